Background: an optimization exercise with open tools, aiming at small area and a short achievable clock period. Do not read the settings as production practice.
Where RTL was checked, it was by simulation tests only, not by an equivalence proof against the original.
The runs stand in the order in which they began. Some may have run side by side, so a run need not build on the results above it, and the first need not be the original design.
Some runs may be left out. An edit can pass the tests and still lose a function that they never use.
No functional check of the RTL was part of runs 7, 13, 14, 23 to 25 and 34.

`flow/config.mk`:
```
export PLATFORM = sky130hd
export DESIGN_NAME = final_log
export DESIGN_NICKNAME = final_log
export VERILOG_FILES = /design/flow/design.v
export SDC_FILE = /design/flow/constraint.sdc
export NUM_CORES = 4
export LEC_CHECK = 0
export CAP_MARGIN = 20
export CORE_MARGIN = 2
export CORE_UTILIZATION = 40
export SLEW_MARGIN = 20
```
`flow/design.v`:
```
`timescale 1ns / 1ps
module final_log(clk, reset, base, in_data, out_data );
    input clk, reset;
    input [1:0] base;
    input [31:0] in_data;
    output reg [31:0] out_data;
    reg [23:0] temp_x, temp_y, err;
    reg [7:0] exp;
    reg [7:0] temp_exp;
    reg [4:0] count;
    reg flag;
    reg [31:0] next_data;
    integer i;
    always@(*)
    begin
         exp = in_data[30:23] - 8'd127;
         temp_x = {1'b1,in_data[22:0]};
         temp_y = 24'd0;
         err = 24'd0;
         temp_exp = 8'd0;
         count = 5'd0;
         flag = 1'b0;
         next_data = 32'hffffffff;
                if(in_data[31]==1'b1)
                    next_data = 32'hffffffff;   
                    else if(exp > 8'd9)
                    next_data = 32'hffffffff;   
                    else
                       begin 
                       if(base ==2'b00)
				        begin  
                            case (exp)
                                8'd0 :begin
                                        temp_x = temp_x >> 1 ;                           
                                        temp_y = 24'b000001001101000100000101 ;         
                                      end
                                8'd1 :begin
                                        temp_x = temp_x >> 1 ;                           
                                        temp_y = 24'b000010011010001000001010 ;         
                                      end
                                8'd2 :begin
                                        temp_x = temp_x >> 1 ;                           
                                        temp_y = 24'b000011100111001100001110 ;         
                                      end
                                8'd3 :begin
                                        temp_x = temp_x >> 1 ;                           
                                        temp_y = 24'b000100110100010000010011 ;         
                                      end
                                8'd4 :begin
                                        temp_x = temp_x >> 1 ;                           
                                        temp_y = 24'b000110000001010100011000 ;         
                                      end
                                8'd5 :begin
                                        temp_x = temp_x >> 1 ;                           
                                        temp_y = 24'b000111001110011000011101 ;         
                                      end
                                8'd6 :begin
                                        temp_x = temp_x >> 1 ;                           
                                        temp_y = 24'b001000011011011100100010 ;         
                                      end
                                8'd7 :begin
                                        temp_x = temp_x >> 1 ;                           
                                        temp_y = 24'b001001101000100000100111 ;         
                                      end
                                8'd8 :begin
                                        temp_x = temp_x >> 1 ;                           
                                        temp_y = 24'b001010110101100100101011 ;         
                                      end
                                8'd9 :begin
                                        temp_x = temp_x >> 1 ;                           
                                        temp_y = 24'b001100000010101000110000 ;         
                                      end       
                            endcase
                            if( ((temp_x + (temp_x>>1)) & 24'h800000)==24'd0)
                                begin
                                temp_x = temp_x + (temp_x>>1) ;                          
                                temp_y = temp_y - 24'b000000101101000101000101 ;         
                                end
                            if( ((temp_x + (temp_x>>2)) & 24'h800000)==24'd0) 
                                begin
                                temp_x = temp_x + (temp_x>>2) ;                           
                                temp_y = temp_y - 24'b000000011000110011110010 ;         
                                end
                            if( ((temp_x + (temp_x>>3)) & 24'h800000)==24'd0) 
                                begin
                                temp_x = temp_x + (temp_x>>3) ;                           
                                temp_y = temp_y - 24'b000000001101000110000101 ;         
                                end
                            if( ((temp_x + (temp_x>>4)) & 24'h800000)==24'd0) 
                                begin
                                temp_x = temp_x + (temp_x>>4) ;                           
                                temp_y = temp_y - 24'b000000000110101111011000 ;         
                                end
                            if( ((temp_x + (temp_x>>5)) & 24'h800000)==24'd0) 
                                begin
                                temp_x = temp_x + (temp_x>>5) ;                           
                                temp_y = temp_y - 24'b000000000011011010111101 ;         
                                end
                            if( ((temp_x + (temp_x>>6)) & 24'h800000)==24'd0) 
                                begin
                                temp_x = temp_x + (temp_x>>6) ;                           
                                temp_y = temp_y - 24'b000000000001101110010100 ;         
                                end
                             if( ((temp_x + (temp_x>>7)) & 24'h800000)==24'd0) 
                                begin
                                temp_x = temp_x + (temp_x>>7) ;                           
                                temp_y = temp_y - 24'b000000000000110111011000 ;         
                                end   
                             err = 24'h800000 - temp_x;
                             err = err >> 3 ;
                             temp_y = temp_y - err;
                             flag=0;
                             count=0;
                             for( i=0; i<24; i=i+1)
                                if(temp_y[23-i]==0 && flag == 0)
                                 count=count+1;
                                 else flag=1;
                             if (count <= 32'd3)
                                begin
                                temp_y = temp_y >> (3 - count);
                                temp_exp = 3-count +8'd127;
                                end
                               else
                                begin
                                temp_y = temp_y << (count - 3);
                                temp_exp = 8'd127 - (count - 3);
                                end
                              next_data = {1'd0,temp_exp[7:0],temp_y[19:0],3'b0}; 
                         end 
                       else if(base == 2'b01)
                        begin
                            case (exp)
                                8'd0 :begin
                                        temp_x = temp_x >> 1 ;                           
                                        temp_y = 24'b000010110001011100100001 ;         
                                      end
                                8'd1 :begin
                                        temp_x = temp_x >> 1 ;                           
                                        temp_y = 24'b000101100010111001000011 ;         
                                      end
                                8'd2 :begin
                                        temp_x = temp_x >> 1 ;                           
                                        temp_y = 24'b001000010100010101100100 ;         
                                      end
                                8'd3 :begin
                                        temp_x = temp_x >> 1 ;                           
                                        temp_y = 24'b001011000101110010000110 ;         
                                      end
                                8'd4 :begin
                                        temp_x = temp_x >> 1 ;                           
                                        temp_y = 24'b001101110111001110100111 ;         
                                      end
                                8'd5 :begin
                                        temp_x = temp_x >> 1 ;                           
                                        temp_y = 24'b010000101000101011001001 ;         
                                      end
                                8'd6 :begin
                                        temp_x = temp_x >> 1 ;                           
                                        temp_y = 24'b010011011010000111101010 ;         
                                      end
                                8'd7 :begin
                                        temp_x = temp_x >> 1 ;                           
                                        temp_y = 24'b010110001011100100001100 ;         
                                      end
                                8'd8 :begin
                                        temp_x = temp_x >> 1 ;                           
                                        temp_y = 24'b011000111101000000101101 ;         
                                      end
                                8'd9 :begin
                                        temp_x = temp_x >> 1 ;                           
                                        temp_y = 24'b011011101110011101001111 ;         
                                      end       
                            endcase
                            if( ((temp_x + (temp_x>>1)) & 24'h800000)==24'd0)
                                begin
                                temp_x = temp_x + (temp_x>>1) ;                          
                                temp_y = temp_y - 24'b000001100111110011001001 ;         
                                end
                            if( ((temp_x + (temp_x>>2)) & 24'h800000)==24'd0) 
                                begin
                                temp_x = temp_x + (temp_x>>2) ;                           
                                temp_y = temp_y - 24'b000000111001000111111111 ;         
                                end
                            if( ((temp_x + (temp_x>>3)) & 24'h800000)==24'd0) 
                                begin
                                temp_x = temp_x + (temp_x>>3) ;                           
                                temp_y = temp_y - 24'b000000011110001001110000 ;         
                                end
                            if( ((temp_x + (temp_x>>4)) & 24'h800000)==24'd0) 
                                begin
                                temp_x = temp_x + (temp_x>>4) ;                           
                                temp_y = temp_y - 24'b000000001111100001010010 ;         
                                end
                            if( ((temp_x + (temp_x>>5)) & 24'h800000)==24'd0) 
                                begin
                                temp_x = temp_x + (temp_x>>5) ;                           
                                temp_y = temp_y - 24'b000000000111111000001010 ;         
                                end
                            if( ((temp_x + (temp_x>>6)) & 24'h800000)==24'd0) 
                                begin
                                temp_x = temp_x + (temp_x>>6) ;                           
                                temp_y = temp_y - 24'b000000000011111110000001 ;         
                                end
                             if( ((temp_x + (temp_x>>7)) & 24'h800000)==24'd0) 
                                begin
                                temp_x = temp_x + (temp_x>>7) ;                           
                                temp_y = temp_y - 24'b000000000001111111100000 ;         
                                end   
                             err = 24'h800000 - temp_x;
                             err = err >> 3 ;
                             temp_y = temp_y - err;
                             flag=0;
                             count=0;
                             for( i=0; i<24; i=i+1)
                                if(temp_y[23-i]==0 && flag == 0)
                                 count=count+1;
                                 else flag=1;
                             if (count <= 32'd3)
                                begin
                                temp_y = temp_y >> (3 - count);
                                temp_exp = 3-count +8'd127;
                                end
                               else
                                begin
                                temp_y = temp_y << (count - 3);
                                temp_exp = 8'd127 - (count - 3);
                                end
                              next_data = {1'd0,temp_exp[7:0],temp_y[19:0],3'b0}; 
                          end   
                     else 
                        begin
                            case (exp)
                                8'd0 :begin
                                        temp_x = temp_x >> 1 ;                           
                                        temp_y = 24'b000100000000000000000000 ;         
                                      end
                                8'd1 :begin
                                        temp_x = temp_x >> 1 ;                           
                                        temp_y = 24'b001000000000000000000000 ;         
                                      end
                                8'd2 :begin
                                        temp_x = temp_x >> 1 ;                           
                                        temp_y = 24'b001100000000000000000000 ;         
                                      end
                                8'd3 :begin
                                        temp_x = temp_x >> 1 ;                           
                                        temp_y = 24'b010000000000000000000000 ;         
                                      end
                                8'd4 :begin
                                        temp_x = temp_x >> 1 ;                           
                                        temp_y = 24'b010100000000000000000000 ;         
                                      end
                                8'd5 :begin
                                        temp_x = temp_x >> 1 ;                           
                                        temp_y = 24'b011000000000000000000000 ;         
                                      end
                                8'd6 :begin
                                        temp_x = temp_x >> 1 ;                           
                                        temp_y = 24'b011100000000000000000000 ;         
                                      end
                                8'd7 :begin
                                        temp_x = temp_x >> 1 ;                           
                                        temp_y = 24'b100000000000000000000000 ;         
                                      end
                                8'd8 :begin
                                        temp_x = temp_x >> 1 ;                           
                                        temp_y = 24'b100100000000000000000000 ;         
                                      end
                                8'd9 :begin
                                        temp_x = temp_x >> 1 ;                           
                                        temp_y = 24'b101000000000000000000000 ;         
                                      end       
                            endcase
                            if( ((temp_x + (temp_x>>1)) & 24'h800000)==24'd0)
                                begin
                                temp_x = temp_x + (temp_x>>1) ;                          
                                temp_y = temp_y - 24'b000010010101110000000010 ;         
                                end
                            if( ((temp_x + (temp_x>>2)) & 24'h800000)==24'd0) 
                                begin
                                temp_x = temp_x + (temp_x>>2) ;                           
                                temp_y = temp_y - 24'b000001010010011010011110 ;         
                                end
                            if( ((temp_x + (temp_x>>3)) & 24'h800000)==24'd0) 
                                begin
                                temp_x = temp_x + (temp_x>>3) ;                           
                                temp_y = temp_y - 24'b000000101011100000000011 ;         
                                end
                            if( ((temp_x + (temp_x>>4)) & 24'h800000)==24'd0) 
                                begin
                                temp_x = temp_x + (temp_x>>4) ;                           
                                temp_y = temp_y - 24'b000000010110011000111111 ;         
                                end
                            if( ((temp_x + (temp_x>>5)) & 24'h800000)==24'd0) 
                                begin
                                temp_x = temp_x + (temp_x>>5) ;                           
                                temp_y = temp_y - 24'b000000001011010111010111 ;         
                                end
                            if( ((temp_x + (temp_x>>6)) & 24'h800000)==24'd0) 
                                begin
                                temp_x = temp_x + (temp_x>>6) ;                           
                                temp_y = temp_y - 24'b000000000101101110011110 ;         
                                end
                             if( ((temp_x + (temp_x>>7)) & 24'h800000)==24'd0) 
                                begin
                                temp_x = temp_x + (temp_x>>7) ;                           
                                temp_y = temp_y - 24'b000000000010110111111101 ;         
                                end   
                             err = 24'h800000 - temp_x;
                             err = err >> 3 ;
                             temp_y = temp_y - err;
                             flag=0;
                             count=0;
                             for( i=0; i<24; i=i+1)
                                if(temp_y[23-i]==0 && flag == 0)
                                 count=count+1;
                                 else flag=1;
                             if (count <= 32'd3)
                                begin
                                temp_y = temp_y >> (3 - count);
                                temp_exp = 3-count +8'd127;
                                end
                               else
                                begin
                                temp_y = temp_y << (count - 3);
                                temp_exp = 8'd127 - (count - 3);
                                end
                              next_data = {1'd0,temp_exp[7:0],temp_y[19:0],3'b0}; 
                          end     
                       end
    end
    always@(posedge clk or posedge reset)
    begin
        if(reset)
        out_data <= 0;
        else
        out_data <= next_data;
    end
endmodule
```
`flow/constraint.sdc`:
```
create_clock -name core_clock -period 60.0 [get_ports {clk}]
set_input_delay 12.0000 -clock core_clock [delete_from_list [all_inputs] [get_ports {clk}]]
set_output_delay 12.0000 -clock core_clock [all_outputs]
set_load 0.01 [all_outputs]
```
`flow/run.sh`:
```
#!/bin/bash
# synth_recipe.tcl (not shown) runs the flow's synth.tcl, then flattens the netlist and writes it again
# the make line also repeats each setting of config.mk as NAME=value (left out here)
make -C /OpenROAD-flow-scripts/flow DESIGN_CONFIG=/design/flow/config.mk WORK_HOME=/design/flow/orfs CLKGATE_MAP_FILE= SYNTH_SCRIPT=/design/flow/synth_recipe.tcl finish
```
==> impl_results.md, run 1 <==
* Area grow syn2layout at 10.4%
* CTS clk-pin slew, worst paths at 50 ps
* Final period util at 0.953
* FF+latch area at 726 µm²
* Vias at 43.7k
* Data arrival, critical path at 57280 ps
* PortBufs at 67
* Crit start category: primary input
* Crit path largest cell delay at 610 ps
* Final Hold Vio Count at 0
* Met3 wire len at 6330 µm
* Synth warnings at 1
* DR top layer: met4
* Final Non-Filler Cells at 7128
* Core Region at 0.0963 mm²
* CP Max Fanout at 34
* Initial Util at 0.402
* Num rows at 114
* Die area at 0.0993 mm²
* Max Cap Viol at 0
* IO Pins at 68
* DP HPWL at 117000 µm
* Max Fclk at 17.5 MHz
* Setup violations, final at 0
* Share of layout cells above drive strength 1 at 0.104
* GRT Total Usage at 0.274
* Critical Path Sink Type: flip-flop
* # fillers at 10.3k
* CTS buffer count at 5
* Die boundary height at 315 µm
* Worst-margin pin slew at 1090 ps
* Root buf cell: clkbuf_16
* Max-slew violations at 0
* Largest net degree at the start of global routing at 58
* WL met2 at 68600 µm
* Avg Inst Size Synth at 6.62 µm²
* Post-layout util at 0.444
* Diodes inserted at 0
* Slowest-stage cell, CP: or4b_4
* Vias in the first global route at 40.4k
* Cell mode on critical path: ha_1
* Min setup slack post-route at 2830 ps
* Max reg flops at 29
* Fin crit period at 57170 ps
* Initial drt markers at 3891
* DRT met1 WL at 63100 µm
* Synth unique cells at 140
* Number of nets with antenna violations after detailed routing at 0
* Synth Register Bits at 29
* Global route overflow at 0
* Avg WL per Cell at 20.2 µm
* Crit Path Class: primary input to flip-flop
* Run status: timing/DRC/antenna clean
* Top_reg_cell synth: dfrtp_1
* CTS tree: built
* Routed WL at 144000 µm
* Post-synthesis net count at 6200
* Clock buffer depth at 2
* Seq/Total Area, Yosys at 0.0188
* CP delay by family, top: compound AO/OA/AOI/OAI gates
* Placed insts at 7061
* Post-synth EDFFs at 0
* Sink Count at 29
* First-pass GRT wire length at 225000 µm
* CP Data Required Time at 60110 ps
* Nets at 6202
* Number of vias per cell at 6.14
* CTS Hold Buffers Added at 0
* Async S/R FF share, synth at 1.00
* Worst path bufs/invs at 25
* Syn Inst Count at 5849
* Slew margin rel. at 0.269
* Multi-input combinational cell area at 0.0369 mm²
* Synthesized area at 0.0387 mm²
* Residual DRC at 0
* GP Congestion at 1.00
* Top flop regs: out_data (29)
* CTS H-tree depth at 2
* Post-Place Setup Slack at -2380 ps
* RSZ-0062 raised after global routing: true
* Antenna violations before repair at 0
* Worst min-delay path class: primary input to asynchronous set/reset pin
* Die extent in x at 315 µm
* Initial DRT Pass Iterations at 8
* Reg with most FFs: out_data
## per-stage QoR
step                cell area [µm²]  hold WS, ps  setup TNS, ps
floorplan                     38800        12080              0
global placement              40900        12610         -34560
detailed placement            40900        12610         -53250
CTS                           41300        12330              0
global route                  42700        12180          -6080
finish                        42700        12110              0
## routing by layer
metal | GRT usage | up-vias
met4 | 0.0932 | 0
met1 | 0.358 | 20700
met2 | 0.480 | 1387
met3 | 0.0124 | 290
li1 | - | 21400
met5 | 0 | -
## timing repair
item / 4_1_cts / 5_1_grt
buffers inserted: 5 / 51
endpoints found under the hold margin: 0 / 0
setup endpoints to repair: 27 / 27
pin swaps: 2 / 38
cloned: 0 / 3
gates resized for setup: 37 / 207
## cell usage in the layout (no fill, tap or decap), types with 59 or more instances in the layout
cell / Yosys / routed
nand3_1: 192 / 189
ha_1: 303 / 279
nor2_1: 534 / 522
nand2b_1: 83 / 83
a21o_1: 119 / 119
nor2b_1: 69 / 66
buf_4: 14 / 189
nor3_1: 133 / 125
and3_1: 75 / 75
a211oi_1: 77 / 74
or3_1: 67 / 65
o21ai_0: 374 / 356
a31oi_1: 79 / 71
nand2_1: 721 / 716
xor2_1: 206 / 200
and2_1: 80 / 80
clkdlybuf4s50_1: 0 / 67
a21oi_1: 500 / 475
mux2i_1: 163 / 155
inv_1: 260 / 256
xnor2_1: 398 / 383
mux2_2: 59 / 59
## final cells by class
type / count / share of cell area
Sequential cell: 29 / 0.0170
Timing Repair Buffer: 269 / 0.0534
Clock buffer: 5 / 0.00293
Tap cell: 1276 / 0.0374
Clock inverter: 3 / 0.00152
Inverter: 280 / 0.0247
Multi-Input combinational cell: 5266 / 0.863
## worst max path at each step
stage / from / endpoint / slack [ps] / depth (start not counted)
after global routing: in_data[28] / out_data[21] / -410 / 237
final: in_data[28] / out_data[14] / 2830 / 230
after CTS: in_data[28] / out_data[18] / 30 / 235
after floorplan: in_data[28] / out_data[18] / 3 / 267
after global placement: in_data[29] / out_data[21] / -1770 / 233
after detailed placement: in_data[29] / out_data[21] / -2380 / 233
## cell usage after synthesis, types with 77 or more instances
cell      number  area, µm²
nand3_1      192        961
clkbuf_1     188        706
a21oi_1      500       2500
xnor2_1      398       3490
xor2_1       206       1800
inv_1        260        976
o21ai_0      374       1870
and2_1        80        500
mux2i_1      163       1630
nand2b_1      83        519
nor2_1       534       2000
a211oi_1      77        578
nor3_1       133        666
a31oi_1       79        494
ha_1         303       3790
nand2_1      721       2710
a21o_1       119        893
## cell families after synthesis
logic type / synth area share
multiplexers: 0.0624
buffers and inverters: 0.0602
flip-flops: 0.0188
AND/OR/NAND/NOR: 0.282
XOR/XNOR: 0.156
adder cells (fa/ha/maj): 0.110
AO/OA/AOI/OAI: 0.311
Power of run 1 is not shown: default switching activity piles up to over one toggle a cycle in this logic, so the estimate is an artifact.
==> run 2, diff against run 1 <==
==> flow/design.v (replaced) <==
`timescale 1ns / 1ps
module final_log(clk, reset, base, in_data, out_data);
    input clk, reset;
    input [1:0] base;
    input [31:0] in_data;
    output reg [31:0] out_data;
    function [20:0] tn0;
        input [1:0] b;
        input [2:0] d;    
        begin
            case ({b[1], b[1] ? 1'b0 : b[0], d})
                5'b00000: tn0 = 21'h1fffff;
                5'b00001: tn0 = 21'h1d2eba;
                5'b00010: tn0 = 21'h1e730d;
                5'b00011: tn0 = 21'h1ba1c8;
                5'b00100: tn0 = 21'h1f2e7a;
                5'b00101: tn0 = 21'h1c5d35;
                5'b00110: tn0 = 21'h1da188;
                5'b00111: tn0 = 21'h1ad043;
                5'b01000: tn0 = 21'h1fffff;
                5'b01001: tn0 = 21'h198336;
                5'b01010: tn0 = 21'h1c6e00;
                5'b01011: tn0 = 21'h15f137;
                5'b01100: tn0 = 21'h1e1d8f;
                5'b01101: tn0 = 21'h17a0c6;
                5'b01110: tn0 = 21'h1a8b90;
                5'b01111: tn0 = 21'h140ec7;
                5'b10000: tn0 = 21'h1fffff;
                5'b10001: tn0 = 21'h16a3fd;
                5'b10010: tn0 = 21'h1ad961;
                5'b10011: tn0 = 21'h117d5f;
                5'b10100: tn0 = 21'h1d47fc;
                5'b10101: tn0 = 21'h13ebfa;
                5'b10110: tn0 = 21'h18215e;
                5'b10111: tn0 = 21'hec55c;
                default: tn0 = 21'h1fffff;
            endcase
        end
    endfunction
    function [17:0] tn1;
        input [1:0] b;
        input [1:0] d;    
        begin
            case ({b[1], b[1] ? 1'b0 : b[0], d})
                4'b0000: tn1 = 18'h3ffff;
                4'b0001: tn1 = 18'h39427;
                4'b0010: tn1 = 18'h3c942;
                4'b0011: tn1 = 18'h35d6a;
                4'b0100: tn1 = 18'h3ffff;
                4'b0101: tn1 = 18'h307ad;
                4'b0110: tn1 = 18'h381f5;
                4'b0111: tn1 = 18'h289a3;
                4'b1000: tn1 = 18'h3ffff;
                4'b1001: tn1 = 18'h299c0;
                4'b1010: tn1 = 18'h34a28;
                4'b1011: tn1 = 18'h1e3e9;
                default: tn1 = 18'h3ffff;
            endcase
        end
    endfunction
    function [15:0] tn2;
        input [1:0] b;
        input [1:0] d;    
        begin
            case ({b[1], b[1] ? 1'b0 : b[0], d})
                4'b0000: tn2 = 16'hffff;
                4'b0001: tn2 = 16'he46b;
                4'b0010: tn2 = 16'hf227;
                4'b0011: tn2 = 16'hd693;
                4'b0100: tn2 = 16'hffff;
                4'b0101: tn2 = 16'hc07e;
                4'b0110: tn2 = 16'he01f;
                4'b0111: tn2 = 16'ha09e;
                4'b1000: tn2 = 16'hffff;
                4'b1001: tn2 = 16'ha461;
                4'b1010: tn2 = 16'hd202;
                4'b1011: tn2 = 16'h7664;
                default: tn2 = 16'hffff;
            endcase
        end
    endfunction
    function [23:0] cst;
        input [1:0] b;
        input [3:0] e;
        begin
            case ({b[1], b[1] ? 1'b0 : b[0], e})
                6'b000000: cst = 24'he4820d;
                6'b000001: cst = 24'he95311;
                6'b000010: cst = 24'hee2416;
                6'b000011: cst = 24'hf2f51b;
                6'b000100: cst = 24'hf7c620;
                6'b000101: cst = 24'hfc9725;
                6'b000110: cst = 24'h01682a;
                6'b000111: cst = 24'h06392e;
                6'b001000: cst = 24'h0b0a33;
                6'b001001: cst = 24'hdae003;
                6'b001010: cst = 24'hdae003;
                6'b001011: cst = 24'hdae003;
                6'b001100: cst = 24'hdae003;
                6'b001101: cst = 24'hdae003;
                6'b001110: cst = 24'hdae003;
                6'b001111: cst = 24'hdfb108;
                6'b010000: cst = 24'hf10e46;
                6'b010001: cst = 24'hfc2567;
                6'b010010: cst = 24'h073c89;
                6'b010011: cst = 24'h1253aa;
                6'b010100: cst = 24'h1d6acc;
                6'b010101: cst = 24'h2881ed;
                6'b010110: cst = 24'h33990f;
                6'b010111: cst = 24'h3eb030;
                6'b011000: cst = 24'h49c752;
                6'b011001: cst = 24'hdae003;
                6'b011010: cst = 24'hdae003;
                6'b011011: cst = 24'hdae003;
                6'b011100: cst = 24'hdae003;
                6'b011101: cst = 24'hdae003;
                6'b011110: cst = 24'hdae003;
                6'b011111: cst = 24'he5f724;
                6'b100000: cst = 24'hfae003;
                6'b100001: cst = 24'h0ae003;
                6'b100010: cst = 24'h1ae003;
                6'b100011: cst = 24'h2ae003;
                6'b100100: cst = 24'h3ae003;
                6'b100101: cst = 24'h4ae003;
                6'b100110: cst = 24'h5ae003;
                6'b100111: cst = 24'h6ae003;
                6'b101000: cst = 24'h7ae003;
                6'b101001: cst = 24'hdae003;
                6'b101010: cst = 24'hdae003;
                6'b101011: cst = 24'hdae003;
                6'b101100: cst = 24'hdae003;
                6'b101101: cst = 24'hdae003;
                6'b101110: cst = 24'hdae003;
                6'b101111: cst = 24'heae003;
                default: cst = 24'hdae003;
            endcase
        end
    endfunction
    wire [7:0] e8 = in_data[30:23];
    wire valid = ~in_data[31] & ((e8 == 8'd127) | ((e8[7:4] == 4'h8) & (e8[3:0] <= 4'd8)));
    wire w0_0 = ~in_data[1];
    wire w0_1 = ~in_data[2];
    wire w0_2 = ~in_data[3];
    wire w0_3 = ~in_data[4];
    wire w0_4 = ~in_data[5];
    wire w0_5 = ~in_data[6];
    wire w0_6 = ~in_data[7];
    wire w0_7 = ~in_data[8];
    wire w0_8 = ~in_data[9];
    wire w0_9 = ~in_data[10];
    wire w0_10 = ~in_data[11];
    wire w0_11 = ~in_data[12];
    wire w0_12 = ~in_data[13];
    wire w0_13 = ~in_data[14];
    wire w0_14 = ~in_data[15];
    wire w0_15 = ~in_data[16];
    wire w0_16 = ~in_data[17];
    wire w0_17 = ~in_data[18];
    wire w0_18 = ~in_data[19];
    wire w0_19 = ~in_data[20];
    wire w0_20 = ~in_data[21];
    wire w0_21 = ~in_data[22];
    wire x1_0 = w0_0 ^ w0_1;
    wire x1_1 = w0_1 ^ w0_2;
    wire x1_2 = w0_2 ^ w0_3;
    wire x1_3 = w0_3 ^ w0_4;
    wire x1_4 = w0_4 ^ w0_5;
    wire x1_5 = w0_5 ^ w0_6;
    wire x1_6 = w0_6 ^ w0_7;
    wire x1_7 = w0_7 ^ w0_8;
    wire x1_8 = w0_8 ^ w0_9;
    wire x1_9 = w0_9 ^ w0_10;
    wire x1_10 = w0_10 ^ w0_11;
    wire x1_11 = w0_11 ^ w0_12;
    wire x1_12 = w0_12 ^ w0_13;
    wire x1_13 = w0_13 ^ w0_14;
    wire x1_14 = w0_14 ^ w0_15;
    wire x1_15 = w0_15 ^ w0_16;
    wire x1_16 = w0_16 ^ w0_17;
    wire x1_17 = w0_17 ^ w0_18;
    wire x1_18 = w0_18 ^ w0_19;
    wire x1_19 = w0_19 ^ w0_20;
    wire x1_20 = w0_20 ^ w0_21;
    wire x1_21 = w0_0 & w0_1;
    wire x1_22 = w0_1 & w0_2;
    wire x1_23 = w0_2 & w0_3;
    wire x1_24 = w0_3 & w0_4;
    wire x1_25 = w0_4 & w0_5;
    wire x1_26 = w0_5 & w0_6;
    wire x1_27 = w0_6 & w0_7;
    wire x1_28 = w0_7 & w0_8;
    wire x1_29 = w0_8 & w0_9;
    wire x1_30 = w0_9 & w0_10;
    wire x1_31 = w0_10 & w0_11;
    wire x1_32 = w0_11 & w0_12;
    wire x1_33 = w0_12 & w0_13;
    wire x1_34 = w0_13 & w0_14;
    wire x1_35 = w0_14 & w0_15;
    wire x1_36 = w0_15 & w0_16;
    wire x1_37 = w0_16 & w0_17;
    wire x1_38 = w0_17 & w0_18;
    wire x1_39 = w0_18 & w0_19;
    wire x1_40 = w0_19 & w0_20;
    wire x1_41 = w0_20 & w0_21;
    wire x1_42 = x1_21 | x1_0;
    wire x1_43 = x1_1 & x1_42;
    wire x1_44 = x1_22 | x1_43;
    wire x1_45 = x1_3 & x1_23;
    wire x1_46 = x1_24 | x1_45;
    wire x1_47 = x1_3 & x1_2;
    wire x1_48 = x1_5 & x1_25;
    wire x1_49 = x1_26 | x1_48;
    wire x1_50 = x1_5 & x1_4;
    wire x1_51 = x1_7 & x1_27;
    wire x1_52 = x1_28 | x1_51;
    wire x1_53 = x1_7 & x1_6;
    wire x1_54 = x1_9 & x1_29;
    wire x1_55 = x1_30 | x1_54;
    wire x1_56 = x1_9 & x1_8;
    wire x1_57 = x1_11 & x1_31;
    wire x1_58 = x1_32 | x1_57;
    wire x1_59 = x1_11 & x1_10;
    wire x1_60 = x1_13 & x1_33;
    wire x1_61 = x1_34 | x1_60;
    wire x1_62 = x1_13 & x1_12;
    wire x1_63 = x1_15 & x1_35;
    wire x1_64 = x1_36 | x1_63;
    wire x1_65 = x1_15 & x1_14;
    wire x1_66 = x1_17 & x1_37;
    wire x1_67 = x1_38 | x1_66;
    wire x1_68 = x1_17 & x1_16;
    wire x1_69 = x1_19 & x1_39;
    wire x1_70 = x1_40 | x1_69;
    wire x1_71 = x1_19 & x1_18;
    wire x1_72 = w0_21 & x1_41;
    wire x1_73 = w0_21 & x1_20;
    wire x1_74 = x1_47 & x1_44;
    wire x1_75 = x1_46 | x1_74;
    wire x1_76 = x1_53 & x1_49;
    wire x1_77 = x1_52 | x1_76;
    wire x1_78 = x1_53 & x1_50;
    wire x1_79 = x1_59 & x1_55;
    wire x1_80 = x1_58 | x1_79;
    wire x1_81 = x1_59 & x1_56;
    wire x1_82 = x1_65 & x1_61;
    wire x1_83 = x1_64 | x1_82;
    wire x1_84 = x1_65 & x1_62;
    wire x1_85 = x1_71 & x1_67;
    wire x1_86 = x1_70 | x1_85;
    wire x1_87 = x1_71 & x1_68;
    wire x1_88 = x1_78 & x1_75;
    wire x1_89 = x1_77 | x1_88;
    wire x1_90 = x1_84 & x1_80;
    wire x1_91 = x1_83 | x1_90;
    wire x1_92 = x1_84 & x1_81;
    wire x1_93 = x1_92 & x1_89;
    wire x1_94 = x1_91 | x1_93;
    wire x1_95 = x1_81 & x1_89;
    wire x1_96 = x1_80 | x1_95;
    wire x1_97 = x1_87 & x1_94;
    wire x1_98 = x1_86 | x1_97;
    wire x1_99 = x1_50 & x1_75;
    wire x1_100 = x1_49 | x1_99;
    wire x1_101 = x1_56 & x1_89;
    wire x1_102 = x1_55 | x1_101;
    wire x1_103 = x1_62 & x1_96;
    wire x1_104 = x1_61 | x1_103;
    wire x1_105 = x1_68 & x1_94;
    wire x1_106 = x1_67 | x1_105;
    wire x1_107 = x1_73 & x1_98;
    wire x1_108 = x1_72 | x1_107;
    wire x1_109 = x1_2 & x1_44;
    wire x1_110 = x1_23 | x1_109;
    wire x1_111 = x1_4 & x1_75;
    wire x1_112 = x1_25 | x1_111;
    wire x1_113 = x1_6 & x1_100;
    wire x1_114 = x1_27 | x1_113;
    wire x1_115 = x1_8 & x1_89;
    wire x1_116 = x1_29 | x1_115;
    wire x1_117 = x1_10 & x1_102;
    wire x1_118 = x1_31 | x1_117;
    wire x1_119 = x1_12 & x1_96;
    wire x1_120 = x1_33 | x1_119;
    wire x1_121 = x1_14 & x1_104;
    wire x1_122 = x1_35 | x1_121;
    wire x1_123 = x1_16 & x1_94;
    wire x1_124 = x1_37 | x1_123;
    wire x1_125 = x1_18 & x1_106;
    wire x1_126 = x1_39 | x1_125;
    wire x1_127 = x1_20 & x1_98;
    wire x1_128 = x1_41 | x1_127;
    wire x1_129 = ~x1_0;
    wire x1_130 = x1_1 ^ x1_42;
    wire x1_131 = x1_2 ^ x1_44;
    wire x1_132 = x1_3 ^ x1_110;
    wire x1_133 = x1_4 ^ x1_75;
    wire x1_134 = x1_5 ^ x1_112;
    wire x1_135 = x1_6 ^ x1_100;
    wire x1_136 = x1_7 ^ x1_114;
    wire x1_137 = x1_8 ^ x1_89;
    wire x1_138 = x1_9 ^ x1_116;
    wire x1_139 = x1_10 ^ x1_102;
    wire x1_140 = x1_11 ^ x1_118;
    wire x1_141 = x1_12 ^ x1_96;
    wire x1_142 = x1_13 ^ x1_120;
    wire x1_143 = x1_14 ^ x1_104;
    wire x1_144 = x1_15 ^ x1_122;
    wire x1_145 = x1_16 ^ x1_94;
    wire x1_146 = x1_17 ^ x1_124;
    wire x1_147 = x1_18 ^ x1_106;
    wire x1_148 = x1_19 ^ x1_126;
    wire x1_149 = x1_20 ^ x1_98;
    wire x1_150 = w0_21 ^ x1_128;
    wire d1 = x1_108;
    wire w1_0 = d1 ? x1_129 : w0_0;
    wire w1_1 = d1 ? x1_130 : w0_1;
    wire w1_2 = d1 ? x1_131 : w0_2;
    wire w1_3 = d1 ? x1_132 : w0_3;
    wire w1_4 = d1 ? x1_133 : w0_4;
    wire w1_5 = d1 ? x1_134 : w0_5;
    wire w1_6 = d1 ? x1_135 : w0_6;
    wire w1_7 = d1 ? x1_136 : w0_7;
    wire w1_8 = d1 ? x1_137 : w0_8;
    wire w1_9 = d1 ? x1_138 : w0_9;
    wire w1_10 = d1 ? x1_139 : w0_10;
    wire w1_11 = d1 ? x1_140 : w0_11;
    wire w1_12 = d1 ? x1_141 : w0_12;
    wire w1_13 = d1 ? x1_142 : w0_13;
    wire w1_14 = d1 ? x1_143 : w0_14;
    wire w1_15 = d1 ? x1_144 : w0_15;
    wire w1_16 = d1 ? x1_145 : w0_16;
    wire w1_17 = d1 ? x1_146 : w0_17;
    wire w1_18 = d1 ? x1_147 : w0_18;
    wire w1_19 = d1 ? x1_148 : w0_19;
    wire w1_20 = d1 ? x1_149 : w0_20;
    wire w1_21 = d1 ? x1_150 : w0_21;
    wire x2_0 = w1_0 ^ w1_2;
    wire x2_1 = w1_1 ^ w1_3;
    wire x2_2 = w1_2 ^ w1_4;
    wire x2_3 = w1_3 ^ w1_5;
    wire x2_4 = w1_4 ^ w1_6;
    wire x2_5 = w1_5 ^ w1_7;
    wire x2_6 = w1_6 ^ w1_8;
    wire x2_7 = w1_7 ^ w1_9;
    wire x2_8 = w1_8 ^ w1_10;
    wire x2_9 = w1_9 ^ w1_11;
    wire x2_10 = w1_10 ^ w1_12;
    wire x2_11 = w1_11 ^ w1_13;
    wire x2_12 = w1_12 ^ w1_14;
    wire x2_13 = w1_13 ^ w1_15;
    wire x2_14 = w1_14 ^ w1_16;
    wire x2_15 = w1_15 ^ w1_17;
    wire x2_16 = w1_16 ^ w1_18;
    wire x2_17 = w1_17 ^ w1_19;
    wire x2_18 = w1_18 ^ w1_20;
    wire x2_19 = w1_19 ^ w1_21;
    wire x2_20 = w1_0 & w1_2;
    wire x2_21 = w1_1 & w1_3;
    wire x2_22 = w1_2 & w1_4;
    wire x2_23 = w1_3 & w1_5;
    wire x2_24 = w1_4 & w1_6;
    wire x2_25 = w1_5 & w1_7;
    wire x2_26 = w1_6 & w1_8;
    wire x2_27 = w1_7 & w1_9;
    wire x2_28 = w1_8 & w1_10;
    wire x2_29 = w1_9 & w1_11;
    wire x2_30 = w1_10 & w1_12;
    wire x2_31 = w1_11 & w1_13;
    wire x2_32 = w1_12 & w1_14;
    wire x2_33 = w1_13 & w1_15;
    wire x2_34 = w1_14 & w1_16;
    wire x2_35 = w1_15 & w1_17;
    wire x2_36 = w1_16 & w1_18;
    wire x2_37 = w1_17 & w1_19;
    wire x2_38 = w1_18 & w1_20;
    wire x2_39 = w1_19 & w1_21;
    wire x2_40 = x2_20 | x2_0;
    wire x2_41 = x2_1 & x2_40;
    wire x2_42 = x2_21 | x2_41;
    wire x2_43 = x2_3 & x2_22;
    wire x2_44 = x2_23 | x2_43;
    wire x2_45 = x2_3 & x2_2;
    wire x2_46 = x2_5 & x2_24;
    wire x2_47 = x2_25 | x2_46;
    wire x2_48 = x2_5 & x2_4;
    wire x2_49 = x2_7 & x2_26;
    wire x2_50 = x2_27 | x2_49;
    wire x2_51 = x2_7 & x2_6;
    wire x2_52 = x2_9 & x2_28;
    wire x2_53 = x2_29 | x2_52;
    wire x2_54 = x2_9 & x2_8;
    wire x2_55 = x2_11 & x2_30;
    wire x2_56 = x2_31 | x2_55;
    wire x2_57 = x2_11 & x2_10;
    wire x2_58 = x2_13 & x2_32;
    wire x2_59 = x2_33 | x2_58;
    wire x2_60 = x2_13 & x2_12;
    wire x2_61 = x2_15 & x2_34;
    wire x2_62 = x2_35 | x2_61;
    wire x2_63 = x2_15 & x2_14;
    wire x2_64 = x2_17 & x2_36;
    wire x2_65 = x2_37 | x2_64;
    wire x2_66 = x2_17 & x2_16;
    wire x2_67 = x2_19 & x2_38;
    wire x2_68 = x2_39 | x2_67;
    wire x2_69 = x2_19 & x2_18;
    wire x2_70 = w1_21 & w1_20;
    wire x2_71 = x2_45 & x2_42;
    wire x2_72 = x2_44 | x2_71;
    wire x2_73 = x2_51 & x2_47;
    wire x2_74 = x2_50 | x2_73;
    wire x2_75 = x2_51 & x2_48;
    wire x2_76 = x2_57 & x2_53;
    wire x2_77 = x2_56 | x2_76;
    wire x2_78 = x2_57 & x2_54;
    wire x2_79 = x2_63 & x2_59;
    wire x2_80 = x2_62 | x2_79;
    wire x2_81 = x2_63 & x2_60;
    wire x2_82 = x2_69 & x2_65;
    wire x2_83 = x2_68 | x2_82;
    wire x2_84 = x2_69 & x2_66;
    wire x2_85 = x2_75 & x2_72;
    wire x2_86 = x2_74 | x2_85;
    wire x2_87 = x2_81 & x2_77;
    wire x2_88 = x2_80 | x2_87;
    wire x2_89 = x2_81 & x2_78;
    wire x2_90 = x2_89 & x2_86;
    wire x2_91 = x2_88 | x2_90;
    wire x2_92 = x2_78 & x2_86;
    wire x2_93 = x2_77 | x2_92;
    wire x2_94 = x2_84 & x2_91;
    wire x2_95 = x2_83 | x2_94;
    wire x2_96 = x2_48 & x2_72;
    wire x2_97 = x2_47 | x2_96;
    wire x2_98 = x2_54 & x2_86;
    wire x2_99 = x2_53 | x2_98;
    wire x2_100 = x2_60 & x2_93;
    wire x2_101 = x2_59 | x2_100;
    wire x2_102 = x2_66 & x2_91;
    wire x2_103 = x2_65 | x2_102;
    wire x2_104 = x2_70 & x2_95;
    wire x2_105 = x2_2 & x2_42;
    wire x2_106 = x2_22 | x2_105;
    wire x2_107 = x2_4 & x2_72;
    wire x2_108 = x2_24 | x2_107;
    wire x2_109 = x2_6 & x2_97;
    wire x2_110 = x2_26 | x2_109;
    wire x2_111 = x2_8 & x2_86;
    wire x2_112 = x2_28 | x2_111;
    wire x2_113 = x2_10 & x2_99;
    wire x2_114 = x2_30 | x2_113;
    wire x2_115 = x2_12 & x2_93;
    wire x2_116 = x2_32 | x2_115;
    wire x2_117 = x2_14 & x2_101;
    wire x2_118 = x2_34 | x2_117;
    wire x2_119 = x2_16 & x2_91;
    wire x2_120 = x2_36 | x2_119;
    wire x2_121 = x2_18 & x2_103;
    wire x2_122 = x2_38 | x2_121;
    wire x2_123 = w1_20 & x2_95;
    wire x2_124 = ~x2_0;
    wire x2_125 = x2_1 ^ x2_40;
    wire x2_126 = x2_2 ^ x2_42;
    wire x2_127 = x2_3 ^ x2_106;
    wire x2_128 = x2_4 ^ x2_72;
    wire x2_129 = x2_5 ^ x2_108;
    wire x2_130 = x2_6 ^ x2_97;
    wire x2_131 = x2_7 ^ x2_110;
    wire x2_132 = x2_8 ^ x2_86;
    wire x2_133 = x2_9 ^ x2_112;
    wire x2_134 = x2_10 ^ x2_99;
    wire x2_135 = x2_11 ^ x2_114;
    wire x2_136 = x2_12 ^ x2_93;
    wire x2_137 = x2_13 ^ x2_116;
    wire x2_138 = x2_14 ^ x2_101;
    wire x2_139 = x2_15 ^ x2_118;
    wire x2_140 = x2_16 ^ x2_91;
    wire x2_141 = x2_17 ^ x2_120;
    wire x2_142 = x2_18 ^ x2_103;
    wire x2_143 = x2_19 ^ x2_122;
    wire x2_144 = w1_20 ^ x2_95;
    wire x2_145 = w1_21 ^ x2_123;
    wire d2 = x2_145;
    wire w2_0 = d2 ? x2_124 : w1_0;
    wire w2_1 = d2 ? x2_125 : w1_1;
    wire w2_2 = d2 ? x2_126 : w1_2;
    wire w2_3 = d2 ? x2_127 : w1_3;
    wire w2_4 = d2 ? x2_128 : w1_4;
    wire w2_5 = d2 ? x2_129 : w1_5;
    wire w2_6 = d2 ? x2_130 : w1_6;
    wire w2_7 = d2 ? x2_131 : w1_7;
    wire w2_8 = d2 ? x2_132 : w1_8;
    wire w2_9 = d2 ? x2_133 : w1_9;
    wire w2_10 = d2 ? x2_134 : w1_10;
    wire w2_11 = d2 ? x2_135 : w1_11;
    wire w2_12 = d2 ? x2_136 : w1_12;
    wire w2_13 = d2 ? x2_137 : w1_13;
    wire w2_14 = d2 ? x2_138 : w1_14;
    wire w2_15 = d2 ? x2_139 : w1_15;
    wire w2_16 = d2 ? x2_140 : w1_16;
    wire w2_17 = d2 ? x2_141 : w1_17;
    wire w2_18 = d2 ? x2_142 : w1_18;
    wire w2_19 = d2 ? x2_143 : w1_19;
    wire w2_20 = d2 ? x2_144 : w1_20;
    wire x3_0 = w2_0 ^ w2_3;
    wire x3_1 = w2_1 ^ w2_4;
    wire x3_2 = w2_2 ^ w2_5;
    wire x3_3 = w2_3 ^ w2_6;
    wire x3_4 = w2_4 ^ w2_7;
    wire x3_5 = w2_5 ^ w2_8;
    wire x3_6 = w2_6 ^ w2_9;
    wire x3_7 = w2_7 ^ w2_10;
    wire x3_8 = w2_8 ^ w2_11;
    wire x3_9 = w2_9 ^ w2_12;
    wire x3_10 = w2_10 ^ w2_13;
    wire x3_11 = w2_11 ^ w2_14;
    wire x3_12 = w2_12 ^ w2_15;
    wire x3_13 = w2_13 ^ w2_16;
    wire x3_14 = w2_14 ^ w2_17;
    wire x3_15 = w2_15 ^ w2_18;
    wire x3_16 = w2_16 ^ w2_19;
    wire x3_17 = w2_17 ^ w2_20;
    wire x3_18 = w2_0 & w2_3;
    wire x3_19 = w2_1 & w2_4;
    wire x3_20 = w2_2 & w2_5;
    wire x3_21 = w2_3 & w2_6;
    wire x3_22 = w2_4 & w2_7;
    wire x3_23 = w2_5 & w2_8;
    wire x3_24 = w2_6 & w2_9;
    wire x3_25 = w2_7 & w2_10;
    wire x3_26 = w2_8 & w2_11;
    wire x3_27 = w2_9 & w2_12;
    wire x3_28 = w2_10 & w2_13;
    wire x3_29 = w2_11 & w2_14;
    wire x3_30 = w2_12 & w2_15;
    wire x3_31 = w2_13 & w2_16;
    wire x3_32 = w2_14 & w2_17;
    wire x3_33 = w2_15 & w2_18;
    wire x3_34 = w2_16 & w2_19;
    wire x3_35 = w2_17 & w2_20;
    wire x3_36 = x3_18 | x3_0;
    wire x3_37 = x3_1 & x3_36;
    wire x3_38 = x3_19 | x3_37;
    wire x3_39 = x3_3 & x3_20;
    wire x3_40 = x3_21 | x3_39;
    wire x3_41 = x3_3 & x3_2;
    wire x3_42 = x3_5 & x3_22;
    wire x3_43 = x3_23 | x3_42;
    wire x3_44 = x3_5 & x3_4;
    wire x3_45 = x3_7 & x3_24;
    wire x3_46 = x3_25 | x3_45;
    wire x3_47 = x3_7 & x3_6;
    wire x3_48 = x3_9 & x3_26;
    wire x3_49 = x3_27 | x3_48;
    wire x3_50 = x3_9 & x3_8;
    wire x3_51 = x3_11 & x3_28;
    wire x3_52 = x3_29 | x3_51;
    wire x3_53 = x3_11 & x3_10;
    wire x3_54 = x3_13 & x3_30;
    wire x3_55 = x3_31 | x3_54;
    wire x3_56 = x3_13 & x3_12;
    wire x3_57 = x3_15 & x3_32;
    wire x3_58 = x3_33 | x3_57;
    wire x3_59 = x3_15 & x3_14;
    wire x3_60 = x3_17 & x3_34;
    wire x3_61 = x3_35 | x3_60;
    wire x3_62 = x3_17 & x3_16;
    wire x3_63 = w2_19 & w2_18;
    wire x3_64 = x3_41 & x3_38;
    wire x3_65 = x3_40 | x3_64;
    wire x3_66 = x3_47 & x3_43;
    wire x3_67 = x3_46 | x3_66;
    wire x3_68 = x3_47 & x3_44;
    wire x3_69 = x3_53 & x3_49;
    wire x3_70 = x3_52 | x3_69;
    wire x3_71 = x3_53 & x3_50;
    wire x3_72 = x3_59 & x3_55;
    wire x3_73 = x3_58 | x3_72;
    wire x3_74 = x3_59 & x3_56;
    wire x3_75 = x3_63 & x3_61;
    wire x3_76 = x3_63 & x3_62;
    wire x3_77 = x3_68 & x3_65;
    wire x3_78 = x3_67 | x3_77;
    wire x3_79 = x3_74 & x3_70;
    wire x3_80 = x3_73 | x3_79;
    wire x3_81 = x3_74 & x3_71;
    wire x3_82 = x3_81 & x3_78;
    wire x3_83 = x3_80 | x3_82;
    wire x3_84 = x3_71 & x3_78;
    wire x3_85 = x3_70 | x3_84;
    wire x3_86 = x3_76 & x3_83;
    wire x3_87 = x3_75 | x3_86;
    wire x3_88 = x3_44 & x3_65;
    wire x3_89 = x3_43 | x3_88;
    wire x3_90 = x3_50 & x3_78;
    wire x3_91 = x3_49 | x3_90;
    wire x3_92 = x3_56 & x3_85;
    wire x3_93 = x3_55 | x3_92;
    wire x3_94 = x3_62 & x3_83;
    wire x3_95 = x3_61 | x3_94;
    wire x3_96 = x3_2 & x3_38;
    wire x3_97 = x3_20 | x3_96;
    wire x3_98 = x3_4 & x3_65;
    wire x3_99 = x3_22 | x3_98;
    wire x3_100 = x3_6 & x3_89;
    wire x3_101 = x3_24 | x3_100;
    wire x3_102 = x3_8 & x3_78;
    wire x3_103 = x3_26 | x3_102;
    wire x3_104 = x3_10 & x3_91;
    wire x3_105 = x3_28 | x3_104;
    wire x3_106 = x3_12 & x3_85;
    wire x3_107 = x3_30 | x3_106;
    wire x3_108 = x3_14 & x3_93;
    wire x3_109 = x3_32 | x3_108;
    wire x3_110 = x3_16 & x3_83;
    wire x3_111 = x3_34 | x3_110;
    wire x3_112 = w2_18 & x3_95;
    wire x3_113 = w2_20 & x3_87;
    wire x3_114 = ~x3_0;
    wire x3_115 = x3_1 ^ x3_36;
    wire x3_116 = x3_2 ^ x3_38;
    wire x3_117 = x3_3 ^ x3_97;
    wire x3_118 = x3_4 ^ x3_65;
    wire x3_119 = x3_5 ^ x3_99;
    wire x3_120 = x3_6 ^ x3_89;
    wire x3_121 = x3_7 ^ x3_101;
    wire x3_122 = x3_8 ^ x3_78;
    wire x3_123 = x3_9 ^ x3_103;
    wire x3_124 = x3_10 ^ x3_91;
    wire x3_125 = x3_11 ^ x3_105;
    wire x3_126 = x3_12 ^ x3_85;
    wire x3_127 = x3_13 ^ x3_107;
    wire x3_128 = x3_14 ^ x3_93;
    wire x3_129 = x3_15 ^ x3_109;
    wire x3_130 = x3_16 ^ x3_83;
    wire x3_131 = x3_17 ^ x3_111;
    wire x3_132 = w2_18 ^ x3_95;
    wire x3_133 = w2_19 ^ x3_112;
    wire x3_134 = w2_20 ^ x3_87;
    wire d3 = x3_134;
    wire w3_0 = d3 ? x3_114 : w2_0;
    wire w3_1 = d3 ? x3_115 : w2_1;
    wire w3_2 = d3 ? x3_116 : w2_2;
    wire w3_3 = d3 ? x3_117 : w2_3;
    wire w3_4 = d3 ? x3_118 : w2_4;
    wire w3_5 = d3 ? x3_119 : w2_5;
    wire w3_6 = d3 ? x3_120 : w2_6;
    wire w3_7 = d3 ? x3_121 : w2_7;
    wire w3_8 = d3 ? x3_122 : w2_8;
    wire w3_9 = d3 ? x3_123 : w2_9;
    wire w3_10 = d3 ? x3_124 : w2_10;
    wire w3_11 = d3 ? x3_125 : w2_11;
    wire w3_12 = d3 ? x3_126 : w2_12;
    wire w3_13 = d3 ? x3_127 : w2_13;
    wire w3_14 = d3 ? x3_128 : w2_14;
    wire w3_15 = d3 ? x3_129 : w2_15;
    wire w3_16 = d3 ? x3_130 : w2_16;
    wire w3_17 = d3 ? x3_131 : w2_17;
    wire w3_18 = d3 ? x3_132 : w2_18;
    wire w3_19 = d3 ? x3_133 : w2_19;
    wire x4_0 = w3_0 ^ w3_4;
    wire x4_1 = w3_1 ^ w3_5;
    wire x4_2 = w3_2 ^ w3_6;
    wire x4_3 = w3_3 ^ w3_7;
    wire x4_4 = w3_4 ^ w3_8;
    wire x4_5 = w3_5 ^ w3_9;
    wire x4_6 = w3_6 ^ w3_10;
    wire x4_7 = w3_7 ^ w3_11;
    wire x4_8 = w3_8 ^ w3_12;
    wire x4_9 = w3_9 ^ w3_13;
    wire x4_10 = w3_10 ^ w3_14;
    wire x4_11 = w3_11 ^ w3_15;
    wire x4_12 = w3_12 ^ w3_16;
    wire x4_13 = w3_13 ^ w3_17;
    wire x4_14 = w3_14 ^ w3_18;
    wire x4_15 = w3_15 ^ w3_19;
    wire x4_16 = w3_0 & w3_4;
    wire x4_17 = w3_1 & w3_5;
    wire x4_18 = w3_2 & w3_6;
    wire x4_19 = w3_3 & w3_7;
    wire x4_20 = w3_4 & w3_8;
    wire x4_21 = w3_5 & w3_9;
    wire x4_22 = w3_6 & w3_10;
    wire x4_23 = w3_7 & w3_11;
    wire x4_24 = w3_8 & w3_12;
    wire x4_25 = w3_9 & w3_13;
    wire x4_26 = w3_10 & w3_14;
    wire x4_27 = w3_11 & w3_15;
    wire x4_28 = w3_12 & w3_16;
    wire x4_29 = w3_13 & w3_17;
    wire x4_30 = w3_14 & w3_18;
    wire x4_31 = w3_15 & w3_19;
    wire x4_32 = x4_16 | x4_0;
    wire x4_33 = x4_1 & x4_32;
    wire x4_34 = x4_17 | x4_33;
    wire x4_35 = x4_3 & x4_18;
    wire x4_36 = x4_19 | x4_35;
    wire x4_37 = x4_3 & x4_2;
    wire x4_38 = x4_5 & x4_20;
    wire x4_39 = x4_21 | x4_38;
    wire x4_40 = x4_5 & x4_4;
    wire x4_41 = x4_7 & x4_22;
    wire x4_42 = x4_23 | x4_41;
    wire x4_43 = x4_7 & x4_6;
    wire x4_44 = x4_9 & x4_24;
    wire x4_45 = x4_25 | x4_44;
    wire x4_46 = x4_9 & x4_8;
    wire x4_47 = x4_11 & x4_26;
    wire x4_48 = x4_27 | x4_47;
    wire x4_49 = x4_11 & x4_10;
    wire x4_50 = x4_13 & x4_28;
    wire x4_51 = x4_29 | x4_50;
    wire x4_52 = x4_13 & x4_12;
    wire x4_53 = x4_15 & x4_30;
    wire x4_54 = x4_31 | x4_53;
    wire x4_55 = x4_15 & x4_14;
    wire x4_56 = w3_17 & w3_16;
    wire x4_57 = w3_19 & w3_18;
    wire x4_58 = x4_37 & x4_34;
    wire x4_59 = x4_36 | x4_58;
    wire x4_60 = x4_43 & x4_39;
    wire x4_61 = x4_42 | x4_60;
    wire x4_62 = x4_43 & x4_40;
    wire x4_63 = x4_49 & x4_45;
    wire x4_64 = x4_48 | x4_63;
    wire x4_65 = x4_49 & x4_46;
    wire x4_66 = x4_55 & x4_51;
    wire x4_67 = x4_54 | x4_66;
    wire x4_68 = x4_55 & x4_52;
    wire x4_69 = x4_57 & x4_56;
    wire x4_70 = x4_62 & x4_59;
    wire x4_71 = x4_61 | x4_70;
    wire x4_72 = x4_68 & x4_64;
    wire x4_73 = x4_67 | x4_72;
    wire x4_74 = x4_68 & x4_65;
    wire x4_75 = x4_74 & x4_71;
    wire x4_76 = x4_73 | x4_75;
    wire x4_77 = x4_65 & x4_71;
    wire x4_78 = x4_64 | x4_77;
    wire x4_79 = x4_69 & x4_76;
    wire x4_80 = x4_40 & x4_59;
    wire x4_81 = x4_39 | x4_80;
    wire x4_82 = x4_46 & x4_71;
    wire x4_83 = x4_45 | x4_82;
    wire x4_84 = x4_52 & x4_78;
    wire x4_85 = x4_51 | x4_84;
    wire x4_86 = x4_56 & x4_76;
    wire x4_87 = x4_2 & x4_34;
    wire x4_88 = x4_18 | x4_87;
    wire x4_89 = x4_4 & x4_59;
    wire x4_90 = x4_20 | x4_89;
    wire x4_91 = x4_6 & x4_81;
    wire x4_92 = x4_22 | x4_91;
    wire x4_93 = x4_8 & x4_71;
    wire x4_94 = x4_24 | x4_93;
    wire x4_95 = x4_10 & x4_83;
    wire x4_96 = x4_26 | x4_95;
    wire x4_97 = x4_12 & x4_78;
    wire x4_98 = x4_28 | x4_97;
    wire x4_99 = x4_14 & x4_85;
    wire x4_100 = x4_30 | x4_99;
    wire x4_101 = w3_16 & x4_76;
    wire x4_102 = w3_18 & x4_86;
    wire x4_103 = ~x4_0;
    wire x4_104 = x4_1 ^ x4_32;
    wire x4_105 = x4_2 ^ x4_34;
    wire x4_106 = x4_3 ^ x4_88;
    wire x4_107 = x4_4 ^ x4_59;
    wire x4_108 = x4_5 ^ x4_90;
    wire x4_109 = x4_6 ^ x4_81;
    wire x4_110 = x4_7 ^ x4_92;
    wire x4_111 = x4_8 ^ x4_71;
    wire x4_112 = x4_9 ^ x4_94;
    wire x4_113 = x4_10 ^ x4_83;
    wire x4_114 = x4_11 ^ x4_96;
    wire x4_115 = x4_12 ^ x4_78;
    wire x4_116 = x4_13 ^ x4_98;
    wire x4_117 = x4_14 ^ x4_85;
    wire x4_118 = x4_15 ^ x4_100;
    wire x4_119 = w3_16 ^ x4_76;
    wire x4_120 = w3_17 ^ x4_101;
    wire x4_121 = w3_18 ^ x4_86;
    wire x4_122 = w3_19 ^ x4_102;
    wire d4 = x4_122;
    wire w4_0 = d4 ? x4_103 : w3_0;
    wire w4_1 = d4 ? x4_104 : w3_1;
    wire w4_2 = d4 ? x4_105 : w3_2;
    wire w4_3 = d4 ? x4_106 : w3_3;
    wire w4_4 = d4 ? x4_107 : w3_4;
    wire w4_5 = d4 ? x4_108 : w3_5;
    wire w4_6 = d4 ? x4_109 : w3_6;
    wire w4_7 = d4 ? x4_110 : w3_7;
    wire w4_8 = d4 ? x4_111 : w3_8;
    wire w4_9 = d4 ? x4_112 : w3_9;
    wire w4_10 = d4 ? x4_113 : w3_10;
    wire w4_11 = d4 ? x4_114 : w3_11;
    wire w4_12 = d4 ? x4_115 : w3_12;
    wire w4_13 = d4 ? x4_116 : w3_13;
    wire w4_14 = d4 ? x4_117 : w3_14;
    wire w4_15 = d4 ? x4_118 : w3_15;
    wire w4_16 = d4 ? x4_119 : w3_16;
    wire w4_17 = d4 ? x4_120 : w3_17;
    wire w4_18 = d4 ? x4_121 : w3_18;
    reg [18:0] wq;         
    reg [3:0] dq;          
    reg [1:0] bq;
    reg [3:0] eq;          
    reg invq;              
    reg nzq;               
    always @(posedge clk or posedge reset)
        if (reset) begin
            wq <= 19'd0; dq <= 4'd0;
            bq <= 2'd0; eq <= 4'd9; invq <= 1'b0; nzq <= 1'b0;
        end else begin
            wq <= {w4_18, w4_17, w4_16, w4_15, w4_14, w4_13, w4_12, w4_11, w4_10, w4_9, w4_8, w4_7, w4_6, w4_5, w4_4, w4_3, w4_2, w4_1, w4_0};
            dq <= {d4, d3, d2, d1};
            bq <= base; eq <= e8[3:0]; invq <= ~valid; nzq <= 1'b1;
        end
    wire x5_0 = wq[0] ^ wq[5];
    wire x5_1 = wq[1] ^ wq[6];
    wire x5_2 = wq[2] ^ wq[7];
    wire x5_3 = wq[3] ^ wq[8];
    wire x5_4 = wq[4] ^ wq[9];
    wire x5_5 = wq[5] ^ wq[10];
    wire x5_6 = wq[6] ^ wq[11];
    wire x5_7 = wq[7] ^ wq[12];
    wire x5_8 = wq[8] ^ wq[13];
    wire x5_9 = wq[9] ^ wq[14];
    wire x5_10 = wq[10] ^ wq[15];
    wire x5_11 = wq[11] ^ wq[16];
    wire x5_12 = wq[12] ^ wq[17];
    wire x5_13 = wq[13] ^ wq[18];
    wire x5_14 = wq[0] & wq[5];
    wire x5_15 = wq[1] & wq[6];
    wire x5_16 = wq[2] & wq[7];
    wire x5_17 = wq[3] & wq[8];
    wire x5_18 = wq[4] & wq[9];
    wire x5_19 = wq[5] & wq[10];
    wire x5_20 = wq[6] & wq[11];
    wire x5_21 = wq[7] & wq[12];
    wire x5_22 = wq[8] & wq[13];
    wire x5_23 = wq[9] & wq[14];
    wire x5_24 = wq[10] & wq[15];
    wire x5_25 = wq[11] & wq[16];
    wire x5_26 = wq[12] & wq[17];
    wire x5_27 = wq[13] & wq[18];
    wire x5_28 = x5_14 | x5_0;
    wire x5_29 = x5_1 & x5_28;
    wire x5_30 = x5_15 | x5_29;
    wire x5_31 = x5_3 & x5_16;
    wire x5_32 = x5_17 | x5_31;
    wire x5_33 = x5_3 & x5_2;
    wire x5_34 = x5_5 & x5_18;
    wire x5_35 = x5_19 | x5_34;
    wire x5_36 = x5_5 & x5_4;
    wire x5_37 = x5_7 & x5_20;
    wire x5_38 = x5_21 | x5_37;
    wire x5_39 = x5_7 & x5_6;
    wire x5_40 = x5_9 & x5_22;
    wire x5_41 = x5_23 | x5_40;
    wire x5_42 = x5_9 & x5_8;
    wire x5_43 = x5_11 & x5_24;
    wire x5_44 = x5_25 | x5_43;
    wire x5_45 = x5_11 & x5_10;
    wire x5_46 = x5_13 & x5_26;
    wire x5_47 = x5_27 | x5_46;
    wire x5_48 = x5_13 & x5_12;
    wire x5_49 = wq[15] & wq[14];
    wire x5_50 = wq[17] & wq[16];
    wire x5_51 = x5_33 & x5_30;
    wire x5_52 = x5_32 | x5_51;
    wire x5_53 = x5_39 & x5_35;
    wire x5_54 = x5_38 | x5_53;
    wire x5_55 = x5_39 & x5_36;
    wire x5_56 = x5_45 & x5_41;
    wire x5_57 = x5_44 | x5_56;
    wire x5_58 = x5_45 & x5_42;
    wire x5_59 = x5_49 & x5_47;
    wire x5_60 = x5_49 & x5_48;
    wire x5_61 = x5_55 & x5_52;
    wire x5_62 = x5_54 | x5_61;
    wire x5_63 = x5_60 & x5_57;
    wire x5_64 = x5_59 | x5_63;
    wire x5_65 = x5_60 & x5_58;
    wire x5_66 = x5_65 & x5_62;
    wire x5_67 = x5_64 | x5_66;
    wire x5_68 = x5_58 & x5_62;
    wire x5_69 = x5_57 | x5_68;
    wire x5_70 = x5_36 & x5_52;
    wire x5_71 = x5_35 | x5_70;
    wire x5_72 = x5_42 & x5_62;
    wire x5_73 = x5_41 | x5_72;
    wire x5_74 = x5_48 & x5_69;
    wire x5_75 = x5_47 | x5_74;
    wire x5_76 = x5_50 & x5_67;
    wire x5_77 = x5_2 & x5_30;
    wire x5_78 = x5_16 | x5_77;
    wire x5_79 = x5_4 & x5_52;
    wire x5_80 = x5_18 | x5_79;
    wire x5_81 = x5_6 & x5_71;
    wire x5_82 = x5_20 | x5_81;
    wire x5_83 = x5_8 & x5_62;
    wire x5_84 = x5_22 | x5_83;
    wire x5_85 = x5_10 & x5_73;
    wire x5_86 = x5_24 | x5_85;
    wire x5_87 = x5_12 & x5_69;
    wire x5_88 = x5_26 | x5_87;
    wire x5_89 = wq[14] & x5_75;
    wire x5_90 = wq[16] & x5_67;
    wire x5_91 = wq[18] & x5_76;
    wire x5_92 = ~x5_0;
    wire x5_93 = x5_1 ^ x5_28;
    wire x5_94 = x5_2 ^ x5_30;
    wire x5_95 = x5_3 ^ x5_78;
    wire x5_96 = x5_4 ^ x5_52;
    wire x5_97 = x5_5 ^ x5_80;
    wire x5_98 = x5_6 ^ x5_71;
    wire x5_99 = x5_7 ^ x5_82;
    wire x5_100 = x5_8 ^ x5_62;
    wire x5_101 = x5_9 ^ x5_84;
    wire x5_102 = x5_10 ^ x5_73;
    wire x5_103 = x5_11 ^ x5_86;
    wire x5_104 = x5_12 ^ x5_69;
    wire x5_105 = x5_13 ^ x5_88;
    wire x5_106 = wq[14] ^ x5_75;
    wire x5_107 = wq[15] ^ x5_89;
    wire x5_108 = wq[16] ^ x5_67;
    wire x5_109 = wq[17] ^ x5_90;
    wire x5_110 = wq[18] ^ x5_76;
    wire d5 = x5_110;
    wire w5_0 = d5 ? x5_92 : wq[0];
    wire w5_1 = d5 ? x5_93 : wq[1];
    wire w5_2 = d5 ? x5_94 : wq[2];
    wire w5_3 = d5 ? x5_95 : wq[3];
    wire w5_4 = d5 ? x5_96 : wq[4];
    wire w5_5 = d5 ? x5_97 : wq[5];
    wire w5_6 = d5 ? x5_98 : wq[6];
    wire w5_7 = d5 ? x5_99 : wq[7];
    wire w5_8 = d5 ? x5_100 : wq[8];
    wire w5_9 = d5 ? x5_101 : wq[9];
    wire w5_10 = d5 ? x5_102 : wq[10];
    wire w5_11 = d5 ? x5_103 : wq[11];
    wire w5_12 = d5 ? x5_104 : wq[12];
    wire w5_13 = d5 ? x5_105 : wq[13];
    wire w5_14 = d5 ? x5_106 : wq[14];
    wire w5_15 = d5 ? x5_107 : wq[15];
    wire w5_16 = d5 ? x5_108 : wq[16];
    wire w5_17 = d5 ? x5_109 : wq[17];
    wire x6_0 = w5_0 ^ w5_6;
    wire x6_1 = w5_1 ^ w5_7;
    wire x6_2 = w5_2 ^ w5_8;
    wire x6_3 = w5_3 ^ w5_9;
    wire x6_4 = w5_4 ^ w5_10;
    wire x6_5 = w5_5 ^ w5_11;
    wire x6_6 = w5_6 ^ w5_12;
    wire x6_7 = w5_7 ^ w5_13;
    wire x6_8 = w5_8 ^ w5_14;
    wire x6_9 = w5_9 ^ w5_15;
    wire x6_10 = w5_10 ^ w5_16;
    wire x6_11 = w5_11 ^ w5_17;
    wire x6_12 = w5_0 & w5_6;
    wire x6_13 = w5_1 & w5_7;
    wire x6_14 = w5_2 & w5_8;
    wire x6_15 = w5_3 & w5_9;
    wire x6_16 = w5_4 & w5_10;
    wire x6_17 = w5_5 & w5_11;
    wire x6_18 = w5_6 & w5_12;
    wire x6_19 = w5_7 & w5_13;
    wire x6_20 = w5_8 & w5_14;
    wire x6_21 = w5_9 & w5_15;
    wire x6_22 = w5_10 & w5_16;
    wire x6_23 = w5_11 & w5_17;
    wire x6_24 = x6_12 | x6_0;
    wire x6_25 = x6_1 & x6_24;
    wire x6_26 = x6_13 | x6_25;
    wire x6_27 = x6_3 & x6_14;
    wire x6_28 = x6_15 | x6_27;
    wire x6_29 = x6_3 & x6_2;
    wire x6_30 = x6_5 & x6_16;
    wire x6_31 = x6_17 | x6_30;
    wire x6_32 = x6_5 & x6_4;
    wire x6_33 = x6_7 & x6_18;
    wire x6_34 = x6_19 | x6_33;
    wire x6_35 = x6_7 & x6_6;
    wire x6_36 = x6_9 & x6_20;
    wire x6_37 = x6_21 | x6_36;
    wire x6_38 = x6_9 & x6_8;
    wire x6_39 = x6_11 & x6_22;
    wire x6_40 = x6_23 | x6_39;
    wire x6_41 = x6_11 & x6_10;
    wire x6_42 = w5_13 & w5_12;
    wire x6_43 = w5_15 & w5_14;
    wire x6_44 = w5_17 & w5_16;
    wire x6_45 = x6_29 & x6_26;
    wire x6_46 = x6_28 | x6_45;
    wire x6_47 = x6_35 & x6_31;
    wire x6_48 = x6_34 | x6_47;
    wire x6_49 = x6_35 & x6_32;
    wire x6_50 = x6_41 & x6_37;
    wire x6_51 = x6_40 | x6_50;
    wire x6_52 = x6_41 & x6_38;
    wire x6_53 = x6_43 & x6_42;
    wire x6_54 = x6_49 & x6_46;
    wire x6_55 = x6_48 | x6_54;
    wire x6_56 = x6_53 & x6_51;
    wire x6_57 = x6_53 & x6_52;
    wire x6_58 = x6_57 & x6_55;
    wire x6_59 = x6_56 | x6_58;
    wire x6_60 = x6_52 & x6_55;
    wire x6_61 = x6_51 | x6_60;
    wire x6_62 = x6_32 & x6_46;
    wire x6_63 = x6_31 | x6_62;
    wire x6_64 = x6_38 & x6_55;
    wire x6_65 = x6_37 | x6_64;
    wire x6_66 = x6_42 & x6_61;
    wire x6_67 = x6_44 & x6_59;
    wire x6_68 = x6_2 & x6_26;
    wire x6_69 = x6_14 | x6_68;
    wire x6_70 = x6_4 & x6_46;
    wire x6_71 = x6_16 | x6_70;
    wire x6_72 = x6_6 & x6_63;
    wire x6_73 = x6_18 | x6_72;
    wire x6_74 = x6_8 & x6_55;
    wire x6_75 = x6_20 | x6_74;
    wire x6_76 = x6_10 & x6_65;
    wire x6_77 = x6_22 | x6_76;
    wire x6_78 = w5_12 & x6_61;
    wire x6_79 = w5_14 & x6_66;
    wire x6_80 = w5_16 & x6_59;
    wire x6_81 = ~x6_0;
    wire x6_82 = x6_1 ^ x6_24;
    wire x6_83 = x6_2 ^ x6_26;
    wire x6_84 = x6_3 ^ x6_69;
    wire x6_85 = x6_4 ^ x6_46;
    wire x6_86 = x6_5 ^ x6_71;
    wire x6_87 = x6_6 ^ x6_63;
    wire x6_88 = x6_7 ^ x6_73;
    wire x6_89 = x6_8 ^ x6_55;
    wire x6_90 = x6_9 ^ x6_75;
    wire x6_91 = x6_10 ^ x6_65;
    wire x6_92 = x6_11 ^ x6_77;
    wire x6_93 = w5_12 ^ x6_61;
    wire x6_94 = w5_13 ^ x6_78;
    wire x6_95 = w5_14 ^ x6_66;
    wire x6_96 = w5_15 ^ x6_79;
    wire x6_97 = w5_16 ^ x6_59;
    wire x6_98 = w5_17 ^ x6_80;
    wire d6 = x6_98;
    wire w6_0 = d6 ? x6_81 : w5_0;
    wire w6_1 = d6 ? x6_82 : w5_1;
    wire w6_2 = d6 ? x6_83 : w5_2;
    wire w6_3 = d6 ? x6_84 : w5_3;
    wire w6_4 = d6 ? x6_85 : w5_4;
    wire w6_5 = d6 ? x6_86 : w5_5;
    wire w6_6 = d6 ? x6_87 : w5_6;
    wire w6_7 = d6 ? x6_88 : w5_7;
    wire w6_8 = d6 ? x6_89 : w5_8;
    wire w6_9 = d6 ? x6_90 : w5_9;
    wire w6_10 = d6 ? x6_91 : w5_10;
    wire w6_11 = d6 ? x6_92 : w5_11;
    wire w6_12 = d6 ? x6_93 : w5_12;
    wire w6_13 = d6 ? x6_94 : w5_13;
    wire w6_14 = d6 ? x6_95 : w5_14;
    wire w6_15 = d6 ? x6_96 : w5_15;
    wire w6_16 = d6 ? x6_97 : w5_16;
    wire x7_0 = w6_0 ^ w6_7;
    wire x7_1 = w6_1 ^ w6_8;
    wire x7_2 = w6_2 ^ w6_9;
    wire x7_3 = w6_3 ^ w6_10;
    wire x7_4 = w6_4 ^ w6_11;
    wire x7_5 = w6_5 ^ w6_12;
    wire x7_6 = w6_6 ^ w6_13;
    wire x7_7 = w6_7 ^ w6_14;
    wire x7_8 = w6_8 ^ w6_15;
    wire x7_9 = w6_9 ^ w6_16;
    wire x7_10 = w6_0 & w6_7;
    wire x7_11 = w6_1 & w6_8;
    wire x7_12 = w6_2 & w6_9;
    wire x7_13 = w6_3 & w6_10;
    wire x7_14 = w6_4 & w6_11;
    wire x7_15 = w6_5 & w6_12;
    wire x7_16 = w6_6 & w6_13;
    wire x7_17 = w6_7 & w6_14;
    wire x7_18 = w6_8 & w6_15;
    wire x7_19 = w6_9 & w6_16;
    wire x7_20 = x7_10 | x7_0;
    wire x7_21 = x7_1 & x7_20;
    wire x7_22 = x7_11 | x7_21;
    wire x7_23 = x7_3 & x7_12;
    wire x7_24 = x7_13 | x7_23;
    wire x7_25 = x7_3 & x7_2;
    wire x7_26 = x7_5 & x7_14;
    wire x7_27 = x7_15 | x7_26;
    wire x7_28 = x7_5 & x7_4;
    wire x7_29 = x7_7 & x7_16;
    wire x7_30 = x7_17 | x7_29;
    wire x7_31 = x7_7 & x7_6;
    wire x7_32 = x7_9 & x7_18;
    wire x7_33 = x7_19 | x7_32;
    wire x7_34 = x7_9 & x7_8;
    wire x7_35 = w6_11 & w6_10;
    wire x7_36 = w6_13 & w6_12;
    wire x7_37 = w6_15 & w6_14;
    wire x7_38 = x7_25 & x7_22;
    wire x7_39 = x7_24 | x7_38;
    wire x7_40 = x7_31 & x7_27;
    wire x7_41 = x7_30 | x7_40;
    wire x7_42 = x7_31 & x7_28;
    wire x7_43 = x7_35 & x7_33;
    wire x7_44 = x7_35 & x7_34;
    wire x7_45 = x7_37 & x7_36;
    wire x7_46 = x7_42 & x7_39;
    wire x7_47 = x7_41 | x7_46;
    wire x7_48 = x7_45 & x7_43;
    wire x7_49 = x7_45 & x7_44;
    wire x7_50 = x7_49 & x7_47;
    wire x7_51 = x7_48 | x7_50;
    wire x7_52 = x7_44 & x7_47;
    wire x7_53 = x7_43 | x7_52;
    wire x7_54 = x7_28 & x7_39;
    wire x7_55 = x7_27 | x7_54;
    wire x7_56 = x7_34 & x7_47;
    wire x7_57 = x7_33 | x7_56;
    wire x7_58 = x7_36 & x7_53;
    wire x7_59 = x7_2 & x7_22;
    wire x7_60 = x7_12 | x7_59;
    wire x7_61 = x7_4 & x7_39;
    wire x7_62 = x7_14 | x7_61;
    wire x7_63 = x7_6 & x7_55;
    wire x7_64 = x7_16 | x7_63;
    wire x7_65 = x7_8 & x7_47;
    wire x7_66 = x7_18 | x7_65;
    wire x7_67 = w6_10 & x7_57;
    wire x7_68 = w6_12 & x7_53;
    wire x7_69 = w6_14 & x7_58;
    wire x7_70 = w6_16 & x7_51;
    wire x7_71 = ~x7_0;
    wire x7_72 = x7_1 ^ x7_20;
    wire x7_73 = x7_2 ^ x7_22;
    wire x7_74 = x7_3 ^ x7_60;
    wire x7_75 = x7_4 ^ x7_39;
    wire x7_76 = x7_5 ^ x7_62;
    wire x7_77 = x7_6 ^ x7_55;
    wire x7_78 = x7_7 ^ x7_64;
    wire x7_79 = x7_8 ^ x7_47;
    wire x7_80 = x7_9 ^ x7_66;
    wire x7_81 = w6_10 ^ x7_57;
    wire x7_82 = w6_11 ^ x7_67;
    wire x7_83 = w6_12 ^ x7_53;
    wire x7_84 = w6_13 ^ x7_68;
    wire x7_85 = w6_14 ^ x7_58;
    wire x7_86 = w6_15 ^ x7_69;
    wire x7_87 = w6_16 ^ x7_51;
    wire d7 = x7_87;
    wire w7_0 = d7 ? x7_71 : w6_0;
    wire w7_1 = d7 ? x7_72 : w6_1;
    wire w7_2 = d7 ? x7_73 : w6_2;
    wire w7_3 = d7 ? x7_74 : w6_3;
    wire w7_4 = d7 ? x7_75 : w6_4;
    wire w7_5 = d7 ? x7_76 : w6_5;
    wire w7_6 = d7 ? x7_77 : w6_6;
    wire w7_7 = d7 ? x7_78 : w6_7;
    wire w7_8 = d7 ? x7_79 : w6_8;
    wire w7_9 = d7 ? x7_80 : w6_9;
    wire w7_10 = d7 ? x7_81 : w6_10;
    wire w7_11 = d7 ? x7_82 : w6_11;
    wire w7_12 = d7 ? x7_83 : w6_12;
    wire w7_13 = d7 ? x7_84 : w6_13;
    wire w7_14 = d7 ? x7_85 : w6_14;
    wire w7_15 = d7 ? x7_86 : w6_15;
    wire c7 = w7_0 & w7_1 & w7_2;    
    wire [23:0] yc = cst(bq, eq);
    wire [20:0] yt0 = tn0(bq, {dq[2], dq[1], dq[0]});
    wire [17:0] yt1 = tn1(bq, {d5, dq[3]});
    wire [15:0] yt2 = tn2(bq, {d7, d6});
    wire y_0 = yc[0] ^ yt0[0];
    wire y_1 = y_0 ^ yt1[0];
    wire y_2 = (yc[0] & yt0[0]) | (yc[0] & yt1[0]) | (yt0[0] & yt1[0]);
    wire y_3 = yc[1] ^ yt0[1];
    wire y_4 = y_3 ^ yt1[1];
    wire y_5 = (yc[1] & yt0[1]) | (yc[1] & yt1[1]) | (yt0[1] & yt1[1]);
    wire y_6 = yc[2] ^ yt0[2];
    wire y_7 = y_6 ^ yt1[2];
    wire y_8 = (yc[2] & yt0[2]) | (yc[2] & yt1[2]) | (yt0[2] & yt1[2]);
    wire y_9 = yc[3] ^ yt0[3];
    wire y_10 = y_9 ^ yt1[3];
    wire y_11 = (yc[3] & yt0[3]) | (yc[3] & yt1[3]) | (yt0[3] & yt1[3]);
    wire y_12 = yc[4] ^ yt0[4];
    wire y_13 = y_12 ^ yt1[4];
    wire y_14 = (yc[4] & yt0[4]) | (yc[4] & yt1[4]) | (yt0[4] & yt1[4]);
    wire y_15 = yc[5] ^ yt0[5];
    wire y_16 = y_15 ^ yt1[5];
    wire y_17 = (yc[5] & yt0[5]) | (yc[5] & yt1[5]) | (yt0[5] & yt1[5]);
    wire y_18 = yc[6] ^ yt0[6];
    wire y_19 = y_18 ^ yt1[6];
    wire y_20 = (yc[6] & yt0[6]) | (yc[6] & yt1[6]) | (yt0[6] & yt1[6]);
    wire y_21 = yc[7] ^ yt0[7];
    wire y_22 = y_21 ^ yt1[7];
    wire y_23 = (yc[7] & yt0[7]) | (yc[7] & yt1[7]) | (yt0[7] & yt1[7]);
    wire y_24 = yc[8] ^ yt0[8];
    wire y_25 = y_24 ^ yt1[8];
    wire y_26 = (yc[8] & yt0[8]) | (yc[8] & yt1[8]) | (yt0[8] & yt1[8]);
    wire y_27 = yc[9] ^ yt0[9];
    wire y_28 = y_27 ^ yt1[9];
    wire y_29 = (yc[9] & yt0[9]) | (yc[9] & yt1[9]) | (yt0[9] & yt1[9]);
    wire y_30 = yc[10] ^ yt0[10];
    wire y_31 = y_30 ^ yt1[10];
    wire y_32 = (yc[10] & yt0[10]) | (yc[10] & yt1[10]) | (yt0[10] & yt1[10]);
    wire y_33 = yc[11] ^ yt0[11];
    wire y_34 = y_33 ^ yt1[11];
    wire y_35 = (yc[11] & yt0[11]) | (yc[11] & yt1[11]) | (yt0[11] & yt1[11]);
    wire y_36 = yc[12] ^ yt0[12];
    wire y_37 = y_36 ^ yt1[12];
    wire y_38 = (yc[12] & yt0[12]) | (yc[12] & yt1[12]) | (yt0[12] & yt1[12]);
    wire y_39 = yc[13] ^ yt0[13];
    wire y_40 = y_39 ^ yt1[13];
    wire y_41 = (yc[13] & yt0[13]) | (yc[13] & yt1[13]) | (yt0[13] & yt1[13]);
    wire y_42 = yc[14] ^ yt0[14];
    wire y_43 = y_42 ^ yt1[14];
    wire y_44 = (yc[14] & yt0[14]) | (yc[14] & yt1[14]) | (yt0[14] & yt1[14]);
    wire y_45 = yc[15] ^ yt0[15];
    wire y_46 = y_45 ^ yt1[15];
    wire y_47 = (yc[15] & yt0[15]) | (yc[15] & yt1[15]) | (yt0[15] & yt1[15]);
    wire y_48 = yc[16] ^ yt0[16];
    wire y_49 = y_48 ^ yt1[16];
    wire y_50 = (yc[16] & yt0[16]) | (yc[16] & yt1[16]) | (yt0[16] & yt1[16]);
    wire y_51 = yc[17] ^ yt0[17];
    wire y_52 = y_51 ^ yt1[17];
    wire y_53 = (yc[17] & yt0[17]) | (yc[17] & yt1[17]) | (yt0[17] & yt1[17]);
    wire y_54 = yc[18] ^ yt0[18];
    wire y_55 = yc[18] & yt0[18];
    wire y_56 = yc[18] ^ yt0[18];
    wire y_57 = yc[19] ^ yt0[19];
    wire y_58 = yc[19] & yt0[19];
    wire y_59 = yc[19] ^ yt0[19];
    wire y_60 = yc[20] ^ yt0[20];
    wire y_61 = yc[20] & yt0[20];
    wire y_62 = yc[20] ^ yt0[20];
    wire y_63 = y_1 ^ yt2[0];
    wire y_64 = y_1 & yt2[0];
    wire y_65 = y_4 ^ y_2;
    wire y_66 = y_65 ^ yt2[1];
    wire y_67 = (y_4 & y_2) | (y_4 & yt2[1]) | (y_2 & yt2[1]);
    wire y_68 = y_7 ^ y_5;
    wire y_69 = y_68 ^ yt2[2];
    wire y_70 = (y_7 & y_5) | (y_7 & yt2[2]) | (y_5 & yt2[2]);
    wire y_71 = y_10 ^ y_8;
    wire y_72 = y_71 ^ yt2[3];
    wire y_73 = (y_10 & y_8) | (y_10 & yt2[3]) | (y_8 & yt2[3]);
    wire y_74 = y_13 ^ y_11;
    wire y_75 = y_74 ^ yt2[4];
    wire y_76 = (y_13 & y_11) | (y_13 & yt2[4]) | (y_11 & yt2[4]);
    wire y_77 = y_16 ^ y_14;
    wire y_78 = y_77 ^ yt2[5];
    wire y_79 = (y_16 & y_14) | (y_16 & yt2[5]) | (y_14 & yt2[5]);
    wire y_80 = y_19 ^ y_17;
    wire y_81 = y_80 ^ yt2[6];
    wire y_82 = (y_19 & y_17) | (y_19 & yt2[6]) | (y_17 & yt2[6]);
    wire y_83 = y_22 ^ y_20;
    wire y_84 = y_83 ^ yt2[7];
    wire y_85 = (y_22 & y_20) | (y_22 & yt2[7]) | (y_20 & yt2[7]);
    wire y_86 = y_25 ^ y_23;
    wire y_87 = y_86 ^ yt2[8];
    wire y_88 = (y_25 & y_23) | (y_25 & yt2[8]) | (y_23 & yt2[8]);
    wire y_89 = y_28 ^ y_26;
    wire y_90 = y_89 ^ yt2[9];
    wire y_91 = (y_28 & y_26) | (y_28 & yt2[9]) | (y_26 & yt2[9]);
    wire y_92 = y_31 ^ y_29;
    wire y_93 = y_92 ^ yt2[10];
    wire y_94 = (y_31 & y_29) | (y_31 & yt2[10]) | (y_29 & yt2[10]);
    wire y_95 = y_34 ^ y_32;
    wire y_96 = y_95 ^ yt2[11];
    wire y_97 = (y_34 & y_32) | (y_34 & yt2[11]) | (y_32 & yt2[11]);
    wire y_98 = y_37 ^ y_35;
    wire y_99 = y_98 ^ yt2[12];
    wire y_100 = (y_37 & y_35) | (y_37 & yt2[12]) | (y_35 & yt2[12]);
    wire y_101 = y_40 ^ y_38;
    wire y_102 = y_101 ^ yt2[13];
    wire y_103 = (y_40 & y_38) | (y_40 & yt2[13]) | (y_38 & yt2[13]);
    wire y_104 = y_43 ^ y_41;
    wire y_105 = y_104 ^ yt2[14];
    wire y_106 = (y_43 & y_41) | (y_43 & yt2[14]) | (y_41 & yt2[14]);
    wire y_107 = y_46 ^ y_44;
    wire y_108 = y_107 ^ yt2[15];
    wire y_109 = (y_46 & y_44) | (y_46 & yt2[15]) | (y_44 & yt2[15]);
    wire y_110 = y_49 ^ y_47;
    wire y_111 = y_49 & y_47;
    wire y_112 = y_49 ^ y_47;
    wire y_113 = y_52 ^ y_50;
    wire y_114 = y_52 & y_50;
    wire y_115 = y_52 ^ y_50;
    wire y_116 = y_54 ^ y_53;
    wire y_117 = y_54 & y_53;
    wire y_118 = y_54 ^ y_53;
    wire y_119 = y_57 ^ y_55;
    wire y_120 = y_57 & y_55;
    wire y_121 = y_57 ^ y_55;
    wire y_122 = y_60 ^ y_58;
    wire y_123 = y_60 & y_58;
    wire y_124 = y_60 ^ y_58;
    wire y_125 = yc[21] ^ y_61;
    wire y_126 = yc[21] & y_61;
    wire y_127 = yc[21] ^ y_61;
    wire y_128 = y_63 ^ ~w7_3;
    wire y_129 = y_63 & ~w7_3;
    wire y_130 = y_66 ^ y_64;
    wire y_131 = y_130 ^ ~w7_4;
    wire y_132 = (y_66 & y_64) | (y_66 & ~w7_4) | (y_64 & ~w7_4);
    wire y_133 = y_69 ^ y_67;
    wire y_134 = y_133 ^ ~w7_5;
    wire y_135 = (y_69 & y_67) | (y_69 & ~w7_5) | (y_67 & ~w7_5);
    wire y_136 = y_72 ^ y_70;
    wire y_137 = y_136 ^ ~w7_6;
    wire y_138 = (y_72 & y_70) | (y_72 & ~w7_6) | (y_70 & ~w7_6);
    wire y_139 = y_75 ^ y_73;
    wire y_140 = y_139 ^ ~w7_7;
    wire y_141 = (y_75 & y_73) | (y_75 & ~w7_7) | (y_73 & ~w7_7);
    wire y_142 = y_78 ^ y_76;
    wire y_143 = y_142 ^ ~w7_8;
    wire y_144 = (y_78 & y_76) | (y_78 & ~w7_8) | (y_76 & ~w7_8);
    wire y_145 = y_81 ^ y_79;
    wire y_146 = y_145 ^ ~w7_9;
    wire y_147 = (y_81 & y_79) | (y_81 & ~w7_9) | (y_79 & ~w7_9);
    wire y_148 = y_84 ^ y_82;
    wire y_149 = y_148 ^ ~w7_10;
    wire y_150 = (y_84 & y_82) | (y_84 & ~w7_10) | (y_82 & ~w7_10);
    wire y_151 = y_87 ^ y_85;
    wire y_152 = y_151 ^ ~w7_11;
    wire y_153 = (y_87 & y_85) | (y_87 & ~w7_11) | (y_85 & ~w7_11);
    wire y_154 = y_90 ^ y_88;
    wire y_155 = y_154 ^ ~w7_12;
    wire y_156 = (y_90 & y_88) | (y_90 & ~w7_12) | (y_88 & ~w7_12);
    wire y_157 = y_93 ^ y_91;
    wire y_158 = y_157 ^ ~w7_13;
    wire y_159 = (y_93 & y_91) | (y_93 & ~w7_13) | (y_91 & ~w7_13);
    wire y_160 = y_96 ^ y_94;
    wire y_161 = y_160 ^ ~w7_14;
    wire y_162 = (y_96 & y_94) | (y_96 & ~w7_14) | (y_94 & ~w7_14);
    wire y_163 = y_99 ^ y_97;
    wire y_164 = y_163 ^ ~w7_15;
    wire y_165 = (y_99 & y_97) | (y_99 & ~w7_15) | (y_97 & ~w7_15);
    wire y_166 = y_102 ^ y_100;
    wire y_167 = y_102 & y_100;
    wire y_168 = y_102 ^ y_100;
    wire y_169 = y_105 ^ y_103;
    wire y_170 = y_105 & y_103;
    wire y_171 = y_105 ^ y_103;
    wire y_172 = y_108 ^ y_106;
    wire y_173 = y_108 & y_106;
    wire y_174 = y_108 ^ y_106;
    wire y_175 = y_110 ^ y_109;
    wire y_176 = y_110 & y_109;
    wire y_177 = y_110 ^ y_109;
    wire y_178 = y_113 ^ y_111;
    wire y_179 = y_113 & y_111;
    wire y_180 = y_113 ^ y_111;
    wire y_181 = y_116 ^ y_114;
    wire y_182 = y_116 & y_114;
    wire y_183 = y_116 ^ y_114;
    wire y_184 = y_119 ^ y_117;
    wire y_185 = y_119 & y_117;
    wire y_186 = y_119 ^ y_117;
    wire y_187 = y_122 ^ y_120;
    wire y_188 = y_122 & y_120;
    wire y_189 = y_122 ^ y_120;
    wire y_190 = y_125 ^ y_123;
    wire y_191 = y_125 & y_123;
    wire y_192 = y_125 ^ y_123;
    wire y_193 = yc[22] ^ y_126;
    wire y_194 = yc[22] & y_126;
    wire y_195 = yc[22] ^ y_126;
    wire y_196 = y_131 ^ y_129;
    wire y_197 = y_134 ^ y_132;
    wire y_198 = y_137 ^ y_135;
    wire y_199 = y_140 ^ y_138;
    wire y_200 = y_143 ^ y_141;
    wire y_201 = y_146 ^ y_144;
    wire y_202 = y_149 ^ y_147;
    wire y_203 = y_152 ^ y_150;
    wire y_204 = y_155 ^ y_153;
    wire y_205 = y_158 ^ y_156;
    wire y_206 = y_161 ^ y_159;
    wire y_207 = y_164 ^ y_162;
    wire y_208 = y_166 ^ y_165;
    wire y_209 = y_169 ^ y_167;
    wire y_210 = y_172 ^ y_170;
    wire y_211 = y_175 ^ y_173;
    wire y_212 = y_178 ^ y_176;
    wire y_213 = y_181 ^ y_179;
    wire y_214 = y_184 ^ y_182;
    wire y_215 = y_187 ^ y_185;
    wire y_216 = y_190 ^ y_188;
    wire y_217 = y_193 ^ y_191;
    wire y_218 = yc[23] ^ y_194;
    wire y_219 = y_131 & y_129;
    wire y_220 = y_134 & y_132;
    wire y_221 = y_137 & y_135;
    wire y_222 = y_140 & y_138;
    wire y_223 = y_143 & y_141;
    wire y_224 = y_146 & y_144;
    wire y_225 = y_149 & y_147;
    wire y_226 = y_152 & y_150;
    wire y_227 = y_155 & y_153;
    wire y_228 = y_158 & y_156;
    wire y_229 = y_161 & y_159;
    wire y_230 = y_164 & y_162;
    wire y_231 = y_166 & y_165;
    wire y_232 = y_169 & y_167;
    wire y_233 = y_172 & y_170;
    wire y_234 = y_175 & y_173;
    wire y_235 = y_178 & y_176;
    wire y_236 = y_181 & y_179;
    wire y_237 = y_184 & y_182;
    wire y_238 = y_187 & y_185;
    wire y_239 = y_190 & y_188;
    wire y_240 = y_193 & y_191;
    wire y_241 = yc[23] & y_194;
    wire y_242 = y_128 & ~c7;
    wire y_243 = y_196 & y_242;
    wire y_244 = y_219 | y_243;
    wire y_245 = y_198 & y_220;
    wire y_246 = y_221 | y_245;
    wire y_247 = y_198 & y_197;
    wire y_248 = y_200 & y_222;
    wire y_249 = y_223 | y_248;
    wire y_250 = y_200 & y_199;
    wire y_251 = y_202 & y_224;
    wire y_252 = y_225 | y_251;
    wire y_253 = y_202 & y_201;
    wire y_254 = y_204 & y_226;
    wire y_255 = y_227 | y_254;
    wire y_256 = y_204 & y_203;
    wire y_257 = y_206 & y_228;
    wire y_258 = y_229 | y_257;
    wire y_259 = y_206 & y_205;
    wire y_260 = y_208 & y_230;
    wire y_261 = y_231 | y_260;
    wire y_262 = y_208 & y_207;
    wire y_263 = y_210 & y_232;
    wire y_264 = y_233 | y_263;
    wire y_265 = y_210 & y_209;
    wire y_266 = y_212 & y_234;
    wire y_267 = y_235 | y_266;
    wire y_268 = y_212 & y_211;
    wire y_269 = y_214 & y_236;
    wire y_270 = y_237 | y_269;
    wire y_271 = y_214 & y_213;
    wire y_272 = y_216 & y_238;
    wire y_273 = y_239 | y_272;
    wire y_274 = y_216 & y_215;
    wire y_275 = y_218 & y_240;
    wire y_276 = y_241 | y_275;
    wire y_277 = y_218 & y_217;
    wire y_278 = y_247 & y_244;
    wire y_279 = y_246 | y_278;
    wire y_280 = y_253 & y_249;
    wire y_281 = y_252 | y_280;
    wire y_282 = y_253 & y_250;
    wire y_283 = y_259 & y_255;
    wire y_284 = y_258 | y_283;
    wire y_285 = y_259 & y_256;
    wire y_286 = y_265 & y_261;
    wire y_287 = y_264 | y_286;
    wire y_288 = y_265 & y_262;
    wire y_289 = y_271 & y_267;
    wire y_290 = y_270 | y_289;
    wire y_291 = y_271 & y_268;
    wire y_292 = y_277 & y_273;
    wire y_293 = y_276 | y_292;
    wire y_294 = y_277 & y_274;
    wire y_295 = y_282 & y_279;
    wire y_296 = y_281 | y_295;
    wire y_297 = y_288 & y_284;
    wire y_298 = y_287 | y_297;
    wire y_299 = y_288 & y_285;
    wire y_300 = y_294 & y_290;
    wire y_301 = y_293 | y_300;
    wire y_302 = y_294 & y_291;
    wire y_303 = y_299 & y_296;
    wire y_304 = y_298 | y_303;
    wire y_305 = y_302 & y_304;
    wire y_306 = y_301 | y_305;
    wire y_307 = y_285 & y_296;
    wire y_308 = y_284 | y_307;
    wire y_309 = y_291 & y_304;
    wire y_310 = y_290 | y_309;
    wire y_311 = y_250 & y_279;
    wire y_312 = y_249 | y_311;
    wire y_313 = y_256 & y_296;
    wire y_314 = y_255 | y_313;
    wire y_315 = y_262 & y_308;
    wire y_316 = y_261 | y_315;
    wire y_317 = y_268 & y_304;
    wire y_318 = y_267 | y_317;
    wire y_319 = y_274 & y_310;
    wire y_320 = y_273 | y_319;
    wire y_321 = y_197 & y_244;
    wire y_322 = y_220 | y_321;
    wire y_323 = y_199 & y_279;
    wire y_324 = y_222 | y_323;
    wire y_325 = y_201 & y_312;
    wire y_326 = y_224 | y_325;
    wire y_327 = y_203 & y_296;
    wire y_328 = y_226 | y_327;
    wire y_329 = y_205 & y_314;
    wire y_330 = y_228 | y_329;
    wire y_331 = y_207 & y_308;
    wire y_332 = y_230 | y_331;
    wire y_333 = y_209 & y_316;
    wire y_334 = y_232 | y_333;
    wire y_335 = y_211 & y_304;
    wire y_336 = y_234 | y_335;
    wire y_337 = y_213 & y_318;
    wire y_338 = y_236 | y_337;
    wire y_339 = y_215 & y_310;
    wire y_340 = y_238 | y_339;
    wire y_341 = y_217 & y_320;
    wire y_342 = y_240 | y_341;
    wire y_343 = y_128 ^ ~c7;
    wire y_344 = y_196 ^ y_242;
    wire y_345 = y_197 ^ y_244;
    wire y_346 = y_198 ^ y_322;
    wire y_347 = y_199 ^ y_279;
    wire y_348 = y_200 ^ y_324;
    wire y_349 = y_201 ^ y_312;
    wire y_350 = y_202 ^ y_326;
    wire y_351 = y_203 ^ y_296;
    wire y_352 = y_204 ^ y_328;
    wire y_353 = y_205 ^ y_314;
    wire y_354 = y_206 ^ y_330;
    wire y_355 = y_207 ^ y_308;
    wire y_356 = y_208 ^ y_332;
    wire y_357 = y_209 ^ y_316;
    wire y_358 = y_210 ^ y_334;
    wire y_359 = y_211 ^ y_304;
    wire y_360 = y_212 ^ y_336;
    wire y_361 = y_213 ^ y_318;
    wire y_362 = y_214 ^ y_338;
    wire y_363 = y_215 ^ y_310;
    wire y_364 = y_216 ^ y_340;
    wire y_365 = y_217 ^ y_320;
    wire y_366 = y_218 ^ y_342;
    wire [23:0] y = {y_366, y_365, y_364, y_363, y_362, y_361, y_360, y_359, y_358, y_357, y_356, y_355, y_354, y_353, y_352, y_351, y_350, y_349, y_348, y_347, y_346, y_345, y_344, y_343};
    reg [4:0] cnt;
    integer i;
    always @(*) begin
        cnt = 5'd24;
        for (i = 0; i < 24; i = i + 1)
            if (y[i]) cnt = 5'd23 - i;
    end
    wire [23:0] ys = y << cnt;
    wire [7:0] expo = (8'd130 - {3'd0, cnt}) & {8{nzq}};
    always @(*) out_data = invq ? 32'hffffffff : {1'b0, expo, ys[22:3], 3'b0};
endmodule
--- a/flow/config.mk
+++ b/flow/config.mk
@@ -5,6 +5,7 @@
 export SDC_FILE = /design/flow/constraint.sdc
 export NUM_CORES = 4
 export LEC_CHECK = 0
+export ABC_AREA = 1
 export CAP_MARGIN = 20
 export CORE_MARGIN = 2
 export CORE_UTILIZATION = 40
==> impl_results.md, run 2 <==
* Run status: timing/DRC/antenna clean
* PortBufs at 66
* IO Pins at 68
* Largest cells by area after synthesis: ha_1 (18%), fa_1 (17%), nand2_1 (13%), inv_1 (10%), o21ai_0 (6.3%)
* Cell mode on critical path: nand2_1
* Number of nets with antenna violations after detailed routing at 0
* Max Fclk at 36.5 MHz
* Final Hold Vio Count at 0
* Syn Inst Count at 1901
* Die area at 0.0335 mm²
* Die extent in x at 183 µm
* Num rows at 65
* Critical Path Sink Type: output pin
* GP Congestion at 0.924
* DP HPWL at 26900 µm
* Reg with most FFs: wq
* Post-synthesis net count at 2227
* Initial drt markers at 712
* Residual DRC at 0
* Crit path largest cell delay at 720 ps
* Synth unique cells at 61
* Data arrival, critical path at 15420 ps
* Most frequent cell after synthesis: nand2_1
* Synth Register Bits at 31
* CTS tree: built
* Global route overflow at 0
* Critical Path Source: wq[5]
* Vias at 11.7k
* Clock buffer depth at 2
* First-pass GRT wire length at 54300 µm
* Root buf cell: clkbuf_16
* Fin Setup TNS at 0 ps
* CP Max Fanout at 39
* CTS H-tree depth at 2
* CP Data Required Time at 48000 ps
* Area grow syn2layout at 8.32%
* Synth area leader: ha_1
* Final period util at 0.457
* Diodes inserted at 0
* Leading cell type in the layout, fill and taps excluded: nand2_1
* # Post-CTS Setup Buffers at 0
* Core Region at 0.0316 mm²
* Die boundary height at 183 µm
* Routed WL at 31300 µm
* Worst-margin pin slew at 980 ps
* CTS clk-pin slew, worst paths at 70 ps
* Slew margin rel. at 0.345
* PostCTS Resize Cnt at 0
* Share of the synthesized area in the top cell type at 0.177
* Worst min-delay path class: primary input to asynchronous set/reset pin
* Initial DRT Pass Iterations at 5
* Avg Inst Size Synth at 6.74 µm²
* Top_reg_cell synth: dfrtp_1
* Async S/R FF share, synth at 1.00
* Avg WL per Cell at 13.5 µm
* Synthesized area at 0.0128 mm²
* Min setup slack post-route at 32580 ps
* Share of layout cells above drive strength 1 at 0.0469
* Crit start category: flip-flop
* Top flop regs: wq (19), dq (4), eq (4)
* Vias in the first global route at 11.6k
* Slowest-stage cell, CP: nand2_1
* Most frequent cells in the layout: nand2_1 (436), inv_1 (350), ha_1 (181)
* GRT Total Usage at 0.193
* Initial Util at 0.406
* Synth top cells by count: nand2_1 (436), inv_1 (350), ha_1 (181)
* CTS Hold Buffers Added at 0
* CTS buffer count at 5
* Number of vias per cell at 5.05
* RSZ-0062 raised after global routing: false
* Crit Path Class: flip-flop to output pin
* Max Cap Viol at 0
* Largest net degree at the start of global routing at 42
* Setup violations, final at 0
* Sink Count at 31
* Antenna violations before repair at 0
* Post-synth EDFFs at 0
* Seq/Total Area, Yosys at 0.0607
* Post-Place Setup Slack at 32880 ps
* Max reg flops at 19
* Synth warnings at 1
* Nets at 2243
* Fin crit period at 27420 ps
* Max-slew violations at 0
## run 2: cell types whose count changed in the layout (fill, tap and decap cells not counted), sizes merged, moves of 196 or more
cell | before | now
nor2 | 536 | 114
nand2 | 724 | 467
xnor2 | 402 | 26
o21ai | 406 | 190
a21oi | 507 | 66
buf | 200 | 4
## run 2: layer usage
layer  track usage  routed length, µm  up-vias
met4        0.0531                668        0
li1              -                  -     6118
met1         0.252              14800     5308
met3        0.0133               1210       42
met2         0.345              14700      259
met5             0                  0        -
## run 2: worst max-delay path: cells and delay by family, from the launching register on
| kind | cells | cell delay, ps |
|---|---|---|
| xor+xnor | 2 | 240 |
| compound gates | 16 | 3660 |
| buf+inv | 12 | 1950 |
| simple gates | 36 | 4570 |
| fa+ha+maj | 12 | 4310 |
| flops | 1 | 390 |
## run 2: kinds of logic (layout without fill, tap and decap cells)
kind of cell / after synthesis / count (layout) / share of synthesized area
DFF: 31 / 31 / 0.0607
adders and majority gates: 290 / 290 / 0.347
other: 1 / 1 / 0.000293
muxes: 3 / 3 / 0.00244
xor gates and xnor gates: 68 / 68 / 0.0485
and+or+nand+nor: 720 / 720 / 0.244
AOI/OAI and AO/OA: 368 / 368 / 0.168
buffers and inverters: 420 / 437 / 0.129
## run 2: final timing paths
path                                 to  slack (ps)
worst min-delay path              dq[3]       12120
max in group asynchronous         eq[0]       47520
worst max-delay path       out_data[14]       32580
min in group core_clock           bq[0]       12140
## run 2: metrics by stage
step	area, µm²	instances	hold slack (ps)	utilization
2_1_floorplan	12800	1901	12000	-
3_3_place_gp	13700	2312	12450	0.434
3_5_place_dp	13700	2312	12450	0.434
4_1_cts	13900	2320	12130	0.440
5_1_grt	13900	2320	12150	0.440
6_report	13900	2320	12120	0.440
## run 2: layout make-up
| class | instances | area, µm² |
|---|---|---|
| Tap cell | 402 | 503 |
| Clock inverter | 3 | 43.8 |
| Timing Repair Buffer | 70 | 691 |
| Fill cell | 3350 | 17700 |
| Sequential cell | 31 | 778 |
| Multi-Input combinational cell | 1450 | 10400 |
| Inverter | 359 | 1350 |
| Clock buffer | 5 | 125 |
Power of run 2 is left out for the same reason.
==> run 3, diff against run 2 <==
--- a/flow/design.v
+++ b/flow/design.v
@@ -806,15 +806,14 @@
     reg [1:0] bq;
     reg [3:0] eq;          
     reg invq;              
-    reg nzq;               
     always @(posedge clk or posedge reset)
         if (reset) begin
             wq <= 19'd0; dq <= 4'd0;
-            bq <= 2'd0; eq <= 4'd9; invq <= 1'b0; nzq <= 1'b0;
+            bq <= 2'd0; eq <= 4'd9; invq <= 1'b0;
         end else begin
             wq <= {w4_18, w4_17, w4_16, w4_15, w4_14, w4_13, w4_12, w4_11, w4_10, w4_9, w4_8, w4_7, w4_6, w4_5, w4_4, w4_3, w4_2, w4_1, w4_0};
             dq <= {d4, d3, d2, d1};
-            bq <= base; eq <= e8[3:0]; invq <= ~valid; nzq <= 1'b1;
+            bq <= base; eq <= e8[3:0]; invq <= ~valid;
         end
     wire x5_0 = wq[0] ^ wq[5];
     wire x5_1 = wq[1] ^ wq[6];
@@ -1549,6 +1548,6 @@
             if (y[i]) cnt = 5'd23 - i;
     end
     wire [23:0] ys = y << cnt;
-    wire [7:0] expo = (8'd130 - {3'd0, cnt}) & {8{nzq}};
+    wire [7:0] expo = (8'd130 - {3'd0, cnt}) & {8{eq != 4'd9}};    
     always @(*) out_data = invq ? 32'hffffffff : {1'b0, expo, ys[22:3], 3'b0};
 endmodule
--- a/flow/config.mk
+++ b/flow/config.mk
@@ -6,7 +6,7 @@
 export NUM_CORES = 4
 export LEC_CHECK = 0
 export ABC_AREA = 1
-export CAP_MARGIN = 20
+export CAP_MARGIN = 70
 export CORE_MARGIN = 2
 export CORE_UTILIZATION = 40
-export SLEW_MARGIN = 20
+export SLEW_MARGIN = 70
==> impl_results.md, run 3 <==
* PostCTS Resize Cnt at 0
* Antenna violations before repair at 0
* Share of the synthesized area in the top cell type at 0.175
* Multi-input combinational cell area at 0.0106 mm²
* Nets at 2262
* CTS clk-pin slew, worst paths at 50 ps
* Fin Setup TNS at 0 ps
* Max Fclk at 38.2 MHz
* CTS H-tree depth at 2
* Syn Inst Count at 1911
* Run status: timing/DRC/antenna clean
* Worst min-delay path class: primary input to asynchronous set/reset pin
* FF+latch area at 757 µm²
* Fin crit period at 26160 ps
* Cell mode on critical path: nand2_1
* First-pass GRT wire length at 54100 µm
* Synth area leader: ha_1
* Most frequent cell after synthesis: nand2_1
* Data arrival, critical path at 14160 ps
* GRT Total Usage at 0.192
* Clock buffer depth at 2
* Synth warnings at 1
* CTS Hold Buffers Added at 0
* Crit path largest cell delay at 530 ps
* DRT met1 WL at 15000 µm
* CP Max Fanout at 34
* IO Pins at 68
* Initial Util at 0.408
* # Post-CTS Setup Buffers at 0
* CTS buffer count at 5
* Synth top cells by count: nand2_1 (430), inv_1 (360), ha_1 (181)
* Initial drt markers at 592
* Crit start category: flip-flop
* Die boundary height at 184 µm
* Slew margin rel. at 0.684
* Met3 wire len at 1190 µm
* DR top layer: met4
* Final period util at 0.436
* RSZ-0062 raised after global routing: false
* Diodes inserted at 0
* Share of layout cells above drive strength 1 at 0.0712
* Post-layout util at 0.448
* Fin Hold WS at 12050 ps
* Die extent in x at 184 µm
* Top flop regs: wq (19), dq (4), eq (4)
* Largest cells by area after synthesis: ha_1 (18%), fa_1 (17%), nand2_1 (12%), inv_1 (10%), o21ai_0 (6.4%)
* Async S/R FF share, synth at 1.00
* Leading cell type in the layout, fill and taps excluded: nand2_1
* Initial DRT Pass Iterations at 5
* Die area at 0.0338 mm²
* Synth Register Bits at 30
* Post-synth EDFFs at 0
* # fillers at 3253
* Routed WL at 31300 µm
* Max reg flops at 19
* Reg with most FFs: wq
* PortBufs at 66
* Final Hold Vio Count at 0
* Max-slew violations at 0
* Worst-margin pin slew at 470 ps
* Critical Path Sink Type: output pin
* Global route overflow at 0
* Residual DRC at 0
* GP Congestion at 0.935
* Slowest-stage cell, CP: fa_1
* Num rows at 65
* Number of vias per cell at 5.01
* Area grow syn2layout at 9.78%
* Crit Path Class: flip-flop to output pin
* Placed cell area at 0.0140 mm²
* Seq/Total Area, Yosys at 0.0582
* DP HPWL at 27000 µm
* Sink Count at 30
* Post-synthesis net count at 2237
* Max Cap Viol at 0
* Root buf cell: clkbuf_16
* Top_reg_cell synth: dfrtp_1
* Number of nets with antenna violations after detailed routing at 0
* CTS tree: built
* Vias in the first global route at 11.5k
* WL met2 at 14700 µm
* Synth unique cells at 64
* Vias at 11.7k
* Most frequent cells in the layout: nand2_1 (428), inv_1 (356), ha_1 (181)
* CP Data Required Time at 48000 ps
* Core Region at 0.0317 mm²
* Final Cell Area at 0.0142 mm²
* Avg Inst Size Synth at 6.77 µm²
* Largest net degree at the start of global routing at 42
* Avg WL per Cell at 13.4 µm
* Setup violations, final at 0
* Synthesized area at 0.0129 mm²
## run 3: cell count changes after synthesis, moves of 4 or more
cell      before  now
nor2_1       109  105
nand2_2       22   26
o21ai_1       22   17
nand2_1      436  430
nand3_1       93   98
buf_1          5    1
inv_1        350  360
o211ai_1       8   13
## run 3: area by class of cell
class | instances | share of cell area
multi-input combinational | 1452 | 0.747
inverter | 371 | 0.0982
sequential | 30 | 0.0533
timing repair buffer | 76 | 0.0519
tap | 402 | 0.0354
clock buffer | 6 | 0.00978
clock inverter | 2 | 0.00423
## run 3: logic make-up after synthesis
family / after synthesis / synth area share
AOI/OAI and AO/OA: 366 / 0.167
xor gates and xnor gates: 69 / 0.0499
adders and majority gates: 290 / 0.344
buffers and inverters: 429 / 0.132
DFF: 30 / 0.0582
muxes: 7 / 0.00561
and+or+nand+nor: 720 / 0.243
## run 3: per-stage QoR
| stage | worst slack [ps] | cells |
|---|---|---|
| 2_1_floorplan | 36000 | 1911 |
| 3_3_place_gp | 33530 | 2328 |
| 3_5_place_dp | 33760 | 2331 |
| 4_1_cts | 33410 | 2339 |
| 5_1_grt | 32380 | 2339 |
| 6_report | 33840 | 2339 |
## run 3: layer usage
layer | vias to the layer above | global-route usage
met5 | - | 0
met1 | 5297 | 0.262
li1 | 6173 | -
met4 | 0 | 0.0400
met3 | 31 | 0.00812
met2 | 225 | 0.337
## run 3: worst paths after layout
check,endpoint,start,depth (start not counted),slack (ps)
max,out_data[22],wq[5],81,33840
min,wq[18],reset,3,12050
max in group asynchronous,eq[0],reset,3,47660
min in group core_clock,bq[1],base[1],1,12170
## run 3: worst max-delay path: cells and delay by family, from the launching register on
kind | cells | cell delay, ps
AOI/OAI and AO/OA | 15 | 2640
adders and majority gates | 12 | 4250
xor gates and xnor gates | 2 | 240
muxes | 1 | 150
buffers and inverters | 14 | 2040
and+or+nand+nor | 37 | 4170
DFF | 1 | 390
Power of run 3 is left out for the same reason.
==> run 4, diff against run 3 <==
==> flow/flow/run.sh (new file) <==
#!/bin/bash
# The standard layout, with ORFS's timing repair asked to leave 38 ns of setup
# slack (a 22 ns period) instead of none, so that it sizes and buffers the
# critical paths; every tool's output is kept in the ORFS logs and in run.log.
set -euo pipefail
bash standard.sh SETUP_SLACK_MARGIN=38 finish > run.log 2>&1
==> flow/standard.sh (new file) <==
#!/bin/bash
# synth_recipe.tcl (not shown) runs the flow's synth.tcl, then flattens the netlist and writes it again
# the make line also repeats each setting of config.mk as NAME=value (left out here)
make -C /OpenROAD-flow-scripts/flow DESIGN_CONFIG=/design/flow/config.mk WORK_HOME=/design/flow/orfs CLKGATE_MAP_FILE= SYNTH_SCRIPT=/design/flow/synth_recipe.tcl "${@:-finish}"
--- a/flow/config.mk
+++ b/flow/config.mk
@@ -6,7 +6,7 @@
 export NUM_CORES = 4
 export LEC_CHECK = 0
 export ABC_AREA = 1
-export CAP_MARGIN = 70
+export CAP_MARGIN = 20
 export CORE_MARGIN = 2
 export CORE_UTILIZATION = 40
-export SLEW_MARGIN = 70
+export SLEW_MARGIN = 20
removed: flow/run.sh
==> impl_results.md, run 4 <==
* Max reg flops at 19
* Synth unique cells at 64
* Synth area leader: ha_1
* Cell mode on critical path: nand2_2
* IO Pins at 68
* Initial DRT Pass Iterations at 5
* Synth top cells by count: nand2_1 (430), inv_1 (360), ha_1 (181)
* CP Data Required Time at 48000 ps
* Avg Inst Size Synth at 6.77 µm²
* Sink Count at 30
* Fin Setup TNS at 0 ps
* Max Cap Viol at 0
* Crit path largest cell delay at 540 ps
* CTS H-tree depth at 2
* Worst-margin pin slew at 941 ps
* CTS clk-pin slew, worst paths at 60 ps
* Multi-input combinational cell area at 0.0124 mm²
* Num rows at 65
* Post-synth EDFFs at 0
* Residual DRC at 0
* Crit start category: flip-flop
* GRT Total Usage at 0.220
* FF+latch area at 756 µm²
* # fillers at 2952
* RSZ-0062 raised after global routing: true
* Synth Register Bits at 30
* Core Region at 0.0317 mm²
* Top flop regs: wq (19), dq (4), eq (4)
* Fin crit period at 23220 ps
* Placed cell area at 0.0142 mm²
* Run status: timing/DRC/antenna clean
* Share of the synthesized area in the top cell type at 0.175
* Number of vias per cell at 5.15
* CTS buffer count at 5
* Largest net degree at the start of global routing at 31
* Initial Util at 0.408
* Clock buffer depth at 2
* Die area at 0.0338 mm²
* Slowest-stage cell, CP: fa_1
* Synthesized area at 0.0129 mm²
* GP Congestion at 0.946
* Final Hold Vio Count at 0
* Synth warnings at 1
* Area grow syn2layout at 33.6%
* Reg with most FFs: wq
* PortBufs at 66
* Share of layout cells above drive strength 1 at 0.287
* Final Cell Area at 0.0173 mm²
* Leading cell type in the layout, fill and taps excluded: nand2_1
* Final period util at 0.387
* Data arrival, critical path at 11220 ps
* Root buf cell: clkbuf_16
* Number of nets with antenna violations after detailed routing at 0
* Vias at 13.0k
* Syn Inst Count at 1911
* Setup violations, final at 0
* Most frequent cells in the layout: nand2_1 (376), inv_1 (320), buf_4 (154)
* Slew margin rel. at 0.372
* Max-slew violations at 0
* First-pass GRT wire length at 61600 µm
* Diodes inserted at 0
* Largest cells by area after synthesis: ha_1 (18%), fa_1 (17%), nand2_1 (12%), inv_1 (10%), o21ai_0 (6.4%)
* Die boundary height at 184 µm
* Global route overflow at 0
* Top_reg_cell synth: dfrtp_1
* Worst min-delay path class: primary input to asynchronous set/reset pin
* CTS tree: built
* Antenna violations before repair at 0
* DP HPWL at 27100 µm
* Avg WL per Cell at 15.0 µm
* Critical Path Sink Type: output pin
* Most frequent cell after synthesis: nand2_1
* Nets at 2443
* Max Fclk at 43.1 MHz
* Die extent in x at 184 µm
* CP Max Fanout at 28
* Seq/Total Area, Yosys at 0.0582
* Async S/R FF share, synth at 1.00
* Routed WL at 37700 µm
* Vias in the first global route at 12.7k
* Crit Path Class: flip-flop to output pin
* Initial drt markers at 695
* CTS Hold Buffers Added at 0
* Post-synthesis net count at 2237
-- run 4: cell counts after synthesis --
No cell type changed its count.
-- run 4: worst max-delay path, delay by kind of cell, from the launching register on --
| kind | cells | cell delay (ps) |
|---|---|---|
| and+or+nand+nor | 30 | 3050 |
| adders and majority gates | 10 | 3430 |
| xor gates and xnor gates | 2 | 430 |
| AOI/OAI and AO/OA | 16 | 2260 |
| buffers and inverters | 13 | 1360 |
| DFF | 1 | 380 |
-- run 4: metrics by stage --
stage	instances	hold WS, ps	setup WS (ps)	utilization
2_1_floorplan	1911	12000	37110	-
3_3_place_gp	2327	12400	34580	0.449
3_5_place_dp	2327	12410	34390	0.449
4_1_cts	2466	12110	36760	0.513
5_1_grt	2520	12150	36110	0.545
6_report	2520	12090	36780	0.545
-- run 4: per-layer routing --
layer / global-route usage / share of wire / vias up
met5: 0 / 0 / -
li1: - / - / 6566
met1: 0.290 / 0.44 / 6069
met4: 0.0573 / 0.019 / 0
met3: 0.00990 / 0.035 / 47
met2: 0.393 / 0.50 / 294
-- run 4: layout make-up --
cell class	instances	share of cell area
Timing Repair inverter	1	0.000507
Tap cell	402	0.0291
Sequential cell	30	0.0437
Clock inverter	2	0.000724
Clock buffer	6	0.00804
Inverter	371	0.0829
Multi-Input combinational cell	1469	0.718
Timing Repair Buffer	239	0.117
-- run 4: final timing paths --
kind	start	endpoint
max in group asynchronous	reset	eq[0]
worst max-delay path	wq[5]	out_data[22]
worst min-delay path	reset	wq[0]
min in group core_clock	base[0]	bq[0]
-- run 4: logic make-up (layout without fill, tap and decap cells) --
group | after synthesis | after routing | synth area share
AND/OR/NAND/NOR | 720 | 737 | 0.243
flip-flops | 30 | 30 | 0.0582
adder cells (fa/ha/maj) | 290 | 290 | 0.344
buffers and inverters | 429 | 619 | 0.132
multiplexers | 7 | 7 | 0.00561
XOR/XNOR | 69 | 69 | 0.0499
AO/OA/AOI/OAI | 366 | 366 | 0.167
-- run 4: what timing repair did --
action	4_1_cts	5_1_grt
resized for setup	330	174
buffers inserted	115	51
pin swaps	106	90
setup endpoints to repair	48	48
gates cloned	16	3
Power of run 4 is left out for the same reason.
==> run 5, diff against run 4 <==
==> flow/flow/run.sh (replaced) <==
#!/bin/bash
# The standard layout, with ORFS's timing repair asked to leave 41 ns of setup
# slack (a 19 ns period) instead of none, so that it sizes and buffers the
# critical paths; every tool's output is kept in the ORFS logs and in run.log.
set -euo pipefail
bash standard.sh SETUP_SLACK_MARGIN=41 finish > run.log 2>&1
==> impl_results.md, run 5 <==
* DP HPWL at 27400 µm
* Final Hold Vio Count at 0
* Reg with most FFs: wq
* Initial drt markers at 688
* Met3 usage at 0.0153
* Setup violations, final at 0
* RSZ-0062 raised after global routing: true
* Antenna violations before repair at 0
* Most frequent cells in the layout: nand2_1 (360), inv_1 (310), buf_4 (187)
* Vias in the first global route at 13.2k
* CP Max Fanout at 6
* Max Cap Viol at 0
* Max-slew violations at 0
* Share of the synthesized area in the top cell type at 0.175
* IO Pins at 68
* Run status: timing/DRC/antenna clean
* Met2 GRT Util at 0.425
* Area grow syn2layout at 42.4%
* Most frequent cell after synthesis: nand2_1
* First-pass GRT wire length at 63100 µm
* Sink Count at 30
* Global route overflow at 0
* Share of layout cells above drive strength 1 at 0.345
* CP Data Required Time at 48000 ps
* Synthesized area at 0.0129 mm²
* Busiest grt layer: met2
* Clock buffer depth at 2
* Worst min-delay path class: primary input to asynchronous set/reset pin
* Synth area leader: ha_1
* Critical Path Sink Type: output pin
* Routed WL at 39900 µm
* Synth Register Bits at 30
* Worst path bufs/invs at 13
* CP delay by family, top: adder cells
* CTS buffer count at 5
* Diodes inserted at 0
* Synth unique cells at 64
* Number of vias per cell at 5.24
* GP Congestion at 0.930
* Largest net degree at the start of global routing at 31
* Max reg flops at 19
* Crit path largest cell delay at 590 ps
* Synth warnings at 1
* Avg Inst Size Synth at 6.77 µm²
* Die extent in x at 184 µm
* CTS tree: built
* PortBufs at 66
* GRT Total Usage at 0.227
* Slowest-stage cell, CP: fa_2
* Synth top cells by count: nand2_1 (430), inv_1 (360), ha_1 (181)
* CTS clk-pin slew, worst paths at 60 ps
* Post-synthesis net count at 2237
* Avg WL per Cell at 15.6 µm
* Nets at 2491
* Post-synth EDFFs at 0
* M1 GR Usage at 0.278
* Top_reg_cell synth: dfrtp_1
* Leading cell type in the layout, fill and taps excluded: nand2_1
* Vias at 13.5k
* Data arrival, critical path at 11130 ps
* Crit Path Class: flip-flop to output pin
* Async S/R FF share, synth at 1.00
* Initial DRT Pass Iterations at 7
* Number of nets with antenna violations after detailed routing at 0
* Syn Inst Count at 1911
* Worst-margin pin slew at 1020 ps
* Fin Setup TNS at 0 ps
* Cell mode on critical path: nand2_4
* Num rows at 65
* Die area at 0.0338 mm²
* Seq/Total Area, Yosys at 0.0582
* Die boundary height at 184 µm
* Critical Path Source: wq[0]
* Residual DRC at 0
* Crit start category: flip-flop
* Initial Util at 0.408
* Top flop regs: wq (19), dq (4), eq (4)
* Root buf cell: clkbuf_16
* CTS H-tree depth at 2
* Largest cells by area after synthesis: ha_1 (18%), fa_1 (17%), nand2_1 (12%), inv_1 (10%), o21ai_0 (6.4%)
* Final period util at 0.385
* Core Region at 0.0317 mm²
* Max Fclk at 43.2 MHz
* Slew margin rel. at 0.315
* Fin crit period at 23130 ps
## run 5: cell counts after synthesis
Identical to the previous run, type by type.
## run 5: final cells by class
cell class,count,area [µm²]
repair buffers,285,2450
well taps,402,503
fillers,2805,13300
clock inverters,2,12.5
multi-input cells,1470,13100
inverters,371,1450
flip-flops and latches,30,756
clock buffers,6,139
repair inverters,2,15.0
## run 5: per-stage QoR
stage                      util  instance area (µm²)  instances  hold WS, ps  worst slack [ps]
after floorplan               -                13700       1911        12000             37110
after global placement    0.455                14400       2326        12410             34600
after detailed placement  0.455                14400       2326        12420             34410
after CTS                 0.545                17300       2521        12120             36870
after global routing      0.581                18400       2568        12140             36230
final                     0.581                18400       2568        12100             36870
## run 5: kinds of logic (layout without fill, tap and decap cells)
group                      count (synthesis)  after routing  share of synthesized area
AOI/OAI and AO/OA                        366            366                      0.167
xor gates and xnor gates                  69             69                     0.0499
adders and majority gates                290            290                      0.344
buffers and inverters                    429            666                      0.132
DFF                                       30             30                     0.0582
muxes                                      7              7                    0.00561
and+or+nand+nor                          720            738                      0.243
## run 5: worst max path at each step
stage | end | slack (ps) | cells after the start
floorplan | out_data[21] | 37110 | 88
global placement | out_data[22] | 34600 | 82
detailed placement | out_data[22] | 34410 | 82
CTS | out_data[22] | 36870 | 78
global route | out_data[18] | 36230 | 76
finish | out_data[22] | 36870 | 77
## run 5: timing repair
item / CTS / global route
pin swaps: 164 / 115
hold buffers: 0 / 0
gates resized for setup: 445 / 178
setup endpoints to repair: 49 / 48
setup buffers: 168 / 45
endpoints found under the hold margin: 0 / 0
cloned: 19 / 2
## run 5: metal layers
| layer | routed length (µm) | share of wire |
|---|---|---|
| met1 | 16800 | 0.42 |
| met4 | 1020 | 0.026 |
| met2 | 20500 | 0.51 |
| met3 | 1650 | 0.041 |
| met5 | 0 | 0 |
Power of run 5 is left out for the same reason.
==> run 6, diff against run 5 <==
==> flow/flow/run.sh (replaced) <==
#!/bin/bash
# The standard layout (standard.sh: ORFS from synthesis to the final
# layout, unchanged), with ORFS's timing repair asked to leave 33 ns of setup
# slack instead of none, so that it sizes and buffers the critical paths.
# The ORFS logs keep each tool's output; run.log keeps make's.
set -euo pipefail
bash standard.sh SETUP_SLACK_MARGIN=33 finish > run.log 2>&1
==> impl_results.md, run 6 <==
* Worst path bufs/invs at 12
* Nets at 2266
* Initial Util at 0.408
* Synth area leader: ha_1
* RSZ-0062 raised after global routing: false
* Seq/Total Area, Yosys at 0.0582
* Reg with most FFs: wq
* PortBufs at 66
* Synth unique cells at 64
* Top_reg_cell synth: dfrtp_1
* Most frequent cells in the layout: nand2_1 (428), inv_1 (357), ha_1 (181)
* # fillers at 3315
* Global route overflow at 0
* Post-synthesis net count at 2237
* Die boundary height at 184 µm
* Worst-margin pin slew at 925 ps
* Vias at 11.8k
* Crit path largest cell delay at 670 ps
* Residual DRC at 0
* Avg Inst Size Synth at 6.77 µm²
* GRT Total Usage at 0.190
* Synth warnings at 1
* Die extent in x at 184 µm
* Async S/R FF share, synth at 1.00
* Met2 GRT Util at 0.336
* Max reg flops at 19
* Fin Setup TNS at 0 ps
* Sink Count at 30
* Initial drt markers at 768
* Max Cap Viol at 0
* Setup violations, final at 0
* Final Hold Vio Count at 0
* CTS clk-pin slew, worst paths at 50 ps
* Root buf cell: clkbuf_16
* CTS Hold Buffers Added at 0
* Slew margin rel. at 0.377
* Initial DRT Pass Iterations at 7
* Synth top cells by count: nand2_1 (430), inv_1 (360), ha_1 (181)
* Final period util at 0.429
* Largest net degree at the start of global routing at 42
* Most frequent cell after synthesis: nand2_1
* Synthesized area at 0.0129 mm²
* DP HPWL at 26900 µm
* Top flop regs: wq (19), dq (4), eq (4)
* Num rows at 65
* Number of nets with antenna violations after detailed routing at 0
* M1 GR Usage at 0.259
* Share of layout cells above drive strength 1 at 0.0623
* Crit start category: flip-flop
* Synth Register Bits at 30
* Syn Inst Count at 1911
* Post-synth EDFFs at 0
* Max Fclk at 38.9 MHz
* CP delay by family, top: simple AND/OR/NAND/NOR gates
* CP Max Fanout at 35
* IO Pins at 68
* Crit Path Class: flip-flop to output pin
* Critical Path Sink Type: output pin
* Antenna violations before repair at 0
* Busiest grt layer: met2
* Core Region at 0.0317 mm²
* Clock buffer depth at 2
* Number of vias per cell at 5.04
* CTS H-tree depth at 2
* Run status: timing/DRC/antenna clean
* Leading cell type in the layout, fill and taps excluded: nand2_1
* CTS tree: built
* Avg WL per Cell at 13.5 µm
* Diodes inserted at 0
* Cell mode on critical path: nand2_1
* CTS buffer count at 5
* GP Congestion at 0.935
* CP Data Required Time at 48000 ps
* Worst min-delay path class: primary input to asynchronous set/reset pin
* Slowest-stage cell, CP: o21ai_0
* Data arrival, critical path at 13730 ps
* Routed WL at 31600 µm
* Area grow syn2layout at 9.38%
* First-pass GRT wire length at 53800 µm
* Share of the synthesized area in the top cell type at 0.175
* Vias in the first global route at 11.5k
* Largest cells by area after synthesis: ha_1 (18%), fa_1 (17%), nand2_1 (12%), inv_1 (10%), o21ai_0 (6.4%)
* Fin crit period at 25730 ps
* Met3 usage at 0.0103
* Die area at 0.0338 mm²
* Max-slew violations at 0
-- run 6: changes by cell type in the layout (fill, tap and decap cells not counted), moves of 32 or more --
cell	delta
buf_4	-177
o21ai_0	+104
nand2_1	+68
o21ai_2	-55
inv_1	+47
clkdlybuf4s50_1	+46
ha_1	+43
ha_4	-41
inv_2	-41
nand2_4	-37
nand3_1	+32
-- run 6: logic make-up after synthesis --
logic type	Yosys count	share of synthesized area
and+or+nand+nor	720	0.243
buffers and inverters	429	0.132
xor gates and xnor gates	69	0.0499
AOI/OAI and AO/OA	366	0.167
DFF	30	0.0582
muxes	7	0.00561
adders and majority gates	290	0.344
-- run 6: worst paths after layout --
| check | start | endpoint | slack, ps | depth (start not counted) |
|---|---|---|---|---|
| worst max-delay path | wq[5] | out_data[22] | 34270 | 77 |
| worst min-delay path | reset | wq[14] | 12090 | 3 |
| max in group asynchronous | reset | eq[0] | 47580 | 3 |
| min in group core_clock | base[1] | bq[1] | 12160 | 1 |
-- run 6: cell type report --
cell class / count / area [µm²] / area share
well taps: 402 / 503 / 0.0356
repair buffers: 77 / 747 / 0.0528
flip-flops and latches: 30 / 753 / 0.0532
clock buffers: 6 / 139 / 0.00982
inverters: 371 / 1400 / 0.0992
clock inverters: 2 / 60.1 / 0.00425
repair inverters: 2 / 12.5 / 0.000884
multi-input cells: 1453 / 10500 / 0.744
-- run 6: through the flow --
stage	cells	hold WS, ps	cell area, µm²	worst slack, ps	utilization
after global routing	2343	12160	14100	33030	0.446
after detailed placement	2328	12410	13800	33370	0.436
after CTS	2336	12110	14000	33020	0.443
after floorplan	1911	12000	12900	36000	-
final	2343	12090	14100	34270	0.446
after global placement	2328	12400	13800	33530	0.436
-- run 6: repair_timing --
action,4_1_cts,5_1_grt
resized for setup,0,18
buffers inserted,0,4
setup endpoints to repair,0,27
-- run 6: layer usage --
metal	wire length [µm]	share of wire
met1	15200	0.48
met2	14900	0.47
met3	1160	0.037
met4	280	0.0089
met5	0	0
Power of run 6 is left out for the same reason.
==> run 7, diff against run 6 <==
--- a/flow/design.v
+++ b/flow/design.v
@@ -801,48 +801,34 @@
     wire w4_16 = d4 ? x4_119 : w3_16;
     wire w4_17 = d4 ? x4_120 : w3_17;
     wire w4_18 = d4 ? x4_121 : w3_18;
-    reg [18:0] wq;         
-    reg [3:0] dq;          
-    reg [1:0] bq;
-    reg [3:0] eq;          
-    reg invq;              
-    always @(posedge clk or posedge reset)
-        if (reset) begin
-            wq <= 19'd0; dq <= 4'd0;
-            bq <= 2'd0; eq <= 4'd9; invq <= 1'b0;
-        end else begin
-            wq <= {w4_18, w4_17, w4_16, w4_15, w4_14, w4_13, w4_12, w4_11, w4_10, w4_9, w4_8, w4_7, w4_6, w4_5, w4_4, w4_3, w4_2, w4_1, w4_0};
-            dq <= {d4, d3, d2, d1};
-            bq <= base; eq <= e8[3:0]; invq <= ~valid;
-        end
-    wire x5_0 = wq[0] ^ wq[5];
-    wire x5_1 = wq[1] ^ wq[6];
-    wire x5_2 = wq[2] ^ wq[7];
-    wire x5_3 = wq[3] ^ wq[8];
-    wire x5_4 = wq[4] ^ wq[9];
-    wire x5_5 = wq[5] ^ wq[10];
-    wire x5_6 = wq[6] ^ wq[11];
-    wire x5_7 = wq[7] ^ wq[12];
-    wire x5_8 = wq[8] ^ wq[13];
-    wire x5_9 = wq[9] ^ wq[14];
-    wire x5_10 = wq[10] ^ wq[15];
-    wire x5_11 = wq[11] ^ wq[16];
-    wire x5_12 = wq[12] ^ wq[17];
-    wire x5_13 = wq[13] ^ wq[18];
-    wire x5_14 = wq[0] & wq[5];
-    wire x5_15 = wq[1] & wq[6];
-    wire x5_16 = wq[2] & wq[7];
-    wire x5_17 = wq[3] & wq[8];
-    wire x5_18 = wq[4] & wq[9];
-    wire x5_19 = wq[5] & wq[10];
-    wire x5_20 = wq[6] & wq[11];
-    wire x5_21 = wq[7] & wq[12];
-    wire x5_22 = wq[8] & wq[13];
-    wire x5_23 = wq[9] & wq[14];
-    wire x5_24 = wq[10] & wq[15];
-    wire x5_25 = wq[11] & wq[16];
-    wire x5_26 = wq[12] & wq[17];
-    wire x5_27 = wq[13] & wq[18];
+    wire x5_0 = w4_0 ^ w4_5;
+    wire x5_1 = w4_1 ^ w4_6;
+    wire x5_2 = w4_2 ^ w4_7;
+    wire x5_3 = w4_3 ^ w4_8;
+    wire x5_4 = w4_4 ^ w4_9;
+    wire x5_5 = w4_5 ^ w4_10;
+    wire x5_6 = w4_6 ^ w4_11;
+    wire x5_7 = w4_7 ^ w4_12;
+    wire x5_8 = w4_8 ^ w4_13;
+    wire x5_9 = w4_9 ^ w4_14;
+    wire x5_10 = w4_10 ^ w4_15;
+    wire x5_11 = w4_11 ^ w4_16;
+    wire x5_12 = w4_12 ^ w4_17;
+    wire x5_13 = w4_13 ^ w4_18;
+    wire x5_14 = w4_0 & w4_5;
+    wire x5_15 = w4_1 & w4_6;
+    wire x5_16 = w4_2 & w4_7;
+    wire x5_17 = w4_3 & w4_8;
+    wire x5_18 = w4_4 & w4_9;
+    wire x5_19 = w4_5 & w4_10;
+    wire x5_20 = w4_6 & w4_11;
+    wire x5_21 = w4_7 & w4_12;
+    wire x5_22 = w4_8 & w4_13;
+    wire x5_23 = w4_9 & w4_14;
+    wire x5_24 = w4_10 & w4_15;
+    wire x5_25 = w4_11 & w4_16;
+    wire x5_26 = w4_12 & w4_17;
+    wire x5_27 = w4_13 & w4_18;
     wire x5_28 = x5_14 | x5_0;
     wire x5_29 = x5_1 & x5_28;
     wire x5_30 = x5_15 | x5_29;
@@ -864,8 +850,8 @@
     wire x5_46 = x5_13 & x5_26;
     wire x5_47 = x5_27 | x5_46;
     wire x5_48 = x5_13 & x5_12;
-    wire x5_49 = wq[15] & wq[14];
-    wire x5_50 = wq[17] & wq[16];
+    wire x5_49 = w4_15 & w4_14;
+    wire x5_50 = w4_17 & w4_16;
     wire x5_51 = x5_33 & x5_30;
     wire x5_52 = x5_32 | x5_51;
     wire x5_53 = x5_39 & x5_35;
@@ -904,9 +890,9 @@
     wire x5_86 = x5_24 | x5_85;
     wire x5_87 = x5_12 & x5_69;
     wire x5_88 = x5_26 | x5_87;
-    wire x5_89 = wq[14] & x5_75;
-    wire x5_90 = wq[16] & x5_67;
-    wire x5_91 = wq[18] & x5_76;
+    wire x5_89 = w4_14 & x5_75;
+    wire x5_90 = w4_16 & x5_67;
+    wire x5_91 = w4_18 & x5_76;
     wire x5_92 = ~x5_0;
     wire x5_93 = x5_1 ^ x5_28;
     wire x5_94 = x5_2 ^ x5_30;
@@ -921,54 +907,68 @@
     wire x5_103 = x5_11 ^ x5_86;
     wire x5_104 = x5_12 ^ x5_69;
     wire x5_105 = x5_13 ^ x5_88;
-    wire x5_106 = wq[14] ^ x5_75;
-    wire x5_107 = wq[15] ^ x5_89;
-    wire x5_108 = wq[16] ^ x5_67;
-    wire x5_109 = wq[17] ^ x5_90;
-    wire x5_110 = wq[18] ^ x5_76;
+    wire x5_106 = w4_14 ^ x5_75;
+    wire x5_107 = w4_15 ^ x5_89;
+    wire x5_108 = w4_16 ^ x5_67;
+    wire x5_109 = w4_17 ^ x5_90;
+    wire x5_110 = w4_18 ^ x5_76;
     wire d5 = x5_110;
-    wire w5_0 = d5 ? x5_92 : wq[0];
-    wire w5_1 = d5 ? x5_93 : wq[1];
-    wire w5_2 = d5 ? x5_94 : wq[2];
-    wire w5_3 = d5 ? x5_95 : wq[3];
-    wire w5_4 = d5 ? x5_96 : wq[4];
-    wire w5_5 = d5 ? x5_97 : wq[5];
-    wire w5_6 = d5 ? x5_98 : wq[6];
-    wire w5_7 = d5 ? x5_99 : wq[7];
-    wire w5_8 = d5 ? x5_100 : wq[8];
-    wire w5_9 = d5 ? x5_101 : wq[9];
-    wire w5_10 = d5 ? x5_102 : wq[10];
-    wire w5_11 = d5 ? x5_103 : wq[11];
-    wire w5_12 = d5 ? x5_104 : wq[12];
-    wire w5_13 = d5 ? x5_105 : wq[13];
-    wire w5_14 = d5 ? x5_106 : wq[14];
-    wire w5_15 = d5 ? x5_107 : wq[15];
-    wire w5_16 = d5 ? x5_108 : wq[16];
-    wire w5_17 = d5 ? x5_109 : wq[17];
-    wire x6_0 = w5_0 ^ w5_6;
-    wire x6_1 = w5_1 ^ w5_7;
-    wire x6_2 = w5_2 ^ w5_8;
-    wire x6_3 = w5_3 ^ w5_9;
-    wire x6_4 = w5_4 ^ w5_10;
-    wire x6_5 = w5_5 ^ w5_11;
-    wire x6_6 = w5_6 ^ w5_12;
-    wire x6_7 = w5_7 ^ w5_13;
-    wire x6_8 = w5_8 ^ w5_14;
-    wire x6_9 = w5_9 ^ w5_15;
-    wire x6_10 = w5_10 ^ w5_16;
-    wire x6_11 = w5_11 ^ w5_17;
-    wire x6_12 = w5_0 & w5_6;
-    wire x6_13 = w5_1 & w5_7;
-    wire x6_14 = w5_2 & w5_8;
-    wire x6_15 = w5_3 & w5_9;
-    wire x6_16 = w5_4 & w5_10;
-    wire x6_17 = w5_5 & w5_11;
-    wire x6_18 = w5_6 & w5_12;
-    wire x6_19 = w5_7 & w5_13;
-    wire x6_20 = w5_8 & w5_14;
-    wire x6_21 = w5_9 & w5_15;
-    wire x6_22 = w5_10 & w5_16;
-    wire x6_23 = w5_11 & w5_17;
+    wire w5_0 = d5 ? x5_92 : w4_0;
+    wire w5_1 = d5 ? x5_93 : w4_1;
+    wire w5_2 = d5 ? x5_94 : w4_2;
+    wire w5_3 = d5 ? x5_95 : w4_3;
+    wire w5_4 = d5 ? x5_96 : w4_4;
+    wire w5_5 = d5 ? x5_97 : w4_5;
+    wire w5_6 = d5 ? x5_98 : w4_6;
+    wire w5_7 = d5 ? x5_99 : w4_7;
+    wire w5_8 = d5 ? x5_100 : w4_8;
+    wire w5_9 = d5 ? x5_101 : w4_9;
+    wire w5_10 = d5 ? x5_102 : w4_10;
+    wire w5_11 = d5 ? x5_103 : w4_11;
+    wire w5_12 = d5 ? x5_104 : w4_12;
+    wire w5_13 = d5 ? x5_105 : w4_13;
+    wire w5_14 = d5 ? x5_106 : w4_14;
+    wire w5_15 = d5 ? x5_107 : w4_15;
+    wire w5_16 = d5 ? x5_108 : w4_16;
+    wire w5_17 = d5 ? x5_109 : w4_17;
+    reg [17:0] wq;         
+    reg [4:0] dq;          
+    reg [1:0] bq;
+    reg [3:0] eq;          
+    reg invq;              
+    always @(posedge clk or posedge reset)
+        if (reset) begin
+            wq <= 18'd0; dq <= 5'd0;
+            bq <= 2'd0; eq <= 4'd9; invq <= 1'b0;
+        end else begin
+            wq <= {w5_17, w5_16, w5_15, w5_14, w5_13, w5_12, w5_11, w5_10, w5_9, w5_8, w5_7, w5_6, w5_5, w5_4, w5_3, w5_2, w5_1, w5_0};
+            dq <= {d5, d4, d3, d2, d1};
+            bq <= base; eq <= e8[3:0]; invq <= ~valid;
+        end
+    wire x6_0 = wq[0] ^ wq[6];
+    wire x6_1 = wq[1] ^ wq[7];
+    wire x6_2 = wq[2] ^ wq[8];
+    wire x6_3 = wq[3] ^ wq[9];
+    wire x6_4 = wq[4] ^ wq[10];
+    wire x6_5 = wq[5] ^ wq[11];
+    wire x6_6 = wq[6] ^ wq[12];
+    wire x6_7 = wq[7] ^ wq[13];
+    wire x6_8 = wq[8] ^ wq[14];
+    wire x6_9 = wq[9] ^ wq[15];
+    wire x6_10 = wq[10] ^ wq[16];
+    wire x6_11 = wq[11] ^ wq[17];
+    wire x6_12 = wq[0] & wq[6];
+    wire x6_13 = wq[1] & wq[7];
+    wire x6_14 = wq[2] & wq[8];
+    wire x6_15 = wq[3] & wq[9];
+    wire x6_16 = wq[4] & wq[10];
+    wire x6_17 = wq[5] & wq[11];
+    wire x6_18 = wq[6] & wq[12];
+    wire x6_19 = wq[7] & wq[13];
+    wire x6_20 = wq[8] & wq[14];
+    wire x6_21 = wq[9] & wq[15];
+    wire x6_22 = wq[10] & wq[16];
+    wire x6_23 = wq[11] & wq[17];
     wire x6_24 = x6_12 | x6_0;
     wire x6_25 = x6_1 & x6_24;
     wire x6_26 = x6_13 | x6_25;
@@ -987,9 +987,9 @@
     wire x6_39 = x6_11 & x6_22;
     wire x6_40 = x6_23 | x6_39;
     wire x6_41 = x6_11 & x6_10;
-    wire x6_42 = w5_13 & w5_12;
-    wire x6_43 = w5_15 & w5_14;
-    wire x6_44 = w5_17 & w5_16;
+    wire x6_42 = wq[13] & wq[12];
+    wire x6_43 = wq[15] & wq[14];
+    wire x6_44 = wq[17] & wq[16];
     wire x6_45 = x6_29 & x6_26;
     wire x6_46 = x6_28 | x6_45;
     wire x6_47 = x6_35 & x6_31;
@@ -1023,9 +1023,9 @@
     wire x6_75 = x6_20 | x6_74;
     wire x6_76 = x6_10 & x6_65;
     wire x6_77 = x6_22 | x6_76;
-    wire x6_78 = w5_12 & x6_61;
-    wire x6_79 = w5_14 & x6_66;
-    wire x6_80 = w5_16 & x6_59;
+    wire x6_78 = wq[12] & x6_61;
+    wire x6_79 = wq[14] & x6_66;
+    wire x6_80 = wq[16] & x6_59;
     wire x6_81 = ~x6_0;
     wire x6_82 = x6_1 ^ x6_24;
     wire x6_83 = x6_2 ^ x6_26;
@@ -1038,30 +1038,30 @@
     wire x6_90 = x6_9 ^ x6_75;
     wire x6_91 = x6_10 ^ x6_65;
     wire x6_92 = x6_11 ^ x6_77;
-    wire x6_93 = w5_12 ^ x6_61;
-    wire x6_94 = w5_13 ^ x6_78;
-    wire x6_95 = w5_14 ^ x6_66;
-    wire x6_96 = w5_15 ^ x6_79;
-    wire x6_97 = w5_16 ^ x6_59;
-    wire x6_98 = w5_17 ^ x6_80;
+    wire x6_93 = wq[12] ^ x6_61;
+    wire x6_94 = wq[13] ^ x6_78;
+    wire x6_95 = wq[14] ^ x6_66;
+    wire x6_96 = wq[15] ^ x6_79;
+    wire x6_97 = wq[16] ^ x6_59;
+    wire x6_98 = wq[17] ^ x6_80;
     wire d6 = x6_98;
-    wire w6_0 = d6 ? x6_81 : w5_0;
-    wire w6_1 = d6 ? x6_82 : w5_1;
-    wire w6_2 = d6 ? x6_83 : w5_2;
-    wire w6_3 = d6 ? x6_84 : w5_3;
-    wire w6_4 = d6 ? x6_85 : w5_4;
-    wire w6_5 = d6 ? x6_86 : w5_5;
-    wire w6_6 = d6 ? x6_87 : w5_6;
-    wire w6_7 = d6 ? x6_88 : w5_7;
-    wire w6_8 = d6 ? x6_89 : w5_8;
-    wire w6_9 = d6 ? x6_90 : w5_9;
-    wire w6_10 = d6 ? x6_91 : w5_10;
-    wire w6_11 = d6 ? x6_92 : w5_11;
-    wire w6_12 = d6 ? x6_93 : w5_12;
-    wire w6_13 = d6 ? x6_94 : w5_13;
-    wire w6_14 = d6 ? x6_95 : w5_14;
-    wire w6_15 = d6 ? x6_96 : w5_15;
-    wire w6_16 = d6 ? x6_97 : w5_16;
+    wire w6_0 = d6 ? x6_81 : wq[0];
+    wire w6_1 = d6 ? x6_82 : wq[1];
+    wire w6_2 = d6 ? x6_83 : wq[2];
+    wire w6_3 = d6 ? x6_84 : wq[3];
+    wire w6_4 = d6 ? x6_85 : wq[4];
+    wire w6_5 = d6 ? x6_86 : wq[5];
+    wire w6_6 = d6 ? x6_87 : wq[6];
+    wire w6_7 = d6 ? x6_88 : wq[7];
+    wire w6_8 = d6 ? x6_89 : wq[8];
+    wire w6_9 = d6 ? x6_90 : wq[9];
+    wire w6_10 = d6 ? x6_91 : wq[10];
+    wire w6_11 = d6 ? x6_92 : wq[11];
+    wire w6_12 = d6 ? x6_93 : wq[12];
+    wire w6_13 = d6 ? x6_94 : wq[13];
+    wire w6_14 = d6 ? x6_95 : wq[14];
+    wire w6_15 = d6 ? x6_96 : wq[15];
+    wire w6_16 = d6 ? x6_97 : wq[16];
     wire x7_0 = w6_0 ^ w6_7;
     wire x7_1 = w6_1 ^ w6_8;
     wire x7_2 = w6_2 ^ w6_9;
@@ -1170,7 +1170,7 @@
     wire c7 = w7_0 & w7_1 & w7_2;    
     wire [23:0] yc = cst(bq, eq);
     wire [20:0] yt0 = tn0(bq, {dq[2], dq[1], dq[0]});
-    wire [17:0] yt1 = tn1(bq, {d5, dq[3]});
+    wire [17:0] yt1 = tn1(bq, {dq[4], dq[3]});
     wire [15:0] yt2 = tn2(bq, {d7, d6});
     wire y_0 = yc[0] ^ yt0[0];
     wire y_1 = y_0 ^ yt1[0];
==> flow/flow/run.sh (replaced) <==
#!/bin/bash
# The standard layout (standard.sh: ORFS from synthesis to the final
# layout, unchanged), with ORFS's timing repair asked to leave 35 ns of setup
# slack instead of none, so that it sizes and buffers the critical paths.
# The ORFS logs keep each tool's output; run.log keeps make's.
set -euo pipefail
bash standard.sh SETUP_SLACK_MARGIN=35 finish > run.log 2>&1
==> impl_results.md, run 7 <==
* Final Hold Vio Count at 0
* Fin Setup TNS at 0 ps
* Largest cells by area after synthesis: ha_1 (18%), fa_1 (16%), nand2_1 (12%), inv_1 (10%), o21ai_0 (6.6%)
* Die boundary height at 185 µm
* CTS tree: built
* Crit path largest cell delay at 490 ps
* Top flop regs: wq (18), dq (5), eq (4)
* Clock buffer depth at 2
* Initial Util at 0.404
* Worst-margin pin slew at 788 ps
* Slowest-stage cell, CP: fa_1
* Worst path bufs/invs at 17
* Antenna violations before repair at 0
* Share of layout cells above drive strength 1 at 0.0961
* M1 GR Usage at 0.261
* Number of vias per cell at 5.07
* Avg Inst Size Synth at 6.76 µm²
* Top_reg_cell synth: dfrtp_1
* CP delay by family, top: simple AND/OR/NAND/NOR gates
* Synthesized area at 0.0131 mm²
* Largest net degree at the start of global routing at 43
* Reg with most FFs: wq
* PortBufs at 66
* Met2 GRT Util at 0.364
* Residual DRC at 0
* Post-synthesis net count at 2260
* Cell mode on critical path: nand2_1
* Final period util at 0.404
* GP Congestion at 0.911
* Fin crit period at 24250 ps
* Root buf cell: clkbuf_16
* Number of nets with antenna violations after detailed routing at 0
* Max Cap Viol at 0
* Leading cell type in the layout, fill and taps excluded: nand2_1
* WP depth at 81
* Seq/Total Area, Yosys at 0.0576
* Run status: timing/DRC/antenna clean
* First-pass GRT wire length at 56900 µm
* Area grow syn2layout at 12.9%
* Most frequent cell after synthesis: nand2_1
* Synth area leader: ha_1
* Busiest grt layer: met2
* CP Max Fanout at 19
* Share of the synthesized area in the top cell type at 0.175
* Max reg flops at 18
* Sink Count at 30
* Setup violations, final at 0
* Initial drt markers at 612
* Synth warnings at 1
* CTS H-tree depth at 2
* Max Fclk at 41.2 MHz
* Die area at 0.0342 mm²
* Vias at 12.3k
* Critical Path Source: wq[6]
* Crit Path Class: flip-flop to output pin
* Data arrival, critical path at 12250 ps
* Initial DRT Pass Iterations at 6
* Global route overflow at 0
* CTS buffer count at 5
* Num rows at 66
* Crit start category: flip-flop
* Vias in the first global route at 11.9k
* Synth top cells by count: nand2_1 (423), inv_1 (354), ha_1 (183)
* DP HPWL at 28400 µm
* Diodes inserted at 0
* CTS clk-pin slew, worst paths at 50 ps
* IO Pins at 68
* Nets at 2312
* GRT Total Usage at 0.201
* Syn Inst Count at 1934
* Synth Register Bits at 30
* Post-synth EDFFs at 0
* Met3 usage at 0.0106
* CP Data Required Time at 48000 ps
* Worst min-delay path class: primary input to asynchronous set/reset pin
* Critical Path Sink Type: output pin
* Die extent in x at 185 µm
* Synth unique cells at 61
* Async S/R FF share, synth at 1.00
* RSZ-0062 raised after global routing: true
* Max-slew violations at 0
* Slew margin rel. at 0.469
* CTS Hold Buffers Added at 0
* Most frequent cells in the layout: nand2_1 (418), inv_1 (348), ha_1 (181)
* Routed WL at 34600 µm
* Avg WL per Cell at 14.2 µm
* Core Region at 0.0324 mm²
[run 7: cell count changes after synthesis, moves of 7 or more]
cell,delta
a21oi_1,-8
nand2_1,-7
nand2_4,+9
nand3_2,+8
nand4_1,+9
nor2_1,+18
nor3_1,+7
o21ai_0,+7
o21ai_1,-13
xor2_1,+10
[run 7: path summary, 6_finish.rpt]
kind / to / slack (ps)
worst max-delay path: out_data[22] / 35750
worst min-delay path: invq / 12080
max in group asynchronous: eq[0] / 47610
min in group core_clock: eq[0] / 12190
[run 7: through the flow]
| step | hold WS, ps | instances | utilization | setup WS [ps] | instance area (µm²) |
|---|---|---|---|---|---|
| finish | 12080 | 2429 | 0.456 | 35750 | 14800 |
| global route | 12190 | 2429 | 0.456 | 34850 | 14800 |
| CTS | 12110 | 2411 | 0.445 | 35020 | 14400 |
| detailed placement | 12400 | 2390 | 0.434 | 33430 | 14100 |
| global placement | 12390 | 2390 | 0.434 | 33580 | 14000 |
| floorplan | 12000 | 1934 | - | 36260 | 13100 |
[run 7: what timing repair did]
item	4_1_cts	5_1_grt
gates resized for setup	32	74
setup buffers	8	14
pin swaps	0	14
cloned	5	4
endpoints found under the setup margin	28	28
[run 7: metal layers]
layer	up-vias	share of wire
met5	-	0
met4	0	0.023
met3	49	0.035
met2	253	0.49
met1	5689	0.45
li1	6333	-
[run 7: cell families (layout without fill, tap and decap cells)]
logic type	Yosys count	after routing	share of synthesized area
and+or+nand+nor	762	764	0.264
muxes	7	7	0.00536
DFF	30	30	0.0576
buffers and inverters	424	475	0.128
xor gates and xnor gates	69	69	0.0462
adders and majority gates	290	290	0.339
AOI/OAI and AO/OA	352	352	0.159
[run 7: area by class of cell]
type | instances | area [µm²]
tap | 442 | 553
clock inverter | 2 | 12.5
timing repair buffer | 98 | 978
timing repair inverter | 6 | 42.5
sequential | 30 | 753
inverter | 363 | 1380
fill | 3402 | 17600
multi-input combinational | 1482 | 10900
clock buffer | 6 | 139
Power of run 7 is left out for the same reason.
==> run 8, diff against run 7 <==
==> flow/design.v: back to that of run 3 <==
--- a/flow/config.mk
+++ b/flow/config.mk
@@ -8,5 +8,5 @@
 export ABC_AREA = 1
 export CAP_MARGIN = 20
 export CORE_MARGIN = 2
-export CORE_UTILIZATION = 40
+export CORE_UTILIZATION = 60
 export SLEW_MARGIN = 20
==> impl_results.md, run 8 <==
* Slew margin rel. at 0.422
* Max Cap Viol at 0
* Clock buffer depth at 2
* Residual DRC at 0
* Crit start category: flip-flop
* Data arrival, critical path at 12420 ps
* Vias at 12.3k
* # fillers at 1879
* DP HPWL at 26800 µm
* Cell mode on critical path: nand2_1
* Nets at 2292
* Final period util at 0.407
* Max reg flops at 19
* First-pass GRT wire length at 53500 µm
* Fin Setup TNS at 0 ps
* Most frequent cells in the layout: nand2_1 (419), inv_1 (351), ha_1 (178)
* Synth top cells by count: nand2_1 (430), inv_1 (360), ha_1 (181)
* CTS clk-pin slew, worst paths at 50 ps
* Synth area leader: ha_1
* Run status: timing/DRC/antenna clean
* Sink Count at 30
* Top_reg_cell synth: dfrtp_1
* CTS tree: built
* Post-synthesis net count at 2237
* Core Region at 0.0211 mm²
* Die area at 0.0227 mm²
* Reg with most FFs: wq
* Avg WL per Cell at 14.6 µm
* Largest cells by area after synthesis: ha_1 (18%), fa_1 (17%), nand2_1 (12%), inv_1 (10%), o21ai_0 (6.4%)
* Avg Inst Size Synth at 6.77 µm²
* Final Hold Vio Count at 0
* Die extent in x at 151 µm
* CTS H-tree depth at 2
* Global route overflow at 0
* Initial Util at 0.613
* Synth warnings at 1
* Worst-margin pin slew at 858 ps
* Post-Synth Adder-Cell Area at 0.344
* Crit Path Class: flip-flop to output pin
* Share of the synthesized area in the top cell type at 0.175
* Setup violations, final at 0
* RSZ-0062 raised after global routing: false
* Fin crit period at 24420 ps
* Root buf cell: clkbuf_16
* Seq/Total Area, Yosys at 0.0582
* Async S/R FF share, synth at 1.00
* Synthesized area at 0.0129 mm²
* Worst path bufs/invs at 15
* Synth unique cells at 64
* Area grow syn2layout at 12.3%
* Simple-Gate Fraction of Synth Area at 0.243
* Routed WL at 32700 µm
* Share of layout cells above drive strength 1 at 0.102
* CTS Hold Buffers Added at 0
* Synth Area in XOR/XNOR at 0.0499
* Synth Register Bits at 30
* Number of nets with antenna violations after detailed routing at 0
* Leading cell type in the layout, fill and taps excluded: nand2_1
* Vias in the first global route at 11.6k
* Top flop regs: wq (19), dq (4), eq (4)
* GRT Total Usage at 0.288
* Initial DRT Pass Iterations at 5
* IO Pins at 68
* GP Congestion at 0.975
* Post-synth EDFFs at 0
* Worst min-delay path class: primary input to asynchronous set/reset pin
* CP Max Fanout at 11
* Num rows at 53
* CP Data Required Time at 48000 ps
* PortBufs at 66
* Synth Area in Compound Gates at 0.167
* Diodes inserted at 0
* Mux cell area share after synthesis at 0.00561
* Initial drt markers at 698
* Syn Inst Count at 1911
* Number of vias per cell at 5.49
* Crit path largest cell delay at 540 ps
* CP delay by family, top: adder cells
* Antenna violations before repair at 0
* Most frequent cell after synthesis: nand2_1
* Max Fclk at 40.9 MHz
* Largest net degree at the start of global routing at 42
* Max-slew violations at 0
* Critical Path Sink Type: output pin
* Largest family of logic cells by synthesized area: adder cells
* Die boundary height at 151 µm
* CTS buffer count at 5
* Slowest-stage cell, CP: fa_1
[run 8: cell count changes after synthesis, moves of 7 or more]
cell / delta
a21oi_1: +8
nand2_1: +7
nand2_4: -9
nand3_2: -8
nand4_1: -9
nor2_1: -18
nor3_1: -7
o21ai_0: -7
o21ai_1: +13
xor2_1: -10
[run 8: cell type report]
type	instances	area, µm²	share of cell area
Inverter	371	1410	0.0972
Clock inverter	2	12.5	0.000861
Tap cell	275	344	0.0237
Multi-Input combinational cell	1457	10900	0.749
Timing Repair Buffer	99	975	0.0671
Clock buffer	6	139	0.00956
Timing Repair inverter	2	15.0	0.00103
Sequential cell	30	753	0.0519
[run 8: kinds of logic (layout without fill, tap and decap cells)]
group	Yosys count	count (layout)
AO/OA/AOI/OAI	366	366
flip-flops	30	30
adder cells (fa/ha/maj)	290	290
multiplexers	7	7
XOR/XNOR	69	69
AND/OR/NAND/NOR	720	725
buffers and inverters	429	480
[run 8: timing repair]
action	in CTS	in global routing
setup buffers	9	21
pin swaps	7	14
gates cloned	6	1
endpoints found under the setup margin	28	48
gates resized for setup	48	100
endpoints found under the hold margin	0	0
[run 8: how the worst max path moves through the flow]
stage	from	endpoint	slack (ps)	cells past startpoint
floorplan	wq[5]	out_data[21]	36000	85
global route	wq[0]	out_data[22]	34910	83
global placement	wq[5]	out_data[20]	33180	81
detailed placement	wq[5]	out_data[22]	32880	80
CTS	wq[5]	out_data[22]	34940	82
finish	wq[5]	out_data[22]	35580	83
[run 8: metrics by stage]
step / cell area [µm²] / util / hold slack [ps] / cells / worst slack (ps)
after floorplan: 12900 / - / 12000 / 1911 / 36000
after global placement: 13700 / 0.647 / 12450 / 2197 / 33180
after detailed placement: 13700 / 0.647 / 12450 / 2197 / 32880
after CTS: 14100 / 0.667 / 12150 / 2220 / 34940
after global routing: 14500 / 0.689 / 12160 / 2242 / 34910
final: 14500 / 0.689 / 12150 / 2242 / 35580
[run 8: per-layer routing]
metal	track usage	up-vias	wire, µm
li1	-	6242	-
met1	0.368	5653	14100
met2	0.516	354	16000
met3	0.0238	66	1620
met4	0.0953	0	978
met5	0	-	0
Power of run 8 is left out for the same reason.
==> run 9, diff against run 8 <==
--- a/flow/config.mk
+++ b/flow/config.mk
@@ -5,8 +5,7 @@
 export SDC_FILE = /design/flow/constraint.sdc
 export NUM_CORES = 4
 export LEC_CHECK = 0
-export ABC_AREA = 1
 export CAP_MARGIN = 20
 export CORE_MARGIN = 2
-export CORE_UTILIZATION = 60
+export CORE_UTILIZATION = 40
 export SLEW_MARGIN = 20
==> impl_results.md, run 9 <==
* Run status: timing/DRC/antenna clean
* Avg WL per Cell at 16.4 µm
* Crit path largest cell delay at 460 ps
* RSZ-0062 raised after global routing: true
* Largest net degree at the start of global routing at 68
* Number of vias per cell at 5.45
* Setup violations, final at 0
* Max Cap Viol at 0
* Seq/Total Area, Yosys at 0.0576
* Largest cells by area after synthesis: ha_1 (17%), fa_1 (17%), inv_1 (5.6%), dfrtp_1 (5.4%), mux2i_1 (5.4%)
* Crit Path Class: flip-flop to output pin
* Slowest-stage cell, CP: fa_1
* Vias at 12.5k
* Reg with most FFs: wq
* CP Max Fanout at 7
* Final period util at 0.422
* Area grow syn2layout at 27.9%
* Synth unique cells at 84
* CTS clk-pin slew, worst paths at 50 ps
* Synth Register Bits at 30
* Data arrival, critical path at 13310 ps
* Synthesized area at 0.0131 mm²
* Avg Inst Size Synth at 7.76 µm²
* Critical Path Source: wq[5]
* IO Pins at 68
* Antenna violations before repair at 0
* Residual DRC at 0
* Die area at 0.0342 mm²
* DP HPWL at 26800 µm
* Num rows at 66
* Post-synth EDFFs at 0
* Fin crit period at 25310 ps
* Share of layout cells above drive strength 1 at 0.239
* CTS Hold Buffers Added at 0
* Leading cell type in the layout, fill and taps excluded: inv_1
* Synth warnings at 1
* Vias in the first global route at 11.9k
* PortBufs at 66
* Fin Setup TNS at 0 ps
* Max Fclk at 39.5 MHz
* CP Data Required Time at 48000 ps
* Share of the synthesized area in the top cell type at 0.173
* Sink Count at 30
* Top flop regs: wq (19), dq (4), eq (4)
* CTS H-tree depth at 2
* Worst min-delay path class: primary input to asynchronous set/reset pin
* Critical Path Sink Type: output pin
* Number of nets with antenna violations after detailed routing at 0
* Most frequent cells in the layout: inv_1 (183), nand2_1 (169), ha_1 (166)
* Max-slew violations at 0
* Post-synthesis net count at 2013
* Most frequent cell after synthesis: inv_1
* Crit path capture: out_data[10]
* GRT Total Usage at 0.209
* Final Hold Vio Count at 0
* Clock buffer depth at 2
* Crit start category: flip-flop
* Syn Inst Count at 1687
* Initial DRT Pass Iterations at 5
* Root buf cell: clkbuf_16
* Die extent in x at 185 µm
* Global route overflow at 0
* First-pass GRT wire length at 59200 µm
* Slew margin rel. at 0.431
* Diodes inserted at 0
* Worst-margin pin slew at 854 ps
* Async S/R FF share, synth at 1.00
* Max reg flops at 19
* Cell mode on critical path: a21o_1
* Synth top cells by count: inv_1 (194), ha_1 (181), nand2_1 (177)
* Initial Util at 0.404
* CTS tree: built
* GP Congestion at 0.880
* Initial drt markers at 833
* Core Region at 0.0324 mm²
* Nets at 2173
* Die boundary height at 185 µm
* Top_reg_cell synth: dfrtp_1
* Synth area leader: ha_1
* Routed WL at 37500 µm
* CTS buffer count at 5
-- run 9: changes by cell type after synthesis, sizes merged, moves of 31 or more --
cell   change
mux2      +31
nand3     -59
o21ai     -56
mux2i     +65
a21oi     +72
a21o      +31
inv      -168
nand2    -287
-- run 9: layout make-up --
type | instances | area (µm²)
fillers | 3042 | 15600
multi-input cells | 1385 | 12500
repair buffers | 225 | 1990
inverters | 199 | 776
flip-flops and latches | 30 | 762
well taps | 442 | 553
clock buffers | 6 | 139
clock inverters | 2 | 12.5
repair inverters | 1 | 8.76
-- run 9: worst min-delay path by stage --
| stage | startpoint | endpoint | depth (start not counted) |
|---|---|---|---|
| 3_3_place_gp | reset | dq[0] | 3 |
| 4_1_cts | reset | eq[2] | 3 |
| 6_report | reset | dq[0] | 3 |
| 2_1_floorplan | in_data[23] | eq[0] | 0 |
| 5_1_grt | reset | eq[2] | 3 |
| 3_5_place_dp | reset | dq[0] | 3 |
-- run 9: logic make-up (layout without fill, tap and decap cells) --
logic type	after synthesis	after routing	share of synthesized area
buffers and inverters	278	433	0.0849
multiplexers	103	103	0.0819
XOR/XNOR	85	86	0.0589
AND/OR/NAND/NOR	441	446	0.154
adder cells (fa/ha/maj)	291	291	0.341
AO/OA/AOI/OAI	459	459	0.222
flip-flops	30	30	0.0576
-- run 9: per-layer routing --
metal | up-vias | global-route usage | part of all wire
met5 | - | 0 | 0
met4 | 0 | 0.0451 | 0.019
met3 | 61 | 0.0132 | 0.038
met2 | 327 | 0.359 | 0.49
met1 | 5946 | 0.289 | 0.46
li1 | 6155 | - | -
-- run 9: through the flow --
step           std cells  utilization  instance area, µm²  hold WS (ps)  setup WS [ps]
6_report            2290        0.517               16700         12110          34690
5_1_grt             2290        0.517               16700         12160          34050
4_1_cts             2220        0.484               15700         12120          34750
3_5_place_dp        2126        0.437               14200         12420          31890
3_3_place_gp        2126        0.437               14200         12430          31980
2_1_floorplan       1687            -               13300         12000          35000
-- run 9: critical path: cells and delay by family, from the launching register on --
kind                     cells  cell delay (ps)
AND/OR/NAND/NOR              8             1160
XOR/XNOR                     3              720
multiplexers                 5              890
flip-flops                   1              370
buffers and inverters       14             1520
AO/OA/AOI/OAI               29             5140
adder cells (fa/ha/maj)     10             3180
-- run 9: what timing repair did --
action	CTS	global route
gates resized for setup	226	165
setup endpoints to repair	48	48
pin swaps	72	90
gates cloned	11	2
buffers inserted	75	68
Power of run 9 is left out for the same reason.
==> run 10, diff against run 9 <==
==> flow/flow/run.sh (replaced) <==
#!/bin/bash
# The standard layout, with ORFS's timing repair asked to leave 35 ns of setup
# slack (a 25 ns period) instead of none, so that it sizes and buffers the
# critical paths; every tool's output is kept in the ORFS logs and in run.log.
set -euo pipefail
bash standard.sh SETUP_SLACK_MARGIN=35 finish > run.log 2>&1
--- a/flow/config.mk
+++ b/flow/config.mk
@@ -5,6 +5,7 @@
 export SDC_FILE = /design/flow/constraint.sdc
 export NUM_CORES = 4
 export LEC_CHECK = 0
+export ABC_AREA = 1
 export CAP_MARGIN = 20
 export CORE_MARGIN = 2
 export CORE_UTILIZATION = 40
==> impl_results.md, run 10 <==
* Run status: timing/DRC/antenna clean
* CTS H-tree depth at 2
* Crit Path Class: flip-flop to output pin
* Antenna violations before repair at 0
* Vias in the first global route at 11.7k
* Synthesized area at 0.0129 mm²
* Max reg flops at 19
* Seq/Total Area, Yosys at 0.0582
* Synth warnings at 1
* Share of the synthesized area in the top cell type at 0.175
* Diodes inserted at 0
* Syn Inst Count at 1911
* Slowest-stage cell, CP: o21ai_0
* Met3 usage at 0.0105
* Slew margin rel. at 0.377
* Final period util at 0.405
* RSZ-0062 raised after global routing: true
* Busiest grt layer: met2
* Worst-margin pin slew at 925 ps
* Most frequent cells in the layout: nand2_1 (419), inv_1 (355), ha_1 (176)
* CTS buffer count at 5
* Synth unique cells at 64
* Data arrival, critical path at 12270 ps
* CP Max Fanout at 28
* Residual DRC at 0
* Max Fclk at 41.2 MHz
* Number of vias per cell at 5.04
* PortBufs at 66
* Reg with most FFs: wq
* Fin Setup TNS at 0 ps
* Die boundary height at 184 µm
* Crit start category: flip-flop
* Async S/R FF share, synth at 1.00
* Clock buffer depth at 2
* # fillers at 3249
* Number of nets with antenna violations after detailed routing at 0
* IO Pins at 68
* Post-Place Setup Slack at 33370 ps
* Initial DRT Pass Iterations at 7
* GP Congestion at 0.935
* Area grow syn2layout at 13.7%
* Crit path largest cell delay at 620 ps
* Initial drt markers at 673
* GRT Total Usage at 0.193
* Top_reg_cell synth: dfrtp_1
* Met2 GRT Util at 0.342
* Share of layout cells above drive strength 1 at 0.0955
* Global route overflow at 0
* Nets at 2293
* Most frequent cell after synthesis: nand2_1
* M1 GR Usage at 0.262
* Sink Count at 30
* Post-synth EDFFs at 0
* Avg Inst Size Synth at 6.77 µm²
* Vias at 11.9k
* Max Cap Viol at 0
* Setup violations, final at 0
* Synth Register Bits at 30
* Largest cells by area after synthesis: ha_1 (18%), fa_1 (17%), nand2_1 (12%), inv_1 (10%), o21ai_0 (6.4%)
* Final Hold Vio Count at 0
* Min setup slack post-route at 35730 ps
* CTS tree: built
* Critical Path Sink Type: output pin
* Fin crit period at 24270 ps
* Top flop regs: wq (19), dq (4), eq (4)
* Synth area leader: ha_1
* Die area at 0.0338 mm²
* CTS clk-pin slew, worst paths at 60 ps
* Max-slew violations at 0
* CP Data Required Time at 48000 ps
* Post-synthesis net count at 2237
* Leading cell type in the layout, fill and taps excluded: nand2_1
* CTS Hold Buffers Added at 0
* Initial Util at 0.408
* Synth top cells by count: nand2_1 (430), inv_1 (360), ha_1 (181)
* Multi-input combinational cell area at 0.0108 mm²
* Root buf cell: clkbuf_16
* Die extent in x at 184 µm
* FF+latch area at 753 µm²
* Routed WL at 32300 µm
* Core Region at 0.0317 mm²
* DP HPWL at 26900 µm
* Num rows at 65
* First-pass GRT wire length at 54600 µm
* Avg WL per Cell at 13.6 µm
* Worst min-delay path class: primary input to asynchronous set/reset pin
* Largest net degree at the start of global routing at 42
==> run 10: cell count changes in the layout (fill, tap and decap cells not counted), moves of 27 or more <==
cell	delta
a21o_1	-30
mux2i_1	-35
nand3_1	+55
a21oi_1	-48
inv_1	+172
buf_4	-96
o21ai_0	+43
nand2_2	+27
nand2_1	+250
==> run 10: repair_timing <==
| action | CTS | global route |
|---|---|---|
| pin swaps | 5 | 15 |
| cloned | 3 | 2 |
| setup buffers | 14 | 15 |
| hold endpoints to repair | 0 | 0 |
| setup endpoints to repair | 28 | 48 |
| gates resized for setup | 42 | 80 |
==> run 10: logic make-up after synthesis <==
kind of cell	after synthesis	share of synthesized area
fa+ha+maj	290	0.344
flops	30	0.0582
compound gates	366	0.167
buf+inv	429	0.132
xor+xnor	69	0.0499
simple gates	720	0.243
mux	7	0.00561
==> run 10: metrics by stage <==
step	hold slack [ps]	utilization	cells	instance area (µm²)
2_1_floorplan	12000	-	1911	12900
3_3_place_gp	12400	0.436	2328	13800
3_5_place_dp	12410	0.436	2328	13800
4_1_cts	12110	0.451	2353	14300
5_1_grt	12160	0.463	2370	14700
6_report	12090	0.463	2370	14700
==> run 10: final timing paths <==
path,from,end,depth (start not counted)
setup / recovery,wq[0],out_data[25],78
hold / removal,reset,wq[14],3
max in group asynchronous,reset,eq[0],3
min in group core_clock,base[1],bq[1],1
==> run 10: cell type report <==
cell class,count,share of cell area
Multi-Input combinational cell,1454,0.735
Tap cell,402,0.0342
Sequential cell,30,0.0512
Inverter,371,0.0961
Clock buffer,6,0.00945
Timing Repair Buffer,104,0.0692
Clock inverter,2,0.00409
Timing Repair inverter,1,0.000511
==> run 10: layer usage <==
| metal | routed length (µm) | vias up |
|---|---|---|
| met5 | 0 | - |
| met4 | 359 | 0 |
| met3 | 1250 | 29 |
| met2 | 15400 | 262 |
| met1 | 15300 | 5411 |
| li1 | - | 6240 |
==> run 10: worst max-delay path, delay by kind of cell, from the launching register on <==
kind	cells	cell delay (ps)
XOR/XNOR	2	410
adder cells (fa/ha/maj)	10	3210
AND/OR/NAND/NOR	38	4100
buffers and inverters	15	1890
flip-flops	1	350
AO/OA/AOI/OAI	13	1950
Power of run 10 is left out for the same reason.
==> run 11, diff against run 10 <==
==> flow/flow/run.sh (replaced) <==
#!/bin/bash
# The standard layout (standard.sh: ORFS from synthesis to the final
# layout, unchanged), with ORFS's timing repair asked to leave 35 ns of setup
# slack instead of none, so that it sizes and buffers the critical paths.
# The ORFS logs keep each tool's output; run.log keeps make's.
set -euo pipefail
bash standard.sh SETUP_SLACK_MARGIN=35 finish > run.log 2>&1
--- a/flow/config.mk
+++ b/flow/config.mk
@@ -10,3 +10,4 @@
 export CORE_MARGIN = 2
 export CORE_UTILIZATION = 40
 export SLEW_MARGIN = 20
+export TNS_END_PERCENT = 10
==> impl_results.md, run 11 <==
* First-pass GRT wire length at 54500 µm
* Data arrival, critical path at 12360 ps
* Largest cells by area after synthesis: ha_1 (18%), fa_1 (17%), nand2_1 (12%), inv_1 (10%), o21ai_0 (6.4%)
* Nets at 2295
* Area grow syn2layout at 13.4%
* Worst-margin pin slew at 923 ps
* Synth warnings at 1
* CP Data Required Time at 48000 ps
* Synthesized area at 0.0129 mm²
* GRT Total Usage at 0.193
* Leading cell type in the layout, fill and taps excluded: nand2_1
* Max-slew violations at 0
* Vias in the first global route at 11.6k
* Most frequent cells in the layout: nand2_1 (420), inv_1 (355), ha_1 (176)
* FF+latch area at 753 µm²
* Crit path largest cell delay at 570 ps
* Synth unique cells at 64
* Max Cap Viol at 0
* Max Fclk at 41.1 MHz
* IO Pins at 68
* Initial drt markers at 696
* Setup violations, final at 0
* Initial DRT Pass Iterations at 5
* CP Max Fanout at 17
* CTS tree: built
* CTS H-tree depth at 2
* Die area at 0.0338 mm²
* CTS clk-pin slew, worst paths at 60 ps
* Antenna violations before repair at 0
* Placed cell area at 0.0138 mm²
* Root buf cell: clkbuf_16
* GP Congestion at 0.935
* Synth top cells by count: nand2_1 (430), inv_1 (360), ha_1 (181)
* Post-synthesis net count at 2237
* Diodes inserted at 0
* Number of nets with antenna violations after detailed routing at 0
* Fin Setup TNS at 0 ps
* Seq/Total Area, Yosys at 0.0582
* Number of vias per cell at 5.05
* Share of layout cells above drive strength 1 at 0.0949
* Crit start category: flip-flop
* Synth Register Bits at 30
* PortBufs at 66
* Slowest-stage cell, CP: clkdlybuf4s50_1
* Placed insts at 2328
* Top_reg_cell synth: dfrtp_1
* Worst min-delay path class: primary input to asynchronous set/reset pin
* Multi-input combinational cell area at 0.0108 mm²
* Residual DRC at 0
* Avg Inst Size Synth at 6.77 µm²
* Vias at 12.0k
* Avg WL per Cell at 13.6 µm
* Max reg flops at 19
* Synth area leader: ha_1
* DP HPWL at 26900 µm
* Fin crit period at 24360 ps
* Global route overflow at 0
* Run status: timing/DRC/antenna clean
* Die extent in x at 184 µm
* Async S/R FF share, synth at 1.00
* CTS buffer count at 5
* Top flop regs: wq (19), dq (4), eq (4)
* Slew margin rel. at 0.378
* Final period util at 0.406
* Num rows at 65
* Critical Path Sink Type: output pin
* Core Region at 0.0317 mm²
* Reg with most FFs: wq
* Die boundary height at 184 µm
* # fillers at 3259
* Sink Count at 30
* Cell mode on critical path: inv_1
* Initial Util at 0.408
* Post-synth EDFFs at 0
* Final Hold Vio Count at 0
* Crit Path Class: flip-flop to output pin
* Final Non-Filler Cells at 2372
* Share of the synthesized area in the top cell type at 0.175
* RSZ-0062 raised after global routing: true
* Routed WL at 32300 µm
* Largest net degree at the start of global routing at 42
* Syn Inst Count at 1911
* Final Cell Area at 0.0147 mm²
* Most frequent cell after synthesis: nand2_1
* Clock buffer depth at 2
-- run 11: cell type report --
cell class,instances,share of cell area
Inverter,371,0.0963
Timing Repair inverter,1,0.000512
Sequential cell,30,0.0513
Clock inverter,2,0.00409
Timing Repair Buffer,106,0.0687
Clock buffer,6,0.00947
Tap cell,402,0.0343
Multi-Input combinational cell,1454,0.735
-- run 11: logic make-up after synthesis --
group / count (synthesis) / share of synthesized area
AND/OR/NAND/NOR: 720 / 0.243
buffers and inverters: 429 / 0.132
AO/OA/AOI/OAI: 366 / 0.167
adder cells (fa/ha/maj): 290 / 0.344
XOR/XNOR: 69 / 0.0499
flip-flops: 30 / 0.0582
multiplexers: 7 / 0.00561
-- run 11: repair_timing --
item | 4_1_cts | 5_1_grt
pin swaps | 5 | 17
hold endpoints to repair | 0 | 0
endpoints found under the setup margin | 28 | 48
hold buffers | 0 | 0
resized for setup | 35 | 74
setup buffers | 10 | 22
gates cloned | 3 | 1
-- run 11: worst max-delay path by stage --
stage                from           end  slack [ps]
floorplan           wq[5]  out_data[21]       36000
global placement    wq[5]  out_data[22]       33530
detailed placement  wq[5]  out_data[22]       33370
CTS                 wq[5]  out_data[12]       34880
global route        wq[5]  out_data[22]       34840
finish              wq[0]  out_data[25]       35640
-- run 11: routing by layer --
metal,GRT usage,share of wire,vias up
met5,0,0,-
met4,0.0362,0.0096,0
met3,0.0105,0.040,22
met2,0.341,0.48,266
met1,0.261,0.47,5446
li1,-,-,6239
-- run 11: stage by stage --
stage | hold WS, ps | util | setup WS (ps)
2_1_floorplan | 12000 | - | 36000
3_3_place_gp | 12400 | 0.436 | 33530
3_5_place_dp | 12410 | 0.436 | 33370
4_1_cts | 12110 | 0.449 | 34880
5_1_grt | 12160 | 0.463 | 34840
6_report | 12090 | 0.463 | 35640
-- run 11: critical path: cells and delay by family, from the launching register on --
family	cells	cell delay, ps
fa+ha+maj	14	4860
simple gates	28	2970
compound gates	13	1690
xor+xnor	2	320
buf+inv	16	1860
flops	1	350
Power of run 11 is left out for the same reason.
==> run 12, diff against run 11 <==
==> flow/flow/run.sh (replaced) <==
#!/bin/bash
# The standard layout (standard.sh: ORFS from synthesis to the final
# layout, unchanged), with ORFS's timing repair asked to leave 35 ns of setup
# slack instead of none, so that it sizes and buffers the critical paths, then lets it downsize the gates off them (RECOVER_POWER).
# The ORFS logs keep each tool's output; run.log keeps make's.
set -euo pipefail
bash standard.sh SETUP_SLACK_MARGIN=35 RECOVER_POWER=100 finish > run.log 2>&1
--- a/flow/config.mk
+++ b/flow/config.mk
@@ -10,4 +10,3 @@
 export CORE_MARGIN = 2
 export CORE_UTILIZATION = 40
 export SLEW_MARGIN = 20
-export TNS_END_PERCENT = 10
==> impl_results.md, run 12 <==
* Antenna violations before repair at 0
* Core Region at 0.0317 mm²
* Most frequent cell after synthesis: nand2_1
* Sink Count at 30
* DP HPWL at 26900 µm
* Area grow syn2layout at 12.3%
* Synth warnings at 1
* CP delay by family, top: simple AND/OR/NAND/NOR gates
* Seq/Total Area, Yosys at 0.0582
* Diodes inserted at 0
* Root buf cell: clkbuf_16
* Number of vias per cell at 5.04
* Hold path endpoint: invq
* Synth area leader: ha_1
* Multi-input combinational cell area at 0.0107 mm²
* PortBufs at 66
* Global route overflow at 0
* Die extent in x at 184 µm
* GRT Total Usage at 0.193
* Max Fclk at 36.7 MHz
* Initial Util at 0.408
* First-pass GRT wire length at 54600 µm
* Syn Inst Count at 1911
* Routed WL at 32300 µm
* DRT met1 WL at 15300 µm
* Cell mode on critical path: nand2_1
* Max reg flops at 19
* CP Max Fanout at 41
* Post-layout util at 0.458
* CTS tree: built
* FF+latch area at 753 µm²
* Final Hold Vio Count at 0
* WP depth at 72
* Most frequent cells in the layout: nand2_1 (428), inv_1 (355), ha_1 (177)
* Violated checks: max-capacitance violations, max-slew violations
* Run status: failed layout checks
* Synth top cells by count: nand2_1 (430), inv_1 (360), ha_1 (181)
* Share of layout cells above drive strength 1 at 0.0843
* Data arrival, critical path at 27400 ps
* WL met2 at 15400 µm
* Leading cell type in the layout, fill and taps excluded: nand2_1
* Async S/R FF share, synth at 1.00
* Top flop regs: wq (19), dq (4), eq (4)
* CTS H-tree depth at 2
* Synthesized area at 0.0129 mm²
* Critical Path Sink Type: flip-flop
* CTS buffer count at 5
* Num rows at 65
* Die boundary height at 184 µm
* Largest cells by area after synthesis: ha_1 (18%), fa_1 (17%), nand2_1 (12%), inv_1 (10%), o21ai_0 (6.4%)
* Fin Setup TNS at 0 ps
* Reg with most FFs: wq
* Worst-margin pin slew at 1620 ps
* Max Cap Viol at 1
* # fillers at 3272
* Residual DRC at 0
* Crit start category: primary input
* Number of nets with antenna violations after detailed routing at 0
* Vias at 12.0k
* Worst min-delay path class: primary input to flip-flop
* Synth Register Bits at 30
* Largest net degree at the start of global routing at 42
* Share of the synthesized area in the top cell type at 0.175
* Post-synthesis net count at 2237
* GP Congestion at 0.935
* CTS Hold Buffers Added at 0
* CTS clk-pin slew, worst paths at 50 ps
* Nets at 2293
* Crit Path Class: primary input to flip-flop
* Fin crit period at 27240 ps
* Worst path bufs/invs at 14
* Initial DRT Pass Iterations at 6
* Die area at 0.0338 mm²
* RSZ-0062 raised after global routing: true
* Avg WL per Cell at 13.6 µm
* Final period util at 0.454
* CP Data Required Time at 60170 ps
* DR top layer: met4
* Post-synth EDFFs at 0
* Top_reg_cell synth: dfrtp_1
* Initial drt markers at 764
* Setup violations, final at 0
* Max-slew violations at 31
* Worst Hold Path Cells at 3
* Slew margin rel. at -0.0815
* Crit path largest cell delay at 780 ps
* Avg Inst Size Synth at 6.77 µm²
* Slowest-stage cell, CP: nand2_1
* Clock buffer depth at 2
* Vias in the first global route at 11.7k
* Worst hold start: in_data[31]
* Synth unique cells at 64
* Met3 wire len at 1220 µm
* IO Pins at 68
[run 12: metal layers]
| layer | vias up | GRT usage |
|---|---|---|
| met5 | - | 0 |
| met4 | 0 | 0.0362 |
| met3 | 25 | 0.0105 |
| met2 | 280 | 0.342 |
| met1 | 5417 | 0.262 |
| li1 | 6231 | - |
[run 12: how the worst max path moves through the flow]
| stage | startpoint | end | slack, ps |
|---|---|---|---|
| final | in_data[1] | wq[9] | 32770 |
| after global routing | in_data[1] | wq[13] | 30780 |
| after CTS | wq[5] | out_data[11] | 35040 |
| after detailed placement | wq[5] | out_data[22] | 33370 |
| after global placement | wq[5] | out_data[22] | 33530 |
| after floorplan | wq[5] | out_data[21] | 36000 |
[run 12: kinds of logic after synthesis]
kind of cell             Yosys count  synth area share
multiplexers                       7           0.00561
adder cells (fa/ha/maj)          290             0.344
AO/OA/AOI/OAI                    366             0.167
AND/OR/NAND/NOR                  720             0.243
buffers and inverters            429             0.132
flip-flops                        30            0.0582
XOR/XNOR                          69            0.0499
[run 12: timing repair]
action	4_1_cts	5_1_grt
endpoints found under the setup margin	28	48
pin swaps	5	15
endpoints found under the hold margin	0	0
setup buffers	14	15
cloned	3	2
resized for setup	42	80
[run 12: worst min-delay path: cells and delay by family]
kind	cells	cell delay [ps]
AND/OR/NAND/NOR	1	60
buffers and inverters	2	440
[run 12: per-stage QoR]
stage | worst slack [ps] | cell area, µm² | hold slack (ps) | cells
global placement | 33530 | 13800 | 12400 | 2328
CTS | 35040 | 14300 | 12110 | 2353
finish | 32770 | 14500 | 12270 | 2370
global route | 30780 | 14500 | 12270 | 2370
detailed placement | 33370 | 13800 | 12410 | 2328
floorplan | 36000 | 12900 | 12000 | 1911
[run 12: final cells by class]
cell class	instances	area share
Clock buffer	6	0.00956
Clock inverter	2	0.00413
Inverter	371	0.0971
Multi-Input combinational cell	1454	0.735
Sequential cell	30	0.0518
Tap cell	402	0.0346
Timing Repair Buffer	104	0.0669
Timing Repair inverter	1	0.000517
Power of run 12 is left out for the same reason.
==> run 13: too many edits to list; what changed since run 12 <==
flow/design.v: 1553 -> 1701 lines; modules unchanged: 0
  final_log: edited, 1552 -> 1700 lines, shown in part
==> module final_log as of run 13, first 48 of 1700 lines <==
module final_log(clk, reset, base, in_data, out_data);
    input clk, reset;
    input [1:0] base;
    input [31:0] in_data;
    output reg [31:0] out_data;
    function [20:0] tn0;
        input [1:0] b;
        input [2:0] d;    
        begin
            case ({b[1], b[1] ? 1'b0 : b[0], d})
                5'b00000: tn0 = 21'h1fffff;
                5'b00001: tn0 = 21'h1d2eba;
                5'b00010: tn0 = 21'h1e730d;
                5'b00011: tn0 = 21'h1ba1c8;
                5'b00100: tn0 = 21'h1f2e7a;
                5'b00101: tn0 = 21'h1c5d35;
                5'b00110: tn0 = 21'h1da188;
                5'b00111: tn0 = 21'h1ad043;
                5'b01000: tn0 = 21'h1fffff;
                5'b01001: tn0 = 21'h198336;
                5'b01010: tn0 = 21'h1c6e00;
                5'b01011: tn0 = 21'h15f137;
                5'b01100: tn0 = 21'h1e1d8f;
                5'b01101: tn0 = 21'h17a0c6;
                5'b01110: tn0 = 21'h1a8b90;
                5'b01111: tn0 = 21'h140ec7;
                5'b10000: tn0 = 21'h1fffff;
                5'b10001: tn0 = 21'h16a3fd;
                5'b10010: tn0 = 21'h1ad961;
                5'b10011: tn0 = 21'h117d5f;
                5'b10100: tn0 = 21'h1d47fc;
                5'b10101: tn0 = 21'h13ebfa;
                5'b10110: tn0 = 21'h18215e;
                5'b10111: tn0 = 21'hec55c;
                default: tn0 = 21'h1fffff;
            endcase
        end
    endfunction
    function [17:0] tn1;
        input [1:0] b;
        input [1:0] d;    
        begin
            case ({b[1], b[1] ? 1'b0 : b[0], d})
                4'b0000: tn1 = 18'h3ffff;
                4'b0001: tn1 = 18'h39427;
                4'b0010: tn1 = 18'h3c942;
                4'b0011: tn1 = 18'h35d6a;
                4'b0100: tn1 = 18'h3ffff;
==> flow/flow/run.sh (replaced) <==
#!/bin/bash
# The standard layout (standard.sh: ORFS from synthesis to the final
# layout, unchanged), with ORFS's timing repair asked to leave 35 ns of setup
# slack instead of none, so that it sizes and buffers the critical paths.
# The ORFS logs keep each tool's output; run.log keeps make's.
set -euo pipefail
bash standard.sh SETUP_SLACK_MARGIN=35 finish > run.log 2>&1
==> impl_results.md, run 13 <==
* Synth Register Bits at 30
* Avg Inst Size Synth at 6.60 µm²
* Max Fclk at 41.3 MHz
* Worst min-delay path class: primary input to asynchronous set/reset pin
* CP Max Fanout at 20
* Largest cells by area after synthesis: ha_1 (17%), fa_1 (13%), nand2_1 (13%), inv_1 (9.4%), o21ai_0 (6.7%)
* Root buf cell: clkbuf_16
* Placed cell area at 0.0135 mm²
* Crit path largest cell delay at 560 ps
* Die area at 0.0330 mm²
* Slowest-stage cell, CP: fa_2
* Final Non-Filler Cells at 2385
* CTS tree: built
* Top_reg_cell synth: dfrtp_1
* Placed insts at 2323
* Residual DRC at 0
* Num rows at 65
* Leading cell type in the layout, fill and taps excluded: nand2_1
* CP Data Required Time at 48000 ps
* Share of layout cells above drive strength 1 at 0.123
* Most frequent cell after synthesis: nand2_1
* Core Region at 0.0313 mm²
* Final Hold Vio Count at 0
* Sink Count at 30
* Post-layout util at 0.470
* GRT Total Usage at 0.199
* Top flop regs: wq (19), dq (4), eq (4)
* Async S/R FF share, synth at 1.00
* Run status: timing/DRC/antenna clean
* Number of vias per cell at 5.22
* Largest net degree at the start of global routing at 44
* Max Cap Viol at 0
* Die boundary height at 182 µm
* Synthesized area at 0.0126 mm²
* Fin crit period at 24210 ps
* Data arrival, critical path at 12210 ps
* Max reg flops at 19
* Synth top cells by count: nand2_1 (423), inv_1 (315), ha_1 (175)
* Nets at 2278
* Die extent in x at 182 µm
* Global route overflow at 0
* Synth unique cells at 63
* Initial drt markers at 727
* Routed WL at 34200 µm
* Worst-margin pin slew at 893 ps
* Max-slew violations at 0
* IO Pins at 68
* Final period util at 0.403
* Initial Util at 0.403
* Post-synth EDFFs at 0
* DP HPWL at 26800 µm
* PortBufs at 66
* Vias at 12.4k
* Vias in the first global route at 11.8k
* Reg with most FFs: wq
* Initial DRT Pass Iterations at 6
* Slew margin rel. at 0.398
* Clock buffer depth at 2
* CTS H-tree depth at 2
* GP Congestion at 0.945
* Share of the synthesized area in the top cell type at 0.174
* Crit start category: flip-flop
* Syn Inst Count at 1911
* Most frequent cells in the layout: nand2_1 (417), inv_1 (309), ha_1 (169)
* CTS buffer count at 5
* Critical Path Sink Type: output pin
* Fin Setup TNS at 0 ps
* Diodes inserted at 0
* Avg WL per Cell at 14.3 µm
* Synth warnings at 1
* First-pass GRT wire length at 55400 µm
* CTS clk-pin slew, worst paths at 60 ps
* Post-synthesis net count at 2207
* Final Cell Area at 0.0147 mm²
* Setup violations, final at 0
* Area grow syn2layout at 16.6%
* Crit Path Class: flip-flop to output pin
* Seq/Total Area, Yosys at 0.0597
* Antenna violations before repair at 0
* Synth area leader: ha_1
* Number of nets with antenna violations after detailed routing at 0
* RSZ-0062 raised after global routing: true
run 13: worst max-delay path, delay by kind of cell (launching register included):
family	cells	cell delay (ps)
XOR/XNOR	1	140
AND/OR/NAND/NOR	41	4170
AO/OA/AOI/OAI	14	2000
multiplexers	1	270
adder cells (fa/ha/maj)	11	3670
buffers and inverters	12	1310
flip-flops	1	350
run 13: cells by family (layout without fill, tap and decap cells):
group | count (synthesis) | in the layout | share of synthesized area
flip-flops | 30 | 30 | 0.0597
adder cells (fa/ha/maj) | 260 | 260 | 0.308
AO/OA/AOI/OAI | 385 | 385 | 0.177
AND/OR/NAND/NOR | 758 | 768 | 0.270
buffers and inverters | 389 | 451 | 0.122
XOR/XNOR | 82 | 82 | 0.0575
multiplexers | 7 | 7 | 0.00555
run 13: per-stage QoR:
stage	hold slack [ps]	worst slack (ps)
after floorplan	12000	35540
after global placement	12430	33300
after detailed placement	12420	33190
after CTS	12110	34950
after global routing	12150	34870
final	12100	35790
run 13: layout make-up:
cell class              instances  area (µm²)
fillers                      3153       16600
repair inverters                5        37.5
repair buffers                111        1110
well taps                     402         503
flip-flops and latches         30         753
multi-input cells            1502       10900
clock buffers                   6         139
clock inverters                 2        60.1
inverters                     327        1250
run 13: what timing repair did:
| action | in CTS | in global routing |
|---|---|---|
| resized for setup | 53 | 117 |
| setup endpoints to repair | 48 | 48 |
| setup buffers | 6 | 31 |
| hold buffers | 0 | 0 |
| gates cloned | 6 | 11 |
| pin swaps | 5 | 27 |
run 13: metal layers:
metal,vias up,global-route usage,wire length [µm]
met5,-,0,0
met1,5764,0.270,15900
met4,0,0.0465,385
met2,281,0.350,16700
met3,31,0.00842,1260
li1,6367,-,-
run 13: path summary, 6_finish.rpt:
check | start | slack [ps] | endpoint | depth (start not counted)
min | reset | 12100 | dq[1] | 3
max | wq[0] | 35790 | out_data[22] | 80
max in group asynchronous | reset | 47580 | eq[3] | 3
min in group core_clock | base[1] | 12170 | bq[1] | 1
Power of run 13 is left out for the same reason.
## Run 14: large edit since run 13, in outline
flow/design.v: 1701 -> 1557 lines; modules unchanged: 0
  final_log: edited, 1700 -> 1556 lines, shown in part
==> module final_log as of run 14, first 48 of 1556 lines <==
module final_log(clk, reset, base, in_data, out_data);
    input clk, reset;
    input [1:0] base;
    input [31:0] in_data;
    output reg [31:0] out_data;
    function [20:0] tn0;
        input [1:0] b;
        input [2:0] d;    
        begin
            case ({b[1], b[1] ? 1'b0 : b[0], d})
                5'b00000: tn0 = 21'h1fffff;
                5'b00001: tn0 = 21'h1d2eba;
                5'b00010: tn0 = 21'h1e730d;
                5'b00011: tn0 = 21'h1ba1c8;
                5'b00100: tn0 = 21'h1f2e7a;
                5'b00101: tn0 = 21'h1c5d35;
                5'b00110: tn0 = 21'h1da188;
                5'b00111: tn0 = 21'h1ad043;
                5'b01000: tn0 = 21'h1fffff;
                5'b01001: tn0 = 21'h198336;
                5'b01010: tn0 = 21'h1c6e00;
                5'b01011: tn0 = 21'h15f137;
                5'b01100: tn0 = 21'h1e1d8f;
                5'b01101: tn0 = 21'h17a0c6;
                5'b01110: tn0 = 21'h1a8b90;
                5'b01111: tn0 = 21'h140ec7;
                5'b10000: tn0 = 21'h1fffff;
                5'b10001: tn0 = 21'h16a3fd;
                5'b10010: tn0 = 21'h1ad961;
                5'b10011: tn0 = 21'h117d5f;
                5'b10100: tn0 = 21'h1d47fc;
                5'b10101: tn0 = 21'h13ebfa;
                5'b10110: tn0 = 21'h18215e;
                5'b10111: tn0 = 21'hec55c;
                default: tn0 = 21'h1fffff;
            endcase
        end
    endfunction
    function [17:0] tn1;
        input [1:0] b;
        input [1:0] d;    
        begin
            case ({b[1], b[1] ? 1'b0 : b[0], d})
                4'b0000: tn1 = 18'h3ffff;
                4'b0001: tn1 = 18'h39427;
                4'b0010: tn1 = 18'h3c942;
                4'b0011: tn1 = 18'h35d6a;
                4'b0100: tn1 = 18'h3ffff;
==> impl_results.md, run 14 <==
* Number of vias per cell at 5.14
* Avg Inst Size Synth at 6.74 µm²
* Largest cells by area after synthesis: ha_1 (18%), fa_1 (17%), nand2_1 (12%), inv_1 (10%), o21ai_0 (5.7%)
* # fillers at 3233
* CTS clk-pin slew, worst paths at 60 ps
* Synth unique cells at 67
* Max Cap Viol at 0
* Synth warnings at 1
* Seq/Total Area, Yosys at 0.0589
* Run status: timing/DRC/antenna clean
* Share of the synthesized area in the top cell type at 0.177
* Async S/R FF share, synth at 1.00
* Initial Util at 0.405
* Initial drt markers at 699
* Most frequent cells in the layout: nand2_1 (408), inv_1 (343), ha_1 (176)
* Synth Register Bits at 30
* Global route overflow at 0
* Die extent in x at 183 µm
* Residual DRC at 0
* Largest net degree at the start of global routing at 42
* Initial DRT Pass Iterations at 5
* Avg WL per Cell at 14.2 µm
* Fin Setup TNS at 0 ps
* Crit Path Class: flip-flop to output pin
* Synth top cells by count: nand2_1 (422), inv_1 (351), ha_1 (181)
* CP delay by family, top: adder cells
* Clock buffer depth at 2
* Critical Path Sink Type: output pin
* GP Congestion at 0.947
* Nets at 2295
* Crit path largest cell delay at 500 ps
* Top_reg_cell synth: dfrtp_1
* FF+latch area at 753 µm²
* Vias at 12.2k
* Max-slew violations at 0
* Number of nets with antenna violations after detailed routing at 0
* Leading cell type in the layout, fill and taps excluded: nand2_1
* RSZ-0062 raised after global routing: true
* Max Fclk at 41.4 MHz
* IO Pins at 68
* Diodes inserted at 0
* Routed WL at 33800 µm
* Core Region at 0.0316 mm²
* Num rows at 65
* Synthesized area at 0.0128 mm²
* CTS tree: built
* Die boundary height at 183 µm
* CP Data Required Time at 48000 ps
* Slowest-stage cell, CP: fa_1
* Max reg flops at 19
* Data arrival, critical path at 12150 ps
* Worst-margin pin slew at 928 ps
* Worst min-delay path class: primary input to asynchronous set/reset pin
* Slew margin rel. at 0.379
* Final Hold Vio Count at 0
* CTS H-tree depth at 2
* Worst path bufs/invs at 9
* Die area at 0.0334 mm²
* Top flop regs: wq (19), dq (4), eq (4)
* First-pass GRT wire length at 55700 µm
* Root buf cell: clkbuf_16
* Fin crit period at 24150 ps
* Antenna violations before repair at 0
* GRT Total Usage at 0.199
* Final period util at 0.403
* Vias in the first global route at 11.5k
* CP Max Fanout at 5
* Multi-input combinational cell area at 0.0110 mm²
* CTS buffer count at 5
* Area grow syn2layout at 15.7%
* PortBufs at 66
* Post-synthesis net count at 2223
* Synth area leader: ha_1
* Share of layout cells above drive strength 1 at 0.116
* Post-synth EDFFs at 0
* Crit start category: flip-flop
* Syn Inst Count at 1897
* CTS Hold Buffers Added at 0
* Reg with most FFs: wq
* Setup violations, final at 0
* Sink Count at 30
* Most frequent cell after synthesis: nand2_1
* DP HPWL at 27300 µm
==> run 14: final timing paths <==
kind / startpoint / end / slack (ps) / cells past startpoint
hold / removal: reset / dq[2] / 12090 / 3
setup / recovery: wq[0] / out_data[17] / 35850 / 76
max in group asynchronous: reset / eq[3] / 47580 / 3
min in group core_clock: base[0] / bq[0] / 12160 / 1
==> run 14: cell type report <==
type / count / area share
multi-input combinational: 1452 / 0.741
sequential: 30 / 0.0509
clock buffer: 6 / 0.00938
timing repair inverter: 2 / 0.000845
tap: 402 / 0.0340
inverter: 359 / 0.0934
clock inverter: 2 / 0.000845
timing repair buffer: 119 / 0.0701
==> run 14: worst min-delay path: stages <==
cell             delay, ps
clkdlybuf4s50_1        390
inv_1                   50
buf_4                  350
==> run 14: logic make-up after synthesis <==
group | synth area share
muxes | 0.00401
adders and majority gates | 0.348
AOI/OAI and AO/OA | 0.163
xor gates and xnor gates | 0.0493
DFF | 0.0589
buffers and inverters | 0.128
and+or+nand+nor | 0.249
==> run 14: through the flow <==
| step | instance area, µm² | util | std cells | setup slack, ps | hold WS, ps |
|---|---|---|---|---|---|
| CTS | 14100 | 0.448 | 2335 | 35000 | 12100 |
| detailed placement | 13700 | 0.434 | 2309 | 33440 | 12420 |
| finish | 14800 | 0.469 | 2372 | 35850 | 12090 |
| global route | 14800 | 0.469 | 2372 | 34880 | 12160 |
| floorplan | 12800 | - | 1897 | 35730 | 12000 |
| global placement | 13700 | 0.434 | 2309 | 33610 | 12440 |
==> run 14: metal layers <==
metal / GRT usage / wire, µm / vias to the layer above
li1: - / - / 6254
met1: 0.262 / 15300 / 5619
met2: 0.356 / 16600 / 281
met3: 0.0141 / 1360 / 38
met4: 0.0493 / 592 / 0
met5: 0 / 0 / -
==> run 14: timing repair <==
action | in CTS | in global routing
endpoints found under the setup margin | 28 | 48
resized for setup | 84 | 125
endpoints found under the hold margin | 0 | 0
pin swaps | 8 | 25
setup buffers | 14 | 35
cloned | 4 | 2
Power of run 14 is left out for the same reason.
==> run 15, diff against run 14 <==
--- a/flow/design.v
+++ b/flow/design.v
@@ -1547,11 +1547,7 @@
         for (i = 0; i < 24; i = i + 1)
             if (y[i]) cnt = 5'd23 - i;
     end
-    wire [23:0] ys16 = cnt[4] ? {y[7:0], 16'd0} : y;
-    wire [23:0] ys8 = cnt[3] ? {ys16[15:0], 8'd0} : ys16;
-    wire [23:0] ys4 = cnt[2] ? {ys8[19:0], 4'd0} : ys8;
-    wire [23:0] ys2 = cnt[1] ? {ys4[21:0], 2'd0} : ys4;
-    wire [23:0] ys = cnt[0] ? {ys2[22:0], 1'd0} : ys2;
+    wire [23:0] ys = y << cnt;
     wire [7:0] expo = (8'd130 - {3'd0, cnt}) & {8{eq != 4'd9}};    
     always @(*) out_data = invq ? 32'hffffffff : {1'b0, expo, ys[22:3], 3'b0};
 endmodule
==> flow/flow/run.sh (replaced) <==
#!/bin/bash
# The standard layout (standard.sh: ORFS from synthesis to the final
# layout, unchanged), with ORFS's timing repair asked to leave 35 ns of setup
# slack instead of none, so that it sizes and buffers the critical paths.
# Ports get buf_1 buffers rather than the delay cells buffer_ports picks on
# its own; the timing repair resizes them where that matters.
# The ORFS logs keep each tool's output; run.log keeps make's.
set -euo pipefail
bash standard.sh SETUP_SLACK_MARGIN=35 "BUFFER_PORTS_ARGS=-buffer_cell sky130_fd_sc_hd__buf_1" finish > run.log 2>&1
==> impl_results.md, run 15 <==
* Clock buffer depth at 2
* First-pass GRT wire length at 55200 µm
* Fin crit period at 24120 ps
* GRT Total Usage at 0.196
* Global route overflow at 0
* Crit Path Class: flip-flop to output pin
* Data arrival, critical path at 12120 ps
* Crit start category: flip-flop
* Core Region at 0.0317 mm²
* CTS buffer count at 5
* Post-synth EDFFs at 0
* Diodes inserted at 0
* CP delay by family, top: adder cells
* IO Pins at 68
* CTS Hold Buffers Added at 0
* Run status: timing/DRC/antenna clean
* Vias at 12.0k
* Synth Register Bits at 30
* Initial DRT Pass Iterations at 5
* Synthesized area at 0.0129 mm²
* Vias in the first global route at 11.6k
* Most frequent cells in the layout: nand2_1 (422), inv_1 (356), ha_1 (177)
* Routed WL at 32300 µm
* # fillers at 3347
* Initial drt markers at 625
* Sink Count at 30
* PortBufs at 66
* CTS H-tree depth at 2
* DP HPWL at 27100 µm
* Avg WL per Cell at 13.7 µm
* Residual DRC at 0
* Top flop regs: wq (19), dq (4), eq (4)
* Fin Setup TNS at 0 ps
* Async S/R FF share, synth at 1.00
* Max Cap Viol at 0
* Critical Path Source: wq[0]
* Share of the synthesized area in the top cell type at 0.175
* GP Congestion at 0.922
* RSZ-0062 raised after global routing: true
* Worst path bufs/invs at 15
* CP Max Fanout at 11
* Final Hold Vio Count at 0
* Cell mode on critical path: nand2_1
* Die area at 0.0338 mm²
* Share of layout cells above drive strength 1 at 0.0879
* Max reg flops at 19
* Synth top cells by count: nand2_1 (430), inv_1 (360), ha_1 (181)
* Largest cells by area after synthesis: ha_1 (18%), fa_1 (17%), nand2_1 (12%), inv_1 (10%), o21ai_0 (6.4%)
* Final period util at 0.402
* Fin Hold WS at 11750 ps
* CP Data Required Time at 48000 ps
* Root buf cell: clkbuf_16
* Top_reg_cell synth: dfrtp_1
* Largest net degree at the start of global routing at 42
* Antenna violations before repair at 0
* Reg with most FFs: wq
* Critical Path Sink Type: output pin
* CTS clk-pin slew, worst paths at 60 ps
* Syn Inst Count at 1911
* Die extent in x at 184 µm
* Num rows at 65
* Initial Util at 0.408
* Worst-margin pin slew at 897 ps
* Number of vias per cell at 5.07
* Setup violations, final at 0
* Seq/Total Area, Yosys at 0.0582
* Slew margin rel. at 0.395
* Area grow syn2layout at 8.80%
* Nets at 2281
* Leading cell type in the layout, fill and taps excluded: nand2_1
* Synth area leader: ha_1
* Crit path largest cell delay at 610 ps
* Most frequent cell after synthesis: nand2_1
* Post-synthesis net count at 2237
* Synth unique cells at 64
* Die boundary height at 184 µm
* Max-slew violations at 0
* Number of nets with antenna violations after detailed routing at 0
* Max Fclk at 41.5 MHz
* CTS tree: built
* Worst min-delay path class: primary input to asynchronous set/reset pin
* Slowest-stage cell, CP: fa_1
* Synth warnings at 1
* Avg Inst Size Synth at 6.77 µm²
## run 15: per-layer routing
| metal | global-route usage | part of all wire | vias up |
|---|---|---|---|
| met5 | 0 | 0 | - |
| met4 | 0.0371 | 0.012 | 0 |
| met3 | 0.0131 | 0.040 | 21 |
| met2 | 0.341 | 0.47 | 228 |
| met1 | 0.268 | 0.48 | 5506 |
| li1 | - | - | 6201 |
## run 15: stage by stage
| stage | utilization | cell area [µm²] | setup WS (ps) | instances |
|---|---|---|---|---|
| global placement | 0.423 | 13400 | 33780 | 2327 |
| floorplan | - | 12900 | 36000 | 1911 |
| CTS | 0.434 | 13800 | 35030 | 2345 |
| finish | 0.444 | 14100 | 35880 | 2358 |
| global route | 0.444 | 14100 | 34950 | 2358 |
| detailed placement | 0.423 | 13400 | 33630 | 2327 |
## run 15: area by class of cell
cell class              count  area [µm²]  share of cell area
repair buffers             91         508              0.0361
repair inverters            2        15.0             0.00107
flip-flops and latches     30         753              0.0535
multi-input cells        1454       10700               0.763
inverters                 371        1410              0.0999
clock inverters             2        12.5            0.000889
clock buffers               6         139             0.00987
well taps                 402         503              0.0357
## run 15: worst paths after layout
kind,cells past startpoint,to
worst min-delay path,3,wq[18]
max in group asynchronous,3,eq[0]
worst max-delay path,82,out_data[22]
min in group core_clock,1,eq[3]
## run 15: worst min-delay path: cells and delay by family
family	cells	cell delay [ps]
buffers and inverters	3	450
## run 15: kinds of logic (layout without fill, tap and decap cells)
family	Yosys count	count (layout)	share of synthesized area
buf+inv	429	472	0.132
mux	7	7	0.00561
simple gates	720	722	0.243
flops	30	30	0.0582
xor+xnor	69	69	0.0499
fa+ha+maj	290	290	0.344
compound gates	366	366	0.167
## run 15: what timing repair did
action,in CTS,in global routing
endpoints found under the setup margin,28,47
setup buffers,6,10
cloned,4,3
gates resized for setup,29,59
pin swaps,5,9
Power of run 15 is left out for the same reason.
==> run 16, diff against run 15 <==
--- a/flow/config.mk
+++ b/flow/config.mk
@@ -9,4 +9,7 @@
 export CAP_MARGIN = 20
 export CORE_MARGIN = 2
 export CORE_UTILIZATION = 40
+export CTS_BUF_LIST = sky130_fd_sc_hd__clkbuf_8
+export CTS_CLUSTER_DIAMETER = 200
+export CTS_CLUSTER_SIZE = 30
 export SLEW_MARGIN = 20
==> impl_results.md, run 16 <==
* Synth top cells by count: nand2_1 (430), inv_1 (360), ha_1 (181)
* Crit Path Class: flip-flop to output pin
* CP Max Fanout at 11
* CTS clk-pin slew, worst paths at 80 ps
* Critical Path Sink Type: output pin
* Initial DRT Pass Iterations at 7
* CTS tree: built
* Synth warnings at 1
* Avg Inst Size Synth at 6.77 µm²
* CTS H-tree depth at 2
* Crit start category: flip-flop
* CP Data Required Time at 48000 ps
* Residual DRC at 0
* Async S/R FF share, synth at 1.00
* Root buf cell: clkbuf_8
* DP HPWL at 27100 µm
* Final period util at 0.402
* Initial Util at 0.408
* Die boundary height at 184 µm
* Run status: timing/DRC/antenna clean
* Number of nets with antenna violations after detailed routing at 0
* Share of the synthesized area in the top cell type at 0.175
* Fin Setup TNS at 0 ps
* Top_reg_cell synth: dfrtp_1
* Seq/Total Area, Yosys at 0.0582
* Die area at 0.0338 mm²
* Max reg flops at 19
* Reg with most FFs: wq
* Data arrival, critical path at 12140 ps
* IO Pins at 68
* Sink Count at 30
* First-pass GRT wire length at 55100 µm
* Max Cap Viol at 0
* Leading cell type in the layout, fill and taps excluded: nand2_1
* Nets at 2281
* Post-synth EDFFs at 0
* Share of layout cells above drive strength 1 at 0.0879
* Antenna violations before repair at 0
* Slowest-stage cell, CP: fa_1
* Crit path largest cell delay at 550 ps
* GP Congestion at 0.922
* Die extent in x at 184 µm
* Max Fclk at 41.4 MHz
* Final Hold Vio Count at 0
* Diodes inserted at 0
* Worst min-delay path class: primary input to asynchronous set/reset pin
* WL met2 at 15200 µm
* Max-slew violations at 0
* Vias in the first global route at 11.6k
* Routed WL at 32400 µm
* Initial drt markers at 637
* Post-Place Setup Slack at 33630 ps
* CTS buffer count at 5
* Worst-margin pin slew at 896 ps
* Synth Register Bits at 30
* Most frequent cells in the layout: nand2_1 (422), inv_1 (356), ha_1 (177)
* RSZ-0062 raised after global routing: true
* Largest cells by area after synthesis: ha_1 (18%), fa_1 (17%), nand2_1 (12%), inv_1 (10%), o21ai_0 (6.4%)
* Synth area leader: ha_1
* Top flop regs: wq (19), dq (4), eq (4)
* DRT met1 WL at 15400 µm
* Number of vias per cell at 5.08
* CTS Hold Buffers Added at 0
* Met3 wire len at 1300 µm
* Avg WL per Cell at 13.7 µm
* DR top layer: met4
* Setup violations, final at 0
* Post-synthesis net count at 2237
* Num rows at 65
* Syn Inst Count at 1911
* Area grow syn2layout at 8.37%
* Cell mode on critical path: nand2_1
* Fin crit period at 24140 ps
* Synthesized area at 0.0129 mm²
* Largest net degree at the start of global routing at 42
* Core Region at 0.0317 mm²
* Clock buffer depth at 2
* Global route overflow at 0
* Vias at 12.0k
* PortBufs at 66
* Min setup slack post-route at 35860 ps
* Synth unique cells at 64
* Most frequent cell after synthesis: nand2_1
* GRT Total Usage at 0.196
* Slew margin rel. at 0.396
[run 16: logic make-up (layout without fill, tap and decap cells)]
family | after synthesis | in the layout | synth area share
fa+ha+maj | 290 | 290 | 0.344
mux | 7 | 7 | 0.00561
compound gates | 366 | 366 | 0.167
simple gates | 720 | 722 | 0.243
xor+xnor | 69 | 69 | 0.0499
flops | 30 | 30 | 0.0582
buf+inv | 429 | 472 | 0.132
[run 16: repair_timing]
action,CTS,global route
cloned,4,3
buffers inserted,6,10
resized for setup,29,59
endpoints found under the hold margin,0,0
pin swaps,5,9
setup endpoints to repair,28,47
[run 16: per-stage QoR]
| step | hold slack (ps) | utilization | area [µm²] | cells |
|---|---|---|---|---|
| 6_report | 11730 | 0.442 | 14000 | 2358 |
| 5_1_grt | 11790 | 0.442 | 14000 | 2358 |
| 4_1_cts | 11740 | 0.432 | 13700 | 2345 |
| 3_5_place_dp | 12070 | 0.423 | 13400 | 2327 |
| 3_3_place_gp | 12070 | 0.423 | 13400 | 2327 |
| 2_1_floorplan | 12000 | - | 12900 | 1911 |
[run 16: worst max-delay path, delay by kind of cell, from the launching register on]
kind            cells  cell delay, ps
fa+ha+maj          12            3870
simple gates       37            3830
mux                 1             110
flops               1             350
compound gates     15            2050
xor+xnor            2             230
buf+inv            15            1370
[run 16: cell type report]
class | instances | area [µm²]
Clock inverter | 2 | 12.5
Sequential cell | 30 | 753
Tap cell | 402 | 503
Multi-Input combinational cell | 1454 | 10700
Inverter | 371 | 1410
Timing Repair inverter | 2 | 15.0
Clock buffer | 6 | 82.6
Timing Repair Buffer | 91 | 508
Fill cell | 3349 | 17700
[run 16: how the worst max path moves through the flow]
stage	startpoint	end	slack (ps)
after floorplan	wq[5]	out_data[21]	36000
after global placement	wq[5]	out_data[17]	33780
after detailed placement	wq[5]	out_data[17]	33630
after CTS	wq[5]	out_data[22]	35010
after global routing	wq[0]	out_data[22]	34920
final	wq[0]	out_data[22]	35860
[run 16: per-layer routing]
layer	GRT usage	up-vias
li1	-	6202
met5	0	-
met4	0.0403	0
met2	0.340	246
met3	0.0123	23
met1	0.268	5513
Power of run 16 is left out for the same reason.
==> run 17, diff against run 16 <==
==> flow/flow/run.sh (replaced) <==
#!/bin/bash
set -euo pipefail
bash standard.sh SETUP_SLACK_MARGIN=35 "BUFFER_PORTS_ARGS=-buffer_cell sky130_fd_sc_hd__buf_1" SKIP_GATE_CLONING=1 finish > run.log 2>&1
--- a/flow/config.mk
+++ b/flow/config.mk
@@ -9,7 +9,4 @@
 export CAP_MARGIN = 20
 export CORE_MARGIN = 2
 export CORE_UTILIZATION = 40
-export CTS_BUF_LIST = sky130_fd_sc_hd__clkbuf_8
-export CTS_CLUSTER_DIAMETER = 200
-export CTS_CLUSTER_SIZE = 30
 export SLEW_MARGIN = 20
==> impl_results.md, run 17 <==
* Die area at 0.0338 mm²
* Max Cap Viol at 0
* Leading cell type in the layout, fill and taps excluded: nand2_1
* Seq/Total Area, Yosys at 0.0582
* Diodes inserted at 0
* Synthesized area at 0.0129 mm²
* Residual DRC at 0
* PortBufs at 66
* Reg with most FFs: wq
* Crit start category: flip-flop
* Async S/R FF share, synth at 1.00
* Initial DRT Pass Iterations at 6
* Max Fclk at 41.6 MHz
* Post-layout util at 0.442
* Final period util at 0.401
* Synth area leader: ha_1
* Data arrival, critical path at 12060 ps
* Synth warnings at 1
* GRT Total Usage at 0.196
* Number of vias per cell at 5.05
* Avg WL per Cell at 13.7 µm
* IO Pins at 68
* Global route overflow at 0
* Synth Register Bits at 30
* Crit Path Class: flip-flop to output pin
* Sink Count at 30
* Worst min-delay path class: primary input to asynchronous set/reset pin
* Share of the synthesized area in the top cell type at 0.175
* Post-synthesis net count at 2237
* Nets at 2280
* CTS Hold Buffers Added at 0
* Vias in the first global route at 11.6k
* Routed WL at 32200 µm
* Most frequent cell after synthesis: nand2_1
* CP Data Required Time at 48000 ps
* Die extent in x at 184 µm
* Die boundary height at 184 µm
* Run status: timing/DRC/antenna clean
* Initial Util at 0.408
* Placed cell area at 0.0134 mm²
* Cell mode on critical path: nand2_1
* Vias at 11.9k
* Largest cells by area after synthesis: ha_1 (18%), fa_1 (17%), nand2_1 (12%), inv_1 (10%), o21ai_0 (6.4%)
* Slowest-stage cell, CP: fa_1
* Fin Setup TNS at 0 ps
* Clock buffer depth at 2
* Root buf cell: clkbuf_16
* Final Hold Vio Count at 0
* Most frequent cells in the layout: nand2_1 (423), inv_1 (356), ha_1 (176)
* Synth top cells by count: nand2_1 (430), inv_1 (360), ha_1 (181)
* Critical Path Sink Type: output pin
* Max-slew violations at 0
* Largest net degree at the start of global routing at 42
* Max reg flops at 19
* GP Congestion at 0.922
* Worst-margin pin slew at 892 ps
* CTS H-tree depth at 2
* Crit path largest cell delay at 540 ps
* CTS tree: built
* Area grow syn2layout at 8.28%
* Setup violations, final at 0
* Number of nets with antenna violations after detailed routing at 0
* First-pass GRT wire length at 55200 µm
* Share of layout cells above drive strength 1 at 0.0870
* Synth unique cells at 64
* DP HPWL at 27100 µm
* Post-synth EDFFs at 0
* Top flop regs: wq (19), dq (4), eq (4)
* CTS buffer count at 5
* Final Cell Area at 0.0140 mm²
* Syn Inst Count at 1911
* Antenna violations before repair at 0
* RSZ-0062 raised after global routing: false
* CTS clk-pin slew, worst paths at 60 ps
* Fin crit period at 24060 ps
* Avg Inst Size Synth at 6.77 µm²
* Top_reg_cell synth: dfrtp_1
* Slew margin rel. at 0.399
* Core Region at 0.0317 mm²
* CP Max Fanout at 18
* Num rows at 65
* Initial drt markers at 636
## run 17: cell counts after synthesis
No cell type changed its count.
## run 17: logic make-up after synthesis
| logic type | count (synthesis) | synth area share |
|---|---|---|
| compound gates | 366 | 0.167 |
| xor+xnor | 69 | 0.0499 |
| fa+ha+maj | 290 | 0.344 |
| buf+inv | 429 | 0.132 |
| flops | 30 | 0.0582 |
| mux | 7 | 0.00561 |
| simple gates | 720 | 0.243 |
## run 17: what timing repair did
action	CTS	global route
gates resized for setup	26	58
buffers inserted	11	11
pin swaps	4	9
setup endpoints to repair	28	47
## run 17: path summary, 6_finish.rpt
path / from / end / slack [ps] / depth (start not counted)
setup / recovery: wq[0] / out_data[12] / 35940 / 80
hold / removal: reset / wq[18] / 11750 / 3
max in group asynchronous: reset / eq[0] / 47920 / 3
min in group core_clock: in_data[26] / eq[3] / 11830 / 1
## run 17: cell type report
cell class,instances,area [µm²]
clock buffers,6,139
clock inverters,2,12.5
fillers,3366,17700
inverters,371,1410
multi-input cells,1452,10700
flip-flops and latches,30,753
well taps,402,503
repair buffers,94,483
## run 17: per-layer routing
| layer | GRT usage | routed length (µm) | vias up |
|---|---|---|---|
| met1 | 0.267 | 15400 | 5459 |
| met3 | 0.0143 | 1220 | 23 |
| met2 | 0.341 | 15100 | 213 |
| met4 | 0.0371 | 411 | 0 |
| li1 | - | - | 6198 |
| met5 | 0 | 0 | - |
## run 17: critical path: cells and delay by family, from the launching register on
kind            cells  cell delay [ps]
fa+ha+maj          12             3980
mux                 2              430
xor+xnor            2              310
compound gates     12             1460
flops               1              340
buf+inv            14             1350
simple gates       38             3860
## run 17: per-stage QoR
step | setup WS, ps | instances | hold slack, ps
floorplan | 36000 | 1911 | 12000
global route | 34990 | 2357 | 11820
detailed placement | 33630 | 2327 | 12070
CTS | 35020 | 2346 | 11770
finish | 35940 | 2357 | 11750
global placement | 33780 | 2327 | 12070
Power of run 17 is left out for the same reason.
==> run 18, diff against run 17 <==
--- a/flow/config.mk
+++ b/flow/config.mk
@@ -9,4 +9,7 @@
 export CAP_MARGIN = 20
 export CORE_MARGIN = 2
 export CORE_UTILIZATION = 40
+export CTS_BUF_LIST = sky130_fd_sc_hd__clkbuf_8
+export CTS_CLUSTER_DIAMETER = 200
+export CTS_CLUSTER_SIZE = 30
 export SLEW_MARGIN = 20
==> impl_results.md, run 18 <==
* Run status: timing/DRC/antenna clean
* Slew margin rel. at 0.396
* CTS Hold Buffers Added at 0
* Synth area leader: ha_1
* Global route overflow at 0
* Mux cell area share after synthesis at 0.00561
* Area grow syn2layout at 7.93%
* Crit Path Class: flip-flop to output pin
* Die boundary height at 184 µm
* Share of layout cells above drive strength 1 at 0.0875
* Final Non-Filler Cells at 2357
* Initial DRT Pass Iterations at 5
* Syn Inst Count at 1911
* Fin crit period at 24090 ps
* Routed WL at 32100 µm
* Diodes inserted at 0
* Vias at 11.9k
* Min setup slack post-route at 35910 ps
* Die extent in x at 184 µm
* Nets at 2280
* Post-synthesis net count at 2237
* Top_reg_cell synth: dfrtp_1
* DP HPWL at 27100 µm
* CTS buffer count at 5
* Largest family of logic cells by synthesized area: adder cells
* Synth top cells by count: nand2_1 (430), inv_1 (360), ha_1 (181)
* Post-Place Setup Slack at 33630 ps
* Slowest-stage cell, CP: fa_1
* Async S/R FF share, synth at 1.00
* Max-slew violations at 0
* Fin Setup TNS at 0 ps
* Avg Inst Size Synth at 6.77 µm²
* Largest cells by area after synthesis: ha_1 (18%), fa_1 (17%), nand2_1 (12%), inv_1 (10%), o21ai_0 (6.4%)
* Critical Path Sink Type: output pin
* Max Cap Viol at 0
* Most frequent cells in the layout: nand2_1 (423), inv_1 (356), ha_1 (176)
* PortBufs at 66
* Largest net degree at the start of global routing at 42
* Placed insts at 2327
* CP Data Required Time at 48000 ps
* Final period util at 0.401
* Leading cell type in the layout, fill and taps excluded: nand2_1
* Setup violations, final at 0
* CTS clk-pin slew, worst paths at 70 ps
* Max Fclk at 41.5 MHz
* Avg WL per Cell at 13.6 µm
* Final Cell Area at 0.0140 mm²
* Synth unique cells at 64
* GRT Total Usage at 0.196
* Post-Synth Adder-Cell Area at 0.344
* Clock buffer depth at 2
* CP Max Fanout at 18
* Cell mode on critical path: nand2_1
* Final Hold Vio Count at 0
* Seq/Total Area, Yosys at 0.0582
* Reg with most FFs: wq
* GP Congestion at 0.922
* Crit path largest cell delay at 540 ps
* Placed cell area at 0.0134 mm²
* Root buf cell: clkbuf_8
* Core Region at 0.0317 mm²
* Post-synth EDFFs at 0
* Share of the synthesized area in the top cell type at 0.175
* Crit start category: flip-flop
* Worst path bufs/invs at 15
* Worst min-delay path class: primary input to asynchronous set/reset pin
* Synth warnings at 1
* Number of vias per cell at 5.06
* Num rows at 65
* Synth Area in XOR/XNOR at 0.0499
* CTS tree: built
* Top flop regs: wq (19), dq (4), eq (4)
* Simple-Gate Fraction of Synth Area at 0.243
* Number of nets with antenna violations after detailed routing at 0
* Sink Count at 30
* Antenna violations before repair at 0
* CTS H-tree depth at 2
* Worst-margin pin slew at 896 ps
* Synth Register Bits at 30
* Initial drt markers at 576
* RSZ-0062 raised after global routing: false
* IO Pins at 68
* Residual DRC at 0
* Initial Util at 0.408
* Synth Area in Compound Gates at 0.167
* First-pass GRT wire length at 55200 µm
* Synthesized area at 0.0129 mm²
* CP delay by family, top: adder cells
* Max reg flops at 19
* Most frequent cell after synthesis: nand2_1
* Die area at 0.0338 mm²
* Data arrival, critical path at 12090 ps
* Vias in the first global route at 11.7k
## run 18: through the flow
step | util | hold slack, ps
after global placement | 0.423 | 12070
after CTS | 0.432 | 11740
final | 0.440 | 11730
after global routing | 0.440 | 11790
after detailed placement | 0.423 | 12070
after floorplan | - | 12000
## run 18: metal layers
| metal | global-route usage | vias to the layer above | share of wire |
|---|---|---|---|
| met4 | 0.0403 | 0 | 0.013 |
| met2 | 0.340 | 206 | 0.47 |
| met5 | 0 | - | 0 |
| met1 | 0.267 | 5491 | 0.48 |
| li1 | - | 6197 | - |
| met3 | 0.0135 | 23 | 0.036 |
## run 18: logic make-up (layout without fill, tap and decap cells)
logic type,after synthesis,count (layout)
AOI/OAI and AO/OA,366,366
muxes,7,7
DFF,30,30
adders and majority gates,290,290
buffers and inverters,429,473
and+or+nand+nor,720,720
xor gates and xnor gates,69,69
## run 18: area by class of cell
| type | instances | area, µm² |
|---|---|---|
| clock inverters | 2 | 12.5 |
| inverters | 371 | 1410 |
| flip-flops and latches | 30 | 753 |
| clock buffers | 6 | 82.6 |
| fillers | 3362 | 17800 |
| multi-input cells | 1452 | 10700 |
| well taps | 402 | 503 |
| repair buffers | 94 | 483 |
## run 18: repair_timing
action                     4_1_cts  5_1_grt
setup endpoints to repair       28       47
gates resized for setup         27       61
pin swaps                        4        9
setup buffers                   11       11
cloned                           0        0
## run 18: path summary, 6_finish.rpt
path                        startpoint  cells after the start           end  slack (ps)
max                              wq[0]                     81  out_data[12]       35910
max in group asynchronous        reset                      3         eq[0]       47940
min in group core_clock    in_data[26]                      1         eq[3]       11810
min                              reset                      3         wq[0]       11730
Power of run 18 is left out for the same reason.
==> run 19, diff against run 18 <==
==> flow/flow/run.sh (replaced) <==
#!/bin/bash
set -euo pipefail
bash standard.sh SETUP_SLACK_MARGIN=37 "BUFFER_PORTS_ARGS=-buffer_cell sky130_fd_sc_hd__buf_1" SKIP_GATE_CLONING=1 finish > run.log 2>&1
==> impl_results.md, run 19 <==
* Run status: timing/DRC/antenna clean
* GP Congestion at 0.941
* Max Cap Viol at 0
* Crit Path Class: flip-flop to output pin
* CP Data Required Time at 48000 ps
* Residual DRC at 0
* Synth Register Bits at 30
* Worst min-delay path class: primary input to asynchronous set/reset pin
* Simple-Gate Fraction of Synth Area at 0.243
* WP depth at 80
* CTS buffer count at 5
* Syn Inst Count at 1911
* Most frequent cells in the layout: nand2_1 (386), inv_1 (326), ha_1 (160)
* Initial drt markers at 727
* CTS tree: built
* Max reg flops at 19
* Synth top cells by count: nand2_1 (430), inv_1 (360), ha_1 (181)
* Die boundary height at 184 µm
* Sink Count at 30
* Setup violations, final at 0
* Antenna violations before repair at 0
* CP Max Fanout at 7
* CTS H-tree depth at 2
* Max Fclk at 42.8 MHz
* Root buf cell: clkbuf_8
* Max-slew violations at 0
* Synth warnings at 1
* Crit start category: flip-flop
* Critical Path Sink Type: output pin
* Core Region at 0.0317 mm²
* GRT Total Usage at 0.199
* Leading cell type in the layout, fill and taps excluded: nand2_1
* Fin crit period at 23350 ps
* Seq/Total Area, Yosys at 0.0582
* Most frequent cell after synthesis: nand2_1
* Synth unique cells at 64
* Final period util at 0.389
* Initial Util at 0.408
* Crit path capture: out_data[22]
* Largest family of logic cells by synthesized area: adder cells
* Vias in the first global route at 12.1k
* Synth area leader: ha_1
* Worst-margin pin slew at 824 ps
* Num rows at 65
* Final Hold Vio Count at 0
* Reg with most FFs: wq
* Cell mode on critical path: nand2_4
* Area grow syn2layout at 25.7%
* Top flop regs: wq (19), dq (4), eq (4)
* Clock buffer depth at 2
* CTS clk-pin slew, worst paths at 70 ps
* Data arrival, critical path at 11350 ps
* Largest cells by area after synthesis: ha_1 (18%), fa_1 (17%), nand2_1 (12%), inv_1 (10%), o21ai_0 (6.4%)
* Number of vias per cell at 5.15
* Crit path largest cell delay at 600 ps
* Routed WL at 35100 µm
* Diodes inserted at 0
* RSZ-0062 raised after global routing: true
* Share of the synthesized area in the top cell type at 0.175
* CP delay by family, top: simple AND/OR/NAND/NOR gates
* Initial DRT Pass Iterations at 5
* Nets at 2394
* Avg Inst Size Synth at 6.77 µm²
* Synth Area in Compound Gates at 0.167
* DP HPWL at 26500 µm
* Die extent in x at 184 µm
* Slew margin rel. at 0.445
* First-pass GRT wire length at 56400 µm
* Synthesized area at 0.0129 mm²
* Fin Setup TNS at 0 ps
* Mux cell area share after synthesis at 0.00561
* Number of nets with antenna violations after detailed routing at 0
* IO Pins at 68
* Avg WL per Cell at 14.2 µm
* Share of layout cells above drive strength 1 at 0.246
* Post-synth EDFFs at 0
* Slowest-stage cell, CP: fa_2
* Global route overflow at 0
* Worst path bufs/invs at 13
* Critical Path Source: wq[0]
* CTS Hold Buffers Added at 0
* Largest net degree at the start of global routing at 42
* Post-synthesis net count at 2237
* PortBufs at 66
* Post-Synth Adder-Cell Area at 0.344
* Async S/R FF share, synth at 1.00
* Vias at 12.7k
* Die area at 0.0338 mm²
* Top_reg_cell synth: dfrtp_1
* Synth Area in XOR/XNOR at 0.0499
## run 19: cells by family after synthesis
logic type | count (synthesis)
flops | 30
buf+inv | 429
simple gates | 720
compound gates | 366
fa+ha+maj | 290
xor+xnor | 69
mux | 7
## run 19: metrics by stage
step	hold slack [ps]	instances	setup WS (ps)	cell area (µm²)	utilization
2_1_floorplan	12000	1911	37020	13200	-
3_3_place_gp	12070	2326	34800	13600	0.429
3_5_place_dp	12070	2326	34670	13600	0.429
4_1_cts	11750	2407	36830	14800	0.467
5_1_grt	11800	2471	36070	16300	0.513
6_report	11740	2471	36650	16300	0.513
## run 19: layout make-up
cell class / count / area, µm²
multi-input combinational: 1452 / 12000
sequential: 30 / 757
fill: 3066 / 15500
clock buffer: 6 / 82.6
tap: 402 / 503
timing repair buffer: 208 / 1500
inverter: 371 / 1430
clock inverter: 2 / 12.5
## run 19: worst min-delay path by stage
stage | start | end | cells after the start
floorplan | in_data[23] | eq[0] | 0
global placement | reset | wq[18] | 3
detailed placement | reset | wq[16] | 3
CTS | reset | wq[16] | 3
global route | reset | wq[16] | 3
finish | reset | wq[16] | 3
## run 19: metal layers
layer,track usage,share of wire
met2,0.361,0.50
met4,0.0400,0.014
met1,0.261,0.45
met3,0.0133,0.039
met5,0,0
## run 19: repair_timing
| action | CTS | global route |
|---|---|---|
| setup buffers | 73 | 64 |
| pin swaps | 74 | 78 |
| resized for setup | 177 | 256 |
| setup endpoints to repair | 48 | 48 |
Power of run 19 is left out for the same reason.
## Run 20: large edit since run 19, in outline
flow/design.v: 1553 -> 2113 lines; modules unchanged: 0
  final_log: edited, 1552 -> 2112 lines, shown in part
==> module final_log as of run 20, first 48 of 2112 lines <==
module final_log(clk, reset, base, in_data, out_data);
    input clk, reset;
    input [1:0] base;
    input [31:0] in_data;
    output reg [31:0] out_data;
    function [20:0] tn0;
        input [1:0] b;
        input [2:0] d;    
        begin
            case ({b[1], b[1] ? 1'b0 : b[0], d})
                5'b00000: tn0 = 21'h1fffff;
                5'b00001: tn0 = 21'h1d2eba;
                5'b00010: tn0 = 21'h1e730d;
                5'b00011: tn0 = 21'h1ba1c8;
                5'b00100: tn0 = 21'h1f2e7a;
                5'b00101: tn0 = 21'h1c5d35;
                5'b00110: tn0 = 21'h1da188;
                5'b00111: tn0 = 21'h1ad043;
                5'b01000: tn0 = 21'h1fffff;
                5'b01001: tn0 = 21'h198336;
                5'b01010: tn0 = 21'h1c6e00;
                5'b01011: tn0 = 21'h15f137;
                5'b01100: tn0 = 21'h1e1d8f;
                5'b01101: tn0 = 21'h17a0c6;
                5'b01110: tn0 = 21'h1a8b90;
                5'b01111: tn0 = 21'h140ec7;
                5'b10000: tn0 = 21'h1fffff;
                5'b10001: tn0 = 21'h16a3fd;
                5'b10010: tn0 = 21'h1ad961;
                5'b10011: tn0 = 21'h117d5f;
                5'b10100: tn0 = 21'h1d47fc;
                5'b10101: tn0 = 21'h13ebfa;
                5'b10110: tn0 = 21'h18215e;
                5'b10111: tn0 = 21'hec55c;
                default: tn0 = 21'h1fffff;
            endcase
        end
    endfunction
    function [17:0] tn1;
        input [1:0] b;
        input [1:0] d;    
        begin
            case ({b[1], b[1] ? 1'b0 : b[0], d})
                4'b0000: tn1 = 18'h3ffff;
                4'b0001: tn1 = 18'h39427;
                4'b0010: tn1 = 18'h3c942;
                4'b0011: tn1 = 18'h35d6a;
                4'b0100: tn1 = 18'h3ffff;
==> flow/flow/run.sh (replaced) <==
#!/bin/bash
set -euo pipefail
bash standard.sh SETUP_SLACK_MARGIN=38 "BUFFER_PORTS_ARGS=-buffer_cell sky130_fd_sc_hd__buf_1" SKIP_GATE_CLONING=1 finish > run.log 2>&1
==> impl_results.md, run 20 <==
* Vias at 12.7k
* CTS tree: built
* Reg with most FFs: wq
* Initial DRT Pass Iterations at 6
* Final Hold Vio Count at 0
* Crit start category: primary input
* DP HPWL at 29500 µm
* Syn Inst Count at 1902
* Top_reg_cell synth: dfrtp_1
* Final period util at 0.365
* Leading cell type in the layout, fill and taps excluded: nand2_1
* Worst-margin pin slew at 783 ps
* Synth warnings at 1
* CTS H-tree depth at 2
* Post-synthesis net count at 2277
* Post-synth EDFFs at 0
* Max-slew violations at 0
* Die area at 0.0347 mm²
* RSZ-0062 raised after global routing: true
* CTS Hold Buffers Added at 0
* GP Congestion at 0.915
* First-pass GRT wire length at 61200 µm
* Max Fclk at 45.7 MHz
* Number of vias per cell at 5.14
* Run status: timing/DRC/antenna clean
* Synth top cells by count: nand2_1 (422), inv_1 (404), fa_1 (181)
* Most frequent cell after synthesis: nand2_1
* Fin crit period at 21900 ps
* Worst path bufs/invs at 11
* Initial Util at 0.408
* GRT Total Usage at 0.210
* Synth unique cells at 57
* Diodes inserted at 0
* CTS clk-pin slew, worst paths at 70 ps
* Critical Path Sink Type: flip-flop
* CP delay by family, top: adder cells
* Core Region at 0.0326 mm²
* Largest net degree at the start of global routing at 34
* Number of nets with antenna violations after detailed routing at 0
* CP Data Required Time at 60210 ps
* Slowest-stage cell, CP: fa_1
* Crit Path Class: primary input to flip-flop
* Largest cells by area after synthesis: fa_1 (27%), ha_1 (15%), nand2_1 (12%), inv_1 (11%), nand3_1 (5.3%)
* Root buf cell: clkbuf_8
* Global route overflow at 0
* Fin Setup TNS at 0 ps
* Share of layout cells above drive strength 1 at 0.159
* Synth Register Bits at 30
* Nets at 2396
* Initial drt markers at 754
* Num rows at 66
* Residual DRC at 0
* Sink Count at 30
* Avg Inst Size Synth at 7.00 µm²
* Seq/Total Area, Yosys at 0.0566
* IO Pins at 68
* Clock buffer depth at 2
* Antenna violations before repair at 0
* Die extent in x at 186 µm
* CTS buffer count at 5
* Crit path largest cell delay at 580 ps
* Post-Place Setup Slack at 34400 ps
* Synth area leader: fa_1
* Max reg flops at 18
* Async S/R FF share, synth at 1.00
* Avg WL per Cell at 15.3 µm
* Area grow syn2layout at 19.5%
* Data arrival, critical path at 22110 ps
* CP Max Fanout at 8
* PortBufs at 66
* Min setup slack post-route at 38100 ps
* Max Cap Viol at 0
* Die boundary height at 186 µm
* WP depth at 54
* Routed WL at 37700 µm
* Synthesized area at 0.0133 mm²
* Worst min-delay path class: primary input to asynchronous set/reset pin
* Vias in the first global route at 13.0k
* Slew margin rel. at 0.473
* Setup violations, final at 0
* Top flop regs: wq (18), dq (5), eq (4)
* Share of the synthesized area in the top cell type at 0.272
* Most frequent cells in the layout: nand2_1 (391), inv_1 (378), fa_1 (163)
run 20: kinds of logic after synthesis:
group,after synthesis,synth area share
AND/OR/NAND/NOR,766,0.240
buffers and inverters,466,0.134
adder cells (fa/ha/maj),339,0.421
AO/OA/AOI/OAI,252,0.116
XOR/XNOR,49,0.0323
flip-flops,30,0.0566
run 20: how the worst max path moves through the flow:
stage                      from  endpoint  slack, ps
floorplan           in_data[15]     wq[7]      38050
global placement    in_data[17]     wq[0]      34610
detailed placement  in_data[15]     wq[5]      34400
CTS                  in_data[2]     wq[5]      37970
global route         in_data[2]    wq[14]      37620
finish               in_data[2]    wq[14]      38100
run 20: cell type report:
cell class / instances / area (µm²)
clock buffers: 6 / 82.6
clock inverters: 1 / 30.0
fillers: 3302 / 16700
inverters: 414 / 1600
multi-input cells: 1406 / 11800
flip-flops and latches: 30 / 754
well taps: 442 / 553
repair buffers: 164 / 1100
run 20: worst min-delay path, cell delays in order:
cell	delay, ps
buf_1	70
inv_1	40
buf_4	350
run 20: what timing repair did:
action | CTS | global route
setup buffers | 48 | 44
gates resized for setup | 134 | 145
endpoints found under the setup margin | 47 | 47
pin swaps | 37 | 68
run 20: through the flow:
stage / instance area (µm²) / utilization / hold slack (ps) / cells
final: 15900 / 0.487 / 11730 / 2463
after global routing: 15900 / 0.487 / 11780 / 2463
after floorplan: 13300 / - / 12000 / 1902
after CTS: 14900 / 0.457 / 11750 / 2419
after detailed placement: 13900 / 0.427 / 12090 / 2364
after global placement: 13900 / 0.427 / 12090 / 2364
run 20: metal layers:
layer	vias to the layer above	wire length [µm]	global-route usage
met5	-	0	0
met4	0	1140	0.0714
met3	65	1230	0.00922
met2	315	19500	0.397
met1	6066	15800	0.255
li1	6219	-	-
Power of run 20 is left out for the same reason.
==> run 21, diff against run 20 <==
==> flow/flow/run.sh (replaced) <==
#!/bin/bash
set -euo pipefail
bash standard.sh SETUP_SLACK_MARGIN=36 "BUFFER_PORTS_ARGS=-buffer_cell sky130_fd_sc_hd__buf_1" SKIP_GATE_CLONING=1 finish > run.log 2>&1
==> impl_results.md, run 21 <==
* Seq/Total Area, Yosys at 0.0566
* Die boundary height at 186 µm
* Diodes inserted at 0
* Routed WL at 34900 µm
* Leading cell type in the layout, fill and taps excluded: nand2_1
* Multi-input combinational cell area at 0.0109 mm²
* PortBufs at 66
* Worst-margin pin slew at 784 ps
* Crit Path Class: primary input to flip-flop
* Max Cap Viol at 0
* Slowest-stage cell, CP: fa_1
* Final period util at 0.385
* Placed cell area at 0.0139 mm²
* Clock buffer depth at 2
* Critical Path Sink Type: flip-flop
* Most frequent cells in the layout: nand2_1 (413), inv_1 (401), fa_1 (181)
* Post-synth EDFFs at 0
* Vias in the first global route at 12.1k
* Data arrival, critical path at 23310 ps
* Synth unique cells at 57
* Fin crit period at 23120 ps
* Initial Util at 0.408
* Crit path largest cell delay at 500 ps
* Cell mode on critical path: fa_1
* Num rows at 66
* Root buf cell: clkbuf_8
* Initial drt markers at 729
* Antenna violations before repair at 0
* Synthesized area at 0.0133 mm²
* First-pass GRT wire length at 58100 µm
* Avg Inst Size Synth at 7.00 µm²
* Vias at 12.2k
* Die extent in x at 186 µm
* CP Max Fanout at 20
* Sink Count at 30
* CTS H-tree depth at 2
* Initial DRT Pass Iterations at 5
* Worst min-delay path class: primary input to asynchronous set/reset pin
* Post-synthesis net count at 2277
* Residual DRC at 0
* Fin Setup TNS at 0 ps
* Avg WL per Cell at 14.7 µm
* Post-layout util at 0.435
* FF+latch area at 753 µm²
* IO Pins at 68
* Synth area leader: fa_1
* Die area at 0.0347 mm²
* Top flop regs: wq (18), dq (5), eq (4)
* Max-slew violations at 0
* Top_reg_cell synth: dfrtp_1
* Core Region at 0.0326 mm²
* Final Hold Vio Count at 0
* Run status: timing/DRC/antenna clean
* Largest cells by area after synthesis: fa_1 (27%), ha_1 (15%), nand2_1 (12%), inv_1 (11%), nand3_1 (5.3%)
* Synth Register Bits at 30
* CTS tree: built
* Synth top cells by count: nand2_1 (422), inv_1 (404), fa_1 (181)
* Fin Hold WS at 11740 ps
* Area grow syn2layout at 6.60%
* Async S/R FF share, synth at 1.00
* Crit start category: primary input
* Share of the synthesized area in the top cell type at 0.272
* Most frequent cell after synthesis: nand2_1
* CTS buffer count at 5
* Synth warnings at 1
* Setup violations, final at 0
* Largest net degree at the start of global routing at 34
* # fillers at 3444
* Slew margin rel. at 0.473
* Max reg flops at 18
* Reg with most FFs: wq
* Share of layout cells above drive strength 1 at 0.0351
* Final Cell Area at 0.0142 mm²
* Number of vias per cell at 5.13
* Global route overflow at 0
* CP Data Required Time at 60190 ps
* CTS clk-pin slew, worst paths at 70 ps
* RSZ-0062 raised after global routing: false
* GRT Total Usage at 0.199
* Number of nets with antenna violations after detailed routing at 0
* Nets at 2310
* GP Congestion at 0.908
* Max Fclk at 43.3 MHz
* Syn Inst Count at 1902
* DP HPWL at 29500 µm
[run 21: cell counts after synthesis]
Identical to the previous run, type by type.
[run 21: what timing repair did]
item / 4_1_cts / 5_1_grt
buffers inserted: 2 / 5
resized for setup: 18 / 22
hold buffers: 0 / 0
pin swaps: 0 / 1
endpoints found under the setup margin: 36 / 47
[run 21: per-stage QoR]
step,setup slack [ps],std cells
CTS,36010,2373
global placement,34310,2363
detailed placement,34110,2363
floorplan,37750,1902
finish,36880,2378
global route,35960,2378
[run 21: how the worst max path moves through the flow]
| stage | startpoint | end | slack (ps) |
|---|---|---|---|
| 2_1_floorplan | in_data[15] | wq[7] | 37750 |
| 3_3_place_gp | in_data[15] | wq[0] | 34310 |
| 3_5_place_dp | in_data[15] | wq[5] | 34110 |
| 4_1_cts | in_data[15] | wq[1] | 36010 |
| 5_1_grt | wq[8] | out_data[27] | 35960 |
| 6_report | in_data[15] | wq[5] | 36880 |
[run 21: cell families (layout without fill, tap and decap cells)]
group / after synthesis / after routing / share of synthesized area
adder cells (fa/ha/maj): 339 / 339 / 0.421
XOR/XNOR: 49 / 49 / 0.0323
buffers and inverters: 466 / 500 / 0.134
AND/OR/NAND/NOR: 766 / 766 / 0.240
flip-flops: 30 / 30 / 0.0566
AO/OA/AOI/OAI: 252 / 252 / 0.116
[run 21: area by class of cell]
type / instances / share of cell area
Multi-Input combinational cell: 1406 / 0.766
Sequential cell: 30 / 0.0531
Timing Repair Buffer: 78 / 0.0238
Inverter: 414 / 0.111
Tap cell: 442 / 0.0390
Clock buffer: 6 / 0.00582
Clock inverter: 2 / 0.000882
[run 21: critical path, delay by kind of cell]
family | cells | cell delay, ps
AO/OA/AOI/OAI | 12 | 2550
XOR/XNOR | 1 | 150
adder cells (fa/ha/maj) | 10 | 4080
buffers and inverters | 7 | 850
AND/OR/NAND/NOR | 25 | 3670
[run 21: routing by layer]
layer	vias up	track usage	part of all wire
li1	6046	-	-
met1	5769	0.251	0.44
met2	313	0.365	0.51
met3	60	0.0102	0.034
met4	0	0.0612	0.024
met5	-	0	0
Power of run 21 is left out for the same reason.
==> run 22, diff against run 21 <==
==> flow/flow/run.sh (replaced) <==
#!/bin/bash
set -euo pipefail
bash standard.sh SETUP_SLACK_MARGIN=37 "BUFFER_PORTS_ARGS=-buffer_cell sky130_fd_sc_hd__buf_1" SKIP_GATE_CLONING=1 finish > run.log 2>&1
==> impl_results.md, run 22 <==
* CP Max Fanout at 11
* CTS H-tree depth at 2
* Diodes inserted at 0
* Worst path bufs/invs at 7
* Most frequent cells in the layout: nand2_1 (408), inv_1 (395), fa_1 (174)
* Global route overflow at 0
* Crit Path Class: primary input to flip-flop
* RSZ-0062 raised after global routing: false
* Cell mode on critical path: fa_1
* Initial DRT Pass Iterations at 5
* Routed WL at 35800 µm
* Worst-margin pin slew at 866 ps
* Area grow syn2layout at 10.4%
* Post-synth EDFFs at 0
* FF+latch area at 753 µm²
* GRT Total Usage at 0.202
* Synth area leader: fa_1
* Synthesized area at 0.0133 mm²
* Largest cells by area after synthesis: fa_1 (27%), ha_1 (15%), nand2_1 (12%), inv_1 (11%), nand3_1 (5.3%)
* Top flop regs: wq (18), dq (5), eq (4)
* Residual DRC at 0
* Crit start category: primary input
* Data arrival, critical path at 22580 ps
* Avg WL per Cell at 14.9 µm
* Crit path largest cell delay at 470 ps
* Post-synthesis net count at 2277
* Initial Util at 0.408
* IO Pins at 68
* Die area at 0.0347 mm²
* Most frequent cell after synthesis: nand2_1
* Critical Path Sink Type: flip-flop
* Run status: timing/DRC/antenna clean
* Synth unique cells at 57
* Multi-input combinational cell area at 0.0111 mm²
* Initial drt markers at 706
* Leading cell type in the layout, fill and taps excluded: nand2_1
* CP delay by family, top: adder cells
* # fillers at 3395
* Sink Count at 30
* Final period util at 0.373
* Die extent in x at 186 µm
* Fin Setup TNS at 0 ps
* Fin crit period at 22370 ps
* Number of nets with antenna violations after detailed routing at 0
* CP Data Required Time at 60210 ps
* Reg with most FFs: wq
* Max Fclk at 44.7 MHz
* Avg Inst Size Synth at 7.00 µm²
* Num rows at 66
* Async S/R FF share, synth at 1.00
* GP Congestion at 0.908
* Max-slew violations at 0
* Vias at 12.3k
* Die boundary height at 186 µm
* Slew margin rel. at 0.418
* Root buf cell: clkbuf_8
* Max reg flops at 18
* Nets at 2338
* PortBufs at 66
* Core Region at 0.0326 mm²
* CTS buffer count at 5
* First-pass GRT wire length at 58900 µm
* Syn Inst Count at 1902
* Number of vias per cell at 5.13
* Final Hold Vio Count at 0
* Share of the synthesized area in the top cell type at 0.272
* Antenna violations before repair at 0
* CTS tree: built
* DP HPWL at 29500 µm
* Top_reg_cell synth: dfrtp_1
* Synth Register Bits at 30
* Clock buffer depth at 2
* Setup violations, final at 0
* Slowest-stage cell, CP: fa_1
* Synth top cells by count: nand2_1 (422), inv_1 (404), fa_1 (181)
* CTS clk-pin slew, worst paths at 80 ps
* Worst min-delay path class: primary input to asynchronous set/reset pin
* Max Cap Viol at 0
* Largest net degree at the start of global routing at 34
* Synth warnings at 1
* Share of layout cells above drive strength 1 at 0.0754
* Vias in the first global route at 12.2k
* Seq/Total Area, Yosys at 0.0566
==> run 22: cell counts after synthesis <==
No cell type changed its count.
==> run 22: what timing repair did <==
action                                  in CTS  in global routing
hold buffers                                 0                  0
pin swaps                                    1                 21
gates resized for setup                     49                 65
buffers inserted                            14                 21
endpoints found under the setup margin      47                 47
==> run 22: cell type report <==
class,count,share of cell area
sequential,30,0.0513
clock inverter,2,0.000852
tap,442,0.0377
clock buffer,6,0.00562
timing repair buffer,106,0.0394
multi-input combinational,1406,0.757
inverter,414,0.108
==> run 22: layer usage <==
layer  track usage  wire (µm)  vias to the layer above
met1         0.254      15400                     5855
met5             0          0                        -
met4        0.0563        826                        0
li1              -          -                     6102
met3       0.00828       1250                       55
met2         0.375      18300                      325
==> run 22: stage by stage <==
stage | setup slack (ps) | util | area (µm²) | instances | hold WS, ps
after global routing | 36950 | 0.450 | 14700 | 2406 | 11790
after global placement | 34310 | 0.427 | 13900 | 2363 | 12080
after detailed placement | 34110 | 0.427 | 13900 | 2363 | 12090
after CTS | 37020 | 0.438 | 14300 | 2385 | 11760
final | 37630 | 0.450 | 14700 | 2406 | 11740
after floorplan | 37750 | - | 13300 | 1902 | 12000
==> run 22: tightest hold or removal path, cell delays in order <==
cell	delay, ps
buf_1	70
inv_1	40
buf_4	340
==> run 22: kinds of logic after synthesis <==
group,after synthesis,synth area share
AOI/OAI and AO/OA,252,0.116
xor gates and xnor gates,49,0.0323
and+or+nand+nor,766,0.240
DFF,30,0.0566
buffers and inverters,466,0.134
adders and majority gates,339,0.421
==> run 22: worst max path at each step <==
stage	startpoint	depth (start not counted)	end	slack (ps)
finish	in_data[2]	57	wq[5]	37630
floorplan	in_data[15]	60	wq[7]	37750
global placement	in_data[15]	55	wq[0]	34310
detailed placement	in_data[15]	55	wq[5]	34110
global route	wq[8]	54	out_data[12]	36950
CTS	wq[8]	52	out_data[27]	37020
Power of run 22 is left out for the same reason.
==> run 23, diff against run 22 <==
--- a/flow/design.v
+++ b/flow/design.v
@@ -2107,7 +2107,11 @@
         for (i = 0; i < 24; i = i + 1)
             if (y[i]) cnt = 5'd23 - i;
     end
-    wire [23:0] ys = y << cnt;
+    wire [23:0] ys16 = cnt[4] ? {y[7:0], 16'd0} : y;
+    wire [23:0] ys8 = cnt[3] ? {ys16[15:0], 8'd0} : ys16;
+    wire [23:0] ys4 = cnt[2] ? {ys8[19:0], 4'd0} : ys8;
+    wire [23:0] ys2 = cnt[1] ? {ys4[21:0], 2'd0} : ys4;
+    wire [23:0] ys = cnt[0] ? {ys2[22:0], 1'd0} : ys2;
     wire [7:0] expo = (8'd130 - {3'd0, cnt}) & {8{eq != 4'd9}};    
     always @(*) out_data = invq ? 32'hffffffff : {1'b0, expo, ys[22:3], 3'b0};
 endmodule
==> flow/flow/run.sh (replaced) <==
#!/bin/bash
set -euo pipefail
bash standard.sh SETUP_SLACK_MARGIN=36 "BUFFER_PORTS_ARGS=-buffer_cell sky130_fd_sc_hd__buf_1" SKIP_GATE_CLONING=1 finish > run.log 2>&1
==> impl_results.md, run 23 <==
* Run status: timing/DRC/antenna clean
* Synth top cells by count: nand2_1 (431), inv_1 (402), fa_1 (181)
* PortBufs at 66
* Seq/Total Area, Yosys at 0.0568
* Global route overflow at 0
* Setup violations, final at 0
* Worst min-delay path class: primary input to asynchronous set/reset pin
* Share of the synthesized area in the top cell type at 0.273
* Synth unique cells at 62
* Crit Path Class: primary input to flip-flop
* Clock buffer depth at 2
* Max Cap Viol at 0
* Die boundary height at 186 µm
* GP Congestion at 0.946
* Root buf cell: clkbuf_8
* RSZ-0062 raised after global routing: false
* Multi-input combinational cell area at 0.0108 mm²
* Vias at 12.0k
* Placed insts at 2337
* Num rows at 66
* Avg Inst Size Synth at 7.08 µm²
* CTS clk-pin slew, worst paths at 80 ps
* Reg with most FFs: wq
* Synth warnings at 1
* CTS H-tree depth at 2
* Sink Count at 30
* Most frequent cells in the layout: nand2_1 (428), inv_1 (399), fa_1 (180)
* CTS tree: built
* First-pass GRT wire length at 57000 µm
* Area grow syn2layout at 6.42%
* Fin Hold WS at 11750 ps
* Top_reg_cell synth: dfrtp_1
* Antenna violations before repair at 0
* Die extent in x at 186 µm
* FF+latch area at 753 µm²
* Final Non-Filler Cells at 2355
* Final Hold Vio Count at 0
* Cell mode on critical path: nand2_1
* Share of layout cells above drive strength 1 at 0.0470
* Post-synthesis net count at 2247
* Crit path largest cell delay at 590 ps
* CTS buffer count at 5
* Max-slew violations at 0
* Die area at 0.0346 mm²
* Leading cell type in the layout, fill and taps excluded: nand2_1
* Synthesized area at 0.0133 mm²
* Fin crit period at 22890 ps
* CP Max Fanout at 19
* Core Region at 0.0326 mm²
* Final period util at 0.381
* GRT Total Usage at 0.201
* Initial drt markers at 526
* Initial DRT Pass Iterations at 5
* Syn Inst Count at 1872
* Synth Register Bits at 30
* Largest net degree at the start of global routing at 34
* Worst-margin pin slew at 842 ps
* Routed WL at 33800 µm
* Initial Util at 0.406
* Synth area leader: fa_1
* Nets at 2287
* # fillers at 3476
* Max Fclk at 43.7 MHz
* Largest cells by area after synthesis: fa_1 (27%), ha_1 (15%), nand2_1 (12%), inv_1 (11%), dfrtp_1 (5.3%)
* IO Pins at 68
* Max reg flops at 18
* Number of nets with antenna violations after detailed routing at 0
* Data arrival, critical path at 23060 ps
* CP delay by family, top: adder cells
* Most frequent cell after synthesis: nand2_1
* Post-synth EDFFs at 0
* Avg WL per Cell at 14.3 µm
* Async S/R FF share, synth at 1.00
* Fin Setup TNS at 0 ps
* DP HPWL at 28800 µm
* Worst path bufs/invs at 11
* Slowest-stage cell, CP: fa_1
* Slew margin rel. at 0.432
* Vias in the first global route at 12.0k
* Residual DRC at 0
* Diodes inserted at 0
* Crit start category: primary input
* Number of vias per cell at 5.10
* Critical Path Sink Type: flip-flop
* CP Data Required Time at 60170 ps
* WP depth at 58
* Top flop regs: wq (18), dq (5), eq (4)
-- run 23: changes by cell type after synthesis, moves of 5 or more --
cell | before | now
nand3_1 | 141 | 105
xor2_1 | 25 | 31
o21ai_0 | 74 | 59
o31ai_1 | 8 | 2
xnor2_1 | 24 | 15
nand2_1 | 422 | 431
buf_2 | 13 | 8
clkbuf_1 | 30 | 24
a31oi_1 | 17 | 22
a211oi_1 | 7 | 2
-- run 23: worst paths after layout --
path,startpoint,endpoint,slack [ps]
min,reset,dq[4],11750
min in group core_clock,base[0],bq[0],11790
max,in_data[3],wq[0],37110
max in group asynchronous,reset,eq[3],47930
-- run 23: per-layer routing --
metal / track usage / share of wire
met1: 0.252 / 0.43
met2: 0.371 / 0.51
met3: 0.0108 / 0.033
met4: 0.0605 / 0.026
met5: 0 / 0
-- run 23: repair_timing --
action                                  in CTS  in global routing
hold buffers                                 0                  0
resized for setup                            8                 16
setup buffers                                1                  9
endpoints found under the setup margin      19                 47
pin swaps                                    1                  3
-- run 23: cell type report --
class	count	share of cell area
multi-input combinational	1379	0.763
inverter	415	0.112
sequential	30	0.0534
tap	442	0.0392
timing repair buffer	81	0.0255
clock buffer	6	0.00585
clock inverter	2	0.000887
-- run 23: cells by family after synthesis --
logic type                 synth area share
AOI/OAI and AO/OA                     0.119
DFF                                  0.0568
xor gates and xnor gates             0.0328
buffers and inverters                 0.136
adders and majority gates             0.422
and+or+nand+nor                       0.233
-- run 23: tightest hold or removal path: stages --
cell	delay (ps)
buf_1	70
inv_1	40
buf_4	350
-- run 23: per-stage QoR --
stage	cell area [µm²]	setup slack (ps)	util
after floorplan	13300	37760	-
after global placement	13900	34630	0.425
after detailed placement	13900	34550	0.425
after CTS	14000	36020	0.429
after global routing	14100	36020	0.433
final	14100	37110	0.433
Power of run 23 is left out for the same reason.
==> run 24, diff against run 23 <==
--- a/flow/design.v
+++ b/flow/design.v
@@ -1727,11 +1727,11 @@
     wire w7_13 = x6_387;
     wire w7_14 = x6_388;
     wire w7_15 = x6_389;
-    wire c7 = w7_0 & w7_1 & w7_2;    
     wire [23:0] yc = cst(bq, eq);
     wire [20:0] yt0 = tn0(bq, {dq[2], dq[1], dq[0]});
     wire [17:0] yt1 = tn1(bq, {dq[4], dq[3]});
     wire [15:0] yt2 = tn2(bq, {d7, d6});
+    wire c7 = w7_0 & w7_1 & w7_2;    
     wire y_0 = yc[0] ^ yt0[0];
     wire y_1 = y_0 ^ yt1[0];
     wire y_2 = (yc[0] & yt0[0]) | (yc[0] & yt1[0]) | (yt0[0] & yt1[0]);
==> flow/flow/run.sh (replaced) <==
#!/bin/bash
set -euo pipefail
bash standard.sh SETUP_SLACK_MARGIN=35 "BUFFER_PORTS_ARGS=-buffer_cell sky130_fd_sc_hd__buf_1" SKIP_GATE_CLONING=1 finish > run.log 2>&1
==> impl_results.md, run 24 <==
* Clock buffer depth at 2
* Async S/R FF share, synth at 1.00
* Die area at 0.0346 mm²
* Max Fclk at 41.9 MHz
* Antenna violations before repair at 0
* Number of vias per cell at 5.11
* CTS H-tree depth at 2
* GRT Total Usage at 0.201
* First-pass GRT wire length at 57000 µm
* GP Congestion at 0.946
* PortBufs at 66
* Avg Inst Size Synth at 7.08 µm²
* Vias in the first global route at 12.0k
* Largest net degree at the start of global routing at 34
* CTS tree: built
* Synth Register Bits at 30
* Synth area leader: fa_1
* Die boundary height at 186 µm
* Share of the synthesized area in the top cell type at 0.273
* CTS clk-pin slew, worst paths at 80 ps
* Area grow syn2layout at 5.56%
* CTS buffer count at 5
* Fin crit period at 23840 ps
* Cell mode on critical path: nand2_1
* CP Data Required Time at 60170 ps
* Worst-margin pin slew at 850 ps
* Syn Inst Count at 1872
* CP Max Fanout at 19
* Max Cap Viol at 0
* Data arrival, critical path at 24020 ps
* Most frequent cells in the layout: nand2_1 (429), inv_1 (400), fa_1 (181)
* Slew margin rel. at 0.426
* Seq/Total Area, Yosys at 0.0568
* Die extent in x at 186 µm
* Critical Path Source: in_data[6]
* Most frequent cell after synthesis: nand2_1
* Number of nets with antenna violations after detailed routing at 0
* Residual DRC at 0
* Vias at 12.0k
* Share of layout cells above drive strength 1 at 0.0383
* Avg WL per Cell at 14.3 µm
* Synth warnings at 1
* Post-synthesis net count at 2247
* Final period util at 0.397
* Core Region at 0.0326 mm²
* Post-synth EDFFs at 0
* Routed WL at 33600 µm
* Crit start category: primary input
* IO Pins at 68
* Leading cell type in the layout, fill and taps excluded: nand2_1
* Num rows at 66
* Max reg flops at 18
* Critical Path Sink Type: flip-flop
* DP HPWL at 28800 µm
* Final Hold Vio Count at 0
* Synthesized area at 0.0133 mm²
* Top flop regs: wq (18), dq (5), eq (4)
* Nets at 2279
* Diodes inserted at 0
* Crit Path Class: primary input to flip-flop
* Top_reg_cell synth: dfrtp_1
* Synth top cells by count: nand2_1 (431), inv_1 (402), fa_1 (181)
* Initial drt markers at 530
* Initial Util at 0.406
* Setup violations, final at 0
* Slowest-stage cell, CP: fa_1
* Largest cells by area after synthesis: fa_1 (27%), ha_1 (15%), nand2_1 (12%), inv_1 (11%), dfrtp_1 (5.3%)
* RSZ-0062 raised after global routing: false
* Run status: timing/DRC/antenna clean
* Worst min-delay path class: primary input to asynchronous set/reset pin
* Sink Count at 30
* Crit path largest cell delay at 590 ps
* CTS Hold Buffers Added at 0
* Initial DRT Pass Iterations at 7
* Global route overflow at 0
* Max-slew violations at 0
* Fin Setup TNS at 0 ps
* Synth unique cells at 62
* Reg with most FFs: wq
* Root buf cell: clkbuf_8
## run 24: worst max-delay path, delay by kind of cell
family	cells	cell delay (ps)
compound gates	12	2780
xor+xnor	1	110
fa+ha+maj	9	3740
buf+inv	11	1950
simple gates	27	3390
## run 24: kinds of logic (layout without fill, tap and decap cells)
kind of cell	Yosys count	in the layout	share of synthesized area
buf+inv	463	496	0.136
xor+xnor	48	48	0.0328
fa+ha+maj	339	339	0.422
simple gates	742	742	0.233
flops	30	30	0.0568
compound gates	250	250	0.119
## run 24: final cells by class
| type | instances | area, µm² |
|---|---|---|
| clock buffer | 6 | 82.6 |
| clock inverter | 2 | 12.5 |
| fill | 3481 | 18600 |
| inverter | 415 | 1580 |
| multi-input combinational | 1379 | 10700 |
| sequential | 30 | 753 |
| tap | 442 | 553 |
| timing repair buffer | 73 | 300 |
## run 24: stage by stage
stage          hold WS [ps]  setup WS (ps)  utilization  area [µm²]  std cells
2_1_floorplan         12000          37760            -       13300       1872
3_3_place_gp          12100          34630        0.425       13900       2337
3_5_place_dp          12090          34550        0.425       13900       2337
4_1_cts               11770          35070        0.428       14000       2345
5_1_grt               11800          35050        0.429       14000       2347
6_report              11750          36160        0.429       14000       2347
## run 24: routing by layer
layer	wire, µm	share of wire	GRT usage
met5	0	0	0
met4	858	0.026	0.0611
met2	17100	0.51	0.371
met3	1230	0.037	0.0108
met1	14400	0.43	0.252
## run 24: how the worst max path moves through the flow
stage                         endpoint  slack (ps)  cells after the start
after detailed placement         wq[0]       34550                     61
final                            wq[0]       36160                     60
after global routing      out_data[27]       35050                     52
after global placement           wq[3]       34630                     64
after floorplan                 wq[15]       37760                     62
after CTS                        wq[0]       35070                     58
## run 24: timing repair
item | CTS | global route
setup buffers | 0 | 2
resized for setup | 1 | 8
endpoints found under the hold margin | 0 | 0
pin swaps | 0 | 1
endpoints found under the setup margin | 19 | 21
Power of run 24 is left out for the same reason.
==> run 25, diff against run 24 <==
==> flow/flow/run.sh (replaced) <==
#!/bin/bash
set -euo pipefail
bash standard.sh SETUP_SLACK_MARGIN=37 "BUFFER_PORTS_ARGS=-buffer_cell sky130_fd_sc_hd__buf_1" SKIP_GATE_CLONING=1 finish > run.log 2>&1
==> impl_results.md, run 25 <==
* Max reg flops at 18
* Share of the synthesized area in the top cell type at 0.273
* Crit start category: primary input
* CTS H-tree depth at 2
* Final Hold Vio Count at 0
* Leading cell type in the layout, fill and taps excluded: nand2_1
* DP HPWL at 28800 µm
* Vias at 12.1k
* Global route overflow at 0
* Cell mode on critical path: nand2_1
* Sink Count at 30
* Residual DRC at 0
* Post-synth EDFFs at 0
* Synth unique cells at 62
* Largest cells by area after synthesis: fa_1 (27%), ha_1 (15%), nand2_1 (12%), inv_1 (11%), dfrtp_1 (5.3%)
* Data arrival, critical path at 22640 ps
* Antenna violations before repair at 0
* Clock buffer depth at 2
* Most frequent cell after synthesis: nand2_1
* GRT Total Usage at 0.202
* Synthesized area at 0.0133 mm²
* Synth area leader: fa_1
* Core Region at 0.0326 mm²
* CP Max Fanout at 15
* Reg with most FFs: wq
* Post-layout util at 0.446
* Initial drt markers at 518
* Syn Inst Count at 1872
* Avg Inst Size Synth at 7.08 µm²
* Setup violations, final at 0
* Area grow syn2layout at 9.82%
* Most frequent cells in the layout: nand2_1 (424), inv_1 (393), fa_1 (174)
* Seq/Total Area, Yosys at 0.0568
* Share of layout cells above drive strength 1 at 0.0825
* Post-synthesis net count at 2247
* Slowest-stage cell, CP: fa_2
* CTS clk-pin slew, worst paths at 80 ps
* Diodes inserted at 0
* Top flop regs: wq (18), dq (5), eq (4)
* Max-slew violations at 0
* Final Non-Filler Cells at 2370
* Slew margin rel. at 0.409
* Post-Place Setup Slack at 34550 ps
* Max Fclk at 44.5 MHz
* Synth top cells by count: nand2_1 (431), inv_1 (402), fa_1 (181)
* CTS buffer count at 5
* Die area at 0.0346 mm²
* Crit path largest cell delay at 630 ps
* Max Cap Viol at 0
* Top_reg_cell synth: dfrtp_1
* Worst min-delay path class: primary input to asynchronous set/reset pin
* Largest net degree at the start of global routing at 34
* Synth Register Bits at 30
* Min setup slack post-route at 37540 ps
* Crit Path Class: primary input to flip-flop
* CTS tree: built
* Vias in the first global route at 12.1k
* Avg WL per Cell at 14.4 µm
* Die boundary height at 186 µm
* Fin Setup TNS at 0 ps
* Fin crit period at 22460 ps
* Synth warnings at 1
* Die extent in x at 186 µm
* CTS Hold Buffers Added at 0
* Number of vias per cell at 5.10
* Placed insts at 2337
* Async S/R FF share, synth at 1.00
* GP Congestion at 0.946
* IO Pins at 68
* Critical Path Sink Type: flip-flop
* Root buf cell: clkbuf_8
* PortBufs at 66
* Routed WL at 34100 µm
* RSZ-0062 raised after global routing: false
* Initial DRT Pass Iterations at 6
* Nets at 2302
* Initial Util at 0.406
* Final period util at 0.374
* Run status: timing/DRC/antenna clean
* First-pass GRT wire length at 57300 µm
* Number of nets with antenna violations after detailed routing at 0
* Worst-margin pin slew at 876 ps
* CP Data Required Time at 60180 ps
* Num rows at 66
run 25: changes by cell type in the layout (fill, tap and decap cells not counted), sizes merged:
cell and change:
clkinv +1, clkinvlp -2, inv +1, clkbuf +8, buf +15
run 25: area by class of cell:
type,instances,area (µm²)
clock buffers,6,82.6
repair buffers,96,508
clock inverters,2,12.5
flip-flops and latches,30,754
well taps,442,553
fillers,3440,18100
multi-input cells,1379,11100
inverters,415,1590
run 25: worst max-delay path: cells and delay by family:
kind            cells  cell delay (ps)
xor+xnor            1              150
simple gates       24             2120
fa+ha+maj          11             4220
buf+inv            11             1280
compound gates     14             2800
run 25: metrics by stage:
| stage | instance area [µm²] | hold slack (ps) |
|---|---|---|
| floorplan | 13300 | 12000 |
| global placement | 13900 | 12100 |
| detailed placement | 13900 | 12090 |
| CTS | 14100 | 11770 |
| global route | 14600 | 11800 |
| finish | 14600 | 11750 |
run 25: per-layer routing:
layer	global-route usage	vias to the layer above	wire length, µm	share of wire
met5	0	-	0	0
met4	0.0611	0	858	0.025
met3	0.0110	51	1300	0.038
met2	0.373	279	17500	0.51
met1	0.254	5787	14500	0.42
li1	-	5970	-	-
run 25: worst max path at each step:
stage / startpoint / to / cells past startpoint
floorplan: in_data[2] / wq[15] / 62
global placement: in_data[8] / wq[3] / 64
detailed placement: in_data[6] / wq[0] / 61
CTS: wq[7] / out_data[20] / 55
global route: in_data[5] / wq[15] / 61
finish: in_data[3] / wq[8] / 61
run 25: kinds of logic after synthesis:
kind of cell    after synthesis  synth area share
buf+inv                     463             0.136
simple gates                742             0.233
compound gates              250             0.119
fa+ha+maj                   339             0.422
flops                        30            0.0568
xor+xnor                     48            0.0328
run 25: repair_timing:
action                     4_1_cts  5_1_grt
gates resized for setup         23       78
setup endpoints to repair       47       47
setup buffers                    7       18
pin swaps                        2       14
Power of run 25 is left out for the same reason.
==> run 26, diff against run 25 <==
--- a/flow/design.v
+++ b/flow/design.v
@@ -39,100 +39,115 @@
     endfunction
     function [17:0] tn1;
         input [1:0] b;
-        input [1:0] d;    
+        input [3:0] d;    
         begin
             case ({b[1], b[1] ? 1'b0 : b[0], d})
-                4'b0000: tn1 = 18'h3ffff;
-                4'b0001: tn1 = 18'h39427;
-                4'b0010: tn1 = 18'h3c942;
-                4'b0011: tn1 = 18'h35d6a;
-                4'b0100: tn1 = 18'h3ffff;
-                4'b0101: tn1 = 18'h307ad;
-                4'b0110: tn1 = 18'h381f5;
-                4'b0111: tn1 = 18'h289a3;
-                4'b1000: tn1 = 18'h3ffff;
-                4'b1001: tn1 = 18'h299c0;
-                4'b1010: tn1 = 18'h34a28;
-                4'b1011: tn1 = 18'h1e3e9;
+                6'b000000: tn1 = 18'h3ffff;
+                6'b000001: tn1 = 18'h39427;
+                6'b000010: tn1 = 18'h3c942;
+                6'b000011: tn1 = 18'h35d6a;
+                6'b000100: tn1 = 18'h3e46b;
+                6'b000101: tn1 = 18'h37893;
+                6'b000110: tn1 = 18'h3adae;
+                6'b000111: tn1 = 18'h341d6;
+                6'b001000: tn1 = 18'h3f227;
+                6'b001001: tn1 = 18'h3864f;
+                6'b001010: tn1 = 18'h3bb6a;
+                6'b001011: tn1 = 18'h34f92;
+                6'b001100: tn1 = 18'h3d693;
+                6'b001101: tn1 = 18'h36abb;
+                6'b001110: tn1 = 18'h39fd6;
+                6'b001111: tn1 = 18'h333fe;
+                6'b010000: tn1 = 18'h3ffff;
+                6'b010001: tn1 = 18'h307ad;
+                6'b010010: tn1 = 18'h381f5;
+                6'b010011: tn1 = 18'h289a3;
+                6'b010100: tn1 = 18'h3c07e;
+                6'b010101: tn1 = 18'h2c82c;
+                6'b010110: tn1 = 18'h34274;
+                6'b010111: tn1 = 18'h24a22;
+                6'b011000: tn1 = 18'h3e01f;
+                6'b011001: tn1 = 18'h2e7cd;
+                6'b011010: tn1 = 18'h36215;
+                6'b011011: tn1 = 18'h269c3;
+                6'b011100: tn1 = 18'h3a09e;
+                6'b011101: tn1 = 18'h2a84c;
+                6'b011110: tn1 = 18'h32294;
+                6'b011111: tn1 = 18'h22a42;
+                6'b100000: tn1 = 18'h3ffff;
+                6'b100001: tn1 = 18'h299c0;
+                6'b100010: tn1 = 18'h34a28;
+                6'b100011: tn1 = 18'h1e3e9;
+                6'b100100: tn1 = 18'h3a461;
+                6'b100101: tn1 = 18'h23e22;
+                6'b100110: tn1 = 18'h2ee8a;
+                6'b100111: tn1 = 18'h1884b;
+                6'b101000: tn1 = 18'h3d202;
+                6'b101001: tn1 = 18'h26bc3;
+                6'b101010: tn1 = 18'h31c2b;
+                6'b101011: tn1 = 18'h1b5ec;
+                6'b101100: tn1 = 18'h37664;
+                6'b101101: tn1 = 18'h21025;
+                6'b101110: tn1 = 18'h2c08d;
+                6'b101111: tn1 = 18'h15a4e;
                 default: tn1 = 18'h3ffff;
             endcase
         end
     endfunction
-    function [15:0] tn2;
-        input [1:0] b;
-        input [1:0] d;    
-        begin
-            case ({b[1], b[1] ? 1'b0 : b[0], d})
-                4'b0000: tn2 = 16'hffff;
-                4'b0001: tn2 = 16'he46b;
-                4'b0010: tn2 = 16'hf227;
-                4'b0011: tn2 = 16'hd693;
-                4'b0100: tn2 = 16'hffff;
-                4'b0101: tn2 = 16'hc07e;
-                4'b0110: tn2 = 16'he01f;
-                4'b0111: tn2 = 16'ha09e;
-                4'b1000: tn2 = 16'hffff;
-                4'b1001: tn2 = 16'ha461;
-                4'b1010: tn2 = 16'hd202;
-                4'b1011: tn2 = 16'h7664;
-                default: tn2 = 16'hffff;
-            endcase
-        end
-    endfunction
     function [23:0] cst;
         input [1:0] b;
         input [3:0] e;
         begin
             case ({b[1], b[1] ? 1'b0 : b[0], e})
-                6'b000000: cst = 24'he4820d;
-                6'b000001: cst = 24'he95311;
-                6'b000010: cst = 24'hee2416;
-                6'b000011: cst = 24'hf2f51b;
-                6'b000100: cst = 24'hf7c620;
-                6'b000101: cst = 24'hfc9725;
-                6'b000110: cst = 24'h01682a;
-                6'b000111: cst = 24'h06392e;
-                6'b001000: cst = 24'h0b0a33;
-                6'b001001: cst = 24'hdae003;
-                6'b001010: cst = 24'hdae003;
-                6'b001011: cst = 24'hdae003;
-                6'b001100: cst = 24'hdae003;
-                6'b001101: cst = 24'hdae003;
-                6'b001110: cst = 24'hdae003;
-                6'b001111: cst = 24'hdfb108;
-                6'b010000: cst = 24'hf10e46;
-                6'b010001: cst = 24'hfc2567;
-                6'b010010: cst = 24'h073c89;
-                6'b010011: cst = 24'h1253aa;
-                6'b010100: cst = 24'h1d6acc;
-                6'b010101: cst = 24'h2881ed;
-                6'b010110: cst = 24'h33990f;
-                6'b010111: cst = 24'h3eb030;
-                6'b011000: cst = 24'h49c752;
-                6'b011001: cst = 24'hdae003;
-                6'b011010: cst = 24'hdae003;
-                6'b011011: cst = 24'hdae003;
-                6'b011100: cst = 24'hdae003;
-                6'b011101: cst = 24'hdae003;
-                6'b011110: cst = 24'hdae003;
-                6'b011111: cst = 24'he5f724;
-                6'b100000: cst = 24'hfae003;
-                6'b100001: cst = 24'h0ae003;
-                6'b100010: cst = 24'h1ae003;
-                6'b100011: cst = 24'h2ae003;
-                6'b100100: cst = 24'h3ae003;
-                6'b100101: cst = 24'h4ae003;
-                6'b100110: cst = 24'h5ae003;
-                6'b100111: cst = 24'h6ae003;
-                6'b101000: cst = 24'h7ae003;
-                6'b101001: cst = 24'hdae003;
-                6'b101010: cst = 24'hdae003;
-                6'b101011: cst = 24'hdae003;
-                6'b101100: cst = 24'hdae003;
-                6'b101101: cst = 24'hdae003;
-                6'b101110: cst = 24'hdae003;
-                6'b101111: cst = 24'heae003;
-                default: cst = 24'hdae003;
+                6'b000000: cst = 24'he5820c;
+                6'b000001: cst = 24'hea5310;
+                6'b000010: cst = 24'hef2415;
+                6'b000011: cst = 24'hf3f51a;
+                6'b000100: cst = 24'hf8c61f;
+                6'b000101: cst = 24'hfd9724;
+                6'b000110: cst = 24'h026829;
+                6'b000111: cst = 24'h07392d;
+                6'b001000: cst = 24'h0c0a32;
+                6'b001001: cst = 24'hdbe002;
+                6'b001010: cst = 24'hdbe002;
+                6'b001011: cst = 24'hdbe002;
+                6'b001100: cst = 24'hdbe002;
+                6'b001101: cst = 24'hdbe002;
+                6'b001110: cst = 24'hdbe002;
+                6'b001111: cst = 24'he0b107;
+                6'b010000: cst = 24'hf20e45;
+                6'b010001: cst = 24'hfd2566;
+                6'b010010: cst = 24'h083c88;
+                6'b010011: cst = 24'h1353a9;
+                6'b010100: cst = 24'h1e6acb;
+                6'b010101: cst = 24'h2981ec;
+                6'b010110: cst = 24'h34990e;
+                6'b010111: cst = 24'h3fb02f;
+                6'b011000: cst = 24'h4ac751;
+                6'b011001: cst = 24'hdbe002;
+                6'b011010: cst = 24'hdbe002;
+                6'b011011: cst = 24'hdbe002;
+                6'b011100: cst = 24'hdbe002;
+                6'b011101: cst = 24'hdbe002;
+                6'b011110: cst = 24'hdbe002;
+                6'b011111: cst = 24'he6f723;
+                6'b100000: cst = 24'hfbe002;
+                6'b100001: cst = 24'h0be002;
+                6'b100010: cst = 24'h1be002;
+                6'b100011: cst = 24'h2be002;
+                6'b100100: cst = 24'h3be002;
+                6'b100101: cst = 24'h4be002;
+                6'b100110: cst = 24'h5be002;
+                6'b100111: cst = 24'h6be002;
+                6'b101000: cst = 24'h7be002;
+                6'b101001: cst = 24'hdbe002;
+                6'b101010: cst = 24'hdbe002;
+                6'b101011: cst = 24'hdbe002;
+                6'b101100: cst = 24'hdbe002;
+                6'b101101: cst = 24'hdbe002;
+                6'b101110: cst = 24'hdbe002;
+                6'b101111: cst = 24'hebe002;
+                default: cst = 24'hdbe002;
             endcase
         end
     endfunction
@@ -1729,8 +1744,7 @@
     wire w7_15 = x6_389;
     wire [23:0] yc = cst(bq, eq);
     wire [20:0] yt0 = tn0(bq, {dq[2], dq[1], dq[0]});
-    wire [17:0] yt1 = tn1(bq, {dq[4], dq[3]});
-    wire [15:0] yt2 = tn2(bq, {d7, d6});
+    wire [17:0] yt1 = tn1(bq, {d7, d6, dq[4], dq[3]});
     wire c7 = w7_0 & w7_1 & w7_2;    
     wire y_0 = yc[0] ^ yt0[0];
     wire y_1 = y_0 ^ yt1[0];
@@ -1795,53 +1809,53 @@
     wire y_60 = yc[20] ^ yt0[20];
     wire y_61 = yc[20] & yt0[20];
     wire y_62 = yc[20] ^ yt0[20];
-    wire y_63 = y_1 ^ yt2[0];
-    wire y_64 = y_1 & yt2[0];
+    wire y_63 = y_1 ^ ~w7_3;
+    wire y_64 = y_1 & ~w7_3;
     wire y_65 = y_4 ^ y_2;
-    wire y_66 = y_65 ^ yt2[1];
-    wire y_67 = (y_4 & y_2) | (y_4 & yt2[1]) | (y_2 & yt2[1]);
+    wire y_66 = y_65 ^ ~w7_4;
+    wire y_67 = (y_4 & y_2) | (y_4 & ~w7_4) | (y_2 & ~w7_4);
     wire y_68 = y_7 ^ y_5;
-    wire y_69 = y_68 ^ yt2[2];
-    wire y_70 = (y_7 & y_5) | (y_7 & yt2[2]) | (y_5 & yt2[2]);
+    wire y_69 = y_68 ^ ~w7_5;
+    wire y_70 = (y_7 & y_5) | (y_7 & ~w7_5) | (y_5 & ~w7_5);
     wire y_71 = y_10 ^ y_8;
-    wire y_72 = y_71 ^ yt2[3];
-    wire y_73 = (y_10 & y_8) | (y_10 & yt2[3]) | (y_8 & yt2[3]);
+    wire y_72 = y_71 ^ ~w7_6;
+    wire y_73 = (y_10 & y_8) | (y_10 & ~w7_6) | (y_8 & ~w7_6);
     wire y_74 = y_13 ^ y_11;
-    wire y_75 = y_74 ^ yt2[4];
-    wire y_76 = (y_13 & y_11) | (y_13 & yt2[4]) | (y_11 & yt2[4]);
+    wire y_75 = y_74 ^ ~w7_7;
+    wire y_76 = (y_13 & y_11) | (y_13 & ~w7_7) | (y_11 & ~w7_7);
     wire y_77 = y_16 ^ y_14;
-    wire y_78 = y_77 ^ yt2[5];
-    wire y_79 = (y_16 & y_14) | (y_16 & yt2[5]) | (y_14 & yt2[5]);
+    wire y_78 = y_77 ^ ~w7_8;
+    wire y_79 = (y_16 & y_14) | (y_16 & ~w7_8) | (y_14 & ~w7_8);
     wire y_80 = y_19 ^ y_17;
-    wire y_81 = y_80 ^ yt2[6];
-    wire y_82 = (y_19 & y_17) | (y_19 & yt2[6]) | (y_17 & yt2[6]);
+    wire y_81 = y_80 ^ ~w7_9;
+    wire y_82 = (y_19 & y_17) | (y_19 & ~w7_9) | (y_17 & ~w7_9);
     wire y_83 = y_22 ^ y_20;
-    wire y_84 = y_83 ^ yt2[7];
-    wire y_85 = (y_22 & y_20) | (y_22 & yt2[7]) | (y_20 & yt2[7]);
+    wire y_84 = y_83 ^ ~w7_10;
+    wire y_85 = (y_22 & y_20) | (y_22 & ~w7_10) | (y_20 & ~w7_10);
     wire y_86 = y_25 ^ y_23;
-    wire y_87 = y_86 ^ yt2[8];
-    wire y_88 = (y_25 & y_23) | (y_25 & yt2[8]) | (y_23 & yt2[8]);
+    wire y_87 = y_86 ^ ~w7_11;
+    wire y_88 = (y_25 & y_23) | (y_25 & ~w7_11) | (y_23 & ~w7_11);
     wire y_89 = y_28 ^ y_26;
-    wire y_90 = y_89 ^ yt2[9];
-    wire y_91 = (y_28 & y_26) | (y_28 & yt2[9]) | (y_26 & yt2[9]);
+    wire y_90 = y_89 ^ ~w7_12;
+    wire y_91 = (y_28 & y_26) | (y_28 & ~w7_12) | (y_26 & ~w7_12);
     wire y_92 = y_31 ^ y_29;
-    wire y_93 = y_92 ^ yt2[10];
-    wire y_94 = (y_31 & y_29) | (y_31 & yt2[10]) | (y_29 & yt2[10]);
+    wire y_93 = y_92 ^ ~w7_13;
+    wire y_94 = (y_31 & y_29) | (y_31 & ~w7_13) | (y_29 & ~w7_13);
     wire y_95 = y_34 ^ y_32;
-    wire y_96 = y_95 ^ yt2[11];
-    wire y_97 = (y_34 & y_32) | (y_34 & yt2[11]) | (y_32 & yt2[11]);
+    wire y_96 = y_95 ^ ~w7_14;
+    wire y_97 = (y_34 & y_32) | (y_34 & ~w7_14) | (y_32 & ~w7_14);
     wire y_98 = y_37 ^ y_35;
-    wire y_99 = y_98 ^ yt2[12];
-    wire y_100 = (y_37 & y_35) | (y_37 & yt2[12]) | (y_35 & yt2[12]);
+    wire y_99 = y_98 ^ ~w7_15;
+    wire y_100 = (y_37 & y_35) | (y_37 & ~w7_15) | (y_35 & ~w7_15);
     wire y_101 = y_40 ^ y_38;
-    wire y_102 = y_101 ^ yt2[13];
-    wire y_103 = (y_40 & y_38) | (y_40 & yt2[13]) | (y_38 & yt2[13]);
+    wire y_102 = y_40 & y_38;
+    wire y_103 = y_40 ^ y_38;
     wire y_104 = y_43 ^ y_41;
-    wire y_105 = y_104 ^ yt2[14];
-    wire y_106 = (y_43 & y_41) | (y_43 & yt2[14]) | (y_41 & yt2[14]);
+    wire y_105 = y_43 & y_41;
+    wire y_106 = y_43 ^ y_41;
     wire y_107 = y_46 ^ y_44;
-    wire y_108 = y_107 ^ yt2[15];
-    wire y_109 = (y_46 & y_44) | (y_46 & yt2[15]) | (y_44 & yt2[15]);
+    wire y_108 = y_46 & y_44;
+    wire y_109 = y_46 ^ y_44;
     wire y_110 = y_49 ^ y_47;
     wire y_111 = y_49 & y_47;
     wire y_112 = y_49 ^ y_47;
@@ -1860,246 +1874,175 @@
     wire y_125 = yc[21] ^ y_61;
     wire y_126 = yc[21] & y_61;
     wire y_127 = yc[21] ^ y_61;
-    wire y_128 = y_63 ^ ~w7_3;
-    wire y_129 = y_63 & ~w7_3;
-    wire y_130 = y_66 ^ y_64;
-    wire y_131 = y_130 ^ ~w7_4;
-    wire y_132 = (y_66 & y_64) | (y_66 & ~w7_4) | (y_64 & ~w7_4);
-    wire y_133 = y_69 ^ y_67;
-    wire y_134 = y_133 ^ ~w7_5;
-    wire y_135 = (y_69 & y_67) | (y_69 & ~w7_5) | (y_67 & ~w7_5);
-    wire y_136 = y_72 ^ y_70;
-    wire y_137 = y_136 ^ ~w7_6;
-    wire y_138 = (y_72 & y_70) | (y_72 & ~w7_6) | (y_70 & ~w7_6);
-    wire y_139 = y_75 ^ y_73;
-    wire y_140 = y_139 ^ ~w7_7;
-    wire y_141 = (y_75 & y_73) | (y_75 & ~w7_7) | (y_73 & ~w7_7);
-    wire y_142 = y_78 ^ y_76;
-    wire y_143 = y_142 ^ ~w7_8;
-    wire y_144 = (y_78 & y_76) | (y_78 & ~w7_8) | (y_76 & ~w7_8);
-    wire y_145 = y_81 ^ y_79;
-    wire y_146 = y_145 ^ ~w7_9;
-    wire y_147 = (y_81 & y_79) | (y_81 & ~w7_9) | (y_79 & ~w7_9);
-    wire y_148 = y_84 ^ y_82;
-    wire y_149 = y_148 ^ ~w7_10;
-    wire y_150 = (y_84 & y_82) | (y_84 & ~w7_10) | (y_82 & ~w7_10);
-    wire y_151 = y_87 ^ y_85;
-    wire y_152 = y_151 ^ ~w7_11;
-    wire y_153 = (y_87 & y_85) | (y_87 & ~w7_11) | (y_85 & ~w7_11);
-    wire y_154 = y_90 ^ y_88;
-    wire y_155 = y_154 ^ ~w7_12;
-    wire y_156 = (y_90 & y_88) | (y_90 & ~w7_12) | (y_88 & ~w7_12);
-    wire y_157 = y_93 ^ y_91;
-    wire y_158 = y_157 ^ ~w7_13;
-    wire y_159 = (y_93 & y_91) | (y_93 & ~w7_13) | (y_91 & ~w7_13);
-    wire y_160 = y_96 ^ y_94;
-    wire y_161 = y_160 ^ ~w7_14;
-    wire y_162 = (y_96 & y_94) | (y_96 & ~w7_14) | (y_94 & ~w7_14);
-    wire y_163 = y_99 ^ y_97;
-    wire y_164 = y_163 ^ ~w7_15;
-    wire y_165 = (y_99 & y_97) | (y_99 & ~w7_15) | (y_97 & ~w7_15);
-    wire y_166 = y_102 ^ y_100;
-    wire y_167 = y_102 & y_100;
-    wire y_168 = y_102 ^ y_100;
-    wire y_169 = y_105 ^ y_103;
-    wire y_170 = y_105 & y_103;
-    wire y_171 = y_105 ^ y_103;
-    wire y_172 = y_108 ^ y_106;
-    wire y_173 = y_108 & y_106;
-    wire y_174 = y_108 ^ y_106;
-    wire y_175 = y_110 ^ y_109;
-    wire y_176 = y_110 & y_109;
-    wire y_177 = y_110 ^ y_109;
-    wire y_178 = y_113 ^ y_111;
-    wire y_179 = y_113 & y_111;
-    wire y_180 = y_113 ^ y_111;
-    wire y_181 = y_116 ^ y_114;
-    wire y_182 = y_116 & y_114;
-    wire y_183 = y_116 ^ y_114;
-    wire y_184 = y_119 ^ y_117;
-    wire y_185 = y_119 & y_117;
-    wire y_186 = y_119 ^ y_117;
-    wire y_187 = y_122 ^ y_120;
-    wire y_188 = y_122 & y_120;
-    wire y_189 = y_122 ^ y_120;
-    wire y_190 = y_125 ^ y_123;
-    wire y_191 = y_125 & y_123;
-    wire y_192 = y_125 ^ y_123;
-    wire y_193 = yc[22] ^ y_126;
-    wire y_194 = yc[22] & y_126;
-    wire y_195 = yc[22] ^ y_126;
-    wire y_196 = y_131 ^ y_129;
-    wire y_197 = y_134 ^ y_132;
-    wire y_198 = y_137 ^ y_135;
-    wire y_199 = y_140 ^ y_138;
-    wire y_200 = y_143 ^ y_141;
-    wire y_201 = y_146 ^ y_144;
-    wire y_202 = y_149 ^ y_147;
-    wire y_203 = y_152 ^ y_150;
-    wire y_204 = y_155 ^ y_153;
-    wire y_205 = y_158 ^ y_156;
-    wire y_206 = y_161 ^ y_159;
-    wire y_207 = y_164 ^ y_162;
-    wire y_208 = y_166 ^ y_165;
-    wire y_209 = y_169 ^ y_167;
-    wire y_210 = y_172 ^ y_170;
-    wire y_211 = y_175 ^ y_173;
-    wire y_212 = y_178 ^ y_176;
-    wire y_213 = y_181 ^ y_179;
-    wire y_214 = y_184 ^ y_182;
-    wire y_215 = y_187 ^ y_185;
-    wire y_216 = y_190 ^ y_188;
-    wire y_217 = y_193 ^ y_191;
-    wire y_218 = yc[23] ^ y_194;
-    wire y_219 = y_131 & y_129;
-    wire y_220 = y_134 & y_132;
-    wire y_221 = y_137 & y_135;
-    wire y_222 = y_140 & y_138;
-    wire y_223 = y_143 & y_141;
-    wire y_224 = y_146 & y_144;
-    wire y_225 = y_149 & y_147;
-    wire y_226 = y_152 & y_150;
-    wire y_227 = y_155 & y_153;
-    wire y_228 = y_158 & y_156;
-    wire y_229 = y_161 & y_159;
-    wire y_230 = y_164 & y_162;
-    wire y_231 = y_166 & y_165;
-    wire y_232 = y_169 & y_167;
-    wire y_233 = y_172 & y_170;
-    wire y_234 = y_175 & y_173;
-    wire y_235 = y_178 & y_176;
-    wire y_236 = y_181 & y_179;
-    wire y_237 = y_184 & y_182;
-    wire y_238 = y_187 & y_185;
-    wire y_239 = y_190 & y_188;
-    wire y_240 = y_193 & y_191;
-    wire y_241 = yc[23] & y_194;
-    wire y_242 = y_128 & ~c7;
-    wire y_243 = y_196 & y_242;
-    wire y_244 = y_219 | y_243;
-    wire y_245 = y_198 & y_220;
-    wire y_246 = y_221 | y_245;
-    wire y_247 = y_198 & y_197;
-    wire y_248 = y_200 & y_222;
-    wire y_249 = y_223 | y_248;
-    wire y_250 = y_200 & y_199;
-    wire y_251 = y_202 & y_224;
-    wire y_252 = y_225 | y_251;
-    wire y_253 = y_202 & y_201;
-    wire y_254 = y_204 & y_226;
-    wire y_255 = y_227 | y_254;
-    wire y_256 = y_204 & y_203;
-    wire y_257 = y_206 & y_228;
-    wire y_258 = y_229 | y_257;
-    wire y_259 = y_206 & y_205;
-    wire y_260 = y_208 & y_230;
-    wire y_261 = y_231 | y_260;
-    wire y_262 = y_208 & y_207;
-    wire y_263 = y_210 & y_232;
-    wire y_264 = y_233 | y_263;
-    wire y_265 = y_210 & y_209;
-    wire y_266 = y_212 & y_234;
-    wire y_267 = y_235 | y_266;
-    wire y_268 = y_212 & y_211;
-    wire y_269 = y_214 & y_236;
-    wire y_270 = y_237 | y_269;
-    wire y_271 = y_214 & y_213;
-    wire y_272 = y_216 & y_238;
-    wire y_273 = y_239 | y_272;
-    wire y_274 = y_216 & y_215;
-    wire y_275 = y_218 & y_240;
-    wire y_276 = y_241 | y_275;
-    wire y_277 = y_218 & y_217;
-    wire y_278 = y_247 & y_244;
-    wire y_279 = y_246 | y_278;
-    wire y_280 = y_253 & y_249;
-    wire y_281 = y_252 | y_280;
-    wire y_282 = y_253 & y_250;
-    wire y_283 = y_259 & y_255;
-    wire y_284 = y_258 | y_283;
-    wire y_285 = y_259 & y_256;
-    wire y_286 = y_265 & y_261;
-    wire y_287 = y_264 | y_286;
-    wire y_288 = y_265 & y_262;
-    wire y_289 = y_271 & y_267;
-    wire y_290 = y_270 | y_289;
-    wire y_291 = y_271 & y_268;
-    wire y_292 = y_277 & y_273;
-    wire y_293 = y_276 | y_292;
-    wire y_294 = y_277 & y_274;
-    wire y_295 = y_282 & y_279;
-    wire y_296 = y_281 | y_295;
-    wire y_297 = y_288 & y_284;
-    wire y_298 = y_287 | y_297;
-    wire y_299 = y_288 & y_285;
-    wire y_300 = y_294 & y_290;
-    wire y_301 = y_293 | y_300;
-    wire y_302 = y_294 & y_291;
-    wire y_303 = y_299 & y_296;
-    wire y_304 = y_298 | y_303;
-    wire y_305 = y_302 & y_304;
-    wire y_306 = y_301 | y_305;
-    wire y_307 = y_285 & y_296;
-    wire y_308 = y_284 | y_307;
-    wire y_309 = y_291 & y_304;
-    wire y_310 = y_290 | y_309;
-    wire y_311 = y_250 & y_279;
-    wire y_312 = y_249 | y_311;
-    wire y_313 = y_256 & y_296;
-    wire y_314 = y_255 | y_313;
-    wire y_315 = y_262 & y_308;
-    wire y_316 = y_261 | y_315;
-    wire y_317 = y_268 & y_304;
-    wire y_318 = y_267 | y_317;
-    wire y_319 = y_274 & y_310;
-    wire y_320 = y_273 | y_319;
-    wire y_321 = y_197 & y_244;
-    wire y_322 = y_220 | y_321;
-    wire y_323 = y_199 & y_279;
-    wire y_324 = y_222 | y_323;
-    wire y_325 = y_201 & y_312;
-    wire y_326 = y_224 | y_325;
-    wire y_327 = y_203 & y_296;
-    wire y_328 = y_226 | y_327;
-    wire y_329 = y_205 & y_314;
-    wire y_330 = y_228 | y_329;
-    wire y_331 = y_207 & y_308;
-    wire y_332 = y_230 | y_331;
-    wire y_333 = y_209 & y_316;
-    wire y_334 = y_232 | y_333;
-    wire y_335 = y_211 & y_304;
-    wire y_336 = y_234 | y_335;
-    wire y_337 = y_213 & y_318;
-    wire y_338 = y_236 | y_337;
-    wire y_339 = y_215 & y_310;
-    wire y_340 = y_238 | y_339;
-    wire y_341 = y_217 & y_320;
-    wire y_342 = y_240 | y_341;
-    wire y_343 = y_128 ^ ~c7;
-    wire y_344 = y_196 ^ y_242;
-    wire y_345 = y_197 ^ y_244;
-    wire y_346 = y_198 ^ y_322;
-    wire y_347 = y_199 ^ y_279;
-    wire y_348 = y_200 ^ y_324;
-    wire y_349 = y_201 ^ y_312;
-    wire y_350 = y_202 ^ y_326;
-    wire y_351 = y_203 ^ y_296;
-    wire y_352 = y_204 ^ y_328;
-    wire y_353 = y_205 ^ y_314;
-    wire y_354 = y_206 ^ y_330;
-    wire y_355 = y_207 ^ y_308;
-    wire y_356 = y_208 ^ y_332;
-    wire y_357 = y_209 ^ y_316;
-    wire y_358 = y_210 ^ y_334;
-    wire y_359 = y_211 ^ y_304;
-    wire y_360 = y_212 ^ y_336;
-    wire y_361 = y_213 ^ y_318;
-    wire y_362 = y_214 ^ y_338;
-    wire y_363 = y_215 ^ y_310;
-    wire y_364 = y_216 ^ y_340;
-    wire y_365 = y_217 ^ y_320;
-    wire y_366 = y_218 ^ y_342;
-    wire [23:0] y = {y_366, y_365, y_364, y_363, y_362, y_361, y_360, y_359, y_358, y_357, y_356, y_355, y_354, y_353, y_352, y_351, y_350, y_349, y_348, y_347, y_346, y_345, y_344, y_343};
+    wire y_128 = y_66 ^ y_64;
+    wire y_129 = y_69 ^ y_67;
+    wire y_130 = y_72 ^ y_70;
+    wire y_131 = y_75 ^ y_73;
+    wire y_132 = y_78 ^ y_76;
+    wire y_133 = y_81 ^ y_79;
+    wire y_134 = y_84 ^ y_82;
+    wire y_135 = y_87 ^ y_85;
+    wire y_136 = y_90 ^ y_88;
+    wire y_137 = y_93 ^ y_91;
+    wire y_138 = y_96 ^ y_94;
+    wire y_139 = y_99 ^ y_97;
+    wire y_140 = y_101 ^ y_100;
+    wire y_141 = y_104 ^ y_102;
+    wire y_142 = y_107 ^ y_105;
+    wire y_143 = y_110 ^ y_108;
+    wire y_144 = y_113 ^ y_111;
+    wire y_145 = y_116 ^ y_114;
+    wire y_146 = y_119 ^ y_117;
+    wire y_147 = y_122 ^ y_120;
+    wire y_148 = y_125 ^ y_123;
+    wire y_149 = yc[22] ^ y_126;
+    wire y_150 = y_66 & y_64;
+    wire y_151 = y_69 & y_67;
+    wire y_152 = y_72 & y_70;
+    wire y_153 = y_75 & y_73;
+    wire y_154 = y_78 & y_76;
+    wire y_155 = y_81 & y_79;
+    wire y_156 = y_84 & y_82;
+    wire y_157 = y_87 & y_85;
+    wire y_158 = y_90 & y_88;
+    wire y_159 = y_93 & y_91;
+    wire y_160 = y_96 & y_94;
+    wire y_161 = y_99 & y_97;
+    wire y_162 = y_101 & y_100;
+    wire y_163 = y_104 & y_102;
+    wire y_164 = y_107 & y_105;
+    wire y_165 = y_110 & y_108;
+    wire y_166 = y_113 & y_111;
+    wire y_167 = y_116 & y_114;
+    wire y_168 = y_119 & y_117;
+    wire y_169 = y_122 & y_120;
+    wire y_170 = y_125 & y_123;
+    wire y_171 = yc[22] & y_126;
+    wire y_172 = y_63 & ~c7;
+    wire y_173 = y_128 & y_172;
+    wire y_174 = y_150 | y_173;
+    wire y_175 = y_130 & y_151;
+    wire y_176 = y_152 | y_175;
+    wire y_177 = y_130 & y_129;
+    wire y_178 = y_132 & y_153;
+    wire y_179 = y_154 | y_178;
+    wire y_180 = y_132 & y_131;
+    wire y_181 = y_134 & y_155;
+    wire y_182 = y_156 | y_181;
+    wire y_183 = y_134 & y_133;
+    wire y_184 = y_136 & y_157;
+    wire y_185 = y_158 | y_184;
+    wire y_186 = y_136 & y_135;
+    wire y_187 = y_138 & y_159;
+    wire y_188 = y_160 | y_187;
+    wire y_189 = y_138 & y_137;
+    wire y_190 = y_140 & y_161;
+    wire y_191 = y_162 | y_190;
+    wire y_192 = y_140 & y_139;
+    wire y_193 = y_142 & y_163;
+    wire y_194 = y_164 | y_193;
+    wire y_195 = y_142 & y_141;
+    wire y_196 = y_144 & y_165;
+    wire y_197 = y_166 | y_196;
+    wire y_198 = y_144 & y_143;
+    wire y_199 = y_146 & y_167;
+    wire y_200 = y_168 | y_199;
+    wire y_201 = y_146 & y_145;
+    wire y_202 = y_148 & y_169;
+    wire y_203 = y_170 | y_202;
+    wire y_204 = y_148 & y_147;
+    wire y_205 = yc[23] & y_171;
+    wire y_206 = yc[23] & y_149;
+    wire y_207 = y_177 & y_174;
+    wire y_208 = y_176 | y_207;
+    wire y_209 = y_183 & y_179;
+    wire y_210 = y_182 | y_209;
+    wire y_211 = y_183 & y_180;
+    wire y_212 = y_189 & y_185;
+    wire y_213 = y_188 | y_212;
+    wire y_214 = y_189 & y_186;
+    wire y_215 = y_195 & y_191;
+    wire y_216 = y_194 | y_215;
+    wire y_217 = y_195 & y_192;
+    wire y_218 = y_201 & y_197;
+    wire y_219 = y_200 | y_218;
+    wire y_220 = y_201 & y_198;
+    wire y_221 = y_206 & y_203;
+    wire y_222 = y_205 | y_221;
+    wire y_223 = y_206 & y_204;
+    wire y_224 = y_211 & y_208;
+    wire y_225 = y_210 | y_224;
+    wire y_226 = y_217 & y_213;
+    wire y_227 = y_216 | y_226;
+    wire y_228 = y_217 & y_214;
+    wire y_229 = y_223 & y_219;
+    wire y_230 = y_222 | y_229;
+    wire y_231 = y_223 & y_220;
+    wire y_232 = y_228 & y_225;
+    wire y_233 = y_227 | y_232;
+    wire y_234 = y_231 & y_233;
+    wire y_235 = y_230 | y_234;
+    wire y_236 = y_214 & y_225;
+    wire y_237 = y_213 | y_236;
+    wire y_238 = y_220 & y_233;
+    wire y_239 = y_219 | y_238;
+    wire y_240 = y_180 & y_208;
+    wire y_241 = y_179 | y_240;
+    wire y_242 = y_186 & y_225;
+    wire y_243 = y_185 | y_242;
+    wire y_244 = y_192 & y_237;
+    wire y_245 = y_191 | y_244;
+    wire y_246 = y_198 & y_233;
+    wire y_247 = y_197 | y_246;
+    wire y_248 = y_204 & y_239;
+    wire y_249 = y_203 | y_248;
+    wire y_250 = y_129 & y_174;
+    wire y_251 = y_151 | y_250;
+    wire y_252 = y_131 & y_208;
+    wire y_253 = y_153 | y_252;
+    wire y_254 = y_133 & y_241;
+    wire y_255 = y_155 | y_254;
+    wire y_256 = y_135 & y_225;
+    wire y_257 = y_157 | y_256;
+    wire y_258 = y_137 & y_243;
+    wire y_259 = y_159 | y_258;
+    wire y_260 = y_139 & y_237;
+    wire y_261 = y_161 | y_260;
+    wire y_262 = y_141 & y_245;
+    wire y_263 = y_163 | y_262;
+    wire y_264 = y_143 & y_233;
+    wire y_265 = y_165 | y_264;
+    wire y_266 = y_145 & y_247;
+    wire y_267 = y_167 | y_266;
+    wire y_268 = y_147 & y_239;
+    wire y_269 = y_169 | y_268;
+    wire y_270 = y_149 & y_249;
+    wire y_271 = y_171 | y_270;
+    wire y_272 = y_63 ^ ~c7;
+    wire y_273 = y_128 ^ y_172;
+    wire y_274 = y_129 ^ y_174;
+    wire y_275 = y_130 ^ y_251;
+    wire y_276 = y_131 ^ y_208;
+    wire y_277 = y_132 ^ y_253;
+    wire y_278 = y_133 ^ y_241;
+    wire y_279 = y_134 ^ y_255;
+    wire y_280 = y_135 ^ y_225;
+    wire y_281 = y_136 ^ y_257;
+    wire y_282 = y_137 ^ y_243;
+    wire y_283 = y_138 ^ y_259;
+    wire y_284 = y_139 ^ y_237;
+    wire y_285 = y_140 ^ y_261;
+    wire y_286 = y_141 ^ y_245;
+    wire y_287 = y_142 ^ y_263;
+    wire y_288 = y_143 ^ y_233;
+    wire y_289 = y_144 ^ y_265;
+    wire y_290 = y_145 ^ y_247;
+    wire y_291 = y_146 ^ y_267;
+    wire y_292 = y_147 ^ y_239;
+    wire y_293 = y_148 ^ y_269;
+    wire y_294 = y_149 ^ y_249;
+    wire y_295 = yc[23] ^ y_271;
+    wire [23:0] y = {y_295, y_294, y_293, y_292, y_291, y_290, y_289, y_288, y_287, y_286, y_285, y_284, y_283, y_282, y_281, y_280, y_279, y_278, y_277, y_276, y_275, y_274, y_273, y_272};
     reg [4:0] cnt;
     integer i;
     always @(*) begin
==> impl_results.md, run 26 <==
* Run status: timing/DRC/antenna clean
* Reg with most FFs: wq
* Largest net degree at the start of global routing at 38
* Data arrival, critical path at 22680 ps
* Crit path largest cell delay at 570 ps
* Cell mode on critical path: nand2_1
* Avg Inst Size Synth at 6.95 µm²
* Met3 usage at 0.00889
* Synth unique cells at 65
* M1 GR Usage at 0.265
* CP Data Required Time at 60170 ps
* Crit start category: primary input
* Residual DRC at 0
* CP Max Fanout at 6
* Share of layout cells above drive strength 1 at 0.101
* PortBufs at 66
* Number of vias per cell at 5.25
* Synth top cells by count: nand2_1 (417), inv_1 (373), fa_1 (165)
* Root buf cell: clkbuf_8
* Async S/R FF share, synth at 1.00
* Crit Path Class: primary input to flip-flop
* Leading cell type in the layout, fill and taps excluded: nand2_1
* Num rows at 65
* Setup violations, final at 0
* Top flop regs: wq (18), dq (5), eq (4)
* Area grow syn2layout at 12.1%
* Die boundary height at 184 µm
* CTS clk-pin slew, worst paths at 80 ps
* Worst-margin pin slew at 881 ps
* Most frequent cells in the layout: nand2_1 (412), inv_1 (354), fa_1 (158)
* Busiest grt layer: met2
* Sink Count at 30
* Synth warnings at 1
* Diodes inserted at 0
* Slowest-stage cell, CP: fa_2
* Fin crit period at 22520 ps
* Fin Hold WS at 11740 ps
* Placed cell area at 0.0135 mm²
* Critical Path Sink Type: flip-flop
* Initial drt markers at 870
* Post-synth EDFFs at 0
* Final Cell Area at 0.0145 mm²
* CTS tree: built
* Largest cells by area after synthesis: fa_1 (25%), ha_1 (15%), nand2_1 (12%), inv_1 (11%), dfrtp_1 (5.4%)
* GRT Total Usage at 0.206
* Nets at 2292
* Clock buffer depth at 2
* Synthesized area at 0.0130 mm²
* Syn Inst Count at 1866
* Seq/Total Area, Yosys at 0.0581
* First-pass GRT wire length at 56800 µm
* Antenna violations before repair at 0
* Avg WL per Cell at 15.1 µm
* Fin Setup TNS at 0 ps
* Top_reg_cell synth: dfrtp_1
* Most frequent cell after synthesis: nand2_1
* Post-synthesis net count at 2218
* Max Fclk at 44.4 MHz
* Routed WL at 35400 µm
* Initial DRT Pass Iterations at 5
* DP HPWL at 29100 µm
* Max-slew violations at 0
* Vias at 12.3k
* Final period util at 0.375
* RSZ-0062 raised after global routing: false
* CTS H-tree depth at 2
* Share of the synthesized area in the top cell type at 0.255
* IO Pins at 68
* Max Cap Viol at 0
* Core Region at 0.0317 mm²
* Final Hold Vio Count at 0
* Slew margin rel. at 0.405
* CTS Hold Buffers Added at 0
* CTS buffer count at 5
* Global route overflow at 0
* GP Congestion at 0.896
* Synth area leader: fa_1
* Vias in the first global route at 11.6k
* Initial Util at 0.409
* Max reg flops at 18
* Die area at 0.0339 mm²
* Worst min-delay path class: primary input to asynchronous set/reset pin
* Synth Register Bits at 30
* Met2 GRT Util at 0.370
* Number of nets with antenna violations after detailed routing at 0
* Die extent in x at 184 µm
[run 26: cell type report]
class,instances,area [µm²]
Tap cell,402,503
Sequential cell,30,753
Clock buffer,6,82.6
Multi-Input combinational cell,1395,11000
Fill cell,3334,17200
Clock inverter,1,30.0
Inverter,384,1480
Timing Repair Buffer,124,722
[run 26: cells by family (layout without fill, tap and decap cells)]
family                     after synthesis  in the layout  synth area share
buffers and inverters                  441            515             0.132
adders and majority gates              316            316             0.400
and+or+nand+nor                        728            728             0.233
DFF                                     30             30            0.0581
AOI/OAI and AO/OA                      299            299             0.140
xor gates and xnor gates                51             51            0.0350
muxes                                    1              1          0.000772
[run 26: layer usage]
layer	part of all wire	vias to the layer above	wire length [µm]
li1	-	6065	-
met4	0.029	0	1030
met3	0.036	61	1280
met2	0.50	361	17800
met5	0	-	0
met1	0.43	5817	15400
[run 26: stage by stage]
step	setup WS [ps]	utilization	std cells
after global routing	36840	0.458	2342
final	37480	0.458	2342
after detailed placement	35110	0.426	2285
after CTS	37040	0.436	2309
after floorplan	37790	-	1866
after global placement	35200	0.426	2285
[run 26: repair_timing]
| item | in CTS | in global routing |
|---|---|---|
| setup buffers | 17 | 33 |
| gates resized for setup | 20 | 114 |
| pin swaps | 6 | 42 |
| setup endpoints to repair | 40 | 46 |
[run 26: worst max-delay path: cells and delay by family]
kind	cells	cell delay, ps
simple gates	25	2550
compound gates	12	2550
xor+xnor	1	150
fa+ha+maj	10	4070
buf+inv	14	1340
[run 26: path summary, 6_finish.rpt]
kind,to,start,cells past startpoint,slack (ps)
worst max-delay path,wq[16],in_data[1],62,37480
max in group asynchronous,eq[0],reset,3,47940
min in group core_clock,bq[1],base[1],1,11800
worst min-delay path,dq[4],reset,3,11740
Power of run 26 is left out for the same reason.
==> run 27, diff against run 26 <==
==> flow/flow/run.sh (replaced) <==
#!/bin/bash
set -euo pipefail
bash standard.sh SETUP_SLACK_MARGIN=36 "BUFFER_PORTS_ARGS=-buffer_cell sky130_fd_sc_hd__buf_1" SKIP_GATE_CLONING=1 finish > run.log 2>&1
==> impl_results.md, run 27 <==
* CP Data Required Time at 60170 ps
* Synth Area in Compound Gates at 0.140
* Share of the synthesized area in the top cell type at 0.255
* Die area at 0.0339 mm²
* Critical Path Sink Type: flip-flop
* First-pass GRT wire length at 56200 µm
* Nets at 2257
* GRT Total Usage at 0.204
* Worst-margin pin slew at 884 ps
* Routed WL at 34400 µm
* Crit path largest cell delay at 580 ps
* Max Fclk at 43.1 MHz
* Number of nets with antenna violations after detailed routing at 0
* Avg Inst Size Synth at 6.95 µm²
* Max Cap Viol at 0
* Largest net degree at the start of global routing at 38
* Synth Area in XOR/XNOR at 0.0350
* Initial DRT Pass Iterations at 6
* Crit start category: primary input
* PortBufs at 66
* Fin crit period at 23190 ps
* Setup violations, final at 0
* Slowest-stage cell, CP: fa_1
* Diodes inserted at 0
* Largest family of logic cells by synthesized area: adder cells
* Async S/R FF share, synth at 1.00
* Vias in the first global route at 11.5k
* Final Hold Vio Count at 0
* Die boundary height at 184 µm
* Num rows at 65
* Synth warnings at 1
* Initial Util at 0.409
* Synth area leader: fa_1
* Global route overflow at 0
* Vias at 12.0k
* # fillers at 3363
* CTS tree: built
* Top flop regs: wq (18), dq (5), eq (4)
* Number of vias per cell at 5.22
* FF+latch area at 753 µm²
* Worst min-delay path class: primary input to asynchronous set/reset pin
* Post-synth EDFFs at 0
* Core Region at 0.0317 mm²
* Crit Path Class: primary input to flip-flop
* Area grow syn2layout at 6.59%
* Avg WL per Cell at 14.9 µm
* Seq/Total Area, Yosys at 0.0581
* Max reg flops at 18
* Syn Inst Count at 1866
* Largest cells by area after synthesis: fa_1 (25%), ha_1 (15%), nand2_1 (12%), inv_1 (11%), dfrtp_1 (5.4%)
* Run status: timing/DRC/antenna clean
* Slew margin rel. at 0.403
* Antenna violations before repair at 0
* CP Max Fanout at 25
* Simple-Gate Fraction of Synth Area at 0.233
* Final period util at 0.387
* Share of layout cells above drive strength 1 at 0.0457
* Initial drt markers at 873
* Most frequent cells in the layout: nand2_1 (417), inv_1 (370), fa_1 (164)
* CTS H-tree depth at 2
* IO Pins at 68
* Reg with most FFs: wq
* Max-slew violations at 0
* Multi-input combinational cell area at 0.0106 mm²
* Post-Synth Adder-Cell Area at 0.400
* CTS clk-pin slew, worst paths at 80 ps
* Root buf cell: clkbuf_8
* GP Congestion at 0.896
* Synth unique cells at 65
* Top_reg_cell synth: dfrtp_1
* Synth Register Bits at 30
* Clock buffer depth at 2
* RSZ-0062 raised after global routing: false
* Post-synthesis net count at 2218
* Most frequent cell after synthesis: nand2_1
* Mux cell area share after synthesis at 0.000772
* Synthesized area at 0.0130 mm²
* CTS buffer count at 5
* Residual DRC at 0
* DP HPWL at 29100 µm
* Data arrival, critical path at 23360 ps
* Die extent in x at 184 µm
* Fin Setup TNS at 0 ps
* Synth top cells by count: nand2_1 (417), inv_1 (373), fa_1 (165)
* Leading cell type in the layout, fill and taps excluded: nand2_1
* Critical Path Source: in_data[3]
* Sink Count at 30
==> run 27: path summary, 6_finish.rpt <==
path / cells past startpoint / end / slack (ps)
max: 64 / wq[16] / 36810
min: 3 / dq[4] / 11740
max in group asynchronous: 3 / eq[0] / 47940
min in group core_clock: 1 / bq[1] / 11800
==> run 27: logic make-up (layout without fill, tap and decap cells) <==
logic type                 count (synthesis)  count (layout)
muxes                                      1               1
and+or+nand+nor                          728             728
xor gates and xnor gates                  51              51
AOI/OAI and AO/OA                        299             299
buffers and inverters                    441             480
adders and majority gates                316             316
DFF                                       30              30
==> run 27: critical path: cells and delay by family <==
kind | cells | cell delay (ps)
compound gates | 13 | 2720
xor+xnor | 1 | 150
fa+ha+maj | 10 | 4130
buf+inv | 14 | 1540
simple gates | 26 | 2790
==> run 27: through the flow <==
stage,setup slack (ps),utilization,std cells,area [µm²],hold slack [ps]
final,36810,0.436,2307,13800,11740
after CTS,36090,0.431,2295,13700,11740
after global routing,35920,0.436,2307,13800,11770
after global placement,35200,0.426,2285,13500,12080
after floorplan,37790,-,1866,13000,12000
after detailed placement,35110,0.426,2285,13500,12080
==> run 27: layer usage <==
metal	GRT usage	vias up	wire (µm)
met2	0.365	319	17100
met1	0.263	5672	15200
met5	0	-	0
met3	0.00869	53	1170
met4	0.0662	0	922
li1	-	6001	-
==> run 27: layout make-up <==
| type | count | share of cell area |
|---|---|---|
| multi-input cells | 1395 | 0.765 |
| inverters | 384 | 0.106 |
| flip-flops and latches | 30 | 0.0545 |
| well taps | 402 | 0.0364 |
| repair buffers | 89 | 0.0305 |
| clock buffers | 6 | 0.00597 |
| clock inverters | 1 | 0.00217 |
==> run 27: what timing repair did <==
item,CTS,global route
hold endpoints to repair,0,0
buffers inserted,3,12
resized for setup,5,20
hold buffers,0,0
setup endpoints to repair,19,40
cloned,0,0
pin swaps,0,3
Power of run 27 is left out for the same reason.
==> run 28, diff against run 27 <==
--- a/flow/config.mk
+++ b/flow/config.mk
@@ -12,4 +12,5 @@
 export CTS_BUF_LIST = sky130_fd_sc_hd__clkbuf_8
 export CTS_CLUSTER_DIAMETER = 200
 export CTS_CLUSTER_SIZE = 30
+export PLACE_DENSITY = 0.85
 export SLEW_MARGIN = 20
==> impl_results.md, run 28 <==
* Seq/Total Area, Yosys at 0.0581
* CTS buffer count at 5
* Critical Path Sink Type: flip-flop
* Final Hold Vio Count at 0
* Synth warnings at 1
* Synth unique cells at 65
* Initial drt markers at 1091
* Syn Inst Count at 1866
* Avg WL per Cell at 15.1 µm
* Vias at 12.5k
* First-pass GRT wire length at 57800 µm
* Largest cells by area after synthesis: fa_1 (25%), ha_1 (15%), nand2_1 (12%), inv_1 (11%), dfrtp_1 (5.4%)
* Slew margin rel. at 0.454
* Routed WL at 34800 µm
* Post-synth EDFFs at 0
* Area grow syn2layout at 7.27%
* Synth top cells by count: nand2_1 (417), inv_1 (373), fa_1 (165)
* Async S/R FF share, synth at 1.00
* Crit Path Class: primary input to flip-flop
* PortBufs at 66
* Antenna violations before repair at 1
* Largest net degree at the start of global routing at 38
* Avg Inst Size Synth at 6.95 µm²
* Initial DRT Pass Iterations at 8
* Max-slew violations at 0
* Crit path largest cell delay at 500 ps
* Die area at 0.0339 mm²
* Setup violations, final at 0
* CTS tree: built
* CTS clk-pin slew, worst paths at 80 ps
* Residual DRC at 0
* Synth Register Bits at 30
* Vias in the first global route at 12.3k
* FF+latch area at 753 µm²
* Multi-input combinational cell area at 0.0106 mm²
* Root buf cell: clkbuf_8
* Number of vias per cell at 5.39
* Max Cap Viol at 0
* Run status: timing/DRC/antenna clean
* IO Pins at 68
* Max Fclk at 42.9 MHz
* Nets at 2261
* RSZ-0062 raised after global routing: false
* Post-synthesis net count at 2218
* Top_reg_cell synth: dfrtp_1
* Most frequent cells in the layout: nand2_1 (415), inv_1 (368), fa_1 (164)
* Sink Count at 30
* Initial Util at 0.409
* Die boundary height at 184 µm
* Share of layout cells above drive strength 1 at 0.0513
* Clock buffer depth at 2
* Fin crit period at 23310 ps
* Most frequent cell after synthesis: nand2_1
* GP Congestion at 1.00
* CP delay by family, top: adder cells
* Die extent in x at 184 µm
* Slowest-stage cell, CP: fa_1
* CTS H-tree depth at 2
* Core Region at 0.0317 mm²
* Crit start category: primary input
* CP Data Required Time at 60180 ps
* Reg with most FFs: wq
* Share of the synthesized area in the top cell type at 0.255
* # fillers at 3175
* Final period util at 0.389
* Worst path bufs/invs at 13
* Fin Setup TNS at 0 ps
* Data arrival, critical path at 23490 ps
* Max reg flops at 18
* Synth area leader: fa_1
* CP Max Fanout at 14
* GRT Total Usage at 0.205
* Leading cell type in the layout, fill and taps excluded: nand2_1
* Critical Path Source: in_data[3]
* Worst min-delay path class: primary input to asynchronous set/reset pin
* Worst-margin pin slew at 808 ps
* CTS Hold Buffers Added at 0
* Cell mode on critical path: nand2_1
* Number of nets with antenna violations after detailed routing at 0
* Global route overflow at 0
* Top flop regs: wq (18), dq (5), eq (4)
* Num rows at 65
* Synthesized area at 0.0130 mm²
* DP HPWL at 28800 µm
run 28: cells by family after synthesis:
family	share of synthesized area
xor+xnor	0.0350
fa+ha+maj	0.400
compound gates	0.140
simple gates	0.233
buf+inv	0.132
mux	0.000772
flops	0.0581
run 28: repair_timing:
action	4_1_cts	5_1_grt
endpoints found under the setup margin	18	46
pin swaps	0	7
resized for setup	4	28
buffers inserted	3	18
run 28: area by class of cell:
| cell class | instances | area share |
|---|---|---|
| timing repair buffer | 93 | 0.0323 |
| clock buffer | 6 | 0.00593 |
| tap | 402 | 0.0361 |
| multi-input combinational | 1395 | 0.762 |
| inverter | 384 | 0.105 |
| antenna | 1 | 0.000180 |
| clock inverter | 2 | 0.00432 |
| sequential | 30 | 0.0541 |
run 28: final timing paths:
| kind | endpoint | slack (ps) | cells past startpoint |
|---|---|---|---|
| max in group asynchronous | eq[3] | 47950 | 3 |
| max | wq[8] | 36690 | 65 |
| min | eq[1] | 11740 | 3 |
| min in group core_clock | bq[1] | 11800 | 1 |
run 28: layer usage:
layer  vias up  GRT usage  part of all wire
met5         -          0                 0
met2       463      0.376              0.50
met4         0     0.0672             0.029
met3        75     0.0158             0.055
met1      5940      0.253              0.41
li1       6000          -                 -
run 28: per-stage QoR:
step | setup WS [ps] | util | cells | hold slack [ps] | cell area [µm²]
2_1_floorplan | 37790 | - | 1866 | 12000 | 13000
6_report | 36690 | 0.439 | 2313 | 11740 | 13900
5_1_grt | 35960 | 0.439 | 2313 | 11780 | 13900
4_1_cts | 36020 | 0.431 | 2294 | 11750 | 13700
3_3_place_gp | 35670 | 0.426 | 2283 | 12060 | 13500
3_5_place_dp | 35340 | 0.426 | 2283 | 12080 | 13500
Power of run 28 is left out for the same reason.
==> run 29, diff against run 28 <==
--- a/flow/design.v
+++ b/flow/design.v
@@ -607,101 +607,125 @@
     wire x1_427 = x1_376 & x1_396;
     wire x1_428 = x1_397 | x1_427;
     wire x1_429 = x1_376 & x1_375;
-    wire x1_430 = x1_405 & x1_402;
-    wire x1_431 = x1_404 | x1_430;
-    wire x1_432 = x1_411 & x1_407;
-    wire x1_433 = x1_410 | x1_432;
-    wire x1_434 = x1_411 & x1_408;
-    wire x1_435 = x1_417 & x1_413;
-    wire x1_436 = x1_416 | x1_435;
-    wire x1_437 = x1_417 & x1_414;
-    wire x1_438 = x1_423 & x1_419;
-    wire x1_439 = x1_422 | x1_438;
-    wire x1_440 = x1_423 & x1_420;
-    wire x1_441 = x1_429 & x1_425;
-    wire x1_442 = x1_428 | x1_441;
-    wire x1_443 = x1_429 & x1_426;
-    wire x1_444 = x1_434 & x1_431;
-    wire x1_445 = x1_433 | x1_444;
-    wire x1_446 = x1_440 & x1_436;
-    wire x1_447 = x1_439 | x1_446;
-    wire x1_448 = x1_440 & x1_437;
-    wire x1_449 = x1_448 & x1_445;
-    wire x1_450 = x1_447 | x1_449;
-    wire x1_451 = x1_437 & x1_445;
-    wire x1_452 = x1_436 | x1_451;
-    wire x1_453 = x1_443 & x1_450;
-    wire x1_454 = x1_442 | x1_453;
-    wire x1_455 = x1_408 & x1_431;
-    wire x1_456 = x1_407 | x1_455;
-    wire x1_457 = x1_414 & x1_445;
-    wire x1_458 = x1_413 | x1_457;
-    wire x1_459 = x1_420 & x1_452;
-    wire x1_460 = x1_419 | x1_459;
-    wire x1_461 = x1_426 & x1_450;
-    wire x1_462 = x1_425 | x1_461;
-    wire x1_463 = x1_359 & x1_402;
-    wire x1_464 = x1_380 | x1_463;
-    wire x1_465 = x1_361 & x1_431;
-    wire x1_466 = x1_382 | x1_465;
-    wire x1_467 = x1_363 & x1_456;
-    wire x1_468 = x1_384 | x1_467;
-    wire x1_469 = x1_365 & x1_445;
-    wire x1_470 = x1_386 | x1_469;
-    wire x1_471 = x1_367 & x1_458;
-    wire x1_472 = x1_388 | x1_471;
-    wire x1_473 = x1_369 & x1_452;
-    wire x1_474 = x1_390 | x1_473;
-    wire x1_475 = x1_371 & x1_460;
-    wire x1_476 = x1_392 | x1_475;
-    wire x1_477 = x1_373 & x1_450;
-    wire x1_478 = x1_394 | x1_477;
-    wire x1_479 = x1_375 & x1_462;
-    wire x1_480 = x1_396 | x1_479;
-    wire x1_481 = x1_377 & x1_454;
-    wire x1_482 = x1_398 | x1_481;
-    wire x1_483 = x1_357 ^ x1_230;
-    wire x1_484 = x1_358 ^ x1_400;
-    wire x1_485 = x1_359 ^ x1_402;
-    wire x1_486 = x1_360 ^ x1_464;
-    wire x1_487 = x1_361 ^ x1_431;
-    wire x1_488 = x1_362 ^ x1_466;
-    wire x1_489 = x1_363 ^ x1_456;
-    wire x1_490 = x1_364 ^ x1_468;
-    wire x1_491 = x1_365 ^ x1_445;
-    wire x1_492 = x1_366 ^ x1_470;
-    wire x1_493 = x1_367 ^ x1_458;
-    wire x1_494 = x1_368 ^ x1_472;
-    wire x1_495 = x1_369 ^ x1_452;
-    wire x1_496 = x1_370 ^ x1_474;
-    wire x1_497 = x1_371 ^ x1_460;
-    wire x1_498 = x1_372 ^ x1_476;
-    wire x1_499 = x1_373 ^ x1_450;
-    wire x1_500 = x1_374 ^ x1_478;
-    wire x1_501 = x1_375 ^ x1_462;
-    wire x1_502 = x1_376 ^ x1_480;
-    wire x1_503 = x1_377 ^ x1_454;
-    wire w2_0 = x1_483;
-    wire w2_1 = x1_484;
-    wire w2_2 = x1_485;
-    wire w2_3 = x1_486;
-    wire w2_4 = x1_487;
-    wire w2_5 = x1_488;
-    wire w2_6 = x1_489;
-    wire w2_7 = x1_490;
-    wire w2_8 = x1_491;
-    wire w2_9 = x1_492;
-    wire w2_10 = x1_493;
-    wire w2_11 = x1_494;
-    wire w2_12 = x1_495;
-    wire w2_13 = x1_496;
-    wire w2_14 = x1_497;
-    wire w2_15 = x1_498;
-    wire w2_16 = x1_499;
-    wire w2_17 = x1_500;
-    wire w2_18 = x1_501;
-    wire w2_19 = x1_502;
-    wire w2_20 = x1_503;
+    wire x1_430 = x1_359 & x1_402;
+    wire x1_431 = x1_380 | x1_430;
+    wire x1_432 = x1_405 & x1_402;
+    wire x1_433 = x1_404 | x1_432;
+    wire x1_434 = x1_363 & x1_407;
+    wire x1_435 = x1_384 | x1_434;
+    wire x1_436 = x1_363 & x1_408;
+    wire x1_437 = x1_411 & x1_407;
+    wire x1_438 = x1_410 | x1_437;
+    wire x1_439 = x1_411 & x1_408;
+    wire x1_440 = x1_367 & x1_413;
+    wire x1_441 = x1_388 | x1_440;
+    wire x1_442 = x1_367 & x1_414;
+    wire x1_443 = x1_417 & x1_413;
+    wire x1_444 = x1_416 | x1_443;
+    wire x1_445 = x1_417 & x1_414;
+    wire x1_446 = x1_371 & x1_419;
+    wire x1_447 = x1_392 | x1_446;
+    wire x1_448 = x1_371 & x1_420;
+    wire x1_449 = x1_423 & x1_419;
+    wire x1_450 = x1_422 | x1_449;
+    wire x1_451 = x1_423 & x1_420;
+    wire x1_452 = x1_375 & x1_425;
+    wire x1_453 = x1_396 | x1_452;
+    wire x1_454 = x1_375 & x1_426;
+    wire x1_455 = x1_429 & x1_425;
+    wire x1_456 = x1_428 | x1_455;
+    wire x1_457 = x1_429 & x1_426;
+    wire x1_458 = x1_361 & x1_433;
+    wire x1_459 = x1_382 | x1_458;
+    wire x1_460 = x1_408 & x1_433;
+    wire x1_461 = x1_407 | x1_460;
+    wire x1_462 = x1_436 & x1_433;
+    wire x1_463 = x1_435 | x1_462;
+    wire x1_464 = x1_439 & x1_433;
+    wire x1_465 = x1_438 | x1_464;
+    wire x1_466 = x1_369 & x1_444;
+    wire x1_467 = x1_390 | x1_466;
+    wire x1_468 = x1_369 & x1_445;
+    wire x1_469 = x1_420 & x1_444;
+    wire x1_470 = x1_419 | x1_469;
+    wire x1_471 = x1_420 & x1_445;
+    wire x1_472 = x1_448 & x1_444;
+    wire x1_473 = x1_447 | x1_472;
+    wire x1_474 = x1_448 & x1_445;
+    wire x1_475 = x1_451 & x1_444;
+    wire x1_476 = x1_450 | x1_475;
+    wire x1_477 = x1_451 & x1_445;
+    wire x1_478 = x1_377 & x1_456;
+    wire x1_479 = x1_398 | x1_478;
+    wire x1_480 = x1_377 & x1_457;
+    wire x1_481 = x1_365 & x1_465;
+    wire x1_482 = x1_386 | x1_481;
+    wire x1_483 = x1_414 & x1_465;
+    wire x1_484 = x1_413 | x1_483;
+    wire x1_485 = x1_442 & x1_465;
+    wire x1_486 = x1_441 | x1_485;
+    wire x1_487 = x1_445 & x1_465;
+    wire x1_488 = x1_444 | x1_487;
+    wire x1_489 = x1_468 & x1_465;
+    wire x1_490 = x1_467 | x1_489;
+    wire x1_491 = x1_471 & x1_465;
+    wire x1_492 = x1_470 | x1_491;
+    wire x1_493 = x1_474 & x1_465;
+    wire x1_494 = x1_473 | x1_493;
+    wire x1_495 = x1_477 & x1_465;
+    wire x1_496 = x1_476 | x1_495;
+    wire x1_497 = x1_373 & x1_496;
+    wire x1_498 = x1_394 | x1_497;
+    wire x1_499 = x1_426 & x1_496;
+    wire x1_500 = x1_425 | x1_499;
+    wire x1_501 = x1_454 & x1_496;
+    wire x1_502 = x1_453 | x1_501;
+    wire x1_503 = x1_457 & x1_496;
+    wire x1_504 = x1_456 | x1_503;
+    wire x1_505 = x1_480 & x1_496;
+    wire x1_506 = x1_479 | x1_505;
+    wire x1_507 = x1_357 ^ x1_230;
+    wire x1_508 = x1_358 ^ x1_400;
+    wire x1_509 = x1_359 ^ x1_402;
+    wire x1_510 = x1_360 ^ x1_431;
+    wire x1_511 = x1_361 ^ x1_433;
+    wire x1_512 = x1_362 ^ x1_459;
+    wire x1_513 = x1_363 ^ x1_461;
+    wire x1_514 = x1_364 ^ x1_463;
+    wire x1_515 = x1_365 ^ x1_465;
+    wire x1_516 = x1_366 ^ x1_482;
+    wire x1_517 = x1_367 ^ x1_484;
+    wire x1_518 = x1_368 ^ x1_486;
+    wire x1_519 = x1_369 ^ x1_488;
+    wire x1_520 = x1_370 ^ x1_490;
+    wire x1_521 = x1_371 ^ x1_492;
+    wire x1_522 = x1_372 ^ x1_494;
+    wire x1_523 = x1_373 ^ x1_496;
+    wire x1_524 = x1_374 ^ x1_498;
+    wire x1_525 = x1_375 ^ x1_500;
+    wire x1_526 = x1_376 ^ x1_502;
+    wire x1_527 = x1_377 ^ x1_504;
+    wire w2_0 = x1_507;
+    wire w2_1 = x1_508;
+    wire w2_2 = x1_509;
+    wire w2_3 = x1_510;
+    wire w2_4 = x1_511;
+    wire w2_5 = x1_512;
+    wire w2_6 = x1_513;
+    wire w2_7 = x1_514;
+    wire w2_8 = x1_515;
+    wire w2_9 = x1_516;
+    wire w2_10 = x1_517;
+    wire w2_11 = x1_518;
+    wire w2_12 = x1_519;
+    wire w2_13 = x1_520;
+    wire w2_14 = x1_521;
+    wire w2_15 = x1_522;
+    wire w2_16 = x1_523;
+    wire w2_17 = x1_524;
+    wire w2_18 = x1_525;
+    wire w2_19 = x1_526;
+    wire w2_20 = x1_527;
     wire x3_0 = ~w2_20;
     wire x3_1 = x3_0 & w2_19;
     wire x3_2 = ~w2_16;
@@ -1106,90 +1130,111 @@
     wire x3_399 = x3_353 & x3_371;
     wire x3_400 = x3_372 | x3_399;
     wire x3_401 = x3_353 & x3_352;
-    wire x3_402 = x3_380 & x3_377;
-    wire x3_403 = x3_379 | x3_402;
-    wire x3_404 = x3_386 & x3_382;
-    wire x3_405 = x3_385 | x3_404;
-    wire x3_406 = x3_386 & x3_383;
-    wire x3_407 = x3_392 & x3_388;
-    wire x3_408 = x3_391 | x3_407;
-    wire x3_409 = x3_392 & x3_389;
-    wire x3_410 = x3_398 & x3_394;
-    wire x3_411 = x3_397 | x3_410;
-    wire x3_412 = x3_398 & x3_395;
-    wire x3_413 = x3_406 & x3_403;
-    wire x3_414 = x3_405 | x3_413;
-    wire x3_415 = x3_412 & x3_408;
-    wire x3_416 = x3_411 | x3_415;
-    wire x3_417 = x3_412 & x3_409;
-    wire x3_418 = x3_417 & x3_414;
-    wire x3_419 = x3_416 | x3_418;
-    wire x3_420 = x3_409 & x3_414;
-    wire x3_421 = x3_408 | x3_420;
-    wire x3_422 = x3_383 & x3_403;
-    wire x3_423 = x3_382 | x3_422;
-    wire x3_424 = x3_389 & x3_414;
-    wire x3_425 = x3_388 | x3_424;
-    wire x3_426 = x3_395 & x3_421;
-    wire x3_427 = x3_394 | x3_426;
-    wire x3_428 = x3_401 & x3_419;
-    wire x3_429 = x3_400 | x3_428;
-    wire x3_430 = x3_338 & x3_377;
-    wire x3_431 = x3_357 | x3_430;
-    wire x3_432 = x3_340 & x3_403;
-    wire x3_433 = x3_359 | x3_432;
-    wire x3_434 = x3_342 & x3_423;
-    wire x3_435 = x3_361 | x3_434;
-    wire x3_436 = x3_344 & x3_414;
-    wire x3_437 = x3_363 | x3_436;
-    wire x3_438 = x3_346 & x3_425;
-    wire x3_439 = x3_365 | x3_438;
-    wire x3_440 = x3_348 & x3_421;
-    wire x3_441 = x3_367 | x3_440;
-    wire x3_442 = x3_350 & x3_427;
-    wire x3_443 = x3_369 | x3_442;
-    wire x3_444 = x3_352 & x3_419;
-    wire x3_445 = x3_371 | x3_444;
-    wire x3_446 = x3_354 & x3_429;
-    wire x3_447 = x3_373 | x3_446;
-    wire x3_448 = x3_336 ^ x3_224;
-    wire x3_449 = x3_337 ^ x3_375;
-    wire x3_450 = x3_338 ^ x3_377;
-    wire x3_451 = x3_339 ^ x3_431;
-    wire x3_452 = x3_340 ^ x3_403;
-    wire x3_453 = x3_341 ^ x3_433;
-    wire x3_454 = x3_342 ^ x3_423;
-    wire x3_455 = x3_343 ^ x3_435;
-    wire x3_456 = x3_344 ^ x3_414;
-    wire x3_457 = x3_345 ^ x3_437;
-    wire x3_458 = x3_346 ^ x3_425;
-    wire x3_459 = x3_347 ^ x3_439;
-    wire x3_460 = x3_348 ^ x3_421;
-    wire x3_461 = x3_349 ^ x3_441;
-    wire x3_462 = x3_350 ^ x3_427;
-    wire x3_463 = x3_351 ^ x3_443;
-    wire x3_464 = x3_352 ^ x3_419;
-    wire x3_465 = x3_353 ^ x3_445;
-    wire x3_466 = x3_354 ^ x3_429;
-    wire w4_0 = x3_448;
-    wire w4_1 = x3_449;
-    wire w4_2 = x3_450;
-    wire w4_3 = x3_451;
-    wire w4_4 = x3_452;
-    wire w4_5 = x3_453;
-    wire w4_6 = x3_454;
-    wire w4_7 = x3_455;
-    wire w4_8 = x3_456;
-    wire w4_9 = x3_457;
-    wire w4_10 = x3_458;
-    wire w4_11 = x3_459;
-    wire w4_12 = x3_460;
-    wire w4_13 = x3_461;
-    wire w4_14 = x3_462;
-    wire w4_15 = x3_463;
-    wire w4_16 = x3_464;
-    wire w4_17 = x3_465;
-    wire w4_18 = x3_466;
+    wire x3_402 = x3_338 & x3_377;
+    wire x3_403 = x3_357 | x3_402;
+    wire x3_404 = x3_380 & x3_377;
+    wire x3_405 = x3_379 | x3_404;
+    wire x3_406 = x3_342 & x3_382;
+    wire x3_407 = x3_361 | x3_406;
+    wire x3_408 = x3_342 & x3_383;
+    wire x3_409 = x3_386 & x3_382;
+    wire x3_410 = x3_385 | x3_409;
+    wire x3_411 = x3_386 & x3_383;
+    wire x3_412 = x3_346 & x3_388;
+    wire x3_413 = x3_365 | x3_412;
+    wire x3_414 = x3_346 & x3_389;
+    wire x3_415 = x3_392 & x3_388;
+    wire x3_416 = x3_391 | x3_415;
+    wire x3_417 = x3_392 & x3_389;
+    wire x3_418 = x3_350 & x3_394;
+    wire x3_419 = x3_369 | x3_418;
+    wire x3_420 = x3_350 & x3_395;
+    wire x3_421 = x3_398 & x3_394;
+    wire x3_422 = x3_397 | x3_421;
+    wire x3_423 = x3_398 & x3_395;
+    wire x3_424 = x3_354 & x3_400;
+    wire x3_425 = x3_373 | x3_424;
+    wire x3_426 = x3_354 & x3_401;
+    wire x3_427 = x3_340 & x3_405;
+    wire x3_428 = x3_359 | x3_427;
+    wire x3_429 = x3_383 & x3_405;
+    wire x3_430 = x3_382 | x3_429;
+    wire x3_431 = x3_408 & x3_405;
+    wire x3_432 = x3_407 | x3_431;
+    wire x3_433 = x3_411 & x3_405;
+    wire x3_434 = x3_410 | x3_433;
+    wire x3_435 = x3_348 & x3_416;
+    wire x3_436 = x3_367 | x3_435;
+    wire x3_437 = x3_348 & x3_417;
+    wire x3_438 = x3_395 & x3_416;
+    wire x3_439 = x3_394 | x3_438;
+    wire x3_440 = x3_395 & x3_417;
+    wire x3_441 = x3_420 & x3_416;
+    wire x3_442 = x3_419 | x3_441;
+    wire x3_443 = x3_420 & x3_417;
+    wire x3_444 = x3_423 & x3_416;
+    wire x3_445 = x3_422 | x3_444;
+    wire x3_446 = x3_423 & x3_417;
+    wire x3_447 = x3_344 & x3_434;
+    wire x3_448 = x3_363 | x3_447;
+    wire x3_449 = x3_389 & x3_434;
+    wire x3_450 = x3_388 | x3_449;
+    wire x3_451 = x3_414 & x3_434;
+    wire x3_452 = x3_413 | x3_451;
+    wire x3_453 = x3_417 & x3_434;
+    wire x3_454 = x3_416 | x3_453;
+    wire x3_455 = x3_437 & x3_434;
+    wire x3_456 = x3_436 | x3_455;
+    wire x3_457 = x3_440 & x3_434;
+    wire x3_458 = x3_439 | x3_457;
+    wire x3_459 = x3_443 & x3_434;
+    wire x3_460 = x3_442 | x3_459;
+    wire x3_461 = x3_446 & x3_434;
+    wire x3_462 = x3_445 | x3_461;
+    wire x3_463 = x3_352 & x3_462;
+    wire x3_464 = x3_371 | x3_463;
+    wire x3_465 = x3_401 & x3_462;
+    wire x3_466 = x3_400 | x3_465;
+    wire x3_467 = x3_426 & x3_462;
+    wire x3_468 = x3_425 | x3_467;
+    wire x3_469 = x3_336 ^ x3_224;
+    wire x3_470 = x3_337 ^ x3_375;
+    wire x3_471 = x3_338 ^ x3_377;
+    wire x3_472 = x3_339 ^ x3_403;
+    wire x3_473 = x3_340 ^ x3_405;
+    wire x3_474 = x3_341 ^ x3_428;
+    wire x3_475 = x3_342 ^ x3_430;
+    wire x3_476 = x3_343 ^ x3_432;
+    wire x3_477 = x3_344 ^ x3_434;
+    wire x3_478 = x3_345 ^ x3_448;
+    wire x3_479 = x3_346 ^ x3_450;
+    wire x3_480 = x3_347 ^ x3_452;
+    wire x3_481 = x3_348 ^ x3_454;
+    wire x3_482 = x3_349 ^ x3_456;
+    wire x3_483 = x3_350 ^ x3_458;
+    wire x3_484 = x3_351 ^ x3_460;
+    wire x3_485 = x3_352 ^ x3_462;
+    wire x3_486 = x3_353 ^ x3_464;
+    wire x3_487 = x3_354 ^ x3_466;
+    wire w4_0 = x3_469;
+    wire w4_1 = x3_470;
+    wire w4_2 = x3_471;
+    wire w4_3 = x3_472;
+    wire w4_4 = x3_473;
+    wire w4_5 = x3_474;
+    wire w4_6 = x3_475;
+    wire w4_7 = x3_476;
+    wire w4_8 = x3_477;
+    wire w4_9 = x3_478;
+    wire w4_10 = x3_479;
+    wire w4_11 = x3_480;
+    wire w4_12 = x3_481;
+    wire w4_13 = x3_482;
+    wire w4_14 = x3_483;
+    wire w4_15 = x3_484;
+    wire w4_16 = x3_485;
+    wire w4_17 = x3_486;
+    wire w4_18 = x3_487;
     wire x5_0 = w4_0 ^ w4_5;
     wire x5_1 = w4_1 ^ w4_6;
     wire x5_2 = w4_2 ^ w4_7;
--- a/flow/config.mk
+++ b/flow/config.mk
@@ -12,5 +12,4 @@
 export CTS_BUF_LIST = sky130_fd_sc_hd__clkbuf_8
 export CTS_CLUSTER_DIAMETER = 200
 export CTS_CLUSTER_SIZE = 30
-export PLACE_DENSITY = 0.85
 export SLEW_MARGIN = 20
==> impl_results.md, run 29 <==
* Fin Hold WS at 11750 ps
* Antenna violations before repair at 0
* First-pass GRT wire length at 60000 µm
* Synth Register Bits at 30
* Sink Count at 30
* Post-synth EDFFs at 0
* Share of layout cells above drive strength 1 at 0.0446
* Routed WL at 35900 µm
* IO Pins at 68
* Slowest-stage cell, CP: fa_1
* Global route overflow at 0
* Nets at 2358
* Max-slew violations at 0
* Diodes inserted at 0
* Cell mode on critical path: nand2_1
* Number of vias per cell at 5.18
* Multi-input combinational cell area at 0.0109 mm²
* Final Hold Vio Count at 0
* Die extent in x at 186 µm
* Most frequent cell after synthesis: nand2_1
* Leading cell type in the layout, fill and taps excluded: nand2_1
* CP Max Fanout at 30
* Syn Inst Count at 1985
* Avg Inst Size Synth at 6.70 µm²
* Final period util at 0.383
* Final Non-Filler Cells at 2460
* Post-synthesis net count at 2326
* CTS H-tree depth at 2
* Synth top cells by count: nand2_1 (492), inv_1 (370), nor2_1 (170)
* Initial DRT Pass Iterations at 6
* CTS buffer count at 5
* Residual DRC at 0
* CTS tree: built
* Post-Place Setup Slack at 35930 ps
* Max reg flops at 18
* DP HPWL at 30200 µm
* Crit Path Class: flip-flop to output pin
* Seq/Total Area, Yosys at 0.0566
* Vias in the first global route at 12.4k
* CP delay by family, top: adder cells
* Avg WL per Cell at 14.6 µm
* Die boundary height at 186 µm
* Setup violations, final at 0
* Synth area leader: fa_1
* Worst path bufs/invs at 9
* Crit start category: flip-flop
* Number of nets with antenna violations after detailed routing at 0
* Max Cap Viol at 0
* Async S/R FF share, synth at 1.00
* Synthesized area at 0.0133 mm²
* Synth warnings at 1
* Worst-margin pin slew at 966 ps
* Placed insts at 2445
* Fin Setup TNS at 0 ps
* Core Region at 0.0326 mm²
* Initial drt markers at 933
* Most frequent cells in the layout: nand2_1 (490), inv_1 (368), nor2_1 (170)
* RSZ-0062 raised after global routing: false
* Crit path largest cell delay at 520 ps
* Largest cells by area after synthesis: fa_1 (23%), ha_1 (14%), nand2_1 (14%), inv_1 (10%), nand3_1 (5.9%)
* Die area at 0.0347 mm²
* GP Congestion at 0.934
* Run status: timing/DRC/antenna clean
* Synth unique cells at 67
* Max Fclk at 43.5 MHz
* Clock buffer depth at 2
* Fin crit period at 22980 ps
* CP Data Required Time at 48000 ps
* Share of the synthesized area in the top cell type at 0.233
* Top_reg_cell synth: dfrtp_1
* FF+latch area at 753 µm²
* # fillers at 3435
* GRT Total Usage at 0.207
* Vias at 12.7k
* PortBufs at 66
* Worst min-delay path class: primary input to asynchronous set/reset pin
* Data arrival, critical path at 10980 ps
* Critical Path Sink Type: output pin
* Num rows at 66
* Largest net degree at the start of global routing at 35
* Top flop regs: wq (18), dq (5), eq (4)
* Root buf cell: clkbuf_8
* Min setup slack post-route at 37020 ps
* Slew margin rel. at 0.348
* Initial Util at 0.408
* Area grow syn2layout at 5.89%
* Reg with most FFs: wq
* CTS clk-pin slew, worst paths at 100 ps
==> run 29: layout make-up <==
type | count | share of cell area
inverters | 384 | 0.103
repair buffers | 81 | 0.0258
clock inverters | 2 | 0.000888
well taps | 442 | 0.0392
clock buffers | 6 | 0.00586
multi-input cells | 1515 | 0.771
flip-flops and latches | 30 | 0.0535
==> run 29: through the flow <==
stage	util	instance area [µm²]
after floorplan	-	13300
after global placement	0.426	13900
after detailed placement	0.426	13900
after CTS	0.429	14000
after global routing	0.432	14100
final	0.432	14100
==> run 29: timing repair <==
item | in CTS | in global routing
gates resized for setup | 0 | 10
hold buffers | 0 | 0
setup endpoints to repair | 0 | 47
setup buffers | 0 | 7
==> run 29: metal layers <==
layer	up-vias	track usage	wire length, µm
met5	-	0	0
met2	388	0.366	17400
li1	6328	-	-
met4	0	0.0646	1010
met1	5945	0.270	16000
met3	70	0.0117	1590
==> run 29: cell families after synthesis <==
kind of cell	after synthesis	synth area share
AO/OA/AOI/OAI	252	0.114
XOR/XNOR	52	0.0370
AND/OR/NAND/NOR	904	0.288
multiplexers	2	0.00150
buffers and inverters	440	0.129
adder cells (fa/ha/maj)	305	0.374
flip-flops	30	0.0566
==> run 29: worst paths after layout <==
check                             from           end  slack, ps  depth (start not counted)
min                              reset         dq[0]      11750                          3
min in group core_clock    in_data[23]         eq[0]      11780                          1
max                              wq[7]  out_data[18]      37020                         49
max in group asynchronous        reset         eq[3]      47900                          3
Power of run 29 is left out for the same reason.
==> run 30, diff against run 29 <==
==> flow/design.v: back to that of run 26 <==
==> flow/run.sh (new file) <==
#!/bin/bash
# synth_recipe.tcl (not shown) runs the flow's synth.tcl, then flattens the netlist and writes it again
# the make line also repeats each setting of config.mk as NAME=value (left out here)
make -C /OpenROAD-flow-scripts/flow DESIGN_CONFIG=/design/flow/config.mk WORK_HOME=/design/flow/orfs CLKGATE_MAP_FILE= SYNTH_SCRIPT=/design/flow/synth_recipe.tcl finish
--- a/flow/config.mk
+++ b/flow/config.mk
@@ -12,4 +12,5 @@
 export CTS_BUF_LIST = sky130_fd_sc_hd__clkbuf_8
 export CTS_CLUSTER_DIAMETER = 200
 export CTS_CLUSTER_SIZE = 30
+export SETUP_SLACK_MARGIN = 5
 export SLEW_MARGIN = 20
removed: flow/flow/run.sh
removed: flow/standard.sh
==> impl_results.md, run 30 <==
* Run status: timing/DRC/antenna clean
* Clock buffer depth at 2
* Fin Setup TNS at 0 ps
* DP HPWL at 29300 µm
* Synth top cells by count: nand2_1 (417), inv_1 (373), fa_1 (165)
* Largest cells by area after synthesis: fa_1 (25%), ha_1 (15%), nand2_1 (12%), inv_1 (11%), dfrtp_1 (5.4%)
* DR top layer: met4
* Top flop regs: wq (18), dq (5), eq (4)
* Synth warnings at 1
* Setup violations, final at 0
* Max Fclk at 39.9 MHz
* Leading cell type in the layout, fill and taps excluded: nand2_1
* # Post-CTS Setup Buffers at 0
* GRT Total Usage at 0.211
* Root buf cell: clkbuf_8
* Slowest-stage cell, CP: fa_1
* Diodes inserted at 0
* CTS H-tree depth at 2
* Initial Util at 0.409
* Worst min-delay path class: primary input to asynchronous set/reset pin
* PostCTS Resize Cnt at 0
* Die area at 0.0339 mm²
* Die boundary height at 184 µm
* Share of the synthesized area in the top cell type at 0.255
* Most frequent cell after synthesis: nand2_1
* Crit path largest cell delay at 620 ps
* GP Congestion at 0.923
* Initial DRT Pass Iterations at 5
* Vias in the first global route at 11.9k
* Core Region at 0.0317 mm²
* Routed WL at 34300 µm
* Residual DRC at 0
* Top_reg_cell synth: dfrtp_1
* Initial drt markers at 856
* CP Data Required Time at 60200 ps
* Max reg flops at 18
* Synth unique cells at 65
* Final Cell Area at 0.0140 mm²
* Cell mode on critical path: inv_1
* Antenna violations before repair at 0
* Final period util at 0.418
* Seq/Total Area, Yosys at 0.0581
* Final Non-Filler Cells at 2292
* Fin crit period at 25060 ps
* IO Pins at 68
* RSZ-0062 raised after global routing: false
* CTS tree: built
* CP Max Fanout at 25
* Share of layout cells above drive strength 1 at 0.0291
* Area grow syn2layout at 8.26%
* Min setup slack post-route at 34940 ps
* Largest net degree at the start of global routing at 38
* Reg with most FFs: wq
* Placed cell area at 0.0139 mm²
* CTS Hold Buffers Added at 0
* Syn Inst Count at 1866
* PortBufs at 66
* WL met2 at 17300 µm
* Synth Register Bits at 30
* First-pass GRT wire length at 58200 µm
* Crit Path Class: primary input to flip-flop
* CTS clk-pin slew, worst paths at 80 ps
* Avg WL per Cell at 15.0 µm
* Max Cap Viol at 0
* Placed insts at 2285
* Number of nets with antenna violations after detailed routing at 0
* Nets at 2242
* Number of vias per cell at 5.25
* Post-synth EDFFs at 0
* DRT met1 WL at 14700 µm
* Vias at 12.0k
* Post-Place Setup Slack at 34730 ps
* Max-slew violations at 0
* Sink Count at 30
* Async S/R FF share, synth at 1.00
* Crit start category: primary input
* Worst-margin pin slew at 954 ps
* Most frequent cells in the layout: nand2_1 (417), inv_1 (373), fa_1 (165)
* Num rows at 65
* Slew margin rel. at 0.356
* Synthesized area at 0.0130 mm²
* Data arrival, critical path at 25260 ps
* Met3 wire len at 1260 µm
* Post-synthesis net count at 2218
* CTS buffer count at 5
* Global route overflow at 0
* # fillers at 3311
* Die extent in x at 184 µm
* Final Hold Vio Count at 0
* Avg Inst Size Synth at 6.95 µm²
* Synth area leader: fa_1
* Critical Path Sink Type: flip-flop
-- run 30: layout make-up --
class / count / area, µm² / area share
inverters: 384 / 1450 / 0.103
multi-input cells: 1395 / 10500 / 0.748
repair buffers: 74 / 721 / 0.0513
clock buffers: 6 / 82.6 / 0.00588
flip-flops and latches: 30 / 753 / 0.0536
well taps: 402 / 503 / 0.0358
clock inverters: 1 / 30.0 / 0.00214
-- run 30: final timing paths --
| kind | slack, ps | end | start |
|---|---|---|---|
| min in group core_clock | 12140 | bq[0] | base[0] |
| min | 12070 | dq[4] | reset |
| max in group asynchronous | 47610 | eq[0] | reset |
| max | 34940 | wq[11] | in_data[19] |
-- run 30: logic make-up after synthesis --
| logic type | count (synthesis) | share of synthesized area |
|---|---|---|
| muxes | 1 | 0.000772 |
| xor gates and xnor gates | 51 | 0.0350 |
| and+or+nand+nor | 728 | 0.233 |
| adders and majority gates | 316 | 0.400 |
| AOI/OAI and AO/OA | 299 | 0.140 |
| buffers and inverters | 441 | 0.132 |
| DFF | 30 | 0.0581 |
-- run 30: critical path: cells and delay by family --
kind / cells / cell delay, ps
buf+inv: 13 / 3360
simple gates: 29 / 3890
fa+ha+maj: 9 / 3650
xor+xnor: 1 / 190
compound gates: 12 / 2160
-- run 30: through the flow --
stage          utilization  hold WS (ps)
6_report             0.443         12070
5_1_grt              0.443         12120
4_1_cts              0.443         12070
3_5_place_dp         0.439         12410
3_3_place_gp         0.439         12400
2_1_floorplan            -         12000
-- run 30: per-layer routing --
layer,up-vias,track usage
li1,5970,-
met1,5662,0.271
met2,353,0.378
met3,58,0.00988
met4,0,0.0800
met5,-,0
Power of run 30 is left out for the same reason.
==> run 31, diff against run 30 <==
==> flow/design.v: back to that of run 29 <==
==> flow/flow/run.sh (new file) <==
#!/bin/bash
set -euo pipefail
bash standard.sh SETUP_SLACK_MARGIN=38 "BUFFER_PORTS_ARGS=-buffer_cell sky130_fd_sc_hd__buf_1" SKIP_GATE_CLONING=1 finish > run.log 2>&1
==> flow/standard.sh (new file) <==
#!/bin/bash
# synth_recipe.tcl (not shown) runs the flow's synth.tcl, then flattens the netlist and writes it again
# the make line also repeats each setting of config.mk as NAME=value (left out here)
make -C /OpenROAD-flow-scripts/flow DESIGN_CONFIG=/design/flow/config.mk WORK_HOME=/design/flow/orfs CLKGATE_MAP_FILE= SYNTH_SCRIPT=/design/flow/synth_recipe.tcl "${@:-finish}"
--- a/flow/config.mk
+++ b/flow/config.mk
@@ -12,5 +12,4 @@
 export CTS_BUF_LIST = sky130_fd_sc_hd__clkbuf_8
 export CTS_CLUSTER_DIAMETER = 200
 export CTS_CLUSTER_SIZE = 30
-export SETUP_SLACK_MARGIN = 5
 export SLEW_MARGIN = 20
removed: flow/run.sh
==> impl_results.md, run 31 <==
* CTS buffer count at 5
* CTS clk-pin slew, worst paths at 100 ps
* Antenna violations before repair at 0
* Core Region at 0.0326 mm²
* RSZ-0062 raised after global routing: true
* Leading cell type in the layout, fill and taps excluded: nand2_1
* Synth unique cells at 67
* Final Hold Vio Count at 0
* Slowest-stage cell, CP: fa_1
* Clock buffer depth at 2
* Fin Setup TNS at 0 ps
* Nets at 2416
* Root buf cell: clkbuf_8
* Number of nets with antenna violations after detailed routing at 0
* Setup violations, final at 0
* Post-synthesis net count at 2326
* Reg with most FFs: wq
* IO Pins at 68
* Post-Place Setup Slack at 35930 ps
* Residual DRC at 0
* Worst min-delay path class: primary input to asynchronous set/reset pin
* Slew margin rel. at 0.338
* Sink Count at 30
* Initial DRT Pass Iterations at 5
* Most frequent cell after synthesis: nand2_1
* Final period util at 0.361
* Area grow syn2layout at 16.5%
* PortBufs at 66
* CTS tree: built
* Synth top cells by count: nand2_1 (492), inv_1 (370), nor2_1 (170)
* Most frequent cells in the layout: nand2_1 (471), inv_1 (351), nor2_1 (157)
* Crit Path Class: primary input to flip-flop
* Vias in the first global route at 12.6k
* Data arrival, critical path at 21830 ps
* Worst-margin pin slew at 981 ps
* Global route overflow at 0
* Initial drt markers at 1135
* Max Cap Viol at 0
* Worst path bufs/invs at 10
* Cell mode on critical path: nand2_2
* Synthesized area at 0.0133 mm²
* Max Fclk at 46.2 MHz
* Avg Inst Size Synth at 6.70 µm²
* GP Congestion at 0.934
* Max-slew violations at 0
* Routed WL at 38100 µm
* Fin Hold WS at 11760 ps
* Die extent in x at 186 µm
* Top flop regs: wq (18), dq (5), eq (4)
* Largest cells by area after synthesis: fa_1 (23%), ha_1 (14%), nand2_1 (14%), inv_1 (10%), nand3_1 (5.9%)
* Seq/Total Area, Yosys at 0.0566
* Synth area leader: fa_1
* First-pass GRT wire length at 61100 µm
* Fin crit period at 21640 ps
* Share of the synthesized area in the top cell type at 0.233
* Syn Inst Count at 1985
* Synth warnings at 1
* CP Data Required Time at 60190 ps
* Die boundary height at 186 µm
* Number of vias per cell at 5.20
* Run status: timing/DRC/antenna clean
* Crit start category: primary input
* Top_reg_cell synth: dfrtp_1
* Vias at 13.1k
* DP HPWL at 30200 µm
* Num rows at 66
* Async S/R FF share, synth at 1.00
* Largest net degree at the start of global routing at 34
* Min setup slack post-route at 38360 ps
* Max reg flops at 18
* Die area at 0.0347 mm²
* Share of layout cells above drive strength 1 at 0.149
* Avg WL per Cell at 15.1 µm
* Critical Path Sink Type: flip-flop
* Post-synth EDFFs at 0
* GRT Total Usage at 0.211
* CP Max Fanout at 10
* Synth Register Bits at 30
* CP delay by family, top: adder cells
* Initial Util at 0.408
* Crit path largest cell delay at 580 ps
* CTS H-tree depth at 2
[run 31: cell count changes after synthesis, moves of 6 or more]
cell and delta:
a31oi_1 -13, nor3_1 +6, o21ai_1 -13, nand4_1 -6, nand3_1 +63, nand2_2 +9
a21oi_1 +9, o21ai_0 -15, clkbuf_1 -11, xnor2_1 -6, nor2_1 +24, fa_1 -10
nand2_1 +75, buf_1 +7
[run 31: area by class of cell]
| type | count | area [µm²] |
|---|---|---|
| sequential | 30 | 757 |
| antenna | 1 | 2.50 |
| fill | 3306 | 17100 |
| multi-input combinational | 1515 | 11600 |
| tap | 442 | 553 |
| clock buffer | 6 | 82.6 |
| timing repair buffer | 139 | 976 |
| inverter | 384 | 1480 |
| clock inverter | 2 | 12.5 |
[run 31: through the flow]
step                instance area (µm²)   util  instances
global placement                  13900  0.426       2445
detailed placement                13900  0.426       2445
global route                      15500  0.475       2518
floorplan                         13300      -       1985
finish                            15500  0.475       2519
CTS                               14400  0.442       2467
[run 31: worst paths after layout]
check / cells past startpoint / endpoint / startpoint / slack [ps]
worst min-delay path: 3 / dq[0] / reset / 11760
max in group asynchronous: 3 / wq[11] / reset / 47880
min in group core_clock: 1 / eq[0] / in_data[23] / 11780
worst max-delay path: 63 / wq[13] / in_data[3] / 38360
[run 31: kinds of logic after synthesis]
logic type | Yosys count | share of synthesized area
compound gates | 252 | 0.114
xor+xnor | 52 | 0.0370
fa+ha+maj | 305 | 0.374
buf+inv | 440 | 0.129
flops | 30 | 0.0566
mux | 2 | 0.00150
simple gates | 904 | 0.288
[run 31: tightest hold or removal path, cell delays in order]
cell and delay, ps:
buf_1 90, inv_1 60, buf_4 360
[run 31: what timing repair did]
item,in CTS,in global routing
pin swaps,9,92
hold buffers,0,0
buffers inserted,14,51
resized for setup,77,184
endpoints found under the setup margin,47,47
[run 31: layer usage]
layer	vias up	wire [µm]	track usage
met5	-	0	0
met1	6179	16500	0.275
met4	0	933	0.0658
met3	69	1760	0.0117
met2	413	18900	0.375
li1	6448	-	-
Power of run 31 is left out for the same reason.
==> run 32, diff against run 31 <==
==> flow/flow/run.sh (replaced) <==
#!/bin/bash
set -euo pipefail
bash standard.sh SETUP_SLACK_MARGIN=37 "BUFFER_PORTS_ARGS=-buffer_cell sky130_fd_sc_hd__buf_1" SKIP_GATE_CLONING=1 finish > run.log 2>&1
==> impl_results.md, run 32 <==
* CTS tree: built
* Async S/R FF share, synth at 1.00
* Avg WL per Cell at 14.8 µm
* Largest cells by area after synthesis: fa_1 (23%), ha_1 (14%), nand2_1 (14%), inv_1 (10%), nand3_1 (5.9%)
* Final period util at 0.370
* Crit start category: flip-flop
* Initial DRT Pass Iterations at 5
* First-pass GRT wire length at 60200 µm
* Syn Inst Count at 1985
* Avg Inst Size Synth at 6.70 µm²
* Die area at 0.0347 mm²
* Data arrival, critical path at 10170 ps
* Synth top cells by count: nand2_1 (492), inv_1 (370), nor2_1 (170)
* Cell mode on critical path: nand2_1
* Global route overflow at 0
* IO Pins at 68
* Post-synthesis net count at 2326
* DP HPWL at 30200 µm
* Sink Count at 30
* Synth area leader: fa_1
* Slowest-stage cell, CP: fa_1
* Number of vias per cell at 5.16
* Synthesized area at 0.0133 mm²
* Fin crit period at 22170 ps
* GP Congestion at 0.934
* Number of nets with antenna violations after detailed routing at 0
* CP Data Required Time at 48000 ps
* Run status: timing/DRC/antenna clean
* Most frequent cells in the layout: nand2_1 (490), inv_1 (368), nor2_1 (166)
* Nets at 2373
* Initial Util at 0.408
* CP Max Fanout at 30
* Setup violations, final at 0
* Root buf cell: clkbuf_8
* Crit Path Class: flip-flop to output pin
* Final Cell Area at 0.0144 mm²
* Synth Register Bits at 30
* Leading cell type in the layout, fill and taps excluded: nand2_1
* Largest net degree at the start of global routing at 34
* Die boundary height at 186 µm
* Placed cell area at 0.0139 mm²
* Antenna violations before repair at 0
* Synth unique cells at 67
* Fin Setup TNS at 0 ps
* Num rows at 66
* CTS H-tree depth at 2
* Max-slew violations at 0
* GRT Total Usage at 0.207
* Vias in the first global route at 12.5k
* Share of layout cells above drive strength 1 at 0.0649
* Most frequent cell after synthesis: nand2_1
* Reg with most FFs: wq
* Area grow syn2layout at 7.90%
* Max Cap Viol at 0
* RSZ-0062 raised after global routing: false
* Core Region at 0.0326 mm²
* Share of the synthesized area in the top cell type at 0.233
* Max reg flops at 18
* CTS Hold Buffers Added at 0
* Clock buffer depth at 2
* Worst min-delay path class: primary input to asynchronous set/reset pin
* Slew margin rel. at 0.341
* CTS clk-pin slew, worst paths at 100 ps
* Max Fclk at 45.1 MHz
* Seq/Total Area, Yosys at 0.0566
* Synth warnings at 1
* PortBufs at 66
* Residual DRC at 0
* Initial drt markers at 1022
* # fillers at 3408
* Critical Path Sink Type: output pin
* Routed WL at 36600 µm
* Crit path largest cell delay at 560 ps
* Vias at 12.8k
* Worst-margin pin slew at 976 ps
* CTS buffer count at 5
* Die extent in x at 186 µm
* Top flop regs: wq (18), dq (5), eq (4)
* Post-synth EDFFs at 0
* Top_reg_cell synth: dfrtp_1
* Final Hold Vio Count at 0
## run 32: how the worst max path moves through the flow
stage	startpoint	endpoint	slack [ps]	cells past startpoint
finish	wq[11]	out_data[20]	37830	46
global route	in_data[15]	wq[17]	36970	73
CTS	in_data[7]	wq[4]	37020	66
detailed placement	in_data[7]	wq[4]	35930	70
global placement	in_data[7]	wq[4]	36100	67
floorplan	in_data[19]	wq[9]	38460	59
## run 32: kinds of logic (layout without fill, tap and decap cells)
kind of cell,Yosys count,after routing,synth area share
AO/OA/AOI/OAI,252,252,0.114
XOR/XNOR,52,52,0.0370
adder cells (fa/ha/maj),305,305,0.374
buffers and inverters,440,488,0.129
flip-flops,30,30,0.0566
multiplexers,2,2,0.00150
other,0,1,0
AND/OR/NAND/NOR,904,904,0.288
## run 32: layer usage
layer	track usage	vias to the layer above	part of all wire	routed length, µm
li1	-	6356	-	-
met1	0.271	5994	0.45	16400
met2	0.367	380	0.48	17700
met3	0.0117	55	0.042	1520
met4	0.0674	0	0.025	903
met5	0	-	0	0
## run 32: repair_timing
item	CTS	global route
endpoints found under the hold margin	0	0
pin swaps	1	4
setup endpoints to repair	47	46
gates resized for setup	9	42
buffers inserted	7	15
## run 32: area by class of cell
cell class	instances	area (µm²)	area share
clock inverters	2	12.5	0.000871
diodes	1	2.50	0.000174
flip-flops and latches	30	753	0.0525
inverters	384	1460	0.102
well taps	442	553	0.0385
multi-input cells	1515	11000	0.764
clock buffers	6	82.6	0.00575
repair buffers	96	519	0.0362
## run 32: per-stage QoR
stage	instances	hold slack, ps	setup WS, ps	util
2_1_floorplan	1985	12000	38460	-
3_3_place_gp	2445	12110	36100	0.426
3_5_place_dp	2445	12110	35930	0.426
4_1_cts	2460	11760	37020	0.432
5_1_grt	2475	11780	36970	0.440
6_report	2476	11740	37830	0.440
## run 32: critical path: cells and delay by family, from the launching register on
kind / cells / cell delay (ps)
simple gates: 16 / 1980
compound gates: 13 / 2610
buf+inv: 8 / 1370
flops: 1 / 450
fa+ha+maj: 8 / 3280
xor+xnor: 1 / 160
Power of run 32 is left out for the same reason.
==> run 33, diff against run 32 <==
--- a/flow/config.mk
+++ b/flow/config.mk
@@ -12,4 +12,5 @@
 export CTS_BUF_LIST = sky130_fd_sc_hd__clkbuf_8
 export CTS_CLUSTER_DIAMETER = 200
 export CTS_CLUSTER_SIZE = 30
+export GPL_TIMING_DRIVEN = 0
 export SLEW_MARGIN = 20
==> impl_results.md, run 33 <==
* Run status: timing/DRC/antenna clean
* Initial Util at 0.408
* Post-synth EDFFs at 0
* Largest cells by area after synthesis: fa_1 (23%), ha_1 (14%), nand2_1 (14%), inv_1 (10%), nand3_1 (5.9%)
* Initial DRT Pass Iterations at 5
* Crit Path Class: primary input to flip-flop
* Synth unique cells at 67
* Share of the synthesized area in the top cell type at 0.233
* PortBufs at 66
* Async S/R FF share, synth at 1.00
* CTS buffer count at 5
* Worst min-delay path class: primary input to asynchronous set/reset pin
* Final period util at 0.370
* Routed WL at 38200 µm
* Seq/Total Area, Yosys at 0.0566
* Initial drt markers at 1071
* Crit path largest cell delay at 470 ps
* Core Region at 0.0326 mm²
* CTS tree: built
* Post-synthesis net count at 2326
* Die extent in x at 186 µm
* RSZ-0062 raised after global routing: false
* Worst path bufs/invs at 13
* Antenna violations before repair at 0
* IO Pins at 68
* Number of nets with antenna violations after detailed routing at 0
* Vias at 12.9k
* Reg with most FFs: wq
* Num rows at 66
* Residual DRC at 0
* Cell mode on critical path: nand2_1
* Synth warnings at 1
* Final Non-Filler Cells at 2504
* Avg WL per Cell at 15.2 µm
* GP Congestion at 0.939
* Diodes inserted at 0
* Sink Count at 30
* Synthesized area at 0.0133 mm²
* Data arrival, critical path at 22410 ps
* Max Fclk at 45.1 MHz
* Final Hold Vio Count at 0
* CP Max Fanout at 11
* Clock buffer depth at 2
* CTS clk-pin slew, worst paths at 80 ps
* Synth Register Bits at 30
* Number of vias per cell at 5.17
* Largest net degree at the start of global routing at 31
* Share of layout cells above drive strength 1 at 0.0698
* Leading cell type in the layout, fill and taps excluded: nand2_1
* Die boundary height at 186 µm
* Max-slew violations at 0
* CTS H-tree depth at 2
* CP delay by family, top: adder cells
* Top flop regs: wq (18), dq (5), eq (4)
* Vias in the first global route at 12.8k
* GRT Total Usage at 0.219
* Global route overflow at 0
* Worst-margin pin slew at 976 ps
* Slowest-stage cell, CP: fa_1
* Nets at 2402
* Placed insts at 2493
* First-pass GRT wire length at 63000 µm
* Avg Inst Size Synth at 6.70 µm²
* Fin Setup TNS at 0 ps
* Synth top cells by count: nand2_1 (492), inv_1 (370), nor2_1 (170)
* Die area at 0.0347 mm²
* Crit start category: primary input
* Root buf cell: clkbuf_8
* Syn Inst Count at 1985
* # fillers at 3461
* Setup violations, final at 0
* CP Data Required Time at 60220 ps
* Top_reg_cell synth: dfrtp_1
* CTS Hold Buffers Added at 0
* Synth area leader: fa_1
* DP HPWL at 32600 µm
* Slew margin rel. at 0.333
* Max reg flops at 18
* Area grow syn2layout at 8.64%
* Max Cap Viol at 0
* Most frequent cells in the layout: nand2_1 (492), inv_1 (367), nor2_1 (166)
* Fin crit period at 22190 ps
* Critical Path Sink Type: flip-flop
* Most frequent cell after synthesis: nand2_1
-- run 33: changes by cell type in the layout (fill, tap and decap cells not counted), sizes merged --
cell	change
clkbuf	+29
clkinvlp	-1
inv	+1
diode	-1
-- run 33: cell type report --
type | count | area, µm² | share of cell area
flip-flops and latches | 30 | 756 | 0.0523
clock inverters | 2 | 12.5 | 0.000865
inverters | 384 | 1450 | 0.100
repair buffers | 69 | 284 | 0.0196
plain buffers | 56 | 292 | 0.0202
multi-input cells | 1515 | 11000 | 0.763
clock buffers | 6 | 82.6 | 0.00571
well taps | 442 | 553 | 0.0383
-- run 33: final timing paths --
kind,cells past startpoint,end,start,slack [ps]
min,2,dq[2],reset,11780
max in group asynchronous,2,wq[11],reset,47710
max,61,wq[5],in_data[6],37810
min in group core_clock,1,eq[0],in_data[23],11800
-- run 33: metrics by stage --
stage | cell area, µm² | setup slack, ps | hold WS [ps] | utilization
6_report | 14500 | 37810 | 11780 | 0.443
5_1_grt | 14500 | 36990 | 11800 | 0.443
3_5_place_dp | 14100 | 35670 | 12120 | 0.433
4_1_cts | 14200 | 37040 | 11780 | 0.436
2_1_floorplan | 13300 | 38460 | 12000 | -
3_3_place_gp | 14100 | 35820 | 12120 | 0.433
-- run 33: repair_timing --
| action | CTS | global route |
|---|---|---|
| buffers inserted | 0 | 3 |
| setup endpoints to repair | 38 | 47 |
| pin swaps | 0 | 2 |
| resized for setup | 10 | 62 |
-- run 33: cell families (layout without fill, tap and decap cells) --
logic type	count (synthesis)	after routing	synth area share
flip-flops	30	30	0.0566
AND/OR/NAND/NOR	904	904	0.288
XOR/XNOR	52	52	0.0370
buffers and inverters	440	517	0.129
multiplexers	2	2	0.00150
adder cells (fa/ha/maj)	305	305	0.374
AO/OA/AOI/OAI	252	252	0.114
-- run 33: layer usage --
layer | vias to the layer above | part of all wire | GRT usage | wire length [µm]
met5 | - | 0 | 0 | 0
met4 | 0 | 0.030 | 0.0778 | 1150
met3 | 73 | 0.045 | 0.0156 | 1730
met2 | 392 | 0.49 | 0.392 | 18700
met1 | 6080 | 0.43 | 0.278 | 16500
li1 | 6400 | - | - | -
Power of run 33 is left out for the same reason.
==> run 34, diff against run 33 <==
--- a/flow/design.v
+++ b/flow/design.v
@@ -1715,78 +1715,96 @@
     wire x6_331 = x6_292 & x6_307;
     wire x6_332 = x6_308 | x6_331;
     wire x6_333 = x6_292 & x6_291;
-    wire x6_334 = x6_315 & x6_312;
-    wire x6_335 = x6_314 | x6_334;
-    wire x6_336 = x6_321 & x6_317;
-    wire x6_337 = x6_320 | x6_336;
-    wire x6_338 = x6_321 & x6_318;
-    wire x6_339 = x6_327 & x6_323;
-    wire x6_340 = x6_326 | x6_339;
-    wire x6_341 = x6_327 & x6_324;
-    wire x6_342 = x6_333 & x6_329;
-    wire x6_343 = x6_332 | x6_342;
-    wire x6_344 = x6_333 & x6_330;
-    wire x6_345 = x6_338 & x6_335;
-    wire x6_346 = x6_337 | x6_345;
-    wire x6_347 = x6_344 & x6_340;
-    wire x6_348 = x6_343 | x6_347;
-    wire x6_349 = x6_344 & x6_341;
-    wire x6_350 = x6_349 & x6_346;
-    wire x6_351 = x6_348 | x6_350;
-    wire x6_352 = x6_341 & x6_346;
-    wire x6_353 = x6_340 | x6_352;
-    wire x6_354 = x6_318 & x6_335;
-    wire x6_355 = x6_317 | x6_354;
-    wire x6_356 = x6_324 & x6_346;
-    wire x6_357 = x6_323 | x6_356;
-    wire x6_358 = x6_330 & x6_353;
-    wire x6_359 = x6_329 | x6_358;
-    wire x6_360 = x6_279 & x6_312;
-    wire x6_361 = x6_295 | x6_360;
-    wire x6_362 = x6_281 & x6_335;
-    wire x6_363 = x6_297 | x6_362;
-    wire x6_364 = x6_283 & x6_355;
-    wire x6_365 = x6_299 | x6_364;
-    wire x6_366 = x6_285 & x6_346;
-    wire x6_367 = x6_301 | x6_366;
-    wire x6_368 = x6_287 & x6_357;
-    wire x6_369 = x6_303 | x6_368;
-    wire x6_370 = x6_289 & x6_353;
-    wire x6_371 = x6_305 | x6_370;
-    wire x6_372 = x6_291 & x6_359;
-    wire x6_373 = x6_307 | x6_372;
-    wire x6_374 = x6_277 ^ x6_195;
-    wire x6_375 = x6_278 ^ x6_310;
-    wire x6_376 = x6_279 ^ x6_312;
-    wire x6_377 = x6_280 ^ x6_361;
-    wire x6_378 = x6_281 ^ x6_335;
-    wire x6_379 = x6_282 ^ x6_363;
-    wire x6_380 = x6_283 ^ x6_355;
-    wire x6_381 = x6_284 ^ x6_365;
-    wire x6_382 = x6_285 ^ x6_346;
-    wire x6_383 = x6_286 ^ x6_367;
-    wire x6_384 = x6_287 ^ x6_357;
-    wire x6_385 = x6_288 ^ x6_369;
-    wire x6_386 = x6_289 ^ x6_353;
-    wire x6_387 = x6_290 ^ x6_371;
-    wire x6_388 = x6_291 ^ x6_359;
-    wire x6_389 = x6_292 ^ x6_373;
-    wire w7_0 = x6_374;
-    wire w7_1 = x6_375;
-    wire w7_2 = x6_376;
-    wire w7_3 = x6_377;
-    wire w7_4 = x6_378;
-    wire w7_5 = x6_379;
-    wire w7_6 = x6_380;
-    wire w7_7 = x6_381;
-    wire w7_8 = x6_382;
-    wire w7_9 = x6_383;
-    wire w7_10 = x6_384;
-    wire w7_11 = x6_385;
-    wire w7_12 = x6_386;
-    wire w7_13 = x6_387;
-    wire w7_14 = x6_388;
-    wire w7_15 = x6_389;
+    wire x6_334 = x6_279 & x6_312;
+    wire x6_335 = x6_295 | x6_334;
+    wire x6_336 = x6_315 & x6_312;
+    wire x6_337 = x6_314 | x6_336;
+    wire x6_338 = x6_283 & x6_317;
+    wire x6_339 = x6_299 | x6_338;
+    wire x6_340 = x6_283 & x6_318;
+    wire x6_341 = x6_321 & x6_317;
+    wire x6_342 = x6_320 | x6_341;
+    wire x6_343 = x6_321 & x6_318;
+    wire x6_344 = x6_287 & x6_323;
+    wire x6_345 = x6_303 | x6_344;
+    wire x6_346 = x6_287 & x6_324;
+    wire x6_347 = x6_327 & x6_323;
+    wire x6_348 = x6_326 | x6_347;
+    wire x6_349 = x6_327 & x6_324;
+    wire x6_350 = x6_291 & x6_329;
+    wire x6_351 = x6_307 | x6_350;
+    wire x6_352 = x6_291 & x6_330;
+    wire x6_353 = x6_333 & x6_329;
+    wire x6_354 = x6_332 | x6_353;
+    wire x6_355 = x6_333 & x6_330;
+    wire x6_356 = x6_281 & x6_337;
+    wire x6_357 = x6_297 | x6_356;
+    wire x6_358 = x6_318 & x6_337;
+    wire x6_359 = x6_317 | x6_358;
+    wire x6_360 = x6_340 & x6_337;
+    wire x6_361 = x6_339 | x6_360;
+    wire x6_362 = x6_343 & x6_337;
+    wire x6_363 = x6_342 | x6_362;
+    wire x6_364 = x6_289 & x6_348;
+    wire x6_365 = x6_305 | x6_364;
+    wire x6_366 = x6_289 & x6_349;
+    wire x6_367 = x6_330 & x6_348;
+    wire x6_368 = x6_329 | x6_367;
+    wire x6_369 = x6_330 & x6_349;
+    wire x6_370 = x6_352 & x6_348;
+    wire x6_371 = x6_351 | x6_370;
+    wire x6_372 = x6_352 & x6_349;
+    wire x6_373 = x6_355 & x6_348;
+    wire x6_374 = x6_354 | x6_373;
+    wire x6_375 = x6_355 & x6_349;
+    wire x6_376 = x6_285 & x6_363;
+    wire x6_377 = x6_301 | x6_376;
+    wire x6_378 = x6_324 & x6_363;
+    wire x6_379 = x6_323 | x6_378;
+    wire x6_380 = x6_346 & x6_363;
+    wire x6_381 = x6_345 | x6_380;
+    wire x6_382 = x6_349 & x6_363;
+    wire x6_383 = x6_348 | x6_382;
+    wire x6_384 = x6_366 & x6_363;
+    wire x6_385 = x6_365 | x6_384;
+    wire x6_386 = x6_369 & x6_363;
+    wire x6_387 = x6_368 | x6_386;
+    wire x6_388 = x6_372 & x6_363;
+    wire x6_389 = x6_371 | x6_388;
+    wire x6_390 = x6_375 & x6_363;
+    wire x6_391 = x6_374 | x6_390;
+    wire x6_392 = x6_277 ^ x6_195;
+    wire x6_393 = x6_278 ^ x6_310;
+    wire x6_394 = x6_279 ^ x6_312;
+    wire x6_395 = x6_280 ^ x6_335;
+    wire x6_396 = x6_281 ^ x6_337;
+    wire x6_397 = x6_282 ^ x6_357;
+    wire x6_398 = x6_283 ^ x6_359;
+    wire x6_399 = x6_284 ^ x6_361;
+    wire x6_400 = x6_285 ^ x6_363;
+    wire x6_401 = x6_286 ^ x6_377;
+    wire x6_402 = x6_287 ^ x6_379;
+    wire x6_403 = x6_288 ^ x6_381;
+    wire x6_404 = x6_289 ^ x6_383;
+    wire x6_405 = x6_290 ^ x6_385;
+    wire x6_406 = x6_291 ^ x6_387;
+    wire x6_407 = x6_292 ^ x6_389;
+    wire w7_0 = x6_392;
+    wire w7_1 = x6_393;
+    wire w7_2 = x6_394;
+    wire w7_3 = x6_395;
+    wire w7_4 = x6_396;
+    wire w7_5 = x6_397;
+    wire w7_6 = x6_398;
+    wire w7_7 = x6_399;
+    wire w7_8 = x6_400;
+    wire w7_9 = x6_401;
+    wire w7_10 = x6_402;
+    wire w7_11 = x6_403;
+    wire w7_12 = x6_404;
+    wire w7_13 = x6_405;
+    wire w7_14 = x6_406;
+    wire w7_15 = x6_407;
     wire [23:0] yc = cst(bq, eq);
     wire [20:0] yt0 = tn0(bq, {dq[2], dq[1], dq[0]});
     wire [17:0] yt1 = tn1(bq, {d7, d6, dq[4], dq[3]});
--- a/flow/config.mk
+++ b/flow/config.mk
@@ -12,5 +12,4 @@
 export CTS_BUF_LIST = sky130_fd_sc_hd__clkbuf_8
 export CTS_CLUSTER_DIAMETER = 200
 export CTS_CLUSTER_SIZE = 30
-export GPL_TIMING_DRIVEN = 0
 export SLEW_MARGIN = 20
==> impl_results.md, run 34 <==
* Final period util at 0.370
* Max Cap Viol at 0
* RSZ-0062 raised after global routing: false
* Seq/Total Area, Yosys at 0.0559
* Synth Register Bits at 30
* Crit path largest cell delay at 510 ps
* Num rows at 67
* Die boundary height at 188 µm
* Largest net degree at the start of global routing at 37
* Root buf cell: clkbuf_8
* Cell mode on critical path: nand2_1
* Clock buffer depth at 2
* Largest cells by area after synthesis: fa_1 (22%), ha_1 (14%), nand2_1 (12%), inv_1 (11%), dfrtp_1 (5.2%)
* GRT Total Usage at 0.204
* Synth top cells by count: nand2_1 (435), inv_1 (379), nor2_1 (152)
* Max reg flops at 18
* Synth warnings at 1
* Run status: timing/DRC/antenna clean
* # fillers at 3599
* Critical Path Sink Type: output pin
* Data arrival, critical path at 10220 ps
* Antenna violations before repair at 0
* Avg WL per Cell at 14.8 µm
* Worst-margin pin slew at 854 ps
* Area grow syn2layout at 8.97%
* Critical Path Source: wq[6]
* CTS tree: built
* Max-slew violations at 0
* Slew margin rel. at 0.423
* CTS buffer count at 5
* Final Cell Area at 0.0147 mm²
* CP Max Fanout at 29
* Core Region at 0.0334 mm²
* CTS H-tree depth at 2
* Max Fclk at 45.0 MHz
* GP Congestion at 0.919
* Placed cell area at 0.0140 mm²
* Share of layout cells above drive strength 1 at 0.102
* Nets at 2338
* Post-synthesis net count at 2284
* CP Data Required Time at 48000 ps
* Most frequent cells in the layout: nand2_1 (430), inv_1 (368), nor2_1 (149), ha_1 (149), fa_1 (148)
* Fin Setup TNS at 0 ps
* Placed insts at 2409
* Crit path capture: out_data[6]
* Residual DRC at 0
* Final Non-Filler Cells at 2450
* Fin crit period at 22220 ps
* Number of vias per cell at 5.18
* Synth unique cells at 71
* Worst min-delay path class: primary input to asynchronous set/reset pin
* Final Hold Vio Count at 0
* IO Pins at 68
* Die area at 0.0352 mm²
* First-pass GRT wire length at 60000 µm
* Top flop regs: wq (18), dq (5), eq (4)
* Slowest-stage cell, CP: fa_1
* Avg Inst Size Synth at 6.92 µm²
* Async S/R FF share, synth at 1.00
* Top_reg_cell synth: dfrtp_1
* Crit Path Class: flip-flop to output pin
* DP HPWL at 29900 µm
* Reg with most FFs: wq
* Initial drt markers at 815
* Setup violations, final at 0
* Post-synth EDFFs at 0
* Vias in the first global route at 12.5k
* Syn Inst Count at 1946
* Initial Util at 0.404
* Number of nets with antenna violations after detailed routing at 0
* PortBufs at 66
* Synth area leader: fa_1
* Sink Count at 30
* Share of the synthesized area in the top cell type at 0.224
* Crit start category: flip-flop
* Synthesized area at 0.0135 mm²
* Routed WL at 36300 µm
* Initial DRT Pass Iterations at 6
* Vias at 12.7k
* CTS clk-pin slew, worst paths at 80 ps
* Leading cell type in the layout, fill and taps excluded: nand2_1
* Global route overflow at 0
* Die extent in x at 188 µm
* Most frequent cell after synthesis: nand2_1
-- run 34: cell count changes after synthesis, moves of 7 or more --
cell,before,now
nor3_1,33,26
nand3_1,157,88
inv_1,370,379
nand4_1,7,15
xnor2_1,20,32
o21ai_0,80,88
nand2_1,492,435
o22ai_1,11,4
nor2_1,170,152
o21ai_1,12,23
nand2_2,14,43
clkbuf_1,25,38
nand2_4,4,19
-- run 34: worst max-delay path: cells and delay by family (launching register included) --
family / cells / cell delay (ps)
adders and majority gates: 7 / 3010
AOI/OAI and AO/OA: 13 / 2200
and+or+nand+nor: 22 / 2160
buffers and inverters: 12 / 1660
DFF: 1 / 440
xor gates and xnor gates: 3 / 420
-- run 34: cell type report --
class | instances | area [µm²] | share of cell area
antenna | 1 | 2.50 | 0.000170
multi-input combinational | 1468 | 11200 | 0.764
clock buffer | 6 | 82.6 | 0.00562
sequential | 30 | 753 | 0.0513
inverter | 391 | 1500 | 0.102
clock inverter | 2 | 12.5 | 0.000852
timing repair buffer | 104 | 557 | 0.0379
tap | 448 | 561 | 0.0382
-- run 34: metrics by stage --
stage	setup slack [ps]	hold slack, ps	util
final	37780	11730	0.440
after global routing	36980	11780	0.440
after CTS	37020	11740	0.427
after detailed placement	35360	12080	0.421
after global placement	35490	12080	0.421
after floorplan	38190	12000	-
-- run 34: cell families (layout without fill, tap and decap cells) --
logic type | count (synthesis) | in the layout | synth area share
AND/OR/NAND/NOR | 809 | 809 | 0.268
buffers and inverters | 448 | 503 | 0.130
adder cells (fa/ha/maj) | 302 | 302 | 0.365
AO/OA/AOI/OAI | 293 | 293 | 0.133
XOR/XNOR | 60 | 60 | 0.0449
flip-flops | 30 | 30 | 0.0559
multiplexers | 4 | 4 | 0.00297
other | 0 | 1 | 0
-- run 34: how the worst min path moves through the flow --
stage / cells past startpoint / slack, ps / to
floorplan: 0 / 12000 / eq[0]
global placement: 3 / 12080 / wq[6]
detailed placement: 3 / 12080 / wq[6]
CTS: 3 / 11740 / dq[4]
global route: 3 / 11780 / dq[4]
finish: 3 / 11730 / dq[4]
-- run 34: timing repair --
| item | in CTS | in global routing |
|---|---|---|
| pin swaps | 0 | 9 |
| resized for setup | 19 | 61 |
| buffers inserted | 4 | 28 |
| endpoints found under the setup margin | 46 | 46 |
| hold buffers | 0 | 0 |
-- run 34: per-layer routing --
layer | global-route usage | part of all wire
met1 | 0.252 | 0.42
met4 | 0.0672 | 0.026
met5 | 0 | 0
met3 | 0.00861 | 0.039
met2 | 0.379 | 0.51
Power of run 34 is left out for the same reason.

-- port drivers added, routing unchanged --
No port has a modelled driver above. Below, the same layouts with a new extraction and two added sets of constraints.
Step 1 assumes that a clkbuf_16 drives the clock port and a buf_2 every other input.
Step 2 adds t to the input delays and takes it off the output delays; t is the mean of the earliest and latest rising clock arrival at the registers after step 1. Input paths then give back, and output paths get back, about the clock's delay inside the block.
Three values: no drivers, after step 1, after step 2; two values: the first two.
run | shift t [ns] | slack for setup (ns) | worst setup path after step 2 | worst register clock-pin slew, ns | worst slew at a driven data input, ns
run 1 | 0.300 | 2.834 / 2.841 / 2.541 | input to register | 0.05 / 0.05 | 0.03
run 2 | 0.335 | 32.575 / 32.532 / 32.866 | register to output | 0.07 / 0.07 | 0.05
run 3 | 0.322 | 33.836 / 33.800 / 34.122 | register to output | 0.05 / 0.05 | 0.04
run 4 | 0.332 | 36.777 / 36.734 / 37.066 | register to output | 0.06 / 0.06 | 0.04
run 5 | 0.327 | 36.872 / 36.831 / 37.158 | register to output | 0.06 / 0.06 | 0.05
run 6 | 0.328 | 34.265 / 34.226 / 34.554 | register to output | 0.06 / 0.06 | 0.04
run 7 | 0.322 | 35.745 / 35.703 / 36.025 | register to output | 0.06 / 0.06 | 0.05
run 8 | 0.315 | 35.580 / 35.542 / 35.857 | register to output | 0.05 / 0.05 | 0.05
run 9 | 0.321 | 34.694 / 34.650 / 34.971 | register to output | 0.05 / 0.05 | 0.04
run 10 | 0.327 | 35.728 / 35.689 / 35.899 | input to register | 0.06 / 0.06 | 0.04
run 11 | 0.327 | 35.644 / 35.605 / 35.909 | input to register | 0.06 / 0.06 | 0.04
run 12 | 0.328 | 32.765 / 32.787 / 32.460 | input to register | 0.06 / 0.06 | 0.04
run 13 | 0.322 | 35.791 / 35.752 / 35.895 | input to register | 0.06 / 0.06 | 0.04
run 14 | 0.322 | 35.847 / 35.807 / 35.809 | input to register | 0.06 / 0.06 | 0.04
run 15 | 0.327 | 35.880 / 35.838 / 36.165 | register to output | 0.06 / 0.06 | 0.03
run 16 | 0.339 | 35.865 / 35.830 / 36.168 | register to output | 0.08 / 0.08 | 0.03
run 17 | 0.327 | 35.941 / 35.898 / 36.172 | input to register | 0.06 / 0.06 | 0.03
run 18 | 0.336 | 35.915 / 35.880 / 36.177 | input to register | 0.07 / 0.07 | 0.03
run 19 | 0.327 | 36.654 / 36.618 / 36.945 | register to output | 0.07 / 0.07 | 0.04
run 20 | 0.338 | 38.099 / 38.084 / 37.747 | input to register | 0.08 / 0.08 | 0.07
run 21 | 0.338 | 36.882 / 36.868 / 36.534 | input to register | 0.08 / 0.08 | 0.05
run 22 | 0.339 | 37.627 / 37.643 / 37.305 | input to register | 0.08 / 0.08 | 0.05
run 23 | 0.330 | 37.110 / 37.118 / 36.789 | input to register | 0.08 / 0.08 | 0.05
run 24 | 0.330 | 36.155 / 36.166 / 35.836 | input to register | 0.08 / 0.08 | 0.05
run 25 | 0.331 | 37.540 / 37.549 / 37.219 | input to register | 0.08 / 0.08 | 0.05
run 26 | 0.331 | 37.484 / 37.500 / 37.169 | input to register | 0.08 / 0.08 | 0.07
run 27 | 0.332 | 36.806 / 36.810 / 36.478 | input to register | 0.08 / 0.08 | 0.05
run 28 | 0.336 | 36.689 / 36.705 / 36.369 | input to register | 0.08 / 0.08 | 0.06
run 29 | 0.345 | 37.016 / 36.979 / 36.742 | input to register | 0.10 / 0.10 | 0.05
run 30 | 0.326 | 34.941 / 34.918 / 34.592 | input to register | 0.08 / 0.08 | 0.06
run 31 | 0.349 | 38.358 / 38.360 / 38.012 | input to register | 0.10 / 0.10 | 0.05
run 32 | 0.350 | 37.828 / 37.789 / 37.513 | input to register | 0.10 / 0.10 | 0.05
run 33 | 0.340 | 37.813 / 37.829 / 37.489 | input to register | 0.08 / 0.08 | 0.05
run 34 | 0.336 | 37.779 / 37.740 / 37.495 | input to register | 0.08 / 0.08 | 0.05
For run 20, which loses most, drivers alone change the setup slack by -0.015 ns; drivers and shift together by -0.352 ns.
